What follows belongs to an exercise in optimizing a design on an open flow for small area and a short achievable clock period; a production flow would make more cautious choices.
RTL that was checked went through simulation tests only; none was proved equivalent to the original.
Order is by start time. A run may have started before the one above it ended, and the first run may already hold edits.
The series may have gaps, and a smaller design here may also do less where the tests do not look.
Function not checked in runs 11 to 14, 19, 20, 22, 29 to 31, 33, 34, 37 and 40: the RTL went through the layout flow alone.
Power figures rest on the tool's default switching activity, not on a simulated workload.

==> design.v <==
`timescale 1ns / 1ps
module TwoToOneMux(
    input logic [15:0] a,
    input logic [15:0] b,
    input logic sel_mux,
    output logic [15:0] out
    );
    always_comb
        begin
        if(sel_mux==1) out=b;
        else out=a;
        end
endmodule
`timescale 1ns / 1ps
module alu( 
    input [3:0] s,
    input signed [15:0] a,
    input signed [15:0] b,
    output logic [15:0] f,
    output logic ovf,
    output logic take_branch
    );
    always_comb  begin
        case(s)
            4'b0000: begin
                f=a+b;
                take_branch=0;
                ovf=a[15]&b[15]&~f[15]|~a[15]&~b[15]&f[15];
                end
           4'b0001 : begin
                f=~b; 
                ovf=0;
                take_branch=0;
                end
          4'b0010 : begin
                f=a&b;
                ovf=0;
                take_branch=0;
                end
          4'b0011 : begin
                f=a|b;
                ovf=0;
                take_branch=0;
                end
          4'b0100 : begin
                f=a>>>b;
                ovf=0;
                take_branch=0;
                end
         4'b0101 : begin
                f=a<<b;
                ovf=0;
                take_branch=0;
                end
        4'b0110 : begin
                f=0;
                ovf=0;
                take_branch=a===0;
                end
        4'b0111 : begin
                f=0;
                ovf=0;
                take_branch=a!==0;
                end
        4'b1000 : begin
                f=a^b;
                ovf=0;
                take_branch=0;
                end
        default : begin
                f=0;
                ovf=0;
                take_branch=0;
                end
        endcase
end
endmodule
`timescale 1ns / 1ps
module regfile(input logic rst, input logic clk, 
                input logic wr_en, input logic [2:0] rd0_addr,
                input logic [2:0] rd1_addr, input logic [2:0] wr_addr,
                input logic [15:0] wr_data, output logic [15:0] rd0_data,
                output logic [15:0] rd1_data
    );
   logic [15:0] array [0:7];
   assign rd0_data=array[rd0_addr];
   assign rd1_data=array[rd1_addr];
    always @(posedge clk or posedge rst) begin
        if(rst==1)
        begin 
            array [0]<=16'd0;
            array [1]<=16'd0;
            array [2]<=16'd0;
            array [3]<=16'd0;
            array [4]<=16'd0;
            array [5]<=16'd0;
            array [6]<=16'd0;
            array [7]<=16'd0;
            end
        else if(wr_en==1) 
            begin 
            array[wr_addr]<=wr_data;
            end
        end
endmodule
`timescale 1ns / 1ps
module mapper(input [15:0] instruction,
              output logic [2:0] rs1,rs2,rd,
              output logic [6:0] immediate,
              output logic [5:0] nzimm,
              output logic [8:0] offset,
              output logic [3:0] opcode);
  always_comb
  begin
  nzimm = 0;
  offset = 0;
  immediate = 0;
  rs1=0;
  rs2=0;
  rd=0;
  opcode=4'b1111;  
  case(instruction[15:13])
  3'b110:begin 
         case(instruction[1:0])
            2'b00 : begin immediate = {instruction[5],instruction[12],instruction[11:10],instruction[6],2'b00};rs1=instruction[9:7];rs2=instruction[4:2];opcode=4'b0001;end  
            2'b01 : begin offset = {instruction[12],instruction[12],instruction[6:5],instruction[2],instruction[11:10],instruction[4:3]}; rs1=instruction[9:7];opcode=4'b1010; end  
         endcase
           end
  3'b010: begin immediate = {instruction[5],instruction[12],instruction[11:10],instruction[6],2'b00};rs1=instruction[9:7]; rd = instruction[4:2];opcode=4'b0000; end  
  3'b100 : begin
           case(instruction[11:10])
                2'b01 : begin
                        case(instruction[1:0])
                        2'b10: begin rd = instruction[9:7]; rs2 = instruction[4:2];opcode=4'b0010; end  
                        2'b01: begin nzimm = {instruction[12],instruction[6:5],instruction[4:2]};rd = instruction[9:7];rs1=instruction[9:7];opcode= 4'b1000; end  
                        endcase 
                        end                                    
                2'b11 : begin
                        case(instruction[6:5])
                            2'b11: begin rs1 = instruction[9:7]; rd = instruction[9:7];rs2 = instruction[4:2];opcode=4'b0100;end  
                            2'b10: begin rs1 = instruction[9:7]; rd = instruction[9:7]; rs2 = instruction[4:2];opcode=4'b0110;end  
                            2'b01 : begin rs1 = instruction[9:7]; rd = instruction[9:7]; rs2 = instruction[4:2];opcode=4'b0111; end  
                         endcase 
                        end 
                2'b10 : begin immediate = {1'b0,instruction[12],instruction[6:5],instruction[4:2]}; rs1 = instruction[9:7]; rd = instruction[9:7];opcode=4'b0101; end  
            endcase
           end
  3'b000 : begin
           case(instruction[1:0])
                2'b01: begin nzimm = {instruction[12],instruction[6:5],instruction[4:2]};rs1 = instruction[9:7]; rd = instruction[9:7];opcode=4'b0011; end  
                2'b10 : begin nzimm = {instruction[12],instruction[6:5],instruction[4:2]};rd = instruction[9:7];opcode=4'b1001; end  
           endcase 
           end
  3'b111 : begin offset = {instruction[12],instruction[12],instruction[6:5],instruction[2],instruction[11:10],instruction[4:3]}; rs1 = instruction[9:7];opcode=4'b1011; end  
  endcase
  end
endmodule
`timescale 1ns / 1ps
module instruction_decoder(
    input logic [6:0] immediate,
    input logic [5:0] nzimm,
    input logic [8:0] offset,
    input logic [3:0] opcode,
    output logic RegWrite,
    output logic RegDst,
    output logic [15:0] instr_i,
    output logic ALUSrc1,
    output logic ALUSrc2,
    output logic [3:0] ALUOp,
    output logic MemWrite,
    output logic MemToReg,
    output logic Regsrc
    );
    always_comb begin
    RegWrite=1'b0;
            RegDst=1'b0;
            instr_i=16'b0;
            ALUSrc1=1'b0;
            ALUSrc2=1'b0;
            ALUOp=4'b0;
            MemWrite=1'b0;
            MemToReg=1'b0;
            Regsrc=1'b0;
    case(opcode)
        4'b0000 : begin
            RegWrite=1;
            RegDst=1;
            instr_i=immediate;
            ALUSrc1=0;
            ALUSrc2=1;
            ALUOp=0;
            MemWrite=0;
            MemToReg=1;
            Regsrc=0;
            end
        4'b0001 : begin
            RegWrite=0;
            RegDst=0;
            instr_i=immediate;
            ALUSrc1=0;
            ALUSrc2=1;
            ALUOp=0;
            MemWrite=1;
            MemToReg=0;
            Regsrc=0;
            end
        4'b0010 : begin
            RegDst=1;
            ALUSrc1=0;
            ALUSrc2=0;
            MemWrite=0;
            MemToReg=0;
            Regsrc=1;
            RegWrite=1;
            ALUOp=0;
            end
        4'b0011 : begin
            RegWrite=1;
            ALUOp=0;
            RegDst=1;
            if(nzimm[5]==0)
               instr_i={10'b0000000000,nzimm};
            else begin 
               instr_i={10'b1111111111, nzimm}; 
               end
            ALUSrc1=0;
            ALUSrc2=1;
            MemWrite=0;
            MemToReg=0;
            Regsrc=1;
            end
        4'b0100 : begin
            RegWrite=1;
            RegDst=1;
            ALUSrc1=0;
            ALUSrc2=0;
            ALUOp=2;
            MemWrite=0;
            MemToReg=0;
            Regsrc=1;
            end
        4'b0101 : begin
            RegWrite=1;
            RegDst=1;
            instr_i=immediate;
            ALUSrc1=0;
            ALUSrc2=1;
            ALUOp=2;
            MemWrite=0;
            MemToReg=0;
            Regsrc=1;
            end
        4'b0110 : begin
            RegWrite=1;
            RegDst=1;
            ALUSrc1=0;
            ALUSrc2=0;
            ALUOp=3;
            MemWrite=0;
            MemToReg=0;
            Regsrc=1;
            end
        4'b0111 : begin
            RegWrite=1;
            RegDst=1;
            ALUSrc1=0;
            ALUSrc2=0;
            ALUOp=8;
            MemWrite=0;
            MemToReg=0;
            Regsrc=1;
            end
        4'b1000 : begin
            RegWrite=1;
            RegDst=1;
            instr_i=nzimm;
            ALUSrc1=0;
            ALUSrc2=1;
            ALUOp=4'b0100;
            MemWrite=0;
            MemToReg=0;
            Regsrc=1;
            end
        4'b1001 : begin
            RegWrite=1;
            RegDst=1;
            instr_i=nzimm;
            ALUSrc1=0;
            ALUSrc2=1;
            ALUOp=5;
            MemWrite=0;
            MemToReg=0;
            Regsrc=1;
            end
        4'b1010 : begin
            RegWrite=0;
            RegDst=1;
            instr_i=offset;
            ALUSrc1=0;
            ALUSrc2=1;
            ALUOp=6;
            MemWrite=0;
            MemToReg=0;
            Regsrc=0;
            end
        4'b1011 : begin
            RegWrite=0;
            RegDst=1;
            instr_i=offset;
            ALUSrc1=0;
            ALUSrc2=1;
            ALUOp=7;
            MemWrite=0;
            MemToReg=0;
            Regsrc=0;
            end
        default : begin
            RegWrite=0;
            RegDst=0;
            instr_i=0;
            ALUSrc1=0;
            ALUSrc2=0;
            ALUOp=4'b1111;
            MemWrite=0;
            MemToReg=0;
            Regsrc=0;
            end
        endcase
    end
endmodule
`timescale 1ns / 1ps
module program_counter(input logic clk, input logic rst, input logic [8:0] offset, input logic take_branch, output logic [8:0]pc
    );
    always@(posedge clk or posedge rst) begin
    if(rst==1) 
    pc<=0;
   else begin
        case(take_branch)
            0:pc<=pc+1;
            1: pc<=pc+offset; 
         endcase
         end
    end 
endmodule
`timescale 1ns / 1ps
module alu_instrmem_top(input clk,	 
        input reset,
        output [7:0] imem_addr,
        input [15:0] imem_data,
        output [9:0] dmem_addr,
        output [15:0] dmem_wdata,
        output dmem_we,
        input [15:0] dmem_rdata,
		output logic ovf_ctrl,
		output logic take_branch
    );
    logic [8:0] pc;
    logic [15:0] alu_input1, alu_input2,alu_input2_instr_src;
    logic [15:0] alu_output;
    logic [3:0] ALUOp;
    logic RegWrite;
    logic alu_ovf_flag, alu_take_branch;
    logic [2:0] regfile_ReadAddress1;	 
    logic [2:0] regfile_ReadAddress2;	 
    logic [2:0] regfile_WriteAddress;	 
    logic [15:0] regfile_WriteData;		 
    logic [15:0] regfile_ReadData1;		 
    logic [15:0] regfile_ReadData2;		 
    logic ALUSrc1, ALUSrc2;
    logic [15:0] DataMemOut;
    logic [15:0] zero_register;
    logic MemWrite, MemToReg;
    logic Regdst,Regsrc;
    logic [15:0] addr1_mux, addr_wr_mux;
    logic [2:0] rs1,rs2,rd;
    logic [6:0] immediate;
    logic [8:0] offset;
    logic [3:0] opcode;
    logic [5:0] nzimm;
    logic [15:0] instruction;
	assign ovf_ctrl = alu_ovf_flag;
	assign take_branch = alu_take_branch;
	assign zero_register = 16'd0;
    assign imem_addr = pc[7:0];
    assign instruction = imem_data;
	program_counter prog_count(.clk(clk),.rst(reset),.offset (offset), .take_branch(alu_take_branch), .pc(pc));
	mapper map(.instruction(instruction), .rs1(rs1),.rs2(rs2),.rd(rd),.immediate(immediate),.nzimm(nzimm),.offset(offset),.opcode(opcode));
	instruction_decoder inst (.nzimm(nzimm),
    .opcode(opcode),.immediate(immediate),.offset(offset),.RegWrite(RegWrite),.RegDst(Regdst),
    .ALUSrc1(ALUSrc1),.ALUSrc2(ALUSrc2),.MemWrite(MemWrite),.MemToReg(MemToReg),.Regsrc(Regsrc),
    .instr_i(alu_input2_instr_src),.ALUOp(ALUOp));
    regfile reg1(.rst(reset),.clk(clk),.wr_en(RegWrite),.rd0_addr(regfile_ReadAddress1),
    .rd1_addr(regfile_ReadAddress2),.wr_addr(regfile_WriteAddress),
    .wr_data(regfile_WriteData),.rd0_data(regfile_ReadData1),.rd1_data(regfile_ReadData2)
    );
    TwoToOneMux mux1(.a(regfile_ReadData1),.b(zero_register),.sel_mux(ALUSrc1),.out(alu_input1));
    TwoToOneMux mux2(.a(regfile_ReadData2),.b(alu_input2_instr_src),.sel_mux(ALUSrc2),.out(alu_input2));
    alu sixteenbit_alu(
        .s(ALUOp),
        .a(alu_input1),
        .b(alu_input2),
        .f(alu_output),
        .ovf(alu_ovf_flag),
        .take_branch(alu_take_branch)
        );
    assign dmem_we = MemWrite;
    assign dmem_addr = alu_output[9:0];
    assign dmem_wdata = regfile_ReadData2;
    assign DataMemOut = dmem_rdata;
    TwoToOneMux mux3(.a(alu_output),.b(DataMemOut),.sel_mux(MemToReg),.out(regfile_WriteData));
    TwoToOneMux mux4(.a({13'd0,rs1}),.b({13'd0,rd}),.sel_mux(Regsrc),.out(addr1_mux));
    TwoToOneMux mux5(.a({13'd0,rs2}),.b({13'd0,rd}),.sel_mux(Regdst),.out(addr_wr_mux));
    assign regfile_ReadAddress1 = addr1_mux[2:0];
    assign regfile_WriteAddress = addr_wr_mux[2:0];
    assign regfile_ReadAddress2 = rs2;
endmodule
==> run.sh <==
#!/bin/bash
# synth_recipe.tcl (not shown) runs the flow's synth.tcl, then flattens the netlist and writes it again
# the make line also repeats each setting of config.mk as NAME=value (left out here)
make -C /OpenROAD-flow-scripts/flow DESIGN_CONFIG=/design/flow/config.mk WORK_HOME=/design/flow/orfs CLKGATE_MAP_FILE= SYNTH_SCRIPT=/design/flow/synth_recipe.tcl finish
==> config.mk <==
export PLATFORM = sky130hd
export DESIGN_NAME = alu_instrmem_top
export DESIGN_NICKNAME = alu_instrmem_top
export VERILOG_FILES = /design/flow/design.v
export SDC_FILE = /design/flow/constraint.sdc
export NUM_CORES = 4
export LEC_CHECK = 0
export CAP_MARGIN = 20
export CORE_MARGIN = 2
export CORE_UTILIZATION = 40
export SETUP_SLACK_MARGIN = 0.3
export SLEW_MARGIN = 20
==> constraint.sdc <==
create_clock -name core_clock -period 10.0 [get_ports {clk}]
set_input_delay 2.0000 -clock core_clock [delete_from_list [all_inputs] [get_ports {clk}]]
set_output_delay 2.0000 -clock core_clock [all_outputs]
set_load 0.01 [all_outputs]
==> results of run 1 <==
[per-layer routing]
layer	routed length (microns)	vias up	part of all wire (%)
met2	31400	991	43
met5	0	-	0
met3	6970	275	9.6
li1	-	6980	-
met4	5530	0	7.6
met1	28900	7772	40
[state kept, by name (all words and copies together), names as in the netlist]
name,count
reg1.array,128
prog_count.pc,8
[critical path: stages]
cell and delay, ps:
clkdlybuf4s50_1 490, or3b_4 420, a211oi_2 310, o211ai_4 210, xnor2_4 420, buf_6 160, buf_6 160, mux2i_1 110
o32ai_2 320, a31oi_2 200, ha_2 230, fa_1 440, a21o_1 200, a21o_1 200, a21o_1 190, a21o_1 220
a21o_1 220, a21oi_2 170, a21oi_1 80, nand2b_1 190, o311ai_0 160, a41oi_1 120, o211ai_1 170, clkbuf_2 180
[area by class of cell]
class | instances | area (sq um)
fill | 3278 | 16000
inverter | 60 | 230
clock buffer | 17 | 425
multi-input combinational | 1393 | 9550
antenna | 2 | 5.00
clock inverter | 15 | 179
tap | 448 | 561
timing repair buffer | 350 | 2950
sequential | 136 | 3400
[power breakdown]
part	switching [mW]	total, mW	internal (mW)
combinational	0.987	1.63	0.644
sequential	0.0904	0.710	0.620
clock	0.309	0.668	0.358
total	1.39	3.01	1.62
[layout by cell type, fill, tap and decap left out, types with 14 or more instances in the layout]
cell type	count
nand2_1	235
and3_1	26
o2111ai_1	16
o31ai_1	34
nor3_1	28
a22o_1	14
inv_1	55
mux2i_1	40
mux2_2	70
a32oi_1	17
nor2_1	138
dfrtp_1	136
a22oi_1	19
clkbuf_16	17
o211ai_1	33
nand4_1	24
o21ai_1	47
a221oi_1	23
o21ai_0	78
clkdlybuf4s50_1	66
or3_1	15
ha_1	43
nand3_1	71
buf_4	261
a21oi_1	111
[path summary, 6_finish.rpt]
check                                              from                            end  slack, ps  cells after the start
setup / recovery                          imem_data[10]                   dmem_addr[8]        410                     24
hold / removal             reg1.array[6][1]$_DFFE_PP0P_   reg1.array[6][1]$_DFFE_PP0P_        520                      1
setup reg to reg           reg1.array[2][1]$_DFFE_PP0P_  reg1.array[2][15]$_DFFE_PP0P_       4580                     23
hold reg to reg            reg1.array[6][1]$_DFFE_PP0P_   reg1.array[6][1]$_DFFE_PP0P_        520                      1
max in group asynchronous                         reset   reg1.array[3][9]$_DFFE_PP0P_       6600                      3
min in group asynchronous                         reset   reg1.array[3][3]$_DFFE_PP0P_       2010                      2
[timing repair]
action / CTS / global route
setup buffers: 8 / 7
pin swaps: 8 / 14
endpoints found under the setup margin: 7 / 12
gates resized for setup: 27 / 58
cloned: 0 / 0
[stage by stage]
step / instance area (sq um) / setup TNS [ps] / utilization (%) / hold WS [ps]
floorplan: 13400 / 0 / - / 460
global placement: 16300 / -141 / 48.8 / 493
detailed placement: 16300 / -272 / 48.8 / 499
CTS: 17000 / 0 / 51.2 / 518
global route: 17300 / 0 / 52.0 / 542
finish: 17300 / 0 / 52.0 / 519
[cells in the mapped netlist, types with 7 or more instances]
library cell  instances  area [sq um]
nand2_1             237           890
nor2_1              143           537
dfrtp_1             136          3400
a21oi_1             115           576
o21ai_0              84           420
mux2_2               72           811
nand3_1              71           355
clkbuf_1             63           236
inv_1                56           210
ha_1                 44           551
o21ai_1              43           215
mux2i_1              42           420
o31ai_1              35           263
nor3_1               33           165
o211ai_1             33           248
buf_2                29           145
and3_1               28           175
nand4_1              24           150
a221oi_1             23           201
a22oi_1              20           150
a32oi_1              17           149
o2111ai_1            17           149
or3_1                16           100
a211oi_1             15           113
a22o_1               14           123
and2_1               14          87.6
a21o_1               13          97.6
a221o_1              13           130
a31oi_1              13          81.3
buf_4                12          90.1
or2_2                10          62.6
xnor2_1              10          87.6
a222oi_1              9          90.1
nor2b_1               9          56.3
a211o_1               7          61.3
a311oi_1              7          61.3
o32ai_1               7          61.3
[cell families after synthesis]
logic type,count (synthesis),synth area share [%]
buf+inv,175,5.84
fa+ha+maj,46,4.40
compound gates,588,31.9
mux,117,9.51
xor+xnor,14,1.05
flops,136,25.4
simple gates,628,21.9
==> results.ini, run 1 <==
[placement]
place_inst = 2372
dp_slack_ps = -115
io_buffer_count = 70
dpl.hpwl_microns = 56400
place_congestion = 1.06

[timing]
relSlewSlack_pct = 25.9
post-route-period-util_pct = 95.9
setup_viol = 0
finalHoldViolations = 0
grt_setup_unrepaired = yes
fmax_ghz = 0.104
worstMarginPinSlew_ps = 1100
final_max_slew_viol_count = 0
fin_ws_ps = 411
post-route-min-period_ps = 9590
fin_skew_ps = 18.6

[job]
drv_cap = 0

[die]
die_w_microns = 187
io_pins = 71
coreArea_sq_mm = 0.0333
start_util_pct = 40.3
row_count = 67
dieHeight_microns = 187
die_area_sq_mm = 0.0350

[global_route]
grt_pass1_vias = 15600
grt_max_degree = 78
grt.total_usage_pct = 41.1
antenna_found_initial = 0
grt-busiest-layer = met2
grt_pass1_wl_microns = 106000
use_met2_pct = 62.4
met1_usage_pct = 53.0
use_met3_pct = 8.74
overflow = 0

[setup_path]
critPathMaxFanout = 13
critPathCaptureType = primary output
arrival_ps = 7590
cp_data_required_time_ps = 8000
startpoint_type = input pin
crit_type = in2out

[power]
finalPower_mw = 3.01
irDropWorstVdd_mv = 0.152
power_density_mw_per_mm2 = 174
power_leakage_nw = 7.42

[logic_synthesis]
syn_nets = 1784
yosys_warnings = 7
seq_area_frac_synth_pct = 25.4
syn_inst = 1704
synth_area_per_cell_sq_um = 7.88
synth_ff_type = dfrtp_1
synth_edf_count = 0
async_flop_share_pct = 100
synthDistinctLibCells = 113
ys_ff_latch = 136
syn_area_sq_mm = 0.0134

[cts]
clockBufferDepth = 2
root_buffer = clkbuf_16
cts_tree = yes
path_clk_slew_ps = 80
postCtsHoldBufs = 0
cts_inserted_buffers = 17
htree_levels = 4
cts.sinks = 136
clk_latency_ps = 460

[detailed_routing]
drtIter0Drc = 1928
via_per_inst = 6.62
vias = 16000
drt-total-wl_microns = 72900
route.detailed.drc = 0
wl_per_cell_microns = 30.1
firstDrtPassIters = 8
detail-route-antenna-nets = 0

[min_path]
hold_path_class = reg2reg

[finish]
drive_gt1_share_pct = 25.1
finalNonFillerCells = 2421
nNetsFinal = 2038
area_growth_pct = 28.9

[outcome]
outcome = no timing/DRC/antenna violations

==> run 2: changes to the inputs <==
==> design.v (replaced) <==
`timescale 1ns / 1ps
module alu_instrmem_top(input clk,
        input reset,
        output [7:0] imem_addr,
        input [15:0] imem_data,
        output [9:0] dmem_addr,
        output [15:0] dmem_wdata,
        output dmem_we,
        input [15:0] dmem_rdata,
        output logic ovf_ctrl,
        output logic take_branch
    );
    wire [15:0] i = imem_data;
    wire [2:0] ra = i[9:7];
    wire [2:0] rb = i[4:2];
    wire f0 = i[15:13] == 3'b000;
    wire f2 = i[15:13] == 3'b010;
    wire f4 = i[15:13] == 3'b100;
    wire f6 = i[15:13] == 3'b110;
    wire f7 = i[15:13] == 3'b111;
    wire is_lw   = f2;
    wire is_sw   = f6 & (i[1:0] == 2'b00);
    wire is_beqz = f6 & (i[1:0] == 2'b01);
    wire is_bnez = f7;
    wire is_add  = f4 & (i[11:10] == 2'b01) & (i[1:0] == 2'b10);
    wire is_srai = f4 & (i[11:10] == 2'b01) & (i[1:0] == 2'b01);
    wire is_lgc  = f4 & (i[11:10] == 2'b11) & (i[6:5] != 2'b00);
    wire is_andi = f4 & (i[11:10] == 2'b10);
    wire is_addi = f0 & (i[1:0] == 2'b01);
    wire is_slli = f0 & (i[1:0] == 2'b10);
    wire we = is_lw | is_add | is_srai | is_lgc | is_andi | is_addi | is_slli;
    wire [2:0] wa = i[14] ? rb : ra;
    logic [15:0] R [0:7];
    logic [7:0] valid;
    logic [15:0] wd;
    always_ff @(posedge clk or posedge reset)
        if (reset) valid <= 8'd0;
        else if (we) valid[wa] <= 1'b1;
    always_ff @(posedge clk)
        if (we) R[wa] <= wd;
    logic [15:0] A, B;
    always_comb begin
        A = 16'd0;
        B = 16'd0;
        for (int k = 0; k < 8; k++) begin
            if (ra == k && valid[k]) A = A | R[k];
            if (rb == k && valid[k]) B = B | R[k];
        end
    end
    wire [4:0] imm5 = {i[5], i[12], i[11:10], i[6]};
    wire [5:0] alo = {1'b0, A[6:2]} + {1'b0, imm5};
    wire [2:0] ahi = A[9:7] + {2'b00, alo[5]};
    assign dmem_addr = {ahi, alo[4:0], A[1:0]};
    wire ovf_mem = ~A[15] & (&A[14:7]) & alo[5];
    wire [15:0] simm = {{10{i[12]}}, i[12], i[6:2]};
    wire [15:0] b = i[15] ? B : simm;       
    wire [15:0] sum = A + b;
    wire ovf_alu = (A[15] == b[15]) & (sum[15] != A[15]);
    assign ovf_ctrl = ((is_lw | is_sw) & ovf_mem) | ((is_add | is_addi) & ovf_alu);
    wire [5:0] sh = {i[12], i[6:2]};
    wire signed [15:0] As = A;
    wire [15:0] sra_s = As >>> sh[3:0];
    wire [15:0] sra = sh[5:4] != 2'b00 ? {16{A[15]}} : sra_s;
    wire [15:0] sll = sh[5:4] != 2'b00 ? 16'd0 : A << sh[3:0];
    wire [15:0] andimm = {10'd0, i[12], i[6:2]};
    logic [15:0] lg;
    always_comb
        if (!i[10]) lg = A & andimm;               
        else case (i[6:5])
            2'b11: lg = A & B;
            2'b10: lg = A | B;
            default: lg = A ^ B;
        endcase
    always_comb
        if (i[14]) wd = dmem_rdata;                 
        else if (!i[15]) wd = i[1] ? sll : sum;     
        else if (!i[11]) wd = i[1] ? sum : sra;     
        else wd = lg;                               
    assign dmem_we = is_sw;
    assign dmem_wdata = B;
    wire az = A == 16'd0;
    assign take_branch = (is_beqz & az) | (is_bnez & ~az);
    wire [7:0] off = {i[12], i[6:5], i[2], i[11:10], i[4:3]};
    logic [7:0] pc;
    always_ff @(posedge clk or posedge reset)
        if (reset) pc <= 8'd0;
        else pc <= take_branch ? pc + off : pc + 8'd1;
    assign imem_addr = pc;
endmodule
==> results.ini, run 2 <==
[die]
die_area_sq_mm = 0.0285  ; -19%
die_w_microns = 169  ; -9.8%
row_count = 60  ; -10%
dieHeight_microns = 169  ; -9.8%
start_util_pct = 40.5  ; +0.21 points
coreArea_sq_mm = 0.0268  ; -19%
io_pins = 71  ; unchanged

[min_path]
min_from = valid[7]$_DFFE_PP0P_
hold_path_class = reg2reg

[cts]
ctsResizeCount = 0  ; -100%
postCtsHoldBufs = 0  ; unchanged
post-cts-setup-buffers = 0  ; -8
clk_latency_ps = 430  ; -30 ps
path_clk_slew_ps = 60  ; -20 ps
clockBufferDepth = 2  ; unchanged
cts.sinks = 144  ; +5.9%
cts_inserted_buffers = 17  ; unchanged
root_buffer = clkbuf_16
htree_levels = 4  ; unchanged
cts_tree = yes

[detailed_routing]
firstDrtPassIters = 9  ; +1
drt-total-wl_microns = 39000  ; -46%
vias = 9837  ; -39%
drtIter0Drc = 1318  ; -32%
route.detailed.drc = 0  ; unchanged
via_per_inst = 6.59  ; -0.42%
wl_per_cell_microns = 26.1  ; -13%
detail-route-antenna-nets = 0  ; unchanged

[finish]
top_register = R
fin_util_pct = 46.8  ; -5.2 points
area_growth_pct = 15.3
reg_top3 = R x128, pc x8, valid x8
largest_reg_flops = 128  ; unchanged
final_cell_mix = edfxtp_1 (128), nand2_1 (79), a21oi_1 (79), a22oi_1 (78), o21ai_0 (75)
final_area_sq_mm = 0.0125  ; -28%
layout_commonest_cell = edfxtp_1
nNetsFinal = 1240  ; -39%
finalNonFillerCells = 1493  ; -38%
drive_gt1_share_pct = 12.4  ; -13 points
diodes = 0  ; -2

[timing]
holdWs_ps = 511  ; -8.16 ps
final_max_slew_viol_count = 0  ; unchanged
post-route-min-period_ps = 8950  ; -644 ps
fin_skew_ps = 13.9  ; -4.71 ps
setup_viol = 0  ; unchanged
fin_ws_ps = 1050  ; +644 ps
worstMarginPinSlew_ps = 1240  ; +144 ps
grt_setup_unrepaired = no
finalHoldViolations = 0  ; unchanged
fmax_ghz = 0.112  ; +7.2%
relSlewSlack_pct = 17.0  ; -8.8 points
finalSetupTns_ps = 0  ; unchanged
post-route-period-util_pct = 89.5  ; -6.4 points

[setup_path]
worstPathCellList = clkdlybuf4s50_1 > nor4b_4 > a22oi_1 > and4_1 > inv_4 > ha_1 > a21oi_1 > o211ai_1 > a211oi_1 > a211oi_1 > or4_1 > o21ai_0 > o21ai_0 > o41ai_1 > clkdlybuf4s50_1
cp-startpoint = imem_data[9]
startpoint_type = input pin
arrival_ps = 6950  ; -640 ps
path_buf_inv = 3  ; -1
slowest_delay_ps = 940  ; +450 ps
cp_top_family = simple AND/OR/NAND/NOR gates
crit_type = in2out
critPathMaxFanout = 12  ; -1
cp_data_required_time_ps = 8000  ; about the same
reg2reg_from = valid[5]$_DFFE_PP0P_
critPathCaptureType = primary output
crit_path_top_delay_cell = nor4b_4
reg2reg_slack_ps = 4410  ; -170 ps

[logic_synthesis]
synth_most_common_cell = edfxtp_1
yosys_warnings = 1  ; -6
syn_inst = 1090  ; -36%
syn_area_sq_mm = 0.0109  ; -19%
syn_nets = 1191  ; -33%
async_flop_share_pct = 11.1  ; -89 points
synth_edf_count = 128  ; +128
synthDistinctLibCells = 95  ; -16%
synth_ff_type = edfxtp_1
ys_ff_latch = 144  ; +5.9%
synth_top_area_cell = edfxtp_1
synth_area_per_cell_sq_um = 9.97  ; +27%
synth_area_leaders = edfxtp_1 (35%), ha_1 (7.4%), a22oi_1 (5.4%)
seq_area_frac_synth_pct = 39.1  ; +14 points
synth_commonest_cells = edfxtp_1 (128), a21oi_1 (79), nand2_1 (79), a22oi_1 (78), o21ai_0 (75)
netlist.area_leader.share_pct = 35.4  ; +10 points

[power]
power_leakage_nw = 4.73  ; -36%
power_density_mw_per_mm2 = 182  ; +4.5%
p_sw_share_pct = 37.3  ; -8.8 points
intPower_mw = 1.43  ; -12%
power_frac_clock_pct = 28.6  ; +6.4 points
finalPower_mw = 2.28  ; -24%
power_switching_mw = 0.848  ; -39%
p_comb_share_pct = 38.1  ; -16 points
power_frac_seq_pct = 33.3  ; +9.7 points
irDropWorstVdd_mv = 0.109  ; -28%

[placement]
place_congestion = 0.955  ; -10%
io_buffer_count = 70  ; unchanged
place_inst = 1461  ; -38%
dpl.hpwl_microns = 27700  ; -51%
dp_slack_ps = 1130  ; +1240 ps
placed_area_sq_mm = 0.0119  ; -27%

[global_route]
antenna_found_initial = 0  ; unchanged
grt_pass1_vias = 9593  ; -38%
grt_max_degree = 48  ; -38%
grt.total_usage_pct = 27.5  ; -14 points
grt_pass1_wl_microns = 59000  ; -45%
overflow = 0  ; unchanged

[job]
drv_cap = 0  ; unchanged

[outcome]
outcome = no timing/DRC/antenna violations

run 2: layout make-up:
class                   count  area, sq um
clock inverters            15          191
repair buffers            110          983
flip-flops and latches    144         4240
clock buffers              17          425
well taps                 341          427
inverters                  60          230
multi-input cells         806         6030
fillers                  2523        14300
run 2: power groups by stage:
stage	Sequential [mW]	Combinational, mW	Clock (mW)
after floorplan	0.753	0.541	0
after global placement	0.771	0.841	0
after detailed placement	0.770	0.849	0
after CTS	0.757	0.854	0.659
after global routing	0.762	0.939	0.685
final	0.758	0.866	0.652
run 2: kinds of logic after synthesis:
group / count (synthesis) / synth area share [%]
AOI/OAI and AO/OA: 392 / 24.9
xor gates and xnor gates: 24 / 1.94
adders and majority gates: 67 / 7.92
buffers and inverters: 140 / 6.07
DFF: 144 / 39.1
muxes: 34 / 5.36
and+or+nand+nor: 289 / 14.7
run 2: final timing paths:
path	end	cells after the start
min in group asynchronous	pc[0]$_DFF_PP0_	2
max in group asynchronous	valid[7]$_DFFE_PP0P_	2
max	ovf_ctrl	15
min	valid[7]$_DFFE_PP0P_	1
min reg2reg	valid[7]$_DFFE_PP0P_	1
max reg2reg	R[2][8]$_DFFE_PP_	15
run 2: per-layer routing:
metal | GRT usage (%) | up-vias | routed length, microns
met2 | 44.2 | 601 | 17900
met5 | 0 | - | 0
met3 | 6.45 | 87 | 4270
met1 | 36.6 | 4786 | 15800
met4 | 9.33 | 0 | 1130
li1 | - | 4363 | -
==> run 3: changes to the inputs <==
--- a/config.mk
+++ b/config.mk
@@ -6,7 +6,8 @@
 export NUM_CORES = 4
 export LEC_CHECK = 0
+export ABC_CLOCK_PERIOD_IN_PS = 3000
 export CAP_MARGIN = 20
 export CORE_MARGIN = 2
 export CORE_UTILIZATION = 40
-export SETUP_SLACK_MARGIN = 0.3
+export SETUP_SLACK_MARGIN = 4
 export SLEW_MARGIN = 20
==> results.ini, run 3 <==
[setup_path]
slowest_delay_ps = 500  ; -440 ps
crit_type = in2out
critPathCaptureType = primary output
cp_data_required_time_ps = 8000  ; about the same
arrival_ps = 5310  ; -1640 ps
startpoint_type = input pin
critPathMaxFanout = 12  ; unchanged
worstPathCellList = buf_12 > nor4b_4 > buf_12 > buf_4 > a222oi_1 > nand3_1 > a21oi_4 > a21oi_2 > ha_2 > buf_4 > nor2_1 > nor2_1 > a211oi_2 > a211oi_4 > or4_1 > o21ai_2 > o21ai_1 > o41ai_2 > buf_2
crit_path_top_delay_cell = or4_1

[detailed_routing]
wl_met3_microns = 4540  ; +6.2%
drt-met1-wl_microns = 16500  ; +4.3%
drt-total-wl_microns = 43800  ; +12%
drtIter0Drc = 1455  ; +10%
dr.max_layer_used = met5
wl_per_cell_microns = 27.5  ; +5.2%
detail-route-antenna-nets = 0  ; unchanged
vias = 10700  ; +8.3%
dr_wl_met2_microns = 20200  ; +13%
route.detailed.drc = 0  ; unchanged
firstDrtPassIters = 10  ; +1
via_per_inst = 6.69  ; +1.6%

[cts]
htree_levels = 4  ; unchanged
root_buffer = clkbuf_16
clk_latency_ps = 430  ; about the same
path_clk_slew_ps = 60  ; about the same
postCtsHoldBufs = 0  ; unchanged
cts_inserted_buffers = 17  ; unchanged
clockBufferDepth = 2  ; unchanged
cts.sinks = 144  ; unchanged
cts_tree = yes

[finish]
fill_cells = 2345  ; -7.1%
nNetsFinal = 1339  ; +8.0%
layout_commonest_cell = edfxtp_1
drive_gt1_share_pct = 26.9  ; +15 points
diodes = 0  ; unchanged
reg_top3 = R x128, pc x8, valid x8
top_register = R
final_cell_mix = edfxtp_1 (128), buf_4 (103), nand2_1 (78), a22oi_1 (69), nor2_1 (67)
area_growth_pct = 30.0
final_area_sq_mm = 0.0141  ; +13%
largest_reg_flops = 128  ; unchanged

[logic_synthesis]
seq_area_frac_synth_pct = 39.1  ; unchanged
synthDistinctLibCells = 95  ; unchanged
synth_area_per_cell_sq_um = 9.97  ; unchanged
syn_area_sq_mm = 0.0109  ; unchanged
synth_area_leaders = edfxtp_1 (35%), ha_1 (7.4%), a22oi_1 (5.4%)
synth_commonest_cells = edfxtp_1 (128), a21oi_1 (79), nand2_1 (79), a22oi_1 (78), o21ai_0 (75)
synth_most_common_cell = edfxtp_1
ys_ff_latch = 144  ; unchanged
synth_top_area_cell = edfxtp_1
async_flop_share_pct = 11.1  ; unchanged
syn_nets = 1191  ; unchanged
yosys_warnings = 1  ; unchanged
synth_ff_type = edfxtp_1
synth_edf_count = 128  ; unchanged
syn_inst = 1090  ; unchanged
netlist.area_leader.share_pct = 35.4  ; unchanged

[job]
drv_cap = 0  ; unchanged

[die]
start_util_pct = 40.5  ; unchanged
die_area_sq_mm = 0.0285  ; unchanged
io_pins = 71  ; unchanged
dieHeight_microns = 169  ; unchanged
die_w_microns = 169  ; unchanged
coreArea_sq_mm = 0.0268  ; unchanged
row_count = 60  ; unchanged

[placement]
place_congestion = 1.01  ; +5.6%
dp_slack_ps = 1090  ; -38.2 ps
dpl.hpwl_microns = 28600  ; +3.2%
placed_area_sq_mm = 0.0120  ; +0.69%
io_buffer_count = 70  ; unchanged

[timing]
post-route-min-period_ps = 7310  ; -1640 ps
post-route-period-util_pct = 73.1  ; -16 points
finalSetupTns_ps = 0  ; unchanged
finalHoldViolations = 0  ; unchanged
final_max_slew_viol_count = 0  ; unchanged
setup_viol = 0  ; unchanged
fmax_ghz = 0.137  ; +22%
grt_setup_unrepaired = yes
worstMarginPinSlew_ps = 1070  ; -178 ps
relSlewSlack_pct = 28.3  ; +11 points
fin_skew_ps = 12.1  ; -1.72 ps
fin_ws_ps = 2690  ; +1640 ps

[global_route]
grt_pass1_vias = 10200  ; +6.8%
grt_max_degree = 47  ; -2.1%
grt.total_usage_pct = 30.0  ; +2.5 points
antenna_found_initial = 1  ; +1
overflow = 0  ; unchanged
grt_pass1_wl_microns = 63800  ; +8.3%

[power]
finalPower_mw = 2.48  ; +8.7%
power_density_mw_per_mm2 = 175  ; -3.5%
power_leakage_nw = 5.46  ; +15%
irDropWorstVdd_mv = 0.101  ; -7.8%

[outcome]
outcome = no timing/DRC/antenna violations

[min_path]
hold_path_class = reg2reg

## run 3: final timing paths
kind	start	to	slack [ps]	cells past startpoint
hold / removal	valid[7]$_DFFE_PP0P_	valid[7]$_DFFE_PP0P_	500	1
min in group asynchronous	reset	pc[1]$_DFF_PP0_	1980	2
hold reg to reg	valid[7]$_DFFE_PP0P_	valid[7]$_DFFE_PP0P_	500	1
setup reg to reg	valid[4]$_DFFE_PP0P_	R[1][8]$_DFFE_PP_	4980	16
setup / recovery	imem_data[2]	ovf_ctrl	2690	19
max in group asynchronous	reset	pc[0]$_DFF_PP0_	7580	2
## run 3: cells by family after synthesis
| group | after synthesis | synth area share [%] |
|---|---|---|
| DFF | 144 | 39.1 |
| AOI/OAI and AO/OA | 392 | 24.9 |
| and+or+nand+nor | 289 | 14.7 |
| adders and majority gates | 67 | 7.92 |
| muxes | 34 | 5.36 |
| buffers and inverters | 140 | 6.07 |
| xor gates and xnor gates | 24 | 1.94 |
## run 3: per-layer routing
layer | track usage (%) | vias to the layer above
li1 | - | 4563
met5 | 0 | -
met2 | 48.8 | 766
met3 | 6.36 | 187
met1 | 37.9 | 5136
met4 | 15.3 | 2
## run 3: area by class of cell
cell class              count  area, sq um  area share (%)
repair buffers            206         2010            14.2
clock buffers              17          425            3.01
inverters                  60          238            1.68
multi-input cells         809         6610            46.8
clock inverters            15          170            1.21
well taps                 341          427            3.02
flip-flops and latches    144         4240            30.1
## run 3: what timing repair did
| item | 4_1_cts | 5_1_grt |
|---|---|---|
| pin swaps | 49 | 55 |
| cloned | 5 | 2 |
| resized for setup | 197 | 37 |
| endpoints found under the hold margin | 0 | 0 |
| buffers inserted | 63 | 31 |
| setup endpoints to repair | 132 | 24 |
## run 3: report_power, final
part,internal (mW),switching (mW)
registers,0.712,0.0506
clock network,0.375,0.271
logic,0.474,0.592
## run 3: through the flow
step / std cells / hold WS (ps) / utilization (%)
after floorplan: 1090 / 433 / -
final: 1592 / 498 / 52.7
after global routing: 1592 / 518 / 52.7
after global placement: 1457 / 470 / 44.7
after detailed placement: 1458 / 471 / 44.8
after CTS: 1558 / 491 / 51.1
## run 3: worst max-delay path: cells and delay by family
kind	cells	cell delay, ps
buffers and inverters	5	780
adder cells (fa/ha/maj)	1	220
AND/OR/NAND/NOR	5	900
AO/OA/AOI/OAI	8	1370
==> run 4: changes to the inputs <==
--- a/config.mk
+++ b/config.mk
@@ -6,5 +6,4 @@
 export NUM_CORES = 4
 export LEC_CHECK = 0
-export ABC_CLOCK_PERIOD_IN_PS = 3000
 export CAP_MARGIN = 20
 export CORE_MARGIN = 2
==> results.ini, run 4 <==
[global_route]
grt_max_degree = 47  ; unchanged
overflow = 0  ; unchanged
grt.total_usage_pct = 30.0  ; unchanged
grt_pass1_vias = 10200  ; unchanged
grt_pass1_wl_microns = 63800  ; unchanged
antenna_found_initial = 1  ; unchanged

[detailed_routing]
wl_per_cell_microns = 27.5  ; unchanged
drt-total-wl_microns = 43800  ; unchanged
drtIter0Drc = 1455  ; unchanged
detail-route-antenna-nets = 0  ; unchanged
via_per_inst = 6.69  ; unchanged
firstDrtPassIters = 10  ; unchanged
route.detailed.drc = 0  ; unchanged
vias = 10700  ; unchanged

[finish]
nNetsFinal = 1339  ; unchanged
finalNonFillerCells = 1592  ; unchanged
reg_top3 = R x128, pc x8, valid x8
top_register = R
area_growth_pct = 30.0  ; unchanged
fin_util_pct = 52.7  ; unchanged
diodes = 0  ; unchanged
largest_reg_flops = 128  ; unchanged
drive_gt1_share_pct = 26.9  ; unchanged
final_cell_mix = edfxtp_1 (128), buf_4 (103), nand2_1 (78), a22oi_1 (69), nor2_1 (67)
final_area_sq_mm = 0.0141  ; unchanged
fill_cells = 2345  ; unchanged
layout_commonest_cell = edfxtp_1

[logic_synthesis]
seq_area_frac_synth_pct = 39.1  ; unchanged
synth_ff_type = edfxtp_1
synthDistinctLibCells = 95  ; unchanged
synth_area_leaders = edfxtp_1 (35%), ha_1 (7.4%), a22oi_1 (5.4%)
syn_nets = 1191  ; unchanged
ys_ff_latch = 144  ; unchanged
syn_area_sq_mm = 0.0109  ; unchanged
synth_area_per_cell_sq_um = 9.97  ; unchanged
yosys_warnings = 1  ; unchanged
syn_inst = 1090  ; unchanged
synth_edf_count = 128  ; unchanged
synth_most_common_cell = edfxtp_1
synth_commonest_cells = edfxtp_1 (128), a21oi_1 (79), nand2_1 (79), a22oi_1 (78), o21ai_0 (75)
netlist.area_leader.share_pct = 35.4  ; unchanged
async_flop_share_pct = 11.1  ; unchanged
synth_top_area_cell = edfxtp_1

[cts]
clk_latency_ps = 430  ; about the same
cts.sinks = 144  ; unchanged
postCtsHoldBufs = 0  ; unchanged
root_buffer = clkbuf_16
htree_levels = 4  ; unchanged
cts_tree = yes
cts_inserted_buffers = 17  ; unchanged
clockBufferDepth = 2  ; unchanged
path_clk_slew_ps = 60  ; about the same

[min_path]
hold_path_class = reg2reg

[setup_path]
critPathMaxFanout = 12  ; unchanged
worstPathCellList = buf_12 > nor4b_4 > buf_12 > buf_4 > a222oi_1 > nand3_1 > a21oi_4 > a21oi_2 > ha_2 > buf_4 > nor2_1 > nor2_1 > a211oi_2 > a211oi_4 > or4_1 > o21ai_2 > o21ai_1 > o41ai_2 > buf_2
critPathCaptureType = primary output
crit_type = in2out
cp_data_required_time_ps = 8000  ; about the same
arrival_ps = 5310  ; about the same
startpoint_type = input pin
path_buf_inv = 5  ; unchanged
crit_path_top_delay_cell = or4_1
slowest_delay_ps = 500  ; about the same
cp_top_family = compound AO/OA/AOI/OAI gates

[placement]
place_inst = 1458  ; unchanged
dpl.hpwl_microns = 28600  ; unchanged
io_buffer_count = 70  ; unchanged
place_congestion = 1.01  ; unchanged
placed_area_sq_mm = 0.0120  ; unchanged

[timing]
setup_viol = 0  ; unchanged
finalSetupTns_ps = 0  ; unchanged
post-route-min-period_ps = 7310  ; unchanged
relSlewSlack_pct = 28.3  ; unchanged
fin_skew_ps = 12.1  ; unchanged
final_max_slew_viol_count = 0  ; unchanged
fmax_ghz = 0.137  ; unchanged
grt_setup_unrepaired = yes
worstMarginPinSlew_ps = 1070  ; unchanged
finalHoldViolations = 0  ; unchanged
post-route-period-util_pct = 73.1  ; unchanged

[job]
drv_cap = 0  ; unchanged

[die]
die_area_sq_mm = 0.0285  ; unchanged
row_count = 60  ; unchanged
coreArea_sq_mm = 0.0268  ; unchanged
die_w_microns = 169  ; unchanged
start_util_pct = 40.5  ; unchanged
io_pins = 71  ; unchanged
dieHeight_microns = 169  ; unchanged

[power]
power_density_mw_per_mm2 = 175  ; unchanged
irDropWorstVdd_mv = 0.101  ; unchanged
power_leakage_nw = 5.46  ; unchanged
finalPower_mw = 2.48  ; unchanged

[outcome]
outcome = no timing/DRC/antenna violations

-- run 4: cell type report --
type                       count  area, sq um  share of cell area [%]
timing repair buffer         206         2010                    14.2
tap                          341          427                    3.02
multi-input combinational    809         6610                    46.8
sequential                   144         4240                    30.1
clock buffer                  17          425                    3.01
inverter                      60          238                    1.68
clock inverter                15          170                    1.21
-- run 4: report_power, final --
| part | leakage (nW) | internal, mW | switching (mW) |
|---|---|---|---|
| combinational | 3.82 | 0.474 | 0.592 |
| clock | 0.294 | 0.375 | 0.271 |
| sequential | 1.34 | 0.712 | 0.0506 |
| total | 5.46 | 1.56 | 0.913 |
-- run 4: worst paths after layout --
check                                startpoint              endpoint  slack (ps)  depth (start not counted)
hold reg to reg            valid[7]$_DFFE_PP0P_  valid[7]$_DFFE_PP0P_         500                          1
setup / recovery                   imem_data[2]              ovf_ctrl        2690                         19
max in group asynchronous                 reset       pc[0]$_DFF_PP0_        7580                          2
setup reg to reg           valid[4]$_DFFE_PP0P_     R[1][8]$_DFFE_PP_        4980                         16
min in group asynchronous                 reset       pc[1]$_DFF_PP0_        1980                          2
hold / removal             valid[7]$_DFFE_PP0P_  valid[7]$_DFFE_PP0P_         500                          1
-- run 4: cell families after synthesis --
kind of cell	synth area share [%]
buffers and inverters	6.07
muxes	5.36
DFF	39.1
AOI/OAI and AO/OA	24.9
xor gates and xnor gates	1.94
adders and majority gates	7.92
and+or+nand+nor	14.7
-- run 4: timing repair --
item | in CTS | in global routing
pin swaps | 49 | 55
endpoints found under the hold margin | 0 | 0
setup endpoints to repair | 132 | 24
buffers inserted | 63 | 31
gates resized for setup | 197 | 37
gates cloned | 5 | 2
-- run 4: stage by stage --
stage	setup WS [ps]	hold slack, ps
detailed placement	1090	471
floorplan	3010	433
global route	2590	518
global placement	1110	470
CTS	2760	491
finish	2690	498
-- run 4: metal layers --
layer | vias up | GRT usage (%) | wire [microns]
met2 | 766 | 48.8 | 20200
met5 | - | 0 | 13
met1 | 5136 | 37.9 | 16500
met4 | 2 | 15.3 | 2560
met3 | 187 | 6.36 | 4540
li1 | 4563 | - | -
==> run 5: changes to the inputs <==
--- a/design.v
+++ b/design.v
@@ -53,27 +53,36 @@
     assign dmem_addr = {ahi, alo[4:0], A[1:0]};
     wire ovf_mem = ~A[15] & (&A[14:7]) & alo[5];
-    wire [15:0] simm = {{10{i[12]}}, i[12], i[6:2]};
-    wire [15:0] b = i[15] ? B : simm;       
+    wire [5:0] imm6 = {i[12], i[6:2]};
+    wire is_andi_f = i[11] & ~i[10];           
+    logic [15:0] b;
+    always_comb
+        if (!i[15]) b = {{10{i[12]}}, imm6};            
+        else if (is_andi_f) b = {10'd0, imm6};           
+        else b = B;                                      
+    wire [15:0] P = A ^ b;
+    wire [15:0] G = A & b;
     wire [15:0] sum = A + b;
     wire ovf_alu = (A[15] == b[15]) & (sum[15] != A[15]);
     assign ovf_ctrl = ((is_lw | is_sw) & ovf_mem) | ((is_add | is_addi) & ovf_alu);
-    wire [5:0] sh = {i[12], i[6:2]};
-    wire signed [15:0] As = A;
-    wire [15:0] sra_s = As >>> sh[3:0];
-    wire [15:0] sra = sh[5:4] != 2'b00 ? {16{A[15]}} : sra_s;
-    wire [15:0] sll = sh[5:4] != 2'b00 ? 16'd0 : A << sh[3:0];
-    wire [15:0] andimm = {10'd0, i[12], i[6:2]};
     logic [15:0] lg;
     always_comb
-        if (!i[10]) lg = A & andimm;               
+        if (!i[10]) lg = G;                     
         else case (i[6:5])
-            2'b11: lg = A & B;
-            2'b10: lg = A | B;
-            default: lg = A ^ B;
+            2'b11: lg = G;                      
+            2'b10: lg = P | G;                  
+            default: lg = P;                    
         endcase
+    wire [5:0] sh = imm6;
+    logic [15:0] Ar, x, y, yr;
+    always_comb for (int k = 0; k < 16; k++) Ar[k] = A[15-k];
+    assign x = i[15] ? A : Ar;                  
+    wire fill = i[15] & A[15];
+    wire [31:0] xs = {{16{fill}}, x} >> sh[3:0];
+    assign y = (sh[5:4] != 2'b00) ? {16{fill}} : xs[15:0];
+    always_comb for (int k = 0; k < 16; k++) yr[k] = y[15-k];
     always_comb
         if (i[14]) wd = dmem_rdata;                 
-        else if (!i[15]) wd = i[1] ? sll : sum;     
-        else if (!i[11]) wd = i[1] ? sum : sra;     
+        else if (!i[15]) wd = i[1] ? yr : sum;      
+        else if (!i[11]) wd = i[1] ? sum : y;       
         else wd = lg;                               
     assign dmem_we = is_sw;
@@ -82,8 +91,9 @@
     assign take_branch = (is_beqz & az) | (is_bnez & ~az);
     wire [7:0] off = {i[12], i[6:5], i[2], i[11:10], i[4:3]};
+    wire [7:0] inc = take_branch ? off : 8'd1;
     logic [7:0] pc;
     always_ff @(posedge clk or posedge reset)
         if (reset) pc <= 8'd0;
-        else pc <= take_branch ? pc + off : pc + 8'd1;
+        else pc <= pc + inc;
     assign imem_addr = pc;
 endmodule
==> results.ini, run 5 <==
[outcome]
outcome = no timing/DRC/antenna violations

[power]
irDropWorstVdd_mv = 0.117  ; +16%
power_density_mw_per_mm2 = 178  ; +1.5%
power_frac_clock_pct = 28.4  ; +2.3 points
power_leakage_nw = 5.61  ; +2.8%
p_sw_share_pct = 35.5  ; -1.4 points
power_frac_seq_pct = 29.5  ; -1.3 points
intPower_mw = 1.63  ; +4.2%
p_comb_share_pct = 42.2  ; -0.9 points
power_switching_mw = 0.897  ; -1.7%

[finish]
diodes = 0  ; unchanged
reg_top3 = R x128, pc x8, valid x8
drive_gt1_share_pct = 32.9  ; +6.0 points
fill_cells = 2075  ; -12%
nNetsFinal = 1292  ; -3.5%
final_cell_mix = edfxtp_1 (128), buf_4 (110), nand2_1 (98), inv_1 (59), nor2_1 (58)
largest_reg_flops = 128  ; unchanged
top_register = R
final_area_sq_mm = 0.0142  ; +0.55%
layout_commonest_cell = edfxtp_1
finalNonFillerCells = 1549  ; -2.7%
area_growth_pct = 41.1

[setup_path]
cp_data_required_time_ps = 8000  ; about the same
critPathCaptureType = primary output
crit_path_top_delay_cell = clkdlybuf4s50_1
slowest_delay_ps = 570  ; +70 ps
path_common_cell = o211ai_1
worstPathCellList = clkdlybuf4s50_1 > clkinv_2 > a21oi_4 > buf_12 > mux2i_2 > ha_1 > nand3_1 > o211ai_1 > o221ai_2 > nor4_2 > nand3b_1 > o211ai_1 > o31a_1 > nor3_2 > a31oi_1 > o21ai_1 > buf_2
startpoint_type = input pin
critPathMaxFanout = 6  ; -6
arrival_ps = 5600  ; +290 ps
crit_type = in2out

[placement]
dpl.hpwl_microns = 27200  ; -5.0%
placed_area_sq_mm = 0.0114  ; -4.6%
place_inst = 1375  ; -5.7%
place_congestion = 0.994  ; -1.4%
io_buffer_count = 70  ; unchanged

[global_route]
grt_pass1_vias = 9579  ; -6.5%
overflow = 0  ; unchanged
grt.total_usage_pct = 30.9  ; +0.84 points
antenna_found_initial = 0  ; -1
grt_pass1_wl_microns = 60000  ; -6.1%
grt_max_degree = 51  ; +8.5%

[detailed_routing]
drt-total-wl_microns = 41500  ; -5.1%
route.detailed.drc = 0  ; unchanged
drtIter0Drc = 1370  ; -5.8%
vias = 10000  ; -5.8%
firstDrtPassIters = 8  ; -2
wl_per_cell_microns = 26.8  ; -2.5%
via_per_inst = 6.48  ; -3.2%
detail-route-antenna-nets = 0  ; unchanged

[cts]
path_clk_slew_ps = 70  ; about the same
htree_levels = 4  ; unchanged
clockBufferDepth = 2  ; unchanged
cts.sinks = 144  ; unchanged
root_buffer = clkbuf_16
cts_inserted_buffers = 17  ; unchanged
clk_latency_ps = 440  ; about the same
cts_tree = yes
postCtsHoldBufs = 0  ; unchanged

[logic_synthesis]
netlist.area_leader.share_pct = 38.2  ; +2.8 points
synth_edf_count = 128  ; unchanged
seq_area_frac_synth_pct = 42.2  ; +3.1 points
yosys_warnings = 1  ; unchanged
ys_ff_latch = 144  ; unchanged
synth_area_leaders = edfxtp_1 (38%), ha_1 (6.1%), a22oi_1 (4.6%)
syn_nets = 1087  ; -8.7%
synth_most_common_cell = edfxtp_1
syn_inst = 1001  ; -8.2%
synthDistinctLibCells = 75  ; -21%
syn_area_sq_mm = 0.0101  ; -7.4%
synth_commonest_cells = edfxtp_1 (128), nand2_1 (109), nor2_1 (65), inv_1 (63), a22oi_1 (62)
synth_top_area_cell = edfxtp_1
synth_ff_type = edfxtp_1
synth_area_per_cell_sq_um = 10.1  ; +0.86%
async_flop_share_pct = 11.1  ; unchanged

[timing]
fmax_ghz = 0.132  ; -3.8%
fin_skew_ps = 13.6  ; +1.40 ps
worstMarginPinSlew_ps = 1280  ; +217 ps
final_max_slew_viol_count = 0  ; unchanged
finalSetupTns_ps = 0  ; unchanged
grt_setup_unrepaired = yes
setup_viol = 0  ; unchanged
post-route-min-period_ps = 7600  ; +289 ps
post-route-period-util_pct = 76.0  ; +2.9 points
finalHoldViolations = 0  ; unchanged
relSlewSlack_pct = 14.4  ; -14 points

[die]
io_pins = 71  ; unchanged
die_area_sq_mm = 0.0264  ; -7.2%
start_util_pct = 40.3  ; -0.23 points
dieHeight_microns = 163  ; -3.7%
row_count = 58  ; -3.3%
die_w_microns = 163  ; -3.7%
coreArea_sq_mm = 0.0250  ; -6.9%

[min_path]
hold_path_class = reg2reg

[job]
drv_cap = 0  ; unchanged

run 5: what timing repair did:
action	4_1_cts	5_1_grt
resized for setup	204	81
cloned	2	0
setup buffers	114	26
pin swaps	59	37
setup endpoints to repair	157	79
run 5: power by group through the flow:
stage | Combinational, mW | Sequential [mW] | Clock (mW)
detailed placement | 0.814 | 0.753 | 0
global route | 1.12 | 0.747 | 0.747
CTS | 0.960 | 0.743 | 0.722
floorplan | 0.521 | 0.751 | 0
global placement | 0.814 | 0.754 | 0
finish | 1.06 | 0.744 | 0.716
run 5: cell families after synthesis:
group | after synthesis | synth area share (%)
AOI/OAI and AO/OA | 300 | 22.3
and+or+nand+nor | 299 | 14.3
DFF | 144 | 42.2
buffers and inverters | 137 | 5.81
adders and majority gates | 52 | 6.69
muxes | 42 | 6.35
xor gates and xnor gates | 27 | 2.35
run 5: routing by layer:
layer	share of wire, %	track usage, %	up-vias
met1	37	38.9	4822
met3	10	5.88	186
li1	-	-	4284
met4	6.5	18.1	0
met2	47	49.6	742
met5	0	0	-
run 5: cell type report:
cell class	instances	area (sq um)	area share, %
inverter	72	303	2.13
clock buffer	17	425	3.00
tap	330	413	2.91
timing repair buffer	251	2530	17.8
multi-input combinational	720	6040	42.6
clock inverter	15	238	1.67
sequential	144	4240	29.9
run 5: stage by stage:
stage                     utilization (%)  worst slack [ps]  total power, mW  hold WS (ps)
final                                56.9              2400             2.53           512
after detailed placement             45.8               737             1.57           492
after global routing                 56.9              2290             2.61           537
after CTS                            54.5              2680             2.42           519
after global placement               45.8               842             1.57           493
after floorplan                         -              2800             1.27           435
run 5: worst paths after layout:
check	startpoint	endpoint	slack, ps	cells after the start
worst max register to register	valid[4]$_DFFE_PP0P_	R[4][13]$_DFFE_PP_	4060	35
worst min-delay path	pc[0]$_DFF_PP0_	pc[0]$_DFF_PP0_	510	1
min in group asynchronous	reset	pc[0]$_DFF_PP0_	1970	2
worst min register to register	pc[0]$_DFF_PP0_	pc[0]$_DFF_PP0_	510	1
worst max-delay path	imem_data[15]	ovf_ctrl	2400	17
max in group asynchronous	reset	valid[4]$_DFFE_PP0P_	7610	2
run 5: critical path, delay by kind of cell:
family	cells	cell delay, ps
AOI/OAI and AO/OA	7	1360
and+or+nand+nor	4	700
muxes	1	250
adders and majority gates	1	220
buffers and inverters	4	1050
==> run 6: changes to the inputs <==
--- a/config.mk
+++ b/config.mk
@@ -11,2 +11,3 @@
 export SETUP_SLACK_MARGIN = 4
 export SLEW_MARGIN = 20
+export TNS_END_PERCENT = 5
==> results.ini, run 6 <==
[logic_synthesis]
synth_edf_count = 128  ; unchanged
synth_area_per_cell_sq_um = 10.1  ; unchanged
syn_inst = 1001  ; unchanged
yosys_warnings = 1  ; unchanged
async_flop_share_pct = 11.1  ; unchanged
synth_commonest_cells = edfxtp_1 (128), nand2_1 (109), nor2_1 (65), inv_1 (63), a22oi_1 (62)
synth_area_leaders = edfxtp_1 (38%), ha_1 (6.1%), a22oi_1 (4.6%)
seq_area_frac_synth_pct = 42.2  ; unchanged
synth_ff_type = edfxtp_1
syn_area_sq_mm = 0.0101  ; unchanged
netlist.area_leader.share_pct = 38.2  ; unchanged
synth_most_common_cell = edfxtp_1
ys_ff_latch = 144  ; unchanged
synthDistinctLibCells = 75  ; unchanged
synth_top_area_cell = edfxtp_1
syn_nets = 1087  ; unchanged

[cts]
clk_latency_ps = 450  ; about the same
clockBufferDepth = 2  ; unchanged
htree_levels = 4  ; unchanged
root_buffer = clkbuf_16
postCtsHoldBufs = 0  ; unchanged
cts_inserted_buffers = 17  ; unchanged
path_clk_slew_ps = 70  ; about the same
cts_tree = yes
cts.sinks = 144  ; unchanged

[timing]
post-route-period-util_pct = 74.5  ; -1.5 points
fin_skew_ps = 31.4  ; +17.9 ps
setup_viol = 0  ; unchanged
finalHoldViolations = 0  ; unchanged
worstMarginPinSlew_ps = 1030  ; -250 ps
fmax_ghz = 0.134  ; +2.0%
final_max_slew_viol_count = 0  ; unchanged
post-route-min-period_ps = 7450  ; -150 ps
finalSetupTns_ps = 0  ; unchanged
grt_setup_unrepaired = yes
relSlewSlack_pct = 30.5  ; +16 points

[finish]
drive_gt1_share_pct = 26.6  ; -6.3 points
fin_util_pct = 53.1  ; -3.8 points
diodes = 0  ; unchanged
layout_commonest_cell = edfxtp_1
final_cell_mix = edfxtp_1 (128), buf_4 (124), nand2_1 (108), nor2_1 (59), inv_1 (56)
reg_top3 = R x128, pc x8, valid x8
area_growth_pct = 31.6
largest_reg_flops = 128  ; unchanged
nNetsFinal = 1263  ; -2.2%
top_register = R

[die]
coreArea_sq_mm = 0.0250  ; unchanged
die_w_microns = 163  ; unchanged
start_util_pct = 40.3  ; unchanged
row_count = 58  ; unchanged
io_pins = 71  ; unchanged
dieHeight_microns = 163  ; unchanged
die_area_sq_mm = 0.0264  ; unchanged

[global_route]
overflow = 0  ; unchanged
grt_pass1_vias = 9494  ; -0.89%
grt_max_degree = 51  ; unchanged
antenna_found_initial = 0  ; unchanged
grt.total_usage_pct = 29.9  ; -0.97 points
grt_pass1_wl_microns = 58300  ; -2.8%

[power]
irDropWorstVdd_mv = 0.102  ; -13%
power_leakage_nw = 5.23  ; -6.7%
finalPower_mw = 2.35  ; -6.7%
power_density_mw_per_mm2 = 178  ; about the same

[detailed_routing]
drt-total-wl_microns = 39300  ; -5.3%
firstDrtPassIters = 8  ; unchanged
route.detailed.drc = 0  ; unchanged
detail-route-antenna-nets = 0  ; unchanged
via_per_inst = 6.41  ; -1.1%
vias = 9737  ; -3.0%
wl_per_cell_microns = 25.9  ; -3.5%
drtIter0Drc = 1224  ; -11%

[setup_path]
critPathMaxFanout = 6  ; unchanged
crit_type = in2out
arrival_ps = 5450  ; -150 ps
worstPathCellList = buf_12 > clkinvlp_4 > buf_6 > nor3_4 > a222oi_1 > nand3_1 > mux2i_1 > ha_1 > nand3_1 > o211ai_1 > o221ai_2 > nor4_2 > nand3b_1 > o211ai_1 > o31a_1 > nor3_1 > a31oi_1 > o21ai_1 > buf_2
critPathCaptureType = primary output
slowest_delay_ps = 380  ; -190 ps
startpoint_type = input pin
cp_data_required_time_ps = 8000  ; about the same
crit_path_top_delay_cell = ha_1

[placement]
io_buffer_count = 70  ; unchanged
dpl.hpwl_microns = 26600  ; -2.1%
place_congestion = 0.959  ; -3.6%

[outcome]
outcome = no timing/DRC/antenna violations

[min_path]
hold_path_class = reg2reg

[job]
drv_cap = 0  ; unchanged

[run 6: kinds of logic (layout without fill, tap and decap cells)]
logic type / after synthesis / in the layout / synth area share, %
AOI/OAI and AO/OA: 300 / 300 / 22.3
and+or+nand+nor: 299 / 299 / 14.3
DFF: 144 / 144 / 42.2
buffers and inverters: 137 / 326 / 5.81
adders and majority gates: 52 / 52 / 6.69
muxes: 42 / 42 / 6.35
xor gates and xnor gates: 27 / 27 / 2.35
[run 6: repair_timing]
action / 4_1_cts / 5_1_grt
endpoints found under the setup margin: 163 / 59
resized for setup: 180 / 10
pin swaps: 48 / 8
endpoints found under the hold margin: 0 / 0
buffers inserted: 103 / 5
cloned: 1 / 0
[run 6: path summary, 6_finish.rpt]
kind | start | cells past startpoint | slack, ps | end
hold reg to reg | pc[0]$_DFF_PP0_ | 1 | 520 | pc[0]$_DFF_PP0_
setup reg to reg | valid[6]$_DFFE_PP0P_ | 36 | 3860 | R[7][0]$_DFFE_PP_
hold / removal | pc[0]$_DFF_PP0_ | 1 | 520 | pc[0]$_DFF_PP0_
max in group asynchronous | reset | 2 | 7670 | valid[0]$_DFFE_PP0P_
setup / recovery | imem_data[2] | 19 | 2550 | ovf_ctrl
min in group asynchronous | reset | 2 | 1940 | valid[1]$_DFFE_PP0P_
[run 6: final cells by class]
cell class	instances	area, sq um
Sequential cell	144	4240
Fill cell	2144	11700
Clock buffer	17	425
Multi-Input combinational cell	720	5640
Timing Repair Buffer	222	2040
Tap cell	330	413
Clock inverter	15	184
Inverter	72	303
[run 6: per-layer routing]
metal	vias to the layer above	wire [microns]	global-route usage, %
li1	4232	-	-
met1	4591	14500	37.0
met5	-	0	0
met3	172	4210	6.82
met4	0	2590	18.1
met2	742	18000	47.8
[run 6: power breakdown]
group	internal (mW)	switching (mW)	total, mW
clock	0.338	0.299	0.637
combinational	0.433	0.542	0.975
sequential	0.710	0.0325	0.743
[run 6: through the flow]
step                cell area (sq um)  hold WS [ps]  setup WS (ps)  std cells
CTS                             13200           511           2710       1514
floorplan                       10300           435           2800       1001
global placement                11300           478            790       1378
detailed placement              11300           492            703       1378
global route                    13200           532           2370       1520
finish                          13200           518           2550       1520
[run 6: worst max-delay path: cells and delay by family]
family                     cells  cell delay (ps)
and+or+nand+nor                6             1130
AOI/OAI and AO/OA              7             1260
muxes                          1              130
buffers and inverters          4              540
adders and majority gates      1              380
==> run 7: changes to the inputs <==
--- a/design.v
+++ b/design.v
@@ -1,2 +1,33 @@
+`timescale 1ns / 1ps
+module pfx_add #(parameter W = 16, parameter L = 4) (    
+    input  logic [W-1:0] a,
+    input  logic [W-1:0] b,
+    input  logic         cin,
+    output logic [W-1:0] p,       
+    output logic [W:0]   c        
+);
+    logic [W-1:0] g [0:L];
+    logic [W-1:0] q [0:L];
+    assign p = a ^ b;
+    always_comb begin
+        g[0] = a;
+        q[0] = p;
+        g[0][0] = p[0] ? cin : a[0];
+        q[0][0] = 1'b0;
+        for (int l = 0; l < L; l++) begin
+            for (int k = 0; k < W; k++) begin
+                if (((k >> l) & 1) == 1) begin
+                    g[l+1][k] = q[l][k] ? g[l][((k >> l) << l) - 1] : g[l][k];
+                    q[l+1][k] = q[l][k] & q[l][((k >> l) << l) - 1];
+                end else begin
+                    g[l+1][k] = g[l][k];
+                    q[l+1][k] = q[l][k];
+                end
+            end
+        end
+        c[0] = cin;
+        for (int k = 0; k < W; k++) c[k+1] = g[L][k];
+    end
+endmodule
 `timescale 1ns / 1ps
 module alu_instrmem_top(input clk,
@@ -39,37 +70,35 @@
     always_ff @(posedge clk)
         if (we) R[wa] <= wd;
-    logic [15:0] A, B;
+    wire [5:0] imm6 = {i[12], i[6:2]};
+    logic [15:0] A, b;
     always_comb begin
         A = 16'd0;
-        B = 16'd0;
+        b = i[15] ? 16'd0 : {{10{i[12]}}, imm6};
         for (int k = 0; k < 8; k++) begin
             if (ra == k && valid[k]) A = A | R[k];
-            if (rb == k && valid[k]) B = B | R[k];
+            if (rb == k && valid[k] && i[15]) b = b | R[k];
         end
     end
     wire [4:0] imm5 = {i[5], i[12], i[11:10], i[6]};
-    wire [5:0] alo = {1'b0, A[6:2]} + {1'b0, imm5};
-    wire [2:0] ahi = A[9:7] + {2'b00, alo[5]};
-    assign dmem_addr = {ahi, alo[4:0], A[1:0]};
-    wire ovf_mem = ~A[15] & (&A[14:7]) & alo[5];
-    wire [5:0] imm6 = {i[12], i[6:2]};
-    wire is_andi_f = i[11] & ~i[10];           
-    logic [15:0] b;
-    always_comb
-        if (!i[15]) b = {{10{i[12]}}, imm6};            
-        else if (is_andi_f) b = {10'd0, imm6};           
-        else b = B;                                      
-    wire [15:0] P = A ^ b;
-    wire [15:0] G = A & b;
-    wire [15:0] sum = A + b;
-    wire ovf_alu = (A[15] == b[15]) & (sum[15] != A[15]);
+    logic [4:0] ap;
+    logic [5:0] ac;
+    pfx_add #(5, 3) addr_add (.a(A[6:2]), .b(imm5), .cin(1'b0), .p(ap), .c(ac));
+    wire [4:0] alo = ap ^ ac[4:0];
+    wire [2:0] ahi = A[9:7] + {2'b00, ac[5]};
+    assign dmem_addr = {ahi, alo, A[1:0]};
+    wire ovf_mem = ~A[15] & (&A[14:7]) & ac[5];
+    logic [15:0] P;
+    logic [16:0] C;
+    pfx_add #(16, 4) main_add (.a(A), .b(b), .cin(1'b0), .p(P), .c(C));
+    wire [15:0] sum = P ^ C[15:0];
+    wire ovf_alu = ~P[15] & (C[15] ^ A[15]);
     assign ovf_ctrl = ((is_lw | is_sw) & ovf_mem) | ((is_add | is_addi) & ovf_alu);
     logic [15:0] lg;
     always_comb
-        if (!i[10]) lg = G;                     
+        if (!i[10]) lg = {10'd0, A[5:0] & imm6};   
         else case (i[6:5])
-            2'b11: lg = G;                      
-            2'b10: lg = P | G;                  
-            default: lg = P;                    
+            2'b11: lg = A & ~P;                     
+            2'b10: lg = A | P;                      
+            default: lg = P;                        
         endcase
     wire [5:0] sh = imm6;
@@ -87,5 +116,5 @@
         else wd = lg;                               
     assign dmem_we = is_sw;
-    assign dmem_wdata = B;
+    assign dmem_wdata = b;                      
     wire az = A == 16'd0;
     assign take_branch = (is_beqz & az) | (is_bnez & ~az);
--- a/config.mk
+++ b/config.mk
@@ -11,3 +11,3 @@
 export SETUP_SLACK_MARGIN = 4
 export SLEW_MARGIN = 20
-export TNS_END_PERCENT = 5
+export TNS_END_PERCENT = 0
==> results.ini, run 7 <==
[outcome]
outcome = no timing/DRC/antenna violations

[finish]
nNetsFinal = 1270  ; +0.55%
final_area_sq_mm = 0.0136  ; +2.5%
fin_util_pct = 54.4  ; +1.3 points
diodes = 0  ; unchanged
drive_gt1_share_pct = 28.9  ; +2.2 points
reg_top3 = R x128, pc x8, valid x8
area_growth_pct = 34.4
finalNonFillerCells = 1532  ; +0.79%
top_register = R
largest_reg_flops = 128  ; unchanged
final_cell_mix = edfxtp_1 (128), nand2_1 (123), buf_4 (120), a22oi_1 (72), nor2_1 (58)
layout_commonest_cell = edfxtp_1

[logic_synthesis]
synth_area_leaders = edfxtp_1 (38%), a22oi_1 (6.5%), ha_1 (5.7%)
synth_ff_type = edfxtp_1
synthDistinctLibCells = 88  ; +17%
async_flop_share_pct = 11.1  ; unchanged
synth_top_area_cell = edfxtp_1
seq_area_frac_synth_pct = 42.0  ; -0.14 points
synth_commonest_cells = edfxtp_1 (128), nand2_1 (128), a22oi_1 (88), nor2_1 (64), clkbuf_1 (47)
syn_nets = 1108  ; +1.9%
synth_area_per_cell_sq_um = 9.83  ; -2.2%
syn_area_sq_mm = 0.0101  ; +0.32%
ys_ff_latch = 144  ; unchanged
yosys_warnings = 7  ; +6
syn_inst = 1027  ; +2.6%
netlist.area_leader.share_pct = 38.1  ; -0.12 points
synth_edf_count = 128  ; unchanged

[timing]
fmax_ghz = 0.141  ; +5.2%
worstMarginPinSlew_ps = 1100  ; +63.6 ps
post-route-period-util_pct = 70.8  ; -3.7 points
fin_skew_ps = 11.6  ; -19.8 ps
relSlewSlack_pct = 26.7  ; -3.8 points
grt_setup_unrepaired = yes
finalSetupTns_ps = 0  ; unchanged
post-route-min-period_ps = 7080  ; -371 ps
finalHoldViolations = 0  ; unchanged
final_max_slew_viol_count = 0  ; unchanged
setup_viol = 0  ; unchanged

[global_route]
antenna_found_initial = 0  ; unchanged
grt_pass1_wl_microns = 58500  ; +0.38%
grt.total_usage_pct = 30.1  ; +0.23 points
overflow = 0  ; unchanged
grt_pass1_vias = 9257  ; -2.5%
grt_max_degree = 47  ; -7.8%

[placement]
io_buffer_count = 70  ; unchanged
place_congestion = 1.00  ; +4.3%
dpl.hpwl_microns = 26600  ; -0.11%
place_inst = 1387  ; +0.65%
placed_area_sq_mm = 0.0113  ; -0.14%

[cts]
root_buffer = clkbuf_16
postCtsHoldBufs = 0  ; unchanged
clk_latency_ps = 440  ; about the same
cts_tree = yes
cts.sinks = 144  ; unchanged
cts_inserted_buffers = 17  ; unchanged
clockBufferDepth = 2  ; unchanged
htree_levels = 4  ; unchanged
path_clk_slew_ps = 60  ; about the same

[die]
row_count = 58  ; unchanged
dieHeight_microns = 163  ; +0.16%
start_util_pct = 40.4  ; +0.13 points
die_w_microns = 163  ; +0.16%
die_area_sq_mm = 0.0265  ; +0.31%
io_pins = 71  ; unchanged
coreArea_sq_mm = 0.0250  ; unchanged

[setup_path]
crit_type = in2out
cp_data_required_time_ps = 8000  ; about the same
startpoint_type = input pin
arrival_ps = 5080  ; -370 ps
critPathCaptureType = primary output
critPathMaxFanout = 11  ; +5

[job]
drv_cap = 0  ; unchanged

[detailed_routing]
via_per_inst = 6.59  ; +2.8%
vias = 10100  ; +3.6%
drt-total-wl_microns = 41500  ; +5.5%
drtIter0Drc = 1656  ; +35%
detail-route-antenna-nets = 0  ; unchanged
firstDrtPassIters = 6  ; -2
route.detailed.drc = 0  ; unchanged
wl_per_cell_microns = 27.1  ; +4.7%

[power]
power_density_mw_per_mm2 = 172  ; -3.4%
power_leakage_nw = 5.24  ; about the same
irDropWorstVdd_mv = 0.105  ; +3.5%

[min_path]
hold_path_class = reg2reg

==> run 7: changes by cell type in the layout (fill, tap and decap cells not counted), sizes merged, moves of 12 or more <==
| cell | change |
|---|---|
| nand2 | +20 |
| o211ai | +13 |
| o21ai | +23 |
| a22o | -16 |
| a221oi | -25 |
| nand3 | -15 |
| inv | -12 |
| a22oi | +29 |
==> run 7: per-layer routing <==
metal / GRT usage [%] / vias up / routed length (microns) / part of all wire [%]
li1: - / 4293 / - / -
met1: 38.4 / 4798 / 15400 / 37
met2: 48.9 / 802 / 18700 / 45
met3: 5.02 / 199 / 4480 / 11
met4: 16.4 / 0 / 2910 / 7.0
met5: 0 / - / 0 / 0
==> run 7: final timing paths <==
check	to	from	cells after the start	slack, ps
min in group asynchronous	valid[7]$_DFFE_PP0P_	reset	2	1960
worst max register to register	pc[7]$_DFF_PP0_	valid[5]$_DFFE_PP0P_	22	5170
worst min-delay path	valid[0]$_DFFE_PP0P_	valid[0]$_DFFE_PP0P_	1	530
max in group asynchronous	valid[0]$_DFFE_PP0P_	reset	2	7600
worst max-delay path	ovf_ctrl	imem_data[12]	15	2920
worst min register to register	valid[0]$_DFFE_PP0P_	valid[0]$_DFFE_PP0P_	1	530
==> run 7: cell type report <==
class / count / area [sq um]
clock buffer: 17 / 425
multi-input combinational: 756 / 6060
fill: 2091 / 11400
clock inverter: 15 / 126
sequential: 144 / 4240
tap: 330 / 413
inverter: 56 / 239
timing repair buffer: 214 / 2060
==> run 7: worst max-delay path, cell delays in order <==
cell,delay (ps)
clkdlybuf4s50_1,670
nor2b_1,200
buf_4,350
a2111oi_4,60
buf_4,170
ha_4,270
nand2b_4,120
o22ai_4,70
a21oi_4,190
nand3_2,130
o211ai_1,290
a21oi_2,130
xnor2_1,140
o21ai_1,140
buf_2,140
==> run 7: repair_timing <==
item / CTS / global route
endpoints found under the setup margin: 155 / 28
gates resized for setup: 158 / 66
pin swaps: 47 / 58
buffers inserted: 73 / 32
gates cloned: 5 / 3
==> run 7: kinds of logic (layout without fill, tap and decap cells) <==
logic type	Yosys count	count (layout)	share of synthesized area, %
AO/OA/AOI/OAI	337	337	24.3
XOR/XNOR	34	34	2.95
adder cells (fa/ha/maj)	50	50	6.23
buffers and inverters	131	302	6.00
flip-flops	144	144	42.0
multiplexers	28	28	3.68
AND/OR/NAND/NOR	303	307	14.8
==> run 7: report_power, final <==
part / internal, mW / switching (mW)
clock: 0.326 / 0.279
combinational: 0.420 / 0.544
sequential: 0.720 / 0.0408
==> run 7: metrics by stage <==
stage                     power [mW]  worst slack [ps]  hold WS (ps)
final                           2.33              2920           534
after detailed placement        1.54              1020           503
after global routing            2.42              2840           544
after CTS                       2.24              2970           534
after global placement          1.54              1130           502
after floorplan                 1.27              3180           434
==> run 8: changes to the inputs <==
--- a/config.mk
+++ b/config.mk
@@ -11,3 +11,3 @@
 export SETUP_SLACK_MARGIN = 4
 export SLEW_MARGIN = 20
-export TNS_END_PERCENT = 0
+export TNS_END_PERCENT = 5
==> results.ini, run 8 <==
[setup_path]
cp-startpoint = imem_data[4]
crit_type = in2out
critPathCaptureType = primary output
r2r_cells = 28  ; +27%
critPathMaxFanout = 6  ; -5
arrival_ps = 5100  ; +20 ps
startpoint_type = input pin
cp_data_required_time_ps = 8000  ; about the same
reg2reg_from = valid[6]$_DFFE_PP0P_

[detailed_routing]
via_per_inst = 6.60  ; +0.21%
drtIter0Drc = 1482  ; -11%
wl_per_cell_microns = 27.3  ; +0.87%
vias = 10200  ; +1.1%
drt-total-wl_microns = 42200  ; +1.7%
firstDrtPassIters = 6  ; unchanged
route.detailed.drc = 0  ; unchanged
detail-route-antenna-nets = 0  ; unchanged

[cts]
cts.sinks = 144  ; unchanged
clk_latency_ps = 440  ; about the same
htree_levels = 4  ; unchanged
cts_inserted_buffers = 17  ; unchanged
cts_tree = yes
path_clk_slew_ps = 70  ; about the same
clockBufferDepth = 2  ; unchanged
root_buffer = clkbuf_16

[power]
irDropWorstVdd_mv = 0.0927  ; -12%
power_leakage_nw = 5.33  ; +1.7%
p_sw_share_pct = 37.1  ; about the same
power_frac_seq_pct = 32.3  ; -0.4 points
power_density_mw_per_mm2 = 171  ; -0.50%
power_switching_mw = 0.876  ; +1.4%
p_comb_share_pct = 42.1  ; +0.7 points
power_frac_clock_pct = 25.6  ; -0.4 points
intPower_mw = 1.48  ; +1.2%
finalPower_mw = 2.36  ; +1.3%

[die]
row_count = 58  ; unchanged
start_util_pct = 40.4  ; unchanged
io_pins = 71  ; unchanged
die_area_sq_mm = 0.0265  ; unchanged
die_w_microns = 163  ; unchanged
dieHeight_microns = 163  ; unchanged
coreArea_sq_mm = 0.0250  ; unchanged

[timing]
setup_viol = 0  ; unchanged
fin_skew_ps = 9.64  ; -1.99 ps
grt_setup_unrepaired = yes
post-route-period-util_pct = 71.0  ; +0.25 points
final_max_slew_viol_count = 0  ; unchanged
post-route-min-period_ps = 7100  ; +25.3 ps
finalHoldViolations = 0  ; unchanged
relSlewSlack_pct = 24.8  ; -1.9 points
worstMarginPinSlew_ps = 1130  ; +28.4 ps
fmax_ghz = 0.141  ; -0.36%
finalSetupTns_ps = 0  ; unchanged

[logic_synthesis]
synth-compound-area-share_pct = 24.3  ; unchanged
seq_area_frac_synth_pct = 42.0  ; unchanged
synth_area_leaders = edfxtp_1 (38%), a22oi_1 (6.5%), ha_1 (5.7%)
synth_commonest_cells = edfxtp_1 (128), nand2_1 (128), a22oi_1 (88), nor2_1 (64), clkbuf_1 (47)
synth_top_family_by_area = compound AO/OA/AOI/OAI gates
syn_inst = 1027  ; unchanged
synth_edf_count = 128  ; unchanged
synthDistinctLibCells = 88  ; unchanged
async_flop_share_pct = 11.1  ; unchanged
netlist.area_leader.share_pct = 38.1  ; unchanged
synth_ff_type = edfxtp_1
syn_nets = 1108  ; unchanged
synth_xor_area_share_pct = 2.95  ; unchanged
synth_area_per_cell_sq_um = 9.83  ; unchanged
synth_mux_area_share_pct = 3.68  ; unchanged
synth_fa_ha_area_share_pct = 6.23  ; unchanged
synth-simple-area-share_pct = 14.8  ; unchanged
yosys_warnings = 7  ; unchanged
syn_area_sq_mm = 0.0101  ; unchanged
synth_top_area_cell = edfxtp_1
ys_ff_latch = 144  ; unchanged

[placement]
io_buffer_count = 70  ; unchanged
place_inst = 1387  ; unchanged
place_congestion = 1.00  ; unchanged
dpl.hpwl_microns = 26600  ; unchanged

[global_route]
grt_pass1_wl_microns = 59600  ; +1.8%
grt_max_degree = 47  ; unchanged
antenna_found_initial = 0  ; unchanged
grt_pass1_vias = 9434  ; +1.9%
grt.total_usage_pct = 30.6  ; +0.43 points
overflow = 0  ; unchanged

[finish]
drive_gt1_share_pct = 30.3  ; +1.4 points
fill_cells = 2058  ; -1.6%
largest_reg_flops = 128  ; unchanged
ff_latch_area_sq_mm = 0.00424  ; unchanged
multi_input_area_sq_mm = 0.00615  ; +1.4%
nNetsFinal = 1283  ; +1.0%
reg_top3 = R x128, pc x8, valid x8
area_growth_pct = 36.9
diodes = 0  ; unchanged
final_cell_mix = buf_4 (129), edfxtp_1 (128), nand2_1 (121), a22oi_1 (72), nor2_1 (58)
finalNonFillerCells = 1545  ; +0.85%
layout_commonest_cell = buf_4
top_register = R

[min_path]
worstHoldPathCells = 1  ; unchanged
hold_path_class = reg2reg
min_from = pc[0]$_DFF_PP0_

[job]
drv_cap = 0  ; unchanged

[outcome]
outcome = no timing/DRC/antenna violations

-- run 8: cell counts after synthesis --
No cell type changed its count.
-- run 8: final cells by class --
| cell class | instances | share of cell area (%) |
|---|---|---|
| timing repair buffer | 227 | 16.1 |
| clock inverter | 15 | 0.915 |
| sequential | 144 | 30.7 |
| tap | 330 | 2.99 |
| clock buffer | 17 | 3.08 |
| multi-input combinational | 756 | 44.5 |
| inverter | 56 | 1.73 |
-- run 8: worst paths after layout --
path / end / slack (ps)
setup / recovery: ovf_ctrl / 2900
setup reg to reg: pc[7]$_DFF_PP0_ / 4320
min in group asynchronous: pc[4]$_DFF_PP0_ / 1950
hold reg to reg: pc[0]$_DFF_PP0_ / 540
max in group asynchronous: valid[2]$_DFFE_PP0P_ / 7620
hold / removal: pc[0]$_DFF_PP0_ / 540
-- run 8: metrics by stage --
step / hold slack, ps / setup slack, ps / util [%] / cell area (sq um)
2_1_floorplan: 434 / 3180 / - / 10400
3_3_place_gp: 502 / 1130 / 45.1 / 11300
3_5_place_dp: 503 / 1020 / 45.2 / 11300
4_1_cts: 534 / 2970 / 52.9 / 13200
5_1_grt: 545 / 2840 / 55.3 / 13800
6_report: 536 / 2900 / 55.3 / 13800
-- run 8: layer usage --
| layer | up-vias | track usage [%] | part of all wire (%) | wire length [microns] |
|---|---|---|---|---|
| met4 | 0 | 17.1 | 7.4 | 3130 |
| met3 | 213 | 5.83 | 11 | 4640 |
| met1 | 4900 | 38.3 | 37 | 15600 |
| met5 | - | 0 | 0 | 0 |
| met2 | 780 | 49.6 | 45 | 18800 |
| li1 | 4306 | - | - | - |
-- run 8: power by group through the flow --
stage	Clock, mW	Combinational [mW]	Sequential, mW
global route	0.634	1.05	0.763
finish	0.605	0.993	0.762
floorplan	0	0.510	0.759
global placement	0	0.774	0.763
detailed placement	0	0.780	0.764
CTS	0.608	0.895	0.755
-- run 8: critical path, cell delays in order --
cell and delay, ps:
buf_4 120, buf_8 140, clkinvlp_4 160, nor2_4 250, and3_4 310, a22oi_1 100, nand2_1 140, a2111oi_4 60
buf_4 170, ha_4 270, nand2b_4 130, o22ai_4 70, a21oi_4 190, nand3_2 130, o211ai_1 290, a21oi_2 130
xnor2_1 140, o21ai_1 140, buf_2 150
-- run 8: repair_timing --
item,CTS,global route
setup buffers,89,27
resized for setup,196,61
pin swaps,55,45
gates cloned,7,3
setup endpoints to repair,155,33
hold buffers,0,0
-- run 8: kinds of logic after synthesis --
| logic type | Yosys count |
|---|---|
| multiplexers | 28 |
| XOR/XNOR | 34 |
| AO/OA/AOI/OAI | 337 |
| AND/OR/NAND/NOR | 303 |
| adder cells (fa/ha/maj) | 50 |
| buffers and inverters | 131 |
| flip-flops | 144 |
==> run 9: changes to the inputs <==
==> flow/run.sh (new file) <==
#!/bin/bash
# Own layout flow: the standard synthesis, then the standard ORFS layout
# with port buffers that start at the smallest buffer (timing repair upsizes
# the ones that matter), a clock tree built from mid-size clock buffers
# without dummy loads. Each step's full output goes to a log file here.
set -euo pipefail
bash standard.sh synth > synth.log 2>&1
bash standard.sh \
  "BUFFER_PORTS_ARGS=-buffer_cell sky130_fd_sc_hd__buf_1" \
  "CTS_ARGS=-sink_clustering_enable -repair_clock_nets -dont_use_dummy_load -buf_list {sky130_fd_sc_hd__clkbuf_4 sky130_fd_sc_hd__clkbuf_8}" \
  finish > layout.log 2>&1
==> standard.sh (new file) <==
#!/bin/bash
# synth_recipe.tcl (not shown) runs the flow's synth.tcl, then flattens the netlist and writes it again
# the make line also repeats each setting of config.mk as NAME=value (left out here)
make -C /OpenROAD-flow-scripts/flow DESIGN_CONFIG=/design/flow/config.mk WORK_HOME=/design/flow/orfs CLKGATE_MAP_FILE= SYNTH_SCRIPT=/design/flow/synth_recipe.tcl "${@:-finish}"
--- a/config.mk
+++ b/config.mk
@@ -11,3 +11,3 @@
 export SETUP_SLACK_MARGIN = 4
 export SLEW_MARGIN = 20
-export TNS_END_PERCENT = 5
+export TNS_END_PERCENT = 0
removed: run.sh
==> results.ini, run 9 <==
[global_route]
overflow = 0  ; unchanged
grt_pass1_vias = 9430  ; -0.042%
grt_pass1_wl_microns = 60600  ; +1.8%
grt_max_degree = 47  ; unchanged
antenna_found_initial = 0  ; unchanged
grt.total_usage_pct = 31.2  ; +0.69 points

[cts]
cts.sinks = 144  ; unchanged
cts_inserted_buffers = 17  ; unchanged
clockBufferDepth = 2  ; unchanged
path_clk_slew_ps = 70  ; about the same
clk_latency_ps = 460  ; +20 ps
postCtsHoldBufs = 0  ; unchanged
htree_levels = 4  ; unchanged
root_buffer = clkbuf_8
cts_tree = yes

[timing]
setup_viol = 0  ; unchanged
holdWs_ps = 518  ; -17.5 ps
post-route-min-period_ps = 7120  ; +23.1 ps
fmax_ghz = 0.140  ; -0.32%
finalHoldViolations = 0  ; unchanged
worstMarginPinSlew_ps = 1180  ; +59.1 ps
grt_setup_unrepaired = yes
relSlewSlack_pct = 20.9  ; -4.0 points
fin_skew_ps = 44.6  ; +34.9 ps
final_max_slew_viol_count = 0  ; unchanged
post-route-period-util_pct = 71.2  ; +0.23 points
finalSetupTns_ps = 0  ; unchanged

[logic_synthesis]
synth_area_leaders = edfxtp_1 (38%), a22oi_1 (6.5%), ha_1 (5.7%)
ys_ff_latch = 144  ; unchanged
synth_area_per_cell_sq_um = 9.83  ; unchanged
synth_commonest_cells = edfxtp_1 (128), nand2_1 (128), a22oi_1 (88), nor2_1 (64), clkbuf_1 (47)
yosys_warnings = 7  ; unchanged
synthDistinctLibCells = 88  ; unchanged
synth_ff_type = edfxtp_1
seq_area_frac_synth_pct = 42.0  ; unchanged
synth_top_area_cell = edfxtp_1
synth_edf_count = 128  ; unchanged
netlist.area_leader.share_pct = 38.1  ; unchanged
syn_inst = 1027  ; unchanged
syn_area_sq_mm = 0.0101  ; unchanged
async_flop_share_pct = 11.1  ; unchanged
syn_nets = 1108  ; unchanged

[job]
drv_cap = 0  ; unchanged

[detailed_routing]
vias = 10000  ; -1.8%
drtIter0Drc = 1740  ; +17%
via_per_inst = 6.69  ; +1.3%
route.detailed.drc = 0  ; unchanged
detail-route-antenna-nets = 0  ; unchanged
wl_per_cell_microns = 27.9  ; +2.1%
drt-total-wl_microns = 41800  ; -1.0%
firstDrtPassIters = 8  ; +2

[finish]
multi_input_area_sq_mm = 0.00593  ; -3.5%
layout_commonest_cell = edfxtp_1
final_cell_mix = edfxtp_1 (128), nand2_1 (124), buf_4 (104), a22oi_1 (77), buf_1 (58)
diodes = 0  ; unchanged
reg_top3 = R x128, pc x8, valid x8
area_growth_pct = 24.2
largest_reg_flops = 128  ; unchanged
drive_gt1_share_pct = 25.7  ; -4.6 points
fill_cells = 2271  ; +10%
top_register = R
nNetsFinal = 1251  ; -2.5%
ff_latch_area_sq_mm = 0.00424  ; unchanged

[placement]
io_buffer_count = 70  ; unchanged
place_congestion = 0.958  ; -4.2%
dpl.hpwl_microns = 26800  ; +0.66%

[setup_path]
crit_path_top_delay_cell = a2111oi_4
worstPathCellList = buf_2 > buf_12 > and2_4 > and3_4 > buf_6 > a22oi_1 > nand2_1 > a2111oi_4 > buf_4 > ha_4 > nand3_1 > o32ai_2 > a21oi_2 > o211ai_1 > a21oi_2 > xnor2_1 > o21ai_1 > buf_2
slowest_delay_ps = 330  ; +20 ps
arrival_ps = 5120  ; +20 ps
cp_data_required_time_ps = 8000  ; about the same
critPathMaxFanout = 9  ; +3
critPathCaptureType = primary output
crit_type = in2out
startpoint_type = input pin

[die]
coreArea_sq_mm = 0.0250  ; unchanged
row_count = 58  ; unchanged
start_util_pct = 40.4  ; unchanged
die_w_microns = 163  ; unchanged
io_pins = 71  ; unchanged
dieHeight_microns = 163  ; unchanged
die_area_sq_mm = 0.0265  ; unchanged

[power]
power_leakage_nw = 4.76  ; -11%
power_density_mw_per_mm2 = 160  ; -6.5%
irDropWorstVdd_mv = 0.0811  ; -12%

[outcome]
outcome = no timing/DRC/antenna violations

[min_path]
hold_path_class = reg2reg

## run 9: stage by stage
stage	setup slack, ps	instance area [sq um]	instances	util (%)	power [mW]
2_1_floorplan	3180	10400	1027	-	1.27
3_3_place_gp	1760	10800	1380	43.2	1.49
3_5_place_dp	1590	10800	1382	43.3	1.50
4_1_cts	2960	12400	1487	49.5	1.95
5_1_grt	2800	12500	1498	50.2	2.08
6_report	2880	12500	1498	50.2	2.00
## run 9: layer usage
layer / routed length [microns] / share of wire (%) / GRT usage, %
met1: 15400 / 37 / 38.9
met5: 0 / 0 / 0
met3: 4130 / 9.9 / 4.79
met4: 3230 / 7.7 / 19.2
met2: 19000 / 46 / 51.2
## run 9: what timing repair did
item                                    4_1_cts  5_1_grt
hold endpoints to repair                      0        0
resized for setup                           136       19
cloned                                        9        0
buffers inserted                             79       11
pin swaps                                    47       22
endpoints found under the setup margin      136       56
## run 9: kinds of logic after synthesis
kind of cell	after synthesis	synth area share, %
AND/OR/NAND/NOR	303	14.8
buffers and inverters	131	6.00
flip-flops	144	42.0
adder cells (fa/ha/maj)	50	6.23
AO/OA/AOI/OAI	337	24.3
multiplexers	28	3.68
XOR/XNOR	34	2.95
## run 9: path summary, 6_finish.rpt
check,from,end,slack [ps],cells past startpoint
worst max-delay path,imem_data[15],ovf_ctrl,2880,18
worst min-delay path,pc[0]$_DFF_PP0_,pc[0]$_DFF_PP0_,520,1
worst max register to register,valid[5]$_DFFE_PP0P_,pc[7]$_DFF_PP0_,4850,21
worst min register to register,pc[0]$_DFF_PP0_,pc[0]$_DFF_PP0_,520,1
min in group asynchronous,reset,valid[5]$_DFFE_PP0P_,1610,2
max in group asynchronous,reset,valid[0]$_DFFE_PP0P_,7950,2
## run 9: worst max-delay path: cells and delay by family
| kind | cells | cell delay (ps) |
|---|---|---|
| compound gates | 7 | 1290 |
| xor+xnor | 1 | 100 |
| buf+inv | 5 | 850 |
| fa+ha+maj | 1 | 240 |
| simple gates | 4 | 630 |
## run 9: final cells by class
| cell class | count | share of cell area [%] |
|---|---|---|
| repair buffers | 195 | 11.8 |
| inverters | 56 | 1.85 |
| multi-input cells | 756 | 47.3 |
| clock buffers | 17 | 1.87 |
| well taps | 330 | 3.29 |
| flip-flops and latches | 144 | 33.8 |
## run 9: power by group
| group | internal, mW | total, mW | switching (mW) |
|---|---|---|---|
| clock network | 0.150 | 0.340 | 0.191 |
| registers | 0.720 | 0.757 | 0.0372 |
| logic | 0.359 | 0.906 | 0.547 |
| total | 1.23 | 2.00 | 0.775 |
==> run 10: changes to the inputs <==
--- a/config.mk
+++ b/config.mk
@@ -8,5 +8,5 @@
 export CAP_MARGIN = 20
 export CORE_MARGIN = 2
-export CORE_UTILIZATION = 40
+export CORE_UTILIZATION = 60
 export SETUP_SLACK_MARGIN = 4
 export SLEW_MARGIN = 20
==> results.ini, run 10 <==
[min_path]
min_from = pc[0]$_DFF_PP0_
worstHoldPathCells = 1  ; unchanged
hold_path_class = reg2reg
min_to = pc[0]$_DFF_PP0_

[setup_path]
r2r_end = R[5][0]$_DFFE_PP_
reg2reg_from = valid[3]$_DFFE_PP0P_
reg2reg_slack_ps = 4970  ; +120 ps
startpoint_type = input pin
crit_type = in2out
critPathMaxFanout = 6  ; -3
crit_path_top_delay_cell = and3_4
path_common_cell = buf_4
path_buf_inv = 8  ; +3
worstPathCellList = buf_8 > buf_12 > clkinvlp_4 > buf_4 > nor2_4 > and3_4 > a22oi_2 > nand2_2 > a2111oi_4 > buf_4 > ha_4 > buf_4 > buf_4 > nand3_2 > a21oi_2 > o211ai_1 > a21oi_2 > xnor2_1 > o21ai_1 > buf_2
critPathCaptureType = primary output
arrival_ps = 5060  ; -60 ps
slowest_delay_ps = 330  ; about the same
cp_data_required_time_ps = 8000  ; about the same
cp_top_family = buffers and inverters
r2r_cells = 13  ; -38%

[detailed_routing]
vias = 10500  ; +5.2%
wl_per_cell_microns = 29.7  ; +6.4%
detail-route-antenna-nets = 0  ; unchanged
drtIter0Drc = 2082  ; +20%
drt-total-wl_microns = 42200  ; +0.97%
via_per_inst = 7.42  ; +11%
firstDrtPassIters = 9  ; +1
route.detailed.drc = 0  ; unchanged

[global_route]
use_met3_pct = 10.2  ; +5.4 points
met1_usage_pct = 56.1  ; +17 points
grt_max_degree = 47  ; unchanged
grt-busiest-layer = met2
overflow = 0  ; unchanged
antenna_found_initial = 2  ; +2
grt.total_usage_pct = 45.0  ; +14 points
grt_pass1_wl_microns = 59100  ; -2.6%
grt_pass1_vias = 9798  ; +3.9%
use_met2_pct = 69.9  ; +19 points

[logic_synthesis]
async_flop_share_pct = 11.1  ; unchanged
synth_top_family_by_area = compound AO/OA/AOI/OAI gates
yosys_warnings = 7  ; unchanged
syn_nets = 1108  ; unchanged
netlist.area_leader.share_pct = 38.1  ; unchanged
synth_commonest_cells = edfxtp_1 (128), nand2_1 (128), a22oi_1 (88), nor2_1 (64), clkbuf_1 (47)
synth_edf_count = 128  ; unchanged
seq_area_frac_synth_pct = 42.0  ; unchanged
synth-simple-area-share_pct = 14.8  ; unchanged
syn_inst = 1027  ; unchanged
synth_fa_ha_area_share_pct = 6.23  ; unchanged
synth_xor_area_share_pct = 2.95  ; unchanged
synth_area_per_cell_sq_um = 9.83  ; unchanged
synth_top_area_cell = edfxtp_1
syn_area_sq_mm = 0.0101  ; unchanged
synthDistinctLibCells = 88  ; unchanged
synth_ff_type = edfxtp_1
ys_ff_latch = 144  ; unchanged
synth_area_leaders = edfxtp_1 (38%), a22oi_1 (6.5%), ha_1 (5.7%)
synth-compound-area-share_pct = 24.3  ; unchanged
synth_mux_area_share_pct = 3.68  ; unchanged

[cts]
clk_latency_ps = 460  ; about the same
cts_inserted_buffers = 17  ; unchanged
clockBufferDepth = 2  ; unchanged
cts_tree = yes
htree_levels = 4  ; unchanged
postCtsHoldBufs = 0  ; unchanged
cts.sinks = 144  ; unchanged
root_buffer = clkbuf_8
path_clk_slew_ps = 70  ; about the same

[power]
power_frac_clock_pct = 16.2  ; -0.8 points
power_leakage_nw = 4.94  ; +3.8%
p_comb_share_pct = 47.3  ; +2.1 points
intPower_mw = 1.26  ; +2.3%
power_density_mw_per_mm2 = 161  ; +1.1%
power_frac_seq_pct = 36.5  ; -1.3 points
p_sw_share_pct = 39.2  ; +0.51 points
power_switching_mw = 0.809  ; +4.5%
irDropWorstVdd_mv = 0.126  ; +55%

[finish]
largest_reg_flops = 128  ; unchanged
area_growth_pct = 26.8
nNetsFinal = 1283  ; +2.6%
finalNonFillerCells = 1421  ; -5.1%
drive_gt1_share_pct = 29.1  ; +3.4 points
fill_cells = 1098  ; -52%
final_cell_mix = buf_4 (130), edfxtp_1 (128), nand2_1 (117), a22oi_1 (73), buf_1 (59)
layout_commonest_cell = buf_4
reg_top3 = R x128, pc x8, valid x8
multi_input_area_sq_mm = 0.00609  ; +2.6%
ff_latch_area_sq_mm = 0.00424  ; unchanged
top_register = R

[timing]
fmax_ghz = 0.142  ; +0.96%
setup_viol = 0  ; unchanged
relSlewSlack_pct = 31.1  ; +10 points
post-route-period-util_pct = 70.6  ; -0.68 points
finalHoldViolations = 0  ; unchanged
fin_skew_ps = 35.5  ; -9.06 ps
grt_setup_unrepaired = yes
post-route-min-period_ps = 7060  ; -68.0 ps
finalSetupTns_ps = 0  ; unchanged
final_max_slew_viol_count = 0  ; unchanged
worstMarginPinSlew_ps = 1030  ; -152 ps

[die]
dieHeight_microns = 134  ; -18%
io_pins = 71  ; unchanged
die_w_microns = 134  ; -18%
coreArea_sq_mm = 0.0165  ; -34%
die_area_sq_mm = 0.0179  ; -33%
start_util_pct = 61.1  ; +21 points
row_count = 47  ; -19%

[placement]
io_buffer_count = 70  ; unchanged
place_congestion = 1.03  ; +7.2%
place_inst = 1270  ; -8.1%
dpl.hpwl_microns = 24900  ; -6.9%

[outcome]
outcome = no timing/DRC/antenna violations

[job]
drv_cap = 0  ; unchanged

## run 10: layer usage
| metal | share of wire, % | vias up |
|---|---|---|
| met1 | 33 | 4850 |
| li1 | - | 4279 |
| met2 | 43 | 1072 |
| met3 | 15 | 341 |
| met5 | 0 | - |
| met4 | 9.1 | 0 |
## run 10: repair_timing
action,4_1_cts,5_1_grt
endpoints found under the hold margin,0,0
pin swaps,50,50
resized for setup,135,51
gates cloned,8,0
setup buffers,100,25
endpoints found under the setup margin,99,21
## run 10: area by class of cell
type / instances / area share [%]
Multi-Input combinational cell: 757 / 47.6
Clock buffer: 17 / 1.83
Inverter: 56 / 1.81
Sequential cell: 144 / 33.2
Timing Repair Buffer: 226 / 13.5
Tap cell: 220 / 2.15
Antenna cell: 1 / 0.0196
## run 10: cell families (layout without fill, tap and decap cells)
group / after synthesis / count (layout)
AND/OR/NAND/NOR: 303 / 308
XOR/XNOR: 34 / 34
other: 0 / 1
multiplexers: 28 / 28
buffers and inverters: 131 / 299
flip-flops: 144 / 144
adder cells (fa/ha/maj): 50 / 50
AO/OA/AOI/OAI: 337 / 337
## run 10: through the flow
step / hold slack [ps] / total power, mW / area [sq um] / worst slack [ps] / utilization, %
5_1_grt: 521 / 2.12 / 12800 / 2780 / 77.4
3_3_place_gp: 472 / 1.48 / 10600 / 1950 / 64.4
6_report: 511 / 2.07 / 12800 / 2940 / 77.4
3_5_place_dp: 482 / 1.48 / 10600 / 1800 / 64.4
2_1_floorplan: 434 / 1.27 / 10400 / 3180 / -
4_1_cts: 508 / 1.93 / 12400 / 3070 / 74.7
## run 10: worst max path at each step
stage / start / end / slack [ps] / cells after the start
2_1_floorplan: imem_data[2] / ovf_ctrl / 3180 / 19
3_3_place_gp: imem_data[3] / ovf_ctrl / 1950 / 19
3_5_place_dp: imem_data[2] / ovf_ctrl / 1800 / 17
4_1_cts: imem_data[3] / ovf_ctrl / 3070 / 20
5_1_grt: imem_data[4] / ovf_ctrl / 2780 / 19
6_report: imem_data[4] / ovf_ctrl / 2940 / 20
## run 10: power groups by stage
stage	Sequential, mW	Clock [mW]	Combinational (mW)
floorplan	0.759	0	0.510
global placement	0.758	0	0.719
detailed placement	0.758	0	0.723
CTS	0.752	0.336	0.841
global route	0.757	0.356	1.01
finish	0.754	0.335	0.976
==> run 11: changes to the inputs <==
--- a/design.v
+++ b/design.v
@@ -72,9 +72,16 @@
     wire [5:0] imm6 = {i[12], i[6:2]};
     logic [15:0] A, b;
+    logic anz, amem;
     always_comb begin
         A = 16'd0;
+        anz = 1'b0;
+        amem = 1'b0;
         b = i[15] ? 16'd0 : {{10{i[12]}}, imm6};
         for (int k = 0; k < 8; k++) begin
-            if (ra == k && valid[k]) A = A | R[k];
+            if (ra == k && valid[k]) begin
+                A = A | R[k];
+                anz = anz | (|R[k]);
+                amem = amem | (~R[k][15] & (&R[k][14:7]));
+            end
             if (rb == k && valid[k] && i[15]) b = b | R[k];
         end
@@ -87,5 +94,5 @@
     wire [2:0] ahi = A[9:7] + {2'b00, ac[5]};
     assign dmem_addr = {ahi, alo, A[1:0]};
-    wire ovf_mem = ~A[15] & (&A[14:7]) & ac[5];
+    wire ovf_mem = amem & ac[5];
     logic [15:0] P;
     logic [16:0] C;
@@ -117,6 +124,5 @@
     assign dmem_we = is_sw;
     assign dmem_wdata = b;                      
-    wire az = A == 16'd0;
-    assign take_branch = (is_beqz & az) | (is_bnez & ~az);
+    assign take_branch = (is_beqz & ~anz) | (is_bnez & anz);
     wire [7:0] off = {i[12], i[6:5], i[2], i[11:10], i[4:3]};
     wire [7:0] inc = take_branch ? off : 8'd1;
--- a/config.mk
+++ b/config.mk
@@ -8,5 +8,5 @@
 export CAP_MARGIN = 20
 export CORE_MARGIN = 2
-export CORE_UTILIZATION = 60
+export CORE_UTILIZATION = 40
 export SETUP_SLACK_MARGIN = 4
 export SLEW_MARGIN = 20
==> results.ini, run 11 <==
[cts]
path_clk_slew_ps = 60  ; about the same
cts_inserted_buffers = 17  ; unchanged
cts_tree = yes
root_buffer = clkbuf_8
cts.sinks = 144  ; unchanged
htree_levels = 4  ; unchanged
clk_latency_ps = 480  ; +20 ps
clockBufferDepth = 2  ; unchanged
postCtsHoldBufs = 0  ; unchanged

[finish]
area_growth_pct = 22.9
largest_reg_flops = 128  ; unchanged
drive_gt1_share_pct = 21.1  ; -8.0 points
ff_latch_area_sq_mm = 0.00424  ; unchanged
final_cell_mix = edfxtp_1 (128), nand2_1 (121), a22oi_1 (80), buf_4 (76), nor2_1 (64)
final_area_sq_mm = 0.0126  ; -1.5%
top_register = R
nNetsFinal = 1279  ; -0.31%
multi_input_area_sq_mm = 0.00614  ; +0.95%
reg_top3 = R x128, pc x8, valid x8
fill_cells = 2340  ; +110%
fin_util_pct = 50.0  ; -27 points
finalNonFillerCells = 1527  ; +7.5%
layout_commonest_cell = edfxtp_1

[detailed_routing]
vias = 10300  ; -2.1%
via_per_inst = 6.76  ; -8.9%
drt-total-wl_microns = 43600  ; +3.4%
drtIter0Drc = 1810  ; -13%
route.detailed.drc = 0  ; unchanged
firstDrtPassIters = 8  ; -1
detail-route-antenna-nets = 0  ; unchanged
wl_per_cell_microns = 28.5  ; -3.8%

[power]
finalPower_mw = 2.00  ; -3.4%
intPower_mw = 1.22  ; -3.2%
p_sw_share_pct = 39.0  ; -0.16 points
irDropWorstVdd_mv = 0.101  ; -19%
p_comb_share_pct = 44.0  ; -3.3 points
power_frac_clock_pct = 17.7  ; +1.5 points
power_leakage_nw = 4.56  ; -7.8%
power_switching_mw = 0.778  ; -3.8%
power_density_mw_per_mm2 = 158  ; -1.9%
power_frac_seq_pct = 38.3  ; +1.8 points

[global_route]
antenna_found_initial = 0  ; -2
grt_max_degree = 42  ; -11%
grt_pass1_wl_microns = 63100  ; +6.9%
grt_pass1_vias = 9634  ; -1.7%
grt.total_usage_pct = 32.0  ; -13 points
overflow = 0  ; unchanged

[logic_synthesis]
synth_commonest_cells = nand2_1 (135), edfxtp_1 (128), a22oi_1 (91), nor2_1 (72), clkbuf_1 (47)
async_flop_share_pct = 11.1  ; unchanged
synth_area_leaders = edfxtp_1 (37%), a22oi_1 (6.7%), ha_1 (5.6%)
seq_area_frac_synth_pct = 41.4  ; -0.66 points
synth_area_per_cell_sq_um = 9.52  ; -3.1%
synthDistinctLibCells = 83  ; -5.7%
syn_nets = 1158  ; +4.5%
synth_most_common_cell = nand2_1
netlist.area_leader.share_pct = 37.5  ; -0.59 points
synth_xor_area_share_pct = 2.99  ; +0.039 points
syn_inst = 1077  ; +4.9%
synth-simple-area-share_pct = 18.1  ; +3.4 points
synth_top_area_cell = edfxtp_1
synth_ff_type = edfxtp_1
ys_ff_latch = 144  ; unchanged
synth_edf_count = 128  ; unchanged
syn_area_sq_mm = 0.0103  ; +1.6%
synth_fa_ha_area_share_pct = 6.03  ; -0.21 points
yosys_warnings = 7  ; unchanged
synth_top_family_by_area = compound AO/OA/AOI/OAI gates
synth_mux_area_share_pct = 3.38  ; -0.30 points
synth-compound-area-share_pct = 23.3  ; -1.0 points

[setup_path]
slowest_delay_ps = 270  ; -60 ps
startpoint_type = input pin
worstPathCellList = buf_6 > buf_12 > buf_12 > nand2_4 > nor3_4 > buf_12 > a22oi_2 > nand2_2 > nor3_4 > inv_2 > ha_2 > nand2b_1 > and3_4 > o31ai_4 > nand4_1 > a21oi_2 > o31ai_4 > mux2i_2 > xnor2_1 > a22o_1 > buf_2
critPathCaptureType = primary output
arrival_ps = 5220  ; +160 ps
path_common_cell = buf_12
cp_data_required_time_ps = 8000  ; about the same
critPathMaxFanout = 12  ; +6
crit_path_top_delay_cell = a21oi_2
crit_type = in2out

[timing]
fin_skew_ps = 44.5  ; +8.99 ps
finalHoldViolations = 0  ; unchanged
worstMarginPinSlew_ps = 1030  ; -2.98 ps
final_max_slew_viol_count = 0  ; unchanged
post-route-min-period_ps = 7220  ; +165 ps
finalSetupTns_ps = 0  ; unchanged
fmax_ghz = 0.138  ; -2.3%
grt_setup_unrepaired = yes
setup_viol = 0  ; unchanged
post-route-period-util_pct = 72.2  ; +1.7 points
relSlewSlack_pct = 31.3  ; +0.21 points

[die]
start_util_pct = 40.7  ; -20 points
die_area_sq_mm = 0.0269  ; +51%
coreArea_sq_mm = 0.0252  ; +52%
io_pins = 71  ; unchanged
dieHeight_microns = 164  ; +23%
row_count = 58  ; +23%
die_w_microns = 164  ; +23%

[min_path]
hold_path_class = reg2reg

[outcome]
outcome = no timing/DRC/antenna violations

[placement]
placed_area_sq_mm = 0.0112  ; +5.0%
io_buffer_count = 70  ; unchanged
dpl.hpwl_microns = 31800  ; +27%
place_congestion = 0.993  ; -3.3%
place_inst = 1438  ; +13%

[job]
drv_cap = 0  ; unchanged

## run 11: timing repair
item	in CTS	in global routing
endpoints found under the setup margin	77	23
gates resized for setup	79	43
gates cloned	2	1
pin swaps	26	36
endpoints found under the hold margin	0	0
buffers inserted	52	16
## run 11: power by group through the flow
stage / clock [mW] / sequential [mW] / combinational, mW
after global routing: 0.376 / 0.768 / 0.935
after floorplan: 0 / 0.765 / 0.527
final: 0.352 / 0.765 / 0.878
after global placement: 0 / 0.775 / 0.749
after CTS: 0.356 / 0.763 / 0.823
after detailed placement: 0 / 0.774 / 0.755
## run 11: layout make-up
| class | count | share of cell area, % |
|---|---|---|
| flip-flops and latches | 144 | 33.7 |
| inverters | 51 | 1.82 |
| multi-input cells | 815 | 48.8 |
| diodes | 1 | 0.0199 |
| well taps | 330 | 3.28 |
| clock buffers | 17 | 1.86 |
| repair buffers | 169 | 10.6 |
## run 11: stage by stage
step           hold WS (ps)  worst slack [ps]
6_report                518              2780
5_1_grt                 528              2710
4_1_cts                 516              2840
3_5_place_dp            501              1900
3_3_place_gp            497              1770
2_1_floorplan           434              3220
## run 11: metal layers
metal | GRT usage, % | wire (microns)
met1 | 44.4 | 17300
met2 | 47.8 | 18800
met3 | 6.16 | 4940
met4 | 16.1 | 2540
met5 | 0 | 0
## run 11: worst paths after layout
check,depth (start not counted),start,end,slack [ps]
max,21,imem_data[15],ovf_ctrl,2780
min reg2reg,1,pc[0]$_DFF_PP0_,pc[0]$_DFF_PP0_,520
max reg2reg,16,R[1][9]$_DFFE_PP_,pc[6]$_DFF_PP0_,5110
max in group asynchronous,2,reset,pc[2]$_DFF_PP0_,7940
min,1,pc[0]$_DFF_PP0_,pc[0]$_DFF_PP0_,520
min in group asynchronous,2,reset,pc[6]$_DFF_PP0_,1630
## run 11: cell families (layout without fill, tap and decap cells)
group                    after synthesis  after routing
AND/OR/NAND/NOR                      375            375
AO/OA/AOI/OAI                        331            331
flip-flops                           144            144
buffers and inverters                118            237
adder cells (fa/ha/maj)               49             49
XOR/XNOR                              35             35
multiplexers                          25             25
other                                  0              1
## run 11: critical path, delay by kind of cell
family | cells | cell delay, ps
AND/OR/NAND/NOR | 7 | 1100
AO/OA/AOI/OAI | 5 | 890
buffers and inverters | 6 | 730
multiplexers | 1 | 200
adder cells (fa/ha/maj) | 1 | 190
XOR/XNOR | 1 | 110
==> run 12: changes to the inputs <==
--- a/design.v
+++ b/design.v
@@ -72,16 +72,9 @@
     wire [5:0] imm6 = {i[12], i[6:2]};
     logic [15:0] A, b;
-    logic anz, amem;
     always_comb begin
         A = 16'd0;
-        anz = 1'b0;
-        amem = 1'b0;
         b = i[15] ? 16'd0 : {{10{i[12]}}, imm6};
         for (int k = 0; k < 8; k++) begin
-            if (ra == k && valid[k]) begin
-                A = A | R[k];
-                anz = anz | (|R[k]);
-                amem = amem | (~R[k][15] & (&R[k][14:7]));
-            end
+            if (ra == k && valid[k]) A = A | R[k];
             if (rb == k && valid[k] && i[15]) b = b | R[k];
         end
@@ -94,5 +87,5 @@
     wire [2:0] ahi = A[9:7] + {2'b00, ac[5]};
     assign dmem_addr = {ahi, alo, A[1:0]};
-    wire ovf_mem = amem & ac[5];
+    wire ovf_mem = ~A[15] & (&A[14:7]) & ac[5];
     logic [15:0] P;
     logic [16:0] C;
@@ -101,12 +94,8 @@
     wire ovf_alu = ~P[15] & (C[15] ^ A[15]);
     assign ovf_ctrl = ((is_lw | is_sw) & ovf_mem) | ((is_add | is_addi) & ovf_alu);
-    logic [15:0] lg;
-    always_comb
-        if (!i[10]) lg = {10'd0, A[5:0] & imm6};   
-        else case (i[6:5])
-            2'b11: lg = A & ~P;                     
-            2'b10: lg = A | P;                      
-            default: lg = P;                        
-        endcase
+    wire t_g = i[10] & i[6];             
+    wire t_p = i[10] & ~(i[6] & i[5]);   
+    wire [15:0] lg = ({16{t_g}} & A & ~P) | ({16{t_p}} & P)
+                   | {10'd0, {6{~i[10]}} & A[5:0] & imm6};
     wire [5:0] sh = imm6;
     logic [15:0] Ar, x, y, yr;
@@ -117,12 +106,15 @@
     assign y = (sh[5:4] != 2'b00) ? {16{fill}} : xs[15:0];
     always_comb for (int k = 0; k < 16; k++) yr[k] = y[15-k];
-    always_comb
-        if (i[14]) wd = dmem_rdata;                 
-        else if (!i[15]) wd = i[1] ? yr : sum;      
-        else if (!i[11]) wd = i[1] ? sum : y;       
-        else wd = lg;                               
+    wire s_rd  = i[14];                                       
+    wire s_sum = ~i[14] & (i[15] ? (~i[11] & i[1]) : ~i[1]);  
+    wire s_yr  = ~i[14] & ~i[15] & i[1];                      
+    wire s_y   = ~i[14] & i[15] & ~i[11] & ~i[1];             
+    wire s_lg  = ~i[14] & i[15] & i[11];                      
+    assign wd = ({16{s_rd}} & dmem_rdata) | ({16{s_sum}} & sum) | ({16{s_yr}} & yr)
+              | ({16{s_y}} & y) | ({16{s_lg}} & lg);
     assign dmem_we = is_sw;
     assign dmem_wdata = b;                      
-    assign take_branch = (is_beqz & ~anz) | (is_bnez & anz);
+    wire az = A == 16'd0;
+    assign take_branch = (is_beqz & az) | (is_bnez & ~az);
     wire [7:0] off = {i[12], i[6:5], i[2], i[11:10], i[4:3]};
     wire [7:0] inc = take_branch ? off : 8'd1;
==> results.ini, run 12 <==
[detailed_routing]
detail-route-antenna-nets = 0  ; unchanged
drt-total-wl_microns = 34400  ; -21%
route.detailed.drc = 0  ; unchanged
via_per_inst = 6.54  ; -3.3%
drtIter0Drc = 1165  ; -36%
firstDrtPassIters = 8  ; unchanged
wl_per_cell_microns = 25.9  ; -9.2%
vias = 8682  ; -16%

[global_route]
grt_pass1_wl_microns = 51400  ; -19%
antenna_found_initial = 0  ; unchanged
grt.total_usage_pct = 28.3  ; -3.8 points
overflow = 0  ; unchanged
grt_pass1_vias = 8175  ; -15%
grt_max_degree = 33  ; -21%

[power]
intPower_mw = 1.12  ; -8.1%
p_comb_share_pct = 37.8  ; -6.2 points
power_density_mw_per_mm2 = 161  ; +1.7%
power_frac_seq_pct = 42.9  ; +4.6 points
p_sw_share_pct = 36.4  ; -2.6 points
irDropWorstVdd_mv = 0.0670  ; -34%
power_frac_clock_pct = 19.3  ; +1.6 points
power_leakage_nw = 3.98  ; -13%
power_switching_mw = 0.640  ; -18%

[finish]
fill_cells = 2058  ; -12%
final_cell_mix = edfxtp_1 (128), buf_4 (66), a22oi_1 (65), nor2_1 (64)
diodes = 0  ; -1
top_register = R
drive_gt1_share_pct = 17.2  ; -3.8 points
largest_reg_flops = 128  ; unchanged
layout_commonest_cell = edfxtp_1
area_growth_pct = 17.0
reg_top3 = R x128, pc x8, valid x8
nNetsFinal = 1067  ; -17%

[timing]
relSlewSlack_pct = 26.8  ; -4.5 points
finalSetupTns_ps = 0  ; unchanged
post-route-min-period_ps = 7620  ; +398 ps
setup_viol = 0  ; unchanged
fmax_ghz = 0.131  ; -5.2%
holdWs_ps = 501  ; -16.8 ps
worstMarginPinSlew_ps = 1090  ; +57.6 ps
finalHoldViolations = 0  ; unchanged
fin_skew_ps = 41.6  ; -2.89 ps
post-route-period-util_pct = 76.2  ; +4.0 points
grt_setup_unrepaired = yes
final_max_slew_viol_count = 0  ; unchanged

[die]
die_area_sq_mm = 0.0246  ; -8.8%
dieHeight_microns = 157  ; -4.5%
row_count = 55  ; -5.2%
coreArea_sq_mm = 0.0228  ; -9.5%
die_w_microns = 157  ; -4.5%
start_util_pct = 41.0  ; +0.23 points
io_pins = 71  ; unchanged

[logic_synthesis]
synth_edf_count = 128  ; unchanged
seq_area_frac_synth_pct = 45.5  ; +4.1 points
synth_most_common_cell = edfxtp_1
syn_nets = 984  ; -15%
syn_area_sq_mm = 0.00933  ; -9.0%
syn_inst = 934  ; -13%
yosys_warnings = 7  ; unchanged
netlist.area_leader.share_pct = 41.2  ; +3.7 points
synth_ff_type = edfxtp_1
ys_ff_latch = 144  ; unchanged
async_flop_share_pct = 11.1  ; unchanged
synth_area_per_cell_sq_um = 9.99  ; +4.9%
synth_commonest_cells = edfxtp_1 (128), nor2_1 (66), a22oi_1 (65), nand2_1 (62), a21oi_1 (57)
synthDistinctLibCells = 68  ; -18%
synth_area_leaders = edfxtp_1 (41%), a22oi_1 (5.2%), dfrtp_1 (4.3%)
synth_top_area_cell = edfxtp_1

[setup_path]
arrival_ps = 5620  ; +400 ps
cp-startpoint = imem_data[7]
cp_data_required_time_ps = 8000  ; about the same
slowest_delay_ps = 340  ; +70 ps
worst-path-stages = 18  ; -14%
path_buf_inv = 5  ; -1
cp_top_family = adder cells
critPathMaxFanout = 11  ; -1
startpoint_type = input pin
r2r_cells = 20  ; +4
path_common_cell = maj3_2
crit_type = in2out
reg2reg_from = valid[4]$_DFFE_PP0P_
worstPathCellList = buf_4 > nor4bb_4 > buf_4 > buf_6 > a221oi_2 > and3_4 > inv_2 > ha_4 > maj3_2 > maj3_2 > a211oi_2 > o31ai_2 > maj3_2 > a211o_1 > a31oi_4 > mux2i_1 > nand2_1 > buf_2
crit_path_top_delay_cell = maj3_2
critPathCaptureType = primary output
r2r_end = pc[7]$_DFF_PP0_
reg2reg_slack_ps = 4850  ; -260 ps

[placement]
dpl.hpwl_microns = 23200  ; -27%
io_buffer_count = 70  ; unchanged
place_congestion = 1.01  ; +2.1%

[min_path]
min_to = pc[0]$_DFF_PP0_
worstHoldPathCells = 1  ; unchanged
hold_path_class = reg2reg
min_from = pc[0]$_DFF_PP0_

[cts]
clk_latency_ps = 460  ; -20 ps
cts_inserted_buffers = 17  ; unchanged
clockBufferDepth = 2  ; unchanged
htree_levels = 4  ; unchanged
root_buffer = clkbuf_8
cts_tree = yes
path_clk_slew_ps = 70  ; about the same
cts.sinks = 144  ; unchanged

[job]
drv_cap = 0  ; unchanged

[outcome]
outcome = no timing/DRC/antenna violations

[run 12: changes by cell type after synthesis, moves of 14 or more]
| cell | delta |
|---|---|
| o211ai_1 | -15 |
| a211oi_1 | +14 |
| and3_1 | +16 |
| nand2_1 | -73 |
| nor4_1 | -28 |
| ha_1 | -31 |
| nor3_1 | -26 |
| a221oi_1 | +14 |
| a22oi_1 | -26 |
| mux2i_1 | +17 |
[run 12: kinds of logic (layout without fill, tap and decap cells)]
group	Yosys count	in the layout	share of synthesized area (%)
multiplexers	40	40	4.67
adder cells (fa/ha/maj)	26	26	3.34
flip-flops	144	144	45.5
XOR/XNOR	42	42	3.94
AO/OA/AOI/OAI	293	293	22.5
AND/OR/NAND/NOR	273	273	15.1
buffers and inverters	116	197	4.92
[run 12: through the flow]
stage          power [mW]  cell area, sq um  instances  utilization [%]  setup slack [ps]
2_1_floorplan        1.17              9450        934                -              2480
3_3_place_gp         1.35              9930       1263             43.6              1450
3_5_place_dp         1.35              9930       1263             43.6              1480
4_1_cts              1.74             10900       1328             47.8              2470
5_1_grt              1.84             10900       1328             47.9              2280
6_report             1.76             10900       1328             47.9              2380
[run 12: per-layer routing]
layer	up-vias	share of wire, %	track usage, %
met5	-	0	0
met4	0	6.1	15.5
met3	154	11	6.18
met2	624	45	44.3
met1	4145	38	36.3
li1	3759	-	-
[run 12: worst max path at each step]
stage	slack, ps	to
finish	2380	ovf_ctrl
global route	2280	ovf_ctrl
CTS	2470	ovf_ctrl
detailed placement	1480	dmem_addr[9]
global placement	1450	ovf_ctrl
floorplan	2480	ovf_ctrl
[run 12: area by class of cell]
type	instances	area [sq um]	share of cell area (%)
Tap cell	313	392	3.59
Timing Repair Buffer	141	988	9.06
Sequential cell	144	4240	38.9
Multi-Input combinational cell	674	4910	45.0
Clock buffer	17	234	2.14
Inverter	39	146	1.34
[run 12: what timing repair did]
| item | in CTS | in global routing |
|---|---|---|
| cloned | 4 | 0 |
| setup buffers | 44 | 0 |
| hold buffers | 0 | 0 |
| pin swaps | 25 | 1 |
| endpoints found under the setup margin | 132 | 44 |
| gates resized for setup | 82 | 4 |
[run 12: power by group through the flow]
stage	clock network [mW]	registers (mW)	logic [mW]
floorplan	0	0.756	0.412
global placement	0	0.763	0.588
detailed placement	0	0.763	0.591
CTS	0.345	0.752	0.644
global route	0.365	0.758	0.715
finish	0.340	0.754	0.664
==> run 13: changes to the inputs <==
--- a/config.mk
+++ b/config.mk
@@ -9,5 +9,5 @@
 export CORE_MARGIN = 2
 export CORE_UTILIZATION = 40
-export SETUP_SLACK_MARGIN = 4
+export SETUP_SLACK_MARGIN = 5
 export SLEW_MARGIN = 20
 export TNS_END_PERCENT = 0
==> results.ini, run 13 <==
[outcome]
outcome = no timing/DRC/antenna violations

[finish]
final_cell_mix = edfxtp_1 (128), buf_4 (66), a22oi_1 (65), nor2_1 (64)
largest_reg_flops = 128  ; unchanged
area_growth_pct = 17.0  ; unchanged
reg_top3 = R x128, pc x8, valid x8
fill_cells = 2058  ; unchanged
nNetsFinal = 1067  ; unchanged
drive_gt1_share_pct = 17.2  ; unchanged
layout_commonest_cell = edfxtp_1
diodes = 0  ; unchanged
fin_util_pct = 47.9  ; unchanged
top_register = R

[timing]
worstMarginPinSlew_ps = 1090  ; unchanged
fin_skew_ps = 41.6  ; unchanged
fmax_ghz = 0.131  ; unchanged
setup_viol = 0  ; unchanged
post-route-min-period_ps = 7620  ; unchanged
finalSetupTns_ps = 0  ; unchanged
finalHoldViolations = 0  ; unchanged
relSlewSlack_pct = 26.8  ; unchanged
fin_ws_ps = 2380  ; unchanged
post-route-period-util_pct = 76.2  ; unchanged
grt_setup_unrepaired = yes
final_max_slew_viol_count = 0  ; unchanged

[detailed_routing]
drtIter0Drc = 1165  ; unchanged
vias = 8682  ; unchanged
via_per_inst = 6.54  ; unchanged
drt-total-wl_microns = 34400  ; unchanged
detail-route-antenna-nets = 0  ; unchanged
firstDrtPassIters = 8  ; unchanged
route.detailed.drc = 0  ; unchanged
wl_per_cell_microns = 25.9  ; unchanged

[cts]
htree_levels = 4  ; unchanged
cts_tree = yes
clk_latency_ps = 460  ; about the same
cts_inserted_buffers = 17  ; unchanged
cts.sinks = 144  ; unchanged
clockBufferDepth = 2  ; unchanged
postCtsHoldBufs = 0  ; unchanged
root_buffer = clkbuf_8
path_clk_slew_ps = 70  ; about the same

[global_route]
antenna_found_initial = 0  ; unchanged
grt_pass1_vias = 8175  ; unchanged
grt.total_usage_pct = 28.3  ; unchanged
overflow = 0  ; unchanged
grt_pass1_wl_microns = 51400  ; unchanged
grt_max_degree = 33  ; unchanged

[logic_synthesis]
synth-simple-area-share_pct = 15.1  ; unchanged
synth_commonest_cells = edfxtp_1 (128), nor2_1 (66), a22oi_1 (65), nand2_1 (62), a21oi_1 (57)
synth-compound-area-share_pct = 22.5  ; unchanged
syn_nets = 984  ; unchanged
syn_inst = 934  ; unchanged
netlist.area_leader.share_pct = 41.2  ; unchanged
synth_xor_area_share_pct = 3.94  ; unchanged
seq_area_frac_synth_pct = 45.5  ; unchanged
async_flop_share_pct = 11.1  ; unchanged
synth_top_area_cell = edfxtp_1
synth_area_per_cell_sq_um = 9.99  ; unchanged
synth_ff_type = edfxtp_1
ys_ff_latch = 144  ; unchanged
yosys_warnings = 7  ; unchanged
synth_area_leaders = edfxtp_1 (41%), a22oi_1 (5.2%), dfrtp_1 (4.3%)
synth_top_family_by_area = compound AO/OA/AOI/OAI gates
synth_edf_count = 128  ; unchanged
synthDistinctLibCells = 68  ; unchanged
synth_most_common_cell = edfxtp_1
synth_mux_area_share_pct = 4.67  ; unchanged
syn_area_sq_mm = 0.00933  ; unchanged
synth_fa_ha_area_share_pct = 3.34  ; unchanged

[die]
start_util_pct = 41.0  ; unchanged
die_w_microns = 157  ; unchanged
dieHeight_microns = 157  ; unchanged
io_pins = 71  ; unchanged
row_count = 55  ; unchanged
die_area_sq_mm = 0.0246  ; unchanged
coreArea_sq_mm = 0.0228  ; unchanged

[power]
power_frac_seq_pct = 42.9  ; about the same
irDropWorstVdd_mv = 0.0670  ; unchanged
intPower_mw = 1.12  ; unchanged
power_leakage_nw = 3.98  ; unchanged
p_comb_share_pct = 37.8  ; about the same
p_sw_share_pct = 36.4  ; unchanged
power_density_mw_per_mm2 = 161  ; unchanged
power_switching_mw = 0.640  ; unchanged
power_frac_clock_pct = 19.3  ; about the same

[setup_path]
r2r_cells = 20  ; unchanged
startpoint_type = input pin
reg2reg_slack_ps = 4850  ; about the same
cp_data_required_time_ps = 8000  ; about the same
cp-startpoint = imem_data[7]
crit_type = in2out
critPathCaptureType = primary output
reg2reg_from = valid[4]$_DFFE_PP0P_
r2r_end = pc[7]$_DFF_PP0_
arrival_ps = 5620  ; about the same
critPathMaxFanout = 11  ; unchanged

[min_path]
worstHoldPathCells = 1  ; unchanged
min_to = pc[0]$_DFF_PP0_
min_from = pc[0]$_DFF_PP0_
hold_path_class = reg2reg

[placement]
dpl.hpwl_microns = 23200  ; unchanged
io_buffer_count = 70  ; unchanged
place_congestion = 1.01  ; unchanged
dp_slack_ps = 1480  ; unchanged

[job]
drv_cap = 0  ; unchanged

run 13: worst max-delay path, stage by stage:
cell	delay [ps]
buf_4	160
nor4bb_4	160
buf_4	190
buf_6	150
a221oi_2	240
and3_4	240
inv_2	70
ha_4	160
maj3_2	310
maj3_2	330
a211oi_2	240
o31ai_2	120
maj3_2	340
a211o_1	320
a31oi_4	170
mux2i_1	190
nand2_1	70
buf_2	140
run 13: metrics by stage:
| stage | hold WS, ps | cells | area (sq um) | total power, mW |
|---|---|---|---|---|
| 6_report | 501 | 1328 | 10900 | 1.76 |
| 3_3_place_gp | 488 | 1263 | 9930 | 1.35 |
| 3_5_place_dp | 492 | 1263 | 9930 | 1.35 |
| 2_1_floorplan | 443 | 934 | 9450 | 1.17 |
| 4_1_cts | 507 | 1328 | 10900 | 1.74 |
| 5_1_grt | 531 | 1328 | 10900 | 1.84 |
run 13: power groups by stage:
stage / sequential (mW) / clock [mW] / combinational [mW]
floorplan: 0.756 / 0 / 0.412
global placement: 0.763 / 0 / 0.588
detailed placement: 0.763 / 0 / 0.591
CTS: 0.752 / 0.345 / 0.644
global route: 0.758 / 0.365 / 0.715
finish: 0.754 / 0.340 / 0.664
run 13: how the worst max path moves through the flow:
stage | depth (start not counted) | to | slack, ps
finish | 18 | ovf_ctrl | 2380
global route | 18 | ovf_ctrl | 2280
CTS | 17 | ovf_ctrl | 2470
detailed placement | 16 | dmem_addr[9] | 1480
global placement | 14 | ovf_ctrl | 1450
floorplan | 17 | ovf_ctrl | 2480
run 13: final cells by class:
type	count	area (sq um)	share of cell area, %
clock buffer	17	234	2.14
multi-input combinational	674	4910	45.0
sequential	144	4240	38.9
inverter	39	146	1.34
tap	313	392	3.59
timing repair buffer	141	988	9.06
run 13: per-layer routing:
layer  vias to the layer above  GRT usage [%]  share of wire, %
met5                         -              0                 0
met4                         0           15.5               6.1
met3                       154           6.18                11
met2                       624           44.3                45
met1                      4145           36.3                38
li1                       3759              -                 -
run 13: what timing repair did:
| item | CTS | global route |
|---|---|---|
| buffers inserted | 44 | 0 |
| pin swaps | 25 | 1 |
| endpoints found under the setup margin | 181 | 165 |
| gates cloned | 4 | 0 |
| resized for setup | 82 | 4 |
run 13: cells by family (layout without fill, tap and decap cells):
group / Yosys count / count (layout)
adder cells (fa/ha/maj): 26 / 26
XOR/XNOR: 42 / 42
buffers and inverters: 116 / 197
AO/OA/AOI/OAI: 293 / 293
multiplexers: 40 / 40
AND/OR/NAND/NOR: 273 / 273
flip-flops: 144 / 144
==> run 14: changes to the inputs <==
--- a/design.v
+++ b/design.v
@@ -3,5 +3,5 @@
     input  logic [W-1:0] a,
     input  logic [W-1:0] b,
-    input  logic         cin,
+    input  logic         g0,      
     output logic [W-1:0] p,       
     output logic [W:0]   c        
@@ -13,5 +13,5 @@
         g[0] = a;
         q[0] = p;
-        g[0][0] = p[0] ? cin : a[0];
+        g[0][0] = g0;
         q[0][0] = 1'b0;
         for (int l = 0; l < L; l++) begin
@@ -26,5 +26,5 @@
             end
         end
-        c[0] = cin;
+        c[0] = 1'b0;
         for (int k = 0; k < W; k++) c[k+1] = g[L][k];
     end
@@ -72,16 +72,23 @@
     wire [5:0] imm6 = {i[12], i[6:2]};
     logic [15:0] A, b;
+    logic g0_main, g0_addr;
     always_comb begin
+        b = i[15] ? 16'd0 : {{10{i[12]}}, imm6};
+        for (int k = 0; k < 8; k++)
+            if (rb == k && valid[k] && i[15]) b = b | R[k];
         A = 16'd0;
-        b = i[15] ? 16'd0 : {{10{i[12]}}, imm6};
-        for (int k = 0; k < 8; k++) begin
-            if (ra == k && valid[k]) A = A | R[k];
-            if (rb == k && valid[k] && i[15]) b = b | R[k];
-        end
+        g0_main = 1'b0;
+        g0_addr = 1'b0;
+        for (int k = 0; k < 8; k++)
+            if (ra == k && valid[k]) begin
+                A = A | R[k];
+                g0_main = g0_main | (R[k][0] & b[0]);
+                g0_addr = g0_addr | (R[k][2] & i[6]);
+            end
     end
     wire [4:0] imm5 = {i[5], i[12], i[11:10], i[6]};
     logic [4:0] ap;
     logic [5:0] ac;
-    pfx_add #(5, 3) addr_add (.a(A[6:2]), .b(imm5), .cin(1'b0), .p(ap), .c(ac));
+    pfx_add #(5, 3) addr_add (.a(A[6:2]), .b(imm5), .g0(g0_addr), .p(ap), .c(ac));
     wire [4:0] alo = ap ^ ac[4:0];
     wire [2:0] ahi = A[9:7] + {2'b00, ac[5]};
@@ -90,5 +97,5 @@
     logic [15:0] P;
     logic [16:0] C;
-    pfx_add #(16, 4) main_add (.a(A), .b(b), .cin(1'b0), .p(P), .c(C));
+    pfx_add #(16, 4) main_add (.a(A), .b(b), .g0(g0_main), .p(P), .c(C));
     wire [15:0] sum = P ^ C[15:0];
     wire ovf_alu = ~P[15] & (C[15] ^ A[15]);
@@ -96,5 +103,5 @@
     wire t_g = i[10] & i[6];             
     wire t_p = i[10] & ~(i[6] & i[5]);   
-    wire [15:0] lg = ({16{t_g}} & A & ~P) | ({16{t_p}} & P)
+    wire [15:0] lg = (A & ({16{t_g}} & ~P)) | ({16{t_p}} & P)
                    | {10'd0, {6{~i[10]}} & A[5:0] & imm6};
     wire [5:0] sh = imm6;
--- a/config.mk
+++ b/config.mk
@@ -9,5 +9,5 @@
 export CORE_MARGIN = 2
 export CORE_UTILIZATION = 40
-export SETUP_SLACK_MARGIN = 5
+export SETUP_SLACK_MARGIN = 4
 export SLEW_MARGIN = 20
 export TNS_END_PERCENT = 0
==> results.ini, run 14 <==
[logic_synthesis]
syn_area_sq_mm = 0.00930  ; -0.25%
synthDistinctLibCells = 78  ; +15%
async_flop_share_pct = 11.1  ; unchanged
synth_mux_area_share_pct = 5.39  ; +0.72 points
seq_area_frac_synth_pct = 45.6  ; +0.12 points
syn_nets = 948  ; -3.7%
synth_xor_area_share_pct = 4.24  ; +0.29 points
syn_inst = 900  ; -3.6%
synth_top_family_by_area = compound AO/OA/AOI/OAI gates
synth_area_per_cell_sq_um = 10.3  ; +3.5%
synth_fa_ha_area_share_pct = 3.31  ; -0.032 points
synth-simple-area-share_pct = 14.5  ; -0.66 points
netlist.area_leader.share_pct = 41.3  ; +0.11 points
synth_commonest_cells = edfxtp_1 (128), nand2_1 (66), a22oi_1 (63), nor2_1 (62), a21oi_1 (45)
synth_ff_type = edfxtp_1
synth_most_common_cell = edfxtp_1
synth_edf_count = 128  ; unchanged
ys_ff_latch = 144  ; unchanged
yosys_warnings = 7  ; unchanged
synth-compound-area-share_pct = 22.0  ; -0.47 points
synth_area_leaders = edfxtp_1 (41%), a22oi_1 (5.1%), dfrtp_1 (4.3%)
synth_top_area_cell = edfxtp_1

[detailed_routing]
detail-route-antenna-nets = 0  ; unchanged
route.detailed.drc = 0  ; unchanged
firstDrtPassIters = 9  ; +1
drt-total-wl_microns = 35300  ; +2.4%
via_per_inst = 6.68  ; +2.2%
drtIter0Drc = 1274  ; +9.4%
vias = 8802  ; +1.4%
wl_per_cell_microns = 26.8  ; +3.2%

[cts]
cts_inserted_buffers = 17  ; unchanged
cts_tree = yes
clk_latency_ps = 460  ; about the same
cts.sinks = 144  ; unchanged
root_buffer = clkbuf_8
postCtsHoldBufs = 0  ; unchanged
htree_levels = 4  ; unchanged
path_clk_slew_ps = 70  ; about the same
clockBufferDepth = 2  ; unchanged

[power]
p_sw_share_pct = 36.5  ; +0.099 points
power_frac_clock_pct = 18.2  ; -1.1 points
finalPower_mw = 1.83  ; +4.2%
power_frac_seq_pct = 41.3  ; -1.6 points
p_comb_share_pct = 40.5  ; +2.7 points
power_leakage_nw = 4.20  ; +5.6%
power_switching_mw = 0.668  ; +4.4%
power_density_mw_per_mm2 = 164  ; +1.6%
irDropWorstVdd_mv = 0.0840  ; +25%
intPower_mw = 1.16  ; +4.0%

[finish]
reg_top3 = R x128, pc x8, valid x8
final_cell_mix = edfxtp_1 (128), buf_4 (103), nand2_1 (66), a22oi_1 (61), buf_1 (61)
top_register = R
area_growth_pct = 20.2
nNetsFinal = 1083  ; +1.5%
layout_commonest_cell = edfxtp_1
largest_reg_flops = 128  ; unchanged
drive_gt1_share_pct = 22.4  ; +5.1 points
diodes = 0  ; unchanged

[setup_path]
reg2reg_from = valid[0]$_DFFE_PP0P_
crit_type = in2reg
critPathMaxFanout = 8  ; -3
startpoint_type = input pin
path_common_cell = buf_4
crit_path_top_delay_cell = a222oi_1
cp-startpoint = imem_data[15]
slowest_delay_ps = 450  ; +110 ps
critPathCaptureType = flip-flop
cp_data_required_time_ps = 10180  ; +2180 ps
arrival_ps = 7580  ; +1960 ps

[outcome]
outcome = no timing/DRC/antenna violations

[timing]
final_max_slew_viol_count = 0  ; unchanged
worstMarginPinSlew_ps = 1110  ; +26.7 ps
post-route-min-period_ps = 7400  ; -220 ps
fmax_ghz = 0.135  ; +3.0%
post-route-period-util_pct = 74.0  ; -2.2 points
relSlewSlack_pct = 25.0  ; -1.8 points
finalHoldViolations = 0  ; unchanged
setup_viol = 0  ; unchanged
grt_setup_unrepaired = yes
fin_skew_ps = 29.7  ; -11.9 ps
finalSetupTns_ps = 0  ; unchanged

[global_route]
grt_pass1_wl_microns = 50800  ; -1.1%
grt.total_usage_pct = 28.5  ; +0.21 points
grt_pass1_vias = 8267  ; +1.1%
grt_max_degree = 45  ; +36%
antenna_found_initial = 0  ; unchanged
overflow = 0  ; unchanged

[placement]
place_congestion = 1.02  ; +0.25%
dpl.hpwl_microns = 23000  ; -0.80%
io_buffer_count = 70  ; unchanged

[die]
io_pins = 71  ; unchanged
coreArea_sq_mm = 0.0227  ; -0.30%
die_area_sq_mm = 0.0245  ; -0.25%
dieHeight_microns = 157  ; -0.12%
start_util_pct = 41.0  ; about the same
die_w_microns = 157  ; -0.12%
row_count = 55  ; unchanged

[job]
drv_cap = 0  ; unchanged

[min_path]
hold_path_class = reg2reg
min_from = pc[0]$_DFF_PP0_

[run 14: cell count changes in the layout (fill, tap and decap cells not counted), moves of 4 or more]
cell and change:
a211oi_1 -11, and3_1 +8, nand3_1 -7, a221o_1 +5, a211o_1 +5, buf_4 +37, a22oi_1 -4, nor2_1 -7
a21oi_1 -10, or3_1 -4, mux4_2 +4, o211ai_1 -5, nand2_1 +5
[run 14: cells by family (layout without fill, tap and decap cells)]
| logic type | Yosys count | after routing |
|---|---|---|
| and+or+nand+nor | 259 | 260 |
| muxes | 42 | 42 |
| buffers and inverters | 107 | 239 |
| xor gates and xnor gates | 45 | 45 |
| AOI/OAI and AO/OA | 277 | 277 |
| adders and majority gates | 26 | 26 |
| DFF | 144 | 144 |
[run 14: area by class of cell]
class,count,area [sq um]
repair buffers,184,1290
multi-input cells,650,4910
clock buffers,17,234
inverters,38,146
fillers,2077,11500
flip-flops and latches,144,4240
well taps,285,357
[run 14: power by group through the flow]
stage	clock network, mW	logic [mW]	registers [mW]
floorplan	0	0.438	0.758
global placement	0	0.621	0.764
detailed placement	0	0.627	0.764
CTS	0.339	0.695	0.754
global route	0.362	0.786	0.760
finish	0.334	0.741	0.756
[run 14: path summary, 6_finish.rpt]
path,cells past startpoint,slack (ps),to
worst max-delay path,37,2600,R[0][4]$_DFFE_PP_
worst min-delay path,1,520,pc[0]$_DFF_PP0_
worst max register to register,33,3990,R[0][4]$_DFFE_PP_
worst min register to register,1,520,pc[0]$_DFF_PP0_
max in group asynchronous,2,7990,valid[5]$_DFFE_PP0P_
min in group asynchronous,2,1590,pc[5]$_DFF_PP0_
[run 14: stage by stage]
step	hold WS (ps)	cell area (sq um)	setup WS [ps]	utilization, %	cells
floorplan	434	9420	2970	-	900
global placement	504	9890	1800	43.5	1210
finish	518	11200	2600	49.3	1318
CTS	517	11000	2610	48.6	1309
global route	531	11200	2560	49.3	1318
detailed placement	500	9890	1710	43.6	1210
[run 14: repair_timing]
item	CTS	global route
pin swaps	22	17
cloned	3	0
setup buffers	79	9
setup endpoints to repair	125	43
resized for setup	70	21
[run 14: critical path, delay by kind of cell]
| family | cells | cell delay, ps |
|---|---|---|
| simple gates | 3 | 480 |
| buf+inv | 31 | 4080 |
| compound gates | 3 | 1000 |
[run 14: routing by layer]
layer | wire, microns | GRT usage, %
met1 | 13300 | 36.8
met2 | 15500 | 44.2
met3 | 4250 | 6.31
met4 | 2200 | 16.3
met5 | 0 | 0
==> run 15: changes to the inputs <==
--- a/design.v
+++ b/design.v
@@ -92,5 +92,6 @@
     pfx_add #(5, 3) addr_add (.a(A[6:2]), .b(imm5), .g0(g0_addr), .p(ap), .c(ac));
     wire [4:0] alo = ap ^ ac[4:0];
-    wire [2:0] ahi = A[9:7] + {2'b00, ac[5]};
+    wire [2:0] ahi1 = A[9:7] + 3'd1;
+    wire [2:0] ahi = ac[5] ? ahi1 : A[9:7];    
     assign dmem_addr = {ahi, alo, A[1:0]};
     wire ovf_mem = ~A[15] & (&A[14:7]) & ac[5];
==> results.ini, run 15 <==
[outcome]
outcome = no timing/DRC/antenna violations

[placement]
io_buffer_count = 70  ; unchanged
place_inst = 1301  ; +7.5%
placed_area_sq_mm = 0.0104  ; +5.2%
place_congestion = 0.997  ; -1.9%
dpl.hpwl_microns = 26700  ; +16%

[logic_synthesis]
syn_inst = 967  ; +7.4%
synth_area_per_cell_sq_um = 10.1  ; -2.1%
yosys_warnings = 7  ; unchanged
synth-compound-area-share_pct = 20.4  ; -1.6 points
seq_area_frac_synth_pct = 43.4  ; -2.2 points
synth_ff_type = edfxtp_1
netlist.area_leader.share_pct = 39.3  ; -2.0 points
syn_nets = 1014  ; +7.0%
synth-simple-area-share_pct = 19.6  ; +5.1 points
syn_area_sq_mm = 0.00979  ; +5.2%
synthDistinctLibCells = 91  ; +17%
synth_top_area_cell = edfxtp_1
synth_fa_ha_area_share_pct = 2.95  ; -0.35 points
synth_top_family_by_area = compound AO/OA/AOI/OAI gates
synth_edf_count = 128  ; unchanged
synth_area_leaders = edfxtp_1 (39%), a22oi_1 (4.8%), dfrtp_1 (4.1%)
async_flop_share_pct = 11.1  ; unchanged
synth_xor_area_share_pct = 3.76  ; -0.48 points
synth_commonest_cells = edfxtp_1 (128), nand2_1 (69), nor2_1 (65), a22oi_1 (63), a21oi_1 (51)
synth_most_common_cell = edfxtp_1
ys_ff_latch = 144  ; unchanged
synth_mux_area_share_pct = 4.58  ; -0.82 points

[setup_path]
reg2reg_from = valid[2]$_DFFE_PP0P_
r2r_end = pc[7]$_DFF_PP0_
cp_data_required_time_ps = 8000  ; -2180 ps
worstPathCellList = buf_12 > nor4bb_4 > buf_6 > a22oi_1 > nand2_1 > nor2_1 > buf_4 > xnor2_1 > nor4_2 > o31ai_4 > nand3_2 > maj3_4 > o21ai_4 > a21oi_2 > o211ai_1 > buf_2
reg2reg_slack_ps = 4880  ; +890 ps
slowest_delay_ps = 510  ; +60 ps
critPathMaxFanout = 7  ; -1
critPathCaptureType = primary output
r2r_cells = 21  ; -36%
startpoint_type = input pin
crit_type = in2out
crit_path_top_delay_cell = nor4bb_4
arrival_ps = 5070  ; -2510 ps

[finish]
diodes = 0  ; unchanged
ff_latch_area_sq_mm = 0.00424  ; unchanged
final_area_sq_mm = 0.0117  ; +4.2%
final_cell_mix = edfxtp_1 (128), buf_4 (75), nand2_1 (66), buf_1 (61), a22oi_1 (58)
finalNonFillerCells = 1385  ; +5.1%
top_register = R
layout_commonest_cell = edfxtp_1
multi_input_area_sq_mm = 0.00547  ; +11%
area_growth_pct = 19.1
reg_top3 = R x128, pc x8, valid x8
nNetsFinal = 1110  ; +2.5%
drive_gt1_share_pct = 23.3  ; +0.92 points
fill_cells = 2184  ; +5.2%
largest_reg_flops = 128  ; unchanged

[cts]
cts_inserted_buffers = 17  ; unchanged
cts_tree = yes
htree_levels = 4  ; unchanged
path_clk_slew_ps = 80  ; about the same
root_buffer = clkbuf_8
clk_latency_ps = 450  ; about the same
cts.sinks = 144  ; unchanged
clockBufferDepth = 2  ; unchanged

[timing]
setup_viol = 0  ; unchanged
final_max_slew_viol_count = 0  ; unchanged
post-route-min-period_ps = 7070  ; -329 ps
fmax_ghz = 0.141  ; +4.7%
finalSetupTns_ps = 0  ; unchanged
finalHoldViolations = 0  ; unchanged
holdWs_ps = 507  ; -10.9 ps
fin_skew_ps = 22.9  ; -6.79 ps
post-route-period-util_pct = 70.7  ; -3.3 points
grt_setup_unrepaired = yes
relSlewSlack_pct = 25.8  ; +0.82 points
worstMarginPinSlew_ps = 1100  ; -14.9 ps

[detailed_routing]
vias = 9208  ; +4.6%
route.detailed.drc = 0  ; unchanged
wl_per_cell_microns = 27.7  ; +3.5%
drt-total-wl_microns = 38400  ; +8.7%
drtIter0Drc = 1335  ; +4.8%
dr_wl_met2_microns = 17000  ; +9.5%
firstDrtPassIters = 8  ; -1
drt-met1-wl_microns = 15000  ; +13%
detail-route-antenna-nets = 0  ; unchanged
dr.max_layer_used = met4
via_per_inst = 6.65  ; -0.45%
wl_met3_microns = 4350  ; +2.4%

[die]
row_count = 57  ; +3.6%
die_w_microns = 160  ; +2.5%
dieHeight_microns = 160  ; +2.5%
die_area_sq_mm = 0.0257  ; +5.0%
io_pins = 71  ; unchanged
coreArea_sq_mm = 0.0242  ; +6.5%
start_util_pct = 40.5  ; -0.49 points

[power]
p_sw_share_pct = 37.8  ; +1.3 points
p_comb_share_pct = 40.5  ; about the same
finalPower_mw = 1.88  ; +2.9%
power_switching_mw = 0.712  ; +6.5%
power_density_mw_per_mm2 = 162  ; -1.3%
power_frac_seq_pct = 40.9  ; -0.4 points
intPower_mw = 1.17  ; +0.78%
power_frac_clock_pct = 18.6  ; +0.4 points
power_leakage_nw = 4.13  ; -1.6%
irDropWorstVdd_mv = 0.0840  ; about the same

[min_path]
worstHoldPathCells = 1  ; unchanged
min_to = pc[0]$_DFF_PP0_
min_from = pc[0]$_DFF_PP0_
hold_path_class = reg2reg

[global_route]
grt_pass1_vias = 8664  ; +4.8%
grt_max_degree = 28  ; -38%
grt.total_usage_pct = 29.1  ; +0.66 points
antenna_found_initial = 1  ; +1
grt_pass1_wl_microns = 56000  ; +10%
overflow = 0  ; unchanged

[job]
drv_cap = 0  ; unchanged

run 15: changes by cell type after synthesis, moves of 6 or more:
cell | before | now
a211o_1 | 8 | 1
a21oi_1 | 45 | 51
a222oi_1 | 14 | 6
a22o_1 | 14 | 6
a31oi_1 | 3 | 10
and2_1 | 10 | 19
inv_1 | 37 | 27
mux2i_1 | 31 | 11
mux4_2 | 6 | 14
nand3_1 | 20 | 44
nand4_1 | 6 | 17
nor3b_1 | 0 | 6
run 15: how the worst max path moves through the flow:
stage / from / to / slack [ps] / cells after the start
final: imem_data[8] / ovf_ctrl / 2930 / 16
after global placement: imem_data[8] / ovf_ctrl / 1860 / 14
after global routing: imem_data[8] / ovf_ctrl / 2790 / 17
after floorplan: imem_data[2] / ovf_ctrl / 3340 / 16
after CTS: imem_data[9] / ovf_ctrl / 3020 / 17
after detailed placement: imem_data[8] / ovf_ctrl / 1860 / 14
run 15: final cells by class:
type	instances	area share [%]
Clock buffer	17	2.01
Inverter	35	1.32
Multi-Input combinational cell	708	46.9
Sequential cell	144	36.4
Tap cell	324	3.48
Timing Repair Buffer	157	9.86
run 15: per-stage QoR:
stage          setup WS (ps)  util, %
3_3_place_gp            1860     43.1
3_5_place_dp            1860     43.1
2_1_floorplan           3340        -
6_report                2930     48.2
5_1_grt                 2790     48.2
4_1_cts                 3020     47.6
run 15: per-layer routing:
metal | vias up | global-route usage (%)
li1 | 3936 | -
met1 | 4422 | 38.5
met2 | 697 | 45.6
met3 | 153 | 6.15
met4 | 0 | 14.3
met5 | - | 0
run 15: cells by family after synthesis:
family,Yosys count
and+or+nand+nor,342
AOI/OAI and AO/OA,273
DFF,144
buffers and inverters,115
xor gates and xnor gates,42
muxes,27
adders and majority gates,24
run 15: power groups by stage:
stage                     clock network [mW]  registers, mW  logic [mW]
after floorplan                            0          0.757       0.479
after global placement                     0          0.778       0.655
after detailed placement                   0          0.776       0.658
after CTS                              0.353          0.766       0.725
after global routing                   0.376          0.772       0.809
final                                  0.350          0.770       0.763
run 15: repair_timing:
action                                  CTS  global route
hold buffers                              0             0
resized for setup                        98             8
gates cloned                              4             1
pin swaps                                28            13
setup buffers                            51             9
hold endpoints to repair                  0             0
endpoints found under the setup margin  136            13
run 15: critical path: cells and delay by family:
| family | cells | cell delay (ps) |
|---|---|---|
| simple gates | 5 | 980 |
| buf+inv | 4 | 670 |
| fa+ha+maj | 1 | 350 |
| xor+xnor | 1 | 430 |
| compound gates | 5 | 630 |
==> run 16: changes to the inputs <==
==> flow/run.sh (replaced) <==
#!/bin/bash
# Own layout flow: the standard synthesis, then the standard ORFS layout
# with port buffers that start at the smallest buffer (timing repair upsizes
# the ones that matter), a clock tree built from mid-size clock buffers
# without dummy loads, and setup repair by cell sizing and pin swaps only
# (no inserted buffers or cloned gates). Each step's full output goes to a
# log file here.
set -euo pipefail
bash standard.sh synth > synth.log 2>&1
bash standard.sh \
  "BUFFER_PORTS_ARGS=-buffer_cell sky130_fd_sc_hd__buf_1" \
  "CTS_ARGS=-sink_clustering_enable -repair_clock_nets -dont_use_dummy_load -buf_list {sky130_fd_sc_hd__clkbuf_4 sky130_fd_sc_hd__clkbuf_8}" \
  "SETUP_MOVE_SEQUENCE=unbuffer,sizeup,swap" \
  finish > layout.log 2>&1
==> results.ini, run 16 <==
[setup_path]
critPathCaptureType = primary output
r2r_end = pc[7]$_DFF_PP0_
cp_data_required_time_ps = 8000  ; about the same
r2r_cells = 20  ; -4.8%
arrival_ps = 5400  ; +330 ps
reg2reg_from = valid[2]$_DFFE_PP0P_
startpoint_type = input pin
crit_type = in2out
reg2reg_slack_ps = 4820  ; -60 ps
critPathMaxFanout = 14  ; +7

[detailed_routing]
route.detailed.drc = 0  ; unchanged
wl_per_cell_microns = 27.9  ; +0.74%
firstDrtPassIters = 6  ; -2
via_per_inst = 6.72  ; +1.1%
drt-total-wl_microns = 36800  ; -4.0%
detail-route-antenna-nets = 0  ; unchanged
vias = 8870  ; -3.7%
drtIter0Drc = 1197  ; -10%

[timing]
setup_viol = 0  ; unchanged
final_max_slew_viol_count = 0  ; unchanged
fmax_ghz = 0.135  ; -4.5%
holdWs_ps = 507  ; -0.125 ps
finalHoldViolations = 0  ; unchanged
worstMarginPinSlew_ps = 1070  ; -32.9 ps
fin_ws_ps = 2600  ; -335 ps
post-route-min-period_ps = 7400  ; +335 ps
grt_setup_unrepaired = yes
finalSetupTns_ps = 0  ; unchanged
relSlewSlack_pct = 28.1  ; +2.2 points
post-route-period-util_pct = 74.0  ; +3.3 points
fin_skew_ps = 22.7  ; -0.156 ps

[power]
irDropWorstVdd_mv = 0.0838  ; -0.25%
power_density_mw_per_mm2 = 167  ; +3.1%
power_leakage_nw = 3.72  ; -10%

[logic_synthesis]
syn_area_sq_mm = 0.00979  ; unchanged
synth_most_common_cell = edfxtp_1
yosys_warnings = 7  ; unchanged
synth_xor_area_share_pct = 3.76  ; unchanged
synth_top_area_cell = edfxtp_1
seq_area_frac_synth_pct = 43.4  ; unchanged
synth_ff_type = edfxtp_1
ys_ff_latch = 144  ; unchanged
synth-compound-area-share_pct = 20.4  ; unchanged
synth_commonest_cells = edfxtp_1 (128), nand2_1 (69), nor2_1 (65), a22oi_1 (63), a21oi_1 (51)
synth_fa_ha_area_share_pct = 2.95  ; unchanged
syn_inst = 967  ; unchanged
synthDistinctLibCells = 91  ; unchanged
synth_edf_count = 128  ; unchanged
synth-simple-area-share_pct = 19.6  ; unchanged
synth_area_leaders = edfxtp_1 (39%), a22oi_1 (4.8%), dfrtp_1 (4.1%)
synth_top_family_by_area = compound AO/OA/AOI/OAI gates
synth_mux_area_share_pct = 4.58  ; unchanged
synth_area_per_cell_sq_um = 10.1  ; unchanged
syn_nets = 1014  ; unchanged
netlist.area_leader.share_pct = 39.3  ; unchanged
async_flop_share_pct = 11.1  ; unchanged

[die]
dieHeight_microns = 160  ; unchanged
coreArea_sq_mm = 0.0242  ; unchanged
die_w_microns = 160  ; unchanged
die_area_sq_mm = 0.0257  ; unchanged
io_pins = 71  ; unchanged
row_count = 57  ; unchanged
start_util_pct = 40.5  ; unchanged

[placement]
dpl.hpwl_microns = 26700  ; unchanged
place_inst = 1301  ; unchanged
place_congestion = 0.997  ; unchanged
dp_slack_ps = 1860  ; unchanged
io_buffer_count = 70  ; unchanged

[min_path]
worstHoldPathCells = 1  ; unchanged
min_to = pc[0]$_DFF_PP0_
min_from = pc[0]$_DFF_PP0_
hold_path_class = reg2reg

[finish]
layout_commonest_cell = edfxtp_1
finalNonFillerCells = 1320  ; -4.7%
fin_util_pct = 45.2  ; -3.0 points
final_cell_mix = edfxtp_1 (128), nand2_1 (65), buf_1 (62), nor2_1 (56), a22oi_1 (56)
fill_cells = 2251  ; +3.1%
top_register = R
diodes = 0  ; unchanged
drive_gt1_share_pct = 17.5  ; -5.8 points
ff_latch_area_sq_mm = 0.00424  ; unchanged
area_growth_pct = 11.6
reg_top3 = R x128, pc x8, valid x8
nNetsFinal = 1045  ; -5.9%
multi_input_area_sq_mm = 0.00536  ; -2.1%
largest_reg_flops = 128  ; unchanged

[cts]
cts_inserted_buffers = 17  ; unchanged
clk_latency_ps = 460  ; about the same
root_buffer = clkbuf_8
postCtsHoldBufs = 0  ; unchanged
cts_tree = yes
htree_levels = 4  ; unchanged
path_clk_slew_ps = 80  ; about the same
cts.sinks = 144  ; unchanged
clockBufferDepth = 2  ; unchanged
post-cts-setup-buffers = 0  ; -100%

[global_route]
met1_usage_pct = 38.1  ; -0.47 points
grt.total_usage_pct = 28.0  ; -1.1 points
overflow = 0  ; unchanged
grt_max_degree = 38  ; +36%
antenna_found_initial = 0  ; -1
use_met3_pct = 4.29  ; -1.9 points
grt_pass1_wl_microns = 53900  ; -3.7%
grt_pass1_vias = 8266  ; -4.6%
grt-busiest-layer = met2
use_met2_pct = 44.2  ; -1.4 points

[outcome]
outcome = no timing/DRC/antenna violations

[job]
drv_cap = 0  ; unchanged

run 16: what timing repair did:
action                                  4_1_cts  5_1_grt
pin swaps                                    21       22
endpoints found under the setup margin      136       20
gates resized for setup                      44       28
run 16: area by class of cell:
cell class	count	share of cell area, %
timing repair buffer	92	4.81
clock buffer	17	2.14
tap	324	3.71
multi-input combinational	708	49.0
inverter	35	1.45
sequential	144	38.9
run 16: routing by layer:
layer / routed length (microns) / vias up
met5: 0 / -
met4: 1890 / 0
met3: 3800 / 135
met2: 16600 / 655
met1: 14600 / 4267
li1: - / 3813
run 16: cells by family (layout without fill, tap and decap cells):
group	Yosys count	in the layout
fa+ha+maj	24	24
buf+inv	115	144
flops	144	144
mux	27	27
xor+xnor	42	42
simple gates	342	342
compound gates	273	273
run 16: worst max path at each step:
stage / startpoint / end
final: imem_data[3] / ovf_ctrl
after global routing: imem_data[2] / ovf_ctrl
after CTS: imem_data[2] / ovf_ctrl
after detailed placement: imem_data[8] / ovf_ctrl
after global placement: imem_data[8] / ovf_ctrl
after floorplan: imem_data[2] / ovf_ctrl
run 16: critical path, stage by stage:
cell and delay [ps]:
clkbuf_8 170, nor4b_4 710, and2_4 330, a222oi_1 110, and3_4 220, inv_4 70
a31oi_4 40, o31a_1 330, o31ai_2 270, nand3_2 140, maj3_4 370, o21ai_4 210
a21oi_2 90, o211ai_1 180, buf_2 160
run 16: power breakdown:
part	switching [mW]	total, mW	internal [mW]
clock	0.201	0.351	0.150
combinational	0.439	0.701	0.262
sequential	0.0547	0.768	0.714
run 16: per-stage QoR:
step	power (mW)	area, sq um
after global placement	1.43	10400
final	1.82	10900
after detailed placement	1.43	10400
after global routing	1.89	10900
after CTS	1.79	10800
after floorplan	1.24	10000
==> run 17: changes to the inputs <==
==> flow/run.sh (replaced) <==
#!/bin/bash
# Own layout flow: the standard synthesis, then the standard ORFS layout
# with port buffers that start at the smallest buffer (timing repair upsizes
# the ones that matter), a clock tree built from mid-size clock buffers
# without dummy loads, and setup repair by cell sizing pin swaps and gate cloning
# (no inserted buffers). Each step's full output goes to a
# log file here.
set -euo pipefail
bash standard.sh synth > synth.log 2>&1
bash standard.sh \
  "BUFFER_PORTS_ARGS=-buffer_cell sky130_fd_sc_hd__buf_1" \
  "CTS_ARGS=-sink_clustering_enable -repair_clock_nets -dont_use_dummy_load -sink_clustering_size 30 -sink_clustering_max_diameter 100 -buf_list {sky130_fd_sc_hd__clkbuf_4 sky130_fd_sc_hd__clkbuf_8}" \
  "SETUP_MOVE_SEQUENCE=unbuffer,sizeup,swap,clone" \
  finish > layout.log 2>&1
==> results.ini, run 17 <==
[global_route]
grt-busiest-layer = met2
grt_pass1_wl_microns = 56000  ; +3.8%
use_met3_pct = 5.73  ; +1.4 points
antenna_found_initial = 1  ; +1
overflow = 0  ; unchanged
grt.total_usage_pct = 29.3  ; +1.3 points
use_met2_pct = 44.9  ; +0.69 points
grt_max_degree = 40  ; +5.3%
grt_pass1_vias = 8489  ; +2.7%
met1_usage_pct = 39.4  ; +1.3 points

[cts]
clk_latency_ps = 450  ; about the same
htree_levels = 4  ; unchanged
cts.sinks = 144  ; unchanged
root_buffer = clkbuf_8
path_clk_slew_ps = 80  ; about the same
cts_tree = yes
postCtsHoldBufs = 0  ; unchanged
cts_inserted_buffers = 17  ; unchanged
clockBufferDepth = 2  ; unchanged

[logic_synthesis]
synth_top_area_cell = edfxtp_1
synthDistinctLibCells = 91  ; unchanged
synth_ff_type = edfxtp_1
seq_area_frac_synth_pct = 43.4  ; unchanged
synth_area_per_cell_sq_um = 10.1  ; unchanged
synth_commonest_cells = edfxtp_1 (128), nand2_1 (69), nor2_1 (65), a22oi_1 (63), a21oi_1 (51)
yosys_warnings = 7  ; unchanged
synth_most_common_cell = edfxtp_1
syn_nets = 1014  ; unchanged
synth_area_leaders = edfxtp_1 (39%), a22oi_1 (4.8%), dfrtp_1 (4.1%)
syn_inst = 967  ; unchanged
synth_xor_area_share_pct = 3.76  ; unchanged
syn_area_sq_mm = 0.00979  ; unchanged
synth-compound-area-share_pct = 20.4  ; unchanged
netlist.area_leader.share_pct = 39.3  ; unchanged
synth-simple-area-share_pct = 19.6  ; unchanged
synth_edf_count = 128  ; unchanged
ys_ff_latch = 144  ; unchanged
async_flop_share_pct = 11.1  ; unchanged
synth_mux_area_share_pct = 4.58  ; unchanged
synth_fa_ha_area_share_pct = 2.95  ; unchanged
synth_top_family_by_area = compound AO/OA/AOI/OAI gates

[detailed_routing]
vias = 9124  ; +2.9%
drtIter0Drc = 1323  ; +11%
wl_per_cell_microns = 28.9  ; +3.7%
drt-total-wl_microns = 38600  ; +4.8%
firstDrtPassIters = 7  ; +1
detail-route-antenna-nets = 0  ; unchanged
via_per_inst = 6.84  ; +1.8%
route.detailed.drc = 0  ; unchanged

[setup_path]
cp_data_required_time_ps = 8000  ; about the same
reg2reg_slack_ps = 4950  ; +130 ps
startpoint_type = input pin
critPathMaxFanout = 5  ; -9
crit_type = in2out
reg2reg_from = valid[2]$_DFFE_PP0P_
r2r_end = pc[7]$_DFF_PP0_
critPathCaptureType = primary output
r2r_cells = 20  ; unchanged
arrival_ps = 5230  ; -170 ps

[job]
drv_cap = 0  ; unchanged

[die]
die_w_microns = 160  ; unchanged
dieHeight_microns = 160  ; unchanged
start_util_pct = 40.5  ; unchanged
row_count = 57  ; unchanged
die_area_sq_mm = 0.0257  ; unchanged
coreArea_sq_mm = 0.0242  ; unchanged
io_pins = 71  ; unchanged

[timing]
setup_viol = 0  ; unchanged
worstMarginPinSlew_ps = 1130  ; +65.5 ps
finalSetupTns_ps = 0  ; unchanged
post-route-min-period_ps = 7230  ; -175 ps
fin_skew_ps = 23.1  ; +0.374 ps
finalHoldViolations = 0  ; unchanged
post-route-period-util_pct = 72.3  ; -1.7 points
holdWs_ps = 507  ; +0.0820 ps
fmax_ghz = 0.138  ; +2.4%
grt_setup_unrepaired = yes
fin_ws_ps = 2770  ; +175 ps
final_max_slew_viol_count = 0  ; unchanged
relSlewSlack_pct = 24.3  ; -3.8 points

[power]
power_density_mw_per_mm2 = 164  ; -1.4%
power_leakage_nw = 3.85  ; +3.6%
irDropWorstVdd_mv = 0.0839  ; +0.14%
finalPower_mw = 1.84  ; +1.0%

[finish]
fin_util_pct = 46.3  ; +1.1 points
largest_reg_flops = 128  ; unchanged
finalNonFillerCells = 1334  ; +1.1%
nNetsFinal = 1058  ; +1.2%
area_growth_pct = 14.4
reg_top3 = R x128, pc x8, valid x8
final_cell_mix = edfxtp_1 (128), nand2_1 (67), buf_1 (62), nor2_1 (57), a22oi_1 (54)
drive_gt1_share_pct = 18.5  ; +1.1 points
final_area_sq_mm = 0.0112  ; +2.5%
layout_commonest_cell = edfxtp_1
top_register = R

[placement]
dp_slack_ps = 1860  ; unchanged
io_buffer_count = 70  ; unchanged
dpl.hpwl_microns = 26700  ; unchanged
place_congestion = 0.997  ; unchanged
placed_area_sq_mm = 0.0104  ; unchanged
place_inst = 1301  ; unchanged

[min_path]
min_to = pc[0]$_DFF_PP0_
min_from = pc[0]$_DFF_PP0_
hold_path_class = reg2reg
worstHoldPathCells = 1  ; unchanged

[outcome]
outcome = no timing/DRC/antenna violations

==> run 17: repair_timing <==
item / 4_1_cts / 5_1_grt
gates resized for setup: 86 / 5
endpoints found under the setup margin: 136 / 14
pin swaps: 25 / 8
cloned: 12 / 1
setup buffers: 0 / 0
==> run 17: where the power goes <==
group	switching, mW	internal, mW	leakage [nW]
sequential	0.0578	0.714	1.35
combinational	0.447	0.273	2.38
clock	0.198	0.150	0.122
==> run 17: metal layers <==
metal,vias up,part of all wire (%),wire length [microns]
met2,731,44,16800
li1,3865,-,-
met1,4363,39,15100
met4,0,5.8,2240
met5,-,0,0
met3,165,11,4420
==> run 17: how the worst max path moves through the flow <==
| stage | endpoint | slack, ps | startpoint |
|---|---|---|---|
| 2_1_floorplan | ovf_ctrl | 3340 | imem_data[2] |
| 3_3_place_gp | ovf_ctrl | 1860 | imem_data[8] |
| 3_5_place_dp | ovf_ctrl | 1860 | imem_data[8] |
| 4_1_cts | ovf_ctrl | 2830 | imem_data[9] |
| 5_1_grt | ovf_ctrl | 2700 | imem_data[8] |
| 6_report | ovf_ctrl | 2770 | imem_data[8] |
==> run 17: final cells by class <==
| class | instances | area, sq um |
|---|---|---|
| Antenna cell | 1 | 2.50 |
| Multi-Input combinational cell | 713 | 5450 |
| Clock buffer | 17 | 234 |
| Timing Repair Buffer | 98 | 691 |
| Inverter | 35 | 156 |
| Fill cell | 2233 | 13000 |
| Sequential cell | 144 | 4240 |
| Tap cell | 324 | 405 |
| Timing Repair inverter | 2 | 10.0 |
==> run 17: cell families (layout without fill, tap and decap cells) <==
kind of cell	count (synthesis)	after routing
AND/OR/NAND/NOR	342	347
AO/OA/AOI/OAI	273	273
flip-flops	144	144
buffers and inverters	115	152
XOR/XNOR	42	42
multiplexers	27	27
adder cells (fa/ha/maj)	24	24
other	0	1
==> run 17: worst max-delay path: stages <==
cell	delay, ps
buf_16	120
nor4bb_4	650
buf_4	270
a22oi_1	70
nand2_1	170
nor4_4	80
maj3_2	330
maj3_2	320
o21ai_2	120
nand3_2	120
maj3_4	370
o21ai_4	210
a21oi_2	80
o211ai_1	160
buf_2	160
==> run 18: changes to the inputs <==
==> flow/run.sh (replaced) <==
#!/bin/bash
# Own layout flow: the standard synthesis, then the standard ORFS layout
# with port buffers that start at the smallest buffer (timing repair upsizes
# the ones that matter), a clock tree built from mid-size clock buffers
# without dummy loads, and setup repair by cell sizing and pin swaps only
# (no inserted buffers or cloned gates). Each step's full output goes to a
# log file here.
set -euo pipefail
bash standard.sh synth > synth.log 2>&1
bash standard.sh \
  "BUFFER_PORTS_ARGS=-buffer_cell sky130_fd_sc_hd__buf_1" \
  "CTS_ARGS=-sink_clustering_enable -repair_clock_nets -dont_use_dummy_load -sink_clustering_size 30 -sink_clustering_max_diameter 100 -buf_list {sky130_fd_sc_hd__clkbuf_4 sky130_fd_sc_hd__clkbuf_8}" \
  "SETUP_MOVE_SEQUENCE=unbuffer,sizeup,swap" \
  finish > layout.log 2>&1
==> results.ini, run 18 <==
[outcome]
outcome = no timing/DRC/antenna violations

[timing]
post-route-min-period_ps = 7400  ; +175 ps
fmax_ghz = 0.135  ; -2.4%
relSlewSlack_pct = 28.1  ; +3.8 points
worstMarginPinSlew_ps = 1070  ; -65.5 ps
finalHoldViolations = 0  ; unchanged
grt_setup_unrepaired = yes
fin_skew_ps = 22.7  ; -0.374 ps
post-route-period-util_pct = 74.0  ; +1.7 points
final_max_slew_viol_count = 0  ; unchanged
finalSetupTns_ps = 0  ; unchanged
fin_ws_ps = 2600  ; -175 ps
setup_viol = 0  ; unchanged
holdWs_ps = 507  ; -0.0820 ps

[placement]
place_inst = 1301  ; unchanged
io_buffer_count = 70  ; unchanged
dpl.hpwl_microns = 26700  ; unchanged
place_congestion = 0.997  ; unchanged
dp_slack_ps = 1860  ; unchanged

[power]
power_switching_mw = 0.694  ; -1.2%
power_frac_seq_pct = 42.2  ; +0.2 points
power_leakage_nw = 3.72  ; -3.5%
p_sw_share_pct = 38.2  ; -0.068 points
irDropWorstVdd_mv = 0.0838  ; -0.14%
power_frac_clock_pct = 19.3  ; +0.4 points
intPower_mw = 1.13  ; -0.93%
power_density_mw_per_mm2 = 167  ; +1.4%
p_comb_share_pct = 38.5  ; -0.6 points

[cts]
htree_levels = 4  ; unchanged
clockBufferDepth = 2  ; unchanged
path_clk_slew_ps = 80  ; about the same
cts_tree = yes
cts.sinks = 144  ; unchanged
clk_latency_ps = 460  ; about the same
cts_inserted_buffers = 17  ; unchanged
root_buffer = clkbuf_8
post-cts-setup-buffers = 0  ; unchanged

[logic_synthesis]
synth_ff_type = edfxtp_1
ys_ff_latch = 144  ; unchanged
synth_commonest_cells = edfxtp_1 (128), nand2_1 (69), nor2_1 (65), a22oi_1 (63), a21oi_1 (51)
seq_area_frac_synth_pct = 43.4  ; unchanged
synth_area_leaders = edfxtp_1 (39%), a22oi_1 (4.8%), dfrtp_1 (4.1%)
async_flop_share_pct = 11.1  ; unchanged
netlist.area_leader.share_pct = 39.3  ; unchanged
synth_edf_count = 128  ; unchanged
syn_area_sq_mm = 0.00979  ; unchanged
yosys_warnings = 7  ; unchanged
syn_nets = 1014  ; unchanged
synth_area_per_cell_sq_um = 10.1  ; unchanged
synth_top_area_cell = edfxtp_1
synthDistinctLibCells = 91  ; unchanged
syn_inst = 967  ; unchanged
synth_most_common_cell = edfxtp_1

[die]
die_w_microns = 160  ; unchanged
die_area_sq_mm = 0.0257  ; unchanged
io_pins = 71  ; unchanged
start_util_pct = 40.5  ; unchanged
row_count = 57  ; unchanged
dieHeight_microns = 160  ; unchanged
coreArea_sq_mm = 0.0242  ; unchanged

[job]
drv_cap = 0  ; unchanged

[finish]
final_cell_mix = edfxtp_1 (128), nand2_1 (65), buf_1 (62), nor2_1 (56), a22oi_1 (56)
ff_latch_area_sq_mm = 0.00424  ; unchanged
nNetsFinal = 1045  ; -1.2%
layout_commonest_cell = edfxtp_1
reg_top3 = R x128, pc x8, valid x8
drive_gt1_share_pct = 17.5  ; -1.1 points
top_register = R
multi_input_area_sq_mm = 0.00536  ; -1.8%
fill_cells = 2251  ; +0.81%
largest_reg_flops = 128  ; unchanged
finalNonFillerCells = 1320  ; -1.0%
diodes = 0  ; -1
area_growth_pct = 11.6

[detailed_routing]
vias = 8870  ; -2.8%
wl_per_cell_microns = 27.9  ; -3.6%
detail-route-antenna-nets = 0  ; unchanged
route.detailed.drc = 0  ; unchanged
drt-total-wl_microns = 36800  ; -4.6%
drtIter0Drc = 1197  ; -9.5%
via_per_inst = 6.72  ; -1.8%
firstDrtPassIters = 6  ; -1

[setup_path]
crit_path_top_delay_cell = nor4b_4
arrival_ps = 5400  ; +170 ps
worstPathCellList = clkbuf_8 > nor4b_4 > and2_4 > a222oi_1 > and3_4 > inv_4 > a31oi_4 > o31a_1 > o31ai_2 > nand3_2 > maj3_4 > o21ai_4 > a21oi_2 > o211ai_1 > buf_2
crit_type = in2out
startpoint_type = input pin
slowest_delay_ps = 710  ; +60 ps
r2r_cells = 20  ; unchanged
critPathCaptureType = primary output
reg2reg_slack_ps = 4820  ; -130 ps
critPathMaxFanout = 14  ; +9
cp_data_required_time_ps = 8000  ; about the same
r2r_end = pc[7]$_DFF_PP0_
reg2reg_from = valid[2]$_DFFE_PP0P_

[min_path]
min_from = pc[0]$_DFF_PP0_
worstHoldPathCells = 1  ; unchanged
hold_path_class = reg2reg
min_to = pc[0]$_DFF_PP0_

[global_route]
overflow = 0  ; unchanged
grt.total_usage_pct = 28.0  ; -1.3 points
antenna_found_initial = 0  ; -1
grt_max_degree = 38  ; -5.0%
grt_pass1_wl_microns = 53900  ; -3.7%
grt_pass1_vias = 8266  ; -2.6%

-- run 18: cells by family (layout without fill, tap and decap cells) --
kind of cell / Yosys count / in the layout / synth area share, %
buffers and inverters: 115 / 144 / 5.34
multiplexers: 27 / 27 / 4.58
AND/OR/NAND/NOR: 342 / 342 / 19.6
XOR/XNOR: 42 / 42 / 3.76
AO/OA/AOI/OAI: 273 / 273 / 20.4
flip-flops: 144 / 144 / 43.4
adder cells (fa/ha/maj): 24 / 24 / 2.95
-- run 18: worst max path at each step --
stage                           to  slack [ps]  cells past startpoint          from
after floorplan           ovf_ctrl        3340                     16  imem_data[2]
after global placement    ovf_ctrl        1860                     14  imem_data[8]
after detailed placement  ovf_ctrl        1860                     14  imem_data[8]
after CTS                 ovf_ctrl        2640                     15  imem_data[2]
after global routing      ovf_ctrl        2490                     14  imem_data[2]
final                     ovf_ctrl        2600                     15  imem_data[3]
-- run 18: timing repair --
item	4_1_cts	5_1_grt
pin swaps	21	22
hold buffers	0	0
gates resized for setup	44	28
endpoints found under the setup margin	136	20
-- run 18: power groups by stage --
stage	sequential, mW	combinational, mW	clock, mW
5_1_grt	0.771	0.747	0.376
4_1_cts	0.765	0.671	0.353
3_3_place_gp	0.778	0.655	0
6_report	0.768	0.701	0.351
3_5_place_dp	0.776	0.658	0
2_1_floorplan	0.757	0.479	0
-- run 18: layout make-up --
cell class / instances / share of cell area [%]
multi-input combinational: 708 / 49.0
sequential: 144 / 38.9
timing repair buffer: 92 / 4.81
tap: 324 / 3.71
clock buffer: 17 / 2.14
inverter: 35 / 1.45
-- run 18: metal layers --
layer	global-route usage (%)	vias up	share of wire (%)
met4	13.1	0	5.1
li1	-	3813	-
met1	38.1	4267	40
met2	44.2	655	45
met5	0	-	0
met3	4.29	135	10
-- run 18: critical path: cells and delay by family --
family                     cells  cell delay (ps)
adders and majority gates      1              370
buffers and inverters          3              400
and+or+nand+nor                4             1400
AOI/OAI and AO/OA              7             1230
-- run 18: stage by stage --
| step | util, % | area [sq um] | power [mW] |
|---|---|---|---|
| 5_1_grt | 45.2 | 10900 | 1.89 |
| 4_1_cts | 44.6 | 10800 | 1.79 |
| 3_3_place_gp | 43.1 | 10400 | 1.43 |
| 2_1_floorplan | - | 10000 | 1.24 |
| 6_report | 45.2 | 10900 | 1.82 |
| 3_5_place_dp | 43.1 | 10400 | 1.43 |
==> run 19: changes to the inputs <==
--- a/design.v
+++ b/design.v
@@ -92,6 +92,5 @@
     pfx_add #(5, 3) addr_add (.a(A[6:2]), .b(imm5), .g0(g0_addr), .p(ap), .c(ac));
     wire [4:0] alo = ap ^ ac[4:0];
-    wire [2:0] ahi1 = A[9:7] + 3'd1;
-    wire [2:0] ahi = ac[5] ? ahi1 : A[9:7];    
+    wire [2:0] ahi = A[9:7] + {2'b00, ac[5]};
     assign dmem_addr = {ahi, alo, A[1:0]};
     wire ovf_mem = ~A[15] & (&A[14:7]) & ac[5];
--- a/flow/run.sh
+++ b/flow/run.sh
@@ -10,5 +10,5 @@
 bash standard.sh \
   "BUFFER_PORTS_ARGS=-buffer_cell sky130_fd_sc_hd__buf_1" \
-  "CTS_ARGS=-sink_clustering_enable -repair_clock_nets -dont_use_dummy_load -sink_clustering_size 30 -sink_clustering_max_diameter 100 -buf_list {sky130_fd_sc_hd__clkbuf_4 sky130_fd_sc_hd__clkbuf_8}" \
+  "CTS_ARGS=-sink_clustering_enable -repair_clock_nets -dont_use_dummy_load -buf_list {sky130_fd_sc_hd__clkbuf_4 sky130_fd_sc_hd__clkbuf_8}" \
   "SETUP_MOVE_SEQUENCE=unbuffer,sizeup,swap" \
   finish > layout.log 2>&1
==> results.ini, run 19 <==
[setup_path]
cp_data_required_time_ps = 8000  ; about the same
reg2reg_from = valid[3]$_DFFE_PP0P_
critPathCaptureType = primary output
arrival_ps = 5830  ; +430 ps
startpoint_type = input pin
critPathMaxFanout = 10  ; -4
crit_type = in2out
cp-startpoint = imem_data[7]

[global_route]
grt.total_usage_pct = 26.6  ; -1.4 points
met1_usage_pct = 35.6  ; -2.5 points
use_met2_pct = 41.4  ; -2.9 points
grt_max_degree = 45  ; +18%
use_met3_pct = 4.57  ; +0.28 points
grt_pass1_vias = 7779  ; -5.9%
grt_pass1_wl_microns = 47900  ; -11%
grt-busiest-layer = met2
antenna_found_initial = 0  ; unchanged
overflow = 0  ; unchanged

[logic_synthesis]
yosys_warnings = 7  ; unchanged
synth_area_leaders = edfxtp_1 (41%), a22oi_1 (5.1%), dfrtp_1 (4.3%)
netlist.area_leader.share_pct = 41.3  ; +2.0 points
syn_inst = 900  ; -6.9%
syn_area_sq_mm = 0.00930  ; -4.9%
synthDistinctLibCells = 78  ; -14%
syn_nets = 948  ; -6.5%
async_flop_share_pct = 11.1  ; unchanged
synth_area_per_cell_sq_um = 10.3  ; +2.2%
synth_top_area_cell = edfxtp_1
synth_ff_type = edfxtp_1
synth_edf_count = 128  ; unchanged
synth_most_common_cell = edfxtp_1
synth_commonest_cells = edfxtp_1 (128), nand2_1 (66), a22oi_1 (63), nor2_1 (62), a21oi_1 (45)
ys_ff_latch = 144  ; unchanged
seq_area_frac_synth_pct = 45.6  ; +2.2 points

[power]
irDropWorstVdd_mv = 0.0818  ; -2.3%
power_density_mw_per_mm2 = 170  ; +1.9%
power_leakage_nw = 3.63  ; -2.3%
finalPower_mw = 1.74  ; -4.6%

[cts]
postCtsHoldBufs = 0  ; unchanged
path_clk_slew_ps = 70  ; about the same
clockBufferDepth = 2  ; unchanged
cts_tree = yes
cts_inserted_buffers = 17  ; unchanged
clk_latency_ps = 450  ; about the same
root_buffer = clkbuf_8
htree_levels = 4  ; unchanged
cts.sinks = 144  ; unchanged

[detailed_routing]
wl_per_cell_microns = 26.5  ; -5.0%
firstDrtPassIters = 9  ; +3
vias = 8157  ; -8.0%
drt-total-wl_microns = 32600  ; -12%
drtIter0Drc = 1539  ; +29%
detail-route-antenna-nets = 0  ; unchanged
route.detailed.drc = 0  ; unchanged
via_per_inst = 6.64  ; -1.1%

[job]
drv_cap = 0  ; unchanged

[finish]
largest_reg_flops = 128  ; unchanged
area_growth_pct = 9.99
final_area_sq_mm = 0.0102  ; -6.3%
reg_top3 = R x128, pc x8, valid x8
top_register = R
layout_commonest_cell = edfxtp_1
diodes = 0  ; unchanged
final_cell_mix = edfxtp_1 (128), nand2_1 (66), buf_1 (66), a22oi_1 (62), nor2_1 (59)
nNetsFinal = 993  ; -5.0%
ff_latch_area_sq_mm = 0.00424  ; unchanged
drive_gt1_share_pct = 12.3  ; -5.2 points
multi_input_area_sq_mm = 0.00477  ; -11%
fill_cells = 2161  ; -4.0%

[timing]
worstMarginPinSlew_ps = 964  ; -101 ps
grt_setup_unrepaired = yes
final_max_slew_viol_count = 0  ; unchanged
finalHoldViolations = 0  ; unchanged
fin_skew_ps = 27.9  ; +5.21 ps
fmax_ghz = 0.128  ; -5.4%
relSlewSlack_pct = 35.1  ; +7.0 points
fin_ws_ps = 2170  ; -425 ps
post-route-period-util_pct = 78.3  ; +4.3 points
post-route-min-period_ps = 7830  ; +425 ps
setup_viol = 0  ; unchanged
finalSetupTns_ps = 0  ; unchanged

[placement]
dp_slack_ps = 1710  ; -143 ps
placed_area_sq_mm = 0.00989  ; -5.0%
dpl.hpwl_microns = 23000  ; -14%
io_buffer_count = 70  ; unchanged
place_congestion = 1.02  ; +1.9%

[die]
start_util_pct = 41.0  ; +0.49 points
die_area_sq_mm = 0.0245  ; -4.8%
io_pins = 71  ; unchanged
die_w_microns = 157  ; -2.4%
dieHeight_microns = 157  ; -2.4%
coreArea_sq_mm = 0.0227  ; -6.1%
row_count = 55  ; -3.5%

[min_path]
min_from = pc[0]$_DFF_PP0_
hold_path_class = reg2reg

[outcome]
outcome = no timing/DRC/antenna violations

==> run 19: final cells by class <==
type                    instances  area share [%]
multi-input cells             649            46.6
well taps                     285            3.48
repair buffers                 95            4.68
inverters                      38            1.43
clock buffers                  17            2.29
flip-flops and latches        144            41.5
==> run 19: per-layer routing <==
layer / vias up / part of all wire [%]
met5: - / 0
met4: 0 / 5.2
met3: 113 / 11
met2: 564 / 44
met1: 3902 / 40
li1: 3578 / -
==> run 19: path summary, 6_finish.rpt <==
path                                   endpoint  slack, ps  cells after the start
max reg2reg                     pc[7]$_DFF_PP0_       5040                     20
min in group asynchronous       pc[5]$_DFF_PP0_       1610                      2
min                             pc[0]$_DFF_PP0_        520                      1
min reg2reg                     pc[0]$_DFF_PP0_        520                      1
max                                    ovf_ctrl       2170                     15
max in group asynchronous  valid[6]$_DFFE_PP0P_       7970                      2
==> run 19: worst max-delay path, stage by stage <==
cell	delay, ps
buf_2	170
nor4bb_4	850
buf_6	240
a22o_1	150
a221oi_1	50
and3_4	280
maj3_1	400
a211o_1	250
o211a_4	290
a32oi_2	210
o22ai_1	120
maj3_2	340
mux2i_1	130
a41o_1	210
buf_1	120
==> run 19: cell families after synthesis <==
logic type / Yosys count / share of synthesized area (%)
XOR/XNOR: 45 / 4.24
multiplexers: 42 / 5.39
buffers and inverters: 107 / 4.95
AO/OA/AOI/OAI: 277 / 22.0
flip-flops: 144 / 45.6
AND/OR/NAND/NOR: 259 / 14.5
adder cells (fa/ha/maj): 26 / 3.31
==> run 19: per-stage QoR <==
step                      utilization, %  hold WS, ps  instances
after floorplan                        -          434        900
after global routing                45.1          531       1228
after global placement              43.5          504       1210
final                               45.1          517       1228
after CTS                           45.0          517       1227
after detailed placement            43.6          500       1210
==> run 19: what timing repair did <==
item / in CTS / in global routing
setup buffers: 0 / 0
cloned: 0 / 0
pin swaps: 6 / 4
endpoints found under the setup margin: 125 / 66
resized for setup: 40 / 2
==> run 19: power breakdown <==
group          switching [mW]  total, mW  internal (mW)
registers              0.0376      0.754          0.716
logic                   0.410      0.653          0.243
clock network           0.181      0.330          0.149
total                   0.629       1.74           1.11
==> run 20: changes to the inputs <==
--- a/design.v
+++ b/design.v
@@ -3,5 +3,5 @@
     input  logic [W-1:0] a,
     input  logic [W-1:0] b,
-    input  logic         g0,      
+    input  logic         cin,
     output logic [W-1:0] p,       
     output logic [W:0]   c        
@@ -13,5 +13,5 @@
         g[0] = a;
         q[0] = p;
-        g[0][0] = g0;
+        g[0][0] = p[0] ? cin : a[0];
         q[0][0] = 1'b0;
         for (int l = 0; l < L; l++) begin
@@ -26,5 +26,5 @@
             end
         end
-        c[0] = 1'b0;
+        c[0] = cin;
         for (int k = 0; k < W; k++) c[k+1] = g[L][k];
     end
@@ -72,23 +72,16 @@
     wire [5:0] imm6 = {i[12], i[6:2]};
     logic [15:0] A, b;
-    logic g0_main, g0_addr;
     always_comb begin
+        A = 16'd0;
         b = i[15] ? 16'd0 : {{10{i[12]}}, imm6};
-        for (int k = 0; k < 8; k++)
+        for (int k = 0; k < 8; k++) begin
+            if (ra == k && valid[k]) A = A | R[k];
             if (rb == k && valid[k] && i[15]) b = b | R[k];
-        A = 16'd0;
-        g0_main = 1'b0;
-        g0_addr = 1'b0;
-        for (int k = 0; k < 8; k++)
-            if (ra == k && valid[k]) begin
-                A = A | R[k];
-                g0_main = g0_main | (R[k][0] & b[0]);
-                g0_addr = g0_addr | (R[k][2] & i[6]);
-            end
+        end
     end
     wire [4:0] imm5 = {i[5], i[12], i[11:10], i[6]};
     logic [4:0] ap;
     logic [5:0] ac;
-    pfx_add #(5, 3) addr_add (.a(A[6:2]), .b(imm5), .g0(g0_addr), .p(ap), .c(ac));
+    pfx_add #(5, 3) addr_add (.a(A[6:2]), .b(imm5), .cin(1'b0), .p(ap), .c(ac));
     wire [4:0] alo = ap ^ ac[4:0];
     wire [2:0] ahi = A[9:7] + {2'b00, ac[5]};
@@ -97,5 +90,5 @@
     logic [15:0] P;
     logic [16:0] C;
-    pfx_add #(16, 4) main_add (.a(A), .b(b), .g0(g0_main), .p(P), .c(C));
+    pfx_add #(16, 4) main_add (.a(A), .b(b), .cin(1'b0), .p(P), .c(C));
     wire [15:0] sum = P ^ C[15:0];
     wire ovf_alu = ~P[15] & (C[15] ^ A[15]);
@@ -103,5 +96,5 @@
     wire t_g = i[10] & i[6];             
     wire t_p = i[10] & ~(i[6] & i[5]);   
-    wire [15:0] lg = (A & ({16{t_g}} & ~P)) | ({16{t_p}} & P)
+    wire [15:0] lg = ({16{t_g}} & A & ~P) | ({16{t_p}} & P)
                    | {10'd0, {6{~i[10]}} & A[5:0] & imm6};
     wire [5:0] sh = imm6;
==> results.ini, run 20 <==
[outcome]
outcome = no timing/DRC/antenna violations

[detailed_routing]
vias = 8346  ; +2.3%
route.detailed.drc = 0  ; unchanged
firstDrtPassIters = 6  ; -3
drt-total-wl_microns = 32900  ; +0.88%
detail-route-antenna-nets = 0  ; unchanged
via_per_inst = 6.52  ; -1.8%
wl_per_cell_microns = 25.7  ; -3.2%
drtIter0Drc = 1015  ; -34%

[logic_synthesis]
syn_area_sq_mm = 0.00933  ; +0.26%
synth_ff_type = edfxtp_1
synth_area_leaders = edfxtp_1 (41%), a22oi_1 (5.2%), dfrtp_1 (4.3%)
synth_top_area_cell = edfxtp_1
synth_area_per_cell_sq_um = 9.99  ; -3.4%
yosys_warnings = 7  ; unchanged
synthDistinctLibCells = 68  ; -13%
synth_most_common_cell = edfxtp_1
netlist.area_leader.share_pct = 41.2  ; -0.11 points
seq_area_frac_synth_pct = 45.5  ; -0.12 points
syn_nets = 984  ; +3.8%
ys_ff_latch = 144  ; unchanged
async_flop_share_pct = 11.1  ; unchanged
synth_edf_count = 128  ; unchanged
synth_commonest_cells = edfxtp_1 (128), nor2_1 (66), a22oi_1 (65), nand2_1 (62), a21oi_1 (57)
syn_inst = 934  ; +3.8%

[cts]
cts.sinks = 144  ; unchanged
clockBufferDepth = 2  ; unchanged
path_clk_slew_ps = 70  ; about the same
htree_levels = 4  ; unchanged
root_buffer = clkbuf_8
cts_inserted_buffers = 17  ; unchanged
cts_tree = yes
clk_latency_ps = 460  ; about the same

[job]
drv_cap = 0  ; unchanged

[global_route]
use_met3_pct = 5.18  ; +0.61 points
use_met2_pct = 41.0  ; -0.33 points
antenna_found_initial = 0  ; unchanged
grt-busiest-layer = met2
grt_max_degree = 38  ; -16%
grt.total_usage_pct = 26.9  ; +0.22 points
grt_pass1_vias = 7823  ; +0.57%
grt_pass1_wl_microns = 48900  ; +2.1%
met1_usage_pct = 35.6  ; about the same
overflow = 0  ; unchanged

[power]
power_switching_mw = 0.628  ; -0.13%
power_frac_seq_pct = 43.8  ; +0.4 points
p_comb_share_pct = 36.4  ; -1.2 points
power_leakage_nw = 3.65  ; +0.41%
irDropWorstVdd_mv = 0.0670  ; -18%
power_density_mw_per_mm2 = 166  ; -2.2%
p_sw_share_pct = 36.6  ; +0.35 points
intPower_mw = 1.09  ; -1.6%
power_frac_clock_pct = 19.8  ; +0.8 points

[finish]
nNetsFinal = 1019  ; +2.6%
fin_util_pct = 45.4  ; +0.38 points
top_register = R
diodes = 0  ; unchanged
layout_commonest_cell = edfxtp_1
reg_top3 = R x128, pc x8, valid x8
area_growth_pct = 11.0
largest_reg_flops = 128  ; unchanged
drive_gt1_share_pct = 12.5  ; +0.21 points
final_cell_mix = edfxtp_1 (128), a22oi_1 (65), nor2_1 (64), nand2_1 (62), buf_1 (62)

[timing]
finalHoldViolations = 0  ; unchanged
grt_setup_unrepaired = yes
setup_viol = 0  ; unchanged
relSlewSlack_pct = 26.2  ; -8.9 points
final_max_slew_viol_count = 0  ; unchanged
fmax_ghz = 0.127  ; -0.41%
worstMarginPinSlew_ps = 1100  ; +132 ps
post-route-min-period_ps = 7860  ; +32.4 ps
fin_skew_ps = 39.4  ; +11.5 ps
finalSetupTns_ps = 0  ; unchanged
post-route-period-util_pct = 78.6  ; +0.32 points

[setup_path]
critPathMaxFanout = 12  ; +2
cp_data_required_time_ps = 8000  ; about the same
crit_type = in2out
startpoint_type = input pin
critPathCaptureType = primary output
arrival_ps = 5860  ; +30 ps

[placement]
io_buffer_count = 70  ; unchanged
place_congestion = 1.01  ; -0.25%
dpl.hpwl_microns = 23200  ; +0.81%

[die]
io_pins = 71  ; unchanged
start_util_pct = 41.0  ; about the same
row_count = 55  ; unchanged
dieHeight_microns = 157  ; +0.12%
coreArea_sq_mm = 0.0228  ; +0.30%
die_area_sq_mm = 0.0246  ; +0.25%
die_w_microns = 157  ; +0.12%

[min_path]
hold_path_class = reg2reg

-- run 20: cell count changes in the layout (fill, tap and decap cells not counted), moves of 6 or more --
cell / before / now
nand3_1: 20 / 26
a211oi_1: 12 / 22
and3_1: 25 / 13
a21oi_1: 45 / 55
-- run 20: cell families (layout without fill, tap and decap cells) --
logic type	after synthesis	in the layout	share of synthesized area (%)
buffers and inverters	116	149	4.92
adders and majority gates	26	26	3.34
and+or+nand+nor	273	273	15.1
xor gates and xnor gates	42	42	3.94
DFF	144	144	45.5
AOI/OAI and AO/OA	293	293	22.5
muxes	40	40	4.67
-- run 20: area by class of cell --
cell class	instances	area, sq um
clock buffer	17	234
fill	2125	12400
inverter	39	146
multi-input combinational	674	4850
sequential	144	4240
tap	313	392
timing repair buffer	93	483
-- run 20: worst paths after layout --
check,from,endpoint,slack (ps),cells after the start
setup / recovery,imem_data[8],dmem_addr[9],2140,16
hold / removal,pc[0]$_DFF_PP0_,pc[0]$_DFF_PP0_,500,1
setup reg to reg,valid[7]$_DFFE_PP0P_,pc[7]$_DFF_PP0_,4770,19
hold reg to reg,pc[0]$_DFF_PP0_,pc[0]$_DFF_PP0_,500,1
max in group asynchronous,reset,valid[4]$_DFFE_PP0P_,7970,2
min in group asynchronous,reset,pc[6]$_DFF_PP0_,1610,2
-- run 20: power groups by stage --
stage	Sequential [mW]	Clock [mW]	Combinational (mW)
6_report	0.752	0.341	0.625
5_1_grt	0.757	0.365	0.675
4_1_cts	0.751	0.345	0.608
3_5_place_dp	0.763	0	0.591
3_3_place_gp	0.763	0	0.588
2_1_floorplan	0.756	0	0.412
-- run 20: critical path, cell delays in order --
cell	delay [ps]
buf_4	170
nor4bb_4	870
a222oi_1	190
nand3_1	180
a21oi_4	90
inv_1	110
ha_1	260
nor2_1	100
a21oi_1	70
maj3_1	390
maj3_2	340
maj3_2	360
ha_1	220
ha_1	220
xnor2_2	120
buf_2	150
-- run 20: per-stage QoR --
step / instances / total power [mW] / cell area (sq um) / hold slack [ps] / setup WS [ps]
final: 1280 / 1.72 / 10400 / 501 / 2140
after CTS: 1280 / 1.70 / 10300 / 507 / 2250
after detailed placement: 1263 / 1.35 / 9930 / 492 / 1480
after global routing: 1280 / 1.80 / 10400 / 531 / 2050
after floorplan: 934 / 1.17 / 9450 / 443 / 2480
after global placement: 1263 / 1.35 / 9930 / 488 / 1450
-- run 20: per-layer routing --
layer / share of wire (%) / wire length (microns)
met4: 5.6 / 1850
met5: 0 / 0
met1: 40 / 13300
met2: 44 / 14600
met3: 9.6 / 3160
-- run 20: repair_timing --
action,in CTS,in global routing
hold buffers,0,0
pin swaps,19,6
endpoints found under the setup margin,132,94
gates resized for setup,57,5
buffers inserted,0,0
==> run 21: changes to the inputs <==
==> design.v: back to that of run 15 <==
--- a/config.mk
+++ b/config.mk
@@ -11,3 +11,5 @@
 export SETUP_SLACK_MARGIN = 4
 export SLEW_MARGIN = 20
+export SYNTH_HIERARCHICAL = 1
+export SYNTH_MINIMUM_KEEP_SIZE = 0
 export TNS_END_PERCENT = 0
==> results.ini, run 21 <==
[outcome]
outcome = no timing/DRC/antenna violations

[min_path]
hold_path_class = reg2reg
min_to = valid[0]$_DFFE_PP0P_
min_from = valid[0]$_DFFE_PP0P_
worstHoldPathCells = 1  ; unchanged

[power]
p_sw_share_pct = 37.0  ; +0.46 points
power_leakage_nw = 3.71  ; +1.8%
power_density_mw_per_mm2 = 171  ; +3.3%
intPower_mw = 1.09  ; about the same
power_frac_seq_pct = 43.5  ; -0.3 points
power_switching_mw = 0.641  ; +2.0%
p_comb_share_pct = 36.9  ; +0.5 points
finalPower_mw = 1.73  ; +0.72%
power_frac_clock_pct = 19.6  ; -0.2 points
irDropWorstVdd_mv = 0.0721  ; +7.7%

[die]
io_pins = 71  ; unchanged
dieHeight_microns = 155  ; -1.4%
die_w_microns = 155  ; -1.4%
row_count = 55  ; unchanged
start_util_pct = 40.4  ; -0.55 points
coreArea_sq_mm = 0.0224  ; -1.5%
die_area_sq_mm = 0.0239  ; -2.8%

[cts]
post-cts-setup-buffers = 0  ; unchanged
clockBufferDepth = 2  ; unchanged
cts_tree = yes
cts_inserted_buffers = 17  ; unchanged
htree_levels = 4  ; unchanged
cts.sinks = 144  ; unchanged
path_clk_slew_ps = 70  ; about the same
root_buffer = clkbuf_8
clk_latency_ps = 470  ; about the same

[timing]
setup_viol = 0  ; unchanged
grt_setup_unrepaired = yes
fmax_ghz = 0.135  ; +6.3%
final_max_slew_viol_count = 0  ; unchanged
relSlewSlack_pct = 26.7  ; +0.54 points
post-route-period-util_pct = 73.9  ; -4.7 points
finalHoldViolations = 0  ; unchanged
finalSetupTns_ps = 0  ; unchanged
post-route-min-period_ps = 7390  ; -469 ps
worstMarginPinSlew_ps = 1090  ; -8.01 ps
fin_skew_ps = 49.6  ; +10.1 ps

[finish]
layout_commonest_cell = edfxtp_1
fill_cells = 2135  ; +0.47%
final_cell_mix = edfxtp_1 (128), nand2_1 (80), buf_1 (62), a22oi_1 (56), nor2_1 (53)
reg_top3 = R x128, pc x8, valid x8
diodes = 0  ; unchanged
drive_gt1_share_pct = 15.0  ; +2.4 points
area_growth_pct = 11.4
nNetsFinal = 971  ; -4.7%
top_register = R
multi_input_area_sq_mm = 0.00463  ; -4.5%
largest_reg_flops = 128  ; unchanged
ff_latch_area_sq_mm = 0.00424  ; unchanged

[detailed_routing]
vias = 8232  ; -1.4%
wl_per_cell_microns = 27.9  ; +8.6%
firstDrtPassIters = 9  ; +3
drt-total-wl_microns = 33700  ; +2.5%
via_per_inst = 6.81  ; +4.5%
route.detailed.drc = 0  ; unchanged
drtIter0Drc = 1130  ; +11%
detail-route-antenna-nets = 0  ; unchanged

[setup_path]
critPathMaxFanout = 16  ; +4
arrival_ps = 5390  ; -470 ps
r2r_end = R[1][7]$_DFFE_PP_
cp_data_required_time_ps = 8000  ; about the same
path_common_cell = maj3_2
crit_type = in2out
critPathCaptureType = primary output
r2r_cells = 17  ; -2
worstPathCellList = buf_8 > and4bb_1 > buf_12 > a222oi_1 > nand2_1 > or2_4 > and2_4 > maj3_2 > o21ai_2 > maj3_2 > a21o_2 > nand2_2 > maj3_2 > xnor2_2 > nand3_2 > o41ai_4 > buf_2
startpoint_type = input pin
reg2reg_slack_ps = 5000  ; +230 ps
slowest_delay_ps = 360  ; -510 ps
crit_path_top_delay_cell = a222oi_1
reg2reg_from = valid[4]$_DFFE_PP0P_

[placement]
dpl.hpwl_microns = 23500  ; +1.2%
io_buffer_count = 70  ; unchanged
place_congestion = 1.03  ; +1.7%

[global_route]
antenna_found_initial = 0  ; unchanged
met1_usage_pct = 36.1  ; +0.56 points
use_met2_pct = 45.5  ; +4.5 points
grt-busiest-layer = met2
grt_max_degree = 33  ; -13%
grt.total_usage_pct = 28.1  ; +1.3 points
use_met3_pct = 5.69  ; +0.51 points
grt_pass1_wl_microns = 50400  ; +3.1%
grt_pass1_vias = 8131  ; +3.9%
overflow = 0  ; unchanged

[logic_synthesis]
syn_inst = 877  ; -6.1%
syn_nets = 923  ; -6.2%
yosys_warnings = 13  ; +6
syn_area_sq_mm = 0.00906  ; -2.8%
synth_area_per_cell_sq_um = 10.3  ; +3.5%

[job]
drv_cap = 0  ; unchanged

[run 21: cell count changes in the layout (fill, tap and decap cells not counted), moves of 10 or more]
cell      change
xor2_1       +29
o22ai_1      +16
nor2_1       -11
a21oi_1      -12
inv_1        -10
mux2i_1      -21
a222oi_1     +19
a211oi_1     -13
xnor2_1      -26
nand2_1      +18
[run 21: layout make-up]
| class | instances | area share, % |
|---|---|---|
| clock buffers | 17 | 2.32 |
| multi-input cells | 639 | 45.9 |
| repair buffers | 92 | 4.96 |
| inverters | 31 | 1.25 |
| well taps | 285 | 3.53 |
| flip-flops and latches | 144 | 42.0 |
[run 21: metrics by stage]
stage                     hold slack, ps  util, %  area (sq um)  worst slack (ps)  instances
after floorplan                      434        -          9250              3210        877
after global placement               497     43.1          9670              1760       1191
after detailed placement             492     43.1          9670              1590       1191
after CTS                            519     44.9         10100              2630       1208
after global routing                 534     45.0         10100              2460       1208
final                                521     45.0         10100              2610       1208
[run 21: power groups by stage]
| stage | logic [mW] | clock network [mW] | registers [mW] |
|---|---|---|---|
| 5_1_grt | 0.687 | 0.370 | 0.757 |
| 4_1_cts | 0.623 | 0.347 | 0.754 |
| 3_3_place_gp | 0.609 | 0 | 0.765 |
| 3_5_place_dp | 0.611 | 0 | 0.765 |
| 2_1_floorplan | 0.409 | 0 | 0.762 |
| 6_report | 0.638 | 0.339 | 0.753 |
[run 21: worst max-delay path, delay by kind of cell]
kind | cells | cell delay (ps)
AOI/OAI and AO/OA | 4 | 720
xor gates and xnor gates | 1 | 140
adders and majority gates | 3 | 940
buffers and inverters | 3 | 460
and+or+nand+nor | 6 | 1100
[run 21: routing by layer]
metal / wire, microns / vias up
li1: - / 3543
met1: 13200 / 3987
met2: 15400 / 573
met3: 3500 / 129
met4: 1570 / 0
met5: 0 / -
[run 21: how the worst max path moves through the flow]
| stage | cells past startpoint | from | endpoint |
|---|---|---|---|
| 4_1_cts | 19 | imem_data[15] | ovf_ctrl |
| 3_3_place_gp | 19 | imem_data[3] | ovf_ctrl |
| 2_1_floorplan | 17 | imem_data[15] | ovf_ctrl |
| 5_1_grt | 17 | imem_data[7] | ovf_ctrl |
| 6_report | 17 | imem_data[7] | ovf_ctrl |
| 3_5_place_dp | 19 | imem_data[3] | ovf_ctrl |
[run 21: what timing repair did]
action	4_1_cts	5_1_grt
setup endpoints to repair	137	46
resized for setup	62	4
pin swaps	14	10
hold buffers	0	0
==> run 22: changes to the inputs <==
--- a/design.v
+++ b/design.v
@@ -73,13 +73,15 @@
     logic [15:0] A, b;
     logic g0_main, g0_addr;
+    logic [7:0] sa, sb;
+    reg_select u_sel (.ra(ra), .rb(rb), .valid(valid), .i15(i[15]), .sa(sa), .sb(sb));
     always_comb begin
         b = i[15] ? 16'd0 : {{10{i[12]}}, imm6};
         for (int k = 0; k < 8; k++)
-            if (rb == k && valid[k] && i[15]) b = b | R[k];
+            if (sb[k]) b = b | R[k];
         A = 16'd0;
         g0_main = 1'b0;
         g0_addr = 1'b0;
         for (int k = 0; k < 8; k++)
-            if (ra == k && valid[k]) begin
+            if (sa[k]) begin
                 A = A | R[k];
                 g0_main = g0_main | (R[k][0] & b[0]);
@@ -133,2 +135,16 @@
     assign imem_addr = pc;
 endmodule
+module reg_select(
+    input  logic [2:0] ra,
+    input  logic [2:0] rb,
+    input  logic [7:0] valid,
+    input  logic       i15,
+    output logic [7:0] sa,
+    output logic [7:0] sb
+);
+    always_comb
+        for (int k = 0; k < 8; k++) begin
+            sa[k] = (ra == k) & valid[k];
+            sb[k] = (rb == k) & valid[k] & i15;
+        end
+endmodule
==> results.ini, run 22 <==
[setup_path]
slowest_delay_ps = 530  ; +170 ps
critPathMaxFanout = 16  ; unchanged
reg2reg_from = valid[7]$_DFFE_PP0P_
crit_type = in2out
r2r_end = R[2][6]$_DFFE_PP_
critPathCaptureType = primary output
worstPathCellList = buf_4 > and4_1 > a22oi_1 > nand4_1 > maj3_2 > o21ai_2 > maj3_2 > a21o_2 > nand2_2 > maj3_2 > xor2_2 > o21ai_1 > o21ai_1 > buf_2
cp-startpoint = imem_data[8]
crit_path_top_delay_cell = maj3_2
arrival_ps = 5510  ; +120 ps
path_common_cell = maj3_2
cp_data_required_time_ps = 8000  ; about the same
startpoint_type = input pin
reg2reg_slack_ps = 4870  ; -130 ps
r2r_cells = 13  ; -4

[timing]
fmax_ghz = 0.133  ; -1.6%
final_max_slew_viol_count = 0  ; unchanged
fin_skew_ps = 31.6  ; -18.0 ps
worstMarginPinSlew_ps = 1180  ; +95.5 ps
finalSetupTns_ps = 0  ; unchanged
finalHoldViolations = 0  ; unchanged
grt_setup_unrepaired = yes
setup_viol = 0  ; unchanged
relSlewSlack_pct = 21.0  ; -5.7 points
post-route-min-period_ps = 7510  ; +117 ps
post-route-period-util_pct = 75.1  ; +1.2 points

[cts]
cts_inserted_buffers = 17  ; unchanged
post-cts-setup-buffers = 0  ; unchanged
cts.sinks = 144  ; unchanged
postCtsHoldBufs = 0  ; unchanged
htree_levels = 4  ; unchanged
path_clk_slew_ps = 60  ; about the same
clockBufferDepth = 2  ; unchanged
clk_latency_ps = 460  ; about the same
cts_tree = yes
root_buffer = clkbuf_8

[finish]
fill_cells = 2166  ; +1.5%
diodes = 0  ; unchanged
largest_reg_flops = 128  ; unchanged
top_register = R
final_cell_mix = edfxtp_1 (128), a22oi_1 (100), buf_1 (65), nand2_1 (49), nor2_1 (46)
reg_top3 = R x128, pc x8, valid x8
layout_commonest_cell = edfxtp_1
ff_latch_area_sq_mm = 0.00424  ; unchanged
drive_gt1_share_pct = 14.1  ; -0.85 points
multi_input_area_sq_mm = 0.00463  ; about the same
nNetsFinal = 963  ; -0.82%
area_growth_pct = 9.76

[min_path]
worstHoldPathCells = 1  ; unchanged
hold_path_class = reg2reg
min_from = pc[7]$_DFF_PP0_
min_to = pc[7]$_DFF_PP0_

[global_route]
grt.total_usage_pct = 28.8  ; +0.67 points
antenna_found_initial = 0  ; unchanged
grt_pass1_vias = 7983  ; -1.8%
grt_max_degree = 30  ; -9.1%
grt_pass1_wl_microns = 51300  ; +1.9%
overflow = 0  ; unchanged

[detailed_routing]
drtIter0Drc = 1123  ; -0.62%
vias = 8342  ; +1.3%
detail-route-antenna-nets = 0  ; unchanged
drt-total-wl_microns = 35000  ; +4.1%
route.detailed.drc = 0  ; unchanged
via_per_inst = 6.95  ; +2.0%
firstDrtPassIters = 7  ; -2
wl_per_cell_microns = 29.2  ; +4.8%

[job]
drv_cap = 0  ; unchanged

[power]
finalPower_mw = 1.69  ; -2.1%
irDropWorstVdd_mv = 0.0580  ; -20%
power_leakage_nw = 3.46  ; -6.9%
power_density_mw_per_mm2 = 168  ; -2.3%

[die]
io_pins = 71  ; unchanged
coreArea_sq_mm = 0.0226  ; +0.92%
row_count = 55  ; unchanged
die_area_sq_mm = 0.0243  ; +1.6%
start_util_pct = 40.7  ; +0.29 points
dieHeight_microns = 156  ; +0.80%
die_w_microns = 156  ; +0.80%

[placement]
io_buffer_count = 70  ; unchanged
dpl.hpwl_microns = 24700  ; +5.0%
place_congestion = 1.05  ; +2.1%

[logic_synthesis]
synth_area_per_cell_sq_um = 10.6  ; +2.7%
syn_nets = 914  ; -0.98%
syn_inst = 868  ; -1.0%
syn_area_sq_mm = 0.00921  ; +1.7%
yosys_warnings = 14  ; +1

[outcome]
outcome = no timing/DRC/antenna violations

[run 22: metrics by stage]
step                      setup WS, ps  hold slack (ps)  utilization [%]  std cells  area [sq um]
after detailed placement          2190              469             43.1       1183          9760
after global routing              2320              505             44.7       1200         10100
after floorplan                   3280              434                -        868          9280
final                             2490              472             44.7       1200         10100
after CTS                         2600              478             44.6       1200         10100
after global placement            2220              460             43.1       1183          9750
[run 22: report_power, final]
group          leakage [nW]  switching, mW  internal [mW]
registers              1.34         0.0298          0.720
logic                  1.99          0.394          0.206
clock network         0.122          0.196          0.150
[run 22: worst max-delay path by stage]
stage / slack (ps) / cells after the start / endpoint
after floorplan: 3280 / 18 / ovf_ctrl
after global placement: 2220 / 16 / ovf_ctrl
after detailed placement: 2190 / 16 / ovf_ctrl
after CTS: 2600 / 15 / ovf_ctrl
after global routing: 2320 / 18 / ovf_ctrl
final: 2490 / 14 / ovf_ctrl
[run 22: critical path: cells and delay by family]
family / cells / cell delay [ps]
buf+inv: 2 / 310
simple gates: 3 / 1030
xor+xnor: 1 / 160
fa+ha+maj: 3 / 1140
compound gates: 5 / 850
[run 22: layout make-up]
type	count	area share, %
clock buffer	17	2.31
tap	285	3.53
timing repair buffer	95	5.08
multi-input combinational	624	45.8
sequential	144	42.0
inverter	35	1.34
[run 22: metal layers]
metal | vias to the layer above | global-route usage (%) | routed length, microns
met5 | - | 0 | 0
met3 | 122 | 5.92 | 3360
met1 | 4061 | 38.1 | 14000
met4 | 0 | 14.5 | 1670
met2 | 580 | 45.0 | 16000
li1 | 3579 | - | -
[run 22: timing repair]
item	4_1_cts	5_1_grt
endpoints found under the setup margin	75	78
gates cloned	0	0
pin swaps	19	3
resized for setup	29	4
==> run 23: changes to the inputs <==
--- a/design.v
+++ b/design.v
@@ -73,15 +73,13 @@
     logic [15:0] A, b;
     logic g0_main, g0_addr;
-    logic [7:0] sa, sb;
-    reg_select u_sel (.ra(ra), .rb(rb), .valid(valid), .i15(i[15]), .sa(sa), .sb(sb));
     always_comb begin
         b = i[15] ? 16'd0 : {{10{i[12]}}, imm6};
         for (int k = 0; k < 8; k++)
-            if (sb[k]) b = b | R[k];
+            if (rb == k && valid[k] && i[15]) b = b | R[k];
         A = 16'd0;
         g0_main = 1'b0;
         g0_addr = 1'b0;
         for (int k = 0; k < 8; k++)
-            if (sa[k]) begin
+            if (ra == k && valid[k]) begin
                 A = A | R[k];
                 g0_main = g0_main | (R[k][0] & b[0]);
@@ -135,16 +133,2 @@
     assign imem_addr = pc;
 endmodule
-module reg_select(
-    input  logic [2:0] ra,
-    input  logic [2:0] rb,
-    input  logic [7:0] valid,
-    input  logic       i15,
-    output logic [7:0] sa,
-    output logic [7:0] sb
-);
-    always_comb
-        for (int k = 0; k < 8; k++) begin
-            sa[k] = (ra == k) & valid[k];
-            sb[k] = (rb == k) & valid[k] & i15;
-        end
-endmodule
--- a/config.mk
+++ b/config.mk
@@ -8,5 +8,5 @@
 export CAP_MARGIN = 20
 export CORE_MARGIN = 2
-export CORE_UTILIZATION = 40
+export CORE_UTILIZATION = 55
 export SETUP_SLACK_MARGIN = 4
 export SLEW_MARGIN = 20
==> results.ini, run 23 <==
[logic_synthesis]
syn_inst = 877  ; +1.0%
syn_area_sq_mm = 0.00906  ; -1.6%
syn_nets = 923  ; +0.98%
yosys_warnings = 13  ; -1
synth_area_per_cell_sq_um = 10.3  ; -2.6%

[setup_path]
cp_top_family = compound AO/OA/AOI/OAI gates
path_buf_inv = 3  ; +1
critPathCaptureType = primary output
crit_path_top_delay_cell = maj3_2
critPathMaxFanout = 32  ; +16
crit_type = in2out
cp_data_required_time_ps = 8000  ; about the same
slowest_delay_ps = 380  ; -150 ps
arrival_ps = 5510  ; about the same
startpoint_type = input pin
worstPathCellList = buf_6 > buf_12 > and2_4 > and3_4 > a22o_1 > a221oi_2 > nand3_2 > a221oi_2 > a211oi_1 > maj3_2 > a21oi_1 > nand2_4 > maj3_2 > xnor2_2 > nand3_2 > o41ai_4 > buf_2

[finish]
top_register = R
drive_gt1_share_pct = 14.9  ; +0.84 points
fill_cells = 1321  ; -39%
largest_reg_flops = 128  ; unchanged
nNetsFinal = 965  ; +0.21%
area_growth_pct = 10.5
final_area_sq_mm = 0.0100  ; -0.95%
final_cell_mix = edfxtp_1 (128), nand2_1 (79), buf_1 (62), a22oi_1 (56), nor2_1 (54)
layout_commonest_cell = edfxtp_1
diodes = 0  ; unchanged
reg_top3 = R x128, pc x8, valid x8

[cts]
clk_latency_ps = 470  ; about the same
cts_tree = yes
cts_inserted_buffers = 17  ; unchanged
root_buffer = clkbuf_8
post-cts-setup-buffers = 0  ; unchanged
path_clk_slew_ps = 60  ; about the same
htree_levels = 4  ; unchanged
clockBufferDepth = 2  ; unchanged
cts.sinks = 144  ; unchanged
postCtsHoldBufs = 0  ; unchanged

[outcome]
outcome = no timing/DRC/antenna violations

[die]
row_count = 46  ; -16%
io_pins = 71  ; unchanged
start_util_pct = 56.6  ; +16 points
coreArea_sq_mm = 0.0160  ; -29%
die_w_microns = 132  ; -15%
die_area_sq_mm = 0.0175  ; -28%
dieHeight_microns = 132  ; -15%

[placement]
placed_area_sq_mm = 0.00952  ; -2.5%
dpl.hpwl_microns = 23700  ; -4.0%
place_congestion = 1.02  ; -2.8%
io_buffer_count = 70  ; unchanged

[timing]
setup_viol = 0  ; unchanged
post-route-min-period_ps = 7510  ; -3.40 ps
finalHoldViolations = 0  ; unchanged
final_max_slew_viol_count = 0  ; unchanged
post-route-period-util_pct = 75.1  ; about the same
finalSetupTns_ps = 0  ; unchanged
worstMarginPinSlew_ps = 1040  ; -140 ps
fmax_ghz = 0.133  ; about the same
relSlewSlack_pct = 29.7  ; +8.7 points
fin_skew_ps = 36.2  ; +4.62 ps
grt_setup_unrepaired = yes

[min_path]
hold_path_class = reg2reg

[global_route]
grt_pass1_wl_microns = 50100  ; -2.4%
grt-busiest-layer = met2
met1_usage_pct = 49.4  ; +11 points
grt.total_usage_pct = 38.4  ; +9.6 points
overflow = 0  ; unchanged
use_met2_pct = 61.5  ; +17 points
grt_pass1_vias = 8172  ; +2.4%
grt_max_degree = 33  ; +10%
antenna_found_initial = 0  ; unchanged
use_met3_pct = 9.61  ; +3.7 points

[detailed_routing]
detail-route-antenna-nets = 0  ; unchanged
firstDrtPassIters = 12  ; +5
drt-total-wl_microns = 34300  ; -2.0%
vias = 8602  ; +3.1%
wl_per_cell_microns = 30.3  ; +3.8%
via_per_inst = 7.59  ; +9.2%
drtIter0Drc = 1717  ; +53%
route.detailed.drc = 0  ; unchanged

[power]
intPower_mw = 1.09  ; +1.4%
power_switching_mw = 0.659  ; +6.4%
p_sw_share_pct = 37.7  ; +1.1 points
power_density_mw_per_mm2 = 175  ; +4.2%
power_frac_seq_pct = 43.1  ; -1.1 points
irDropWorstVdd_mv = 0.133  ; +130%
p_comb_share_pct = 37.3  ; +1.9 points
power_frac_clock_pct = 19.6  ; -0.8 points
power_leakage_nw = 3.70  ; +6.9%

[job]
drv_cap = 0  ; unchanged

-- run 23: final cells by class --
type                    instances  area [sq um]  area share (%)
multi-input cells             639          4680            46.8
flip-flops and latches        144          4240            42.4
repair buffers                 86           460            4.60
well taps                     216           270            2.70
clock buffers                  17           234            2.34
inverters                      31           124            1.24
-- run 23: worst reg2reg max path, delay by kind of cell (launching register included) --
| kind | cells | cell delay [ps] |
|---|---|---|
| flops | 1 | 420 |
| compound gates | 7 | 1630 |
| xor+xnor | 2 | 310 |
| buf+inv | 2 | 240 |
| fa+ha+maj | 1 | 220 |
| simple gates | 6 | 2420 |
-- run 23: per-layer routing --
layer | vias up | wire length [microns]
li1 | 3538 | -
met1 | 4085 | 11900
met2 | 816 | 15800
met3 | 163 | 4820
met4 | 0 | 1860
met5 | - | 0
-- run 23: metrics by stage --
step | hold slack (ps) | setup WS (ps) | std cells | utilization [%] | total power [mW]
global placement | 488 | 1780 | 1116 | 59.5 | 1.35
finish | 528 | 2490 | 1133 | 62.6 | 1.75
global route | 537 | 2430 | 1133 | 62.6 | 1.81
detailed placement | 497 | 1670 | 1116 | 59.5 | 1.37
floorplan | 434 | 3210 | 877 | - | 1.17
CTS | 526 | 2620 | 1133 | 62.4 | 1.71
-- run 23: power by group through the flow --
stage	Sequential, mW	Clock, mW	Combinational (mW)
after floorplan	0.762	0	0.409
after global placement	0.760	0	0.589
after detailed placement	0.764	0	0.603
after CTS	0.753	0.339	0.623
after global routing	0.758	0.363	0.687
final	0.754	0.344	0.652
-- run 23: path summary, 6_finish.rpt --
check | to | depth (start not counted) | slack (ps) | from
setup / recovery | ovf_ctrl | 17 | 2490 | imem_data[15]
hold / removal | valid[1]$_DFFE_PP0P_ | 1 | 530 | valid[1]$_DFFE_PP0P_
setup reg to reg | pc[7]$_DFF_PP0_ | 18 | 4630 | valid[2]$_DFFE_PP0P_
hold reg to reg | valid[1]$_DFFE_PP0P_ | 1 | 530 | valid[1]$_DFFE_PP0P_
max in group asynchronous | valid[6]$_DFFE_PP0P_ | 2 | 7910 | reset
min in group asynchronous | pc[0]$_DFF_PP0_ | 2 | 1630 | reset
-- run 23: what timing repair did --
| action | in CTS | in global routing |
|---|---|---|
| hold endpoints to repair | 0 | 0 |
| gates cloned | 0 | 0 |
| gates resized for setup | 77 | 7 |
| pin swaps | 29 | 9 |
| endpoints found under the setup margin | 129 | 63 |
==> run 24: changes to the inputs <==
==> flow/run.sh (replaced) <==
#!/bin/bash
# Own layout flow: the standard synthesis, then the standard ORFS layout
# with port buffers that start at the smallest buffer (timing repair upsizes
# the ones that matter), a clock tree built from mid-size clock buffers
# without dummy loads, and setup repair by cell sizing pin swaps and buffering
# (no cloned gates). Each step's full output goes to a
# log file here.
set -euo pipefail
bash standard.sh synth > synth.log 2>&1
bash standard.sh \
  "BUFFER_PORTS_ARGS=-buffer_cell sky130_fd_sc_hd__buf_1" \
  "CTS_ARGS=-sink_clustering_enable -repair_clock_nets -dont_use_dummy_load -buf_list {sky130_fd_sc_hd__clkbuf_4 sky130_fd_sc_hd__clkbuf_8}" \
  "SETUP_MOVE_SEQUENCE=unbuffer,sizeup,swap,buffer" \
  finish > layout.log 2>&1
--- a/config.mk
+++ b/config.mk
@@ -8,5 +8,5 @@
 export CAP_MARGIN = 20
 export CORE_MARGIN = 2
-export CORE_UTILIZATION = 55
+export CORE_UTILIZATION = 40
 export SETUP_SLACK_MARGIN = 4
 export SLEW_MARGIN = 20
==> results.ini, run 24 <==
[setup_path]
r2r_cells = 19  ; +1
arrival_ps = 5210  ; -300 ps
reg2reg_slack_ps = 4940  ; +310 ps
critPathCaptureType = primary output
critPathMaxFanout = 14  ; -56%
reg2reg_from = valid[4]$_DFFE_PP0P_
cp_data_required_time_ps = 8000  ; about the same
r2r_end = R[1][7]$_DFFE_PP_
cp-startpoint = imem_data[3]
crit_type = in2out
crit_end = ovf_ctrl
startpoint_type = input pin

[cts]
postCtsHoldBufs = 0  ; unchanged
root_buffer = clkbuf_8
htree_levels = 4  ; unchanged
cts_tree = yes
clockBufferDepth = 2  ; unchanged
clk_latency_ps = 470  ; about the same
cts_inserted_buffers = 17  ; unchanged
path_clk_slew_ps = 50  ; about the same
cts.sinks = 144  ; unchanged

[detailed_routing]
firstDrtPassIters = 8  ; -4
drt-total-wl_microns = 34600  ; +0.82%
detail-route-antenna-nets = 0  ; unchanged
drtIter0Drc = 1169  ; -32%
via_per_inst = 6.76  ; -11%
route.detailed.drc = 0  ; unchanged
vias = 8514  ; -1.0%
wl_per_cell_microns = 27.5  ; -9.3%

[die]
dieHeight_microns = 155  ; +17%
coreArea_sq_mm = 0.0224  ; +40%
row_count = 55  ; +20%
start_util_pct = 40.4  ; -16 points
die_w_microns = 155  ; +17%
io_pins = 71  ; unchanged
die_area_sq_mm = 0.0239  ; +36%

[placement]
dpl.hpwl_microns = 23500  ; -0.79%
place_congestion = 1.03  ; +0.77%
io_buffer_count = 70  ; unchanged
placed_area_sq_mm = 0.00967  ; +1.6%
place_inst = 1191  ; +6.7%

[finish]
layout_commonest_cell = edfxtp_1
area_growth_pct = 17.2
final_area_sq_mm = 0.0106  ; +6.0%
largest_reg_flops = 128  ; unchanged
nNetsFinal = 1022  ; +5.9%
final_cell_mix = edfxtp_1 (128), nand2_1 (80), buf_4 (71), buf_1 (62), a22oi_1 (56)
finalNonFillerCells = 1260  ; +11%
reg_top3 = R x128, pc x8, valid x8
drive_gt1_share_pct = 20.7  ; +5.8 points
top_register = R
fin_util_pct = 47.3  ; -15 points

[min_path]
min_from = valid[5]$_DFFE_PP0P_
hold_path_class = reg2reg

[power]
power_density_mw_per_mm2 = 168  ; -3.7%
power_leakage_nw = 4.02  ; +8.6%
irDropWorstVdd_mv = 0.0765  ; -42%

[logic_synthesis]
syn_area_sq_mm = 0.00906  ; unchanged
synth_area_per_cell_sq_um = 10.3  ; unchanged
yosys_warnings = 13  ; unchanged
syn_inst = 877  ; unchanged
syn_nets = 923  ; unchanged

[timing]
worstMarginPinSlew_ps = 1090  ; +43.3 ps
finalHoldViolations = 0  ; unchanged
fmax_ghz = 0.139  ; +4.1%
grt_setup_unrepaired = yes
holdWs_ps = 520  ; -8.35 ps
post-route-period-util_pct = 72.1  ; -2.9 points
relSlewSlack_pct = 26.8  ; -2.9 points
finalSetupTns_ps = 0  ; unchanged
post-route-min-period_ps = 7210  ; -293 ps
final_max_slew_viol_count = 0  ; unchanged
setup_viol = 0  ; unchanged
fin_skew_ps = 47.3  ; +11.1 ps

[global_route]
grt_pass1_wl_microns = 51300  ; +2.4%
antenna_found_initial = 1  ; +1
grt.total_usage_pct = 28.6  ; -9.8 points
grt_pass1_vias = 8304  ; +1.6%
overflow = 0  ; unchanged
grt_max_degree = 33  ; unchanged

[job]
drv_cap = 0  ; unchanged

[outcome]
outcome = no timing/DRC/antenna violations

==> run 24: changes by cell type in the layout (fill, tap and decap cells not counted), moves of 2 or more <==
cell,before,now
and2_4,4,2
buf_12,3,5
buf_4,15,71
buf_6,4,2
nand3_1,24,20
nand3_2,6,10
nor2_1,54,51
nor2_4,2,5
xor2_1,36,31
xor2_2,0,5
==> run 24: worst max-delay path: stages <==
cell      delay [ps]
buf_4            170
inv_6            120
nor2_2           110
and3_4           290
a222oi_1         390
nand3_2          260
buf_4            210
a21oi_1          130
a211oi_1         100
maj3_2           330
a21oi_2          170
nand2_2           90
maj3_2           350
xnor2_2          140
nand3_2          100
o41ai_4           70
buf_2            180
==> run 24: timing repair <==
| action | 4_1_cts | 5_1_grt |
|---|---|---|
| pin swaps | 25 | 20 |
| setup endpoints to repair | 137 | 44 |
| buffers inserted | 36 | 15 |
| cloned | 0 | 0 |
| resized for setup | 70 | 21 |
==> run 24: power breakdown <==
part / internal (mW) / total, mW / switching (mW)
Combinational: 0.251 / 0.691 / 0.439
Clock: 0.150 / 0.342 / 0.192
Sequential: 0.723 / 0.754 / 0.0306
==> run 24: worst min path at each step <==
stage	end	slack, ps	cells after the start
after floorplan	valid[7]$_DFFE_PP0P_	430	1
after global placement	valid[0]$_DFFE_PP0P_	500	1
after detailed placement	valid[0]$_DFFE_PP0P_	490	1
after CTS	valid[0]$_DFFE_PP0P_	520	1
after global routing	valid[0]$_DFFE_PP0P_	540	1
final	valid[5]$_DFFE_PP0P_	520	1
==> run 24: area by class of cell <==
type	count	area, sq um
well taps	285	357
inverters	31	133
repair buffers	143	936
multi-input cells	639	4720
clock buffers	17	234
diodes	1	2.50
flip-flops and latches	144	4240
fillers	2097	11800
==> run 24: stage by stage <==
stage / setup slack, ps / power [mW]
detailed placement: 1590 / 1.38
CTS: 2830 / 1.75
global route: 2730 / 1.87
finish: 2790 / 1.79
floorplan: 3210 / 1.17
global placement: 1760 / 1.37
==> run 24: routing by layer <==
metal / routed length (microns) / up-vias / global-route usage [%]
li1: - / 3647 / -
met1: 13200 / 4157 / 36.3
met2: 16000 / 585 / 46.6
met3: 3890 / 125 / 6.44
met4: 1620 / 0 / 13.9
met5: 0 / - / 0
==> run 25: changes to the inputs <==
==> flow/run.sh (replaced) <==
#!/bin/bash
# Own layout flow: the standard synthesis, then the standard ORFS layout
# with port buffers that start at the smallest buffer (timing repair upsizes
# the ones that matter), a clock tree built from mid-size clock buffers
# without dummy loads, and setup repair by cell sizing and pin swaps only
# (no inserted buffers or cloned gates). Each step's full output goes to a
# log file here.
set -euo pipefail
bash standard.sh synth > synth.log 2>&1
bash standard.sh \
  "BUFFER_PORTS_ARGS=-buffer_cell sky130_fd_sc_hd__buf_1" \
  "CTS_ARGS=-sink_clustering_enable -repair_clock_nets -dont_use_dummy_load -buf_list {sky130_fd_sc_hd__clkbuf_4 sky130_fd_sc_hd__clkbuf_8}" \
  "SETUP_MOVE_SEQUENCE=unbuffer,sizeup,swap" \
  finish > layout.log 2>&1
--- a/config.mk
+++ b/config.mk
@@ -6,4 +6,5 @@
 export NUM_CORES = 4
 export LEC_CHECK = 0
+export ABC_AREA = 1
 export CAP_MARGIN = 20
 export CORE_MARGIN = 2
==> results.ini, run 25 <==
[setup_path]
startpoint_type = input pin
cp_top_family = simple AND/OR/NAND/NOR gates
worstPathCellList = buf_6 > buf_16 > nand2_4 > clkinvlp_4 > nand3_2 > clkinvlp_4 > a221oi_2 > nand4_1 > nand2_1 > nand2_1 > nor2_1 > nand2_2 > nand3_4 > nand3_4 > nand2_4 > a21oi_2 > o21ai_1 > o32ai_2 > buf_2
crit_path_top_delay_cell = a221oi_2
arrival_ps = 5090  ; -120 ps
critPathCaptureType = primary output
critPathMaxFanout = 25  ; +11
slowest_delay_ps = 400  ; about the same
crit_type = in2out
path_buf_inv = 5  ; +1
cp_data_required_time_ps = 8000  ; about the same

[die]
die_area_sq_mm = 0.0266  ; +12%
start_util_pct = 40.5  ; +0.088 points
io_pins = 71  ; unchanged
row_count = 58  ; +5.5%
dieHeight_microns = 163  ; +5.6%
die_w_microns = 163  ; +5.6%
coreArea_sq_mm = 0.0250  ; +12%

[timing]
post-route-period-util_pct = 70.9  ; -1.2 points
holdWs_ps = 516  ; -3.43 ps
grt_setup_unrepaired = yes
post-route-min-period_ps = 7090  ; -120 ps
worstMarginPinSlew_ps = 867  ; -220 ps
relSlewSlack_pct = 42.2  ; +15 points
setup_viol = 0  ; unchanged
fin_skew_ps = 31.3  ; -16.1 ps
fmax_ghz = 0.141  ; +1.7%
final_max_slew_viol_count = 0  ; unchanged
finalSetupTns_ps = 0  ; unchanged
finalHoldViolations = 0  ; unchanged

[cts]
cts_inserted_buffers = 17  ; unchanged
clockBufferDepth = 2  ; unchanged
root_buffer = clkbuf_8
cts_tree = yes
clk_latency_ps = 450  ; -20 ps
htree_levels = 4  ; unchanged
postCtsHoldBufs = 0  ; unchanged
cts.sinks = 144  ; unchanged
path_clk_slew_ps = 80  ; +30 ps

[detailed_routing]
firstDrtPassIters = 7  ; -1
via_per_inst = 5.80  ; -14%
vias = 9896  ; +16%
drt-total-wl_microns = 35800  ; +3.4%
route.detailed.drc = 0  ; unchanged
wl_per_cell_microns = 21.0  ; -24%
drtIter0Drc = 1374  ; +18%
detail-route-antenna-nets = 0  ; unchanged

[placement]
io_buffer_count = 70  ; unchanged
dpl.hpwl_microns = 26800  ; +14%
place_congestion = 0.982  ; -4.8%

[logic_synthesis]
syn_inst = 1336  ; +52%
synth_area_per_cell_sq_um = 7.59  ; -27%
syn_area_sq_mm = 0.0101  ; +12%
syn_nets = 1382  ; +50%
yosys_warnings = 13  ; unchanged

[finish]
area_growth_pct = 10.6
nNetsFinal = 1425  ; +39%
layout_commonest_cell = nand2_1
final_cell_mix = nand2_1 (364), nand3_1 (233), edfxtp_1 (128), inv_1 (98), nor2_1 (74)
largest_reg_flops = 128  ; unchanged
drive_gt1_share_pct = 13.4  ; -7.4 points
top_register = R
reg_top3 = R x128, pc x8, valid x8
diodes = 0  ; -1

[global_route]
met1_usage_pct = 35.2  ; -1.1 points
overflow = 0  ; unchanged
grt_pass1_wl_microns = 53900  ; +5.1%
grt.total_usage_pct = 26.8  ; -1.8 points
grt_pass1_vias = 9179  ; +11%
use_met2_pct = 44.2  ; -2.4 points
use_met3_pct = 4.95  ; -1.5 points
grt-busiest-layer = met2
antenna_found_initial = 0  ; -1
grt_max_degree = 29  ; -12%

[outcome]
outcome = no timing/DRC/antenna violations

[power]
irDropWorstVdd_mv = 0.0888  ; +16%
power_density_mw_per_mm2 = 138  ; -18%
power_leakage_nw = 4.67  ; +16%

[min_path]
hold_path_class = reg2reg

[job]
drv_cap = 0  ; unchanged

-- run 25: cell types whose count changed in the layout (fill, tap and decap cells not counted), moves of 28 or more --
cell	before	now
nand2_2	3	31
buf_4	71	13
a222oi_1	34	0
inv_1	23	98
a22oi_1	56	23
nand2_1	80	364
nand3_1	20	233
nor2_2	7	35
-- run 25: power by group --
| group | leakage (nW) | total, mW | internal (mW) | switching (mW) |
|---|---|---|---|---|
| clock network | 0.122 | 0.342 | 0.150 | 0.192 |
| registers | 1.33 | 0.720 | 0.702 | 0.0182 |
| logic | 3.22 | 0.491 | 0.143 | 0.349 |
| total | 4.67 | 1.55 | 0.994 | 0.559 |
-- run 25: layout make-up --
type	count	area (sq um)
Fill cell	2515	13800
Multi-Input combinational cell	1009	5400
Sequential cell	144	4240
Inverter	123	508
Tap cell	330	413
Timing Repair Buffer	84	412
Clock buffer	17	234
-- run 25: repair_timing --
| action | CTS | global route |
|---|---|---|
| endpoints found under the setup margin | 85 | 24 |
| resized for setup | 52 | 21 |
| setup buffers | 0 | 0 |
| pin swaps | 23 | 17 |
-- run 25: path summary, 6_finish.rpt --
kind / start / endpoint / slack (ps) / depth (start not counted)
max reg2reg: valid[4]$_DFFE_PP0P_ / R[4][12]$_DFFE_PP_ / 5730 / 19
min: pc[0]$_DFF_PP0_ / pc[0]$_DFF_PP0_ / 520 / 1
max: imem_data[15] / ovf_ctrl / 2910 / 19
max in group asynchronous: reset / valid[4]$_DFFE_PP0P_ / 7980 / 2
min reg2reg: pc[0]$_DFF_PP0_ / pc[0]$_DFF_PP0_ / 520 / 1
min in group asynchronous: reset / pc[3]$_DFF_PP0_ / 1590 / 2
-- run 25: metal layers --
layer / vias up / share of wire, %
li1: 4646 / -
met1: 4644 / 41
met2: 530 / 47
met3: 76 / 8.9
met4: 0 / 3.2
met5: - / 0
-- run 25: per-stage QoR --
stage               util [%]  total power [mW]  cell area, sq um  worst slack (ps)  cells
finish                  44.8              1.55             11200              2910   1707
detailed placement      42.7              1.20             10700              2250   1689
global placement        42.7              1.20             10700              2310   1689
floorplan                  -              1.06             10300              3690   1336
CTS                     44.4              1.54             11100              2980   1706
global route            44.8              1.63             11200              2730   1707
==> run 26: changes to the inputs <==
--- a/config.mk
+++ b/config.mk
@@ -12,5 +12,3 @@
 export SETUP_SLACK_MARGIN = 4
 export SLEW_MARGIN = 20
-export SYNTH_HIERARCHICAL = 1
-export SYNTH_MINIMUM_KEEP_SIZE = 0
 export TNS_END_PERCENT = 0
==> results.ini, run 26 <==
[outcome]
outcome = no timing/DRC/antenna violations

[logic_synthesis]
netlist.area_leader.share_pct = 36.3
synth_area_per_cell_sq_um = 7.55  ; -0.45%
yosys_warnings = 7  ; -6
async_flop_share_pct = 11.1
synth_top_area_cell = edfxtp_1
syn_area_sq_mm = 0.0106  ; +4.5%
ys_ff_latch = 144
synth_most_common_cell = nand2_1
synth_edf_count = 128
synthDistinctLibCells = 55
synth_commonest_cells = nand2_1 (410), nand3_1 (241), edfxtp_1 (128), nor2_1 (117), inv_1 (97)
synth_area_leaders = edfxtp_1 (36%), nand2_1 (15%), nand3_1 (11%)
syn_nets = 1449  ; +4.8%
synth_ff_type = edfxtp_1
seq_area_frac_synth_pct = 40.1
syn_inst = 1402  ; +4.9%

[detailed_routing]
firstDrtPassIters = 6  ; -1
drtIter0Drc = 1441  ; +4.9%
route.detailed.drc = 0  ; unchanged
drt-total-wl_microns = 42600  ; +19%
vias = 10600  ; +6.9%
detail-route-antenna-nets = 0  ; unchanged
via_per_inst = 5.87  ; +1.2%
wl_per_cell_microns = 23.6  ; +13%

[placement]
io_buffer_count = 70  ; unchanged
dp_slack_ps = 2740  ; +485 ps
dpl.hpwl_microns = 32700  ; +22%
place_congestion = 1.03  ; +4.7%

[cts]
postCtsHoldBufs = 0  ; unchanged
post-cts-setup-buffers = 0  ; unchanged
clockBufferDepth = 2  ; unchanged
htree_levels = 4  ; unchanged
cts_tree = yes
cts_inserted_buffers = 17  ; unchanged
root_buffer = clkbuf_8
cts.sinks = 144  ; unchanged
path_clk_slew_ps = 70  ; about the same
clk_latency_ps = 460  ; about the same

[die]
row_count = 59  ; +1.7%
die_w_microns = 167  ; +2.2%
die_area_sq_mm = 0.0278  ; +4.4%
start_util_pct = 40.6  ; +0.15 points
coreArea_sq_mm = 0.0261  ; +4.1%
io_pins = 71  ; unchanged
dieHeight_microns = 167  ; +2.2%

[timing]
post-route-min-period_ps = 6570  ; -521 ps
grt_setup_unrepaired = yes
holdWs_ps = 510  ; -6.48 ps
post-route-period-util_pct = 65.7  ; -5.2 points
relSlewSlack_pct = 33.8  ; -8.4 points
setup_viol = 0  ; unchanged
fin_skew_ps = 41.9  ; +10.6 ps
finalSetupTns_ps = 0  ; unchanged
finalHoldViolations = 0  ; unchanged
worstMarginPinSlew_ps = 990  ; +123 ps
final_max_slew_viol_count = 0  ; unchanged
fmax_ghz = 0.152  ; +7.9%
fin_ws_ps = 3430  ; +521 ps

[setup_path]
slowest_delay_ps = 580  ; +180 ps
r2r_end = pc[7]$_DFF_PP0_
crit_type = in2out
reg2reg_from = valid[0]$_DFFE_PP0P_
reg2reg_slack_ps = 5630  ; -100 ps
crit_path_top_delay_cell = nor2_4
startpoint_type = input pin
critPathCaptureType = primary output
critPathMaxFanout = 16  ; -36%
arrival_ps = 4570  ; -520 ps
worstPathCellList = buf_12 > nand2_2 > nor2_4 > nand2_1 > nand2_1 > nor2_2 > nand2_4 > ha_4 > inv_4 > nand2_4 > o21ai_4 > a21boi_2 > inv_2 > nand2_2 > nand2_2 > nand3_4 > nand2_4 > nor2_1 > a21oi_1 > buf_2
cp_data_required_time_ps = 8000  ; about the same
r2r_cells = 26  ; +7

[min_path]
hold_path_class = reg2reg
min_from = pc[0]$_DFF_PP0_
min_to = pc[0]$_DFF_PP0_
worstHoldPathCells = 1  ; unchanged

[power]
power_leakage_nw = 5.00  ; +7.1%
irDropWorstVdd_mv = 0.0822  ; -7.4%
power_density_mw_per_mm2 = 137  ; -0.71%
finalPower_mw = 1.63  ; +4.7%

[finish]
drive_gt1_share_pct = 17.9  ; +4.5 points
nNetsFinal = 1516  ; +6.4%
fin_util_pct = 45.4  ; +0.58 points
final_cell_mix = nand2_1 (395), nand3_1 (236), edfxtp_1 (128), nor2_1 (100), inv_1 (96)
diodes = 0  ; unchanged
area_growth_pct = 11.6
top_register = R
layout_commonest_cell = nand2_1
reg_top3 = R x128, pc x8, valid x8
largest_reg_flops = 128  ; unchanged

[global_route]
grt_pass1_wl_microns = 62700  ; +16%
grt_max_degree = 30  ; +3.4%
antenna_found_initial = 0  ; unchanged
grt.total_usage_pct = 30.2  ; +3.4 points
grt_pass1_vias = 9615  ; +4.7%
overflow = 0  ; unchanged

[job]
drv_cap = 0  ; unchanged

-- run 26: cells by family (layout without fill, tap and decap cells) --
kind of cell | count (synthesis) | after routing | share of synthesized area (%)
AND/OR/NAND/NOR | 943 | 943 | 42.9
buffers and inverters | 167 | 232 | 7.01
flip-flops | 144 | 144 | 40.1
AO/OA/AOI/OAI | 123 | 123 | 7.38
adder cells (fa/ha/maj) | 13 | 13 | 1.61
XOR/XNOR | 12 | 12 | 0.993
-- run 26: through the flow --
stage,area (sq um),std cells
after floorplan,10600,1402
after global placement,11200,1785
after detailed placement,11200,1785
after CTS,11800,1802
after global routing,11800,1802
final,11800,1802
-- run 26: repair_timing --
| item | CTS | global route |
|---|---|---|
| pin swaps | 46 | 4 |
| endpoints found under the setup margin | 25 | 8 |
| resized for setup | 116 | 6 |
-- run 26: worst max-delay path by stage --
stage	start	endpoint	slack, ps	cells past startpoint
finish	imem_data[9]	dmem_addr[8]	3430	20
global route	imem_data[15]	ovf_ctrl	3330	23
CTS	imem_data[2]	ovf_ctrl	3540	22
floorplan	imem_data[9]	dmem_addr[8]	3990	18
global placement	imem_data[4]	ovf_ctrl	2770	22
detailed placement	imem_data[4]	ovf_ctrl	2740	22
-- run 26: worst max-delay path, delay by kind of cell --
| kind | cells | cell delay [ps] |
|---|---|---|
| and+or+nand+nor | 12 | 1590 |
| AOI/OAI and AO/OA | 3 | 330 |
| adders and majority gates | 1 | 240 |
| buffers and inverters | 4 | 400 |
-- run 26: cell type report --
cell class | instances | area (sq um)
Clock buffer | 17 | 234
Fill cell | 2666 | 14200
Inverter | 130 | 569
Multi-Input combinational cell | 1091 | 5890
Sequential cell | 144 | 4240
Tap cell | 335 | 419
Timing Repair Buffer | 85 | 470
-- run 26: layer usage --
metal	share of wire, %	vias up	track usage (%)
met1	42	4994	41.8
met5	0	-	0
met4	4.3	0	12.3
met2	44	636	47.1
met3	9.4	95	5.28
li1	-	4851	-
-- run 26: report_power, final --
part           switching [mW]  internal [mW]
clock                   0.207          0.150
combinational           0.389          0.159
sequential             0.0183          0.702
==> run 27: changes to the inputs <==
==> flow/run.sh (replaced) <==
#!/bin/bash
# Own layout flow: the standard synthesis, then the standard ORFS layout
# with port buffers that start at the smallest buffer (timing repair upsizes
# the ones that matter), a clock tree built from mid-size clock buffers
# without dummy loads, and setup repair by cell sizing, pin swaps and buffering
# (no cloned gates). Each step's full output goes to a
# log file here.
set -euo pipefail
bash standard.sh synth > synth.log 2>&1
bash standard.sh \
  "BUFFER_PORTS_ARGS=-buffer_cell sky130_fd_sc_hd__buf_1" \
  "CTS_ARGS=-sink_clustering_enable -repair_clock_nets -dont_use_dummy_load -buf_list {sky130_fd_sc_hd__clkbuf_4 sky130_fd_sc_hd__clkbuf_8}" \
  "SETUP_MOVE_SEQUENCE=unbuffer,sizeup,swap,buffer" \
  finish > layout.log 2>&1
==> results.ini, run 27 <==
[detailed_routing]
wl_per_cell_microns = 23.3  ; -1.3%
via_per_inst = 5.84  ; -0.55%
drtIter0Drc = 1487  ; +3.2%
dr_wl_met2_microns = 19400  ; +3.1%
route.detailed.drc = 0  ; unchanged
firstDrtPassIters = 8  ; +2
dr.max_layer_used = met4
drt-met1-wl_microns = 18000  ; +0.68%
drt-total-wl_microns = 44000  ; +3.3%
detail-route-antenna-nets = 0  ; unchanged
wl_met3_microns = 4370  ; +8.7%
vias = 11000  ; +4.1%

[timing]
fin_ws_ps = 3670  ; +244 ps
finalHoldViolations = 0  ; unchanged
grt_setup_unrepaired = yes
fmax_ghz = 0.158  ; +3.9%
finalSetupTns_ps = 0  ; unchanged
fin_skew_ps = 42.1  ; +0.187 ps
holdWs_ps = 510  ; -0.0340 ps
worstMarginPinSlew_ps = 982  ; -8.00 ps
relSlewSlack_pct = 34.3  ; +0.54 points
setup_viol = 0  ; unchanged
final_max_slew_viol_count = 0  ; unchanged
post-route-min-period_ps = 6330  ; -244 ps
post-route-period-util_pct = 63.3  ; -2.4 points

[logic_synthesis]
synth_edf_count = 128  ; unchanged
yosys_warnings = 7  ; unchanged
synth_top_area_cell = edfxtp_1
synth_most_common_cell = nand2_1
syn_nets = 1449  ; unchanged
async_flop_share_pct = 11.1  ; unchanged
synth_ff_type = edfxtp_1
netlist.area_leader.share_pct = 36.3  ; unchanged
ys_ff_latch = 144  ; unchanged
synth_area_per_cell_sq_um = 7.55  ; unchanged
synth_commonest_cells = nand2_1 (410), nand3_1 (241), edfxtp_1 (128), nor2_1 (117), inv_1 (97)
synth_area_leaders = edfxtp_1 (36%), nand2_1 (15%), nand3_1 (11%)
syn_inst = 1402  ; unchanged
synthDistinctLibCells = 55  ; unchanged
seq_area_frac_synth_pct = 40.1  ; unchanged
syn_area_sq_mm = 0.0106  ; unchanged

[die]
start_util_pct = 40.6  ; unchanged
die_w_microns = 167  ; unchanged
coreArea_sq_mm = 0.0261  ; unchanged
dieHeight_microns = 167  ; unchanged
io_pins = 71  ; unchanged
die_area_sq_mm = 0.0278  ; unchanged
row_count = 59  ; unchanged

[cts]
clockBufferDepth = 2  ; unchanged
path_clk_slew_ps = 70  ; about the same
cts_tree = yes
htree_levels = 4  ; unchanged
cts_inserted_buffers = 17  ; unchanged
cts.sinks = 144  ; unchanged
clk_latency_ps = 470  ; about the same
root_buffer = clkbuf_8

[setup_path]
crit_path_top_delay_cell = buf_16
cp_top_family = buffers and inverters
path_common_cell = nand2_1
path_buf_inv = 8  ; +4
slowest_delay_ps = 190  ; -390 ps
critPathCaptureType = primary output
critPathMaxFanout = 29  ; +13
worstPathCellList = buf_8 > buf_16 > clkinv_16 > nor2_4 > buf_12 > nand3_4 > buf_12 > o22ai_4 > a21oi_4 > buf_4 > nand3_4 > nand2_4 > nor2_4 > nand2_4 > inv_4 > nand2_1 > nand2_2 > nand3_1 > nand2_1 > nand2_1 > nand2_1 > buf_2
arrival_ps = 4330  ; -240 ps
cp_data_required_time_ps = 8000  ; about the same
crit_type = in2out
startpoint_type = input pin

[placement]
dp_slack_ps = 2740  ; unchanged
dpl.hpwl_microns = 32700  ; unchanged
placed_area_sq_mm = 0.0112  ; unchanged
io_buffer_count = 70  ; unchanged
place_congestion = 1.03  ; unchanged

[global_route]
antenna_found_initial = 0  ; unchanged
grt_pass1_wl_microns = 64500  ; +3.0%
grt_max_degree = 30  ; unchanged
overflow = 0  ; unchanged
grt_pass1_vias = 10100  ; +5.1%
grt.total_usage_pct = 31.0  ; +0.80 points

[finish]
diodes = 0  ; unchanged
drive_gt1_share_pct = 24.4  ; +6.6 points
area_growth_pct = 22.4
top_register = R
final_cell_mix = nand2_1 (386), nand3_1 (235), edfxtp_1 (128), inv_1 (94), nor2_1 (88)
final_area_sq_mm = 0.0130  ; +9.6%
reg_top3 = R x128, pc x8, valid x8
nNetsFinal = 1600  ; +5.5%
layout_commonest_cell = nand2_1
largest_reg_flops = 128  ; unchanged

[power]
finalPower_mw = 1.70  ; +4.4%
power_density_mw_per_mm2 = 131  ; -4.7%
irDropWorstVdd_mv = 0.0823  ; +0.14%
power_leakage_nw = 5.57  ; +11%

[job]
drv_cap = 0  ; unchanged

[outcome]
outcome = no timing/DRC/antenna violations

[min_path]
hold_path_class = reg2reg

==> run 27: path summary, 6_finish.rpt <==
check | cells after the start | slack, ps | endpoint | start
min in group asynchronous | 2 | 1620 | pc[3]$_DFF_PP0_ | reset
min | 1 | 510 | pc[0]$_DFF_PP0_ | pc[0]$_DFF_PP0_
max reg2reg | 27 | 5520 | pc[7]$_DFF_PP0_ | valid[0]$_DFFE_PP0P_
min reg2reg | 1 | 510 | pc[0]$_DFF_PP0_ | pc[0]$_DFF_PP0_
max | 22 | 3670 | ovf_ctrl | imem_data[15]
max in group asynchronous | 2 | 7920 | valid[3]$_DFFE_PP0P_ | reset
==> run 27: metal layers <==
layer / vias to the layer above / track usage, %
met5: - / 0
met4: 0 / 14.5
met3: 128 / 5.73
met2: 693 / 47.9
met1: 5170 / 42.3
li1: 5017 / -
==> run 27: where the power goes <==
group | switching [mW] | internal (mW)
Sequential | 0.0179 | 0.702
Combinational | 0.414 | 0.206
Clock | 0.208 | 0.150
Total | 0.640 | 1.06
==> run 27: timing repair <==
item	CTS	global route
setup buffers	65	19
pin swaps	61	45
resized for setup	154	59
hold buffers	0	0
gates cloned	0	0
setup endpoints to repair	25	9
==> run 27: area by class of cell <==
type / instances / area [sq um]
Clock buffer: 17 / 234
Fill cell: 2532 / 13100
Inverter: 130 / 582
Multi-Input combinational cell: 1091 / 6220
Sequential cell: 144 / 4240
Tap cell: 335 / 419
Timing Repair Buffer: 169 / 1260
==> run 27: logic make-up after synthesis <==
family	share of synthesized area, %
and+or+nand+nor	42.9
buffers and inverters	7.01
DFF	40.1
AOI/OAI and AO/OA	7.38
adders and majority gates	1.61
xor gates and xnor gates	0.993
==> run 27: stage by stage <==
step | utilization, % | instances
floorplan | - | 1402
global placement | 42.8 | 1785
detailed placement | 42.8 | 1785
CTS | 48.2 | 1867
global route | 49.7 | 1886
finish | 49.7 | 1886
==> run 28: changes to the inputs <==
==> flow/run.sh (replaced) <==
#!/bin/bash
# Own layout flow: the standard synthesis, then the standard ORFS layout
# with port buffers that start at the smallest buffer (timing repair upsizes
# the ones that matter), a clock tree built from mid-size clock buffers
# without dummy loads, and setup repair by cell sizing and pin swaps only
# (no inserted buffers or cloned gates), and nets of more than 10 pins buffered before that. Each step's full output goes to a
# log file here.
set -euo pipefail
bash standard.sh synth > synth.log 2>&1
bash standard.sh \
  "BUFFER_PORTS_ARGS=-buffer_cell sky130_fd_sc_hd__buf_1" \
  "CTS_ARGS=-sink_clustering_enable -repair_clock_nets -dont_use_dummy_load -buf_list {sky130_fd_sc_hd__clkbuf_4 sky130_fd_sc_hd__clkbuf_8}" \
  "SETUP_MOVE_SEQUENCE=unbuffer,sizeup,swap" \
  "PRE_RESIZE_TCL=$PWD/flow/fanout.tcl" \
  finish > layout.log 2>&1
==> flow/fanout.tcl (new file) <==
# Sourced before the placement-stage repair_design: nets driving more than
# 10 pins get buffered, which keeps the register-select nets fast.
set_max_fanout 10 [current_design]
==> results.ini, run 28 <==
[outcome]
outcome = no timing/DRC/antenna violations

[logic_synthesis]
synth_ff_type = edfxtp_1
syn_area_sq_mm = 0.0106  ; unchanged
async_flop_share_pct = 11.1  ; unchanged
synth_area_per_cell_sq_um = 7.55  ; unchanged
ys_ff_latch = 144  ; unchanged
yosys_warnings = 7  ; unchanged
syn_inst = 1402  ; unchanged
synth_commonest_cells = nand2_1 (410), nand3_1 (241), edfxtp_1 (128), nor2_1 (117), inv_1 (97)
synth_top_area_cell = edfxtp_1
seq_area_frac_synth_pct = 40.1  ; unchanged
netlist.area_leader.share_pct = 36.3  ; unchanged
synth_edf_count = 128  ; unchanged
synth_area_leaders = edfxtp_1 (36%), nand2_1 (15%), nand3_1 (11%)
synth_most_common_cell = nand2_1
syn_nets = 1449  ; unchanged
synthDistinctLibCells = 55  ; unchanged

[setup_path]
cp_data_required_time_ps = 8000  ; about the same
reg2reg_from = valid[0]$_DFFE_PP0P_
reg2reg_slack_ps = 5230  ; -290 ps
critPathCaptureType = primary output
slowest_delay_ps = 490  ; +300 ps
crit_path_top_delay_cell = clkdlybuf4s15_2
startpoint_type = input pin
arrival_ps = 4900  ; +570 ps
worstPathCellList = buf_2 > nor2_2 > clkdlybuf4s15_2 > nand3_1 > nand2_1 > nor2_2 > nand2_4 > ha_1 > inv_1 > nand2_1 > o21ai_2 > a21boi_2 > inv_2 > nand2_1 > nand2_1 > nand3_2 > nand2_2 > nor2_1 > a21oi_1 > buf_1
cp_top_family = simple AND/OR/NAND/NOR gates
path_common_cell = nand2_1
path_buf_inv = 5  ; -3
critPathMaxFanout = 10  ; -66%
r2r_cells = 27  ; unchanged
crit_type = in2out
r2r_end = pc[7]$_DFF_PP0_
worst-path-stages = 20  ; -9.1%

[finish]
reg_top3 = R x128, pc x8, valid x8
largest_reg_flops = 128  ; unchanged
drive_gt1_share_pct = 19.0  ; -5.5 points
area_growth_pct = 16.6
top_register = R
finalNonFillerCells = 1863  ; -1.2%
final_cell_mix = nand2_1 (400), nand3_1 (238), edfxtp_1 (128), inv_1 (97), nor2_1 (95)
layout_commonest_cell = nand2_1
nNetsFinal = 1577  ; -1.4%
fin_util_pct = 47.4  ; -2.3 points
final_area_sq_mm = 0.0123  ; -4.7%
diodes = 0  ; unchanged

[timing]
finalHoldViolations = 0  ; unchanged
final_max_slew_viol_count = 0  ; unchanged
fin_skew_ps = 42.4  ; +0.379 ps
setup_viol = 0  ; unchanged
relSlewSlack_pct = 37.2  ; +2.9 points
fmax_ghz = 0.145  ; -8.3%
grt_setup_unrepaired = yes
worstMarginPinSlew_ps = 938  ; -44.1 ps
post-route-period-util_pct = 69.0  ; +5.8 points
holdWs_ps = 516  ; +6.06 ps
post-route-min-period_ps = 6900  ; +576 ps
finalSetupTns_ps = 0  ; unchanged

[placement]
place_congestion = 1.03  ; unchanged
dpl.hpwl_microns = 36800  ; +13%
placed_area_sq_mm = 0.0118  ; +5.4%
place_inst = 1846  ; +3.4%
io_buffer_count = 70  ; unchanged

[cts]
post-cts-setup-buffers = 0  ; -100%
htree_levels = 4  ; unchanged
cts_tree = yes
cts_inserted_buffers = 17  ; unchanged
clk_latency_ps = 470  ; about the same
path_clk_slew_ps = 90  ; +20 ps
clockBufferDepth = 2  ; unchanged
cts.sinks = 144  ; unchanged
root_buffer = clkbuf_8
postCtsHoldBufs = 0  ; unchanged

[min_path]
min_from = pc[0]$_DFF_PP0_
hold_path_class = reg2reg
min_to = pc[0]$_DFF_PP0_
worstHoldPathCells = 1  ; unchanged

[detailed_routing]
via_per_inst = 5.91  ; +1.3%
route.detailed.drc = 0  ; unchanged
wl_per_cell_microns = 24.6  ; +5.4%
drtIter0Drc = 1620  ; +8.9%
vias = 11000  ; +0.064%
drt-total-wl_microns = 45800  ; +4.1%
detail-route-antenna-nets = 0  ; unchanged
firstDrtPassIters = 6  ; -2

[die]
die_w_microns = 167  ; unchanged
io_pins = 71  ; unchanged
start_util_pct = 40.6  ; unchanged
dieHeight_microns = 167  ; unchanged
die_area_sq_mm = 0.0278  ; unchanged
row_count = 59  ; unchanged
coreArea_sq_mm = 0.0261  ; unchanged

[global_route]
grt_pass1_vias = 10200  ; +1.1%
grt_max_degree = 17  ; -43%
antenna_found_initial = 0  ; unchanged
overflow = 0  ; unchanged
grt_pass1_wl_microns = 66500  ; +3.1%
grt.total_usage_pct = 32.5  ; +1.4 points

[power]
power_density_mw_per_mm2 = 133  ; +1.5%
power_leakage_nw = 5.29  ; -5.1%
irDropWorstVdd_mv = 0.0897  ; +8.9%

[job]
drv_cap = 0  ; unchanged

## run 28: power breakdown
part,switching (mW),leakage (nW),internal [mW]
sequential,0.0182,1.33,0.702
combinational,0.400,3.83,0.171
clock,0.200,0.122,0.150
total,0.618,5.29,1.02
## run 28: final cells by class
class,count,area (sq um)
inverters,130,510
fillers,2623,13700
clock buffers,17,234
flip-flops and latches,144,4240
well taps,335,419
repair buffers,146,1010
multi-input cells,1091,5930
## run 28: cells by family (layout without fill, tap and decap cells)
logic type	count (synthesis)	in the layout	share of synthesized area, %
compound gates	123	123	7.38
xor+xnor	12	12	0.993
fa+ha+maj	13	13	1.61
buf+inv	167	293	7.01
flops	144	144	40.1
simple gates	943	943	42.9
## run 28: stage by stage
step / power [mW] / setup slack [ps]
floorplan: 1.08 / 3990
detailed placement: 1.27 / 300
finish: 1.64 / 3100
global placement: 1.24 / 2770
CTS: 1.62 / 3150
global route: 1.72 / 2930
## run 28: worst max path at each step
stage | start | to | slack [ps]
5_1_grt | imem_data[15] | ovf_ctrl | 2930
6_report | imem_data[9] | dmem_addr[8] | 3100
3_3_place_gp | imem_data[4] | ovf_ctrl | 2770
3_5_place_dp | imem_data[15] | ovf_ctrl | 300
2_1_floorplan | imem_data[9] | dmem_addr[8] | 3990
4_1_cts | imem_data[15] | ovf_ctrl | 3150
## run 28: routing by layer
layer	global-route usage [%]	routed length, microns	vias up
met2	50.2	20100	754
met3	6.42	4610	157
met4	16.4	2640	0
met5	0	0	-
li1	-	-	4984
met1	43.4	18500	5120
## run 28: worst reg2reg max path, stage by stage, from the launching register on
cell,delay [ps]
dfrtp_1,510
inv_1,200
nor2_2,110
clkdlybuf4s15_2,400
nand3_1,160
o21ai_0,90
nor2_1,320
nand2_2,140
inv_1,100
nand4_1,140
nor2_1,350
nand2_1,90
nand4_1,80
nand2_1,170
inv_2,160
nor2_1,60
ha_1,340
a21oi_1,140
nand2_1,100
a21o_1,170
a21oi_1,190
nor2_1,60
nor2_1,90
nor2_1,40
nor2_1,100
xor2_1,190
xnor2_1,140
inv_1,50
## run 28: timing repair
item                       in CTS  in global routing
pin swaps                      25                 31
setup endpoints to repair     298                158
resized for setup             218                 37
gates cloned                    0                  0
==> run 29: changes to the inputs <==
--- a/design.v
+++ b/design.v
@@ -73,17 +73,26 @@
     logic [15:0] A, b;
     logic g0_main, g0_addr;
+    logic [7:0] sa [0:3];
+    logic [7:0] sb [0:3];
+    genvar q;
+    for (q = 0; q < 4; q++) begin : g_sel
+        reg_select u_sel (.ra(ra), .rb(rb), .valid(valid), .i15(i[15]), .sa(sa[q]), .sb(sb[q]));
+    end
     always_comb begin
         b = i[15] ? 16'd0 : {{10{i[12]}}, imm6};
         for (int k = 0; k < 8; k++)
-            if (rb == k && valid[k] && i[15]) b = b | R[k];
+            for (int n = 0; n < 4; n++)
+                if (sb[n][k]) b[4*n +: 4] = b[4*n +: 4] | R[k][4*n +: 4];
         A = 16'd0;
         g0_main = 1'b0;
         g0_addr = 1'b0;
-        for (int k = 0; k < 8; k++)
-            if (ra == k && valid[k]) begin
-                A = A | R[k];
+        for (int k = 0; k < 8; k++) begin
+            for (int n = 0; n < 4; n++)
+                if (sa[n][k]) A[4*n +: 4] = A[4*n +: 4] | R[k][4*n +: 4];
+            if (sa[0][k]) begin
                 g0_main = g0_main | (R[k][0] & b[0]);
                 g0_addr = g0_addr | (R[k][2] & i[6]);
             end
+        end
     end
     wire [4:0] imm5 = {i[5], i[12], i[11:10], i[6]};
@@ -133,2 +142,16 @@
     assign imem_addr = pc;
 endmodule
+module reg_select(
+    input  logic [2:0] ra,
+    input  logic [2:0] rb,
+    input  logic [7:0] valid,
+    input  logic       i15,
+    output logic [7:0] sa,
+    output logic [7:0] sb
+);
+    always_comb
+        for (int k = 0; k < 8; k++) begin
+            sa[k] = (ra == k) & valid[k];
+            sb[k] = (rb == k) & valid[k] & i15;
+        end
+endmodule
--- a/flow/run.sh
+++ b/flow/run.sh
@@ -4,5 +4,5 @@
 # the ones that matter), a clock tree built from mid-size clock buffers
 # without dummy loads, and setup repair by cell sizing and pin swaps only
-# (no inserted buffers or cloned gates), and nets of more than 10 pins buffered before that. Each step's full output goes to a
+# (no inserted buffers or cloned gates). Each step's full output goes to a
 # log file here.
 set -euo pipefail
@@ -12,4 +12,3 @@
   "CTS_ARGS=-sink_clustering_enable -repair_clock_nets -dont_use_dummy_load -buf_list {sky130_fd_sc_hd__clkbuf_4 sky130_fd_sc_hd__clkbuf_8}" \
   "SETUP_MOVE_SEQUENCE=unbuffer,sizeup,swap" \
-  "PRE_RESIZE_TCL=$PWD/flow/fanout.tcl" \
   finish > layout.log 2>&1
--- a/config.mk
+++ b/config.mk
@@ -6,5 +6,4 @@
 export NUM_CORES = 4
 export LEC_CHECK = 0
-export ABC_AREA = 1
 export CAP_MARGIN = 20
 export CORE_MARGIN = 2
@@ -12,3 +11,5 @@
 export SETUP_SLACK_MARGIN = 4
 export SLEW_MARGIN = 20
+export SYNTH_HIERARCHICAL = 1
+export SYNTH_MINIMUM_KEEP_SIZE = 0
 export TNS_END_PERCENT = 0
removed: flow/fanout.tcl
==> results.ini, run 29 <==
[cts]
cts.sinks = 144  ; unchanged
root_buffer = clkbuf_8
post-cts-setup-buffers = 0  ; unchanged
htree_levels = 4  ; unchanged
clockBufferDepth = 2  ; unchanged
cts_tree = yes
path_clk_slew_ps = 70  ; -20 ps
cts_inserted_buffers = 17  ; unchanged
clk_latency_ps = 460  ; about the same

[detailed_routing]
drtIter0Drc = 1343  ; -17%
detail-route-antenna-nets = 0  ; unchanged
via_per_inst = 7.00  ; +18%
vias = 8987  ; -18%
drt-total-wl_microns = 36200  ; -21%
firstDrtPassIters = 10  ; +4
route.detailed.drc = 0  ; unchanged
wl_per_cell_microns = 28.2  ; +15%

[power]
power_leakage_nw = 3.61  ; -32%
irDropWorstVdd_mv = 0.0789  ; -12%
power_density_mw_per_mm2 = 164  ; +23%

[job]
drv_cap = 0  ; unchanged

[global_route]
antenna_found_initial = 0  ; unchanged
grt_pass1_wl_microns = 53600  ; -19%
grt_pass1_vias = 8524  ; -17%
grt_max_degree = 43  ; +26
grt.total_usage_pct = 27.9  ; -4.6 points
overflow = 0  ; unchanged

[setup_path]
startpoint_type = input pin
crit_end = ovf_ctrl
critPathCaptureType = primary output
slowest_delay_ps = 640  ; +150 ps
reg2reg_slack_ps = 4920  ; -310 ps
cp_data_required_time_ps = 8000  ; about the same
r2r_end = R[3][7]$_DFFE_PP_
crit_path_top_delay_cell = nor3b_1
crit_type = in2out
critPathMaxFanout = 34  ; +24
worst-path-stages = 16  ; -20%
cp_top_family = simple AND/OR/NAND/NOR gates
arrival_ps = 5410  ; +510 ps
worstPathCellList = buf_1 > buf_12 > nand3b_1 > nor3b_1 > a221oi_1 > nand4_1 > xor2_1 > and4_1 > nand4_1 > a21o_2 > nand2_2 > maj3_2 > xor2_1 > nand3_1 > o21ai_2 > buf_2
cp-startpoint = imem_data[15]
r2r_cells = 14  ; -48%
reg2reg_from = valid[7]$_DFFE_PP0P_
path_buf_inv = 3  ; -2

[timing]
post-route-period-util_pct = 74.1  ; +5.0 points
finalHoldViolations = 0  ; unchanged
fin_skew_ps = 37.1  ; -5.35 ps
post-route-min-period_ps = 7410  ; +501 ps
holdWs_ps = 505  ; -10.5 ps
fmax_ghz = 0.135  ; -6.8%
worstMarginPinSlew_ps = 1080  ; +146 ps
final_max_slew_viol_count = 0  ; unchanged
setup_viol = 0  ; unchanged
finalSetupTns_ps = 0  ; unchanged
grt_setup_unrepaired = yes
fin_ws_ps = 2590  ; -501 ps
relSlewSlack_pct = 27.0  ; -10 points

[logic_synthesis]
syn_nets = 940  ; -35%
yosys_warnings = 16  ; +9
synth_area_per_cell_sq_um = 10.8  ; +43%
syn_area_sq_mm = 0.00963  ; -9.1%
syn_inst = 894  ; -36%

[finish]
diodes = 0  ; unchanged
drive_gt1_share_pct = 16.2  ; -2.8 points
largest_reg_flops = 128  ; unchanged
layout_commonest_cell = edfxtp_1
final_area_sq_mm = 0.0108  ; -12%
final_cell_mix = edfxtp_1 (128), a22oi_1 (98), nand2_1 (67), buf_1 (66), nor2_1 (39)
nNetsFinal = 1013  ; -36%
area_growth_pct = 12.4
top_register = R
reg_top3 = R x128, pc x8, valid x8

[placement]
placed_area_sq_mm = 0.0103  ; -13%
place_congestion = 1.01  ; -1.6%
dpl.hpwl_microns = 25200  ; -31%
io_buffer_count = 70  ; unchanged
dp_slack_ps = 2040  ; +1740 ps

[die]
die_w_microns = 159  ; -4.5%
dieHeight_microns = 159  ; -4.5%
io_pins = 71  ; unchanged
start_util_pct = 40.9  ; +0.25 points
die_area_sq_mm = 0.0253  ; -8.9%
coreArea_sq_mm = 0.0235  ; -9.7%
row_count = 56  ; -5.1%

[outcome]
outcome = no timing/DRC/antenna violations

[min_path]
hold_path_class = reg2reg

[run 29: metrics by stage]
step           instances  utilization, %  total power, mW
2_1_floorplan        894               -             1.19
3_3_place_gp        1266            43.5             1.40
3_5_place_dp        1266            43.6             1.40
4_1_cts             1283            45.7             1.75
5_1_grt             1284            46.0             1.85
6_report            1284            46.0             1.77
[run 29: routing by layer]
layer  GRT usage (%)  part of all wire [%]  routed length (microns)  up-vias
met4            11.9                   4.2                     1520        0
met2            42.1                    44                    15800      766
met5               0                     0                        0        -
li1                -                     -                        -     3810
met3            7.55                    12                     4510      135
met1            37.9                    40                    14400     4276
[run 29: what timing repair did]
| action | in CTS | in global routing |
|---|---|---|
| resized for setup | 55 | 9 |
| endpoints found under the setup margin | 126 | 49 |
| hold buffers | 0 | 0 |
| pin swaps | 10 | 11 |
| hold endpoints to repair | 0 | 0 |
[run 29: cell type report]
type                       count  area (sq um)
clock buffer                  17           234
inverter                      26           106
timing repair buffer          90           513
tap                          319           399
sequential                   144          4240
multi-input combinational    688          5330
fill                        2206         12700
[run 29: how the worst min path moves through the flow]
stage / from / slack (ps) / depth (start not counted) / end
after global placement: pc[0]$_DFF_PP0_ / 490 / 1 / pc[0]$_DFF_PP0_
after CTS: pc[0]$_DFF_PP0_ / 510 / 1 / pc[0]$_DFF_PP0_
after detailed placement: pc[0]$_DFF_PP0_ / 490 / 1 / pc[0]$_DFF_PP0_
final: pc[0]$_DFF_PP0_ / 510 / 1 / pc[0]$_DFF_PP0_
after floorplan: valid[0]$_DFFE_PP0P_ / 520 / 1 / valid[0]$_DFFE_PP0P_
after global routing: pc[0]$_DFF_PP0_ / 560 / 1 / pc[0]$_DFF_PP0_
[run 29: power breakdown]
group | leakage (nW) | switching, mW | total (mW) | internal [mW]
Combinational | 2.14 | 0.419 | 0.653 | 0.234
Clock | 0.122 | 0.190 | 0.339 | 0.149
Sequential | 1.34 | 0.0548 | 0.779 | 0.725
==> run 30: changes to the inputs <==
--- a/design.v
+++ b/design.v
@@ -73,25 +73,23 @@
     logic [15:0] A, b;
     logic g0_main, g0_addr;
-    logic [7:0] sa [0:3];
-    logic [7:0] sb [0:3];
-    genvar q;
-    for (q = 0; q < 4; q++) begin : g_sel
-        reg_select u_sel (.ra(ra), .rb(rb), .valid(valid), .i15(i[15]), .sa(sa[q]), .sb(sb[q]));
-    end
+    logic [7:0] sa_lo, sb_lo, sa_hi, sb_hi;
+    reg_select u_sel_lo (.ra(ra), .rb(rb), .valid(valid), .i15(i[15]), .sa(sa_lo), .sb(sb_lo));
+    reg_select u_sel_hi (.ra(ra), .rb(rb), .valid(valid), .i15(i[15]), .sa(sa_hi), .sb(sb_hi));
     always_comb begin
         b = i[15] ? 16'd0 : {{10{i[12]}}, imm6};
-        for (int k = 0; k < 8; k++)
-            for (int n = 0; n < 4; n++)
-                if (sb[n][k]) b[4*n +: 4] = b[4*n +: 4] | R[k][4*n +: 4];
+        for (int k = 0; k < 8; k++) begin
+            if (sb_lo[k]) b[7:0] = b[7:0] | R[k][7:0];
+            if (sb_hi[k]) b[15:8] = b[15:8] | R[k][15:8];
+        end
         A = 16'd0;
         g0_main = 1'b0;
         g0_addr = 1'b0;
         for (int k = 0; k < 8; k++) begin
-            for (int n = 0; n < 4; n++)
-                if (sa[n][k]) A[4*n +: 4] = A[4*n +: 4] | R[k][4*n +: 4];
-            if (sa[0][k]) begin
+            if (sa_lo[k]) begin
+                A[7:0] = A[7:0] | R[k][7:0];
                 g0_main = g0_main | (R[k][0] & b[0]);
                 g0_addr = g0_addr | (R[k][2] & i[6]);
             end
+            if (sa_hi[k]) A[15:8] = A[15:8] | R[k][15:8];
         end
     end
==> results.ini, run 30 <==
[setup_path]
startpoint_type = input pin
slowest_delay_ps = 410  ; -230 ps
cp_data_required_time_ps = 8000  ; about the same
critPathMaxFanout = 23  ; -32%
worstPathCellList = clkbuf_2 > buf_12 > nand3b_1 > nor2_4 > a22o_1 > a221oi_2 > nand4_1 > a221oi_2 > a211oi_2 > maj3_2 > a21oi_2 > nand2_2 > maj3_2 > nand3b_1 > o21ai_2 > buf_2
cp_top_family = compound AO/OA/AOI/OAI gates
crit_path_top_delay_cell = a221oi_2
reg2reg_from = valid[2]$_DFFE_PP0P_
crit_type = in2out
critPathCaptureType = primary output
reg2reg_slack_ps = 5010  ; +90 ps
path_buf_inv = 3  ; unchanged
r2r_cells = 15  ; +1
arrival_ps = 5260  ; -150 ps
r2r_end = R[4][13]$_DFFE_PP_

[cts]
root_buffer = clkbuf_8
htree_levels = 4  ; unchanged
clk_latency_ps = 460  ; about the same
path_clk_slew_ps = 70  ; about the same
clockBufferDepth = 2  ; unchanged
cts.sinks = 144  ; unchanged
cts_tree = yes
cts_inserted_buffers = 17  ; unchanged

[die]
start_util_pct = 40.5  ; -0.41 points
die_w_microns = 157  ; -1.1%
die_area_sq_mm = 0.0248  ; -2.1%
row_count = 56  ; unchanged
coreArea_sq_mm = 0.0233  ; -1.2%
io_pins = 71  ; unchanged
dieHeight_microns = 157  ; -1.1%

[power]
power_leakage_nw = 3.56  ; -1.3%
irDropWorstVdd_mv = 0.0684  ; -13%
power_frac_clock_pct = 20.1  ; +0.9 points
intPower_mw = 1.08  ; -2.3%
power_switching_mw = 0.654  ; -1.5%
finalPower_mw = 1.74  ; -2.0%
p_sw_share_pct = 37.7  ; +0.20 points
power_frac_seq_pct = 43.6  ; -0.4 points
power_density_mw_per_mm2 = 165  ; +0.67%
p_comb_share_pct = 36.3  ; -0.6 points

[global_route]
grt_max_degree = 31  ; -28%
overflow = 0  ; unchanged
grt_pass1_vias = 8012  ; -6.0%
grt_pass1_wl_microns = 52100  ; -2.8%
antenna_found_initial = 0  ; unchanged
grt.total_usage_pct = 29.1  ; +1.2 points

[placement]
io_buffer_count = 70  ; unchanged
dpl.hpwl_microns = 25700  ; +2.0%
place_inst = 1256  ; -0.79%
place_congestion = 0.997  ; -1.4%

[finish]
area_growth_pct = 11.9
largest_reg_flops = 128  ; unchanged
layout_commonest_cell = edfxtp_1
diodes = 0  ; unchanged
fill_cells = 2194  ; -0.54%
final_cell_mix = edfxtp_1 (128), a22oi_1 (95), buf_1 (62), nand2_1 (54), nor2_1 (44)
drive_gt1_share_pct = 16.9  ; +0.69 points
reg_top3 = R x128, pc x8, valid x8
fin_util_pct = 45.3  ; -0.69 points
nNetsFinal = 1003  ; -0.99%
top_register = R
finalNonFillerCells = 1274  ; -0.78%

[timing]
finalSetupTns_ps = 0  ; unchanged
fin_skew_ps = 35.6  ; -1.54 ps
setup_viol = 0  ; unchanged
finalHoldViolations = 0  ; unchanged
fmax_ghz = 0.138  ; +2.1%
grt_setup_unrepaired = yes
post-route-period-util_pct = 72.6  ; -1.5 points
worstMarginPinSlew_ps = 1150  ; +67.9 ps
post-route-min-period_ps = 7260  ; -149 ps
final_max_slew_viol_count = 0  ; unchanged
relSlewSlack_pct = 22.4  ; -4.6 points

[min_path]
hold_path_class = reg2reg
min_from = pc[7]$_DFF_PP0_
worstHoldPathCells = 1  ; unchanged
min_to = pc[7]$_DFF_PP0_

[detailed_routing]
via_per_inst = 6.82  ; -2.6%
vias = 8685  ; -3.4%
dr_wl_met2_microns = 15500  ; -2.2%
drt-total-wl_microns = 35900  ; -1.0%
drtIter0Drc = 1503  ; +12%
firstDrtPassIters = 6  ; -4
route.detailed.drc = 0  ; unchanged
dr.max_layer_used = met4
detail-route-antenna-nets = 0  ; unchanged
wl_met3_microns = 4360  ; -3.3%
wl_per_cell_microns = 28.1  ; -0.23%
drt-met1-wl_microns = 14800  ; +2.8%

[logic_synthesis]
syn_area_sq_mm = 0.00942  ; -2.2%
yosys_warnings = 14  ; -2
syn_nets = 947  ; +0.74%
syn_inst = 901  ; +0.78%
synth_area_per_cell_sq_um = 10.4  ; -2.9%

[job]
drv_cap = 0  ; unchanged

[outcome]
outcome = no timing/DRC/antenna violations

[run 30: power by group through the flow]
stage	Combinational [mW]	Sequential, mW	Clock (mW)
floorplan	0.395	0.759	0
global placement	0.586	0.767	0
detailed placement	0.590	0.766	0
CTS	0.603	0.754	0.355
global route	0.676	0.761	0.379
finish	0.631	0.756	0.349
[run 30: worst max path at each step]
stage	start	endpoint	slack (ps)	cells after the start
5_1_grt	imem_data[4]	ovf_ctrl	2560	17
3_3_place_gp	imem_data[15]	ovf_ctrl	2130	15
6_report	imem_data[15]	ovf_ctrl	2740	16
4_1_cts	imem_data[4]	ovf_ctrl	2760	17
3_5_place_dp	imem_data[8]	ovf_ctrl	2070	14
2_1_floorplan	imem_data[4]	ovf_ctrl	3450	15
[run 30: timing repair]
item	4_1_cts	5_1_grt
pin swaps	16	28
buffers inserted	0	0
hold buffers	0	0
resized for setup	38	32
setup endpoints to repair	114	84
[run 30: through the flow]
step                cell area, sq um  hold WS, ps  setup WS (ps)
floorplan                       9440          461           3450
global placement                9970          460           2130
detailed placement             10000          462           2070
CTS                            10400          470           2760
global route                   10500          508           2560
finish                         10500          470           2740
[run 30: layout make-up]
cell class              count  area, sq um  share of cell area [%]
flip-flops and latches    144         4240                    40.3
multi-input cells         658         4910                    46.6
inverters                  32          128                    1.21
clock buffers              17          234                    2.22
repair buffers            104          618                    5.87
well taps                 319          399                    3.79
[run 30: routing by layer]
layer / vias up / global-route usage [%]
met5: - / 0
met4: 0 / 10.4
met3: 113 / 6.44
met2: 627 / 42.6
met1: 4224 / 42.1
li1: 3721 / -
==> run 31: changes to the inputs <==
--- a/design.v
+++ b/design.v
@@ -3,5 +3,5 @@
     input  logic [W-1:0] a,
     input  logic [W-1:0] b,
-    input  logic         g0,      
+    input  logic         g0,
     output logic [W-1:0] p,       
     output logic [W:0]   c        
@@ -11,12 +11,12 @@
     assign p = a ^ b;
     always_comb begin
-        g[0] = a;
+        g[0] = a & b;
         q[0] = p;
-        g[0][0] = g0;
+        g[0][0] = g0;         
         q[0][0] = 1'b0;
         for (int l = 0; l < L; l++) begin
             for (int k = 0; k < W; k++) begin
                 if (((k >> l) & 1) == 1) begin
-                    g[l+1][k] = q[l][k] ? g[l][((k >> l) << l) - 1] : g[l][k];
+                    g[l+1][k] = g[l][k] | (q[l][k] & g[l][((k >> l) << l) - 1]);
                     q[l+1][k] = q[l][k] & q[l][((k >> l) << l) - 1];
                 end else begin
@@ -73,24 +73,17 @@
     logic [15:0] A, b;
     logic g0_main, g0_addr;
-    logic [7:0] sa_lo, sb_lo, sa_hi, sb_hi;
-    reg_select u_sel_lo (.ra(ra), .rb(rb), .valid(valid), .i15(i[15]), .sa(sa_lo), .sb(sb_lo));
-    reg_select u_sel_hi (.ra(ra), .rb(rb), .valid(valid), .i15(i[15]), .sa(sa_hi), .sb(sb_hi));
     always_comb begin
         b = i[15] ? 16'd0 : {{10{i[12]}}, imm6};
-        for (int k = 0; k < 8; k++) begin
-            if (sb_lo[k]) b[7:0] = b[7:0] | R[k][7:0];
-            if (sb_hi[k]) b[15:8] = b[15:8] | R[k][15:8];
-        end
+        for (int k = 0; k < 8; k++)
+            if (rb == k && valid[k] && i[15]) b = b | R[k];
         A = 16'd0;
         g0_main = 1'b0;
         g0_addr = 1'b0;
-        for (int k = 0; k < 8; k++) begin
-            if (sa_lo[k]) begin
-                A[7:0] = A[7:0] | R[k][7:0];
+        for (int k = 0; k < 8; k++)
+            if (ra == k && valid[k]) begin
+                A = A | R[k];
                 g0_main = g0_main | (R[k][0] & b[0]);
                 g0_addr = g0_addr | (R[k][2] & i[6]);
             end
-            if (sa_hi[k]) A[15:8] = A[15:8] | R[k][15:8];
-        end
     end
     wire [4:0] imm5 = {i[5], i[12], i[11:10], i[6]};
@@ -140,16 +133,2 @@
     assign imem_addr = pc;
 endmodule
-module reg_select(
-    input  logic [2:0] ra,
-    input  logic [2:0] rb,
-    input  logic [7:0] valid,
-    input  logic       i15,
-    output logic [7:0] sa,
-    output logic [7:0] sb
-);
-    always_comb
-        for (int k = 0; k < 8; k++) begin
-            sa[k] = (ra == k) & valid[k];
-            sb[k] = (rb == k) & valid[k] & i15;
-        end
-endmodule
==> results.ini, run 31 <==
[cts]
clockBufferDepth = 2  ; unchanged
cts_inserted_buffers = 17  ; unchanged
htree_levels = 4  ; unchanged
cts_tree = yes
postCtsHoldBufs = 0  ; unchanged
clk_latency_ps = 460  ; about the same
path_clk_slew_ps = 90  ; +20 ps
cts.sinks = 144  ; unchanged
root_buffer = clkbuf_8

[power]
power_density_mw_per_mm2 = 173  ; +5.1%
power_leakage_nw = 3.82  ; +7.3%
irDropWorstVdd_mv = 0.0936  ; +37%

[setup_path]
crit_type = in2out
worstPathCellList = buf_12 > nor4bb_4 > buf_6 > a222oi_1 > nand4_1 > ha_4 > a21o_1 > a22o_4 > a41o_4 > a21oi_4 > o21ai_4 > xnor2_2 > nand3_2 > o41ai_4 > buf_2
critPathCaptureType = primary output
arrival_ps = 5310  ; +50 ps
slowest_delay_ps = 490  ; +80 ps
startpoint_type = input pin
reg2reg_slack_ps = 5110  ; +100 ps
cp_data_required_time_ps = 8000  ; about the same
crit_path_top_delay_cell = nand4_1
critPathMaxFanout = 16  ; -30%

[finish]
largest_reg_flops = 128  ; unchanged
area_growth_pct = 13.4
finalNonFillerCells = 1194  ; -6.3%
nNetsFinal = 981  ; -2.2%
layout_commonest_cell = edfxtp_1
top_register = R
reg_top3 = R x128, pc x8, valid x8
diodes = 0  ; unchanged
final_cell_mix = edfxtp_1 (128), nand2_1 (84), buf_1 (64), a22oi_1 (57), nor2_1 (49)
drive_gt1_share_pct = 15.1  ; -1.8 points

[detailed_routing]
drtIter0Drc = 1192  ; -21%
vias = 8208  ; -5.5%
route.detailed.drc = 0  ; unchanged
firstDrtPassIters = 10  ; +4
drt-total-wl_microns = 35400  ; -1.4%
detail-route-antenna-nets = 0  ; unchanged
wl_per_cell_microns = 29.6  ; +5.2%
via_per_inst = 6.87  ; +0.84%

[min_path]
hold_path_class = reg2reg

[outcome]
outcome = no timing/DRC/antenna violations

[die]
start_util_pct = 41.0  ; +0.57 points
io_pins = 71  ; unchanged
dieHeight_microns = 154  ; -2.1%
die_w_microns = 154  ; -2.1%
die_area_sq_mm = 0.0237  ; -4.2%
coreArea_sq_mm = 0.0220  ; -5.6%
row_count = 54  ; -3.6%

[timing]
post-route-min-period_ps = 7310  ; +53.1 ps
finalSetupTns_ps = 0  ; unchanged
fin_skew_ps = 36.6  ; +1.09 ps
grt_setup_unrepaired = yes
setup_viol = 0  ; unchanged
fin_ws_ps = 2690  ; -53.1 ps
final_max_slew_viol_count = 0  ; unchanged
post-route-period-util_pct = 73.1  ; +0.53 points
relSlewSlack_pct = 24.5  ; +2.1 points
fmax_ghz = 0.137  ; -0.73%
worstMarginPinSlew_ps = 1130  ; -23.3 ps
finalHoldViolations = 0  ; unchanged

[placement]
place_inst = 1177  ; -6.3%
dpl.hpwl_microns = 24500  ; -4.8%
io_buffer_count = 70  ; unchanged
dp_slack_ps = 1900  ; -170 ps
place_congestion = 1.04  ; +4.2%

[global_route]
antenna_found_initial = 1  ; +1
overflow = 0  ; unchanged
grt_pass1_vias = 7743  ; -3.4%
grt_max_degree = 34  ; +9.7%
grt_pass1_wl_microns = 51500  ; -1.1%
grt.total_usage_pct = 29.6  ; +0.55 points

[logic_synthesis]
syn_inst = 864  ; -4.1%
syn_nets = 929  ; -1.9%
yosys_warnings = 13  ; -1
synth_area_per_cell_sq_um = 10.4  ; -0.18%
syn_area_sq_mm = 0.00901  ; -4.3%

[job]
drv_cap = 0  ; unchanged

run 31: changes by cell type in the layout (fill, tap and decap cells not counted), moves of 13 or more:
cell / before / now
nand2_1: 54 / 84
a22oi_1: 95 / 57
nand4_1: 23 / 5
a222oi_1: 5 / 34
a21oi_1: 26 / 42
nor3_1: 22 / 9
run 31: final cells by class:
| class | instances | area, sq um |
|---|---|---|
| fill | 2051 | 11700 |
| sequential | 144 | 4240 |
| multi-input combinational | 630 | 4730 |
| clock buffer | 17 | 234 |
| inverter | 27 | 116 |
| tap | 280 | 350 |
| timing repair buffer | 96 | 546 |
run 31: path summary, 6_finish.rpt:
path	from	to	depth (start not counted)
setup / recovery	imem_data[7]	ovf_ctrl	15
hold / removal	pc[0]$_DFF_PP0_	pc[0]$_DFF_PP0_	1
setup reg to reg	valid[1]$_DFFE_PP0P_	pc[7]$_DFF_PP0_	18
hold reg to reg	pc[0]$_DFF_PP0_	pc[0]$_DFF_PP0_	1
max in group asynchronous	reset	valid[0]$_DFFE_PP0P_	2
min in group asynchronous	reset	pc[3]$_DFF_PP0_	2
run 31: stage by stage:
step,instance area [sq um],utilization (%),total power [mW],hold slack (ps)
2_1_floorplan,9360,-,1.19,434
3_3_place_gp,9790,44.6,1.39,490
3_5_place_dp,9790,44.6,1.39,497
4_1_cts,10200,46.4,1.76,517
5_1_grt,10200,46.5,1.84,537
6_report,10200,46.5,1.77,510
run 31: what timing repair did:
item                       CTS  global route
setup endpoints to repair  121            21
gates cloned                 0             0
setup buffers                0             0
pin swaps                   21             7
gates resized for setup     52             6
run 31: critical path: cells and delay by family:
| family | cells | cell delay (ps) |
|---|---|---|
| compound gates | 7 | 1460 |
| xor+xnor | 1 | 150 |
| fa+ha+maj | 1 | 430 |
| buf+inv | 3 | 470 |
| simple gates | 3 | 750 |
run 31: power by group:
part	internal (mW)	total [mW]	switching, mW
logic	0.237	0.663	0.425
registers	0.723	0.755	0.0318
clock network	0.150	0.352	0.202
total	1.11	1.77	0.660
run 31: metal layers:
layer  up-vias  wire (microns)  track usage [%]  share of wire [%]
met4         0            1470             12.8                4.2
li1       3504               -                -                  -
met5         -               0                0                  0
met3       104            4230             6.82                 12
met2       647           15800             45.6                 45
met1      3953           13800             40.2                 39
==> run 32: changes to the inputs <==
--- a/design.v
+++ b/design.v
@@ -3,5 +3,4 @@
     input  logic [W-1:0] a,
     input  logic [W-1:0] b,
-    input  logic         g0,
     output logic [W-1:0] p,       
     output logic [W:0]   c        
@@ -13,6 +12,5 @@
         g[0] = a & b;
         q[0] = p;
-        g[0][0] = g0;         
-        q[0][0] = 1'b0;
+        q[0][0] = 1'b0;       
         for (int l = 0; l < L; l++) begin
             for (int k = 0; k < W; k++) begin
@@ -72,5 +70,4 @@
     wire [5:0] imm6 = {i[12], i[6:2]};
     logic [15:0] A, b;
-    logic g0_main, g0_addr;
     always_comb begin
         b = i[15] ? 16'd0 : {{10{i[12]}}, imm6};
@@ -78,17 +75,11 @@
             if (rb == k && valid[k] && i[15]) b = b | R[k];
         A = 16'd0;
-        g0_main = 1'b0;
-        g0_addr = 1'b0;
         for (int k = 0; k < 8; k++)
-            if (ra == k && valid[k]) begin
-                A = A | R[k];
-                g0_main = g0_main | (R[k][0] & b[0]);
-                g0_addr = g0_addr | (R[k][2] & i[6]);
-            end
+            if (ra == k && valid[k]) A = A | R[k];
     end
     wire [4:0] imm5 = {i[5], i[12], i[11:10], i[6]};
     logic [4:0] ap;
     logic [5:0] ac;
-    pfx_add #(5, 3) addr_add (.a(A[6:2]), .b(imm5), .g0(g0_addr), .p(ap), .c(ac));
+    pfx_add #(5, 3) addr_add (.a(A[6:2]), .b(imm5), .p(ap), .c(ac));
     wire [4:0] alo = ap ^ ac[4:0];
     wire [2:0] ahi1 = A[9:7] + 3'd1;
@@ -98,5 +89,5 @@
     logic [15:0] P;
     logic [16:0] C;
-    pfx_add #(16, 4) main_add (.a(A), .b(b), .g0(g0_main), .p(P), .c(C));
+    pfx_add #(16, 4) main_add (.a(A), .b(b), .p(P), .c(C));
     wire [15:0] sum = P ^ C[15:0];
     wire ovf_alu = ~P[15] & (C[15] ^ A[15]);
==> results.ini, run 32 <==
[outcome]
outcome = no timing/DRC/antenna violations

[setup_path]
critPathMaxFanout = 15  ; -1
cp_data_required_time_ps = 8000  ; about the same
startpoint_type = input pin
crit_type = in2out
critPathCaptureType = primary output
arrival_ps = 5330  ; +20 ps

[die]
dieHeight_microns = 154  ; -0.11%
die_w_microns = 154  ; -0.11%
row_count = 54  ; unchanged
io_pins = 71  ; unchanged
die_area_sq_mm = 0.0237  ; -0.22%
start_util_pct = 41.0  ; -0.091 points
coreArea_sq_mm = 0.0220  ; unchanged

[power]
power_frac_clock_pct = 19.9  ; about the same
power_switching_mw = 0.634  ; -3.9%
p_sw_share_pct = 36.8  ; -0.43 points
p_comb_share_pct = 36.3  ; -1.1 points
power_frac_seq_pct = 43.8  ; +1.1 points
power_leakage_nw = 3.55  ; -7.0%
irDropWorstVdd_mv = 0.0797  ; -15%
intPower_mw = 1.09  ; -2.0%
power_density_mw_per_mm2 = 172  ; -0.54%

[finish]
drive_gt1_share_pct = 13.1  ; -2.0 points
top_register = R
finalNonFillerCells = 1165  ; -2.4%
diodes = 0  ; unchanged
reg_top3 = R x128, pc x8, valid x8
nNetsFinal = 954  ; -2.8%
area_growth_pct = 11.2
largest_reg_flops = 128  ; unchanged
layout_commonest_cell = edfxtp_1
final_cell_mix = edfxtp_1 (128), a22oi_1 (72), nand2_1 (68), buf_1 (65), a21oi_1 (43)

[timing]
relSlewSlack_pct = 16.4  ; -8.0 points
finalSetupTns_ps = 0  ; unchanged
fmax_ghz = 0.136  ; -0.22%
post-route-min-period_ps = 7330  ; +15.9 ps
finalHoldViolations = 0  ; unchanged
final_max_slew_viol_count = 0  ; unchanged
setup_viol = 0  ; unchanged
fin_skew_ps = 45.2  ; +8.54 ps
post-route-period-util_pct = 73.3  ; +0.16 points
worstMarginPinSlew_ps = 1250  ; +120 ps
grt_setup_unrepaired = yes

[cts]
post-cts-setup-buffers = 0  ; unchanged
clockBufferDepth = 2  ; unchanged
cts.sinks = 144  ; unchanged
cts_inserted_buffers = 17  ; unchanged
cts_tree = yes
htree_levels = 4  ; unchanged
clk_latency_ps = 460  ; about the same
path_clk_slew_ps = 60  ; -30 ps
root_buffer = clkbuf_8

[global_route]
grt.total_usage_pct = 29.2  ; -0.44 points
use_met3_pct = 5.10  ; -1.7 points
use_met2_pct = 44.5  ; -1.1 points
antenna_found_initial = 0  ; -1
grt_pass1_wl_microns = 51200  ; -0.60%
grt_pass1_vias = 7765  ; +0.28%
grt_max_degree = 30  ; -12%
met1_usage_pct = 40.4  ; +0.22 points
overflow = 0  ; unchanged
grt-busiest-layer = met2

[job]
drv_cap = 0  ; unchanged

[placement]
place_inst = 1147  ; -2.5%
io_buffer_count = 70  ; unchanged
dpl.hpwl_microns = 24200  ; -1.2%
place_congestion = 1.02  ; -1.6%

[detailed_routing]
drtIter0Drc = 1580  ; +33%
via_per_inst = 7.03  ; +2.2%
vias = 8187  ; -0.26%
firstDrtPassIters = 7  ; -3
route.detailed.drc = 0  ; unchanged
drt-total-wl_microns = 34300  ; -3.0%
detail-route-antenna-nets = 0  ; unchanged
wl_per_cell_microns = 29.4  ; -0.63%

[logic_synthesis]
syn_area_sq_mm = 0.00899  ; -0.22%
synth_area_per_cell_sq_um = 10.6  ; +1.8%
syn_inst = 847  ; -2.0%
syn_nets = 914  ; -1.6%
yosys_warnings = 13  ; unchanged

[min_path]
hold_path_class = reg2reg

==> run 32: layout make-up <==
class / instances / area [sq um]
inverters: 19 / 97.6
fillers: 2034 / 12000
repair buffers: 87 / 474
clock buffers: 17 / 234
multi-input cells: 618 / 4600
flip-flops and latches: 144 / 4240
well taps: 280 / 350
==> run 32: path summary, 6_finish.rpt <==
check | end | startpoint | cells after the start | slack (ps)
worst min register to register | pc[0]$_DFF_PP0_ | pc[0]$_DFF_PP0_ | 1 | 510
worst max-delay path | ovf_ctrl | imem_data[7] | 14 | 2670
max in group asynchronous | valid[3]$_DFFE_PP0P_ | reset | 2 | 7960
worst max register to register | pc[7]$_DFF_PP0_ | valid[0]$_DFFE_PP0P_ | 17 | 5010
worst min-delay path | pc[0]$_DFF_PP0_ | pc[0]$_DFF_PP0_ | 1 | 510
min in group asynchronous | pc[2]$_DFF_PP0_ | reset | 2 | 1620
==> run 32: power by group through the flow <==
stage / Sequential [mW] / Clock (mW) / Combinational (mW)
after floorplan: 0.760 / 0 / 0.392
after global placement: 0.765 / 0 / 0.588
after detailed placement: 0.766 / 0 / 0.586
after CTS: 0.754 / 0.348 / 0.602
after global routing: 0.758 / 0.370 / 0.670
final: 0.754 / 0.344 / 0.624
==> run 32: metal layers <==
metal,up-vias,wire [microns],part of all wire [%]
met5,-,0,0
met4,0,1760,5.1
met3,116,3860,11
met2,670,15100,44
met1,3928,13600,40
li1,3473,-,-
==> run 32: repair_timing <==
action	4_1_cts	5_1_grt
hold buffers	0	0
cloned	0	0
endpoints found under the setup margin	144	54
pin swaps	16	15
resized for setup	45	13
==> run 32: per-stage QoR <==
step                utilization [%]  total power [mW]  worst slack (ps)  hold WS (ps)  instance area [sq um]
finish                         45.5              1.72              2670           512                  10000
global route                   45.5              1.80              2490           537                  10000
CTS                            45.3              1.70              2720           517                   9940
detailed placement             43.6              1.35              1670           503                   9570
global placement               43.4              1.35              1780           497                   9530
floorplan                         -              1.15              3200           433                   9180
==> run 32: critical path, cell delays in order <==
cell	delay, ps
buf_12	100
and4bb_4	320
a222oi_1	360
nand4_1	560
ha_4	470
a21o_1	230
a22o_1	280
a41o_4	240
a21oi_4	220
o21ai_4	80
xor2_1	140
nand3_1	90
o21ai_2	60
buf_2	130
==> run 33: changes to the inputs <==
--- a/design.v
+++ b/design.v
@@ -27,4 +27,19 @@
         for (int k = 0; k < W; k++) c[k+1] = g[L][k];
     end
+endmodule
+module agu(
+    input  logic [15:0] A,
+    input  logic [4:0]  imm5,
+    output logic [9:0]  addr,
+    output logic        ovf
+);
+    logic [4:0] ap;
+    logic [5:0] ac;
+    pfx_add #(5, 3) addr_add (.a(A[6:2]), .b(imm5), .p(ap), .c(ac));
+    wire [4:0] alo = ap ^ ac[4:0];
+    wire [2:0] ahi1 = A[9:7] + 3'd1;
+    wire [2:0] ahi = ac[5] ? ahi1 : A[9:7];    
+    assign addr = {ahi, alo, A[1:0]};
+    assign ovf = ~A[15] & (&A[14:7]) & ac[5];
 endmodule
 `timescale 1ns / 1ps
@@ -79,12 +94,6 @@
     end
     wire [4:0] imm5 = {i[5], i[12], i[11:10], i[6]};
-    logic [4:0] ap;
-    logic [5:0] ac;
-    pfx_add #(5, 3) addr_add (.a(A[6:2]), .b(imm5), .p(ap), .c(ac));
-    wire [4:0] alo = ap ^ ac[4:0];
-    wire [2:0] ahi1 = A[9:7] + 3'd1;
-    wire [2:0] ahi = ac[5] ? ahi1 : A[9:7];    
-    assign dmem_addr = {ahi, alo, A[1:0]};
-    wire ovf_mem = ~A[15] & (&A[14:7]) & ac[5];
+    logic ovf_mem;
+    agu u_agu (.A(A), .imm5(imm5), .addr(dmem_addr), .ovf(ovf_mem));
     logic [15:0] P;
     logic [16:0] C;
==> results.ini, run 33 <==
[power]
power_density_mw_per_mm2 = 168  ; -2.7%
irDropWorstVdd_mv = 0.0569  ; -29%
power_leakage_nw = 3.64  ; +2.5%

[finish]
nNetsFinal = 985  ; +3.2%
final_area_sq_mm = 0.0100  ; about the same
reg_top3 = R x128, pc x8, valid x8
area_growth_pct = 10.9
layout_commonest_cell = edfxtp_1
final_cell_mix = edfxtp_1 (128), nand2_1 (72), nor2_1 (65), a22oi_1 (65), buf_1 (62)
diodes = 0  ; unchanged
drive_gt1_share_pct = 11.8  ; -1.3 points
top_register = R
largest_reg_flops = 128  ; unchanged

[setup_path]
arrival_ps = 5600  ; +270 ps
cp_top_family = compound AO/OA/AOI/OAI gates
startpoint_type = input pin
cp_data_required_time_ps = 8000  ; about the same
crit_type = in2out
crit_path_top_delay_cell = nor4b_4
critPathMaxFanout = 14  ; -1
path_buf_inv = 2  ; unchanged
worstPathCellList = buf_4 > nand2_4 > nor4b_4 > a222oi_1 > nand3_1 > a221o_1 > ha_4 > a21o_1 > a22o_4 > a41o_4 > a21oi_4 > o21ai_4 > xnor2_1 > a32o_2 > buf_6
slowest_delay_ps = 820  ; +260 ps
critPathCaptureType = primary output

[logic_synthesis]
yosys_warnings = 13  ; unchanged
syn_inst = 865  ; +2.1%
synth_area_per_cell_sq_um = 10.4  ; -1.8%
syn_nets = 932  ; +2.0%
syn_area_sq_mm = 0.00902  ; +0.26%

[detailed_routing]
vias = 8251  ; +0.78%
route.detailed.drc = 0  ; unchanged
wl_per_cell_microns = 26.8  ; -8.9%
drtIter0Drc = 1675  ; +6.0%
via_per_inst = 6.90  ; -1.8%
firstDrtPassIters = 10  ; +3
detail-route-antenna-nets = 0  ; unchanged
drt-total-wl_microns = 32100  ; -6.4%

[outcome]
outcome = no timing/DRC/antenna violations

[timing]
setup_viol = 0  ; unchanged
finalHoldViolations = 0  ; unchanged
grt_setup_unrepaired = yes
relSlewSlack_pct = 27.9  ; +11 points
fin_skew_ps = 45.9  ; +0.747 ps
finalSetupTns_ps = 0  ; unchanged
post-route-period-util_pct = 76.0  ; +2.7 points
fmax_ghz = 0.132  ; -3.6%
final_max_slew_viol_count = 0  ; unchanged
worstMarginPinSlew_ps = 1070  ; -178 ps
post-route-min-period_ps = 7600  ; +271 ps

[die]
coreArea_sq_mm = 0.0220  ; unchanged
die_area_sq_mm = 0.0238  ; +0.26%
die_w_microns = 154  ; +0.13%
dieHeight_microns = 154  ; +0.13%
io_pins = 71  ; unchanged
start_util_pct = 41.1  ; +0.11 points
row_count = 54  ; unchanged

[placement]
placed_area_sq_mm = 0.00962  ; +0.51%
dpl.hpwl_microns = 22200  ; -8.1%
place_congestion = 0.984  ; -3.8%
io_buffer_count = 70  ; unchanged

[min_path]
hold_path_class = reg2reg

[global_route]
grt_max_degree = 37  ; +23%
grt_pass1_vias = 7643  ; -1.6%
grt.total_usage_pct = 26.6  ; -2.6 points
grt_pass1_wl_microns = 47000  ; -8.3%
overflow = 0  ; unchanged
antenna_found_initial = 0  ; unchanged

[cts]
htree_levels = 4  ; unchanged
path_clk_slew_ps = 70  ; about the same
root_buffer = clkbuf_8
post-cts-setup-buffers = 0  ; unchanged
cts_tree = yes
postCtsHoldBufs = 0  ; unchanged
clk_latency_ps = 480  ; +20 ps
cts.sinks = 144  ; unchanged
clockBufferDepth = 2  ; unchanged
cts_inserted_buffers = 17  ; unchanged

[job]
drv_cap = 0  ; unchanged

==> run 33: cell types whose count changed in the layout (fill, tap and decap cells not counted), moves of 6 or more <==
| cell | previous run | this run |
|---|---|---|
| and3_4 | 9 | 3 |
| nor2_2 | 7 | 0 |
| o21ai_0 | 32 | 39 |
| a22oi_1 | 72 | 65 |
| o32ai_1 | 5 | 13 |
| nor3_1 | 5 | 11 |
| buf_4 | 11 | 24 |
| nor2_4 | 8 | 1 |
| nor2_1 | 37 | 65 |
| inv_1 | 13 | 19 |
==> run 33: worst paths after layout <==
check                                startpoint  cells after the start                   end  slack [ps]
setup reg to reg           valid[1]$_DFFE_PP0P_                     13    R[6][14]$_DFFE_PP_        5280
setup / recovery                   imem_data[2]                     15              ovf_ctrl        2400
hold reg to reg                 pc[0]$_DFF_PP0_                      1       pc[0]$_DFF_PP0_         510
max in group asynchronous                 reset                      2  valid[0]$_DFFE_PP0P_        8000
min in group asynchronous                 reset                      2  valid[6]$_DFFE_PP0P_        1590
hold / removal                  pc[0]$_DFF_PP0_                      1       pc[0]$_DFF_PP0_         510
==> run 33: layout make-up <==
cell class / count / area (sq um)
fillers: 2058 / 12000
multi-input cells: 635 / 4550
flip-flops and latches: 144 / 4240
repair buffers: 96 / 522
well taps: 280 / 350
clock buffers: 17 / 234
inverters: 24 / 104
==> run 33: metrics by stage <==
stage / cells / hold WS [ps] / setup slack (ps) / power (mW) / util (%)
5_1_grt: 1196 / 543 / 2380 / 1.76 / 45.5
2_1_floorplan: 865 / 447 / 3150 / 1.14 / -
3_3_place_gp: 1178 / 493 / 1650 / 1.32 / 43.8
6_report: 1196 / 512 / 2400 / 1.68 / 45.5
4_1_cts: 1195 / 515 / 2500 / 1.66 / 45.3
3_5_place_dp: 1178 / 501 / 1600 / 1.32 / 43.8
==> run 33: per-layer routing <==
layer  vias to the layer above  track usage [%]  share of wire [%]
met2                       640             40.7                 44
met5                         -                0                  0
met4                         0             11.7                3.8
met1                      3943             36.4                 40
li1                       3563                -                  -
met3                       105             5.78                 12
==> run 33: worst register-to-register path, cell delays in order, from the launching register on <==
cell,delay (ps)
dfrtp_1,440
and4bb_4,320
a222oi_1,370
nand4_1,610
ha_4,510
and3_4,180
a22o_4,260
a41o_4,240
a21oi_4,210
o21ai_0,140
a22oi_1,190
nor2_1,70
a221oi_1,310
o221ai_1,480
==> run 33: timing repair <==
item | CTS | global route
setup endpoints to repair | 133 | 56
pin swaps | 12 | 13
gates resized for setup | 38 | 8
==> run 33: power by group <==
part	total, mW	internal [mW]	switching [mW]
Sequential	0.747	0.717	0.0296
Clock	0.340	0.149	0.190
Combinational	0.591	0.211	0.380
==> run 34: changes to the inputs <==
--- a/design.v
+++ b/design.v
@@ -28,18 +28,15 @@
     end
 endmodule
-module agu(
+module main_adder(
     input  logic [15:0] A,
-    input  logic [4:0]  imm5,
-    output logic [9:0]  addr,
+    input  logic [15:0] b,
+    output logic [15:0] p,
+    output logic [15:0] sum,
     output logic        ovf
 );
-    logic [4:0] ap;
-    logic [5:0] ac;
-    pfx_add #(5, 3) addr_add (.a(A[6:2]), .b(imm5), .p(ap), .c(ac));
-    wire [4:0] alo = ap ^ ac[4:0];
-    wire [2:0] ahi1 = A[9:7] + 3'd1;
-    wire [2:0] ahi = ac[5] ? ahi1 : A[9:7];    
-    assign addr = {ahi, alo, A[1:0]};
-    assign ovf = ~A[15] & (&A[14:7]) & ac[5];
+    logic [16:0] c;
+    pfx_add #(16, 4) add (.a(A), .b(b), .p(p), .c(c));
+    assign sum = p ^ c[15:0];
+    assign ovf = ~p[15] & (c[15] ^ A[15]);
 endmodule
 `timescale 1ns / 1ps
@@ -94,11 +91,15 @@
     end
     wire [4:0] imm5 = {i[5], i[12], i[11:10], i[6]};
-    logic ovf_mem;
-    agu u_agu (.A(A), .imm5(imm5), .addr(dmem_addr), .ovf(ovf_mem));
-    logic [15:0] P;
-    logic [16:0] C;
-    pfx_add #(16, 4) main_add (.a(A), .b(b), .p(P), .c(C));
-    wire [15:0] sum = P ^ C[15:0];
-    wire ovf_alu = ~P[15] & (C[15] ^ A[15]);
+    logic [4:0] ap;
+    logic [5:0] ac;
+    pfx_add #(5, 3) addr_add (.a(A[6:2]), .b(imm5), .p(ap), .c(ac));
+    wire [4:0] alo = ap ^ ac[4:0];
+    wire [2:0] ahi1 = A[9:7] + 3'd1;
+    wire [2:0] ahi = ac[5] ? ahi1 : A[9:7];    
+    assign dmem_addr = {ahi, alo, A[1:0]};
+    wire ovf_mem = ~A[15] & (&A[14:7]) & ac[5];
+    logic [15:0] P, sum;
+    logic ovf_alu;
+    main_adder u_add (.A(A), .b(b), .p(P), .sum(sum), .ovf(ovf_alu));
     assign ovf_ctrl = ((is_lw | is_sw) & ovf_mem) | ((is_add | is_addi) & ovf_alu);
     wire t_g = i[10] & i[6];             
==> results.ini, run 34 <==
[outcome]
outcome = no timing/DRC/antenna violations

[setup_path]
critPathCaptureType = primary output
crit_type = in2out
arrival_ps = 5210  ; -390 ps
crit_end = ovf_ctrl
cp-startpoint = imem_data[8]
critPathMaxFanout = 11  ; -3
reg2reg_from = valid[1]$_DFFE_PP0P_
r2r_end = R[2][10]$_DFFE_PP_
r2r_cells = 16  ; +3
cp_data_required_time_ps = 8000  ; about the same
startpoint_type = input pin
reg2reg_slack_ps = 5420  ; +140 ps

[power]
p_sw_share_pct = 36.9  ; +1.1 points
intPower_mw = 1.10  ; +2.4%
power_switching_mw = 0.645  ; +7.5%
power_density_mw_per_mm2 = 172  ; +2.5%
irDropWorstVdd_mv = 0.0677  ; +19%
power_frac_seq_pct = 42.8  ; -1.7 points
power_frac_clock_pct = 19.6  ; -0.6 points
p_comb_share_pct = 37.6  ; +2.4 points
power_leakage_nw = 3.70  ; +1.6%

[placement]
dpl.hpwl_microns = 23300  ; +4.9%
io_buffer_count = 70  ; unchanged
dp_slack_ps = 1570  ; -26.9 ps
place_congestion = 0.967  ; -1.7%
placed_area_sq_mm = 0.00974  ; +1.3%

[cts]
clockBufferDepth = 2  ; unchanged
cts_tree = yes
root_buffer = clkbuf_8
cts_inserted_buffers = 17  ; unchanged
clk_latency_ps = 470  ; about the same
path_clk_slew_ps = 60  ; about the same
htree_levels = 4  ; unchanged
cts.sinks = 144  ; unchanged

[timing]
relSlewSlack_pct = 27.8  ; -0.059 points
fmax_ghz = 0.139  ; +5.3%
worstMarginPinSlew_ps = 1080  ; +9.98 ps
post-route-min-period_ps = 7210  ; -385 ps
grt_setup_unrepaired = yes
post-route-period-util_pct = 72.1  ; -3.9 points
fin_skew_ps = 57.8  ; +11.8 ps
finalSetupTns_ps = 0  ; unchanged
setup_viol = 0  ; unchanged
fin_ws_ps = 2790  ; +385 ps
finalHoldViolations = 0  ; unchanged
final_max_slew_viol_count = 0  ; unchanged

[finish]
largest_reg_flops = 128  ; unchanged
area_growth_pct = 11.0  ; about the same
final_cell_mix = edfxtp_1 (128), nand2_1 (91), buf_1 (65), nor2_1 (51), a222oi_1 (50)
layout_commonest_cell = edfxtp_1
top_register = R
diodes = 0  ; unchanged
drive_gt1_share_pct = 13.6  ; +1.8 points
nNetsFinal = 976  ; -0.91%
reg_top3 = R x128, pc x8, valid x8
final_area_sq_mm = 0.0102  ; +1.7%

[detailed_routing]
detail-route-antenna-nets = 0  ; unchanged
route.detailed.drc = 0  ; unchanged
vias = 8032  ; -2.7%
wl_per_cell_microns = 28.5  ; +6.2%
drt-met1-wl_microns = 13200  ; +3.8%
drtIter0Drc = 1386  ; -17%
wl_met3_microns = 3910  ; +0.10%
dr.max_layer_used = met4
dr_wl_met2_microns = 15500  ; +8.7%
drt-total-wl_microns = 34000  ; +5.9%
firstDrtPassIters = 9  ; -1
via_per_inst = 6.74  ; -2.3%

[die]
io_pins = 71  ; unchanged
die_w_microns = 155  ; +0.78%
coreArea_sq_mm = 0.0226  ; +2.8%
die_area_sq_mm = 0.0241  ; +1.6%
start_util_pct = 40.6  ; -0.47 points
dieHeight_microns = 155  ; +0.78%
row_count = 55  ; +1.9%

[global_route]
grt_pass1_wl_microns = 49900  ; +6.1%
overflow = 0  ; unchanged
antenna_found_initial = 0  ; unchanged
grt_max_degree = 34  ; -8.1%
grt_pass1_vias = 7894  ; +3.3%
grt.total_usage_pct = 28.0  ; +1.4 points

[logic_synthesis]
synth_area_per_cell_sq_um = 10.6  ; +1.8%
syn_inst = 863  ; -0.23%
syn_nets = 930  ; -0.21%
yosys_warnings = 13  ; unchanged
syn_area_sq_mm = 0.00916  ; +1.6%

[min_path]
hold_path_class = reg2reg
min_from = valid[7]$_DFFE_PP0P_

[job]
drv_cap = 0  ; unchanged

==> run 34: changes by cell type in the layout (fill, tap and decap cells not counted), sizes merged, moves of 6 or more <==
cell | previous run | this run
xor2 | 14 | 25
a22oi | 65 | 27
o21ai | 46 | 36
nand2 | 74 | 92
o221ai | 3 | 10
a222oi | 32 | 50
nor3 | 13 | 5
o32ai | 13 | 6
nor2 | 66 | 55
and2 | 5 | 12
nor2b | 1 | 7
==> run 34: power by group through the flow <==
| stage | sequential [mW] | combinational [mW] | clock [mW] |
|---|---|---|---|
| CTS | 0.747 | 0.641 | 0.346 |
| global placement | 0.758 | 0.623 | 0 |
| finish | 0.748 | 0.658 | 0.342 |
| detailed placement | 0.758 | 0.627 | 0 |
| global route | 0.750 | 0.705 | 0.370 |
| floorplan | 0.756 | 0.427 | 0 |
==> run 34: metal layers <==
layer / global-route usage, % / vias up
li1: - / 3520
met2: 44.9 / 537
met5: 0 / -
met3: 6.57 / 88
met4: 12.1 / 0
met1: 36.2 / 3887
==> run 34: final cells by class <==
class | instances | area, sq um
Inverter | 17 | 67.6
Timing Repair Buffer | 93 | 504
Tap cell | 285 | 357
Clock buffer | 17 | 234
Fill cell | 2125 | 12400
Multi-Input combinational cell | 636 | 4760
Sequential cell | 144 | 4240
==> run 34: worst min path at each step <==
stage	end	slack, ps	depth (start not counted)
after floorplan	valid[1]$_DFFE_PP0P_	430	1
after global placement	valid[7]$_DFFE_PP0P_	490	1
after detailed placement	valid[0]$_DFFE_PP0P_	490	1
after CTS	valid[0]$_DFFE_PP0P_	510	1
after global routing	valid[7]$_DFFE_PP0P_	520	1
final	valid[7]$_DFFE_PP0P_	510	1
==> run 34: what timing repair did <==
| action | in CTS | in global routing |
|---|---|---|
| hold buffers | 0 | 0 |
| gates resized for setup | 63 | 2 |
| buffers inserted | 0 | 0 |
| pin swaps | 32 | 2 |
| setup endpoints to repair | 128 | 20 |
==> run 34: critical path, stage by stage <==
cell       delay, ps
buf_12           120
nor4bb_4         710
buf_6            250
a22oi_2           90
nand2_2          120
a211oi_4          50
inv_2            180
ha_4             240
and3_4           170
a22o_1           260
a41o_4           250
a21oi_4          160
o21ai_2          100
xnor2_1          120
nor2_1           130
o2bb2ai_2        110
buf_2            140
==> run 34: metrics by stage <==
step	utilization [%]	instances	power, mW	hold WS, ps
detailed placement	43.1	1175	1.38	493
global route	45.1	1192	1.83	521
CTS	45.0	1192	1.73	514
finish	45.1	1192	1.75	508
global placement	43.1	1175	1.38	489
floorplan	-	863	1.18	434
==> run 35: changes to the inputs <==
--- a/design.v
+++ b/design.v
@@ -27,16 +27,4 @@
         for (int k = 0; k < W; k++) c[k+1] = g[L][k];
     end
-endmodule
-module main_adder(
-    input  logic [15:0] A,
-    input  logic [15:0] b,
-    output logic [15:0] p,
-    output logic [15:0] sum,
-    output logic        ovf
-);
-    logic [16:0] c;
-    pfx_add #(16, 4) add (.a(A), .b(b), .p(p), .c(c));
-    assign sum = p ^ c[15:0];
-    assign ovf = ~p[15] & (c[15] ^ A[15]);
 endmodule
 `timescale 1ns / 1ps
@@ -99,7 +87,9 @@
     assign dmem_addr = {ahi, alo, A[1:0]};
     wire ovf_mem = ~A[15] & (&A[14:7]) & ac[5];
-    logic [15:0] P, sum;
-    logic ovf_alu;
-    main_adder u_add (.A(A), .b(b), .p(P), .sum(sum), .ovf(ovf_alu));
+    logic [15:0] P;
+    logic [16:0] C;
+    pfx_add #(16, 4) main_add (.a(A), .b(b), .p(P), .c(C));
+    wire [15:0] sum = P ^ C[15:0];
+    wire ovf_alu = ~P[15] & (C[15] ^ A[15]);
     assign ovf_ctrl = ((is_lw | is_sw) & ovf_mem) | ((is_add | is_addi) & ovf_alu);
     wire t_g = i[10] & i[6];             
--- a/config.mk
+++ b/config.mk
@@ -6,9 +6,9 @@
 export NUM_CORES = 4
 export LEC_CHECK = 0
-export CAP_MARGIN = 20
+export CAP_MARGIN = 0
 export CORE_MARGIN = 2
 export CORE_UTILIZATION = 40
 export SETUP_SLACK_MARGIN = 4
-export SLEW_MARGIN = 20
+export SLEW_MARGIN = 0
 export SYNTH_HIERARCHICAL = 1
 export SYNTH_MINIMUM_KEEP_SIZE = 0
==> results.ini, run 35 <==
[finish]
nNetsFinal = 951  ; -2.6%
fill_cells = 2023  ; -4.8%
reg_top3 = R x128, pc x8, valid x8
final_cell_mix = edfxtp_1 (128), a22oi_1 (72), nand2_1 (68), buf_1 (65), a21oi_1 (43)
layout_commonest_cell = edfxtp_1
diodes = 0  ; unchanged
area_growth_pct = 10.7
largest_reg_flops = 128  ; unchanged
drive_gt1_share_pct = 12.8  ; -0.75 points
top_register = R

[setup_path]
worstPathCellList = buf_12 > and4bb_4 > a222oi_1 > nand4_1 > ha_1 > a21oi_1 > o21ai_0 > a41o_4 > a21oi_4 > o21ai_4 > xor2_1 > nand3_1 > o21ai_2 > buf_2
crit_path_top_delay_cell = nand4_1
startpoint_type = input pin
slowest_delay_ps = 630  ; -80 ps
critPathCaptureType = primary output
arrival_ps = 5350  ; +140 ps
path_buf_inv = 2  ; -2
critPathMaxFanout = 15  ; +4
crit_type = in2out
cp_top_family = compound AO/OA/AOI/OAI gates
cp_data_required_time_ps = 8000  ; about the same

[timing]
grt_setup_unrepaired = yes
fin_ws_ps = 2650  ; -138 ps
fin_skew_ps = 38.6  ; -19.1 ps
final_max_slew_viol_count = 0  ; unchanged
worstMarginPinSlew_ps = 1220  ; +143 ps
setup_viol = 0  ; unchanged
fmax_ghz = 0.136  ; -1.9%
finalHoldViolations = 0  ; unchanged
post-route-min-period_ps = 7350  ; +138 ps
finalSetupTns_ps = 0  ; unchanged
post-route-period-util_pct = 73.5  ; +1.4 points
relSlewSlack_pct = 17.6  ; -10 points

[die]
die_area_sq_mm = 0.0237  ; -1.8%
row_count = 54  ; -1.8%
dieHeight_microns = 154  ; -0.90%
die_w_microns = 154  ; -0.90%
start_util_pct = 41.0  ; +0.36 points
coreArea_sq_mm = 0.0220  ; -2.7%
io_pins = 71  ; unchanged

[cts]
path_clk_slew_ps = 70  ; about the same
cts_tree = yes
htree_levels = 4  ; unchanged
root_buffer = clkbuf_8
cts.sinks = 144  ; unchanged
cts_inserted_buffers = 17  ; unchanged
clk_latency_ps = 470  ; about the same
clockBufferDepth = 2  ; unchanged

[global_route]
overflow = 0  ; unchanged
grt.total_usage_pct = 28.9  ; +0.90 points
grt_max_degree = 30  ; -12%
antenna_found_initial = 0  ; unchanged
grt_pass1_vias = 7829  ; -0.82%
grt_pass1_wl_microns = 50800  ; +1.8%

[power]
irDropWorstVdd_mv = 0.0866  ; +28%
power_leakage_nw = 3.53  ; -4.5%
power_density_mw_per_mm2 = 172  ; +0.24%

[detailed_routing]
firstDrtPassIters = 7  ; -2
via_per_inst = 7.03  ; +4.3%
wl_per_cell_microns = 29.3  ; +2.9%
vias = 8165  ; +1.7%
route.detailed.drc = 0  ; unchanged
detail-route-antenna-nets = 0  ; unchanged
drt-total-wl_microns = 34100  ; +0.35%
drtIter0Drc = 1313  ; -5.3%

[job]
drv_cap = 0  ; unchanged

[placement]
place_congestion = 1.02  ; +5.8%
dpl.hpwl_microns = 23800  ; +2.1%
io_buffer_count = 70  ; unchanged
dp_slack_ps = 1630  ; +51.6 ps

[logic_synthesis]
yosys_warnings = 13  ; unchanged
syn_inst = 847  ; -1.9%
syn_area_sq_mm = 0.00899  ; -1.8%
synth_area_per_cell_sq_um = 10.6  ; about the same
syn_nets = 914  ; -1.7%

[outcome]
outcome = no timing/DRC/antenna violations

[min_path]
hold_path_class = reg2reg

run 35: through the flow:
stage	util [%]	std cells	power (mW)	hold slack (ps)	instance area (sq um)
after CTS	45.1	1162	1.70	519	9900
after global placement	43.4	1145	1.35	497	9530
after global routing	45.3	1162	1.79	540	9950
final	45.3	1162	1.71	515	9950
after floorplan	-	847	1.15	433	9180
after detailed placement	43.4	1145	1.35	503	9530
run 35: final timing paths:
path                                      startpoint                    to  slack, ps  cells after the start
worst max-delay path                    imem_data[8]              ovf_ctrl       2650                     14
worst min-delay path                 pc[0]$_DFF_PP0_       pc[0]$_DFF_PP0_        520                      1
worst max register to register  valid[0]$_DFFE_PP0P_    R[5][15]$_DFFE_PP_       4960                     14
worst min register to register       pc[0]$_DFF_PP0_       pc[0]$_DFF_PP0_        520                      1
max in group asynchronous                      reset  valid[3]$_DFFE_PP0P_       7960                      2
min in group asynchronous                      reset       pc[1]$_DFF_PP0_       1610                      2
run 35: cell type report:
class | instances | area [sq um] | share of cell area, %
sequential | 144 | 4240 | 42.7
inverter | 19 | 97.6 | 0.981
multi-input combinational | 618 | 4580 | 46.1
clock buffer | 17 | 234 | 2.35
timing repair buffer | 84 | 440 | 4.43
tap | 280 | 350 | 3.52
run 35: layer usage:
metal	track usage [%]	routed length [microns]
met1	39.1	13600
met2	44.1	15100
met3	5.95	3700
met4	14.4	1730
met5	0	0
run 35: what timing repair did:
item | in CTS | in global routing
buffers inserted | 0 | 0
setup endpoints to repair | 144 | 29
resized for setup | 46 | 12
pin swaps | 16 | 19
hold buffers | 0 | 0
run 35: report_power, final:
group | leakage, nW | switching, mW | internal, mW
Clock | 0.122 | 0.191 | 0.150
Sequential | 1.35 | 0.0331 | 0.721
Combinational | 2.07 | 0.406 | 0.215
==> run 36: changes to the inputs <==
==> flow/run.sh (replaced) <==
#!/bin/bash
# Own layout flow: the standard synthesis, then the standard ORFS layout
# with port buffers that start at the smallest buffer (timing repair upsizes
# the ones that matter), a clock tree built from mid-size clock buffers
# without dummy loads, and setup repair by cell sizing, pin swaps and gate cloning
# (no inserted buffers). Each step's full output goes to a
# log file here.
set -euo pipefail
bash standard.sh synth > synth.log 2>&1
bash standard.sh \
  "BUFFER_PORTS_ARGS=-buffer_cell sky130_fd_sc_hd__buf_1" \
  "CTS_ARGS=-sink_clustering_enable -repair_clock_nets -dont_use_dummy_load -buf_list {sky130_fd_sc_hd__clkbuf_4 sky130_fd_sc_hd__clkbuf_8}" \
  "SETUP_MOVE_SEQUENCE=unbuffer,sizeup,swap,clone" \
  finish > layout.log 2>&1
--- a/config.mk
+++ b/config.mk
@@ -6,9 +6,9 @@
 export NUM_CORES = 4
 export LEC_CHECK = 0
-export CAP_MARGIN = 0
+export CAP_MARGIN = 20
 export CORE_MARGIN = 2
 export CORE_UTILIZATION = 40
 export SETUP_SLACK_MARGIN = 4
-export SLEW_MARGIN = 0
+export SLEW_MARGIN = 20
 export SYNTH_HIERARCHICAL = 1
 export SYNTH_MINIMUM_KEEP_SIZE = 0
==> results.ini, run 36 <==
[timing]
post-route-min-period_ps = 7270  ; -84.6 ps
finalSetupTns_ps = 0  ; unchanged
setup_viol = 0  ; unchanged
fmax_ghz = 0.138  ; +1.2%
final_max_slew_viol_count = 0  ; unchanged
post-route-period-util_pct = 72.7  ; -0.85 points
holdWs_ps = 513  ; -2.64 ps
fin_ws_ps = 2730  ; +84.6 ps
relSlewSlack_pct = 24.8  ; +7.2 points
fin_skew_ps = 45.0  ; +6.35 ps
finalHoldViolations = 0  ; unchanged
grt_setup_unrepaired = yes
worstMarginPinSlew_ps = 1120  ; -99.3 ps

[cts]
clockBufferDepth = 2  ; unchanged
cts.sinks = 144  ; unchanged
cts_tree = yes
cts_inserted_buffers = 17  ; unchanged
clk_latency_ps = 460  ; about the same
postCtsHoldBufs = 0  ; unchanged
post-cts-setup-buffers = 0  ; unchanged
root_buffer = clkbuf_8
path_clk_slew_ps = 70  ; about the same
htree_levels = 4  ; unchanged

[placement]
io_buffer_count = 70  ; unchanged
dp_slack_ps = 1670  ; +47.6 ps
place_congestion = 1.02  ; unchanged
dpl.hpwl_microns = 24200  ; +1.6%

[min_path]
hold_path_class = reg2reg

[setup_path]
crit_type = in2out
critPathCaptureType = primary output
critPathMaxFanout = 9  ; -6
startpoint_type = input pin
arrival_ps = 5270  ; -80 ps
cp_data_required_time_ps = 8000  ; about the same

[finish]
drive_gt1_share_pct = 15.5  ; +2.7 points
largest_reg_flops = 128  ; unchanged
reg_top3 = R x128, pc x8, valid x8
top_register = R
final_cell_mix = edfxtp_1 (128), a22oi_1 (72), nand2_1 (68), buf_1 (63), a21oi_1 (43)
diodes = 0  ; unchanged
area_growth_pct = 14.6
layout_commonest_cell = edfxtp_1
nNetsFinal = 977  ; +2.7%

[logic_synthesis]
syn_area_sq_mm = 0.00899  ; unchanged
synth_area_per_cell_sq_um = 10.6  ; unchanged
syn_nets = 914  ; unchanged
syn_inst = 847  ; unchanged
yosys_warnings = 13  ; unchanged

[global_route]
grt_pass1_vias = 8109  ; +3.6%
grt_max_degree = 30  ; unchanged
grt.total_usage_pct = 31.5  ; +2.6 points
grt_pass1_wl_microns = 54800  ; +7.9%
overflow = 0  ; unchanged
antenna_found_initial = 0  ; unchanged

[outcome]
outcome = no timing/DRC/antenna violations

[power]
power_density_mw_per_mm2 = 171  ; -0.92%
irDropWorstVdd_mv = 0.0809  ; -6.7%
power_leakage_nw = 3.72  ; +5.4%
finalPower_mw = 1.76  ; +2.6%

[die]
row_count = 54  ; unchanged
io_pins = 71  ; unchanged
die_w_microns = 154  ; unchanged
start_util_pct = 41.0  ; unchanged
coreArea_sq_mm = 0.0220  ; unchanged
die_area_sq_mm = 0.0237  ; unchanged
dieHeight_microns = 154  ; unchanged

[detailed_routing]
via_per_inst = 7.15  ; +1.8%
detail-route-antenna-nets = 0  ; unchanged
drtIter0Drc = 1586  ; +21%
wl_per_cell_microns = 31.5  ; +7.3%
drt-total-wl_microns = 37400  ; +9.7%
route.detailed.drc = 0  ; unchanged
vias = 8494  ; +4.0%
firstDrtPassIters = 6  ; -1

[job]
drv_cap = 0  ; unchanged

[run 36: changes by cell type in the layout (fill, tap and decap cells not counted), moves of 2 or more]
| cell | delta |
|---|---|
| buf_8 | +2 |
| buf_2 | +4 |
| bufbuf_16 | +2 |
| nor2_4 | +3 |
| and3_2 | +8 |
| clkinvlp_2 | +2 |
| clkbuf_16 | +3 |
| buf_1 | -2 |
[run 36: cell type report]
class / instances / area [sq um]
repair buffers: 95 / 651
multi-input cells: 630 / 4700
flip-flops and latches: 144 / 4240
repair inverters: 3 / 18.8
inverters: 19 / 109
well taps: 280 / 350
fillers: 2019 / 11700
clock buffers: 17 / 234
[run 36: path summary, 6_finish.rpt]
kind | to | startpoint | slack (ps) | cells past startpoint
setup reg to reg | pc[7]$_DFF_PP0_ | valid[0]$_DFFE_PP0P_ | 4970 | 17
min in group asynchronous | pc[0]$_DFF_PP0_ | reset | 1620 | 2
setup / recovery | ovf_ctrl | imem_data[4] | 2730 | 18
max in group asynchronous | valid[3]$_DFFE_PP0P_ | reset | 7950 | 2
hold reg to reg | pc[0]$_DFF_PP0_ | pc[0]$_DFF_PP0_ | 510 | 1
hold / removal | pc[0]$_DFF_PP0_ | pc[0]$_DFF_PP0_ | 510 | 1
[run 36: report_power, final]
part | switching, mW | leakage, nW | internal [mW]
clock | 0.195 | 0.122 | 0.150
sequential | 0.0482 | 1.35 | 0.720
combinational | 0.420 | 2.25 | 0.227
[run 36: per-stage QoR]
| stage | cells | util, % | area (sq um) |
|---|---|---|---|
| floorplan | 847 | - | 9180 |
| detailed placement | 1147 | 43.6 | 9570 |
| global placement | 1145 | 43.4 | 9530 |
| CTS | 1183 | 46.3 | 10200 |
| global route | 1188 | 46.9 | 10300 |
| finish | 1188 | 46.9 | 10300 |
[run 36: per-layer routing]
metal	GRT usage, %	vias up	part of all wire, %	wire length [microns]
met2	48.3	756	44	16400
li1	-	3555	-	-
met4	16.6	0	6.4	2390
met1	41.3	4017	37	13800
met5	0	-	0	0
met3	7.75	166	13	4720
[run 36: critical path, stage by stage]
cell and delay, ps:
buf_2 120, buf_6 160, clkinv_8 90, nor2_4 70
and3_4 240, a22o_1 240, a221oi_1 210, nand4_1 280
ha_1 330, a21o_1 230, a22o_1 280, a41o_4 240
a21oi_4 220, o21ai_4 90, xor2_1 140, nand3_1 90
o21ai_2 60, buf_2 130
[run 36: timing repair]
item                       4_1_cts  5_1_grt
resized for setup               58        8
pin swaps                       27        9
setup endpoints to repair      144       14
gates cloned                    19        4
==> run 37: changes to the inputs <==
--- a/design.v
+++ b/design.v
@@ -100,6 +100,6 @@
     logic [15:0] Ar, x, y, yr;
     always_comb for (int k = 0; k < 16; k++) Ar[k] = A[15-k];
-    assign x = i[15] ? A : Ar;                  
-    wire fill = i[15] & A[15];
+    assign x = i[0] ? A : Ar;
+    wire fill = i[0] & A[15];
     wire [31:0] xs = {{16{fill}}, x} >> sh[3:0];
     assign y = (sh[5:4] != 2'b00) ? {16{fill}} : xs[15:0];
==> flow/run.sh (replaced) <==
#!/bin/bash
# Own layout flow: the standard synthesis, then the standard ORFS layout
# with port buffers that start at the smallest buffer (timing repair upsizes
# the ones that matter), a clock tree built from mid-size clock buffers
# without dummy loads, and setup repair by cell sizing and pin swaps only
# (no inserted buffers or cloned gates). Each step's full output goes to a
# log file here.
set -euo pipefail
bash standard.sh synth > synth.log 2>&1
bash standard.sh \
  "BUFFER_PORTS_ARGS=-buffer_cell sky130_fd_sc_hd__buf_1" \
  "CTS_ARGS=-sink_clustering_enable -repair_clock_nets -dont_use_dummy_load -buf_list {sky130_fd_sc_hd__clkbuf_4 sky130_fd_sc_hd__clkbuf_8}" \
  "SETUP_MOVE_SEQUENCE=unbuffer,sizeup,swap" \
  finish > layout.log 2>&1
==> results.ini, run 37 <==
[finish]
drive_gt1_share_pct = 13.9  ; -1.7 points
finalNonFillerCells = 1179  ; -0.76%
area_growth_pct = 9.68
largest_reg_flops = 128  ; unchanged
reg_top3 = R x128, pc x8, valid x8
final_cell_mix = edfxtp_1 (128), buf_1 (64), nand2_1 (62), nor2_1 (54), a22oi_1 (48)
nNetsFinal = 963  ; -1.4%
layout_commonest_cell = edfxtp_1
diodes = 0  ; unchanged
top_register = R

[power]
power_frac_seq_pct = 44.4  ; +0.7 points
power_leakage_nw = 3.64  ; -2.1%
intPower_mw = 1.08  ; -1.4%
p_sw_share_pct = 36.0  ; -1.6 points
p_comb_share_pct = 35.9  ; -0.8 points
irDropWorstVdd_mv = 0.0722  ; -11%
finalPower_mw = 1.69  ; -3.9%
power_frac_clock_pct = 19.7  ; about the same
power_density_mw_per_mm2 = 168  ; -1.6%
power_switching_mw = 0.609  ; -8.1%

[timing]
finalHoldViolations = 0  ; unchanged
fmax_ghz = 0.137  ; -0.50%
post-route-period-util_pct = 73.0  ; +0.37 points
finalSetupTns_ps = 0  ; unchanged
grt_setup_unrepaired = yes
worstMarginPinSlew_ps = 1110  ; -15.6 ps
fin_skew_ps = 40.9  ; -4.11 ps
final_max_slew_viol_count = 0  ; unchanged
post-route-min-period_ps = 7300  ; +36.9 ps
setup_viol = 0  ; unchanged
relSlewSlack_pct = 25.5  ; +0.75 points

[detailed_routing]
route.detailed.drc = 0  ; unchanged
wl_per_cell_microns = 28.3  ; -9.9%
detail-route-antenna-nets = 0  ; unchanged
drtIter0Drc = 1524  ; -3.9%
drt-total-wl_microns = 33400  ; -11%
vias = 8266  ; -2.7%
firstDrtPassIters = 8  ; +2
via_per_inst = 7.01  ; -1.9%

[global_route]
grt-busiest-layer = met2
use_met3_pct = 8.11  ; +0.36 points
use_met2_pct = 43.4  ; -4.9 points
grt.total_usage_pct = 27.5  ; -3.9 points
antenna_found_initial = 1  ; +1
overflow = 0  ; unchanged
grt_pass1_wl_microns = 49500  ; -9.7%
met1_usage_pct = 35.3  ; -6.0 points
grt_pass1_vias = 8131  ; +0.27%
grt_max_degree = 32  ; +6.7%

[setup_path]
cp-startpoint = imem_data[4]
arrival_ps = 5300  ; +30 ps
reg2reg_slack_ps = 5120  ; +150 ps
critPathCaptureType = primary output
critPathMaxFanout = 30  ; +21
startpoint_type = input pin
cp_data_required_time_ps = 8000  ; about the same
r2r_end = R[7][13]$_DFFE_PP_
reg2reg_from = valid[0]$_DFFE_PP0P_
r2r_cells = 15  ; -2
crit_type = in2out

[placement]
io_buffer_count = 70  ; unchanged
place_inst = 1162  ; +1.3%
place_congestion = 1.01  ; -0.99%
dpl.hpwl_microns = 23500  ; -2.8%

[die]
row_count = 55  ; +1.9%
io_pins = 71  ; unchanged
die_area_sq_mm = 0.0242  ; +2.0%
dieHeight_microns = 155  ; +0.98%
coreArea_sq_mm = 0.0226  ; +2.8%
start_util_pct = 40.6  ; -0.30 points
die_w_microns = 155  ; +0.98%

[cts]
path_clk_slew_ps = 60  ; about the same
cts.sinks = 144  ; unchanged
clockBufferDepth = 2  ; unchanged
cts_tree = yes
clk_latency_ps = 470  ; about the same
cts_inserted_buffers = 17  ; unchanged
root_buffer = clkbuf_8
htree_levels = 4  ; unchanged
post-cts-setup-buffers = 0  ; unchanged

[logic_synthesis]
syn_inst = 850  ; +0.35%
syn_area_sq_mm = 0.00918  ; +2.0%
syn_nets = 917  ; +0.33%
synth_area_per_cell_sq_um = 10.8  ; +1.7%
yosys_warnings = 13  ; unchanged

[job]
drv_cap = 0  ; unchanged

[outcome]
outcome = no timing/DRC/antenna violations

[min_path]
min_from = pc[0]$_DFF_PP0_
hold_path_class = reg2reg
worstHoldPathCells = 1  ; unchanged
min_to = pc[0]$_DFF_PP0_

==> run 37: changes by cell type in the layout (fill, tap and decap cells not counted), moves of 5 or more <==
cell	before	now
a221oi_2	0	6
a222oi_1	28	45
a22oi_1	72	48
and3_1	1	6
and3_2	8	2
buf_4	11	16
nand2_1	68	62
nand3_1	34	29
nor2_1	37	54
nor2_4	9	1
o211ai_1	8	3
o22ai_1	17	11
==> run 37: power groups by stage <==
stage               Combinational [mW]  Sequential, mW  Clock, mW
CTS                              0.588           0.750      0.344
finish                           0.606           0.752      0.333
detailed placement               0.579           0.761          0
global placement                 0.575           0.762          0
global route                     0.647           0.754      0.366
floorplan                        0.397           0.758          0
==> run 37: repair_timing <==
item	in CTS	in global routing
gates resized for setup	35	11
pin swaps	9	10
cloned	0	0
setup endpoints to repair	126	24
hold buffers	0	0
==> run 37: how the worst max path moves through the flow <==
stage,depth (start not counted),slack (ps),endpoint
floorplan,17,3220,ovf_ctrl
CTS,17,2700,ovf_ctrl
global placement,16,1820,ovf_ctrl
finish,18,2700,ovf_ctrl
detailed placement,16,1710,ovf_ctrl
global route,18,2560,ovf_ctrl
==> run 37: cell type report <==
type,count,area (sq um)
clock buffers,17,234
fillers,2131,12500
inverters,26,104
multi-input cells,619,4700
flip-flops and latches,144,4240
well taps,285,357
repair buffers,88,427
==> run 37: critical path: stages <==
cell	delay, ps
buf_1	130
buf_12	200
clkinvlp_4	300
nor2_4	170
and3_4	380
a22o_1	190
a221oi_2	40
o2111ai_2	170
ha_4	290
and3_4	160
a22o_1	280
a41o_4	260
a21oi_4	180
o21ai_4	90
xnor2_1	140
nand3_1	100
o21ai_2	60
buf_2	140
==> run 37: metrics by stage <==
| step | util, % | cell area (sq um) | setup WS (ps) | hold WS (ps) |
|---|---|---|---|---|
| floorplan | - | 9270 | 3220 | 434 |
| global placement | 43.0 | 9700 | 1820 | 491 |
| detailed placement | 43.0 | 9700 | 1710 | 496 |
| CTS | 44.4 | 10000 | 2700 | 518 |
| global route | 44.6 | 10100 | 2560 | 551 |
| finish | 44.6 | 10100 | 2700 | 512 |
==> run 37: layer usage <==
layer	vias up	routed length [microns]
met3	107	4240
met1	3996	12800
met5	-	0
met2	633	15100
li1	3530	-
met4	0	1260
==> run 38: changes to the inputs <==
--- a/design.v
+++ b/design.v
@@ -100,6 +100,6 @@
     logic [15:0] Ar, x, y, yr;
     always_comb for (int k = 0; k < 16; k++) Ar[k] = A[15-k];
-    assign x = i[0] ? A : Ar;
-    wire fill = i[0] & A[15];
+    assign x = i[15] ? A : Ar;                  
+    wire fill = i[15] & A[15];
     wire [31:0] xs = {{16{fill}}, x} >> sh[3:0];
     assign y = (sh[5:4] != 2'b00) ? {16{fill}} : xs[15:0];
--- a/config.mk
+++ b/config.mk
@@ -8,5 +8,5 @@
 export CAP_MARGIN = 20
 export CORE_MARGIN = 2
-export CORE_UTILIZATION = 40
+export CORE_UTILIZATION = 50
 export SETUP_SLACK_MARGIN = 4
 export SLEW_MARGIN = 20
==> results.ini, run 38 <==
[outcome]
outcome = no timing/DRC/antenna violations

[detailed_routing]
drtIter0Drc = 1592  ; +4.5%
via_per_inst = 7.38  ; +5.3%
wl_per_cell_microns = 30.1  ; +6.1%
firstDrtPassIters = 8  ; unchanged
vias = 8258  ; -0.097%
drt-total-wl_microns = 33600  ; +0.66%
route.detailed.drc = 0  ; unchanged
detail-route-antenna-nets = 0  ; unchanged

[cts]
post-cts-setup-buffers = 0  ; unchanged
root_buffer = clkbuf_8
postCtsHoldBufs = 0  ; unchanged
cts_tree = yes
clk_latency_ps = 460  ; about the same
path_clk_slew_ps = 60  ; about the same
cts.sinks = 144  ; unchanged
htree_levels = 4  ; unchanged
cts_inserted_buffers = 17  ; unchanged
clockBufferDepth = 2  ; unchanged

[setup_path]
startpoint_type = input pin
critPathCaptureType = primary output
crit_path_top_delay_cell = a221o_1
reg2reg_from = valid[6]$_DFFE_PP0P_
cp_data_required_time_ps = 8000  ; about the same
crit_type = in2out
cp-startpoint = imem_data[15]
slowest_delay_ps = 400  ; +20 ps
arrival_ps = 5510  ; +210 ps
critPathMaxFanout = 16  ; -47%
worstPathCellList = buf_6 > buf_12 > clkinvlp_4 > nor2_4 > and3_4 > a222oi_1 > nand3_1 > a221o_1 > ha_4 > a21o_1 > a22o_1 > a41o_4 > a21oi_4 > o21ai_2 > xor2_1 > nand3_1 > o21ai_2 > buf_2
cp_top_family = compound AO/OA/AOI/OAI gates
path_buf_inv = 4  ; unchanged

[finish]
area_growth_pct = 9.73  ; about the same
multi_input_area_sq_mm = 0.00455  ; -3.1%
top_register = R
final_cell_mix = edfxtp_1 (128), a22oi_1 (71), nand2_1 (68), buf_1 (64), nor2_1 (44)
ff_latch_area_sq_mm = 0.00424  ; unchanged
finalNonFillerCells = 1119  ; -5.1%
layout_commonest_cell = edfxtp_1
largest_reg_flops = 128  ; unchanged
fill_cells = 1577  ; -26%
nNetsFinal = 958  ; -0.52%
reg_top3 = R x128, pc x8, valid x8
drive_gt1_share_pct = 12.8  ; -1.0 points

[die]
die_w_microns = 138  ; -11%
start_util_pct = 50.6  ; +9.9 points
io_pins = 71  ; unchanged
dieHeight_microns = 138  ; -11%
die_area_sq_mm = 0.0191  ; -21%
coreArea_sq_mm = 0.0178  ; -21%
row_count = 49  ; -11%

[global_route]
grt_pass1_vias = 8093  ; -0.47%
antenna_found_initial = 0  ; -1
grt_pass1_wl_microns = 49600  ; +0.21%
grt.total_usage_pct = 34.5  ; +7.0 points
grt_max_degree = 30  ; -6.3%
overflow = 0  ; unchanged

[timing]
fmax_ghz = 0.133  ; -2.7%
finalHoldViolations = 0  ; unchanged
finalSetupTns_ps = 0  ; unchanged
final_max_slew_viol_count = 0  ; unchanged
fin_skew_ps = 41.0  ; +0.0951 ps
post-route-period-util_pct = 75.1  ; +2.0 points
grt_setup_unrepaired = yes
setup_viol = 0  ; unchanged
post-route-min-period_ps = 7510  ; +203 ps
worstMarginPinSlew_ps = 959  ; -150 ps
relSlewSlack_pct = 35.4  ; +9.9 points

[job]
drv_cap = 0  ; unchanged

[placement]
place_congestion = 1.03  ; +1.7%
io_buffer_count = 70  ; unchanged
dpl.hpwl_microns = 23600  ; +0.19%
place_inst = 1101  ; -5.2%

[power]
power_density_mw_per_mm2 = 173  ; +3.0%
p_comb_share_pct = 36.0  ; about the same
intPower_mw = 1.08  ; +0.25%
power_frac_seq_pct = 44.1  ; -0.3 points
irDropWorstVdd_mv = 0.106  ; +46%
power_switching_mw = 0.622  ; +2.2%
power_leakage_nw = 3.56  ; -2.3%
p_sw_share_pct = 36.5  ; +0.45 points
power_frac_clock_pct = 19.9  ; +0.2 points

[min_path]
min_from = valid[7]$_DFFE_PP0P_
hold_path_class = reg2reg

[logic_synthesis]
synth_area_per_cell_sq_um = 10.6  ; -1.6%
syn_inst = 847  ; -0.35%
yosys_warnings = 13  ; unchanged
syn_area_sq_mm = 0.00899  ; -2.0%
syn_nets = 914  ; -0.33%

## run 38: layout make-up
cell class / count / area share [%]
tap: 229 / 2.90
clock buffer: 17 / 2.37
antenna: 1 / 0.0254
sequential: 144 / 43.0
multi-input combinational: 618 / 46.2
timing repair buffer: 91 / 4.65
inverter: 19 / 0.875
## run 38: power by group through the flow
stage               Combinational (mW)  Sequential [mW]  Clock, mW
global route                     0.657            0.757      0.368
finish                           0.615            0.753      0.340
CTS                              0.596            0.752      0.345
global placement                 0.576            0.762          0
detailed placement               0.586            0.764          0
floorplan                        0.392            0.760          0
## run 38: metal layers
layer	share of wire (%)	vias to the layer above	global-route usage, %	routed length [microns]
met5	0	-	0	0
met1	37	3991	44.6	12500
met4	4.9	0	15.2	1650
li1	-	3489	-	-
met2	47	655	56.5	15700
met3	11	123	7.38	3810
## run 38: repair_timing
action                     CTS  global route
setup endpoints to repair  117            62
pin swaps                   20             8
resized for setup           40             1
## run 38: per-stage QoR
| stage | hold slack, ps | instance area (sq um) | utilization (%) | worst slack, ps | total power [mW] |
|---|---|---|---|---|---|
| floorplan | 433 | 9180 | - | 3200 | 1.15 |
| global placement | 499 | 9500 | 53.4 | 2040 | 1.34 |
| detailed placement | 495 | 9500 | 53.4 | 1900 | 1.35 |
| CTS | 516 | 9860 | 55.5 | 2580 | 1.69 |
| global route | 545 | 9860 | 55.5 | 2380 | 1.78 |
| finish | 513 | 9870 | 55.5 | 2490 | 1.71 |
## run 38: path summary, 6_finish.rpt
| check | end | slack, ps | cells past startpoint |
|---|---|---|---|
| min in group asynchronous | valid[3]$_DFFE_PP0P_ | 1610 | 2 |
| max in group asynchronous | valid[5]$_DFFE_PP0P_ | 7910 | 2 |
| hold / removal | valid[7]$_DFFE_PP0P_ | 510 | 1 |
| setup reg to reg | pc[7]$_DFF_PP0_ | 5140 | 16 |
| setup / recovery | ovf_ctrl | 2490 | 18 |
| hold reg to reg | valid[7]$_DFFE_PP0P_ | 510 | 1 |
==> run 39: changes to the inputs <==
--- a/config.mk
+++ b/config.mk
@@ -8,5 +8,6 @@
 export CAP_MARGIN = 20
 export CORE_MARGIN = 2
-export CORE_UTILIZATION = 50
+export CORE_UTILIZATION = 40
+export PLACE_DENSITY = 0.75
 export SETUP_SLACK_MARGIN = 4
 export SLEW_MARGIN = 20
==> results.ini, run 39 <==
[setup_path]
r2r_cells = 14  ; -2
critPathMaxFanout = 15  ; -1
arrival_ps = 5440  ; -70 ps
reg2reg_from = valid[0]$_DFFE_PP0P_
r2r_end = R[4][15]$_DFFE_PP_
cp_data_required_time_ps = 8000  ; about the same
reg2reg_slack_ps = 4900  ; -240 ps
crit_type = in2out
critPathCaptureType = primary output
startpoint_type = input pin

[timing]
setup_viol = 0  ; unchanged
post-route-period-util_pct = 74.4  ; -0.71 points
relSlewSlack_pct = 23.2  ; -12 points
worstMarginPinSlew_ps = 1140  ; +181 ps
final_max_slew_viol_count = 0  ; unchanged
finalSetupTns_ps = 0  ; unchanged
finalHoldViolations = 0  ; unchanged
fmax_ghz = 0.134  ; +0.95%
fin_skew_ps = 32.0  ; -9.00 ps
grt_setup_unrepaired = yes
post-route-min-period_ps = 7440  ; -70.7 ps

[outcome]
outcome = no timing/DRC/antenna violations

[logic_synthesis]
syn_nets = 914  ; unchanged
synth_area_per_cell_sq_um = 10.6  ; unchanged
syn_area_sq_mm = 0.00899  ; unchanged
yosys_warnings = 13  ; unchanged
syn_inst = 847  ; unchanged

[cts]
root_buffer = clkbuf_8
clk_latency_ps = 460  ; about the same
path_clk_slew_ps = 70  ; about the same
cts.sinks = 144  ; unchanged
htree_levels = 4  ; unchanged
cts_tree = yes
clockBufferDepth = 2  ; unchanged
cts_inserted_buffers = 17  ; unchanged

[global_route]
grt_pass1_vias = 7749  ; -4.3%
grt_pass1_wl_microns = 48600  ; -2.1%
grt_max_degree = 30  ; unchanged
antenna_found_initial = 0  ; unchanged
grt.total_usage_pct = 27.3  ; -7.3 points
overflow = 0  ; unchanged

[die]
start_util_pct = 41.0  ; -9.6 points
die_area_sq_mm = 0.0237  ; +24%
dieHeight_microns = 154  ; +11%
die_w_microns = 154  ; +11%
coreArea_sq_mm = 0.0220  ; +24%
io_pins = 71  ; unchanged
row_count = 54  ; +10%

[finish]
final_area_sq_mm = 0.00994  ; +0.71%
diodes = 0  ; -1
drive_gt1_share_pct = 12.5  ; -0.30 points
largest_reg_flops = 128  ; unchanged
nNetsFinal = 955  ; -0.31%
reg_top3 = R x128, pc x8, valid x8
final_cell_mix = edfxtp_1 (128), a22oi_1 (72), nand2_1 (68), buf_1 (64), nor2_1 (44)
layout_commonest_cell = edfxtp_1
area_growth_pct = 10.5
top_register = R

[min_path]
worstHoldPathCells = 1  ; unchanged
min_to = pc[0]$_DFF_PP0_
hold_path_class = reg2reg
min_from = pc[0]$_DFF_PP0_

[power]
irDropWorstVdd_mv = 0.0719  ; -32%
power_switching_mw = 0.620  ; -0.43%
intPower_mw = 1.08  ; -0.17%
power_frac_clock_pct = 19.8  ; about the same
power_frac_seq_pct = 44.4  ; +0.3 points
power_leakage_nw = 3.56  ; -0.11%
p_sw_share_pct = 36.4  ; -0.060 points
p_comb_share_pct = 35.8  ; -0.2 points
power_density_mw_per_mm2 = 171  ; -0.96%

[detailed_routing]
detail-route-antenna-nets = 0  ; unchanged
firstDrtPassIters = 9  ; +1
drtIter0Drc = 1558  ; -2.1%
vias = 8316  ; +0.70%
via_per_inst = 7.13  ; -3.4%
route.detailed.drc = 0  ; unchanged
drt-total-wl_microns = 33000  ; -1.8%
wl_per_cell_microns = 28.3  ; -5.8%

[placement]
place_congestion = 1.06  ; +2.6%
io_buffer_count = 70  ; unchanged
dpl.hpwl_microns = 23300  ; -1.2%
placed_area_sq_mm = 0.00954  ; +0.38%

[job]
drv_cap = 0  ; unchanged

run 39: cell types whose count changed in the layout (fill, tap and decap cells not counted), sizes merged:
cell / before / now
buf: 91 / 88
diode: 1 / 0
run 39: power by group through the flow:
| stage | sequential, mW | combinational, mW | clock [mW] |
|---|---|---|---|
| 2_1_floorplan | 0.760 | 0.392 | 0 |
| 3_3_place_gp | 0.765 | 0.572 | 0 |
| 3_5_place_dp | 0.766 | 0.577 | 0 |
| 4_1_cts | 0.755 | 0.585 | 0.336 |
| 5_1_grt | 0.759 | 0.647 | 0.357 |
| 6_report | 0.756 | 0.610 | 0.337 |
run 39: critical path, cell delays in order:
cell	delay (ps)
buf_6	120
and4bb_4	330
a222oi_1	350
nand4_1	670
ha_4	520
a21o_1	210
a22o_1	280
a41o_4	240
a21oi_4	180
o21ai_4	90
xor2_1	130
nand3_1	100
o21ai_2	60
buf_2	140
run 39: worst max path at each step:
stage,start,end,depth (start not counted)
after floorplan,imem_data[2],ovf_ctrl,17
after global placement,imem_data[15],ovf_ctrl,17
after detailed placement,imem_data[15],ovf_ctrl,17
after CTS,imem_data[7],ovf_ctrl,14
after global routing,imem_data[8],ovf_ctrl,14
final,imem_data[8],ovf_ctrl,14
run 39: routing by layer:
metal  up-vias  track usage (%)  wire length (microns)
li1       3477                -                      -
met1      3969             36.1                  12200
met2       735             41.8                  14400
met3       135             6.45                   4400
met4         0             14.2                   2020
met5         -                0                      0
run 39: stage by stage:
stage	util, %	setup slack (ps)	hold WS [ps]	instances	power (mW)
3_3_place_gp	43.4	1830	489	1148	1.34
4_1_cts	45.0	2680	533	1165	1.67
6_report	45.3	2560	524	1166	1.70
3_5_place_dp	43.4	1720	518	1148	1.34
5_1_grt	45.3	2520	554	1166	1.76
2_1_floorplan	-	3200	433	847	1.15
run 39: timing repair:
item                                    4_1_cts  5_1_grt
pin swaps                                    11       14
endpoints found under the setup margin      137       32
hold buffers                                  0        0
buffers inserted                              0        0
resized for setup                            43        9
run 39: layout make-up:
class	count	area, sq um
Fill cell	2002	12000
Multi-Input combinational cell	618	4570
Sequential cell	144	4240
Timing Repair Buffer	88	454
Tap cell	280	350
Clock buffer	17	234
Inverter	19	88.8
==> run 40: changes to the inputs <==
--- a/design.v
+++ b/design.v
@@ -69,13 +69,14 @@
         if (we) R[wa] <= wd;
     wire [5:0] imm6 = {i[12], i[6:2]};
-    logic [15:0] A, b;
+    logic [15:0] A, B;
     always_comb begin
-        b = i[15] ? 16'd0 : {{10{i[12]}}, imm6};
-        for (int k = 0; k < 8; k++)
-            if (rb == k && valid[k] && i[15]) b = b | R[k];
         A = 16'd0;
-        for (int k = 0; k < 8; k++)
+        B = 16'd0;
+        for (int k = 0; k < 8; k++) begin
             if (ra == k && valid[k]) A = A | R[k];
+            if (rb == k && valid[k]) B = B | R[k];
+        end
     end
+    wire [15:0] b = ({16{i[15]}} & B) | ({16{~i[15]}} & {{10{i[12]}}, imm6});
     wire [4:0] imm5 = {i[5], i[12], i[11:10], i[6]};
     logic [4:0] ap;
@@ -113,5 +114,5 @@
               | ({16{s_y}} & y) | ({16{s_lg}} & lg);
     assign dmem_we = is_sw;
-    assign dmem_wdata = b;                      
+    assign dmem_wdata = B;
     wire az = A == 16'd0;
     assign take_branch = (is_beqz & az) | (is_bnez & ~az);
--- a/config.mk
+++ b/config.mk
@@ -9,5 +9,4 @@
 export CORE_MARGIN = 2
 export CORE_UTILIZATION = 40
-export PLACE_DENSITY = 0.75
 export SETUP_SLACK_MARGIN = 4
 export SLEW_MARGIN = 20
==> results.ini, run 40 <==
[global_route]
use_met2_pct = 43.7  ; +1.9 points
grt.total_usage_pct = 28.0  ; +0.74 points
met1_usage_pct = 35.8  ; -0.39 points
overflow = 0  ; unchanged
use_met3_pct = 7.42  ; +0.97 points
antenna_found_initial = 2  ; +2
grt_pass1_wl_microns = 49800  ; +2.6%
grt_pass1_vias = 7726  ; -0.30%
grt_max_degree = 42  ; +40%
grt-busiest-layer = met2

[logic_synthesis]
syn_area_sq_mm = 0.00927  ; +3.1%
syn_nets = 948  ; +3.7%
syn_inst = 881  ; +4.0%
yosys_warnings = 13  ; unchanged
synth_area_per_cell_sq_um = 10.5  ; -0.92%

[timing]
holdWs_ps = 526  ; +2.08 ps
finalSetupTns_ps = 0  ; unchanged
fin_ws_ps = 2660  ; +97.7 ps
post-route-min-period_ps = 7340  ; -97.7 ps
final_max_slew_viol_count = 0  ; unchanged
relSlewSlack_pct = 26.7  ; +3.5 points
post-route-period-util_pct = 73.4  ; -0.98 points
finalHoldViolations = 0  ; unchanged
fin_skew_ps = 55.8  ; +23.8 ps
grt_setup_unrepaired = yes
worstMarginPinSlew_ps = 1090  ; -52.1 ps
setup_viol = 0  ; unchanged
fmax_ghz = 0.136  ; +1.3%

[setup_path]
path_buf_inv = 5  ; +3
startpoint_type = input pin
cp_data_required_time_ps = 8000  ; about the same
crit_path_top_delay_cell = a221oi_2
crit_type = in2out
worstPathCellList = buf_1 > buf_12 > inv_4 > nand2_1 > nor3_2 > buf_4 > a221oi_2 > nand3_2 > mux2_4 > ha_4 > and3_1 > a22o_1 > a41o_4 > a21oi_4 > o21ai_2 > xnor2_1 > o22ai_2 > buf_2
cp_top_family = compound AO/OA/AOI/OAI gates
r2r_cells = 17  ; +3
slowest_delay_ps = 340  ; -330 ps
worst-path-stages = 18  ; +4
critPathCaptureType = primary output
arrival_ps = 5340  ; -100 ps
critPathMaxFanout = 20  ; +5

[placement]
io_buffer_count = 70  ; unchanged
dp_slack_ps = 2110  ; +386 ps
place_inst = 1184  ; +3.1%
place_congestion = 0.984  ; -6.8%
placed_area_sq_mm = 0.00997  ; +4.5%
dpl.hpwl_microns = 23900  ; +2.8%

[cts]
clockBufferDepth = 2  ; unchanged
path_clk_slew_ps = 80  ; about the same
cts_inserted_buffers = 17  ; unchanged
clk_latency_ps = 490  ; +30 ps
cts.sinks = 144  ; unchanged
post-cts-setup-buffers = 0  ; unchanged
root_buffer = clkbuf_8
htree_levels = 4  ; unchanged
cts_tree = yes

[power]
power_density_mw_per_mm2 = 169  ; -1.5%
power_leakage_nw = 3.82  ; +7.5%
irDropWorstVdd_mv = 0.0699  ; -2.7%

[finish]
layout_commonest_cell = edfxtp_1
top_register = R
area_growth_pct = 11.8
drive_gt1_share_pct = 14.9  ; +2.4 points
fill_cells = 2135  ; +6.6%
nNetsFinal = 986  ; +3.2%
largest_reg_flops = 128  ; unchanged
finalNonFillerCells = 1203  ; +3.2%
final_cell_mix = edfxtp_1 (128), a22oi_1 (105), nand2_1 (74), buf_1 (65), nor2_1 (38)
reg_top3 = R x128, pc x8, valid x8
final_area_sq_mm = 0.0104  ; +4.3%

[die]
io_pins = 71  ; unchanged
row_count = 55  ; +1.9%
coreArea_sq_mm = 0.0227  ; +3.4%
dieHeight_microns = 156  ; +1.5%
die_w_microns = 156  ; +1.5%
start_util_pct = 40.8  ; -0.14 points
die_area_sq_mm = 0.0244  ; +3.0%

[min_path]
worstHoldPathCells = 1  ; unchanged
hold_path_class = reg2reg

[detailed_routing]
drtIter0Drc = 1276  ; -18%
detail-route-antenna-nets = 0  ; unchanged
route.detailed.drc = 0  ; unchanged
drt-total-wl_microns = 34500  ; +4.5%
firstDrtPassIters = 9  ; unchanged
vias = 8233  ; -1.0%
via_per_inst = 6.84  ; -4.0%
wl_per_cell_microns = 28.7  ; +1.3%

[outcome]
outcome = no timing/DRC/antenna violations

[job]
drv_cap = 0  ; unchanged

==> run 40: what timing repair did <==
| action | 4_1_cts | 5_1_grt |
|---|---|---|
| setup endpoints to repair | 136 | 29 |
| resized for setup | 43 | 2 |
| hold buffers | 0 | 0 |
| pin swaps | 12 | 5 |
==> run 40: layer usage <==
layer,vias to the layer above,part of all wire (%)
met4,2,5.2
met2,563,45
met5,-,0.049
met1,3994,39
li1,3546,-
met3,128,11
==> run 40: area by class of cell <==
class                   instances  area (sq um)  share of cell area, %
clock buffers                  17           234                   2.26
well taps                     285           357                   3.44
multi-input cells             649          4990                   48.1
repair buffers                 92           463                   4.47
inverters                      15          75.1                  0.724
flip-flops and latches        144          4240                   41.0
diodes                          1          2.50                 0.0241
==> run 40: worst reg2reg max path, stage by stage (launching register included) <==
cell and delay (ps):
dfrtp_1 440, and4b_2 450, a22oi_1 300, nand2_1 120, or2_1 440, or4_4 610
or4_4 540, a21oi_4 240, and2_1 220, ha_1 240, a21o_1 160, a21oi_1 230
o21bai_1 90, a21oi_1 230, o21bai_1 90, a21oi_1 180, xnor2_1 150, xnor2_1 140
==> run 40: worst paths after layout <==
path                                       from               to  slack, ps
max                                imem_data[3]         ovf_ctrl       2660
min                             pc[0]$_DFF_PP0_  pc[0]$_DFF_PP0_        530
max reg2reg                valid[5]$_DFFE_PP0P_  pc[7]$_DFF_PP0_       5030
min reg2reg                     pc[0]$_DFF_PP0_  pc[0]$_DFF_PP0_        530
max in group asynchronous                 reset  pc[1]$_DFF_PP0_       8000
min in group asynchronous                 reset  pc[6]$_DFF_PP0_       1580
==> run 40: through the flow <==
stage	total power [mW]	utilization, %
after floorplan	1.18	-
after global placement	1.38	43.9
after detailed placement	1.38	43.9
after CTS	1.73	45.5
after global routing	1.82	45.6
final	1.75	45.6
==> run 40: report_power, final <==
part,internal (mW),switching (mW)
sequential,0.716,0.0306
clock,0.149,0.198
combinational,0.236,0.419

-- static timing again, ports no longer ideal --
The flow's constraints put no driver on any port. The routed layouts listed below were extracted and timed again, unchanged, in two steps. Step 1 assumes that a clkbuf_16 drives the clock port and a buf_2 every other input. Step 2, shift: input delay + t, output delay - t, t = (earliest + latest rising clock arrival at the registers) / 2. This alone moves slack from input paths to output paths. a / b / c = no drivers / after step 1 / after step 2; a / b = the first two.
run	shift t [ns]	setup WS [ns]	hold slack, ns	worst setup path after step 2
run 1	0.506	0.411 / 0.385 / 0.385	0.519 / 0.519 / 0.519	input to output
run 2	0.475	1.054 / 1.008 / 1.008	0.511 / 0.511 / 0.511	input to output
run 3	0.476	2.692 / 2.544 / 2.544	0.498 / 0.498 / 0.498	input to output
run 4	0.476	2.692 / 2.544 / 2.544	0.498 / 0.498 / 0.498	input to output
run 5	0.483	2.403 / 2.362 / 2.223	0.512 / 0.512 / 0.512	input to register
run 6	0.482	2.553 / 2.492 / 2.128	0.518 / 0.518 / 0.518	input to register
run 7	0.482	2.924 / 2.887 / 2.887	0.534 / 0.534 / 0.534	input to output
run 8	0.484	2.899 / 2.827 / 2.617	0.536 / 0.536 / 0.536	input to register
run 9	0.485	2.876 / 2.745 / 2.745	0.518 / 0.518 / 0.518	input to output
run 10	0.483	2.944 / 2.879 / 2.879	0.511 / 0.511 / 0.511	input to output
run 11	0.502	2.778 / 2.735 / 2.735	0.518 / 0.518 / 0.518	input to output
run 12	0.488	2.381 / 2.350 / 2.350	0.501 / 0.501 / 0.501	input to output
run 13	0.488	2.381 / 2.350 / 2.350	0.501 / 0.501 / 0.501	input to output
run 14	0.485	2.601 / 2.591 / 2.137	0.518 / 0.518 / 0.518	input to register
run 15	0.480	2.930 / 2.765 / 2.765	0.507 / 0.507 / 0.507	input to output
run 16	0.483	2.595 / 2.527 / 2.527	0.507 / 0.507 / 0.507	input to output
run 17	0.478	2.770 / 2.672 / 2.672	0.507 / 0.507 / 0.507	input to output
run 18	0.483	2.595 / 2.527 / 2.527	0.507 / 0.507 / 0.507	input to output
run 19	0.478	2.170 / 2.152 / 2.152	0.517 / 0.517 / 0.517	input to output
run 20	0.486	2.137 / 2.117 / 2.117	0.501 / 0.501 / 0.501	input to output
run 21	0.487	2.606 / 2.557 / 2.557	0.521 / 0.521 / 0.521	input to output
run 22	0.483	2.490 / 2.450 / 2.450	0.472 / 0.472 / 0.472	input to output
run 23	0.490	2.493 / 2.457 / 2.457	0.528 / 0.528 / 0.528	input to output
run 24	0.495	2.786 / 2.754 / 2.754	0.520 / 0.520 / 0.520	input to output
run 25	0.480	2.907 / 2.870 / 2.870	0.516 / 0.516 / 0.516	input to output
run 26	0.481	3.428 / 3.367 / 3.367	0.510 / 0.510 / 0.510	input to output
run 27	0.490	3.672 / 3.621 / 3.621	0.510 / 0.510 / 0.510	input to output
run 28	0.487	3.095 / 3.063 / 2.953	0.516 / 0.516 / 0.516	input to register
run 29	0.482	2.594 / 2.566 / 2.566	0.505 / 0.505 / 0.505	input to output
run 30	0.487	2.743 / 2.706 / 2.706	0.470 / 0.470 / 0.470	input to output
run 31	0.479	2.690 / 2.644 / 2.644	0.510 / 0.510 / 0.510	input to output
run 32	0.480	2.674 / 2.608 / 2.608	0.512 / 0.512 / 0.512	input to output
run 33	0.504	2.402 / 2.358 / 2.358	0.512 / 0.512 / 0.512	input to output
run 34	0.484	2.788 / 2.742 / 2.742	0.508 / 0.508 / 0.508	input to output
run 35	0.488	2.649 / 2.585 / 2.585	0.515 / 0.515 / 0.515	input to output
run 36	0.481	2.734 / 2.650 / 2.650	0.513 / 0.513 / 0.513	input to output
run 37	0.493	2.697 / 2.676 / 2.676	0.512 / 0.512 / 0.512	input to output
run 38	0.488	2.494 / 2.460 / 2.460	0.513 / 0.513 / 0.513	input to output
run 39	0.483	2.565 / 2.507 / 2.507	0.524 / 0.524 / 0.524	input to output
run 40	0.502	2.662 / 2.635 / 2.635	0.526 / 0.526 / 0.526	input to output
After both steps every run listed still meets setup and hold. The setup slack of run 14, which loses most, moves by -0.010 ns with the drivers and by -0.464 ns with both steps.
